This design comes from an exercise in tuning for small area and a short achievable clock period on the open sky130 flow, not from production work.
RTL that was checked went through simulation tests only; none was proved equivalent to the original.
Order is by start time. A run may have started before the one above it ended, and the first run may already hold edits.
Some runs may be left out. An edit can pass the tests and still lose a function that they never use.
The RTL of runs 1 to 6, 11 to 17, 20, 21, 24 and 29 was laid out without a check of its function.
Power and IR drop assume default switching activity.

===== flow/design.v =====
module add1(
	input clk,
	input en,
	input [15:0] x,
	output [15:0] z
	);
wire       nz = |x;
wire [4:0] e1 = x[14:10] + 5'd1;
wire [14:0] d = {e1[4:1], e1[0] & nz, x[9:0]};
reg [14:0] q;
always @(posedge clk) begin
	if (en) q <= d;
end
assign z = {1'b0, q};
endmodule
module fp16(
	input clk_50,reset_50,
	input [15:0] x_50,y_50,
	output [15:0] m_50,a_50
	);
reg        s1_s;
reg  [4:0] s1_e;
reg  [9:0] s1_xm, s1_ym;
reg        s1_nz;
always @(posedge clk_50) begin
	s1_s  <= x_50[15] ^ y_50[15];
	s1_e  <= x_50[14:10] + y_50[14:10] + 5'd17;	 
	s1_xm <= x_50[9:0];
	s1_ym <= y_50[9:0];
end
always @(posedge clk_50 or posedge reset_50) begin
	if (reset_50) s1_nz <= 1'b0;
	else          s1_nz <= (x_50 != 16'h0000) && (y_50 != 16'h0000);
end
wire [9:0] xm = s1_xm, ym = s1_ym;
wire [9:0] nxm = ~xm, nym = ~ym;
wire [9:0] npp [0:9];
genvar gi, gj;
generate for (gi = 0; gi < 10; gi = gi + 1) begin : g_pp
	for (gj = 0; gj < 10; gj = gj + 1) begin : g_pp2
		assign npp[gi][gj] = ~(xm[gi] & ym[gj]);
	end
end endgenerate
  wire hs0, hc0;
  assign hs0 = ~(npp[0][9] ^ npp[1][8]);
  assign hc0 = npp[0][9] | npp[1][8];
  wire fs1, fc1;
  fp16_fa u_fa1 (.a(nxm[0]), .b(nym[0]), .c(npp[1][9]), .s(fs1), .co(fc1));
  wire hs2, hc2;
  assign hs2 = ~(npp[2][8] ^ npp[3][7]);
  assign hc2 = npp[2][8] | npp[3][7];
  wire fs3, fc3;
  fp16_fa u_fa3 (.a(nxm[1]), .b(nym[1]), .c(npp[2][9]), .s(fs3), .co(fc3));
  wire hs4, hc4;
  assign hs4 = ~(npp[3][8] ^ npp[4][7]);
  assign hc4 = npp[3][8] | npp[4][7];
  wire fs5, fc5;
  fp16_fa u_fa5 (.a(nxm[2]), .b(nym[2]), .c(npp[3][9]), .s(fs5), .co(fc5));
  wire hs6, hc6;
  assign hs6 = ~(npp[0][6] ^ npp[1][5]);
  assign hc6 = npp[0][6] | npp[1][5];
  wire fs7, fc7;
  fp16_fa u_fa7 (.a(npp[0][7]), .b(npp[1][6]), .c(npp[2][5]), .s(fs7), .co(fc7));
  wire hs8, hc8;
  assign hs8 = ~(npp[3][4] ^ npp[4][3]);
  assign hc8 = npp[3][4] | npp[4][3];
  wire fs9, fc9;
  fp16_fa u_fa9 (.a(npp[0][8]), .b(npp[1][7]), .c(npp[2][6]), .s(fs9), .co(fc9));
  wire fs10, fc10;
  fp16_fa u_fa10 (.a(npp[3][5]), .b(npp[4][4]), .c(npp[5][3]), .s(fs10), .co(fc10));
  wire hs11, hc11;
  assign hs11 = ~(npp[6][2] ^ npp[7][1]);
  assign hc11 = npp[6][2] | npp[7][1];
  wire fs12, fc12;
  fp16_fa u_fa12 (.a(npp[2][7]), .b(npp[3][6]), .c(npp[4][5]), .s(fs12), .co(fc12));
  wire fs13, fc13;
  fp16_fa u_fa13 (.a(npp[5][4]), .b(npp[6][3]), .c(npp[7][2]), .s(fs13), .co(fc13));
  wire fs14, fc14;
  fp16_fa u_fa14 (.a(npp[8][1]), .b(npp[9][0]), .c(hs0), .s(fs14), .co(fc14));
  wire fs15, fc15;
  fp16_fa u_fa15 (.a(npp[4][6]), .b(npp[5][5]), .c(npp[6][4]), .s(fs15), .co(fc15));
  wire fs16, fc16;
  fp16_fa u_fa16 (.a(npp[7][3]), .b(npp[8][2]), .c(npp[9][1]), .s(fs16), .co(fc16));
  wire fs17, fc17;
  fp16_fa u_fa17 (.a(hc0), .b(hs2), .c(fs1), .s(fs17), .co(fc17));
  wire fs18, fc18;
  fp16_fa u_fa18 (.a(npp[5][6]), .b(npp[6][5]), .c(npp[7][4]), .s(fs18), .co(fc18));
  wire fs19, fc19;
  fp16_fa u_fa19 (.a(npp[8][3]), .b(npp[9][2]), .c(hc2), .s(fs19), .co(fc19));
  wire fs20, fc20;
  fp16_fa u_fa20 (.a(hs4), .b(fc1), .c(fs3), .s(fs20), .co(fc20));
  wire fs21, fc21;
  fp16_fa u_fa21 (.a(npp[4][8]), .b(npp[5][7]), .c(npp[6][6]), .s(fs21), .co(fc21));
  wire fs22, fc22;
  fp16_fa u_fa22 (.a(npp[7][5]), .b(npp[8][4]), .c(npp[9][3]), .s(fs22), .co(fc22));
  wire fs23, fc23;
  fp16_fa u_fa23 (.a(hc4), .b(fc3), .c(fs5), .s(fs23), .co(fc23));
  wire fs24, fc24;
  fp16_fa u_fa24 (.a(nxm[3]), .b(nym[3]), .c(npp[4][9]), .s(fs24), .co(fc24));
  wire fs25, fc25;
  fp16_fa u_fa25 (.a(npp[5][8]), .b(npp[6][7]), .c(npp[7][6]), .s(fs25), .co(fc25));
  wire fs26, fc26;
  fp16_fa u_fa26 (.a(npp[8][5]), .b(npp[9][4]), .c(fc5), .s(fs26), .co(fc26));
  wire fs27, fc27;
  fp16_fa u_fa27 (.a(nxm[4]), .b(nym[4]), .c(npp[5][9]), .s(fs27), .co(fc27));
  wire fs28, fc28;
  fp16_fa u_fa28 (.a(npp[6][8]), .b(npp[7][7]), .c(npp[8][6]), .s(fs28), .co(fc28));
  wire fs29, fc29;
  fp16_fa u_fa29 (.a(nxm[5]), .b(nym[5]), .c(npp[6][9]), .s(fs29), .co(fc29));
  wire hs30, hc30;
  assign hs30 = ~(npp[0][4] ^ npp[1][3]);
  assign hc30 = npp[0][4] | npp[1][3];
  wire fs31, fc31;
  fp16_fa u_fa31 (.a(npp[0][5]), .b(npp[1][4]), .c(npp[2][3]), .s(fs31), .co(fc31));
  wire hs32, hc32;
  assign hs32 = ~(npp[3][2] ^ npp[4][1]);
  assign hc32 = npp[3][2] | npp[4][1];
  wire fs33, fc33;
  fp16_fa u_fa33 (.a(npp[2][4]), .b(npp[3][3]), .c(npp[4][2]), .s(fs33), .co(fc33));
  wire fs34, fc34;
  fp16_fa u_fa34 (.a(npp[5][1]), .b(npp[6][0]), .c(hs6), .s(fs34), .co(fc34));
  wire fs35, fc35;
  fp16_fa u_fa35 (.a(npp[5][2]), .b(npp[6][1]), .c(npp[7][0]), .s(fs35), .co(fc35));
  wire fs36, fc36;
  fp16_fa u_fa36 (.a(hc6), .b(hs8), .c(fs7), .s(fs36), .co(fc36));
  wire fs37, fc37;
  fp16_fa u_fa37 (.a(npp[8][0]), .b(hc8), .c(hs11), .s(fs37), .co(fc37));
  wire fs38, fc38;
  fp16_fa u_fa38 (.a(fc7), .b(fs9), .c(fs10), .s(fs38), .co(fc38));
  wire fs39, fc39;
  fp16_fa u_fa39 (.a(hc11), .b(fc9), .c(fc10), .s(fs39), .co(fc39));
  wire fs40, fc40;
  fp16_fa u_fa40 (.a(fs12), .b(fs13), .c(fs14), .s(fs40), .co(fc40));
  wire fs41, fc41;
  fp16_fa u_fa41 (.a(fc12), .b(fc13), .c(fs15), .s(fs41), .co(fc41));
  wire fs42, fc42;
  fp16_fa u_fa42 (.a(fs16), .b(fc14), .c(fs17), .s(fs42), .co(fc42));
  wire fs43, fc43;
  fp16_fa u_fa43 (.a(fc15), .b(fc16), .c(fs18), .s(fs43), .co(fc43));
  wire fs44, fc44;
  fp16_fa u_fa44 (.a(fs19), .b(fc17), .c(fs20), .s(fs44), .co(fc44));
  wire fs45, fc45;
  fp16_fa u_fa45 (.a(fc18), .b(fs21), .c(fs22), .s(fs45), .co(fc45));
  wire fs46, fc46;
  fp16_fa u_fa46 (.a(fc19), .b(fc20), .c(fs23), .s(fs46), .co(fc46));
  wire fs47, fc47;
  fp16_fa u_fa47 (.a(fc21), .b(fc22), .c(fs24), .s(fs47), .co(fc47));
  wire fs48, fc48;
  fp16_fa u_fa48 (.a(fs25), .b(fc23), .c(fs26), .s(fs48), .co(fc48));
  wire fs49, fc49;
  fp16_fa u_fa49 (.a(npp[9][5]), .b(fc24), .c(fc25), .s(fs49), .co(fc49));
  wire fs50, fc50;
  fp16_fa u_fa50 (.a(fs27), .b(fs28), .c(fc26), .s(fs50), .co(fc50));
  wire fs51, fc51;
  fp16_fa u_fa51 (.a(npp[7][8]), .b(npp[8][7]), .c(npp[9][6]), .s(fs51), .co(fc51));
  wire fs52, fc52;
  fp16_fa u_fa52 (.a(fc27), .b(fc28), .c(fs29), .s(fs52), .co(fc52));
  wire fs53, fc53;
  fp16_fa u_fa53 (.a(nxm[6]), .b(nym[6]), .c(npp[7][9]), .s(fs53), .co(fc53));
  wire fs54, fc54;
  fp16_fa u_fa54 (.a(npp[8][8]), .b(npp[9][7]), .c(fc29), .s(fs54), .co(fc54));
  wire fs55, fc55;
  fp16_fa u_fa55 (.a(nxm[7]), .b(nym[7]), .c(npp[8][9]), .s(fs55), .co(fc55));
  wire hs56, hc56;
  assign hs56 = ~(npp[0][3] ^ npp[1][2]);
  assign hc56 = npp[0][3] | npp[1][2];
  wire fs57, fc57;
  fp16_fa u_fa57 (.a(npp[2][2]), .b(npp[3][1]), .c(npp[4][0]), .s(fs57), .co(fc57));
  wire fs58, fc58;
  fp16_fa u_fa58 (.a(npp[5][0]), .b(hc30), .c(hs32), .s(fs58), .co(fc58));
  wire fs59, fc59;
  fp16_fa u_fa59 (.a(hc32), .b(fc31), .c(fs33), .s(fs59), .co(fc59));
  wire fs60, fc60;
  fp16_fa u_fa60 (.a(fc33), .b(fs35), .c(fc34), .s(fs60), .co(fc60));
  wire fs61, fc61;
  fp16_fa u_fa61 (.a(fc35), .b(fs37), .c(fc36), .s(fs61), .co(fc61));
  wire fs62, fc62;
  fp16_fa u_fa62 (.a(fc37), .b(fc38), .c(fs39), .s(fs62), .co(fc62));
  wire fs63, fc63;
  fp16_fa u_fa63 (.a(fc39), .b(fs41), .c(fc40), .s(fs63), .co(fc63));
  wire fs64, fc64;
  fp16_fa u_fa64 (.a(fc41), .b(fs43), .c(fc42), .s(fs64), .co(fc64));
  wire fs65, fc65;
  fp16_fa u_fa65 (.a(fc43), .b(fs45), .c(fc44), .s(fs65), .co(fc65));
  wire fs66, fc66;
  fp16_fa u_fa66 (.a(fc45), .b(fs47), .c(fc46), .s(fs66), .co(fc66));
  wire fs67, fc67;
  fp16_fa u_fa67 (.a(fc47), .b(fs49), .c(fc48), .s(fs67), .co(fc67));
  wire fs68, fc68;
  fp16_fa u_fa68 (.a(fs51), .b(fc49), .c(fs52), .s(fs68), .co(fc68));
  wire fs69, fc69;
  fp16_fa u_fa69 (.a(fc51), .b(fs53), .c(fc52), .s(fs69), .co(fc69));
  wire fs70, fc70;
  fp16_fa u_fa70 (.a(npp[9][8]), .b(fc53), .c(fs55), .s(fs70), .co(fc70));
  wire fs71, fc71;
  fp16_fa u_fa71 (.a(nxm[8]), .b(nym[8]), .c(npp[9][9]), .s(fs71), .co(fc71));
  wire hs72, hc72;
  assign hs72 = ~(npp[0][2] ^ npp[1][1]);
  assign hc72 = npp[0][2] | npp[1][1];
  wire fs73, fc73;
  fp16_fa u_fa73 (.a(npp[2][1]), .b(npp[3][0]), .c(hs56), .s(fs73), .co(fc73));
  wire fs74, fc74;
  fp16_fa u_fa74 (.a(hc56), .b(hs30), .c(fs57), .s(fs74), .co(fc74));
  wire fs75, fc75;
  fp16_fa u_fa75 (.a(fc57), .b(fs31), .c(fs58), .s(fs75), .co(fc75));
  wire fs76, fc76;
  fp16_fa u_fa76 (.a(fc58), .b(fs34), .c(fs59), .s(fs76), .co(fc76));
  wire fs77, fc77;
  fp16_fa u_fa77 (.a(fc59), .b(fs36), .c(fs60), .s(fs77), .co(fc77));
  wire fs78, fc78;
  fp16_fa u_fa78 (.a(fs38), .b(fc60), .c(fs61), .s(fs78), .co(fc78));
  wire fs79, fc79;
  fp16_fa u_fa79 (.a(fc61), .b(fs40), .c(fs62), .s(fs79), .co(fc79));
  wire fs80, fc80;
  fp16_fa u_fa80 (.a(fc62), .b(fs42), .c(fs63), .s(fs80), .co(fc80));
  wire fs81, fc81;
  fp16_fa u_fa81 (.a(fs44), .b(fc63), .c(fs64), .s(fs81), .co(fc81));
  wire fs82, fc82;
  fp16_fa u_fa82 (.a(fs46), .b(fc64), .c(fs65), .s(fs82), .co(fc82));
  wire fs83, fc83;
  fp16_fa u_fa83 (.a(fs48), .b(fc65), .c(fs66), .s(fs83), .co(fc83));
  wire fs84, fc84;
  fp16_fa u_fa84 (.a(fs50), .b(fc66), .c(fs67), .s(fs84), .co(fc84));
  wire fs85, fc85;
  fp16_fa u_fa85 (.a(fc50), .b(fs68), .c(fc67), .s(fs85), .co(fc85));
  wire fs86, fc86;
  fp16_fa u_fa86 (.a(fs54), .b(fc68), .c(fs69), .s(fs86), .co(fc86));
  wire fs87, fc87;
  fp16_fa u_fa87 (.a(fc54), .b(fs70), .c(fc69), .s(fs87), .co(fc87));
  wire fs88, fc88;
  fp16_fa u_fa88 (.a(fc55), .b(fs71), .c(fc70), .s(fs88), .co(fc88));
  wire fs89, fc89;
  fp16_fa u_fa89 (.a(nxm[9]), .b(nym[9]), .c(fc71), .s(fs89), .co(fc89));
wire [21:0] nra = {1'b1, fc89, fc88, fc87, fc86, fc85, fc84, fc83, fc82, fc81, fc80, fc79, fc78, fc77, fc76, fc75, fc74, fc73, hc72, hs72, npp[0][1], npp[0][0]};
wire [21:0] nrb = {1'b1, 1'b0, fs89, fs88, fs87, fs86, fs85, fs84, fs83, fs82, fs81, fs80, fs79, fs78, fs77, fs76, fs75, fs74, fs73, npp[2][0], npp[1][0], 1'b1};
wire [21:0] np  = nra + nrb + 22'd1;
wire [21:0] p   = ~np;
wire       hi  = p[21];
wire       sa  = s1_nz & hi;
wire       sb  = s1_nz & ~hi;
wire [4:0] e1  = s1_e + 5'd1;
wire [14:0] mag = ({15{sa}} & {e1, p[20:11]}) | ({15{sb}} & {s1_e, p[19:10]});
wire [15:0] m_d = {s1_nz & s1_s, mag};
reg [15:0] m_q;
always @(posedge clk_50 or posedge reset_50) begin
	if (reset_50) m_q <= 16'h0000;
	else          m_q <= m_d;
end
assign m_50 = m_q;
reg c0, c1;
wire ph0 = ~(c0 | c1);
always @(posedge clk_50 or posedge reset_50) begin
	if (reset_50) begin
		c0 <= 1'b0;
		c1 <= 1'b0;
	end else begin
		c0 <= ph0;
		c1 <= c0;
	end
end
add1 a1(.clk(clk_50), .en(ph0), .x(m_q), .z(a_50));
endmodule
module fp16_fa(input a, b, c, output s, co);
	assign s  = a ^ b ^ c;
	assign co = (a & b) | (a & c) | (b & c);
endmodule

===== flow/run.sh =====
#!/bin/bash
# synth_recipe.tcl (not shown) runs the flow's synth.tcl, then flattens the netlist and writes it again
# the make line also repeats each setting of config.mk as NAME=value (left out here)
make -C /OpenROAD-flow-scripts/flow DESIGN_CONFIG=/design/flow/config.mk WORK_HOME=/design/flow/orfs CLKGATE_MAP_FILE= SYNTH_SCRIPT=/design/flow/synth_recipe.tcl finish

===== flow/config.mk =====
export PLATFORM = sky130hd
export DESIGN_NAME = fp16
export DESIGN_NICKNAME = fp16
export VERILOG_FILES = /design/flow/design.v
export SDC_FILE = /design/flow/constraint.sdc
export NUM_CORES = 4
export LEC_CHECK = 0
export CAP_MARGIN = 20
export CORE_MARGIN = 2
export CORE_UTILIZATION = 40
export PLACE_DENSITY = 0.6
export SLEW_MARGIN = 20
export SYNTH_HIERARCHICAL = 1
export SYNTH_MINIMUM_KEEP_SIZE = 0

===== flow/constraint.sdc =====
create_clock -name core_clock -period 6.0 [get_ports {clk_50}]
set_input_delay 1.2000 -clock core_clock [delete_from_list [all_inputs] [get_ports {clk_50}]]
set_output_delay 1.2000 -clock core_clock [all_outputs]
set_load 0.01 [all_outputs]

==> flow_summary.json, run 1 <==
{
  "hold_ws_ns": 0.3918,
  "grt_antenna_before_repair": 0,
  "worst_slack_ns": 0.7988,
  "rr_worst_depth": 15,
  "crit_type": "register to register",
  "ios": 66,
  "postSynthCellCount": 563,
  "final_nets": 763,
  "clock_sink_count": 60,
  "status": "complete, no violations",
  "drtPass1Iterations": 4,
  "first_iter_violations": 230,
  "finalNonFillerCells": 791,
  "dominantRegCellSynth": "sky130_fd_sc_hd__dfxtp_1",
  "drv_cap": 0,
  "crit_path_frequent_cell": "sky130_fd_sc_hd__fa_1",
  "worst_r2r_endpoint": "m_q[4]$_DFF_PP0_",
  "route.detailed.wl_per_inst_um": 17.66,
  "tritoncts": "yes",
  "finalCritPeriodShare_pct": 86.69,
  "die_y_um": 121.7,
  "design_power_total_mw": 3.797,
  "globalplace.congestion": 0.9448,
  "critical_path_peak_fanout": 11,
  "worst_skew_pair.late_latency_ns": 0.34,
  "timing.critical_path.from": "s1_xm[1]$_DFF_P_",
  "ff2ff_setup_slack_ns": 0.80,
  "post_synth_instance_area_um2": 5539,
  "vias_per_cell": 5.381,
  "core-area_um2": 13400,
  "initial_core_utilization_pct": 41.34,
  "die_w_um": 121.7,
  "drcViolationCount": 0,
  "path_clk_slew_ns": 0.05,
  "grt_max_degree": 20,
  "critPathMaxStageDelay_ns": 0.53,
  "layout.filler_cells": 1245,
  "critPathRequiredTime_ns": 6.24,
  "synth_cell_type_count": 55,
  "timing.critical_path.cells": "inv_1 -> nor2_1 -> ha_1 -> inv_1 -> fa_1 -> fa_1 -> fa_1 -> fa_1 -> ha_1 -> nand2_1 -> o21ai_0 -> nor2_1 -> a21oi_2 -> o21ai_1 -> o22ai_1",
  "dieArea_um2": 14800,
  "timing.hold.worst.class": "register to register",
  "post_cts_setup_buffers": 0,
  "clock_tree.root_cell": "sky130_fd_sc_hd__clkbuf_16",
  "critPathSlowestCell": "sky130_fd_sc_hd__dfxtp_1",
  "crit_path_end_kind": "register",
  "ys_seq_area_share_pct": 26.11,
  "edff_count_synth": 15,
  "multi_input_area_um2": 3775,
  "total_cts_buffers": 9,
  "design_area_um2": 6556,
  "normalized_max_slew_margin_pct": 47.10,
  "placed_area_um2": 6267,
  "dr_total_vias": 4256,
  "max_freq_mhz": 192.3,
  "final_layout_size_suffix_gt1_share_pct": 3.577,
  "rsz0062_at_grt": "no",
  "overall_overflow_remaining_after_global_route": 0,
  "crit-reg2reg-launch": "s1_xm[1]$_DFF_P_",
  "area.growth.synth_to_final_pct": 18.36,
  "critical_path_at_ns": 5.44,
  "hpwlAfterDp_um": 11580,
  "leakagePower_nw": 2.580,
  "final_core_util_pct": 48.93,
  "detail_route.wirelength_um": 13970,
  "peakVddDrop_mv": 0.3048,
  "setup.worst_path.end": "m_q[4]$_DFF_PP0_",
  "clock-skew-final_ns": 0.006091,
  "final_hold_viol_count": 0,
  "rows": 42,
  "timing_worst_slew_pin_value_ns": 0.7862,
  "antenna_cells_inserted": 0,
  "setup-tns-final_ns": 0,
  "timing.final.max_slew_violations": 0,
  "numPortBuffers": 64,
  "synth_warnings": 8,
  "cts-hold-fix-buffers": 0,
  "cts_max_path_buffers": 2,
  "count_of_placed_standard_cells_including_taps": 775,
  "dpl_worst_slack_ns": 0.8567,
  "cts_resized": 0,
  "setup_viol": 0,
  "postSynthRegisterBits": 60,
  "ant_nets": 0,
  "syn_area_per_cell_um2": 9.838,
  "htreeDepth": 3,
  "pd_cells_nw_per_um2": 579.2,
  "register_area_um2": 1446,
  "critPathLaunchType": "register",
  "min_clock_period_post_route_ns": 5.201,
  "first_global_vias": 4415,
  "first_pass_grt_wire_length_um": 22880,
  "async_reset_ff_share_pct": 31.67,
  "groute.usage.overall_pct": 20.43
}
[synthesized netlist by cell type (all sizes together) (2+ instances only)]
| cell | number | area share (%) |
|---|---|---|
| nor2 | 32 | 2.2 |
| or4 | 3 | 0.41 |
| o21a | 4 | 0.54 |
| nand3 | 12 | 1.1 |
| o21ai | 17 | 1.7 |
| nor3b | 3 | 0.41 |
| nor4 | 13 | 1.5 |
| and4 | 3 | 0.52 |
| a211oi | 8 | 1.1 |
| or3 | 2 | 0.23 |
| o31ai | 3 | 0.41 |
| nand4 | 8 | 0.90 |
| fa | 81 | 29 |
| a21o | 8 | 1.1 |
| mux2i | 2 | 0.36 |
| and2 | 7 | 0.79 |
| dfxtp | 26 | 9.4 |
| buf | 6 | 0.90 |
| xnor2 | 9 | 1.4 |
| and3 | 5 | 0.56 |
| nor3 | 5 | 0.45 |
| a211o | 2 | 0.32 |
| a31oi | 4 | 0.45 |
| a2111oi | 2 | 0.32 |
| o22ai | 6 | 0.68 |
| xor2 | 5 | 0.79 |
| nand2 | 96 | 6.6 |
| a21boi | 2 | 0.27 |
| inv | 50 | 3.4 |
| nand2b | 3 | 0.34 |
| edfxtp | 15 | 8.1 |
| a21oi | 24 | 2.2 |
| clkbuf | 22 | 1.5 |
| o211ai | 7 | 1.0 |
| dfrtp | 19 | 8.6 |
| ha | 38 | 8.6 |
[kinds of logic after synthesis]
kind of cell | count (synthesis) | synth area share, %
DFF | 60 | 26.11
xor gates and xnor gates | 14 | 2.214
other | 1 | 0.06770
adders and majority gates | 119 | 37.86
muxes | 2 | 0.3614
AOI/OAI and AO/OA | 95 | 11.50
and+or+nand+nor | 194 | 16.11
buffers and inverters | 78 | 5.783
[cell usage in the layout (no fill, tap or decap), drive strengths merged, types with 4 or more instances in the layout]
| master | n |
|---|---|
| o21a | 4 |
| nand3 | 12 |
| a31oi | 4 |
| and2 | 7 |
| o21ai | 17 |
| clkdlybuf4s50 | 64 |
| nand4 | 8 |
| xor2 | 5 |
| a21o | 8 |
| a21oi | 24 |
| nor2 | 32 |
| inv | 50 |
| clkbuf | 11 |
| dfrtp | 19 |
| xnor2 | 9 |
| dfxtp | 26 |
| and3 | 5 |
| a211oi | 8 |
| o211ai | 7 |
| o22ai | 6 |
| ha | 38 |
| nor3 | 5 |
| edfxtp | 15 |
| nor4 | 13 |
| nand2 | 96 |
| fa | 81 |
[worst max-delay path, delay by kind of cell (launching register included)]
kind | cells | cell delay [ns]
fa+ha+maj | 6 | 2.40
compound gates | 4 | 1.40
flops | 1 | 0.53
simple gates | 3 | 0.47
buf+inv | 2 | 0.31
[Yosys stat by module (local to each module, per instance)]
module   cells  times used
fp16       452           1
fp16_fa      1          80
add1        31           1
[per-layer routing]
layer	vias to the layer above	wire [um]	track usage, %
met1	2081	6024	26.51
li1	1997	-	-
met4	0	301	7.256
met2	156	6785	34.09
met3	22	860	4.213
met5	-	0	0
[final cells by class]
cell class              count  area share [%]
clock inverters             5          0.8206
clock buffers              11           3.550
multi-input cells         425           57.58
repair buffers             64           9.771
inverters                  50           2.863
well taps                 176           3.359
flip-flops and latches     60           22.06
[how the worst min path moves through the flow]
| stage | startpoint | to | depth (start not counted) |
|---|---|---|---|
| 2_1_floorplan | c0$_DFF_PP0_ | c1$_DFF_PP0_ | 0 |
| 3_3_place_gp | c0$_DFF_PP0_ | c1$_DFF_PP0_ | 0 |
| 3_5_place_dp | c0$_DFF_PP0_ | c1$_DFF_PP0_ | 0 |
| 4_1_cts | c0$_DFF_PP0_ | c1$_DFF_PP0_ | 0 |
| 5_1_grt | c0$_DFF_PP0_ | c1$_DFF_PP0_ | 0 |
| 6_report | c0$_DFF_PP0_ | c1$_DFF_PP0_ | 0 |
[power by group]
group          switching (mW)  internal [mW]
Sequential             0.0877          0.571
Combinational            1.50           1.14
Clock                   0.181          0.319
Total                    1.77           2.03
[flip-flops by register name (all words and copies together), names as in the netlist]
name   cells
c1         1
a1.q      15
m_q       16
s1_e       5
s1_nz      1
s1_xm     10
s1_s       1
s1_ym     10
c0         1
==> run 2, diff against run 1 <==
--- a/flow/config.mk
+++ b/flow/config.mk
@@ -9,6 +9,7 @@
 export CORE_MARGIN = 2
 export CORE_UTILIZATION = 40
 export PLACE_DENSITY = 0.6
+export SETUP_SLACK_MARGIN = 2.5
 export SLEW_MARGIN = 20
 export SYNTH_HIERARCHICAL = 1
 export SYNTH_MINIMUM_KEEP_SIZE = 0
==> run 2 against run 1 <==
  * Clock-buffer cell count stayed put
  * Synthesized area stayed put
  * Total power is 40% higher
  * Die area stayed put
  * Clock skew hardly changed
==> flow_summary.json, run 2 <==
{
  "timing.critical_path.cells": "inv_6 -> fa_2 -> fa_1 -> fa_2 -> fa_2 -> fa_1 -> ha_4 -> a21o_4 -> and2_1 -> a2111oi_4 -> o211ai_1 -> o31ai_1 -> a21oi_1",
  "design_power_total_mw": 5.335,
  "hpwlAfterDp_um": 12010,
  "grt_antenna_before_repair": 0,
  "grt.busiest_layer": "met2",
  "final_layout_size_suffix_gt1_share_pct": 26.36,
  "drcViolationCount": 0,
  "max_freq_mhz": 222.8,
  "rsz0062_at_grt": "yes",
  "critPathSlowestCell": "sky130_fd_sc_hd__fa_2",
  "clock_tree.root_cell": "sky130_fd_sc_hd__clkbuf_16",
  "timing.hold.worst.class": "register to register",
  "design_area_um2": 7546,
  "overall_overflow_remaining_after_global_route": 0,
  "numPortBuffers": 64,
  "count_of_placed_standard_cells_including_taps": 775,
  "sw_frac_of_total_pct": 43.99,
  "leakagePower_nw": 2.925,
  "internal_power_mw": 2.988,
  "detail_route.wirelength_um": 15560,
  "die_w_um": 121.7,
  "first_global_vias": 4906,
  "register_containing_the_most_flip_flops_in_the_final_layout": "m_q",
  "post-synth-top-area-fraction_pct": 29.27,
  "syn_area_per_cell_um2": 9.838,
  "gr-usage-met3_pct": 4.213,
  "ys_seq_area_share_pct": 26.11,
  "setup_viol": 0,
  "crit_path_end_kind": "register",
  "critical_path_peak_fanout": 4,
  "dr_total_vias": 4601,
  "groute.usage.overall_pct": 22.08,
  "timing.final.max_slew_violations": 0,
  "finalNonFillerCells": 836,
  "die_y_um": 121.7,
  "clockPowerShare_pct": 11.0,
  "postSynthCellCount": 563,
  "setup-tns-final_ns": 0,
  "clock-skew-final_ns": 0.006058,
  "crit_type": "register to register",
  "grt_max_degree": 20,
  "synth_warnings": 8,
  "initial_core_utilization_pct": 41.34,
  "hold_ws_ns": 0.4114,
  "layout.cells.most_common_list": "sky130_fd_sc_hd__nand2_1, sky130_fd_sc_hd__fa_1, sky130_fd_sc_hd__clkdlybuf4s50_1, sky130_fd_sc_hd__inv_1, sky130_fd_sc_hd__buf_4",
  "synth.most_common_cell": "sky130_fd_sc_hd__nand2_1",
  "pd_cells_nw_per_um2": 706.9,
  "drv_cap": 0,
  "layout.filler_cells": 1125,
  "dpl_worst_slack_ns": 1.150,
  "layout_commonest_cell": "sky130_fd_sc_hd__nand2_1",
  "path_clk_slew_ns": 0.05,
  "antenna_cells_inserted": 0,
  "vias_per_cell": 5.504,
  "largest_register_ffs": 16,
  "postSynthRegisterBits": 60,
  "ant_nets": 0,
  "groute.layer.met2.usage_pct": 38.31,
  "edff_count_synth": 15,
  "path_buf_inv": 1,
  "crit-reg2reg-launch": "s1_xm[1]$_DFF_P_",
  "synth.area.top_cells": "sky130_fd_sc_hd__fa_1, sky130_fd_sc_hd__dfxtp_1, sky130_fd_sc_hd__dfrtp_1, sky130_fd_sc_hd__ha_1, sky130_fd_sc_hd__edfxtp_1",
  "p_switching_mw": 2.347,
  "async_reset_ff_share_pct": 31.67,
  "finalCritPeriodShare_pct": 74.81,
  "largestRegisters": "m_q: 16 flops, a1.q: 15 flops",
  "final_hold_viol_count": 0,
  "synth_cell_type_count": 55,
  "final_nets": 808,
  "first_iter_violations": 249,
  "critPathRequiredTime_ns": 6.21,
  "drtPass1Iterations": 5,
  "area.growth.synth_to_final_pct": 36.23,
  "netlist_top_cells_count": "sky130_fd_sc_hd__nand2_1, sky130_fd_sc_hd__fa_1, sky130_fd_sc_hd__inv_1, sky130_fd_sc_hd__ha_1, sky130_fd_sc_hd__nor2_1",
  "normalized_max_slew_margin_pct": 50.15,
  "route.detailed.wl_per_inst_um": 18.62,
  "tritoncts": "yes",
  "hold_path.startpoint": "c0$_DFF_PP0_",
  "critPathMaxStageDelay_ns": 0.56,
  "dieArea_um2": 14800,
  "critPathLaunchType": "register",
  "post_synth_instance_area_um2": 5539,
  "timing_worst_slew_pin_value_ns": 0.7409,
  "core-area_um2": 13400,
  "placed_area_um2": 6326,
  "min_clock_period_post_route_ns": 4.489,
  "total_cts_buffers": 9,
  "worst_skew_pair.late_latency_ns": 0.33,
  "clock_sink_count": 60,
  "rows": 42,
  "htreeDepth": 3,
  "status": "complete, no violations",
  "crit_path_frequent_cell": "sky130_fd_sc_hd__fa_2",
  "sequentialPowerShare_pct": 12.2,
  "peakVddDrop_mv": 0.3951,
  "timing.critical_path.from": "s1_xm[1]$_DFF_P_",
  "cts-hold-fix-buffers": 0,
  "gr-usage-met1_pct": 26.75,
  "critical_path_at_ns": 4.70,
  "ios": 66,
  "worst_path_dominant_cell_family": "adder cells",
  "synth_area_leader_cell": "sky130_fd_sc_hd__fa_1",
  "worst_slack_ns": 1.511,
  "cts_max_path_buffers": 2,
  "dominantRegCellSynth": "sky130_fd_sc_hd__dfxtp_1",
  "final_core_util_pct": 56.31,
  "first_pass_grt_wire_length_um": 24940,
  "globalplace.congestion": 0.9522,
  "combinationalPowerShare_pct": 76.7
}
run 2: cell types whose count changed in the layout (fill, tap and decap cells not counted), moves of 7 or more:
cell	before	now
sky130_fd_sc_hd__fa_1	81	66
sky130_fd_sc_hd__buf_6	0	9
sky130_fd_sc_hd__buf_4	0	34
sky130_fd_sc_hd__ha_1	38	28
sky130_fd_sc_hd__ha_4	0	7
sky130_fd_sc_hd__dfxtp_1	26	6
sky130_fd_sc_hd__dfxtp_4	0	17
sky130_fd_sc_hd__fa_2	0	15
sky130_fd_sc_hd__inv_1	50	40
run 2: worst register-to-register path: stages (launching register included):
cell                        delay [ns]
sky130_fd_sc_hd__dfxtp_4          0.40
sky130_fd_sc_hd__inv_6            0.06
sky130_fd_sc_hd__fa_2             0.56
sky130_fd_sc_hd__fa_1             0.42
sky130_fd_sc_hd__fa_2             0.35
sky130_fd_sc_hd__fa_2             0.53
sky130_fd_sc_hd__fa_1             0.45
sky130_fd_sc_hd__ha_4             0.26
sky130_fd_sc_hd__a21o_4           0.23
sky130_fd_sc_hd__and2_1           0.18
sky130_fd_sc_hd__a2111oi_4        0.33
sky130_fd_sc_hd__o211ai_1         0.23
sky130_fd_sc_hd__o31ai_1          0.28
sky130_fd_sc_hd__a21oi_1          0.07
run 2: final timing paths:
check	endpoint	slack, ns	cells after the start
worst min-delay path	c1$_DFF_PP0_	0.41	0
worst max-delay path	m_q[2]$_DFF_PP0_	1.51	13
max in group asynchronous	m_q[4]$_DFF_PP0_	4.29	2
worst max register to register	m_q[2]$_DFF_PP0_	1.51	13
min in group asynchronous	m_q[12]$_DFF_PP0_	1.27	2
worst min register to register	c1$_DFF_PP0_	0.41	0
run 2: final cells by class:
| class | instances | area [um2] | share of cell area (%) |
|---|---|---|---|
| timing repair buffer | 108 | 1017 | 13.48 |
| inverter | 50 | 200.2 | 2.653 |
| clock buffer | 11 | 242.7 | 3.217 |
| multi-input combinational | 426 | 4253 | 56.36 |
| clock inverter | 5 | 98.84 | 1.310 |
| tap | 176 | 220.2 | 2.918 |
| sequential | 60 | 1514 | 20.06 |
run 2: power by group through the flow:
| stage | combinational (mW) | clock, mW | sequential [mW] |
|---|---|---|---|
| floorplan | 2.02 | 0 | 0.690 |
| global placement | 2.71 | 0 | 0.664 |
| detailed placement | 2.74 | 0 | 0.667 |
| CTS | 3.62 | 0.597 | 0.655 |
| global route | 4.37 | 0.613 | 0.671 |
| finish | 4.09 | 0.589 | 0.653 |
run 2: Yosys stat by module, one instance, submodules excluded:
module	cell area, um2	cells inside	flip-flops and latches	times used
add1	565.5	31	15	1
fp16	3372	452	45	1
fp16_fa	20.02	1	0	80
run 2: kinds of logic after synthesis:
logic type	count (synthesis)	synth area share (%)
AO/OA/AOI/OAI	95	11.50
XOR/XNOR	14	2.214
adder cells (fa/ha/maj)	119	37.86
buffers and inverters	78	5.783
flip-flops	60	26.11
multiplexers	2	0.3614
other	1	0.06770
AND/OR/NAND/NOR	194	16.11
run 2: metal layers:
| metal | vias to the layer above | wire length (um) |
|---|---|---|
| met1 | 2283 | 6289 |
| li1 | 2091 | - |
| met5 | - | 0 |
| met4 | 0 | 571 |
| met2 | 185 | 7805 |
| met3 | 42 | 897 |
run 2: what timing repair did:
action | in CTS | in global routing
setup endpoints to repair | 15 | 15
buffers inserted | 40 | 4
gates resized for setup | 122 | 27
gates cloned | 1 | 0
pin swaps | 41 | 17
==> run 3, diff against run 2 <==
==> flow/flow/run.sh (new file) <==
#!/bin/bash
set -e
export BUFFER_PORTS_ARGS="-buffer_cell sky130_fd_sc_hd__buf_1"
bash standard.sh > standard.log 2>&1
==> flow/standard.sh (new file) <==
#!/bin/bash
# synth_recipe.tcl (not shown) runs the flow's synth.tcl, then flattens the netlist and writes it again
# the make line also repeats each setting of config.mk as NAME=value (left out here)
make -C /OpenROAD-flow-scripts/flow DESIGN_CONFIG=/design/flow/config.mk WORK_HOME=/design/flow/orfs CLKGATE_MAP_FILE= SYNTH_SCRIPT=/design/flow/synth_recipe.tcl "${@:-finish}"
--- a/flow/config.mk
+++ b/flow/config.mk
@@ -8,6 +8,7 @@
 export CAP_MARGIN = 20
 export CORE_MARGIN = 2
 export CORE_UTILIZATION = 40
+export CTS_BUF_LIST = sky130_fd_sc_hd__clkbuf_4 sky130_fd_sc_hd__clkbuf_8
 export PLACE_DENSITY = 0.6
 export SETUP_SLACK_MARGIN = 2.5
 export SLEW_MARGIN = 20
removed: flow/run.sh
==> run 3 against run 2 <==
  * Wire length shrank 5.0%
  * Synthesized cell count unchanged
  * Synthesized area stayed put
  * Clock power down 31%
  * Final area decreased by 11%
  * Cell count shrank 2.4%
  * Total power shrank 17%
  * Sequential power hardly changed
  * First-iteration DRC count shrank 10%
  * Global-route usage shrank 0.54 points
  * Register-to-register slack better by 0.06 ns
  * Combinational power is 18% lower
==> flow_summary.json, run 3 <==
{
  "die_w_um": 121.7,
  "ys_seq_area_share_pct": 26.11,
  "synth.most_common_cell": "sky130_fd_sc_hd__nand2_1",
  "timing_worst_slew_pin_value_ns": 0.9172,
  "synth_warnings": 8,
  "async_reset_ff_share_pct": 31.67,
  "synthAdderAreaFrac_pct": 37.86,
  "clock_tree.root_cell": "sky130_fd_sc_hd__clkbuf_8",
  "internal_power_mw": 2.361,
  "critical_path_peak_fanout": 6,
  "setup-tns-final_ns": 0,
  "critPathRequiredTime_ns": 6.24,
  "post-synth-top-area-fraction_pct": 29.27,
  "sw_frac_of_total_pct": 46.67,
  "pd_cells_nw_per_um2": 662.2,
  "synth-compound-area-share_pct": 11.50,
  "groute.usage.overall_pct": 21.54,
  "min_clock_period_post_route_ns": 4.427,
  "layout_commonest_cell": "sky130_fd_sc_hd__nand2_1",
  "cts_max_path_buffers": 2,
  "critPathLaunchType": "register",
  "combinationalPowerShare_pct": 76.1,
  "synth.area.top_cells": "sky130_fd_sc_hd__fa_1, sky130_fd_sc_hd__dfxtp_1, sky130_fd_sc_hd__dfrtp_1, sky130_fd_sc_hd__ha_1, sky130_fd_sc_hd__edfxtp_1",
  "total_cts_buffers": 9,
  "synth_area_leader_cell": "sky130_fd_sc_hd__fa_1",
  "sequentialPowerShare_pct": 14.8,
  "antenna_cells_inserted": 0,
  "initial_core_utilization_pct": 41.34,
  "postSynthCellCount": 563,
  "worst_skew_pair.late_latency_ns": 0.37,
  "drcViolationCount": 0,
  "tritoncts": "yes",
  "cts-hold-fix-buffers": 0,
  "first_pass_grt_wire_length_um": 24140,
  "overall_overflow_remaining_after_global_route": 0,
  "crit_path_end_kind": "register",
  "setup_viol": 0,
  "synth-xor-area-share_pct": 2.214,
  "drv_cap": 0,
  "first_global_vias": 4720,
  "clockPowerShare_pct": 9.1,
  "path_clk_slew_ns": 0.07,
  "final_layout_size_suffix_gt1_share_pct": 21.25,
  "globalplace.congestion": 0.9778,
  "status": "complete, no violations",
  "placed_area_um2": 5933,
  "hpwlAfterDp_um": 11670,
  "area.growth.synth_to_final_pct": 20.67,
  "die_y_um": 121.7,
  "dominantRegCellSynth": "sky130_fd_sc_hd__dfxtp_1",
  "first_iter_violations": 223,
  "netlist_top_cells_count": "sky130_fd_sc_hd__nand2_1, sky130_fd_sc_hd__fa_1, sky130_fd_sc_hd__inv_1, sky130_fd_sc_hd__ha_1, sky130_fd_sc_hd__nor2_1",
  "clock-skew-final_ns": 0.005895,
  "route.detailed.wl_per_inst_um": 18.11,
  "ios": 66,
  "layout.filler_cells": 1238,
  "htreeDepth": 3,
  "grt_max_degree": 20,
  "grt_antenna_before_repair": 0,
  "ant_nets": 0,
  "syn_area_per_cell_um2": 9.838,
  "rows": 42,
  "largest_register_ffs": 16,
  "p_switching_mw": 2.066,
  "synth-simple-area-share_pct": 16.11,
  "largestRegisters": "m_q: 16 flops, a1.q: 15 flops",
  "numPortBuffers": 64,
  "largest_family_of_logic_cells_by_synthesized_area": "adder cells",
  "drtPass1Iterations": 5,
  "layout.cells.most_common_list": "sky130_fd_sc_hd__nand2_1, sky130_fd_sc_hd__fa_1, sky130_fd_sc_hd__buf_1, sky130_fd_sc_hd__inv_1, sky130_fd_sc_hd__nor2_1",
  "dr_total_vias": 4420,
  "clock_sink_count": 60,
  "detail_route.wirelength_um": 14780,
  "normalized_max_slew_margin_pct": 38.29,
  "crit_type": "register to register",
  "post_synth_mux_area_share_pct": 0.3614,
  "design_area_um2": 6684,
  "rsz0062_at_grt": "yes",
  "postSynthRegisterBits": 60,
  "critical_path_at_ns": 4.67,
  "post_synth_instance_area_um2": 5539,
  "leakagePower_nw": 2.568,
  "register_containing_the_most_flip_flops_in_the_final_layout": "m_q",
  "timing.final.max_slew_violations": 0,
  "edff_count_synth": 15,
  "peakVddDrop_mv": 0.4105,
  "finalCritPeriodShare_pct": 73.79,
  "timing.hold.worst.class": "register to register",
  "vias_per_cell": 5.417,
  "final_hold_viol_count": 0,
  "synth_cell_type_count": 55,
  "dieArea_um2": 14800,
  "core-area_um2": 13400,
  "max_freq_mhz": 225.9,
  "final_nets": 788
}
## run 3: cell counts after synthesis
No cell type changed its count.
## run 3: worst paths after layout
path	startpoint	to	slack, ns	cells past startpoint
max in group asynchronous	reset_50	c1$_DFF_PP0_	4.67	2
hold / removal	c0$_DFF_PP0_	c1$_DFF_PP0_	0.40	0
setup reg to reg	s1_xm[1]$_DFF_P_	m_q[0]$_DFF_PP0_	1.57	13
setup / recovery	s1_xm[1]$_DFF_P_	m_q[0]$_DFF_PP0_	1.57	13
min in group asynchronous	reset_50	m_q[15]$_DFF_PP0_	0.89	2
hold reg to reg	c0$_DFF_PP0_	c1$_DFF_PP0_	0.40	0
## run 3: area by class of cell
class | count | area, um2 | share of cell area [%]
Multi-Input combinational cell | 425 | 4090 | 61.19
Sequential cell | 60 | 1503 | 22.48
Timing Repair Buffer | 89 | 459.2 | 6.870
Tap cell | 176 | 220.2 | 3.295
Inverter | 50 | 195.2 | 2.920
Clock buffer | 11 | 138.9 | 2.078
Clock inverter | 5 | 77.57 | 1.161
## run 3: through the flow
stage / std cells / utilization (%) / worst slack [ns] / power (mW) / hold WS, ns
floorplan: 563 / - / 1.656 / 2.705 / 0.3546
global placement: 776 / 44.28 / 1.125 / 3.222 / 0.3631
detailed placement: 776 / 44.28 / 1.115 / 3.247 / 0.3756
CTS: 814 / 49.32 / 1.603 / 4.247 / 0.3893
global route: 816 / 49.88 / 1.457 / 4.784 / 0.4264
finish: 816 / 49.88 / 1.573 / 4.426 / 0.4033
## run 3: power by group through the flow
stage / clock, mW / sequential (mW) / combinational, mW
3_5_place_dp: 0 / 0.665 / 2.58
6_report: 0.404 / 0.655 / 3.37
5_1_grt: 0.433 / 0.670 / 3.68
3_3_place_gp: 0 / 0.660 / 2.56
4_1_cts: 0.416 / 0.654 / 3.18
2_1_floorplan: 0 / 0.690 / 2.02
## run 3: timing repair
action,4_1_cts,5_1_grt
buffers inserted,22,2
resized for setup,95,15
pin swaps,28,10
endpoints found under the setup margin,15,15
## run 3: Yosys stat by module (local to each module, per instance)
| module | flip-flops and latches | area [um2] | cells |
|---|---|---|---|
| fp16_fa | 0 | 20.02 | 1 |
| add1 | 15 | 565.5 | 31 |
| fp16 | 45 | 3372 | 452 |
## run 3: per-layer routing
layer / vias to the layer above / global-route usage [%] / share of wire, %
met1: 2175 / 27.69 / 43
met3: 38 / 4.494 / 5.5
li1: 2046 / - / -
met5: - / 0 / 0
met2: 161 / 34.90 / 48
met4: 0 / 10.27 / 3.9
## run 3: worst max-delay path, stage by stage (launching register included)
cell                       delay [ns]
sky130_fd_sc_hd__dfxtp_4         0.40
sky130_fd_sc_hd__buf_4           0.14
sky130_fd_sc_hd__nand2_1         0.06
sky130_fd_sc_hd__fa_1            0.43
sky130_fd_sc_hd__fa_1            0.46
sky130_fd_sc_hd__fa_1            0.56
sky130_fd_sc_hd__fa_1            0.45
sky130_fd_sc_hd__ha_2            0.41
sky130_fd_sc_hd__nand2_1         0.11
sky130_fd_sc_hd__or3_1           0.45
sky130_fd_sc_hd__o21ai_2         0.26
sky130_fd_sc_hd__o21ai_0         0.15
sky130_fd_sc_hd__xnor2_1         0.31
sky130_fd_sc_hd__a211oi_2        0.12
## run 3: cells by family (layout without fill, tap and decap cells)
family,Yosys count,in the layout
simple gates,194,194
fa+ha+maj,119,119
compound gates,95,95
other cells,1,1
xor+xnor,14,14
buf+inv,78,155
mux,2,2
flops,60,60
==> run 4, diff against run 3 <==
--- a/flow/config.mk
+++ b/flow/config.mk
@@ -10,7 +10,7 @@
 export CORE_UTILIZATION = 40
 export CTS_BUF_LIST = sky130_fd_sc_hd__clkbuf_4 sky130_fd_sc_hd__clkbuf_8
 export PLACE_DENSITY = 0.6
-export SETUP_SLACK_MARGIN = 2.5
+export SETUP_SLACK_MARGIN = 1.5
 export SLEW_MARGIN = 20
 export SYNTH_HIERARCHICAL = 1
 export SYNTH_MINIMUM_KEEP_SIZE = 0
==> run 4 against run 3 <==
  * Clock-buffer cell count decreased by 1
  * Cell count shrank 0.98%
  * Wire length down 2.3%
  * Clock power fell by 9.4%
  * Combinational power fell by 7.7%
  * Synthesized cell count unchanged
  * Still clean on timing, DRC and antenna
  * Largest cell class unchanged
  * Critical endpoint unchanged
  * Synthesized area is the same
  * Final area decreased by 3.1%
  * Clock skew increased by 0.0013 ns
  * Total power decreased by 6.7%
  * Sequential cell count is the same
  * Maximum frequency decreased by 0.79%
==> flow_summary.json, run 4 <==
{
  "layout.cells.most_common_list": "sky130_fd_sc_hd__nand2_1, sky130_fd_sc_hd__fa_1, sky130_fd_sc_hd__buf_1, sky130_fd_sc_hd__inv_1",
  "timing_worst_slew_pin_value_ns": 0.8313,
  "rows": 42,
  "detail_route.wirelength_um": 14440,
  "netlist_top_cells_count": "sky130_fd_sc_hd__nand2_1, sky130_fd_sc_hd__fa_1, sky130_fd_sc_hd__inv_1, sky130_fd_sc_hd__ha_1, sky130_fd_sc_hd__nor2_1",
  "layout_commonest_cell": "sky130_fd_sc_hd__nand2_1",
  "setup_viol": 0,
  "design_power_total_mw": 4.131,
  "post_synth_instance_area_um2": 5539,
  "layout.filler_cells": 1290,
  "rr_worst_depth": 12,
  "crit_path_end_kind": "register",
  "path_buf_inv": 0,
  "largestRegisters": "m_q: 16 flops, a1.q: 15 flops",
  "final_core_util_pct": 48.31,
  "dr_total_vias": 4390,
  "dieArea_um2": 14800,
  "worst_slack_ns": 1.537,
  "path_clk_slew_ns": 0.07,
  "synth_warnings": 8,
  "die_y_um": 121.7,
  "final_nets": 780,
  "final_hold_viol_count": 0,
  "timing.critical_path.from": "s1_xm[5]$_DFF_P_",
  "vias_per_cell": 5.433,
  "async_reset_ff_share_pct": 31.67,
  "peakVddDrop_mv": 0.3591,
  "critical_path_peak_fanout": 11,
  "critPathMaxStageDelay_ns": 0.62,
  "final_layout_size_suffix_gt1_share_pct": 17.72,
  "hold_path.startpoint": "c0$_DFF_PP0_",
  "synth_area_leader_cell": "sky130_fd_sc_hd__fa_1",
  "worst_r2r_endpoint": "m_q[0]$_DFF_PP0_",
  "clock_sink_count": 60,
  "numPortBuffers": 64,
  "finalCritPeriodShare_pct": 74.38,
  "hpwlAfterDp_um": 11680,
  "min_clock_period_post_route_ns": 4.463,
  "ios": 66,
  "critPathLaunchType": "register",
  "drtPass1Iterations": 5,
  "pd_cells_nw_per_um2": 638.0,
  "edff_count_synth": 15,
  "area.growth.synth_to_final_pct": 16.87,
  "syn_area_per_cell_um2": 9.838,
  "clock-skew-final_ns": 0.007147,
  "timing.critical_path.cells": "nand2_1 -> fa_1 -> fa_1 -> fa_1 -> fa_1 -> ha_2 -> nand2_1 -> or3_1 -> o21ai_2 -> o21ai_0 -> xnor2_1 -> a211oi_1",
  "finalNonFillerCells": 808,
  "placed_area_um2": 5872,
  "htreeDepth": 3,
  "dpl_worst_slack_ns": 1.068,
  "crit-reg2reg-launch": "s1_xm[5]$_DFF_P_",
  "worst_skew_pair.late_latency_ns": 0.36,
  "groute.usage.overall_pct": 20.86,
  "timing.final.max_slew_violations": 0,
  "drv_cap": 0,
  "total_cts_buffers": 9,
  "design_area_um2": 6474,
  "overall_overflow_remaining_after_global_route": 0,
  "synth_cell_type_count": 55,
  "postSynthRegisterBits": 60,
  "tritoncts": "yes",
  "hold_ws_ns": 0.4001,
  "grt_antenna_before_repair": 0,
  "core-area_um2": 13400,
  "crit_path_frequent_cell": "sky130_fd_sc_hd__fa_1",
  "first_iter_violations": 223,
  "timing.hold.worst.class": "register to register",
  "setup-tns-final_ns": 0,
  "crit_type": "register to register",
  "register_containing_the_most_flip_flops_in_the_final_layout": "m_q",
  "normalized_max_slew_margin_pct": 44.07,
  "status": "complete, no violations",
  "multi_input_area_um2": 3990,
  "postSynthCellCount": 563,
  "critPathSlowestCell": "sky130_fd_sc_hd__fa_1",
  "post-synth-top-area-fraction_pct": 29.27,
  "first_global_vias": 4549,
  "drcViolationCount": 0,
  "max_freq_mhz": 224.1,
  "leakagePower_nw": 2.467,
  "setup.worst_path.end": "m_q[0]$_DFF_PP0_",
  "synth.area.top_cells": "sky130_fd_sc_hd__fa_1, sky130_fd_sc_hd__dfxtp_1, sky130_fd_sc_hd__dfrtp_1, sky130_fd_sc_hd__ha_1, sky130_fd_sc_hd__edfxtp_1",
  "ys_seq_area_share_pct": 26.11,
  "worst_path_dominant_cell_family": "adder cells",
  "route.detailed.wl_per_inst_um": 17.88,
  "ant_nets": 0,
  "cts_max_path_buffers": 2,
  "clock_tree.root_cell": "sky130_fd_sc_hd__clkbuf_8",
  "largest_register_ffs": 16,
  "critPathRequiredTime_ns": 6.26,
  "critical_path_at_ns": 4.72,
  "die_w_um": 121.7,
  "count_of_placed_standard_cells_including_taps": 775,
  "antenna_cells_inserted": 0,
  "grt_max_degree": 20,
  "ff2ff_setup_slack_ns": 1.54,
  "initial_core_utilization_pct": 41.34,
  "first_pass_grt_wire_length_um": 23450,
  "rsz0062_at_grt": "yes",
  "dominantRegCellSynth": "sky130_fd_sc_hd__dfxtp_1",
  "cp_num_cells": 12,
  "register_area_um2": 1506,
  "globalplace.congestion": 0.9140,
  "synth.most_common_cell": "sky130_fd_sc_hd__nand2_1"
}
==> run 4: cell counts after synthesis <==
No cell type changed its count.
==> run 4: power breakdown <==
group | total [mW] | internal, mW | switching, mW
logic | 3.11 | 1.38 | 1.73
registers | 0.653 | 0.568 | 0.0850
clock network | 0.366 | 0.196 | 0.170
total | 4.13 | 2.15 | 1.98
==> run 4: area by class of cell <==
| class | instances | share of cell area [%] |
|---|---|---|
| Multi-Input combinational cell | 426 | 61.64 |
| Sequential cell | 60 | 23.27 |
| Timing Repair Buffer | 80 | 5.721 |
| Tap cell | 176 | 3.402 |
| Inverter | 50 | 2.938 |
| Clock buffer | 10 | 2.029 |
| Clock inverter | 6 | 1.005 |
==> run 4: logic make-up (layout without fill, tap and decap cells) <==
| family | after synthesis | in the layout | share of synthesized area, % |
|---|---|---|---|
| buffers and inverters | 78 | 146 | 5.783 |
| other | 1 | 1 | 0.06770 |
| flip-flops | 60 | 60 | 26.11 |
| XOR/XNOR | 14 | 14 | 2.214 |
| AND/OR/NAND/NOR | 194 | 194 | 16.11 |
| AO/OA/AOI/OAI | 95 | 96 | 11.50 |
| adder cells (fa/ha/maj) | 119 | 119 | 37.86 |
| multiplexers | 2 | 2 | 0.3614 |
==> run 4: metal layers <==
| layer | up-vias | track usage, % | share of wire (%) |
|---|---|---|---|
| met5 | - | 0 | 0 |
| met1 | 2160 | 26.94 | 43 |
| met3 | 23 | 3.839 | 5.7 |
| met4 | 0 | 8.980 | 2.7 |
| li1 | 2034 | - | - |
| met2 | 173 | 34.48 | 48 |
==> run 4: repair_timing <==
item / CTS / global route
hold buffers: 0 / 0
setup buffers: 6 / 10
gates cloned: 0 / 1
resized for setup: 59 / 39
setup endpoints to repair: 15 / 15
pin swaps: 4 / 8
==> run 4: worst min-delay path by stage <==
stage	slack, ns	cells after the start	endpoint
after floorplan	0.35	0	c1$_DFF_PP0_
after global placement	0.36	0	c1$_DFF_PP0_
after detailed placement	0.37	0	c1$_DFF_PP0_
after CTS	0.38	0	c1$_DFF_PP0_
after global routing	0.41	0	c1$_DFF_PP0_
final	0.40	0	c1$_DFF_PP0_
==> run 4: modules after synthesis (local to each module, per instance) <==
module	flops+latches	copies in the design	cell area (um2)
fp16	45	1	3372
add1	15	1	565.5
fp16_fa	0	80	20.02
==> run 5, diff against run 4 <==
--- a/flow/config.mk
+++ b/flow/config.mk
@@ -10,7 +10,7 @@
 export CORE_UTILIZATION = 40
 export CTS_BUF_LIST = sky130_fd_sc_hd__clkbuf_4 sky130_fd_sc_hd__clkbuf_8
 export PLACE_DENSITY = 0.6
-export SETUP_SLACK_MARGIN = 1.5
+export SETUP_SLACK_MARGIN = 2.0
 export SLEW_MARGIN = 20
 export SYNTH_HIERARCHICAL = 1
 export SYNTH_MINIMUM_KEEP_SIZE = 0
==> run 5 against run 4 <==
  * Wire length up 2.3%
  * Global-route usage is 0.69 points higher
  * Utilization grew 1.6 points
  * Die area unchanged
  * Sequential power barely moved
  * Clock-buffer cell count rose by 1
  * Cell count rose by 0.99%
  * Clock power is about 10% higher
  * Final area is 3.2% higher
  * Clock skew down 0.0013 ns
  * Setup slack improved by 0.035 ns
  * Highest routed layer unchanged
==> flow_summary.json, run 5 <==
{
  "status": "complete, no violations",
  "total_cts_buffers": 9,
  "edff_count_synth": 15,
  "grt_antenna_before_repair": 0,
  "first_global_vias": 4720,
  "drtPass1Iterations": 5,
  "critical_path_at_ns": 4.67,
  "timing.final.max_slew_violations": 0,
  "numPortBuffers": 64,
  "internal_power_mw": 2.361,
  "critical_path_peak_fanout": 6,
  "cts_max_path_buffers": 2,
  "clockPowerShare_pct": 9.1,
  "critPathRequiredTime_ns": 6.24,
  "clock-skew-final_ns": 0.005895,
  "first_iter_violations": 223,
  "globalplace.congestion": 0.9778,
  "drcViolationCount": 0,
  "hpwlAfterDp_um": 11670,
  "area.growth.synth_to_final_pct": 20.67,
  "layout.filler_cells": 1238,
  "final_hold_viol_count": 0,
  "path_clk_slew_ns": 0.07,
  "cts-hold-fix-buffers": 0,
  "vias_per_cell": 5.417,
  "syn_area_per_cell_um2": 9.838,
  "overall_overflow_remaining_after_global_route": 0,
  "max_freq_mhz": 225.9,
  "setup-tns-final_ns": 0,
  "combinationalPowerShare_pct": 76.1,
  "hold_path.startpoint": "c0$_DFF_PP0_",
  "multi_input_area_um2": 4090,
  "dr_total_vias": 4420,
  "drv_cap": 0,
  "groute.usage.overall_pct": 21.54,
  "register_area_um2": 1503,
  "worst_slack_ns": 1.573,
  "sw_frac_of_total_pct": 46.67,
  "design_area_um2": 6684,
  "detail_route.wirelength_um": 14780,
  "critPathLaunchType": "register",
  "dominantRegCellSynth": "sky130_fd_sc_hd__dfxtp_1",
  "first_pass_grt_wire_length_um": 24140,
  "crit_path_end_kind": "register",
  "postSynthCellCount": 563,
  "leakagePower_nw": 2.568,
  "timing.critical_path.from": "s1_xm[1]$_DFF_P_",
  "die_y_um": 121.7,
  "initial_core_utilization_pct": 41.34,
  "htreeDepth": 3,
  "synth.most_common_cell": "sky130_fd_sc_hd__nand2_1",
  "layout.cells.most_common_list": "sky130_fd_sc_hd__nand2_1, sky130_fd_sc_hd__fa_1, sky130_fd_sc_hd__buf_1, sky130_fd_sc_hd__inv_1, sky130_fd_sc_hd__nor2_1",
  "peakVddDrop_mv": 0.4105,
  "grt_max_degree": 20,
  "tritoncts": "yes",
  "core-area_um2": 13400,
  "largestRegisters": "m_q: 16 flops, a1.q: 15 flops",
  "synth_area_leader_cell": "sky130_fd_sc_hd__fa_1",
  "route.detailed.wl_per_inst_um": 18.11,
  "post-synth-top-area-fraction_pct": 29.27,
  "postSynthRegisterBits": 60,
  "async_reset_ff_share_pct": 31.67,
  "dieArea_um2": 14800,
  "p_switching_mw": 2.066,
  "grt.busiest_layer": "met2",
  "gr-usage-met3_pct": 4.494,
  "final_core_util_pct": 49.88,
  "whs_path_depth": 0,
  "sequentialPowerShare_pct": 14.8,
  "ys_seq_area_share_pct": 26.11,
  "groute.layer.met2.usage_pct": 34.90,
  "die_w_um": 121.7,
  "synth_warnings": 8,
  "placed_area_um2": 5933,
  "ant_nets": 0,
  "pd_cells_nw_per_um2": 662.2,
  "synth_cell_type_count": 55,
  "rsz0062_at_grt": "yes",
  "clock_tree.root_cell": "sky130_fd_sc_hd__clkbuf_8",
  "rows": 42,
  "final_layout_size_suffix_gt1_share_pct": 21.25,
  "finalCritPeriodShare_pct": 73.79,
  "crit_type": "register to register",
  "gr-usage-met1_pct": 27.69,
  "worst_skew_pair.late_latency_ns": 0.37,
  "final_nets": 788,
  "timing.hold.worst.class": "register to register",
  "timing_worst_slew_pin_value_ns": 0.9172,
  "normalized_max_slew_margin_pct": 38.29,
  "rr_worst_depth": 13,
  "layout_commonest_cell": "sky130_fd_sc_hd__nand2_1",
  "crit-reg2reg-launch": "s1_xm[1]$_DFF_P_",
  "setup_viol": 0,
  "antenna_cells_inserted": 0,
  "dpl_worst_slack_ns": 1.115,
  "ios": 66,
  "synth.area.top_cells": "sky130_fd_sc_hd__fa_1, sky130_fd_sc_hd__dfxtp_1, sky130_fd_sc_hd__dfrtp_1, sky130_fd_sc_hd__ha_1, sky130_fd_sc_hd__edfxtp_1",
  "register_containing_the_most_flip_flops_in_the_final_layout": "m_q",
  "netlist_top_cells_count": "sky130_fd_sc_hd__nand2_1, sky130_fd_sc_hd__fa_1, sky130_fd_sc_hd__inv_1, sky130_fd_sc_hd__ha_1, sky130_fd_sc_hd__nor2_1",
  "post_synth_instance_area_um2": 5539,
  "clock_sink_count": 60,
  "largest_register_ffs": 16,
  "min_clock_period_post_route_ns": 4.427
}
[run 5: cell counts after synthesis]
Identical to the previous run, type by type.
[run 5: worst paths after layout]
path | endpoint | slack [ns]
setup / recovery | m_q[0]$_DFF_PP0_ | 1.57
hold / removal | c1$_DFF_PP0_ | 0.40
setup reg to reg | m_q[0]$_DFF_PP0_ | 1.57
hold reg to reg | c1$_DFF_PP0_ | 0.40
max in group asynchronous | c1$_DFF_PP0_ | 4.67
min in group asynchronous | m_q[15]$_DFF_PP0_ | 0.89
[run 5: repair_timing]
item / 4_1_cts / 5_1_grt
gates resized for setup: 95 / 15
buffers inserted: 22 / 2
setup endpoints to repair: 15 / 15
pin swaps: 28 / 10
[run 5: kinds of logic (layout without fill, tap and decap cells)]
group                      after synthesis  in the layout  synth area share (%)
AOI/OAI and AO/OA                       95             95                 11.50
buffers and inverters                   78            155                 5.783
other                                    1              1               0.06770
DFF                                     60             60                 26.11
adders and majority gates              119            119                 37.86
xor gates and xnor gates                14             14                 2.214
and+or+nand+nor                        194            194                 16.11
muxes                                    2              2                0.3614
[run 5: layout make-up]
class | instances | area share (%)
sequential | 60 | 22.48
timing repair buffer | 89 | 6.870
clock inverter | 5 | 1.161
inverter | 50 | 2.920
multi-input combinational | 425 | 61.19
tap | 176 | 3.295
clock buffer | 11 | 2.078
[run 5: per-layer routing]
metal / vias up / routed length [um]
met5: - / 0
met1: 2175 / 6362
li1: 2046 / -
met2: 161 / 7022
met3: 38 / 818
met4: 0 / 578
[run 5: modules after synthesis (local to each module, per instance)]
module	copies in the design	cells	flops+latches	cell area (um2)
add1	1	31	15	565.5
fp16	1	452	45	3372
fp16_fa	80	1	0	20.02
[run 5: per-stage QoR]
stage	std cells	total power [mW]	hold slack, ns
global route	816	4.784	0.4264
floorplan	563	2.705	0.3546
CTS	814	4.247	0.3893
finish	816	4.426	0.4033
detailed placement	776	3.247	0.3756
global placement	776	3.222	0.3631
[run 5: worst max-delay path: stages, from the launching register on]
cell and delay [ns]:
sky130_fd_sc_hd__dfxtp_4 0.40, sky130_fd_sc_hd__buf_4 0.14, sky130_fd_sc_hd__nand2_1 0.06, sky130_fd_sc_hd__fa_1 0.43, sky130_fd_sc_hd__fa_1 0.46, sky130_fd_sc_hd__fa_1 0.56, sky130_fd_sc_hd__fa_1 0.45, sky130_fd_sc_hd__ha_2 0.41
sky130_fd_sc_hd__nand2_1 0.11, sky130_fd_sc_hd__or3_1 0.45, sky130_fd_sc_hd__o21ai_2 0.26, sky130_fd_sc_hd__o21ai_0 0.15, sky130_fd_sc_hd__xnor2_1 0.31, sky130_fd_sc_hd__a211oi_2 0.12
[run 5: power by group through the flow]
stage | Combinational (mW) | Sequential, mW | Clock (mW)
3_3_place_gp | 2.56 | 0.660 | 0
3_5_place_dp | 2.58 | 0.665 | 0
6_report | 3.37 | 0.655 | 0.404
4_1_cts | 3.18 | 0.654 | 0.416
5_1_grt | 3.68 | 0.670 | 0.433
2_1_floorplan | 2.02 | 0.690 | 0
==> run 6, diff against run 5 <==
==> flow/design.v (replaced) <==
module add1(
	input clk,
	input en,
	input [15:0] x,
	output [15:0] z
	);
wire       nz = |x;
wire [4:0] e1 = x[14:10] + 5'd1;
wire [14:0] d = {e1[4:1], e1[0] & nz, x[9:0]};
reg [14:0] q;
always @(posedge clk) begin
	if (en) q <= d;
end
assign z = {1'b0, q};
endmodule
module fp16(
	input clk_50,reset_50,
	input [15:0] x_50,y_50,
	output [15:0] m_50,a_50
	);
reg        s1_s;
reg  [4:0] s1_e;
reg  [9:0] s1_xm, s1_ym;
reg        s1_nz;
always @(posedge clk_50) begin
	s1_s  <= x_50[15] ^ y_50[15];
	s1_e  <= x_50[14:10] + y_50[14:10] + 5'd17;	 
	s1_xm <= x_50[9:0];
	s1_ym <= y_50[9:0];
end
always @(posedge clk_50 or posedge reset_50) begin
	if (reset_50) s1_nz <= 1'b0;
	else          s1_nz <= (x_50 != 16'h0000) && (y_50 != 16'h0000);
end
wire [11:0] X  = {2'b01, s1_xm};
wire [12:0] Yx = {1'b1, s1_ym, 1'b0};	 
wire [4:0]  one, two, pneg, nneg;
wire [11:0] nb0, nb1, nb2, nb3, nb4, nb5;
wire [12:0] X2 = {X, 1'b0};
genvar gk;
generate for (gk = 0; gk < 5; gk = gk + 1) begin : g_enc
	wire ym1 = Yx[2*gk], y0 = Yx[2*gk+1], yp1 = Yx[2*gk+2];
	assign one[gk]  = y0 ^ ym1;
	assign two[gk]  = (yp1 & ~y0 & ~ym1) | (~yp1 & y0 & ym1);
	assign pneg[gk] = yp1;
	assign nneg[gk] = ~yp1;
end endgenerate
wire [11:0] nbr [0:4];
genvar gj;
generate for (gk = 0; gk < 5; gk = gk + 1) begin : g_row
	assign nbr[gk][0]  = ~((one[gk] & X[0]) ^ pneg[gk]);
	for (gj = 1; gj < 10; gj = gj + 1) begin : g_sel
		fp16_bsel u_sel (.one(one[gk]), .two(two[gk]), .neg(pneg[gk]), .a(X[gj]), .b(X[gj-1]), .nb(nbr[gk][gj]));
	end
	assign nbr[gk][10] = ~((one[gk] | two[gk] & X[9]) ^ pneg[gk]);
	assign nbr[gk][11] = ~(two[gk] ^ pneg[gk]);
end endgenerate
assign nb0 = nbr[0];
assign nb1 = nbr[1];
assign nb2 = nbr[2];
assign nb3 = nbr[3];
assign nb4 = nbr[4];
assign nb5 = ~(s1_ym[9] ? X2[11:0] : X);
wire ts0, tc0;
assign ts0 = ~(nneg[3] ^ nb0[6]);
assign tc0 = nneg[3] | nb0[6];
wire ts1, tc1;
assign ts1 = ~(nb0[7] ^ nb1[5]);
assign tc1 = nb0[7] | nb1[5];
wire ts2, tc2;
fp16_fa u_fa2 (.a(nneg[4]), .b(nb0[8]), .c(nb1[6]), .s(ts2), .co(tc2));
wire ts3, tc3;
assign ts3 = ~(nb2[4] ^ nb3[2]);
assign tc3 = nb2[4] | nb3[2];
wire ts4, tc4;
fp16_fa u_fa4 (.a(nb0[9]), .b(nb1[7]), .c(nb2[5]), .s(ts4), .co(tc4));
wire ts5, tc5;
assign ts5 = ~(nb3[3] ^ nb4[1]);
assign tc5 = nb3[3] | nb4[1];
wire ts6, tc6;
fp16_fa u_fa6 (.a(nb5[0]), .b(nb0[10]), .c(nb1[8]), .s(ts6), .co(tc6));
wire ts7, tc7;
fp16_fa u_fa7 (.a(nb2[6]), .b(nb3[4]), .c(nb4[2]), .s(ts7), .co(tc7));
wire ts8, tc8;
fp16_fa u_fa8 (.a(nb5[1]), .b(nb0[11]), .c(nb1[9]), .s(ts8), .co(tc8));
wire ts9, tc9;
fp16_fa u_fa9 (.a(nb2[7]), .b(nb3[5]), .c(nb4[3]), .s(ts9), .co(tc9));
wire ts10, tc10;
fp16_fa u_fa10 (.a(nneg[0]), .b(nb5[2]), .c(nb1[10]), .s(ts10), .co(tc10));
wire ts11, tc11;
fp16_fa u_fa11 (.a(nb2[8]), .b(nb3[6]), .c(nb4[4]), .s(ts11), .co(tc11));
wire ts12, tc12;
fp16_fa u_fa12 (.a(nneg[0]), .b(nb5[3]), .c(nb1[11]), .s(ts12), .co(tc12));
wire ts13, tc13;
fp16_fa u_fa13 (.a(nb2[9]), .b(nb3[7]), .c(nb4[5]), .s(ts13), .co(tc13));
wire ts14, tc14;
fp16_fa u_fa14 (.a(pneg[0]), .b(pneg[1]), .c(nb5[4]), .s(ts14), .co(tc14));
wire ts15, tc15;
fp16_fa u_fa15 (.a(nb2[10]), .b(nb3[8]), .c(nb4[6]), .s(ts15), .co(tc15));
wire ts16, tc16;
assign ts16 = nb5[5] ^ nb2[11];
assign tc16 = nb5[5] & nb2[11];
wire ts17, tc17;
assign ts17 = ~(nb3[9] ^ nb4[7]);
assign tc17 = nb3[9] | nb4[7];
wire ts18, tc18;
fp16_fa u_fa18 (.a(pneg[2]), .b(nb5[6]), .c(nb3[10]), .s(ts18), .co(tc18));
wire ts19, tc19;
assign ts19 = ~(1'b0 ^ nb5[7]);
assign tc19 = 1'b0 | nb5[7];
wire ts20, tc20;
assign ts20 = ~(nneg[2] ^ nb0[4]);
assign tc20 = nneg[2] | nb0[4];
wire ts21, tc21;
assign ts21 = ~(nb0[5] ^ nb1[3]);
assign tc21 = nb0[5] | nb1[3];
wire ts22, tc22;
fp16_fa u_fa22 (.a(nb1[4]), .b(nb2[2]), .c(nb3[0]), .s(ts22), .co(tc22));
wire ts23, tc23;
fp16_fa u_fa23 (.a(nb2[3]), .b(nb3[1]), .c(tc0), .s(ts23), .co(tc23));
wire ts24, tc24;
fp16_fa u_fa24 (.a(nb4[0]), .b(tc1), .c(ts3), .s(ts24), .co(tc24));
wire ts25, tc25;
fp16_fa u_fa25 (.a(tc3), .b(ts5), .c(tc2), .s(ts25), .co(tc25));
wire ts26, tc26;
fp16_fa u_fa26 (.a(tc5), .b(tc4), .c(ts6), .s(ts26), .co(tc26));
wire ts27, tc27;
fp16_fa u_fa27 (.a(tc6), .b(tc7), .c(ts8), .s(ts27), .co(tc27));
wire ts28, tc28;
fp16_fa u_fa28 (.a(tc8), .b(tc9), .c(ts10), .s(ts28), .co(tc28));
wire ts29, tc29;
fp16_fa u_fa29 (.a(tc10), .b(tc11), .c(ts12), .s(ts29), .co(tc29));
wire ts30, tc30;
fp16_fa u_fa30 (.a(ts14), .b(tc12), .c(tc13), .s(ts30), .co(tc30));
wire ts31, tc31;
fp16_fa u_fa31 (.a(tc14), .b(ts16), .c(ts17), .s(ts31), .co(tc31));
wire ts32, tc32;
fp16_fa u_fa32 (.a(nb4[8]), .b(tc16), .c(tc17), .s(ts32), .co(tc32));
wire ts33, tc33;
fp16_fa u_fa33 (.a(nb3[11]), .b(nb4[9]), .c(ts19), .s(ts33), .co(tc33));
wire ts34, tc34;
fp16_fa u_fa34 (.a(pneg[3]), .b(nb5[8]), .c(nb4[10]), .s(ts34), .co(tc34));
wire ts35, tc35;
assign ts35 = ~(1'b0 ^ nb5[9]);
assign tc35 = 1'b0 | nb5[9];
wire ts36, tc36;
assign ts36 = ~(nneg[1] ^ nb0[2]);
assign tc36 = nneg[1] | nb0[2];
wire ts37, tc37;
assign ts37 = ~(nb0[3] ^ nb1[1]);
assign tc37 = nb0[3] | nb1[1];
wire ts38, tc38;
fp16_fa u_fa38 (.a(nb1[2]), .b(nb2[0]), .c(ts20), .s(ts38), .co(tc38));
wire ts39, tc39;
fp16_fa u_fa39 (.a(nb2[1]), .b(tc20), .c(ts21), .s(ts39), .co(tc39));
wire ts40, tc40;
fp16_fa u_fa40 (.a(tc21), .b(ts0), .c(ts22), .s(ts40), .co(tc40));
wire ts41, tc41;
fp16_fa u_fa41 (.a(ts1), .b(tc22), .c(ts23), .s(ts41), .co(tc41));
wire ts42, tc42;
fp16_fa u_fa42 (.a(ts2), .b(tc23), .c(ts24), .s(ts42), .co(tc42));
wire ts43, tc43;
fp16_fa u_fa43 (.a(ts4), .b(tc24), .c(ts25), .s(ts43), .co(tc43));
wire ts44, tc44;
fp16_fa u_fa44 (.a(ts7), .b(tc25), .c(ts26), .s(ts44), .co(tc44));
wire ts45, tc45;
fp16_fa u_fa45 (.a(ts9), .b(tc26), .c(ts27), .s(ts45), .co(tc45));
wire ts46, tc46;
fp16_fa u_fa46 (.a(ts11), .b(tc27), .c(ts28), .s(ts46), .co(tc46));
wire ts47, tc47;
fp16_fa u_fa47 (.a(ts13), .b(tc28), .c(ts29), .s(ts47), .co(tc47));
wire ts48, tc48;
fp16_fa u_fa48 (.a(ts15), .b(tc29), .c(ts30), .s(ts48), .co(tc48));
wire ts49, tc49;
fp16_fa u_fa49 (.a(tc15), .b(ts31), .c(tc30), .s(ts49), .co(tc49));
wire ts50, tc50;
fp16_fa u_fa50 (.a(ts18), .b(ts32), .c(tc31), .s(ts50), .co(tc50));
wire ts51, tc51;
fp16_fa u_fa51 (.a(tc18), .b(tc32), .c(ts33), .s(ts51), .co(tc51));
wire ts52, tc52;
fp16_fa u_fa52 (.a(tc19), .b(ts34), .c(tc33), .s(ts52), .co(tc52));
wire ts53, tc53;
fp16_fa u_fa53 (.a(nb4[11]), .b(ts35), .c(tc34), .s(ts53), .co(tc53));
wire ts54, tc54;
fp16_fa u_fa54 (.a(pneg[4]), .b(nb5[10]), .c(tc35), .s(ts54), .co(tc54));
wire ts55, tc55;
assign ts55 = ~(1'b0 ^ nb5[11]);
assign tc55 = 1'b0 | nb5[11];
wire [21:0] nra = {tc54, tc53, tc52, tc51, tc50, tc49, tc48, tc47, tc46, tc45, tc44, tc43, tc42, tc41, tc40, tc39, tc38, tc37, tc36, ts36, nb0[1], nneg[0]};
wire [21:0] nrb = {ts55, ts54, ts53, ts52, ts51, ts50, ts49, ts48, ts47, ts46, ts45, ts44, ts43, ts42, ts41, ts40, ts39, ts38, ts37, nb1[0], 1'b1, nb0[0]};
wire [21:0] np  = nra + nrb + 22'd1;
wire [21:0] p   = ~np;
wire       hi  = p[21];
wire       sa  = s1_nz & hi;
wire       sb  = s1_nz & ~hi;
wire [4:0] e1  = s1_e + 5'd1;
wire [14:0] mag = ({15{sa}} & {e1, p[20:11]}) | ({15{sb}} & {s1_e, p[19:10]});
wire [15:0] m_d = {s1_nz & s1_s, mag};
reg [15:0] m_q;
always @(posedge clk_50 or posedge reset_50) begin
	if (reset_50) m_q <= 16'h0000;
	else          m_q <= m_d;
end
assign m_50 = m_q;
reg c0, c1;
wire ph0 = ~(c0 | c1);
always @(posedge clk_50 or posedge reset_50) begin
	if (reset_50) begin
		c0 <= 1'b0;
		c1 <= 1'b0;
	end else begin
		c0 <= ph0;
		c1 <= c0;
	end
end
add1 a1(.clk(clk_50), .en(ph0), .x(m_q), .z(a_50));
endmodule
module fp16_fa(input a, b, c, output s, co);
	assign s  = a ^ b ^ c;
	assign co = (a & b) | (a & c) | (b & c);
endmodule
module fp16_bsel(input one, two, neg, a, b, output nb);
	assign nb = ~(((one & a) | (two & b)) ^ neg);
endmodule
--- a/flow/config.mk
+++ b/flow/config.mk
@@ -10,7 +10,7 @@
 export CORE_UTILIZATION = 40
 export CTS_BUF_LIST = sky130_fd_sc_hd__clkbuf_4 sky130_fd_sc_hd__clkbuf_8
 export PLACE_DENSITY = 0.6
-export SETUP_SLACK_MARGIN = 2.0
+export SETUP_SLACK_MARGIN = 2.5
 export SLEW_MARGIN = 20
 export SYNTH_HIERARCHICAL = 1
 export SYNTH_MINIMUM_KEEP_SIZE = 0
==> run 6 against run 5 <==
  * Via count is 10% higher
  * Setup slack got worse by 0.22 ns
  * Critical endpoint is now m_q[14]$_DFF_PP0_
  * Hold slack better by 0.0071 ns
  * Final area is 15% higher
  * Largest cell class unchanged
  * Sequential cell count did not move
  * Clock skew rose by 0.0033 ns
  * Clock-buffer cell count decreased by 1
  * Non-clock buffer count increased by 45
  * Synthesized cell count is 0.71% higher
  * Sequential power increased by 2%
  * Largest power group unchanged
  * First-iteration DRC count rose by 11%
==> flow_summary.json, run 6 <==
{
  "status": "complete, no violations",
  "peakVddDrop_mv": 0.3865,
  "dominantRegCellSynth": "sky130_fd_sc_hd__dfxtp_1",
  "critPathSlowestCell": "sky130_fd_sc_hd__or4_4",
  "synth_cell_type_count": 68,
  "grt_max_degree": 23,
  "rows": 44,
  "final_nets": 815,
  "async_reset_ff_share_pct": 31.67,
  "timing.critical_path.cells": "or2_4 -> mux2i_4 -> buf_12 -> a22oi_2 -> xor2_1 -> fa_2 -> fa_1 -> fa_1 -> ha_4 -> a211o_1 -> a21oi_4 -> o21ai_4 -> a221oi_4 -> a21oi_4 -> or4_4 -> a21oi_2",
  "count_of_placed_standard_cells_including_taps": 802,
  "timing.hold.worst.class": "register to register",
  "setup_viol": 0,
  "clock_sink_count": 60,
  "die_y_um": 124.5,
  "postSynthCellCount": 567,
  "tritoncts": "yes",
  "post-synth-top-area-fraction_pct": 15.17,
  "initial_core_utilization_pct": 40.42,
  "first_global_vias": 4870,
  "clock-skew-final_ns": 0.009176,
  "pd_cells_nw_per_um2": 635.4,
  "groute.usage.overall_pct": 19.80,
  "crit_type": "register to register",
  "ys_seq_area_share_pct": 24.90,
  "synth_warnings": 8,
  "largest_register_ffs": 16,
  "globalplace.congestion": 0.8561,
  "synth.area.top_cells": "sky130_fd_sc_hd__fa_1, sky130_fd_sc_hd__a22oi_2, sky130_fd_sc_hd__dfxtp_1, sky130_fd_sc_hd__xor2_1, sky130_fd_sc_hd__ha_1",
  "finalNonFillerCells": 887,
  "max_freq_mhz": 215.0,
  "internal_power_mw": 2.522,
  "final_hold_viol_count": 0,
  "netlist_top_cells_count": "sky130_fd_sc_hd__xor2_1, sky130_fd_sc_hd__inv_1, sky130_fd_sc_hd__a22oi_2, sky130_fd_sc_hd__fa_1, sky130_fd_sc_hd__ha_1",
  "register_area_um2": 1471,
  "critPathMaxStageDelay_ns": 0.55,
  "critPathLaunchType": "register",
  "postSynthRegisterBits": 60,
  "dr_total_vias": 4877,
  "timing_worst_slew_pin_value_ns": 0.7673,
  "htreeDepth": 3,
  "register_containing_the_most_flip_flops_in_the_final_layout": "m_q",
  "edff_count_synth": 15,
  "route.detailed.wl_per_inst_um": 17.74,
  "ant_nets": 0,
  "layout.cells.most_common_list": "sky130_fd_sc_hd__buf_1, sky130_fd_sc_hd__buf_4, sky130_fd_sc_hd__xor2_1, sky130_fd_sc_hd__inv_1, sky130_fd_sc_hd__a22oi_2",
  "placed_area_um2": 6379,
  "core-area_um2": 14370,
  "leakagePower_nw": 2.974,
  "first_pass_grt_wire_length_um": 24630,
  "area.growth.synth_to_final_pct": 32.10,
  "worst_slack_ns": 1.349,
  "first_iter_violations": 248,
  "post_synth_instance_area_um2": 5808,
  "total_cts_buffers": 9,
  "setup-tns-final_ns": 0,
  "ios": 66,
  "drcViolationCount": 0,
  "finalCritPeriodShare_pct": 77.52,
  "rr_worst_depth": 16,
  "critical_path_at_ns": 4.94,
  "final_core_util_pct": 53.40,
  "critPathRequiredTime_ns": 6.29,
  "worst_skew_pair.late_latency_ns": 0.37,
  "dieArea_um2": 15500,
  "rsz0062_at_grt": "yes",
  "dpl_worst_slack_ns": 0.6901,
  "p_switching_mw": 2.353,
  "timing.final.max_slew_violations": 0,
  "antenna_cells_inserted": 0,
  "synth_area_leader_cell": "sky130_fd_sc_hd__fa_1",
  "combinationalPowerShare_pct": 78.8,
  "numPortBuffers": 64,
  "sw_frac_of_total_pct": 48.27,
  "whs_path_depth": 0,
  "final_layout_size_suffix_gt1_share_pct": 33.57,
  "overall_overflow_remaining_after_global_route": 0,
  "hold_ws_ns": 0.4104,
  "die_w_um": 124.5,
  "hpwlAfterDp_um": 11370,
  "largestRegisters": "m_q: 16 flops, a1.q: 15 flops",
  "syn_area_per_cell_um2": 10.24,
  "path_clk_slew_ns": 0.07,
  "synth.most_common_cell": "sky130_fd_sc_hd__xor2_1",
  "detail_route.wirelength_um": 15740,
  "grt_antenna_before_repair": 0,
  "critical_path_peak_fanout": 8,
  "crit_path_end_kind": "register",
  "cts_max_path_buffers": 2,
  "drv_cap": 0,
  "design_power_total_mw": 4.875,
  "layout_commonest_cell": "sky130_fd_sc_hd__buf_1",
  "layout.filler_cells": 1222,
  "sequentialPowerShare_pct": 13.6,
  "clock_tree.root_cell": "sky130_fd_sc_hd__clkbuf_8",
  "vias_per_cell": 5.498,
  "multi_input_area_um2": 4684,
  "drtPass1Iterations": 5,
  "normalized_max_slew_margin_pct": 48.68,
  "design_area_um2": 7672,
  "min_clock_period_post_route_ns": 4.651,
  "clockPowerShare_pct": 7.6
}
-- run 6: changes by cell type after synthesis, moves of 6 or more --
cell / delta
sky130_fd_sc_hd__nand2_1: -68
sky130_fd_sc_hd__clkbuf_1: -15
sky130_fd_sc_hd__xor2_1: +52
sky130_fd_sc_hd__a21oi_1: +8
sky130_fd_sc_hd__fa_1: -37
sky130_fd_sc_hd__a211oi_1: -6
sky130_fd_sc_hd__mux2i_1: +8
sky130_fd_sc_hd__nor2_1: -18
sky130_fd_sc_hd__a22oi_2: +45
sky130_fd_sc_hd__nand3_1: +8
-- run 6: worst max-delay path: cells and delay by family, from the launching register on --
| kind | cells | cell delay, ns |
|---|---|---|
| xor+xnor | 1 | 0.19 |
| compound gates | 7 | 1.24 |
| fa+ha+maj | 4 | 1.58 |
| buf+inv | 1 | 0.15 |
| flops | 1 | 0.40 |
| simple gates | 2 | 0.83 |
| mux | 1 | 0.17 |
-- run 6: cell families (layout without fill, tap and decap cells) --
logic type | Yosys count | after routing | share of synthesized area [%]
buffers and inverters | 66 | 201 | 4.696
AOI/OAI and AO/OA | 153 | 153 | 22.62
other | 1 | 1 | 0.06457
DFF | 60 | 60 | 24.90
muxes | 11 | 11 | 1.917
and+or+nand+nor | 124 | 125 | 11.83
xor gates and xnor gates | 69 | 69 | 10.41
adders and majority gates | 83 | 83 | 23.57
-- run 6: repair_timing --
action / in CTS / in global routing
setup buffers: 46 / 21
pin swaps: 20 / 38
hold buffers: 0 / 0
endpoints found under the setup margin: 15 / 15
gates cloned: 0 / 2
resized for setup: 41 / 49
-- run 6: worst paths after layout --
path	slack [ns]	end	startpoint
worst max-delay path	1.35	m_q[14]$_DFF_PP0_	s1_ym[7]$_DFF_P_
worst min-delay path	0.41	c1$_DFF_PP0_	c0$_DFF_PP0_
worst max register to register	1.35	m_q[14]$_DFF_PP0_	s1_ym[7]$_DFF_P_
worst min register to register	0.41	c1$_DFF_PP0_	c0$_DFF_PP0_
max in group asynchronous	4.68	m_q[7]$_DFF_PP0_	reset_50
min in group asynchronous	0.89	s1_nz$_DFF_PP0_	reset_50
-- run 6: area by class of cell --
cell class	count	area share, %
multi-input combinational	442	61.06
sequential	60	19.18
timing repair buffer	134	11.64
tap	184	3.001
inverter	51	2.560
clock buffer	10	1.712
clock inverter	6	0.8480
-- run 6: power by group through the flow --
| stage | Sequential [mW] | Clock (mW) | Combinational [mW] |
|---|---|---|---|
| final | 0.665 | 0.369 | 3.84 |
| after floorplan | 0.710 | 0 | 2.08 |
| after detailed placement | 0.682 | 0 | 2.68 |
| after global routing | 0.683 | 0.396 | 4.17 |
| after CTS | 0.665 | 0.375 | 3.04 |
| after global placement | 0.678 | 0 | 2.64 |
-- run 6: Yosys stat by module, one instance, submodules excluded --
module	cells	flops+latches	area [um2]	copies in the design
fp16_bsel	2	0	21.27	45
fp16_fa	1	0	20.02	43
add1	31	15	565.5	1
fp16	403	45	3425	1
-- run 6: routing by layer --
metal  vias to the layer above  global-route usage (%)  wire, um
met5                         -                       0         0
met4                         0                   7.006       398
met3                        27                   4.081       786
met2                       159                   33.17      7732
met1                      2374                   25.41      6820
li1                       2317                       -         -
==> run 7, diff against run 6 <==
--- a/flow/design.v
+++ b/flow/design.v
@@ -18,33 +18,38 @@
 	input [15:0] x_50,y_50,
 	output [15:0] m_50,a_50
 	);
+wire [12:0] Yx = {1'b1, y_50[9:0], 1'b0};	 
+wire [4:0]  one_d, two_d, neg_d;
+genvar gk;
+generate for (gk = 0; gk < 5; gk = gk + 1) begin : g_enc
+	wire ym1 = Yx[2*gk], y0 = Yx[2*gk+1], yp1 = Yx[2*gk+2];
+	assign one_d[gk] = y0 ^ ym1;
+	assign two_d[gk] = (yp1 & ~y0 & ~ym1) | (~yp1 & y0 & ym1);
+	assign neg_d[gk] = yp1;
+end endgenerate
 reg        s1_s;
 reg  [4:0] s1_e;
-reg  [9:0] s1_xm, s1_ym;
+reg  [9:0] s1_xm;
+reg  [4:0] s1_one, s1_two, s1_neg;
+reg        s1_y9;
 reg        s1_nz;
 always @(posedge clk_50) begin
-	s1_s  <= x_50[15] ^ y_50[15];
-	s1_e  <= x_50[14:10] + y_50[14:10] + 5'd17;	 
-	s1_xm <= x_50[9:0];
-	s1_ym <= y_50[9:0];
+	s1_s   <= x_50[15] ^ y_50[15];
+	s1_e   <= x_50[14:10] + y_50[14:10] + 5'd17;	 
+	s1_xm  <= x_50[9:0];
+	s1_one <= one_d;
+	s1_two <= two_d;
+	s1_neg <= neg_d;
+	s1_y9  <= y_50[9];
 end
 always @(posedge clk_50 or posedge reset_50) begin
 	if (reset_50) s1_nz <= 1'b0;
 	else          s1_nz <= (x_50 != 16'h0000) && (y_50 != 16'h0000);
 end
 wire [11:0] X  = {2'b01, s1_xm};
-wire [12:0] Yx = {1'b1, s1_ym, 1'b0};	 
-wire [4:0]  one, two, pneg, nneg;
+wire [4:0]  one = s1_one, two = s1_two, pneg = s1_neg, nneg = ~s1_neg;
 wire [11:0] nb0, nb1, nb2, nb3, nb4, nb5;
 wire [12:0] X2 = {X, 1'b0};
-genvar gk;
-generate for (gk = 0; gk < 5; gk = gk + 1) begin : g_enc
-	wire ym1 = Yx[2*gk], y0 = Yx[2*gk+1], yp1 = Yx[2*gk+2];
-	assign one[gk]  = y0 ^ ym1;
-	assign two[gk]  = (yp1 & ~y0 & ~ym1) | (~yp1 & y0 & ym1);
-	assign pneg[gk] = yp1;
-	assign nneg[gk] = ~yp1;
-end endgenerate
 wire [11:0] nbr [0:4];
 genvar gj;
 generate for (gk = 0; gk < 5; gk = gk + 1) begin : g_row
@@ -60,7 +65,7 @@
 assign nb2 = nbr[2];
 assign nb3 = nbr[3];
 assign nb4 = nbr[4];
-assign nb5 = ~(s1_ym[9] ? X2[11:0] : X);
+assign nb5 = ~(s1_y9 ? X2[11:0] : X);
 wire ts0, tc0;
 assign ts0 = ~(nneg[3] ^ nb0[6]);
 assign tc0 = nneg[3] | nb0[6];
@@ -186,21 +191,50 @@
 wire ts55, tc55;
 assign ts55 = ~(1'b0 ^ nb5[11]);
 assign tc55 = 1'b0 | nb5[11];
-wire [21:0] nra = {tc54, tc53, tc52, tc51, tc50, tc49, tc48, tc47, tc46, tc45, tc44, tc43, tc42, tc41, tc40, tc39, tc38, tc37, tc36, ts36, nb0[1], nneg[0]};
-wire [21:0] nrb = {ts55, ts54, ts53, ts52, ts51, ts50, ts49, ts48, ts47, ts46, ts45, ts44, ts43, ts42, ts41, ts40, ts39, ts38, ts37, nb1[0], 1'b1, nb0[0]};
-wire [21:0] np  = nra + nrb + 22'd1;
-wire [21:0] p   = ~np;
-wire       hi  = p[21];
-wire       sa  = s1_nz & hi;
-wire       sb  = s1_nz & ~hi;
-wire [4:0] e1  = s1_e + 5'd1;
-wire [14:0] mag = ({15{sa}} & {e1, p[20:11]}) | ({15{sb}} & {s1_e, p[19:10]});
-wire [15:0] m_d = {s1_nz & s1_s, mag};
-reg [15:0] m_q;
+wire [21:0] ra = ~{tc54, tc53, tc52, tc51, tc50, tc49, tc48, tc47, tc46, tc45, tc44, tc43, tc42, tc41, tc40, tc39, tc38, tc37, tc36, ts36, nb0[1], nneg[0]};
+wire [21:0] rb = ~{ts55, ts54, ts53, ts52, ts51, ts50, ts49, ts48, ts47, ts46, ts45, ts44, ts43, ts42, ts41, ts40, ts39, ts38, ts37, nb1[0], 1'b1, nb0[0]};
+wire [10:0] lo = {1'b0, ra[9:0]} + {1'b0, rb[9:0]};
+wire [11:0] pd = ra[21:10] ^ rb[21:10];
+wire [11:0] gd = ra[21:10] & rb[21:10];
+reg [11:0] s2_p, s2_g;
+reg        s2_c;
+reg        s2_s;
+reg  [4:0] s2_e;
+reg        s2_nz;
+always @(posedge clk_50) begin
+	s2_p <= pd;
+	s2_g <= gd;
+	s2_c <= lo[10];
+	s2_s <= s1_s;
+	s2_e <= s1_e;
+end
 always @(posedge clk_50 or posedge reset_50) begin
-	if (reset_50) m_q <= 16'h0000;
-	else          m_q <= m_d;
-end
+	if (reset_50) s2_nz <= 1'b0;
+	else          s2_nz <= s1_nz;
+end
+wire [12:0] kg [0:4];
+wire [12:0] kp [0:4];
+assign kg[0] = {s2_g, s2_c};
+assign kp[0] = {s2_p, 1'b0};
+genvar gl, gi;
+generate for (gl = 0; gl < 4; gl = gl + 1) begin : g_lvl
+	for (gi = 0; gi < 13; gi = gi + 1) begin : g_pos
+		if (gi >= (1 << gl)) begin : g_node
+			assign kg[gl+1][gi] = kg[gl][gi] | (kp[gl][gi] & kg[gl][gi-(1<<gl)]);
+			assign kp[gl+1][gi] = kp[gl][gi] & kp[gl][gi-(1<<gl)];
+		end else begin : g_pass
+			assign kg[gl+1][gi] = kg[gl][gi];
+			assign kp[gl+1][gi] = kp[gl][gi];
+		end
+	end
+end endgenerate
+wire [11:0] p = s2_p ^ kg[4][11:0];	 
+wire       hi  = p[11];
+wire       sa  = s2_nz & hi;
+wire       sb  = s2_nz & ~hi;
+wire [4:0] e1  = s2_e + 5'd1;
+wire [14:0] mag = ({15{sa}} & {e1, p[10:1]}) | ({15{sb}} & {s2_e, p[9:0]});
+wire [15:0] m_q = {s2_nz & s2_s, mag};
 assign m_50 = m_q;
 reg c0, c1;
 wire ph0 = ~(c0 | c1);
--- a/flow/config.mk
+++ b/flow/config.mk
@@ -10,7 +10,7 @@
 export CORE_UTILIZATION = 40
 export CTS_BUF_LIST = sky130_fd_sc_hd__clkbuf_4 sky130_fd_sc_hd__clkbuf_8
 export PLACE_DENSITY = 0.6
-export SETUP_SLACK_MARGIN = 2.5
+export SETUP_SLACK_MARGIN = 1.5
 export SLEW_MARGIN = 20
 export SYNTH_HIERARCHICAL = 1
 export SYNTH_MINIMUM_KEEP_SIZE = 0
==> run 7 against run 6 <==
  * Still clean
  * Hold slack worse by 0.081 ns
  * Wire length down 25%
  * Sequential power increased by 37%
  * Non-clock buffer count decreased by 69
  * Register-to-register slack better by 1.4 ns
  * First-iteration DRC count shrank 31%
  * Die area shrank 1.2%
  * Critical path depth shrank 8
  * Total power fell by 43%
  * Synthesized cell count shrank 7.6%
  * Synthesized area is 1.2% lower
  * Largest power group unchanged
  * Highest routed layer unchanged
==> flow_summary.json, run 7 <==
{
  "drcViolationCount": 0,
  "dieArea_um2": 15320,
  "async_reset_ff_share_pct": 5.000,
  "status": "complete, no violations",
  "finalNonFillerCells": 778,
  "htreeDepth": 3,
  "register_area_um2": 1772,
  "largestRegisters": "a1.q: 15 flops, s2_p: 12 flops, s2_g: 11 flops",
  "ant_nets": 0,
  "edff_count_synth": 15,
  "dr_total_vias": 3900,
  "core-area_um2": 13930,
  "first_pass_grt_wire_length_um": 19860,
  "route.detailed.wl_per_inst_um": 15.11,
  "critical_path_at_ns": 3.03,
  "die_w_um": 123.8,
  "synth_warnings": 8,
  "synth.most_common_cell": "sky130_fd_sc_hd__inv_1",
  "min_clock_period_post_route_ns": 4.227,
  "synth_area_leader_cell": "sky130_fd_sc_hd__dfxtp_1",
  "hpwlAfterDp_um": 9081,
  "critPathLaunchType": "register",
  "syn_area_per_cell_um2": 10.95,
  "timing_worst_slew_pin_value_ns": 0.8640,
  "leakagePower_nw": 2.656,
  "timing.final.max_slew_violations": 0,
  "final_layout_size_suffix_gt1_share_pct": 11.71,
  "critPathRequiredTime_ns": 4.80,
  "rr_worst_depth": 12,
  "cts_max_path_buffers": 2,
  "postSynthRegisterBits": 80,
  "clock_tree.root_cell": "sky130_fd_sc_hd__clkbuf_8",
  "setup-tns-final_ns": 0,
  "ys_seq_area_share_pct": 30.88,
  "clock-skew-final_ns": 0.01473,
  "antenna_cells_inserted": 0,
  "drtPass1Iterations": 4,
  "rows": 43,
  "ff2ff_setup_slack_ns": 2.70,
  "total_cts_buffers": 9,
  "groute.usage.overall_pct": 16.64,
  "die_y_um": 123.8,
  "finalCritPeriodShare_pct": 70.45,
  "globalplace.congestion": 0.8110,
  "synth_cell_type_count": 48,
  "setup_viol": 0,
  "dominantRegCellSynth": "sky130_fd_sc_hd__dfxtp_1",
  "whs_path_depth": 0,
  "ios": 66,
  "pd_cells_nw_per_um2": 437.3,
  "post-synth-top-area-fraction_pct": 21.28,
  "netlist_top_cells_count": "sky130_fd_sc_hd__inv_1, sky130_fd_sc_hd__xor2_1, sky130_fd_sc_hd__dfxtp_1, sky130_fd_sc_hd__a22oi_2, sky130_fd_sc_hd__fa_1",
  "layout_commonest_cell": "sky130_fd_sc_hd__inv_1",
  "max_freq_mhz": 236.6,
  "initial_core_utilization_pct": 41.18,
  "synth.area.top_cells": "sky130_fd_sc_hd__dfxtp_1, sky130_fd_sc_hd__fa_1, sky130_fd_sc_hd__a22oi_2, sky130_fd_sc_hd__xor2_1, sky130_fd_sc_hd__ha_1",
  "post_cts_setup_buffers": 0,
  "rsz0062_at_grt": "no",
  "layout.filler_cells": 1336,
  "design_area_um2": 6360,
  "clock_sink_count": 80,
  "layout.cells.most_common_list": "sky130_fd_sc_hd__inv_1, sky130_fd_sc_hd__xor2_1, sky130_fd_sc_hd__buf_1, sky130_fd_sc_hd__dfxtp_1, sky130_fd_sc_hd__a22oi_2",
  "crit_type": "register to primary output",
  "timing.hold.worst.class": "register to register",
  "numPortBuffers": 64,
  "count_of_placed_standard_cells_including_taps": 762,
  "design_power_total_mw": 2.781,
  "first_global_vias": 3925,
  "final_nets": 711,
  "overall_overflow_remaining_after_global_route": 0,
  "grt_max_degree": 23,
  "placed_area_um2": 6140,
  "register_containing_the_most_flip_flops_in_the_final_layout": "a1.q",
  "postSynthCellCount": 524,
  "tritoncts": "yes",
  "detail_route.wirelength_um": 11750,
  "path_clk_slew_ns": 0.08,
  "vias_per_cell": 5.013,
  "first_iter_violations": 171,
  "post_synth_instance_area_um2": 5738,
  "grt_antenna_before_repair": 0,
  "worst_skew_pair.late_latency_ns": 0.37,
  "crit_path_end_kind": "primary output",
  "drv_cap": 0,
  "area.growth.synth_to_final_pct": 10.84,
  "largest_register_ffs": 15,
  "peakVddDrop_mv": 0.1796,
  "critical_path_peak_fanout": 21,
  "final_hold_viol_count": 0,
  "multi_input_area_um2": 3625,
  "normalized_max_slew_margin_pct": 42.32
}
[run 7: changes by cell type in the layout (fill, tap and decap cells not counted), moves of 7 or more]
cell,previous run,this run
sky130_fd_sc_hd__nand2_1,25,17
sky130_fd_sc_hd__xor2_1,52,64
sky130_fd_sc_hd__dfrtp_1,19,4
sky130_fd_sc_hd__nand3_1,16,8
sky130_fd_sc_hd__buf_12,7,0
sky130_fd_sc_hd__xnor2_1,9,21
sky130_fd_sc_hd__nor3_2,9,0
sky130_fd_sc_hd__buf_4,56,1
sky130_fd_sc_hd__dfxtp_1,16,61
sky130_fd_sc_hd__ha_4,9,0
sky130_fd_sc_hd__ha_1,27,40
sky130_fd_sc_hd__a21oi_2,12,0
sky130_fd_sc_hd__inv_1,46,74
[run 7: per-module statistics from Yosys (local to each module, per instance)]
module | times used | cells inside | flops+latches
add1 | 1 | 31 | 15
fp16_bsel | 45 | 2 | 0
fp16 | 1 | 360 | 65
fp16_fa | 43 | 1 | 0
[run 7: worst max-delay path, cell delays in order, from the launching register on]
cell,delay [ns]
sky130_fd_sc_hd__dfxtp_1,0.33
sky130_fd_sc_hd__ha_1,0.21
sky130_fd_sc_hd__o211ai_1,0.31
sky130_fd_sc_hd__a2111oi_2,0.17
sky130_fd_sc_hd__o2111ai_1,0.38
sky130_fd_sc_hd__nand3_4,0.31
sky130_fd_sc_hd__or3_1,0.42
sky130_fd_sc_hd__a21oi_1,0.32
sky130_fd_sc_hd__buf_1,0.20
[run 7: logic make-up after synthesis]
group           synth area share (%)
simple gates                   7.305
xor+xnor                       12.97
other cells                  0.06535
fa+ha+maj                      24.07
compound gates                 15.94
flops                          30.88
mux                            2.638
buf+inv                        6.127
[run 7: cell type report]
| cell class | instances | share of cell area [%] |
|---|---|---|
| repair buffers | 65 | 3.895 |
| multi-input cells | 363 | 56.99 |
| clock buffers | 10 | 2.164 |
| inverters | 74 | 4.367 |
| clock inverters | 6 | 1.180 |
| well taps | 180 | 3.541 |
| flip-flops and latches | 80 | 27.86 |
[run 7: metrics by stage]
stage	setup WS [ns]	hold slack (ns)	utilization (%)
after CTS	1.600	0.3314	45.59
final	1.773	0.3298	45.64
after global routing	1.537	0.3384	45.64
after floorplan	2.698	0.3096	-
after detailed placement	2.020	0.3150	44.06
after global placement	2.112	0.3130	44.04
[run 7: report_power, final]
| group | leakage, nW | switching, mW | total, mW | internal [mW] |
|---|---|---|---|---|
| sequential | 0.691 | 0.156 | 0.912 | 0.756 |
| combinational | 1.86 | 0.835 | 1.45 | 0.614 |
| clock | 0.105 | 0.211 | 0.420 | 0.209 |
[run 7: worst paths after layout]
path                                       start               to
worst max-delay path                s2_c$_DFF_P_         m_50[13]
worst min-delay path             s1_e[1]$_DFF_P_  s2_e[1]$_DFF_P_
worst max register to register  s1_xm[6]$_DFF_P_     s2_c$_DFF_P_
worst min register to register   s1_e[1]$_DFF_P_  s2_e[1]$_DFF_P_
max in group asynchronous               reset_50  s2_nz$_DFF_PP0_
min in group asynchronous               reset_50     c0$_DFF_PP0_
[run 7: routing by layer]
metal	vias up	track usage [%]	routed length [um]	share of wire, %
met5	-	0	0	0
met4	0	4.688	133	1.1
met3	12	3.205	524	4.5
met2	83	27.58	5527	47
met1	1877	22.18	5566	47
li1	1928	-	-	-
[run 7: repair_timing]
action,4_1_cts,5_1_grt
resized for setup,0,1
setup endpoints to repair,0,2
hold buffers,0,0
==> run 8, diff against run 7 <==
--- a/flow/config.mk
+++ b/flow/config.mk
@@ -10,7 +10,7 @@
 export CORE_UTILIZATION = 40
 export CTS_BUF_LIST = sky130_fd_sc_hd__clkbuf_4 sky130_fd_sc_hd__clkbuf_8
 export PLACE_DENSITY = 0.6
-export SETUP_SLACK_MARGIN = 1.5
+export SETUP_SLACK_MARGIN = 2.5
 export SLEW_MARGIN = 20
 export SYNTH_HIERARCHICAL = 1
 export SYNTH_MINIMUM_KEEP_SIZE = 0
==> run 8 against run 7 <==
  * Largest power group unchanged
  * Critical path depth increased by 2
  * Critical endpoint unchanged
  * Largest cell class unchanged
  * Highest routed layer unchanged
  * Non-clock buffer count is 25 higher
  * Still clean
  * First-iteration DRC count up 4.1%
  * Total power rose by 14%
  * Synthesized cell count is the same
  * Wire length increased by 6.3%
  * Critical path type unchanged
  * Synthesized area did not move
  * Maximum frequency rose by 12%
  * Register-to-register slack about the same
  * Sequential cell count is the same
  * Cell count up 3.6%
  * Global-route usage grew 0.71 points
==> flow_summary.json, run 8 <==
{
  "post_synth_instance_area_um2": 5738,
  "clockPowerShare_pct": 13.4,
  "critical_path_peak_fanout": 6,
  "synth.most_common_cell": "sky130_fd_sc_hd__inv_1",
  "htreeDepth": 3,
  "largest_register_ffs": 15,
  "timing.final.max_slew_violations": 0,
  "clock-skew-final_ns": 0.01439,
  "critPathLaunchType": "register",
  "ff2ff_setup_slack_ns": 2.70,
  "ant_nets": 0,
  "route.detailed.wl_per_inst_um": 15.50,
  "layout.filler_cells": 1283,
  "netlist_top_cells_count": "sky130_fd_sc_hd__inv_1, sky130_fd_sc_hd__xor2_1, sky130_fd_sc_hd__dfxtp_1, sky130_fd_sc_hd__a22oi_2, sky130_fd_sc_hd__fa_1",
  "largest_family_of_logic_cells_by_synthesized_area": "adder cells",
  "finalCritPeriodShare_pct": 63.14,
  "final_layout_size_suffix_gt1_share_pct": 20.61,
  "worst_skew_pair.late_latency_ns": 0.37,
  "async_reset_ff_share_pct": 5.000,
  "overall_overflow_remaining_after_global_route": 0,
  "synth_area_leader_cell": "sky130_fd_sc_hd__dfxtp_1",
  "crit-reg2reg-launch": "s1_xm[6]$_DFF_P_",
  "critical_path_at_ns": 2.59,
  "core-area_um2": 13930,
  "initial_core_utilization_pct": 41.18,
  "die_w_um": 123.8,
  "syn_area_per_cell_um2": 10.95,
  "crit_type": "register to primary output",
  "edff_count_synth": 15,
  "globalplace.congestion": 0.8110,
  "drtPass1Iterations": 4,
  "detail_route.wirelength_um": 12490,
  "rsz0062_at_grt": "yes",
  "gr-usage-met3_pct": 3.205,
  "first_global_vias": 4128,
  "numPortBuffers": 64,
  "status": "complete, no violations",
  "normalized_max_slew_margin_pct": 41.40,
  "pd_cells_nw_per_um2": 467.6,
  "cts_max_path_buffers": 2,
  "final_core_util_pct": 48.65,
  "synth-simple-area-share_pct": 7.305,
  "dieArea_um2": 15320,
  "post-synth-top-area-fraction_pct": 21.28,
  "dominantRegCellSynth": "sky130_fd_sc_hd__dfxtp_1",
  "grt.busiest_layer": "met2",
  "hold_path.startpoint": "s1_e[1]$_DFF_P_",
  "sw_frac_of_total_pct": 42.58,
  "leakagePower_nw": 2.849,
  "worst_r2r_endpoint": "s2_c$_DFF_P_",
  "gr-usage-met1_pct": 22.80,
  "post_synth_mux_area_share_pct": 2.638,
  "internal_power_mw": 1.820,
  "grt_max_degree": 23,
  "ios": 66,
  "multi_input_area_um2": 3815,
  "p_switching_mw": 1.350,
  "worst_slack_ns": 2.211,
  "crit_path_end_kind": "primary output",
  "path_clk_slew_ns": 0.09,
  "synth_warnings": 8,
  "synth-compound-area-share_pct": 15.94,
  "synth_cell_type_count": 48,
  "first_pass_grt_wire_length_um": 20710,
  "die_y_um": 123.8,
  "vias_per_cell": 5.027,
  "synthAdderAreaFrac_pct": 24.07,
  "max_freq_mhz": 264.0,
  "register_containing_the_most_flip_flops_in_the_final_layout": "a1.q",
  "sequentialPowerShare_pct": 28.9,
  "groute.layer.met2.usage_pct": 29.36,
  "drv_cap": 0,
  "groute.usage.overall_pct": 17.35,
  "hpwlAfterDp_um": 9081,
  "final_hold_viol_count": 0,
  "largestRegisters": "a1.q: 15 flops, s2_p: 12 flops, s2_g: 11 flops",
  "dpl_worst_slack_ns": 2.020,
  "timing.hold.worst.class": "register to register",
  "synth-xor-area-share_pct": 12.97,
  "rows": 43,
  "antenna_cells_inserted": 0,
  "critPathRequiredTime_ns": 4.80,
  "dr_total_vias": 4052,
  "layout_commonest_cell": "sky130_fd_sc_hd__inv_1",
  "timing_worst_slew_pin_value_ns": 0.8778,
  "clock_sink_count": 80,
  "postSynthCellCount": 524,
  "synth.area.top_cells": "sky130_fd_sc_hd__dfxtp_1, sky130_fd_sc_hd__fa_1, sky130_fd_sc_hd__a22oi_2, sky130_fd_sc_hd__xor2_1, sky130_fd_sc_hd__ha_1",
  "whs_path_depth": 0,
  "first_iter_violations": 178,
  "area.growth.synth_to_final_pct": 18.14,
  "grt_antenna_before_repair": 0,
  "setup-tns-final_ns": 0,
  "postSynthRegisterBits": 80,
  "tritoncts": "yes",
  "holdPathEnd": "s2_e[1]$_DFF_P_",
  "ys_seq_area_share_pct": 30.88,
  "final_nets": 739,
  "min_clock_period_post_route_ns": 3.789,
  "total_cts_buffers": 9,
  "drcViolationCount": 0,
  "layout.cells.most_common_list": "sky130_fd_sc_hd__inv_1, sky130_fd_sc_hd__xor2_1, sky130_fd_sc_hd__dfxtp_1, sky130_fd_sc_hd__buf_1, sky130_fd_sc_hd__a22oi_2",
  "setup_viol": 0,
  "register_area_um2": 1778,
  "combinationalPowerShare_pct": 57.7,
  "timing.critical_path.from": "s2_c$_DFF_P_",
  "peakVddDrop_mv": 0.1926,
  "rr_worst_depth": 12,
  "clock_tree.root_cell": "sky130_fd_sc_hd__clkbuf_8"
}
run 8: cell counts after synthesis:
No cell type changed its count.
run 8: logic make-up (layout without fill, tap and decap cells):
family,Yosys count,after routing
xor+xnor,85,85
simple gates,78,81
flops,80,80
fa+ha+maj,84,84
buf+inv,81,180
mux,15,15
other cells,1,1
compound gates,100,100
run 8: timing repair:
item,CTS,global route
pin swaps,20,10
setup endpoints to repair,15,15
hold endpoints to repair,0,0
cloned,3,0
resized for setup,30,22
hold buffers,0,0
buffers inserted,17,8
run 8: worst max path at each step:
stage / cells after the start / end
global route: 11 / m_50[6]
floorplan: 8 / m_50[5]
detailed placement: 8 / m_50[13]
CTS: 10 / m_50[14]
finish: 10 / m_50[13]
global placement: 8 / m_50[13]
run 8: per-stage QoR:
step / instance area [um2] / instances / hold slack [ns] / total power, mW
finish: 6779 / 806 / 0.3296 / 3.170
global route: 6779 / 806 / 0.3384 / 3.463
CTS: 6628 / 798 / 0.3314 / 3.064
detailed placement: 6140 / 762 / 0.3150 / 2.389
global placement: 6137 / 762 / 0.3130 / 2.364
floorplan: 5738 / 524 / 0.3096 / 2.009
run 8: power groups by stage:
stage          registers (mW)  clock network [mW]  logic, mW
6_report                0.917               0.423       1.83
5_1_grt                 0.940               0.455       2.07
4_1_cts                 0.913               0.436       1.72
3_5_place_dp            0.923                   0       1.47
3_3_place_gp            0.915                   0       1.45
2_1_floorplan           0.912                   0       1.10
run 8: worst max-delay path: stages (launching register included):
cell and delay, ns:
sky130_fd_sc_hd__dfxtp_2 0.34, sky130_fd_sc_hd__ha_4 0.15, sky130_fd_sc_hd__o211ai_1 0.15, sky130_fd_sc_hd__buf_4 0.16
sky130_fd_sc_hd__a2111oi_4 0.07, sky130_fd_sc_hd__buf_4 0.18, sky130_fd_sc_hd__o2111ai_4 0.33, sky130_fd_sc_hd__nand3_4 0.17
sky130_fd_sc_hd__or3_4 0.37, sky130_fd_sc_hd__a21oi_4 0.17, sky130_fd_sc_hd__buf_6 0.12
run 8: modules after synthesis, one instance, submodules excluded:
| module | flip-flops and latches | area [um2] |
|---|---|---|
| fp16 | 65 | 3354 |
| add1 | 15 | 565.5 |
| fp16_bsel | 0 | 21.27 |
| fp16_fa | 0 | 20.02 |
run 8: per-layer routing:
metal	part of all wire (%)	wire length, um	up-vias
met5	0	0	-
li1	-	-	1990
met2	49	6092	86
met4	1.1	135	0
met1	46	5726	1964
met3	4.3	534	12
run 8: layout make-up:
cell class	instances	area share, %
Multi-Input combinational cell	366	56.28
Sequential cell	80	26.23
Timing Repair Buffer	90	6.940
Inverter	74	4.097
Tap cell	180	3.322
Clock buffer	10	2.030
Clock inverter	6	1.107
==> run 9, diff against run 8 <==
==> flow/design.v (replaced) <==
module add1(
	input clk,
	input en,
	input [15:0] x,
	output [15:0] z
	);
wire       nz = |x;
wire [4:0] e1 = x[14:10] + 5'd1;
wire [14:0] d = {e1[4:1], e1[0] & nz, x[9:0]};
reg [14:0] q;
always @(posedge clk) begin
	if (en) q <= d;
end
assign z = {1'b0, q};
endmodule
module fp16(
	input clk_50,reset_50,
	input [15:0] x_50,y_50,
	output [15:0] m_50,a_50
	);
reg        s1_s;
reg  [4:0] s1_e;
reg  [9:0] s1_xm, s1_ym;
reg        s1_nz;
always @(posedge clk_50) begin
	s1_s  <= x_50[15] ^ y_50[15];
	s1_e  <= x_50[14:10] + y_50[14:10] + 5'd17;	 
	s1_xm <= x_50[9:0];
	s1_ym <= y_50[9:0];
end
always @(posedge clk_50 or posedge reset_50) begin
	if (reset_50) s1_nz <= 1'b0;
	else          s1_nz <= (x_50 != 16'h0000) && (y_50 != 16'h0000);
end
wire [9:0] xm = s1_xm, ym = s1_ym;
wire [9:0] nxm = ~xm, nym = ~ym;
wire [9:0] npp [0:9];
genvar gi, gj;
generate for (gi = 0; gi < 10; gi = gi + 1) begin : g_pp
	for (gj = 0; gj < 10; gj = gj + 1) begin : g_pp2
		assign npp[gi][gj] = ~(xm[gi] & ym[gj]);
	end
end endgenerate
  wire hs0, hc0;
  assign hs0 = ~(npp[0][9] ^ npp[1][8]);
  assign hc0 = npp[0][9] | npp[1][8];
  wire fs1, fc1;
  fp16_fa u_fa1 (.a(nxm[0]), .b(nym[0]), .c(npp[1][9]), .s(fs1), .co(fc1));
  wire hs2, hc2;
  assign hs2 = ~(npp[2][8] ^ npp[3][7]);
  assign hc2 = npp[2][8] | npp[3][7];
  wire fs3, fc3;
  fp16_fa u_fa3 (.a(nxm[1]), .b(nym[1]), .c(npp[2][9]), .s(fs3), .co(fc3));
  wire hs4, hc4;
  assign hs4 = ~(npp[3][8] ^ npp[4][7]);
  assign hc4 = npp[3][8] | npp[4][7];
  wire fs5, fc5;
  fp16_fa u_fa5 (.a(nxm[2]), .b(nym[2]), .c(npp[3][9]), .s(fs5), .co(fc5));
  wire hs6, hc6;
  assign hs6 = ~(npp[0][6] ^ npp[1][5]);
  assign hc6 = npp[0][6] | npp[1][5];
  wire fs7, fc7;
  fp16_fa u_fa7 (.a(npp[0][7]), .b(npp[1][6]), .c(npp[2][5]), .s(fs7), .co(fc7));
  wire hs8, hc8;
  assign hs8 = ~(npp[3][4] ^ npp[4][3]);
  assign hc8 = npp[3][4] | npp[4][3];
  wire fs9, fc9;
  fp16_fa u_fa9 (.a(npp[0][8]), .b(npp[1][7]), .c(npp[2][6]), .s(fs9), .co(fc9));
  wire fs10, fc10;
  fp16_fa u_fa10 (.a(npp[3][5]), .b(npp[4][4]), .c(npp[5][3]), .s(fs10), .co(fc10));
  wire hs11, hc11;
  assign hs11 = ~(npp[6][2] ^ npp[7][1]);
  assign hc11 = npp[6][2] | npp[7][1];
  wire fs12, fc12;
  fp16_fa u_fa12 (.a(npp[2][7]), .b(npp[3][6]), .c(npp[4][5]), .s(fs12), .co(fc12));
  wire fs13, fc13;
  fp16_fa u_fa13 (.a(npp[5][4]), .b(npp[6][3]), .c(npp[7][2]), .s(fs13), .co(fc13));
  wire fs14, fc14;
  fp16_fa u_fa14 (.a(npp[8][1]), .b(npp[9][0]), .c(hs0), .s(fs14), .co(fc14));
  wire fs15, fc15;
  fp16_fa u_fa15 (.a(npp[4][6]), .b(npp[5][5]), .c(npp[6][4]), .s(fs15), .co(fc15));
  wire fs16, fc16;
  fp16_fa u_fa16 (.a(npp[7][3]), .b(npp[8][2]), .c(npp[9][1]), .s(fs16), .co(fc16));
  wire fs17, fc17;
  fp16_fa u_fa17 (.a(hc0), .b(hs2), .c(fs1), .s(fs17), .co(fc17));
  wire fs18, fc18;
  fp16_fa u_fa18 (.a(npp[5][6]), .b(npp[6][5]), .c(npp[7][4]), .s(fs18), .co(fc18));
  wire fs19, fc19;
  fp16_fa u_fa19 (.a(npp[8][3]), .b(npp[9][2]), .c(hc2), .s(fs19), .co(fc19));
  wire fs20, fc20;
  fp16_fa u_fa20 (.a(hs4), .b(fc1), .c(fs3), .s(fs20), .co(fc20));
  wire fs21, fc21;
  fp16_fa u_fa21 (.a(npp[4][8]), .b(npp[5][7]), .c(npp[6][6]), .s(fs21), .co(fc21));
  wire fs22, fc22;
  fp16_fa u_fa22 (.a(npp[7][5]), .b(npp[8][4]), .c(npp[9][3]), .s(fs22), .co(fc22));
  wire fs23, fc23;
  fp16_fa u_fa23 (.a(hc4), .b(fc3), .c(fs5), .s(fs23), .co(fc23));
  wire fs24, fc24;
  fp16_fa u_fa24 (.a(nxm[3]), .b(nym[3]), .c(npp[4][9]), .s(fs24), .co(fc24));
  wire fs25, fc25;
  fp16_fa u_fa25 (.a(npp[5][8]), .b(npp[6][7]), .c(npp[7][6]), .s(fs25), .co(fc25));
  wire fs26, fc26;
  fp16_fa u_fa26 (.a(npp[8][5]), .b(npp[9][4]), .c(fc5), .s(fs26), .co(fc26));
  wire fs27, fc27;
  fp16_fa u_fa27 (.a(nxm[4]), .b(nym[4]), .c(npp[5][9]), .s(fs27), .co(fc27));
  wire fs28, fc28;
  fp16_fa u_fa28 (.a(npp[6][8]), .b(npp[7][7]), .c(npp[8][6]), .s(fs28), .co(fc28));
  wire fs29, fc29;
  fp16_fa u_fa29 (.a(nxm[5]), .b(nym[5]), .c(npp[6][9]), .s(fs29), .co(fc29));
  wire hs30, hc30;
  assign hs30 = ~(npp[0][4] ^ npp[1][3]);
  assign hc30 = npp[0][4] | npp[1][3];
  wire fs31, fc31;
  fp16_fa u_fa31 (.a(npp[0][5]), .b(npp[1][4]), .c(npp[2][3]), .s(fs31), .co(fc31));
  wire hs32, hc32;
  assign hs32 = ~(npp[3][2] ^ npp[4][1]);
  assign hc32 = npp[3][2] | npp[4][1];
  wire fs33, fc33;
  fp16_fa u_fa33 (.a(npp[2][4]), .b(npp[3][3]), .c(npp[4][2]), .s(fs33), .co(fc33));
  wire fs34, fc34;
  fp16_fa u_fa34 (.a(npp[5][1]), .b(npp[6][0]), .c(hs6), .s(fs34), .co(fc34));
  wire fs35, fc35;
  fp16_fa u_fa35 (.a(npp[5][2]), .b(npp[6][1]), .c(npp[7][0]), .s(fs35), .co(fc35));
  wire fs36, fc36;
  fp16_fa u_fa36 (.a(hc6), .b(hs8), .c(fs7), .s(fs36), .co(fc36));
  wire fs37, fc37;
  fp16_fa u_fa37 (.a(npp[8][0]), .b(hc8), .c(hs11), .s(fs37), .co(fc37));
  wire fs38, fc38;
  fp16_fa u_fa38 (.a(fc7), .b(fs9), .c(fs10), .s(fs38), .co(fc38));
  wire fs39, fc39;
  fp16_fa u_fa39 (.a(hc11), .b(fc9), .c(fc10), .s(fs39), .co(fc39));
  wire fs40, fc40;
  fp16_fa u_fa40 (.a(fs12), .b(fs13), .c(fs14), .s(fs40), .co(fc40));
  wire fs41, fc41;
  fp16_fa u_fa41 (.a(fc12), .b(fc13), .c(fs15), .s(fs41), .co(fc41));
  wire fs42, fc42;
  fp16_fa u_fa42 (.a(fs16), .b(fc14), .c(fs17), .s(fs42), .co(fc42));
  wire fs43, fc43;
  fp16_fa u_fa43 (.a(fc15), .b(fc16), .c(fs18), .s(fs43), .co(fc43));
  wire fs44, fc44;
  fp16_fa u_fa44 (.a(fs19), .b(fc17), .c(fs20), .s(fs44), .co(fc44));
  wire fs45, fc45;
  fp16_fa u_fa45 (.a(fc18), .b(fs21), .c(fs22), .s(fs45), .co(fc45));
  wire fs46, fc46;
  fp16_fa u_fa46 (.a(fc19), .b(fc20), .c(fs23), .s(fs46), .co(fc46));
  wire fs47, fc47;
  fp16_fa u_fa47 (.a(fc21), .b(fc22), .c(fs24), .s(fs47), .co(fc47));
  wire fs48, fc48;
  fp16_fa u_fa48 (.a(fs25), .b(fc23), .c(fs26), .s(fs48), .co(fc48));
  wire fs49, fc49;
  fp16_fa u_fa49 (.a(npp[9][5]), .b(fc24), .c(fc25), .s(fs49), .co(fc49));
  wire fs50, fc50;
  fp16_fa u_fa50 (.a(fs27), .b(fs28), .c(fc26), .s(fs50), .co(fc50));
  wire fs51, fc51;
  fp16_fa u_fa51 (.a(npp[7][8]), .b(npp[8][7]), .c(npp[9][6]), .s(fs51), .co(fc51));
  wire fs52, fc52;
  fp16_fa u_fa52 (.a(fc27), .b(fc28), .c(fs29), .s(fs52), .co(fc52));
  wire fs53, fc53;
  fp16_fa u_fa53 (.a(nxm[6]), .b(nym[6]), .c(npp[7][9]), .s(fs53), .co(fc53));
  wire fs54, fc54;
  fp16_fa u_fa54 (.a(npp[8][8]), .b(npp[9][7]), .c(fc29), .s(fs54), .co(fc54));
  wire fs55, fc55;
  fp16_fa u_fa55 (.a(nxm[7]), .b(nym[7]), .c(npp[8][9]), .s(fs55), .co(fc55));
  wire hs56, hc56;
  assign hs56 = ~(npp[0][3] ^ npp[1][2]);
  assign hc56 = npp[0][3] | npp[1][2];
  wire fs57, fc57;
  fp16_fa u_fa57 (.a(npp[2][2]), .b(npp[3][1]), .c(npp[4][0]), .s(fs57), .co(fc57));
  wire fs58, fc58;
  fp16_fa u_fa58 (.a(npp[5][0]), .b(hc30), .c(hs32), .s(fs58), .co(fc58));
  wire fs59, fc59;
  fp16_fa u_fa59 (.a(hc32), .b(fc31), .c(fs33), .s(fs59), .co(fc59));
  wire fs60, fc60;
  fp16_fa u_fa60 (.a(fc33), .b(fs35), .c(fc34), .s(fs60), .co(fc60));
  wire fs61, fc61;
  fp16_fa u_fa61 (.a(fc35), .b(fs37), .c(fc36), .s(fs61), .co(fc61));
  wire fs62, fc62;
  fp16_fa u_fa62 (.a(fc37), .b(fc38), .c(fs39), .s(fs62), .co(fc62));
  wire fs63, fc63;
  fp16_fa u_fa63 (.a(fc39), .b(fs41), .c(fc40), .s(fs63), .co(fc63));
  wire fs64, fc64;
  fp16_fa u_fa64 (.a(fc41), .b(fs43), .c(fc42), .s(fs64), .co(fc64));
  wire fs65, fc65;
  fp16_fa u_fa65 (.a(fc43), .b(fs45), .c(fc44), .s(fs65), .co(fc65));
  wire fs66, fc66;
  fp16_fa u_fa66 (.a(fc45), .b(fs47), .c(fc46), .s(fs66), .co(fc66));
  wire fs67, fc67;
  fp16_fa u_fa67 (.a(fc47), .b(fs49), .c(fc48), .s(fs67), .co(fc67));
  wire fs68, fc68;
  fp16_fa u_fa68 (.a(fs51), .b(fc49), .c(fs52), .s(fs68), .co(fc68));
  wire fs69, fc69;
  fp16_fa u_fa69 (.a(fc51), .b(fs53), .c(fc52), .s(fs69), .co(fc69));
  wire fs70, fc70;
  fp16_fa u_fa70 (.a(npp[9][8]), .b(fc53), .c(fs55), .s(fs70), .co(fc70));
  wire fs71, fc71;
  fp16_fa u_fa71 (.a(nxm[8]), .b(nym[8]), .c(npp[9][9]), .s(fs71), .co(fc71));
  wire hs72, hc72;
  assign hs72 = ~(npp[0][2] ^ npp[1][1]);
  assign hc72 = npp[0][2] | npp[1][1];
  wire fs73, fc73;
  fp16_fa u_fa73 (.a(npp[2][1]), .b(npp[3][0]), .c(hs56), .s(fs73), .co(fc73));
  wire fs74, fc74;
  fp16_fa u_fa74 (.a(hc56), .b(hs30), .c(fs57), .s(fs74), .co(fc74));
  wire fs75, fc75;
  fp16_fa u_fa75 (.a(fc57), .b(fs31), .c(fs58), .s(fs75), .co(fc75));
  wire fs76, fc76;
  fp16_fa u_fa76 (.a(fc58), .b(fs34), .c(fs59), .s(fs76), .co(fc76));
  wire fs77, fc77;
  fp16_fa u_fa77 (.a(fc59), .b(fs36), .c(fs60), .s(fs77), .co(fc77));
  wire fs78, fc78;
  fp16_fa u_fa78 (.a(fs38), .b(fc60), .c(fs61), .s(fs78), .co(fc78));
  wire fs79, fc79;
  fp16_fa u_fa79 (.a(fc61), .b(fs40), .c(fs62), .s(fs79), .co(fc79));
  wire fs80, fc80;
  fp16_fa u_fa80 (.a(fc62), .b(fs42), .c(fs63), .s(fs80), .co(fc80));
  wire fs81, fc81;
  fp16_fa u_fa81 (.a(fs44), .b(fc63), .c(fs64), .s(fs81), .co(fc81));
  wire fs82, fc82;
  fp16_fa u_fa82 (.a(fs46), .b(fc64), .c(fs65), .s(fs82), .co(fc82));
  wire fs83, fc83;
  fp16_fa u_fa83 (.a(fs48), .b(fc65), .c(fs66), .s(fs83), .co(fc83));
  wire fs84, fc84;
  fp16_fa u_fa84 (.a(fs50), .b(fc66), .c(fs67), .s(fs84), .co(fc84));
  wire fs85, fc85;
  fp16_fa u_fa85 (.a(fc50), .b(fs68), .c(fc67), .s(fs85), .co(fc85));
  wire fs86, fc86;
  fp16_fa u_fa86 (.a(fs54), .b(fc68), .c(fs69), .s(fs86), .co(fc86));
  wire fs87, fc87;
  fp16_fa u_fa87 (.a(fc54), .b(fs70), .c(fc69), .s(fs87), .co(fc87));
  wire fs88, fc88;
  fp16_fa u_fa88 (.a(fc55), .b(fs71), .c(fc70), .s(fs88), .co(fc88));
  wire fs89, fc89;
  fp16_fa u_fa89 (.a(nxm[9]), .b(nym[9]), .c(fc71), .s(fs89), .co(fc89));
wire [21:0] nra = {1'b1, fc89, fc88, fc87, fc86, fc85, fc84, fc83, fc82, fc81, fc80, fc79, fc78, fc77, fc76, fc75, fc74, fc73, hc72, hs72, npp[0][1], npp[0][0]};
wire [21:0] nrb = {1'b1, 1'b0, fs89, fs88, fs87, fs86, fs85, fs84, fs83, fs82, fs81, fs80, fs79, fs78, fs77, fs76, fs75, fs74, fs73, npp[2][0], npp[1][0], 1'b1};
wire [21:0] kd  = nra & nrb;
wire [21:0] pd  = nra ^ nrb;
wire [9:0] lk [0:4];
wire [9:0] lp [0:4];
assign lk[0] = kd[9:0];
assign lp[0] = pd[9:0];
genvar gl;
generate for (gl = 0; gl < 4; gl = gl + 1) begin : g_lo
	for (gi = 0; gi < 10; gi = gi + 1) begin : g_pos
		if (gi >= (1 << gl)) begin : g_node
			assign lk[gl+1][gi] = lk[gl][gi] | (lp[gl][gi] & lk[gl][gi-(1<<gl)]);
			assign lp[gl+1][gi] = lp[gl][gi] & lp[gl][gi-(1<<gl)];
		end else begin : g_pass
			assign lk[gl+1][gi] = lk[gl][gi];
			assign lp[gl+1][gi] = lp[gl][gi];
		end
	end
end endgenerate
wire nc10 = lk[4][9] | lp[4][9];
reg [11:0] s2_p, s2_k;
reg        s2_nc;
reg        s2_s;
reg  [4:0] s2_e;
reg        s2_nz;
always @(posedge clk_50) begin
	s2_p  <= pd[21:10];
	s2_k  <= kd[21:10];
	s2_nc <= nc10;
	s2_s  <= s1_s;
	s2_e  <= s1_e;
end
always @(posedge clk_50 or posedge reset_50) begin
	if (reset_50) s2_nz <= 1'b0;
	else          s2_nz <= s1_nz;
end
wire [12:0] kk [0:4];
wire [12:0] kp [0:4];
assign kk[0] = {s2_k, s2_nc};
assign kp[0] = {s2_p, 1'b0};
generate for (gl = 0; gl < 4; gl = gl + 1) begin : g_lvl
	for (gi = 0; gi < 13; gi = gi + 1) begin : g_pos
		if (gi >= (1 << gl)) begin : g_node
			assign kk[gl+1][gi] = kk[gl][gi] | (kp[gl][gi] & kk[gl][gi-(1<<gl)]);
			assign kp[gl+1][gi] = kp[gl][gi] & kp[gl][gi-(1<<gl)];
		end else begin : g_pass
			assign kk[gl+1][gi] = kk[gl][gi];
			assign kp[gl+1][gi] = kp[gl][gi];
		end
	end
end endgenerate
wire [11:0] p = ~(s2_p ^ kk[4][11:0]);	 
wire       hi  = p[11];
wire       sa  = s2_nz & hi;
wire       sb  = s2_nz & ~hi;
wire [4:0] e1  = s2_e + 5'd1;
wire [14:0] mag = ({15{sa}} & {e1, p[10:1]}) | ({15{sb}} & {s2_e, p[9:0]});
wire [15:0] m_q = {s2_nz & s2_s, mag};
assign m_50 = m_q;
reg c0, c1;
wire ph0 = ~(c0 | c1);
always @(posedge clk_50 or posedge reset_50) begin
	if (reset_50) begin
		c0 <= 1'b0;
		c1 <= 1'b0;
	end else begin
		c0 <= ph0;
		c1 <= c0;
	end
end
add1 a1(.clk(clk_50), .en(ph0), .x(m_q), .z(a_50));
endmodule
module fp16_fa(input a, b, c, output s, co);
	assign s  = a ^ b ^ c;
	assign co = (a & b) | (a & c) | (b & c);
endmodule
==> run 9 against run 8 <==
  * Die area shrank 7.5%
  * Total power fell by 16%
  * Register-to-register slack hardly changed
  * Final area down 9.3%
  * Cell count fell by 7.8%
  * Sequential power down about 10%
  * First-iteration DRC count increased by 60%
  * Non-clock buffer count decreased by 16
  * Sequential cell count down 7
  * Via count decreased by 9.2%
  * Sequential share of layout area rose by 0.86 points
  * Utilization is 1.7 points lower
  * Highest routed layer unchanged
==> flow_summary.json, run 9 <==
{
  "clock_sink_count": 73,
  "overall_overflow_remaining_after_global_route": 0,
  "layout.cells.most_common_list": "sky130_fd_sc_hd__nand2_1, sky130_fd_sc_hd__fa_1, sky130_fd_sc_hd__buf_1, sky130_fd_sc_hd__inv_1, sky130_fd_sc_hd__ha_1",
  "largest_family_of_logic_cells_by_synthesized_area": "adder cells",
  "multi_input_area_um2": 3501,
  "dieArea_um2": 14170,
  "critical_path_at_ns": 2.23,
  "first_pass_grt_wire_length_um": 19400,
  "status": "complete, no violations",
  "ios": 66,
  "synth_area_leader_cell": "sky130_fd_sc_hd__fa_1",
  "setup-tns-final_ns": 0,
  "path_clk_slew_ns": 0.08,
  "min_clock_period_post_route_ns": 3.429,
  "layout_commonest_cell": "sky130_fd_sc_hd__nand2_1",
  "register_containing_the_most_flip_flops_in_the_final_layout": "a1.q",
  "post_synth_instance_area_um2": 5295,
  "die_w_um": 119.1,
  "drtPass1Iterations": 6,
  "core-area_um2": 13090,
  "critPathRequiredTime_ns": 4.80,
  "area.growth.synth_to_final_pct": 16.12,
  "critical_path_peak_fanout": 6,
  "hpwlAfterDp_um": 9674,
  "layout.filler_cells": 1222,
  "setup_viol": 0,
  "crit_type": "register to primary output",
  "final_layout_size_suffix_gt1_share_pct": 14.46,
  "grt_max_degree": 20,
  "peakVddDrop_mv": 0.1837,
  "ys_seq_area_share_pct": 30.81,
  "async_reset_ff_share_pct": 5.479,
  "clock-skew-final_ns": 0.01435,
  "path_buf_inv": 1,
  "synth_cell_type_count": 49,
  "ant_nets": 0,
  "design_area_um2": 6148,
  "crit_path_frequent_cell": "sky130_fd_sc_hd__a21oi_4",
  "netlist_top_cells_count": "sky130_fd_sc_hd__nand2_1, sky130_fd_sc_hd__fa_1, sky130_fd_sc_hd__dfxtp_1, sky130_fd_sc_hd__inv_1, sky130_fd_sc_hd__ha_1",
  "route.detailed.wl_per_inst_um": 16.01,
  "critPathLaunchType": "register",
  "timing.final.max_slew_violations": 0,
  "cts_max_path_buffers": 2,
  "worst_skew_pair.late_latency_ns": 0.36,
  "final_hold_viol_count": 0,
  "synth-xor-area-share_pct": 2.977,
  "largest_register_ffs": 15,
  "grt_antenna_before_repair": 0,
  "critPathSlowestCell": "sky130_fd_sc_hd__or3_4",
  "vias_per_cell": 4.953,
  "finalCritPeriodShare_pct": 57.15,
  "first_global_vias": 3830,
  "drv_cap": 0,
  "htreeDepth": 3,
  "normalized_max_slew_margin_pct": 47.76,
  "dominantRegCellSynth": "sky130_fd_sc_hd__dfxtp_1",
  "timing.critical_path.cells": "ha_4 -> nor2_4 -> o21ai_4 -> a21oi_4 -> a21oi_4 -> or3_4 -> a21boi_4 -> buf_6",
  "synth.area.top_cells": "sky130_fd_sc_hd__fa_1, sky130_fd_sc_hd__dfxtp_1, sky130_fd_sc_hd__ha_1, sky130_fd_sc_hd__edfxtp_1, sky130_fd_sc_hd__nand2_1",
  "pd_cells_nw_per_um2": 432.5,
  "synthAdderAreaFrac_pct": 40.08,
  "edff_count_synth": 15,
  "largestRegisters": "a1.q: 15 flops, s2_p: 11 flops",
  "globalplace.congestion": 0.9400,
  "numPortBuffers": 64,
  "total_cts_buffers": 9,
  "initial_core_utilization_pct": 40.47,
  "die_y_um": 119.1,
  "max_freq_mhz": 291.6,
  "leakagePower_nw": 2.424,
  "syn_area_per_cell_um2": 10.68,
  "tritoncts": "yes",
  "synth-compound-area-share_pct": 6.262,
  "timing_worst_slew_pin_value_ns": 0.7827,
  "post_synth_mux_area_share_pct": 1.701,
  "final_nets": 717,
  "synth.most_common_cell": "sky130_fd_sc_hd__nand2_1",
  "clock_tree.root_cell": "sky130_fd_sc_hd__clkbuf_8",
  "drcViolationCount": 0,
  "placed_area_um2": 5667,
  "first_iter_violations": 284,
  "worst_path_dominant_cell_family": "compound AO/OA/AOI/OAI gates",
  "post-synth-top-area-fraction_pct": 30.62,
  "rsz0062_at_grt": "yes",
  "crit_path_end_kind": "primary output",
  "postSynthCellCount": 496,
  "detail_route.wirelength_um": 11900,
  "rows": 42,
  "antenna_cells_inserted": 0,
  "design_power_total_mw": 2.659,
  "register_area_um2": 1665,
  "synth-simple-area-share_pct": 12.90,
  "postSynthRegisterBits": 73,
  "timing.hold.worst.class": "register to register",
  "dpl_worst_slack_ns": 2.488,
  "dr_total_vias": 3680,
  "cts-hold-fix-buffers": 0,
  "groute.usage.overall_pct": 17.99,
  "worst_slack_ns": 2.571,
  "final_core_util_pct": 46.99,
  "synth_warnings": 8,
  "critPathMaxStageDelay_ns": 0.42
}
-- run 9: cell count changes after synthesis, sizes merged, moves of 15 or more --
cell	before	now
a22oi	45	0
clkbuf	1	17
fa	44	81
inv	74	49
nand2	17	89
nor2	13	28
xor2	64	6
-- run 9: power by group --
| part | total, mW | switching, mW | leakage (nW) | internal (mW) |
|---|---|---|---|---|
| clock network | 0.429 | 0.179 | 0.113 | 0.249 |
| logic | 1.41 | 0.752 | 1.68 | 0.654 |
| registers | 0.825 | 0.123 | 0.633 | 0.702 |
-- run 9: per-stage QoR --
step | hold slack [ns] | cells
after floorplan | 0.3096 | 496
after global placement | 0.3132 | 716
after detailed placement | 0.3128 | 716
after CTS | 0.3183 | 739
after global routing | 0.3303 | 743
final | 0.3195 | 743
-- run 9: per-module statistics from Yosys, one instance, submodules excluded --
| module | cells | area, um2 | copies in the design |
|---|---|---|---|
| fp16 | 385 | 3128 | 1 |
| fp16_fa | 1 | 20.02 | 80 |
| add1 | 31 | 565.5 | 1 |
-- run 9: path summary, 6_finish.rpt --
check,slack [ns],cells past startpoint,startpoint,to
worst min-delay path,0.32,0,s1_e[0]$_DFF_P_,s2_e[0]$_DFF_P_
max in group asynchronous,5.18,2,reset_50,c0$_DFF_PP0_
worst min register to register,0.32,0,s1_e[0]$_DFF_P_,s2_e[0]$_DFF_P_
min in group asynchronous,0.67,2,reset_50,c1$_DFF_PP0_
worst max-delay path,2.57,8,s2_nc$_DFF_P_,m_50[14]
worst max register to register,2.69,11,s1_ym[6]$_DFF_P_,s2_nc$_DFF_P_
-- run 9: routing by layer --
layer | vias to the layer above | routed length, um | part of all wire, % | track usage [%]
met3 | 16 | 677 | 5.7 | 3.927
met2 | 121 | 5819 | 49 | 29.35
met5 | - | 0 | 0 | 0
met4 | 0 | 199 | 1.7 | 6.399
met1 | 1819 | 5203 | 44 | 23.65
li1 | 1724 | - | - | -
-- run 9: final cells by class --
type / instances / share of cell area [%]
Multi-Input combinational cell: 355 / 56.94
Sequential cell: 73 / 27.09
Timing Repair Buffer: 74 / 5.759
Tap cell: 176 / 3.582
Inverter: 49 / 2.991
Clock buffer: 11 / 2.361
Clock inverter: 5 / 1.282
-- run 9: cells by family (layout without fill, tap and decap cells) --
group / after synthesis / count (layout)
simple gates: 155 / 155
fa+ha+maj: 121 / 121
mux: 9 / 9
xor+xnor: 18 / 18
compound gates: 50 / 51
other cells: 1 / 1
flops: 73 / 73
buf+inv: 69 / 139
-- run 9: repair_timing --
action                                  in CTS  in global routing
gates cloned                                 1                  0
gates resized for setup                     15                 41
buffers inserted                             6                  4
endpoints found under the setup margin      16                 21
pin swaps                                    9                  8
==> run 10, diff against run 9 <==
==> flow/flow/run.sh (replaced) <==
#!/bin/bash
set -e
export BUFFER_PORTS_ARGS="-buffer_cell sky130_fd_sc_hd__buf_1"
export CTS_ARGS="-sink_clustering_enable -repair_clock_nets -dont_use_dummy_load -buf_list {sky130_fd_sc_hd__clkbuf_4 sky130_fd_sc_hd__clkbuf_8}"
bash standard.sh > standard.log 2>&1
==> run 10 against run 9 <==
  * Wire length hardly changed
  * Maximum frequency is 0.17% lower
  * Sequential cell count stayed put
  * Clock-buffer cell count is 2 lower
  * Highest routed layer unchanged
  * First-iteration DRC count stayed put
  * Hold slack worse by 0.014 ns
  * Largest power group unchanged
  * Clock skew is 0.0048 ns higher
  * Combinational power is 4% lower
  * Sequential power hardly changed
  * Still clean
  * Clock power is 32% lower
  * Global-route usage stayed put
==> flow_summary.json, run 10 <==
{
  "status": "complete, no violations",
  "setup-tns-final_ns": 0,
  "finalCritPeriodShare_pct": 57.24,
  "pd_cells_nw_per_um2": 411.6,
  "post_synth_instance_area_um2": 5295,
  "synth-xor-area-share_pct": 2.977,
  "htreeDepth": 3,
  "rsz0062_at_grt": "yes",
  "critical_path_peak_fanout": 3,
  "postSynthCellCount": 496,
  "setup_viol": 0,
  "largest_family_of_logic_cells_by_synthesized_area": "adder cells",
  "final_hold_viol_count": 0,
  "ant_nets": 0,
  "dr_total_vias": 3691,
  "timing.hold.worst.class": "register to register",
  "die_w_um": 119.1,
  "layout_commonest_cell": "sky130_fd_sc_hd__nand2_1",
  "initial_core_utilization_pct": 40.47,
  "largest_register_ffs": 15,
  "normalized_max_slew_margin_pct": 46.72,
  "critPathRequiredTime_ns": 4.80,
  "detail_route.wirelength_um": 11890,
  "hold_path.startpoint": "s1_e[0]$_DFF_P_",
  "worst_slack_ns": 2.565,
  "vias_per_cell": 5.022,
  "postSynthRegisterBits": 73,
  "edff_count_synth": 15,
  "critPathSlowestCell": "sky130_fd_sc_hd__dfxtp_4",
  "synthAdderAreaFrac_pct": 40.08,
  "route.detailed.wl_per_inst_um": 16.17,
  "overall_overflow_remaining_after_global_route": 0,
  "clock_sink_count": 73,
  "timing.final.max_slew_violations": 0,
  "synth_cell_type_count": 49,
  "area.growth.synth_to_final_pct": 13.19,
  "synth-compound-area-share_pct": 6.262,
  "async_reset_ff_share_pct": 5.479,
  "worst_skew_pair.late_latency_ns": 0.36,
  "synth.most_common_cell": "sky130_fd_sc_hd__nand2_1",
  "peakVddDrop_mv": 0.1849,
  "dieArea_um2": 14170,
  "placed_area_um2": 5667,
  "final_core_util_pct": 45.80,
  "grt_antenna_before_repair": 0,
  "timing_worst_slew_pin_value_ns": 0.7983,
  "hpwlAfterDp_um": 9674,
  "clock-skew-final_ns": 0.01915,
  "synth-simple-area-share_pct": 12.90,
  "critical_path_at_ns": 2.23,
  "path_clk_slew_ns": 0.07,
  "drv_cap": 0,
  "critPathLaunchType": "register",
  "die_y_um": 119.1,
  "post-synth-top-area-fraction_pct": 30.62,
  "worst_path_dominant_cell_family": "compound AO/OA/AOI/OAI gates",
  "max_freq_mhz": 291.2,
  "ff2ff_setup_slack_ns": 2.68,
  "crit_type": "register to primary output",
  "register_containing_the_most_flip_flops_in_the_final_layout": "a1.q",
  "first_iter_violations": 284,
  "final_layout_size_suffix_gt1_share_pct": 12.52,
  "final_nets": 716,
  "path_buf_inv": 2,
  "first_global_vias": 3838,
  "largestRegisters": "a1.q: 15 flops, s2_p: 11 flops",
  "clock_tree.root_cell": "sky130_fd_sc_hd__clkbuf_8",
  "globalplace.congestion": 0.9400,
  "timing.critical_path.from": "s2_nc$_DFF_P_",
  "dominantRegCellSynth": "sky130_fd_sc_hd__dfxtp_1",
  "antenna_cells_inserted": 0,
  "first_pass_grt_wire_length_um": 19460,
  "dpl_worst_slack_ns": 2.488,
  "layout.cells.most_common_list": "sky130_fd_sc_hd__nand2_1, sky130_fd_sc_hd__fa_1, sky130_fd_sc_hd__buf_1, sky130_fd_sc_hd__inv_1, sky130_fd_sc_hd__ha_1",
  "rows": 42,
  "core-area_um2": 13090,
  "cts_max_path_buffers": 2,
  "min_clock_period_post_route_ns": 3.435,
  "numPortBuffers": 64,
  "design_area_um2": 5993,
  "netlist_top_cells_count": "sky130_fd_sc_hd__nand2_1, sky130_fd_sc_hd__fa_1, sky130_fd_sc_hd__dfxtp_1, sky130_fd_sc_hd__inv_1, sky130_fd_sc_hd__ha_1",
  "grt_max_degree": 20,
  "leakagePower_nw": 2.345,
  "groute.usage.overall_pct": 17.99,
  "drtPass1Iterations": 4,
  "total_cts_buffers": 9,
  "syn_area_per_cell_um2": 10.68,
  "drcViolationCount": 0,
  "ios": 66,
  "ys_seq_area_share_pct": 30.81,
  "synth_warnings": 8,
  "layout.filler_cells": 1227,
  "crit-reg2reg-launch": "s1_ym[6]$_DFF_P_",
  "synth.area.top_cells": "sky130_fd_sc_hd__fa_1, sky130_fd_sc_hd__dfxtp_1, sky130_fd_sc_hd__ha_1, sky130_fd_sc_hd__edfxtp_1, sky130_fd_sc_hd__nand2_1",
  "critPathMaxStageDelay_ns": 0.36,
  "synth_area_leader_cell": "sky130_fd_sc_hd__fa_1",
  "timing.critical_path.cells": "ha_2 -> nor2_4 -> o21ai_4 -> a21oi_4 -> buf_4 -> and2b_2 -> mux2i_1 -> o221ai_1 -> buf_1",
  "crit_path_end_kind": "primary output",
  "hold_ws_ns": 0.3055,
  "tritoncts": "yes",
  "post_synth_mux_area_share_pct": 1.701,
  "cts-hold-fix-buffers": 0
}
==> run 10: cell counts after synthesis <==
Identical to the previous run, type by type.
==> run 10: Yosys stat by module (local to each module, per instance) <==
| module | flops+latches | cells inside |
|---|---|---|
| fp16 | 58 | 385 |
| add1 | 15 | 31 |
| fp16_fa | 0 | 1 |
==> run 10: cell families after synthesis <==
kind of cell / after synthesis
and+or+nand+nor: 155
adders and majority gates: 121
DFF: 73
buffers and inverters: 69
AOI/OAI and AO/OA: 50
xor gates and xnor gates: 18
muxes: 9
other: 1
==> run 10: layout make-up <==
class,count,area [um2],share of cell area [%]
multi-input cells,355,3475,57.97
inverters,49,183.9,3.069
repair buffers,73,325.3,5.428
flip-flops and latches,73,1665,27.79
well taps,176,220.2,3.674
clock buffers,9,123.9,2.067
==> run 10: final timing paths <==
path | to | cells past startpoint
setup reg to reg | s2_nc$_DFF_P_ | 11
setup / recovery | m_50[9] | 9
hold reg to reg | s2_e[0]$_DFF_P_ | 0
max in group asynchronous | c0$_DFF_PP0_ | 2
hold / removal | s2_e[0]$_DFF_P_ | 0
min in group asynchronous | c1$_DFF_PP0_ | 2
==> run 10: stage by stage <==
step / power (mW) / cells
finish: 2.467 / 735
CTS: 2.437 / 733
global route: 2.693 / 735
detailed placement: 2.063 / 716
floorplan: 1.692 / 496
global placement: 2.024 / 716
==> run 10: power breakdown <==
group / total, mW / switching, mW / internal, mW
Sequential: 0.822 / 0.120 / 0.703
Clock: 0.290 / 0.157 / 0.134
Combinational: 1.35 / 0.743 / 0.611
==> run 10: timing repair <==
action | in CTS | in global routing
setup buffers | 7 | 2
pin swaps | 9 | 2
setup endpoints to repair | 16 | 18
gates cloned | 1 | 0
gates resized for setup | 17 | 32
==> run 10: layer usage <==
metal	vias to the layer above	share of wire (%)	track usage, %	wire [um]
li1	1717	-	-	-
met1	1839	44	23.72	5234
met2	113	48	29.45	5740
met3	22	5.5	3.448	656
met4	0	2.2	6.771	257
met5	-	0	0	0
==> run 11, diff against run 10 <==
--- a/flow/design.v
+++ b/flow/design.v
@@ -42,35 +42,35 @@
 	end
 end endgenerate
   wire hs0, hc0;
-  assign hs0 = ~(npp[0][9] ^ npp[1][8]);
-  assign hc0 = npp[0][9] | npp[1][8];
+  fp16_xnor u_hx0 (.a(npp[0][9]), .b(npp[1][8]), .y(hs0));
+  fp16_or u_ho0 (.a(npp[0][9]), .b(npp[1][8]), .y(hc0));
   wire fs1, fc1;
   fp16_fa u_fa1 (.a(nxm[0]), .b(nym[0]), .c(npp[1][9]), .s(fs1), .co(fc1));
   wire hs2, hc2;
-  assign hs2 = ~(npp[2][8] ^ npp[3][7]);
-  assign hc2 = npp[2][8] | npp[3][7];
+  fp16_xnor u_hx2 (.a(npp[2][8]), .b(npp[3][7]), .y(hs2));
+  fp16_or u_ho2 (.a(npp[2][8]), .b(npp[3][7]), .y(hc2));
   wire fs3, fc3;
   fp16_fa u_fa3 (.a(nxm[1]), .b(nym[1]), .c(npp[2][9]), .s(fs3), .co(fc3));
   wire hs4, hc4;
-  assign hs4 = ~(npp[3][8] ^ npp[4][7]);
-  assign hc4 = npp[3][8] | npp[4][7];
+  fp16_xnor u_hx4 (.a(npp[3][8]), .b(npp[4][7]), .y(hs4));
+  fp16_or u_ho4 (.a(npp[3][8]), .b(npp[4][7]), .y(hc4));
   wire fs5, fc5;
   fp16_fa u_fa5 (.a(nxm[2]), .b(nym[2]), .c(npp[3][9]), .s(fs5), .co(fc5));
   wire hs6, hc6;
-  assign hs6 = ~(npp[0][6] ^ npp[1][5]);
-  assign hc6 = npp[0][6] | npp[1][5];
+  fp16_xnor u_hx6 (.a(npp[0][6]), .b(npp[1][5]), .y(hs6));
+  fp16_or u_ho6 (.a(npp[0][6]), .b(npp[1][5]), .y(hc6));
   wire fs7, fc7;
   fp16_fa u_fa7 (.a(npp[0][7]), .b(npp[1][6]), .c(npp[2][5]), .s(fs7), .co(fc7));
   wire hs8, hc8;
-  assign hs8 = ~(npp[3][4] ^ npp[4][3]);
-  assign hc8 = npp[3][4] | npp[4][3];
+  fp16_xnor u_hx8 (.a(npp[3][4]), .b(npp[4][3]), .y(hs8));
+  fp16_or u_ho8 (.a(npp[3][4]), .b(npp[4][3]), .y(hc8));
   wire fs9, fc9;
   fp16_fa u_fa9 (.a(npp[0][8]), .b(npp[1][7]), .c(npp[2][6]), .s(fs9), .co(fc9));
   wire fs10, fc10;
   fp16_fa u_fa10 (.a(npp[3][5]), .b(npp[4][4]), .c(npp[5][3]), .s(fs10), .co(fc10));
   wire hs11, hc11;
-  assign hs11 = ~(npp[6][2] ^ npp[7][1]);
-  assign hc11 = npp[6][2] | npp[7][1];
+  fp16_xnor u_hx11 (.a(npp[6][2]), .b(npp[7][1]), .y(hs11));
+  fp16_or u_ho11 (.a(npp[6][2]), .b(npp[7][1]), .y(hc11));
   wire fs12, fc12;
   fp16_fa u_fa12 (.a(npp[2][7]), .b(npp[3][6]), .c(npp[4][5]), .s(fs12), .co(fc12));
   wire fs13, fc13;
@@ -108,13 +108,13 @@
   wire fs29, fc29;
   fp16_fa u_fa29 (.a(nxm[5]), .b(nym[5]), .c(npp[6][9]), .s(fs29), .co(fc29));
   wire hs30, hc30;
-  assign hs30 = ~(npp[0][4] ^ npp[1][3]);
-  assign hc30 = npp[0][4] | npp[1][3];
+  fp16_xnor u_hx30 (.a(npp[0][4]), .b(npp[1][3]), .y(hs30));
+  fp16_or u_ho30 (.a(npp[0][4]), .b(npp[1][3]), .y(hc30));
   wire fs31, fc31;
   fp16_fa u_fa31 (.a(npp[0][5]), .b(npp[1][4]), .c(npp[2][3]), .s(fs31), .co(fc31));
   wire hs32, hc32;
-  assign hs32 = ~(npp[3][2] ^ npp[4][1]);
-  assign hc32 = npp[3][2] | npp[4][1];
+  fp16_xnor u_hx32 (.a(npp[3][2]), .b(npp[4][1]), .y(hs32));
+  fp16_or u_ho32 (.a(npp[3][2]), .b(npp[4][1]), .y(hc32));
   wire fs33, fc33;
   fp16_fa u_fa33 (.a(npp[2][4]), .b(npp[3][3]), .c(npp[4][2]), .s(fs33), .co(fc33));
   wire fs34, fc34;
@@ -162,8 +162,8 @@
   wire fs55, fc55;
   fp16_fa u_fa55 (.a(nxm[7]), .b(nym[7]), .c(npp[8][9]), .s(fs55), .co(fc55));
   wire hs56, hc56;
-  assign hs56 = ~(npp[0][3] ^ npp[1][2]);
-  assign hc56 = npp[0][3] | npp[1][2];
+  fp16_xnor u_hx56 (.a(npp[0][3]), .b(npp[1][2]), .y(hs56));
+  fp16_or u_ho56 (.a(npp[0][3]), .b(npp[1][2]), .y(hc56));
   wire fs57, fc57;
   fp16_fa u_fa57 (.a(npp[2][2]), .b(npp[3][1]), .c(npp[4][0]), .s(fs57), .co(fc57));
   wire fs58, fc58;
@@ -195,8 +195,8 @@
   wire fs71, fc71;
   fp16_fa u_fa71 (.a(nxm[8]), .b(nym[8]), .c(npp[9][9]), .s(fs71), .co(fc71));
   wire hs72, hc72;
-  assign hs72 = ~(npp[0][2] ^ npp[1][1]);
-  assign hc72 = npp[0][2] | npp[1][1];
+  fp16_xnor u_hx72 (.a(npp[0][2]), .b(npp[1][1]), .y(hs72));
+  fp16_or u_ho72 (.a(npp[0][2]), .b(npp[1][1]), .y(hc72));
   wire fs73, fc73;
   fp16_fa u_fa73 (.a(npp[2][1]), .b(npp[3][0]), .c(hs56), .s(fs73), .co(fc73));
   wire fs74, fc74;
@@ -308,3 +308,9 @@
 	assign s  = a ^ b ^ c;
 	assign co = (a & b) | (a & c) | (b & c);
 endmodule
+module fp16_xnor(input a, b, output y);
+	assign y = ~(a ^ b);
+endmodule
+module fp16_or(input a, b, output y);
+	assign y = a | b;
+endmodule
--- a/flow/config.mk
+++ b/flow/config.mk
@@ -10,7 +10,7 @@
 export CORE_UTILIZATION = 40
 export CTS_BUF_LIST = sky130_fd_sc_hd__clkbuf_4 sky130_fd_sc_hd__clkbuf_8
 export PLACE_DENSITY = 0.6
-export SETUP_SLACK_MARGIN = 2.5
+export SETUP_SLACK_MARGIN = 3.0
 export SLEW_MARGIN = 20
 export SYNTH_HIERARCHICAL = 1
 export SYNTH_MINIMUM_KEEP_SIZE = 0
==> run 11 against run 10 <==
  * Clock-buffer cell count did not move
  * Critical path depth is 1 lower
  * Combinational power rose by 25%
  * Sequential share of layout area down 1.2 points
  * Utilization increased by 5.1 points
  * Setup slack better by 0.11 ns
  * Maximum frequency increased by 3.3%
  * Final area is 8.1% higher
  * Clock power increased by 4%
  * Hold slack improved by 0.020 ns
  * Register-to-register slack gained 0.18 ns
  * Via count rose by 2.9%
  * Critical path type unchanged
==> flow_summary.json, run 11 <==
{
  "first_global_vias": 3858,
  "drtPass1Iterations": 4,
  "cts_max_path_buffers": 2,
  "first_iter_violations": 267,
  "final_hold_viol_count": 0,
  "synth_area_leader_cell": "sky130_fd_sc_hd__fa_1",
  "dominantRegCellSynth": "sky130_fd_sc_hd__dfxtp_1",
  "sequentialPowerShare_pct": 29.6,
  "timing.hold.worst.class": "register to register",
  "final_nets": 737,
  "htreeDepth": 3,
  "max_freq_mhz": 300.8,
  "synth_cell_type_count": 47,
  "drcViolationCount": 0,
  "register_containing_the_most_flip_flops_in_the_final_layout": "a1.q",
  "largest_register_ffs": 15,
  "initial_core_utilization_pct": 41.41,
  "vias_per_cell": 4.983,
  "finalCritPeriodShare_pct": 55.41,
  "detail_route.wirelength_um": 11880,
  "grt_max_degree": 20,
  "dr_total_vias": 3797,
  "clock-skew-final_ns": 0.01886,
  "combinationalPowerShare_pct": 59.7,
  "status": "complete, no violations",
  "layout_commonest_cell": "sky130_fd_sc_hd__nand2_1",
  "finalNonFillerCells": 762,
  "post_synth_instance_area_um2": 5269,
  "post-synth-top-area-fraction_pct": 30.78,
  "synth.most_common_cell": "sky130_fd_sc_hd__nand2_1",
  "hold_ws_ns": 0.3259,
  "leakagePower_nw": 2.517,
  "die_w_um": 118.8,
  "sw_frac_of_total_pct": 39.15,
  "dieArea_um2": 14110,
  "ys_seq_area_share_pct": 30.97,
  "async_reset_ff_share_pct": 5.479,
  "crit_path_end_kind": "primary output",
  "count_of_placed_standard_cells_including_taps": 706,
  "ant_nets": 0,
  "setup_viol": 0,
  "edff_count_synth": 15,
  "tritoncts": "yes",
  "largestRegisters": "a1.q: 15 flops, s2_p: 11 flops",
  "antenna_cells_inserted": 0,
  "crit_type": "register to primary output",
  "groute.usage.overall_pct": 17.18,
  "synth.area.top_cells": "sky130_fd_sc_hd__fa_1, sky130_fd_sc_hd__dfxtp_1, sky130_fd_sc_hd__edfxtp_1, sky130_fd_sc_hd__nand2_1, sky130_fd_sc_hd__ha_1",
  "clockPowerShare_pct": 10.7,
  "critPathLaunchType": "register",
  "area.growth.synth_to_final_pct": 22.94,
  "internal_power_mw": 1.718,
  "normalized_max_slew_margin_pct": 47.46,
  "postSynthCellCount": 494,
  "layout.cells.most_common_list": "sky130_fd_sc_hd__nand2_1, sky130_fd_sc_hd__fa_1, sky130_fd_sc_hd__buf_1, sky130_fd_sc_hd__buf_4, sky130_fd_sc_hd__inv_1",
  "grt_antenna_before_repair": 0,
  "postSynthRegisterBits": 73,
  "clock_sink_count": 73,
  "p_switching_mw": 1.106,
  "rsz0062_at_grt": "yes",
  "setup-tns-final_ns": 0,
  "hpwlAfterDp_um": 8668,
  "worst_slack_ns": 2.675,
  "core-area_um2": 12720,
  "drv_cap": 0,
  "syn_area_per_cell_um2": 10.67,
  "critical_path_peak_fanout": 8,
  "path_clk_slew_ns": 0.07,
  "total_cts_buffers": 9,
  "final_layout_size_suffix_gt1_share_pct": 27.46,
  "ios": 66,
  "worst_skew_pair.late_latency_ns": 0.37,
  "netlist_top_cells_count": "sky130_fd_sc_hd__nand2_1, sky130_fd_sc_hd__fa_1, sky130_fd_sc_hd__dfxtp_1, sky130_fd_sc_hd__inv_1, sky130_fd_sc_hd__ha_1",
  "numPortBuffers": 64,
  "synth_warnings": 8,
  "peakVddDrop_mv": 0.1609,
  "timing.final.max_slew_violations": 0,
  "critical_path_at_ns": 2.12,
  "route.detailed.wl_per_inst_um": 15.58,
  "clock_tree.root_cell": "sky130_fd_sc_hd__clkbuf_8",
  "pd_cells_nw_per_um2": 436.0,
  "min_clock_period_post_route_ns": 3.325,
  "first_pass_grt_wire_length_um": 18890,
  "die_y_um": 118.8,
  "rows": 41,
  "timing_worst_slew_pin_value_ns": 0.7873,
  "overall_overflow_remaining_after_global_route": 0,
  "critPathRequiredTime_ns": 4.80,
  "dpl_worst_slack_ns": 2.571,
  "globalplace.congestion": 0.8980
}
## run 11: final timing paths
kind / start / end / slack [ns] / cells past startpoint
setup / recovery: s2_nc$_DFF_P_ / m_50[14] / 2.68 / 8
hold / removal: s1_e[1]$_DFF_P_ / s2_e[1]$_DFF_P_ / 0.33 / 0
setup reg to reg: s1_xm[2]$_DFF_P_ / s2_p[3]$_DFF_P_ / 2.86 / 7
hold reg to reg: s1_e[1]$_DFF_P_ / s2_e[1]$_DFF_P_ / 0.33 / 0
max in group asynchronous: reset_50 / c1$_DFF_PP0_ / 5.17 / 2
min in group asynchronous: reset_50 / s1_nz$_DFF_PP0_ / 0.68 / 2
## run 11: stage by stage
| stage | utilization (%) | power, mW | instance area, um2 |
|---|---|---|---|
| 2_1_floorplan | - | 1.706 | 5384 |
| 3_3_place_gp | 44.34 | 2.028 | 5640 |
| 3_5_place_dp | 44.35 | 2.058 | 5643 |
| 4_1_cts | 49.20 | 2.650 | 6260 |
| 5_1_grt | 50.91 | 3.061 | 6477 |
| 6_report | 50.91 | 2.824 | 6477 |
## run 11: critical path, cell delays in order (launching register included)
cell and delay (ns):
sky130_fd_sc_hd__dfxtp_4 0.36, sky130_fd_sc_hd__ha_4 0.16, sky130_fd_sc_hd__nor2_4 0.11, sky130_fd_sc_hd__o21ai_4 0.08, sky130_fd_sc_hd__a21oi_4 0.23, sky130_fd_sc_hd__a21oi_4 0.13, sky130_fd_sc_hd__or3_4 0.35, sky130_fd_sc_hd__a21boi_2 0.19
sky130_fd_sc_hd__buf_2 0.16
## run 11: repair_timing
item,CTS,global route
setup buffers,31,15
setup endpoints to repair,30,26
cloned,1,0
gates resized for setup,99,33
hold buffers,0,0
pin swaps,16,10
## run 11: metal layers
layer | vias up | GRT usage [%] | share of wire [%]
li1 | 1783 | - | -
met3 | 23 | 4.826 | 6.4
met1 | 1870 | 23.01 | 43
met2 | 121 | 26.15 | 48
met5 | - | 0 | 0
met4 | 0 | 7.217 | 2.3
## run 11: cells by family after synthesis
group	count (synthesis)	synth area share (%)
flip-flops	73	30.97
AO/OA/AOI/OAI	50	6.246
other	1	0.07117
XOR/XNOR	28	4.654
buffers and inverters	57	4.346
AND/OR/NAND/NOR	165	14.11
adder cells (fa/ha/maj)	111	37.90
multiplexers	9	1.710
## run 11: layout make-up
cell class	instances	area, um2
clock buffer	9	123.9
fill	1173	6245
sequential	73	1723
multi-input combinational	365	3638
timing repair buffer	110	653.1
tap	172	215.2
inverter	33	123.9
## run 11: Yosys stat by module (local to each module, per instance)
module	times used	area [um2]	cells	flip-flops and latches
fp16_fa	80	20.02	1	0
fp16_or	10	6.256	1	0
add1	1	565.5	31	15
fp16	1	2952	363	58
fp16_xnor	10	8.758	1	0
## run 11: power groups by stage
| stage | Combinational (mW) | Sequential (mW) | Clock (mW) |
|---|---|---|---|
| detailed placement | 1.23 | 0.827 | 0 |
| global route | 1.87 | 0.855 | 0.336 |
| finish | 1.69 | 0.835 | 0.303 |
| CTS | 1.51 | 0.827 | 0.312 |
| global placement | 1.20 | 0.824 | 0 |
| floorplan | 0.896 | 0.811 | 0 |
==> run 12, diff against run 11 <==
--- a/flow/config.mk
+++ b/flow/config.mk
@@ -10,7 +10,7 @@
 export CORE_UTILIZATION = 40
 export CTS_BUF_LIST = sky130_fd_sc_hd__clkbuf_4 sky130_fd_sc_hd__clkbuf_8
 export PLACE_DENSITY = 0.6
-export SETUP_SLACK_MARGIN = 3.0
+export SETUP_SLACK_MARGIN = 3.5
 export SLEW_MARGIN = 20
 export SYNTH_HIERARCHICAL = 1
 export SYNTH_MINIMUM_KEEP_SIZE = 0
==> run 12 against run 11 <==
  * Register-to-register slack got worse by 0.02 ns
  * Critical path depth grew 1
  * Sequential cell count stayed put
  * Utilization up 3.3 points
  * Die area stayed put
  * First-iteration DRC count fell by 33%
  * Setup slack lost 0.0083 ns
  * Synthesized cell count unchanged
  * Maximum frequency fell by 0.25%
  * Clock-buffer cell count did not move
  * Hold slack is essentially flat
  * Sequential share of layout area is 1.7 points lower
  * Critical path type unchanged
  * Highest routed layer unchanged
==> flow_summary.json, run 12 <==
{
  "htreeDepth": 3,
  "edff_count_synth": 15,
  "tritoncts": "yes",
  "ys_seq_area_share_pct": 30.97,
  "die_y_um": 118.8,
  "synth.area.top_cells": "sky130_fd_sc_hd__fa_1, sky130_fd_sc_hd__dfxtp_1, sky130_fd_sc_hd__edfxtp_1, sky130_fd_sc_hd__nand2_1, sky130_fd_sc_hd__ha_1",
  "drcViolationCount": 0,
  "post-synth-top-area-fraction_pct": 30.78,
  "status": "complete, no violations",
  "ios": 66,
  "critical_path_at_ns": 2.13,
  "antenna_cells_inserted": 0,
  "register_containing_the_most_flip_flops_in_the_final_layout": "a1.q",
  "overall_overflow_remaining_after_global_route": 0,
  "setup_viol": 0,
  "vias_per_cell": 4.971,
  "critical_path_peak_fanout": 7,
  "groute.usage.overall_pct": 18.15,
  "grt_antenna_before_repair": 0,
  "dominantRegCellSynth": "sky130_fd_sc_hd__dfxtp_1",
  "die_w_um": 118.8,
  "min_clock_period_post_route_ns": 3.333,
  "layout_commonest_cell": "sky130_fd_sc_hd__nand2_1",
  "cts_max_path_buffers": 2,
  "post_synth_mux_area_share_pct": 1.710,
  "largest_register_ffs": 15,
  "leakagePower_nw": 2.682,
  "synth_area_leader_cell": "sky130_fd_sc_hd__fa_1",
  "synth_cell_type_count": 47,
  "initial_core_utilization_pct": 41.41,
  "total_cts_buffers": 9,
  "first_pass_grt_wire_length_um": 19970,
  "clockPowerShare_pct": 9.7,
  "postSynthRegisterBits": 73,
  "synthAdderAreaFrac_pct": 37.90,
  "grt_max_degree": 20,
  "synth-compound-area-share_pct": 6.246,
  "clock_sink_count": 73,
  "timing.hold.worst.class": "register to register",
  "normalized_max_slew_margin_pct": 53.40,
  "numPortBuffers": 64,
  "timing.final.max_slew_violations": 0,
  "post_synth_instance_area_um2": 5269,
  "ant_nets": 0,
  "crit_path_end_kind": "primary output",
  "setup-tns-final_ns": 0,
  "worst_skew_pair.late_latency_ns": 0.35,
  "p_switching_mw": 1.194,
  "synth-simple-area-share_pct": 14.11,
  "syn_area_per_cell_um2": 10.67,
  "first_global_vias": 4098,
  "rsz0062_at_grt": "yes",
  "detail_route.wirelength_um": 12740,
  "clock_tree.root_cell": "sky130_fd_sc_hd__clkbuf_8",
  "critPathRequiredTime_ns": 4.80,
  "finalCritPeriodShare_pct": 55.55,
  "dieArea_um2": 14110,
  "synth_warnings": 8,
  "clock-skew-final_ns": 0.02125,
  "async_reset_ff_share_pct": 5.479,
  "synth.most_common_cell": "sky130_fd_sc_hd__nand2_1",
  "rows": 41,
  "final_core_util_pct": 54.21,
  "crit_type": "register to primary output",
  "critPathLaunchType": "register",
  "whs_path_depth": 0,
  "largestRegisters": "a1.q: 15 flops, s2_p: 11 flops",
  "final_layout_size_suffix_gt1_share_pct": 36.56,
  "layout.cells.most_common_list": "sky130_fd_sc_hd__nand2_1, sky130_fd_sc_hd__buf_4, sky130_fd_sc_hd__fa_1, sky130_fd_sc_hd__buf_1",
  "timing_worst_slew_pin_value_ns": 0.6965,
  "first_iter_violations": 178,
  "route.detailed.wl_per_inst_um": 16.30,
  "postSynthCellCount": 494,
  "sequentialPowerShare_pct": 27.4,
  "internal_power_mw": 1.869,
  "cts-hold-fix-buffers": 0,
  "largest_family_of_logic_cells_by_synthesized_area": "adder cells",
  "pd_cells_nw_per_um2": 444.1,
  "path_clk_slew_ns": 0.07,
  "final_hold_viol_count": 0,
  "core-area_um2": 12720,
  "drv_cap": 0,
  "final_nets": 757,
  "combinationalPowerShare_pct": 62.9,
  "sw_frac_of_total_pct": 38.97,
  "dr_total_vias": 3887,
  "drtPass1Iterations": 4,
  "peakVddDrop_mv": 0.2279,
  "rr_worst_depth": 7,
  "synth-xor-area-share_pct": 4.654,
  "hpwlAfterDp_um": 9226,
  "netlist_top_cells_count": "sky130_fd_sc_hd__nand2_1, sky130_fd_sc_hd__fa_1, sky130_fd_sc_hd__dfxtp_1, sky130_fd_sc_hd__inv_1, sky130_fd_sc_hd__ha_1",
  "max_freq_mhz": 300.0,
  "area.growth.synth_to_final_pct": 30.90,
  "globalplace.congestion": 0.8712
}
## run 12: cell counts after synthesis
Identical to the previous run, type by type.
## run 12: area by class of cell
class	instances	area (um2)
timing repair buffer	131	860.8
tap	172	215.2
clock buffer	9	123.9
multi-input combinational	364	3852
sequential	73	1720
inverter	33	123.9
fill	1140	5826
## run 12: worst max-delay path: stages, from the launching register on
cell	delay [ns]
sky130_fd_sc_hd__dfxtp_4	0.37
sky130_fd_sc_hd__ha_4	0.16
sky130_fd_sc_hd__nor2_4	0.11
sky130_fd_sc_hd__o21ai_4	0.08
sky130_fd_sc_hd__a21oi_4	0.19
sky130_fd_sc_hd__a21oi_4	0.12
sky130_fd_sc_hd__buf_6	0.15
sky130_fd_sc_hd__or3_4	0.34
sky130_fd_sc_hd__a21boi_4	0.14
sky130_fd_sc_hd__buf_2	0.14
## run 12: path summary, 6_finish.rpt
| kind | startpoint | endpoint | slack, ns |
|---|---|---|---|
| worst max-delay path | s2_nc$_DFF_P_ | m_50[13] | 2.67 |
| max in group asynchronous | reset_50 | s2_nz$_DFF_PP0_ | 5.13 |
| min in group asynchronous | reset_50 | s1_nz$_DFF_PP0_ | 0.70 |
| worst max register to register | s1_xm[2]$_DFF_P_ | s2_p[3]$_DFF_P_ | 2.84 |
| worst min register to register | s1_e[3]$_DFF_P_ | s2_e[3]$_DFF_P_ | 0.33 |
| worst min-delay path | s1_e[3]$_DFF_P_ | s2_e[3]$_DFF_P_ | 0.33 |
## run 12: cell families (layout without fill, tap and decap cells)
family,Yosys count,in the layout
adders and majority gates,111,111
muxes,9,9
and+or+nand+nor,165,165
buffers and inverters,57,173
AOI/OAI and AO/OA,50,50
DFF,73,73
xor gates and xnor gates,28,28
other,1,1
## run 12: Yosys stat by module, one instance, submodules excluded
| module | copies in the design | cell area (um2) |
|---|---|---|
| add1 | 1 | 565.5 |
| fp16 | 1 | 2952 |
| fp16_fa | 80 | 20.02 |
| fp16_or | 10 | 6.256 |
| fp16_xnor | 10 | 8.758 |
## run 12: what timing repair did
item / in CTS / in global routing
pin swaps: 23 / 29
endpoints found under the setup margin: 36 / 35
gates resized for setup: 101 / 48
setup buffers: 46 / 20
## run 12: power by group through the flow
stage                     Sequential [mW]  Combinational [mW]  Clock (mW)
after floorplan                     0.818                1.03           0
after global placement              0.834                1.35           0
after detailed placement            0.837                1.37           0
after CTS                           0.824                1.74       0.304
after global routing                0.857                2.13       0.324
final                               0.840                1.93       0.296
## run 12: layer usage
metal  vias to the layer above  track usage, %  wire [um]
li1                       1817               -          -
met1                      1931           23.99       5390
met2                       125           29.17       6304
met3                        14           5.261        866
met4                         0           4.911        183
met5                         -               0          0
## run 12: stage by stage
step	setup WS, ns	instance area, um2	hold WS [ns]	power (mW)	instances
floorplan	2.898	5564	0.3096	1.847	494
global placement	2.569	5777	0.3137	2.180	706
detailed placement	2.530	5784	0.3172	2.206	707
CTS	2.614	6570	0.3301	2.872	762
global route	2.570	6897	0.3375	3.307	782
finish	2.667	6897	0.3254	3.063	782
==> run 13, diff against run 12 <==
--- a/flow/config.mk
+++ b/flow/config.mk
@@ -10,7 +10,7 @@
 export CORE_UTILIZATION = 40
 export CTS_BUF_LIST = sky130_fd_sc_hd__clkbuf_4 sky130_fd_sc_hd__clkbuf_8
 export PLACE_DENSITY = 0.6
-export SETUP_SLACK_MARGIN = 3.5
+export SETUP_SLACK_MARGIN = 2.5
 export SLEW_MARGIN = 20
 export SYNTH_HIERARCHICAL = 1
 export SYNTH_MINIMUM_KEEP_SIZE = 0
==> run 13 against run 12 <==
  * Still clean on timing, DRC and antenna
  * Sequential power shrank 2.9%
  * Clock power fell by 4%
  * Maximum frequency down 1.4%
  * Critical path depth fell by 2
  * Cell count down 7.5%
  * Synthesized cell count unchanged
  * Sequential share of layout area is 3.2 points higher
  * Die area stayed put
  * Clock skew down 0.0065 ns
  * Synthesized area stayed put
  * Utilization down 7.5 points
  * Register-to-register slack worse by 0.22 ns
==> flow_summary.json, run 13 <==
{
  "status": "complete, no violations",
  "layout_commonest_cell": "sky130_fd_sc_hd__nand2_1",
  "post_synth_mux_area_share_pct": 1.710,
  "timing.final.max_slew_violations": 0,
  "whs_path_depth": 0,
  "final_layout_size_suffix_gt1_share_pct": 11.07,
  "normalized_max_slew_margin_pct": 51.14,
  "path_clk_slew_ns": 0.07,
  "setup_viol": 0,
  "initial_core_utilization_pct": 41.41,
  "crit_path_end_kind": "register",
  "timing_worst_slew_pin_value_ns": 0.7252,
  "design_power_total_mw": 2.417,
  "critical_path_peak_fanout": 11,
  "largest_family_of_logic_cells_by_synthesized_area": "adder cells",
  "area.growth.synth_to_final_pct": 12.78,
  "dieArea_um2": 14110,
  "crit_type": "register to register",
  "post_synth_instance_area_um2": 5269,
  "synth.most_common_cell": "sky130_fd_sc_hd__nand2_1",
  "layout.cells.most_common_list": "sky130_fd_sc_hd__nand2_1, sky130_fd_sc_hd__fa_1, sky130_fd_sc_hd__buf_1, sky130_fd_sc_hd__dfxtp_1, sky130_fd_sc_hd__inv_1",
  "setup-tns-final_ns": 0,
  "htreeDepth": 3,
  "core-area_um2": 12720,
  "largest_register_ffs": 15,
  "synth_area_leader_cell": "sky130_fd_sc_hd__fa_1",
  "worst_skew_pair.late_latency_ns": 0.35,
  "min_clock_period_post_route_ns": 3.381,
  "hpwlAfterDp_um": 8530,
  "cts-hold-fix-buffers": 0,
  "synth-simple-area-share_pct": 14.11,
  "clock_sink_count": 73,
  "drtPass1Iterations": 5,
  "register_containing_the_most_flip_flops_in_the_final_layout": "a1.q",
  "route.detailed.wl_per_inst_um": 14.73,
  "clock_tree.root_cell": "sky130_fd_sc_hd__clkbuf_8",
  "postSynthRegisterBits": 73,
  "overall_overflow_remaining_after_global_route": 0,
  "syn_area_per_cell_um2": 10.67,
  "ios": 66,
  "grt_max_degree": 20,
  "peakVddDrop_mv": 0.1652,
  "die_w_um": 118.8,
  "async_reset_ff_share_pct": 5.479,
  "finalNonFillerCells": 723,
  "largestRegisters": "a1.q: 15 flops, s2_p: 11 flops",
  "dr_total_vias": 3574,
  "first_global_vias": 3739,
  "detail_route.wirelength_um": 10650,
  "ant_nets": 0,
  "final_nets": 698,
  "critical_path_at_ns": 3.61,
  "rows": 41,
  "numPortBuffers": 64,
  "synth-compound-area-share_pct": 6.246,
  "clock-skew-final_ns": 0.01472,
  "critPathLaunchType": "register",
  "cts_max_path_buffers": 2,
  "rsz0062_at_grt": "yes",
  "layout.filler_cells": 1233,
  "vias_per_cell": 4.943,
  "first_iter_violations": 162,
  "final_hold_viol_count": 0,
  "timing.hold.worst.class": "register to register",
  "synth.area.top_cells": "sky130_fd_sc_hd__fa_1, sky130_fd_sc_hd__dfxtp_1, sky130_fd_sc_hd__edfxtp_1, sky130_fd_sc_hd__nand2_1, sky130_fd_sc_hd__ha_1",
  "edff_count_synth": 15,
  "ys_seq_area_share_pct": 30.97,
  "synth_cell_type_count": 47,
  "hold_ws_ns": 0.3264,
  "synthAdderAreaFrac_pct": 37.90,
  "post-synth-top-area-fraction_pct": 30.78,
  "netlist_top_cells_count": "sky130_fd_sc_hd__nand2_1, sky130_fd_sc_hd__fa_1, sky130_fd_sc_hd__dfxtp_1, sky130_fd_sc_hd__inv_1, sky130_fd_sc_hd__ha_1",
  "drcViolationCount": 0,
  "critPathRequiredTime_ns": 6.23,
  "rr_worst_depth": 7,
  "groute.usage.overall_pct": 16.57,
  "total_cts_buffers": 9,
  "finalCritPeriodShare_pct": 56.34,
  "pd_cells_nw_per_um2": 406.8,
  "postSynthCellCount": 494,
  "dominantRegCellSynth": "sky130_fd_sc_hd__dfxtp_1",
  "antenna_cells_inserted": 0,
  "drv_cap": 0,
  "leakagePower_nw": 2.257,
  "count_of_placed_standard_cells_including_taps": 706,
  "synth_warnings": 8,
  "tritoncts": "yes",
  "synth-xor-area-share_pct": 4.654,
  "first_pass_grt_wire_length_um": 18350,
  "die_y_um": 118.8,
  "max_freq_mhz": 295.8,
  "grt_antenna_before_repair": 0,
  "globalplace.congestion": 0.8793
}
==> run 13: critical path, cell delays in order, from the launching register on <==
cell                      delay, ns
sky130_fd_sc_hd__dfxtp_1       0.59
sky130_fd_sc_hd__nand2_1       0.13
sky130_fd_sc_hd__fa_1          0.52
sky130_fd_sc_hd__fa_1          0.43
sky130_fd_sc_hd__fa_1          0.40
sky130_fd_sc_hd__fa_1          0.51
sky130_fd_sc_hd__fa_1          0.42
sky130_fd_sc_hd__ha_1          0.27
==> run 13: path summary, 6_finish.rpt <==
kind / slack [ns] / endpoint / startpoint
max: 2.62 / s2_p[3]$_DFF_P_ / s1_ym[9]$_DFF_P_
min: 0.33 / s2_e[2]$_DFF_P_ / s1_e[2]$_DFF_P_
max reg2reg: 2.62 / s2_p[3]$_DFF_P_ / s1_ym[9]$_DFF_P_
min reg2reg: 0.33 / s2_e[2]$_DFF_P_ / s1_e[2]$_DFF_P_
max in group asynchronous: 5.16 / s1_nz$_DFF_PP0_ / reset_50
min in group asynchronous: 0.70 / s2_nz$_DFF_PP0_ / reset_50
==> run 13: cell families (layout without fill, tap and decap cells) <==
family	count (synthesis)	after routing
buffers and inverters	57	113
DFF	73	73
adders and majority gates	111	111
xor gates and xnor gates	28	28
and+or+nand+nor	165	165
other	1	1
muxes	9	9
AOI/OAI and AO/OA	50	51
==> run 13: per-module statistics from Yosys (local to each module, per instance) <==
module / flops+latches / times used / area (um2) / cells inside
fp16_xnor: 0 / 10 / 8.758 / 1
fp16: 58 / 1 / 2952 / 363
fp16_fa: 0 / 80 / 20.02 / 1
fp16_or: 0 / 10 / 6.256 / 1
add1: 15 / 1 / 565.5 / 31
==> run 13: power breakdown <==
group | internal (mW) | switching [mW] | total (mW)
Clock | 0.134 | 0.152 | 0.285
Sequential | 0.700 | 0.116 | 0.816
Combinational | 0.599 | 0.717 | 1.32
==> run 13: area by class of cell <==
class	instances	area [um2]	share of cell area, %
sequential	73	1674	28.17
tap	172	215.2	3.622
inverter	33	123.9	2.085
multi-input combinational	365	3508	59.04
timing repair buffer	71	296.5	4.991
clock buffer	9	123.9	2.085
==> run 13: layer usage <==
layer	wire [um]	up-vias	track usage [%]
met5	0	-	0
met4	123	0	4.464
met3	629	10	3.620
met2	4904	123	26.04
met1	4992	1744	23.19
li1	-	1697	-
==> run 13: per-stage QoR <==
step	worst slack, ns	instance area [um2]	util [%]
floorplan	2.687	5269	-
global placement	2.571	5619	44.17
detailed placement	2.463	5622	44.19
CTS	2.507	5856	46.03
global route	2.474	5942	46.71
finish	2.619	5942	46.71
==> run 13: what timing repair did <==
item                                    CTS  global route
gates cloned                              1             0
endpoints found under the setup margin   15            18
setup buffers                             5             2
pin swaps                                 7             8
resized for setup                        14            38
==> run 14, diff against run 13 <==
--- a/flow/config.mk
+++ b/flow/config.mk
@@ -10,7 +10,7 @@
 export CORE_UTILIZATION = 40
 export CTS_BUF_LIST = sky130_fd_sc_hd__clkbuf_4 sky130_fd_sc_hd__clkbuf_8
 export PLACE_DENSITY = 0.6
-export SETUP_SLACK_MARGIN = 2.5
+export SETUP_SLACK_MARGIN = 2.2
 export SLEW_MARGIN = 20
 export SYNTH_HIERARCHICAL = 1
 export SYNTH_MINIMUM_KEEP_SIZE = 0
==> run 14 against run 13 <==
  * Wire length down 1.5%
  * Sequential cell count did not move
  * Clock skew barely moved
  * Synthesized area unchanged
  * Register-to-register slack lost 0.06 ns
  * Final area is 2.7% lower
  * Sequential share of layout area grew 0.17 points
  * Cell count down 0.97%
  * Largest cell class unchanged
==> flow_summary.json, run 14 <==
{
  "timing.hold.worst.class": "register to register",
  "cts_max_path_buffers": 2,
  "post-synth-top-area-fraction_pct": 30.78,
  "setup.worst_path.end": "m_50[14]",
  "finalNonFillerCells": 716,
  "path_clk_slew_ns": 0.07,
  "numPortBuffers": 64,
  "final_hold_viol_count": 0,
  "dr_total_vias": 3518,
  "max_freq_mhz": 277.0,
  "internal_power_mw": 1.364,
  "total_cts_buffers": 9,
  "largestRegisters": "a1.q: 15 flops, s2_p: 11 flops",
  "route.detailed.wl_per_inst_um": 14.65,
  "timing.final.max_slew_violations": 0,
  "status": "complete, no violations",
  "hold_path.startpoint": "s1_e[2]$_DFF_P_",
  "multi_input_area_um2": 3441,
  "normalized_max_slew_margin_pct": 51.24,
  "synth_warnings": 8,
  "postSynthCellCount": 494,
  "syn_area_per_cell_um2": 10.67,
  "critPathMaxStageDelay_ns": 0.42,
  "dieArea_um2": 14110,
  "combinationalPowerShare_pct": 52.6,
  "overall_overflow_remaining_after_global_route": 0,
  "count_of_placed_standard_cells_including_taps": 706,
  "worst_path_dominant_cell_family": "compound AO/OA/AOI/OAI gates",
  "final_core_util_pct": 45.46,
  "critPathRequiredTime_ns": 4.80,
  "post_synth_instance_area_um2": 5269,
  "rsz0062_at_grt": "no",
  "final_layout_size_suffix_gt1_share_pct": 4.963,
  "detail_route.wirelength_um": 10490,
  "grt_max_degree": 20,
  "antenna_cells_inserted": 0,
  "first_pass_grt_wire_length_um": 18170,
  "cp_num_cells": 8,
  "p_switching_uw": 947.6,
  "ys_seq_area_share_pct": 30.97,
  "final_nets": 691,
  "die_y_um": 118.8,
  "synth.most_common_cell": "sky130_fd_sc_hd__nand2_1",
  "core-area_um2": 12720,
  "min_clock_period_post_route_ns": 3.610,
  "finalCritPeriodShare_pct": 60.17,
  "layout.filler_cells": 1253,
  "design_area_um2": 5783,
  "setup-tns-final_ns": 0,
  "synth_area_leader_cell": "sky130_fd_sc_hd__fa_1",
  "critPathSlowestCell": "sky130_fd_sc_hd__or3_1",
  "tritoncts": "yes",
  "clock_tree.root_cell": "sky130_fd_sc_hd__clkbuf_8",
  "initial_core_utilization_pct": 41.41,
  "ant_nets": 0,
  "globalplace.congestion": 0.8793,
  "clock-skew-final_ns": 0.01458,
  "sw_frac_of_total_pct": 41.00,
  "sequentialPowerShare_pct": 35.1,
  "drv_cap": 0,
  "drtPass1Iterations": 7,
  "crit_path_end_kind": "primary output",
  "first_iter_violations": 152,
  "groute.usage.overall_pct": 16.40,
  "post_cts_setup_buffers": 0,
  "ff2ff_setup_slack_ns": 2.56,
  "hpwlAfterDp_um": 8530,
  "setup_viol": 0,
  "cts_resized": 0,
  "critical_path_at_ns": 2.41,
  "peakVddDrop_mv": 0.1652,
  "path_buf_inv": 1,
  "first_global_vias": 3718,
  "timing.critical_path.from": "s2_nc$_DFF_P_",
  "die_w_um": 118.8,
  "leakagePower_nw": 2.189,
  "rr_worst_depth": 7,
  "vias_per_cell": 4.913,
  "htreeDepth": 3,
  "placed_area_um2": 5622,
  "synth_cell_type_count": 47,
  "critPathLaunchType": "register",
  "async_reset_ff_share_pct": 5.479,
  "register_containing_the_most_flip_flops_in_the_final_layout": "a1.q",
  "grt_antenna_before_repair": 0,
  "pd_cells_nw_per_um2": 399.6,
  "timing.critical_path.cells": "ha_1 -> nor2_2 -> o21ai_2 -> a21oi_4 -> a21oi_2 -> or3_1 -> a21boi_2 -> buf_1",
  "layout_commonest_cell": "sky130_fd_sc_hd__nand2_1",
  "drcViolationCount": 0,
  "register_area_um2": 1639,
  "synth.area.top_cells": "sky130_fd_sc_hd__fa_1, sky130_fd_sc_hd__dfxtp_1, sky130_fd_sc_hd__edfxtp_1, sky130_fd_sc_hd__nand2_1, sky130_fd_sc_hd__ha_1",
  "cts-hold-fix-buffers": 0,
  "timing_worst_slew_pin_value_ns": 0.7306,
  "postSynthRegisterBits": 73,
  "crit_type": "register to primary output",
  "crit-reg2reg-launch": "s1_xm[2]$_DFF_P_",
  "dominantRegCellSynth": "sky130_fd_sc_hd__dfxtp_1",
  "clockPowerShare_pct": 12.3,
  "critical_path_peak_fanout": 8,
  "layout.cells.most_common_list": "sky130_fd_sc_hd__nand2_1, sky130_fd_sc_hd__fa_1, sky130_fd_sc_hd__buf_1, sky130_fd_sc_hd__dfxtp_1, sky130_fd_sc_hd__inv_1",
  "area.growth.synth_to_final_pct": 9.760,
  "clock_sink_count": 73,
  "worst_r2r_endpoint": "s2_p[3]$_DFF_P_",
  "rows": 41,
  "ios": 66,
  "worst_skew_pair.late_latency_ns": 0.34,
  "edff_count_synth": 15,
  "largest_register_ffs": 15,
  "netlist_top_cells_count": "sky130_fd_sc_hd__nand2_1, sky130_fd_sc_hd__fa_1, sky130_fd_sc_hd__dfxtp_1, sky130_fd_sc_hd__inv_1, sky130_fd_sc_hd__ha_1"
}
-- run 14: changes by cell type in the layout (fill, tap and decap cells not counted), moves of 3 or more --
cell | before | now
sky130_fd_sc_hd__dfxtp_4 | 7 | 0
sky130_fd_sc_hd__dfxtp_2 | 13 | 6
sky130_fd_sc_hd__dfxtp_1 | 34 | 48
sky130_fd_sc_hd__buf_1 | 61 | 64
sky130_fd_sc_hd__buf_4 | 7 | 0
sky130_fd_sc_hd__and2_1 | 8 | 11
-- run 14: cell type report --
cell class / count / share of cell area (%)
well taps: 172 / 3.721
inverters: 33 / 2.142
multi-input cells: 365 / 59.50
repair buffers: 64 / 4.154
flip-flops and latches: 73 / 28.34
clock buffers: 9 / 2.142
-- run 14: power by group through the flow --
stage	clock (mW)	combinational, mW	sequential [mW]
after floorplan	0	0.883	0.810
after global placement	0	1.19	0.818
after detailed placement	0	1.22	0.822
after CTS	0.300	1.23	0.811
after global routing	0.321	1.42	0.837
final	0.285	1.21	0.812
-- run 14: kinds of logic (layout without fill, tap and decap cells) --
kind of cell,count (synthesis),after routing,synth area share (%)
compound gates,50,51,6.246
xor+xnor,28,28,4.654
fa+ha+maj,111,111,37.90
buf+inv,57,106,4.346
flops,73,73,30.97
mux,9,9,1.710
other cells,1,1,0.07117
simple gates,165,165,14.11
-- run 14: modules after synthesis (local to each module, per instance) --
module | cells | copies in the design | flip-flops and latches
fp16 | 363 | 1 | 58
fp16_or | 1 | 10 | 0
add1 | 31 | 1 | 15
fp16_xnor | 1 | 10 | 0
fp16_fa | 1 | 80 | 0
-- run 14: worst register-to-register path, stage by stage, from the launching register on --
cell	delay [ns]
sky130_fd_sc_hd__dfxtp_1	0.59
sky130_fd_sc_hd__inv_1	0.14
sky130_fd_sc_hd__fa_1	0.58
sky130_fd_sc_hd__fa_1	0.43
sky130_fd_sc_hd__fa_1	0.39
sky130_fd_sc_hd__fa_1	0.51
sky130_fd_sc_hd__fa_1	0.42
sky130_fd_sc_hd__ha_1	0.27
-- run 14: how the worst min path moves through the flow --
stage	endpoint	cells after the start	slack (ns)
after floorplan	s2_e[0]$_DFF_P_	0	0.31
after global placement	s2_e[4]$_DFF_P_	0	0.31
after detailed placement	s2_e[0]$_DFF_P_	0	0.31
after CTS	s2_e[0]$_DFF_P_	0	0.33
after global routing	s2_e[0]$_DFF_P_	0	0.33
final	s2_e[2]$_DFF_P_	0	0.33
-- run 14: per-layer routing --
metal | global-route usage, % | part of all wire, % | up-vias
li1 | - | - | 1687
met1 | 22.97 | 48 | 1726
met2 | 25.72 | 46 | 96
met3 | 3.620 | 5.2 | 9
met4 | 4.464 | 0.95 | 0
met5 | 0 | 0 | -
-- run 14: metrics by stage --
step | total power, mW | hold WS, ns | worst slack (ns)
after floorplan | 1.693 | 0.3096 | 2.687
after global placement | 2.010 | 0.3144 | 2.571
after detailed placement | 2.042 | 0.3150 | 2.463
after CTS | 2.344 | 0.3275 | 2.207
after global routing | 2.579 | 0.3321 | 2.208
final | 2.311 | 0.3263 | 2.390
==> run 15, diff against run 14 <==
--- a/flow/design.v
+++ b/flow/design.v
@@ -268,27 +268,239 @@
 	if (reset_50) s2_nz <= 1'b0;
 	else          s2_nz <= s1_nz;
 end
-wire [12:0] kk [0:4];
-wire [12:0] kp [0:4];
-assign kk[0] = {s2_k, s2_nc};
-assign kp[0] = {s2_p, 1'b0};
-generate for (gl = 0; gl < 4; gl = gl + 1) begin : g_lvl
-	for (gi = 0; gi < 13; gi = gi + 1) begin : g_pos
-		if (gi >= (1 << gl)) begin : g_node
-			assign kk[gl+1][gi] = kk[gl][gi] | (kp[gl][gi] & kk[gl][gi-(1<<gl)]);
-			assign kp[gl+1][gi] = kp[gl][gi] & kp[gl][gi-(1<<gl)];
-		end else begin : g_pass
-			assign kk[gl+1][gi] = kk[gl][gi];
-			assign kp[gl+1][gi] = kp[gl][gi];
-		end
-	end
-end endgenerate
-wire [11:0] p = ~(s2_p ^ kk[4][11:0]);	 
-wire       hi  = p[11];
-wire       sa  = s2_nz & hi;
-wire       sb  = s2_nz & ~hi;
-wire [4:0] e1  = s2_e + 5'd1;
-wire [14:0] mag = ({15{sa}} & {e1, p[10:1]}) | ({15{sb}} & {s2_e, p[9:0]});
+wire [4:0]  e1 = s2_e + 5'd1;
+wire [14:0] mag;
+wire o0;
+fp16_aoi21 u_o0 (.a1(s2_p[0]), .a2(s2_nc), .b1(s2_k[0]), .y(o0));
+wire o1;
+fp16_aoi21 u_o1 (.a1(s2_p[1]), .a2(s2_k[0]), .b1(s2_k[1]), .y(o1));
+wire o2;
+fp16_nand2 u_o2 (.a(s2_p[1]), .b(s2_p[0]), .y(o2));
+wire o3;
+fp16_aoi21 u_o3 (.a1(s2_p[2]), .a2(s2_k[1]), .b1(s2_k[2]), .y(o3));
+wire o4;
+fp16_nand2 u_o4 (.a(s2_p[2]), .b(s2_p[1]), .y(o4));
+wire o5;
+fp16_aoi21 u_o5 (.a1(s2_p[3]), .a2(s2_k[2]), .b1(s2_k[3]), .y(o5));
+wire o6;
+fp16_nand2 u_o6 (.a(s2_p[3]), .b(s2_p[2]), .y(o6));
+wire o7;
+fp16_aoi21 u_o7 (.a1(s2_p[4]), .a2(s2_k[3]), .b1(s2_k[4]), .y(o7));
+wire o8;
+fp16_nand2 u_o8 (.a(s2_p[4]), .b(s2_p[3]), .y(o8));
+wire o9;
+fp16_aoi21 u_o9 (.a1(s2_p[5]), .a2(s2_k[4]), .b1(s2_k[5]), .y(o9));
+wire o10;
+fp16_nand2 u_o10 (.a(s2_p[5]), .b(s2_p[4]), .y(o10));
+wire o11;
+fp16_aoi21 u_o11 (.a1(s2_p[6]), .a2(s2_k[5]), .b1(s2_k[6]), .y(o11));
+wire o12;
+fp16_nand2 u_o12 (.a(s2_p[6]), .b(s2_p[5]), .y(o12));
+wire o13;
+fp16_aoi21 u_o13 (.a1(s2_p[7]), .a2(s2_k[6]), .b1(s2_k[7]), .y(o13));
+wire o14;
+fp16_nand2 u_o14 (.a(s2_p[7]), .b(s2_p[6]), .y(o14));
+wire o15;
+fp16_aoi21 u_o15 (.a1(s2_p[8]), .a2(s2_k[7]), .b1(s2_k[8]), .y(o15));
+wire o16;
+fp16_nand2 u_o16 (.a(s2_p[8]), .b(s2_p[7]), .y(o16));
+wire o17;
+fp16_aoi21 u_o17 (.a1(s2_p[9]), .a2(s2_k[8]), .b1(s2_k[9]), .y(o17));
+wire o18;
+fp16_nand2 u_o18 (.a(s2_p[9]), .b(s2_p[8]), .y(o18));
+wire o19;
+fp16_aoi21 u_o19 (.a1(s2_p[10]), .a2(s2_k[9]), .b1(s2_k[10]), .y(o19));
+wire o20;
+fp16_nand2 u_o20 (.a(s2_p[10]), .b(s2_p[9]), .y(o20));
+wire o21;
+fp16_aoi21 u_o21 (.a1(s2_p[11]), .a2(s2_k[10]), .b1(s2_k[11]), .y(o21));
+wire o22;
+fp16_nand2 u_o22 (.a(s2_p[11]), .b(s2_p[10]), .y(o22));
+wire o23;
+fp16_inv u_o23 (.a(s2_nc), .y(o23));
+wire o24;
+fp16_oai21 u_o24 (.a1(o2), .a2(o23), .b1(o1), .y(o24));
+wire o25;
+fp16_oai21 u_o25 (.a1(o4), .a2(o0), .b1(o3), .y(o25));
+wire o26;
+fp16_oai21 u_o26 (.a1(o6), .a2(o1), .b1(o5), .y(o26));
+wire o27;
+fp16_nor2 u_o27 (.a(o6), .b(o2), .y(o27));
+wire o28;
+fp16_oai21 u_o28 (.a1(o8), .a2(o3), .b1(o7), .y(o28));
+wire o29;
+fp16_nor2 u_o29 (.a(o8), .b(o4), .y(o29));
+wire o30;
+fp16_oai21 u_o30 (.a1(o10), .a2(o5), .b1(o9), .y(o30));
+wire o31;
+fp16_nor2 u_o31 (.a(o10), .b(o6), .y(o31));
+wire o32;
+fp16_oai21 u_o32 (.a1(o12), .a2(o7), .b1(o11), .y(o32));
+wire o33;
+fp16_nor2 u_o33 (.a(o12), .b(o8), .y(o33));
+wire o34;
+fp16_oai21 u_o34 (.a1(o14), .a2(o9), .b1(o13), .y(o34));
+wire o35;
+fp16_nor2 u_o35 (.a(o14), .b(o10), .y(o35));
+wire o36;
+fp16_oai21 u_o36 (.a1(o16), .a2(o11), .b1(o15), .y(o36));
+wire o37;
+fp16_nor2 u_o37 (.a(o16), .b(o12), .y(o37));
+wire o38;
+fp16_oai21 u_o38 (.a1(o18), .a2(o13), .b1(o17), .y(o38));
+wire o39;
+fp16_nor2 u_o39 (.a(o18), .b(o14), .y(o39));
+wire o40;
+fp16_oai21 u_o40 (.a1(o20), .a2(o15), .b1(o19), .y(o40));
+wire o41;
+fp16_nor2 u_o41 (.a(o20), .b(o16), .y(o41));
+wire o42;
+fp16_oai21 u_o42 (.a1(o22), .a2(o17), .b1(o21), .y(o42));
+wire o43;
+fp16_nor2 u_o43 (.a(o22), .b(o18), .y(o43));
+wire o44;
+fp16_aoi21 u_o44 (.a1(o27), .a2(s2_nc), .b1(o26), .y(o44));
+wire o45;
+fp16_inv u_o45 (.a(o0), .y(o45));
+wire o46;
+fp16_aoi21 u_o46 (.a1(o29), .a2(o45), .b1(o28), .y(o46));
+wire o47;
+fp16_aoi21 u_o47 (.a1(o31), .a2(o24), .b1(o30), .y(o47));
+wire o48;
+fp16_aoi21 u_o48 (.a1(o33), .a2(o25), .b1(o32), .y(o48));
+wire o49;
+fp16_aoi21 u_o49 (.a1(o35), .a2(o26), .b1(o34), .y(o49));
+wire o50;
+fp16_nand2 u_o50 (.a(o35), .b(o27), .y(o50));
+wire o51;
+fp16_aoi21 u_o51 (.a1(o37), .a2(o28), .b1(o36), .y(o51));
+wire o52;
+fp16_nand2 u_o52 (.a(o37), .b(o29), .y(o52));
+wire o53;
+fp16_aoi21 u_o53 (.a1(o39), .a2(o30), .b1(o38), .y(o53));
+wire o54;
+fp16_nand2 u_o54 (.a(o39), .b(o31), .y(o54));
+wire o55;
+fp16_aoi21 u_o55 (.a1(o41), .a2(o32), .b1(o40), .y(o55));
+wire o56;
+fp16_nand2 u_o56 (.a(o41), .b(o33), .y(o56));
+wire o57;
+fp16_aoi21 u_o57 (.a1(o43), .a2(o34), .b1(o42), .y(o57));
+wire o58;
+fp16_nand2 u_o58 (.a(o43), .b(o35), .y(o58));
+wire o59;
+fp16_oai21 u_o59 (.a1(o50), .a2(o23), .b1(o49), .y(o59));
+wire o60;
+fp16_oai21 u_o60 (.a1(o52), .a2(o0), .b1(o51), .y(o60));
+wire o61;
+fp16_inv u_o61 (.a(o24), .y(o61));
+wire o62;
+fp16_oai21 u_o62 (.a1(o54), .a2(o61), .b1(o53), .y(o62));
+wire o63;
+fp16_inv u_o63 (.a(o25), .y(o63));
+wire o64;
+fp16_oai21 u_o64 (.a1(o56), .a2(o63), .b1(o55), .y(o64));
+wire o65;
+fp16_oai21 u_o65 (.a1(o58), .a2(o44), .b1(o57), .y(o65));
+wire o66;
+fp16_xnor2 u_o66 (.a(s2_p[0]), .b(s2_nc), .y(o66));
+wire o67;
+fp16_xor2 u_o67 (.a(s2_p[1]), .b(o0), .y(o67));
+wire o68;
+fp16_xnor2 u_o68 (.a(s2_p[2]), .b(o24), .y(o68));
+wire o69;
+fp16_xnor2 u_o69 (.a(s2_p[3]), .b(o25), .y(o69));
+wire o70;
+fp16_xor2 u_o70 (.a(s2_p[4]), .b(o44), .y(o70));
+wire o71;
+fp16_xor2 u_o71 (.a(s2_p[5]), .b(o46), .y(o71));
+wire o72;
+fp16_xor2 u_o72 (.a(s2_p[6]), .b(o47), .y(o72));
+wire o73;
+fp16_xor2 u_o73 (.a(s2_p[7]), .b(o48), .y(o73));
+wire o74;
+fp16_xnor2 u_o74 (.a(s2_p[8]), .b(o59), .y(o74));
+wire o75;
+fp16_xnor2 u_o75 (.a(s2_p[9]), .b(o60), .y(o75));
+wire o76;
+fp16_xnor2 u_o76 (.a(s2_p[10]), .b(o62), .y(o76));
+wire o77;
+fp16_xnor2 u_o77 (.a(s2_p[11]), .b(o64), .y(o77));
+wire o78;
+fp16_xnor2 u_o78 (.a(s2_p[11]), .b(o64), .y(o78));
+wire o79;
+fp16_nand2 u_o79 (.a(s2_nz), .b(o66), .y(o79));
+wire o80;
+fp16_nand2 u_o80 (.a(s2_nz), .b(o67), .y(o80));
+wire o81;
+fp16_nand2 u_o81 (.a(s2_nz), .b(o68), .y(o81));
+wire o82;
+fp16_nand2 u_o82 (.a(s2_nz), .b(o69), .y(o82));
+wire o83;
+fp16_nand2 u_o83 (.a(s2_nz), .b(o70), .y(o83));
+wire o84;
+fp16_nand2 u_o84 (.a(s2_nz), .b(o71), .y(o84));
+wire o85;
+fp16_nand2 u_o85 (.a(s2_nz), .b(o72), .y(o85));
+wire o86;
+fp16_nand2 u_o86 (.a(s2_nz), .b(o73), .y(o86));
+wire o87;
+fp16_nand2 u_o87 (.a(s2_nz), .b(o74), .y(o87));
+wire o88;
+fp16_nand2 u_o88 (.a(s2_nz), .b(o75), .y(o88));
+wire o89;
+fp16_nand2 u_o89 (.a(s2_nz), .b(o76), .y(o89));
+wire o90;
+fp16_nand2 u_o90 (.a(s2_nz), .b(s2_e[0]), .y(o90));
+wire o91;
+fp16_nand2 u_o91 (.a(s2_nz), .b(s2_e[1]), .y(o91));
+wire o92;
+fp16_nand2 u_o92 (.a(s2_nz), .b(s2_e[2]), .y(o92));
+wire o93;
+fp16_nand2 u_o93 (.a(s2_nz), .b(s2_e[3]), .y(o93));
+wire o94;
+fp16_nand2 u_o94 (.a(s2_nz), .b(s2_e[4]), .y(o94));
+wire o95;
+fp16_nand2 u_o95 (.a(s2_nz), .b(e1[0]), .y(o95));
+wire o96;
+fp16_nand2 u_o96 (.a(s2_nz), .b(e1[1]), .y(o96));
+wire o97;
+fp16_nand2 u_o97 (.a(s2_nz), .b(e1[2]), .y(o97));
+wire o98;
+fp16_nand2 u_o98 (.a(s2_nz), .b(e1[3]), .y(o98));
+wire o99;
+fp16_nand2 u_o99 (.a(s2_nz), .b(e1[4]), .y(o99));
+wire o100;
+fp16_mux2i u_o100 (.s(o77), .a0(o79), .a1(o80), .y(o100));
+wire o101;
+fp16_mux2i u_o101 (.s(o77), .a0(o80), .a1(o81), .y(o101));
+wire o102;
+fp16_mux2i u_o102 (.s(o77), .a0(o81), .a1(o82), .y(o102));
+wire o103;
+fp16_mux2i u_o103 (.s(o77), .a0(o82), .a1(o83), .y(o103));
+wire o104;
+fp16_mux2i u_o104 (.s(o77), .a0(o83), .a1(o84), .y(o104));
+wire o105;
+fp16_mux2i u_o105 (.s(o77), .a0(o84), .a1(o85), .y(o105));
+wire o106;
+fp16_mux2i u_o106 (.s(o77), .a0(o85), .a1(o86), .y(o106));
+wire o107;
+fp16_mux2i u_o107 (.s(o77), .a0(o86), .a1(o87), .y(o107));
+wire o108;
+fp16_mux2i u_o108 (.s(o78), .a0(o87), .a1(o88), .y(o108));
+wire o109;
+fp16_mux2i u_o109 (.s(o78), .a0(o88), .a1(o89), .y(o109));
+wire o110;
+fp16_mux2i u_o110 (.s(o78), .a0(o90), .a1(o95), .y(o110));
+wire o111;
+fp16_mux2i u_o111 (.s(o78), .a0(o91), .a1(o96), .y(o111));
+wire o112;
+fp16_mux2i u_o112 (.s(o78), .a0(o92), .a1(o97), .y(o112));
+wire o113;
+fp16_mux2i u_o113 (.s(o78), .a0(o93), .a1(o98), .y(o113));
+wire o114;
+fp16_mux2i u_o114 (.s(o78), .a0(o94), .a1(o99), .y(o114));
+assign mag = {o114, o113, o112, o111, o110, o109, o108, o107, o106, o105, o104, o103, o102, o101, o100};
 wire [15:0] m_q = {s2_nz & s2_s, mag};
 assign m_50 = m_q;
 reg c0, c1;
@@ -314,3 +526,27 @@
 module fp16_or(input a, b, output y);
 	assign y = a | b;
 endmodule
+module fp16_inv(input a, output y);
+	assign y = ~a;
+endmodule
+module fp16_nand2(input a, b, output y);
+	assign y = ~(a & b);
+endmodule
+module fp16_nor2(input a, b, output y);
+	assign y = ~(a | b);
+endmodule
+module fp16_aoi21(input a1, a2, b1, output y);
+	assign y = ~((a1 & a2) | b1);
+endmodule
+module fp16_oai21(input a1, a2, b1, output y);
+	assign y = ~((a1 | a2) & b1);
+endmodule
+module fp16_xor2(input a, b, output y);
+	assign y = a ^ b;
+endmodule
+module fp16_xnor2(input a, b, output y);
+	assign y = ~(a ^ b);
+endmodule
+module fp16_mux2i(input s, a0, a1, output y);
+	assign y = ~(s ? a1 : a0);
+endmodule
--- a/flow/config.mk
+++ b/flow/config.mk
@@ -10,7 +10,7 @@
 export CORE_UTILIZATION = 40
 export CTS_BUF_LIST = sky130_fd_sc_hd__clkbuf_4 sky130_fd_sc_hd__clkbuf_8
 export PLACE_DENSITY = 0.6
-export SETUP_SLACK_MARGIN = 2.2
+export SETUP_SLACK_MARGIN = 2.5
 export SLEW_MARGIN = 20
 export SYNTH_HIERARCHICAL = 1
 export SYNTH_MINIMUM_KEEP_SIZE = 0
==> run 15 against run 14 <==
  * Clock power fell by 3%
  * Clock skew rose by 0.0069 ns
  * Final area rose by 3.6%
  * Total power rose by 5.6%
  * Clock-buffer cell count did not move
  * Global-route usage fell by 0.60 points
  * Die area rose by 3.3%
  * Synthesized area rose by 3.4%
  * Setup slack improved by 0.25 ns
  * Synthesized cell count rose by 6.3%
  * Utilization fell by 0.38 points
  * Critical path type is now register to register
  * Largest cell class unchanged
==> flow_summary.json, run 15 <==
{
  "status": "complete, no violations",
  "normalized_max_slew_margin_pct": 60.77,
  "clock_tree.root_cell": "sky130_fd_sc_hd__clkbuf_8",
  "crit_path_end_kind": "register",
  "met2_length_um": 5089,
  "cts_max_path_buffers": 2,
  "final_nets": 715,
  "ff2ff_setup_slack_ns": 2.64,
  "ios": 66,
  "cts-hold-fix-buffers": 0,
  "max_freq_mhz": 298.0,
  "synth.most_common_cell": "sky130_fd_sc_hd__nand2_1",
  "postSynthCellCount": 525,
  "vias_per_cell": 4.823,
  "synth_cell_type_count": 32,
  "leakagePower_nw": 2.326,
  "finalCritPeriodShare_pct": 55.93,
  "route.top_layer_used": "met4",
  "largestRegisters": "a1.q: 15 flops, s2_p: 11 flops",
  "detail_route.wirelength_um": 10830,
  "crit_path_frequent_cell": "sky130_fd_sc_hd__fa_1",
  "drtPass1Iterations": 5,
  "clock-skew-final_ns": 0.02151,
  "rsz0062_at_grt": "yes",
  "setup_viol": 0,
  "numPortBuffers": 64,
  "timing_worst_slew_pin_value_ns": 0.5885,
  "dieArea_um2": 14570,
  "synth_warnings": 8,
  "die_w_um": 120.7,
  "hpwlAfterDp_um": 8893,
  "syn_area_per_cell_um2": 10.38,
  "pd_cells_nw_per_um2": 407.3,
  "first_pass_grt_wire_length_um": 18040,
  "post-synth-top-area-fraction_pct": 29.77,
  "critPathLaunchType": "register",
  "total_cts_buffers": 9,
  "dominantRegCellSynth": "sky130_fd_sc_hd__dfxtp_1",
  "die_y_um": 120.7,
  "groute.usage.overall_pct": 15.80,
  "final_layout_size_suffix_gt1_share_pct": 11.95,
  "critPathSlowestCell": "sky130_fd_sc_hd__dfxtp_1",
  "overall_overflow_remaining_after_global_route": 0,
  "globalplace.congestion": 0.8546,
  "ant_nets": 0,
  "post_synth_instance_area_um2": 5448,
  "largest_register_ffs": 15,
  "ys_seq_area_share_pct": 29.95,
  "netlist_top_cells_count": "sky130_fd_sc_hd__nand2_1, sky130_fd_sc_hd__fa_1, sky130_fd_sc_hd__dfxtp_1, sky130_fd_sc_hd__inv_1, sky130_fd_sc_hd__ha_1",
  "crit_type": "register to register",
  "synth.area.top_cells": "sky130_fd_sc_hd__fa_1, sky130_fd_sc_hd__dfxtp_1, sky130_fd_sc_hd__nand2_1, sky130_fd_sc_hd__edfxtp_1, sky130_fd_sc_hd__ha_1",
  "path_clk_slew_ns": 0.06,
  "route.detailed.wl_per_inst_um": 14.53,
  "drv_cap": 0,
  "layout_commonest_cell": "sky130_fd_sc_hd__nand2_1",
  "edff_count_synth": 15,
  "wl_met1_um": 5151,
  "grt_max_degree": 23,
  "dr_total_vias": 3593,
  "clock_sink_count": 73,
  "dpl_worst_slack_ns": 2.399,
  "area.growth.synth_to_final_pct": 10.01,
  "critPathMaxStageDelay_ns": 0.60,
  "detailroute.wirelength.met3_um": 501,
  "layout.cells.most_common_list": "sky130_fd_sc_hd__nand2_1, sky130_fd_sc_hd__fa_1, sky130_fd_sc_hd__buf_1, sky130_fd_sc_hd__inv_1, sky130_fd_sc_hd__dfxtp_1",
  "register_containing_the_most_flip_flops_in_the_final_layout": "a1.q",
  "setup-tns-final_ns": 0,
  "core-area_um2": 13300,
  "min_clock_period_post_route_ns": 3.356,
  "drcViolationCount": 0,
  "timing.critical_path.cells": "nand2_1 -> or2_1 -> fa_1 -> fa_1 -> fa_1 -> ha_1 -> and4_1 -> a32oi_1 -> o211ai_1",
  "timing.final.max_slew_violations": 0,
  "postSynthRegisterBits": 73,
  "grt_antenna_before_repair": 0,
  "placed_area_um2": 5728,
  "worst_slack_ns": 2.644,
  "worst_skew_pair.late_latency_ns": 0.34,
  "critPathRequiredTime_ns": 6.20,
  "first_iter_violations": 168,
  "antenna_cells_inserted": 0,
  "initial_core_utilization_pct": 40.97,
  "htreeDepth": 3,
  "async_reset_ff_share_pct": 5.479,
  "tritoncts": "yes",
  "critical_path_at_ns": 3.56,
  "final_hold_viol_count": 0,
  "synth_area_leader_cell": "sky130_fd_sc_hd__fa_1",
  "design_area_um2": 5993,
  "first_global_vias": 3699,
  "timing.hold.worst.class": "register to register",
  "rows": 42,
  "peakVddDrop_mv": 0.1618,
  "critical_path_peak_fanout": 11
}
-- run 15: cell count changes after synthesis, sizes merged, moves of 4 or more --
cell / before / now
nand2: 109 / 135
buf: 2 / 16
and2: 11 / 2
mux2i: 9 / 15
a21oi: 17 / 21
xor2: 5 / 9
-- run 15: cell families (layout without fill, tap and decap cells) --
group           count (synthesis)  in the layout  synth area share [%]
simple gates                  176            176                 13.55
fa+ha+maj                     110            110                 36.43
flops                          73             73                 29.95
buf+inv                        72            114                 6.063
compound gates                 43             43                 5.650
xor+xnor                       34             34                 5.466
mux                            15             15                 2.756
other cells                     2              4                0.1379
-- run 15: path summary, 6_finish.rpt --
| kind | from | to | cells after the start |
|---|---|---|---|
| max reg2reg | s1_xm[7]$_DFF_P_ | s2_nc$_DFF_P_ | 9 |
| max | s1_xm[7]$_DFF_P_ | s2_nc$_DFF_P_ | 9 |
| min | s1_e[4]$_DFF_P_ | s2_e[4]$_DFF_P_ | 0 |
| min reg2reg | s1_e[4]$_DFF_P_ | s2_e[4]$_DFF_P_ | 0 |
| min in group asynchronous | reset_50 | c0$_DFF_PP0_ | 2 |
| max in group asynchronous | reset_50 | s1_nz$_DFF_PP0_ | 2 |
-- run 15: stage by stage --
step	utilization, %	std cells	hold WS, ns	power, mW
floorplan	-	527	0.3096	1.872
global placement	43.08	732	0.3120	2.089
detailed placement	43.08	732	0.3121	2.121
CTS	44.49	744	0.3261	2.435
global route	45.08	745	0.3311	2.687
finish	45.08	745	0.3254	2.441
-- run 15: layout make-up --
type	count	area, um2
inverters	36	135.1
well taps	176	220.2
multi-input cells	382	3547
repair buffers	69	292.8
flip-flops and latches	73	1674
fillers	1234	7302
clock buffers	9	123.9
-- run 15: power breakdown --
group	switching (mW)	leakage (nW)	total [mW]	internal [mW]
logic	0.775	1.63	1.34	0.560
registers	0.128	0.633	0.829	0.701
clock network	0.144	0.0647	0.277	0.133
total	1.05	2.33	2.44	1.39
-- run 15: critical path, delay by kind of cell, from the launching register on --
family | cells | cell delay [ns]
simple gates | 3 | 0.61
fa+ha+maj | 4 | 1.78
flops | 1 | 0.60
compound gates | 2 | 0.25
-- run 15: layer usage --
layer,global-route usage (%),up-vias
li1,-,1740
met1,22.06,1753
met2,24.65,94
met3,3.160,6
met4,5.305,0
met5,0,-
-- run 15: repair_timing --
action,CTS,global route
pin swaps,2,1
endpoints found under the setup margin,16,22
gates resized for setup,7,35
setup buffers,3,1
-- run 15: modules after synthesis, one instance, submodules excluded, excerpt --
module	cells inside	area [um2]	copies in the design
fp16_nor2	1	3.754	8
fp16_xor2	1	8.758	5
fp16_oai21	1	5.005	14
fp16_inv	1	3.754	4
fp16_mux2i	1	10.01	15
fp16_xnor2	1	8.758	8
fp16_nand2	1	3.754	35
fp16	286	2454	1
fp16_or	1	6.256	10
==> run 16, diff against run 15 <==
==> flow/flow/run.sh (replaced) <==
#!/bin/bash
set -e
export BUFFER_PORTS_ARGS="-buffer_cell sky130_fd_sc_hd__buf_1"
export CTS_ARGS="-repair_clock_nets -dont_use_dummy_load -buf_list {sky130_fd_sc_hd__clkbuf_8 sky130_fd_sc_hd__clkbuf_16}"
bash standard.sh > standard.log 2>&1
==> run 16 against run 15 <==
  * Clock power up 52%
  * Cell count decreased by 0.13%
  * Combinational power barely moved
  * Total power up 5.8%
  * Utilization rose by 0.72 points
  * Synthesized area unchanged
  * Hold slack worse by 0.0021 ns
  * Still clean on timing, DRC and antenna
  * Highest routed layer unchanged
  * Final area grew 1.6%
==> flow_summary.json, run 16 <==
{
  "final_core_util_pct": 45.79,
  "async_reset_ff_share_pct": 5.479,
  "dieArea_um2": 14570,
  "path_clk_slew_ns": 0.05,
  "die_w_um": 120.7,
  "setup-tns-final_ns": 0,
  "drtPass1Iterations": 5,
  "groute.usage.overall_pct": 15.73,
  "grt_antenna_before_repair": 0,
  "clock-skew-final_ns": 0.01586,
  "crit-reg2reg-launch": "s1_xm[1]$_DFF_P_",
  "largest_register_ffs": 15,
  "design_area_um2": 6088,
  "timing.hold.worst.class": "register to register",
  "first_global_vias": 3739,
  "clock_sink_count": 73,
  "first_pass_grt_wire_length_um": 18110,
  "detail_route.wirelength_um": 10880,
  "critPathSlowestCell": "sky130_fd_sc_hd__dfxtp_2",
  "post-synth-top-area-fraction_pct": 29.77,
  "max_freq_mhz": 298.3,
  "route.detailed.wl_per_inst_um": 14.62,
  "synth_cell_type_count": 32,
  "placed_area_um2": 5728,
  "netlist_top_cells_count": "sky130_fd_sc_hd__nand2_1, sky130_fd_sc_hd__fa_1, sky130_fd_sc_hd__dfxtp_1, sky130_fd_sc_hd__inv_1, sky130_fd_sc_hd__ha_1",
  "postSynthRegisterBits": 73,
  "syn_area_per_cell_um2": 10.38,
  "first_iter_violations": 187,
  "timing.critical_path.from": "s2_nc$_DFF_P_",
  "critical_path_at_ns": 2.15,
  "drv_cap": 0,
  "leakagePower_nw": 2.362,
  "area.growth.synth_to_final_pct": 11.76,
  "initial_core_utilization_pct": 40.97,
  "cts_max_path_buffers": 2,
  "synth.most_common_cell": "sky130_fd_sc_hd__nand2_1",
  "status": "complete, no violations",
  "grt.busiest_layer": "met2",
  "synth.area.top_cells": "sky130_fd_sc_hd__fa_1, sky130_fd_sc_hd__dfxtp_1, sky130_fd_sc_hd__nand2_1, sky130_fd_sc_hd__edfxtp_1, sky130_fd_sc_hd__ha_1",
  "dr_total_vias": 3622,
  "hpwlAfterDp_um": 8893,
  "final_nets": 714,
  "path_buf_inv": 4,
  "pd_cells_nw_per_um2": 424.3,
  "cts-hold-fix-buffers": 0,
  "timing.final.max_slew_violations": 0,
  "core-area_um2": 13300,
  "clock_tree.root_cell": "sky130_fd_sc_hd__clkbuf_16",
  "critPathRequiredTime_ns": 4.80,
  "grt_max_degree": 23,
  "critPathLaunchType": "register",
  "drcViolationCount": 0,
  "largestRegisters": "a1.q: 15 flops, s2_p: 11 flops",
  "antenna_cells_inserted": 0,
  "peakVddDrop_mv": 0.1567,
  "total_cts_buffers": 9,
  "gr-usage-met3_pct": 3.302,
  "edff_count_synth": 15,
  "final_layout_size_suffix_gt1_share_pct": 11.27,
  "rsz0062_at_grt": "yes",
  "final_hold_viol_count": 0,
  "min_clock_period_post_route_ns": 3.353,
  "setup_viol": 0,
  "crit_type": "register to primary output",
  "rows": 42,
  "design_power_total_mw": 2.584,
  "worst_skew_pair.late_latency_ns": 0.32,
  "groute.layer.met2.usage_pct": 25.00,
  "ff2ff_setup_slack_ns": 2.65,
  "vias_per_cell": 4.868,
  "timing_worst_slew_pin_value_ns": 0.5870,
  "critical_path_peak_fanout": 6,
  "tritoncts": "yes",
  "timing.critical_path.cells": "a21oi_2 -> o21ai_4 -> inv_1 -> o21ai_4 -> xnor2_2 -> buf_4 -> buf_4 -> mux2i_2 -> buf_1",
  "htreeDepth": 3,
  "finalCritPeriodShare_pct": 55.88,
  "gr-usage-met1_pct": 22.09,
  "postSynthCellCount": 525,
  "register_containing_the_most_flip_flops_in_the_final_layout": "a1.q",
  "synth_warnings": 8,
  "worst_path_dominant_cell_family": "buffers and inverters",
  "die_y_um": 120.7,
  "layout_commonest_cell": "sky130_fd_sc_hd__nand2_1",
  "synth_area_leader_cell": "sky130_fd_sc_hd__fa_1",
  "crit_path_end_kind": "primary output",
  "layout.cells.most_common_list": "sky130_fd_sc_hd__nand2_1, sky130_fd_sc_hd__fa_1, sky130_fd_sc_hd__buf_1, sky130_fd_sc_hd__inv_1, sky130_fd_sc_hd__dfxtp_1",
  "dominantRegCellSynth": "sky130_fd_sc_hd__dfxtp_1",
  "numPortBuffers": 64,
  "ant_nets": 0,
  "post_synth_instance_area_um2": 5448,
  "ys_seq_area_share_pct": 29.95,
  "normalized_max_slew_margin_pct": 60.87,
  "globalplace.congestion": 0.8546,
  "ios": 66,
  "hold_path.startpoint": "s1_s$_DFF_P_",
  "overall_overflow_remaining_after_global_route": 0,
  "critPathMaxStageDelay_ns": 0.35
}
[run 16: cell counts after synthesis]
Identical to the previous run, type by type.
[run 16: per-layer routing]
metal | vias to the layer above | share of wire (%)
met5 | - | 0
met1 | 1761 | 47
met3 | 9 | 5.4
met4 | 0 | 0.96
met2 | 111 | 47
li1 | 1741 | -
[run 16: report_power, final]
| part | switching (mW) | internal [mW] |
|---|---|---|
| combinational | 0.780 | 0.552 |
| clock | 0.159 | 0.261 |
| sequential | 0.129 | 0.702 |
[run 16: path summary, 6_finish.rpt]
path	end	depth (start not counted)
setup / recovery	m_50[9]	9
hold / removal	s2_s$_DFF_P_	0
setup reg to reg	s2_nc$_DFF_P_	9
hold reg to reg	s2_s$_DFF_P_	0
max in group asynchronous	c1$_DFF_PP0_	2
min in group asynchronous	c0$_DFF_PP0_	2
[run 16: per-module statistics from Yosys (local to each module, per instance), a selection]
module,flops+latches,cells,area (um2),times used
fp16,58,286,2454,1
add1,15,31,565.5,1
fp16_fa,0,1,20.02,80
fp16_mux2i,0,1,10.01,15
fp16_xnor,0,1,8.758,10
fp16_xnor2,0,1,8.758,8
fp16_xor2,0,1,8.758,5
fp16_oai21,0,1,5.005,14
fp16_nor2,0,1,3.754,8
[run 16: cell type report]
class	instances	area [um2]
clock buffer	9	225.2
fill	1227	7207
inverter	36	135.1
multi-input combinational	382	3555
sequential	73	1670
tap	176	220.2
timing repair buffer	68	282.8
[run 16: cells by family (layout without fill, tap and decap cells)]
group,count (synthesis),in the layout,synth area share [%]
flops,73,73,29.95
other cells,2,4,0.1379
mux,15,15,2.756
simple gates,176,176,13.55
fa+ha+maj,110,110,36.43
xor+xnor,34,34,5.466
compound gates,43,43,5.650
buf+inv,72,113,6.063
[run 16: per-stage QoR]
step | setup WS, ns | hold WS (ns) | cells
global route | 2.485 | 0.3343 | 744
CTS | 2.507 | 0.3238 | 744
global placement | 2.429 | 0.3120 | 732
floorplan | 2.656 | 0.3096 | 527
finish | 2.647 | 0.3233 | 744
detailed placement | 2.399 | 0.3121 | 732
[run 16: timing repair]
action | in CTS | in global routing
pin swaps | 2 | 0
resized for setup | 6 | 33
setup buffers | 3 | 0
setup endpoints to repair | 16 | 22
==> run 17, diff against run 16 <==
==> flow/flow/run.sh (replaced) <==
#!/bin/bash
set -e
export BUFFER_PORTS_ARGS="-buffer_cell sky130_fd_sc_hd__buf_1"
export CTS_ARGS="-sink_clustering_enable -repair_clock_nets -dont_use_dummy_load -sink_clustering_size 100 -sink_clustering_max_diameter 1000 -buf_list {sky130_fd_sc_hd__clkbuf_16}"
bash standard.sh > standard.log 2>&1
==> run 17 against run 16 <==
  * Highest routed layer unchanged
  * Wire length unchanged
  * Largest cell class unchanged
  * Clock-buffer cell count unchanged
  * Still clean
  * Utilization unchanged
  * Die area unchanged
  * Sequential share of layout area unchanged
  * Synthesized area unchanged
==> flow_summary.json, run 17 <==
{
  "worst_path_dominant_cell_family": "buffers and inverters",
  "dominantRegCellSynth": "sky130_fd_sc_hd__dfxtp_1",
  "finalCritPeriodShare_pct": 55.88,
  "syn_area_per_cell_um2": 10.38,
  "async_reset_ff_share_pct": 5.479,
  "first_pass_grt_wire_length_um": 18110,
  "rsz0062_at_grt": "yes",
  "final_hold_viol_count": 0,
  "crit_type": "register to primary output",
  "min_clock_period_post_route_ns": 3.353,
  "timing_worst_slew_pin_value_ns": 0.5870,
  "final_layout_size_suffix_gt1_share_pct": 11.27,
  "ant_nets": 0,
  "final_nets": 714,
  "worst_skew_pair.late_latency_ns": 0.32,
  "post_synth_instance_area_um2": 5448,
  "antenna_cells_inserted": 0,
  "synth.area.top_cells": "sky130_fd_sc_hd__fa_1, sky130_fd_sc_hd__dfxtp_1, sky130_fd_sc_hd__nand2_1, sky130_fd_sc_hd__edfxtp_1, sky130_fd_sc_hd__ha_1",
  "ios": 66,
  "clock-skew-final_ns": 0.01586,
  "globalplace.congestion": 0.8546,
  "core-area_um2": 13300,
  "cp_num_cells": 9,
  "detail_route.wirelength_um": 10880,
  "dieArea_um2": 14570,
  "area.growth.synth_to_final_pct": 11.76,
  "layout.cells.most_common_list": "sky130_fd_sc_hd__nand2_1, sky130_fd_sc_hd__fa_1, sky130_fd_sc_hd__buf_1, sky130_fd_sc_hd__inv_1, sky130_fd_sc_hd__dfxtp_1",
  "first_iter_violations": 187,
  "peakVddDrop_mv": 0.1567,
  "setup_viol": 0,
  "numPortBuffers": 64,
  "whs_path_depth": 0,
  "netlist_top_cells_count": "sky130_fd_sc_hd__nand2_1, sky130_fd_sc_hd__fa_1, sky130_fd_sc_hd__dfxtp_1, sky130_fd_sc_hd__inv_1, sky130_fd_sc_hd__ha_1",
  "path_clk_slew_ns": 0.05,
  "critical_path_at_ns": 2.15,
  "drtPass1Iterations": 5,
  "grt_max_degree": 23,
  "hpwlAfterDp_um": 8893,
  "path_buf_inv": 4,
  "dpl_worst_slack_ns": 2.399,
  "synth.most_common_cell": "sky130_fd_sc_hd__nand2_1",
  "timing.hold.worst.class": "register to register",
  "synth_cell_type_count": 32,
  "rows": 42,
  "vias_per_cell": 4.868,
  "critPathMaxStageDelay_ns": 0.35,
  "grt_antenna_before_repair": 0,
  "die_y_um": 120.7,
  "leakagePower_nw": 2.362,
  "die_w_um": 120.7,
  "cts-hold-fix-buffers": 0,
  "edff_count_synth": 15,
  "dr_total_vias": 3622,
  "ys_seq_area_share_pct": 29.95,
  "htreeDepth": 3,
  "clock_sink_count": 73,
  "layout.filler_cells": 1227,
  "overall_overflow_remaining_after_global_route": 0,
  "critPathLaunchType": "register",
  "first_global_vias": 3739,
  "critPathRequiredTime_ns": 4.80,
  "total_cts_buffers": 9,
  "synth_warnings": 8,
  "register_containing_the_most_flip_flops_in_the_final_layout": "a1.q",
  "postSynthRegisterBits": 73,
  "setup-tns-final_ns": 0,
  "tritoncts": "yes",
  "critPathSlowestCell": "sky130_fd_sc_hd__dfxtp_2",
  "cts_max_path_buffers": 2,
  "max_freq_mhz": 298.3,
  "worst_slack_ns": 2.647,
  "timing.critical_path.cells": "a21oi_2 -> o21ai_4 -> inv_1 -> o21ai_4 -> xnor2_2 -> buf_4 -> buf_4 -> mux2i_2 -> buf_1",
  "placed_area_um2": 5728,
  "layout_commonest_cell": "sky130_fd_sc_hd__nand2_1",
  "groute.usage.overall_pct": 15.73,
  "drcViolationCount": 0,
  "status": "complete, no violations",
  "postSynthCellCount": 525,
  "post-synth-top-area-fraction_pct": 29.77,
  "critical_path_peak_fanout": 6,
  "normalized_max_slew_margin_pct": 60.87,
  "crit_path_end_kind": "primary output",
  "largestRegisters": "a1.q: 15 flops, s2_p: 11 flops",
  "drv_cap": 0,
  "synth_area_leader_cell": "sky130_fd_sc_hd__fa_1",
  "largest_register_ffs": 15,
  "clock_tree.root_cell": "sky130_fd_sc_hd__clkbuf_16",
  "timing.final.max_slew_violations": 0,
  "pd_cells_nw_per_um2": 424.3,
  "design_area_um2": 6088,
  "final_core_util_pct": 45.79,
  "initial_core_utilization_pct": 40.97,
  "rr_worst_depth": 9,
  "route.detailed.wl_per_inst_um": 14.62
}
-- run 17: cell counts in the layout (fill, tap and decap cells not counted) --
No cell type changed its count.
-- run 17: report_power, final --
part	leakage, nW	switching [mW]	internal, mW
clock network	0.111	0.159	0.261
registers	0.633	0.129	0.702
logic	1.62	0.780	0.552
-- run 17: path summary, 6_finish.rpt --
check | startpoint | slack (ns) | to
setup / recovery | s2_nc$_DFF_P_ | 2.65 | m_50[9]
max in group asynchronous | reset_50 | 5.11 | c1$_DFF_PP0_
hold reg to reg | s1_s$_DFF_P_ | 0.32 | s2_s$_DFF_P_
min in group asynchronous | reset_50 | 0.73 | c0$_DFF_PP0_
setup reg to reg | s1_xm[1]$_DFF_P_ | 2.65 | s2_nc$_DFF_P_
hold / removal | s1_s$_DFF_P_ | 0.32 | s2_s$_DFF_P_
-- run 17: cells by family (layout without fill, tap and decap cells) --
logic type,Yosys count,after routing,synth area share [%]
simple gates,176,176,13.55
fa+ha+maj,110,110,36.43
flops,73,73,29.95
buf+inv,72,113,6.063
compound gates,43,43,5.650
xor+xnor,34,34,5.466
mux,15,15,2.756
other cells,2,4,0.1379
-- run 17: through the flow --
step	hold WS, ns	total power [mW]	std cells
floorplan	0.3096	1.872	527
global placement	0.3120	2.089	732
detailed placement	0.3121	2.121	732
CTS	0.3238	2.580	744
global route	0.3343	2.829	744
finish	0.3233	2.584	744
-- run 17: cell type report --
cell class | count | area (um2) | share of cell area, %
repair buffers | 68 | 282.8 | 4.644
flip-flops and latches | 73 | 1670 | 27.44
inverters | 36 | 135.1 | 2.219
multi-input cells | 382 | 3555 | 58.38
clock buffers | 9 | 225.2 | 3.699
well taps | 176 | 220.2 | 3.617
-- run 17: metal layers --
layer | part of all wire, % | GRT usage (%) | vias to the layer above
met5 | 0 | 0 | -
met4 | 0.96 | 3.779 | 0
met3 | 5.4 | 3.302 | 9
met2 | 47 | 25.00 | 111
met1 | 47 | 22.09 | 1761
li1 | - | - | 1741
-- run 17: timing repair --
action | 4_1_cts | 5_1_grt
pin swaps | 2 | 0
buffers inserted | 3 | 0
gates cloned | 0 | 0
endpoints found under the setup margin | 16 | 22
resized for setup | 6 | 33
-- run 17: Yosys stat by module (local to each module, per instance), excerpt --
module	flip-flops and latches	cell area, um2	cells	times used
fp16_nor2	0	3.754	1	8
fp16_fa	0	20.02	1	80
fp16_xnor	0	8.758	1	10
fp16_or	0	6.256	1	10
fp16_xor2	0	8.758	1	5
fp16_nand2	0	3.754	1	35
fp16	58	2454	286	1
fp16_inv	0	3.754	1	4
fp16_xnor2	0	8.758	1	8
fp16_aoi21	0	8.758	1	19
fp16_oai21	0	5.005	1	14
==> run 18, diff against run 17 <==
--- a/flow/design.v
+++ b/flow/design.v
@@ -309,198 +309,168 @@
 wire o18;
 fp16_nand2 u_o18 (.a(s2_p[9]), .b(s2_p[8]), .y(o18));
 wire o19;
-fp16_aoi21 u_o19 (.a1(s2_p[10]), .a2(s2_k[9]), .b1(s2_k[10]), .y(o19));
+fp16_inv u_o19 (.a(s2_nc), .y(o19));
 wire o20;
-fp16_nand2 u_o20 (.a(s2_p[10]), .b(s2_p[9]), .y(o20));
+fp16_oai21 u_o20 (.a1(o2), .a2(o19), .b1(o1), .y(o20));
 wire o21;
-fp16_aoi21 u_o21 (.a1(s2_p[11]), .a2(s2_k[10]), .b1(s2_k[11]), .y(o21));
+fp16_oai21 u_o21 (.a1(o4), .a2(o0), .b1(o3), .y(o21));
 wire o22;
-fp16_nand2 u_o22 (.a(s2_p[11]), .b(s2_p[10]), .y(o22));
+fp16_oai21 u_o22 (.a1(o6), .a2(o1), .b1(o5), .y(o22));
 wire o23;
-fp16_inv u_o23 (.a(s2_nc), .y(o23));
+fp16_nor2 u_o23 (.a(o6), .b(o2), .y(o23));
 wire o24;
-fp16_oai21 u_o24 (.a1(o2), .a2(o23), .b1(o1), .y(o24));
+fp16_oai21 u_o24 (.a1(o8), .a2(o3), .b1(o7), .y(o24));
 wire o25;
-fp16_oai21 u_o25 (.a1(o4), .a2(o0), .b1(o3), .y(o25));
+fp16_nor2 u_o25 (.a(o8), .b(o4), .y(o25));
 wire o26;
-fp16_oai21 u_o26 (.a1(o6), .a2(o1), .b1(o5), .y(o26));
+fp16_oai21 u_o26 (.a1(o10), .a2(o5), .b1(o9), .y(o26));
 wire o27;
-fp16_nor2 u_o27 (.a(o6), .b(o2), .y(o27));
+fp16_nor2 u_o27 (.a(o10), .b(o6), .y(o27));
 wire o28;
-fp16_oai21 u_o28 (.a1(o8), .a2(o3), .b1(o7), .y(o28));
+fp16_oai21 u_o28 (.a1(o12), .a2(o7), .b1(o11), .y(o28));
 wire o29;
-fp16_nor2 u_o29 (.a(o8), .b(o4), .y(o29));
+fp16_nor2 u_o29 (.a(o12), .b(o8), .y(o29));
 wire o30;
-fp16_oai21 u_o30 (.a1(o10), .a2(o5), .b1(o9), .y(o30));
+fp16_oai21 u_o30 (.a1(o14), .a2(o9), .b1(o13), .y(o30));
 wire o31;
-fp16_nor2 u_o31 (.a(o10), .b(o6), .y(o31));
+fp16_nor2 u_o31 (.a(o14), .b(o10), .y(o31));
 wire o32;
-fp16_oai21 u_o32 (.a1(o12), .a2(o7), .b1(o11), .y(o32));
+fp16_oai21 u_o32 (.a1(o16), .a2(o11), .b1(o15), .y(o32));
 wire o33;
-fp16_nor2 u_o33 (.a(o12), .b(o8), .y(o33));
+fp16_nor2 u_o33 (.a(o16), .b(o12), .y(o33));
 wire o34;
-fp16_oai21 u_o34 (.a1(o14), .a2(o9), .b1(o13), .y(o34));
+fp16_oai21 u_o34 (.a1(o18), .a2(o13), .b1(o17), .y(o34));
 wire o35;
-fp16_nor2 u_o35 (.a(o14), .b(o10), .y(o35));
+fp16_nor2 u_o35 (.a(o18), .b(o14), .y(o35));
 wire o36;
-fp16_oai21 u_o36 (.a1(o16), .a2(o11), .b1(o15), .y(o36));
+fp16_aoi21 u_o36 (.a1(o23), .a2(s2_nc), .b1(o22), .y(o36));
 wire o37;
-fp16_nor2 u_o37 (.a(o16), .b(o12), .y(o37));
+fp16_inv u_o37 (.a(o0), .y(o37));
 wire o38;
-fp16_oai21 u_o38 (.a1(o18), .a2(o13), .b1(o17), .y(o38));
+fp16_aoi21 u_o38 (.a1(o25), .a2(o37), .b1(o24), .y(o38));
 wire o39;
-fp16_nor2 u_o39 (.a(o18), .b(o14), .y(o39));
+fp16_aoi21 u_o39 (.a1(o27), .a2(o20), .b1(o26), .y(o39));
 wire o40;
-fp16_oai21 u_o40 (.a1(o20), .a2(o15), .b1(o19), .y(o40));
+fp16_aoi21 u_o40 (.a1(o29), .a2(o21), .b1(o28), .y(o40));
 wire o41;
-fp16_nor2 u_o41 (.a(o20), .b(o16), .y(o41));
+fp16_aoi21 u_o41 (.a1(o31), .a2(o22), .b1(o30), .y(o41));
 wire o42;
-fp16_oai21 u_o42 (.a1(o22), .a2(o17), .b1(o21), .y(o42));
+fp16_nand2 u_o42 (.a(o31), .b(o23), .y(o42));
 wire o43;
-fp16_nor2 u_o43 (.a(o22), .b(o18), .y(o43));
+fp16_aoi21 u_o43 (.a1(o33), .a2(o24), .b1(o32), .y(o43));
 wire o44;
-fp16_aoi21 u_o44 (.a1(o27), .a2(s2_nc), .b1(o26), .y(o44));
+fp16_nand2 u_o44 (.a(o33), .b(o25), .y(o44));
 wire o45;
-fp16_inv u_o45 (.a(o0), .y(o45));
+fp16_aoi21 u_o45 (.a1(o35), .a2(o26), .b1(o34), .y(o45));
 wire o46;
-fp16_aoi21 u_o46 (.a1(o29), .a2(o45), .b1(o28), .y(o46));
+fp16_nand2 u_o46 (.a(o35), .b(o27), .y(o46));
 wire o47;
-fp16_aoi21 u_o47 (.a1(o31), .a2(o24), .b1(o30), .y(o47));
+fp16_oai21 u_o47 (.a1(o42), .a2(o19), .b1(o41), .y(o47));
 wire o48;
-fp16_aoi21 u_o48 (.a1(o33), .a2(o25), .b1(o32), .y(o48));
+fp16_oai21 u_o48 (.a1(o44), .a2(o0), .b1(o43), .y(o48));
 wire o49;
-fp16_aoi21 u_o49 (.a1(o35), .a2(o26), .b1(o34), .y(o49));
+fp16_inv u_o49 (.a(o20), .y(o49));
 wire o50;
-fp16_nand2 u_o50 (.a(o35), .b(o27), .y(o50));
+fp16_oai21 u_o50 (.a1(o46), .a2(o49), .b1(o45), .y(o50));
 wire o51;
-fp16_aoi21 u_o51 (.a1(o37), .a2(o28), .b1(o36), .y(o51));
+fp16_xnor2 u_o51 (.a(s2_p[0]), .b(s2_nc), .y(o51));
 wire o52;
-fp16_nand2 u_o52 (.a(o37), .b(o29), .y(o52));
+fp16_xor2 u_o52 (.a(s2_p[1]), .b(o0), .y(o52));
 wire o53;
-fp16_aoi21 u_o53 (.a1(o39), .a2(o30), .b1(o38), .y(o53));
+fp16_xnor2 u_o53 (.a(s2_p[2]), .b(o20), .y(o53));
 wire o54;
-fp16_nand2 u_o54 (.a(o39), .b(o31), .y(o54));
+fp16_xnor2 u_o54 (.a(s2_p[3]), .b(o21), .y(o54));
 wire o55;
-fp16_aoi21 u_o55 (.a1(o41), .a2(o32), .b1(o40), .y(o55));
+fp16_xor2 u_o55 (.a(s2_p[4]), .b(o36), .y(o55));
 wire o56;
-fp16_nand2 u_o56 (.a(o41), .b(o33), .y(o56));
+fp16_xor2 u_o56 (.a(s2_p[5]), .b(o38), .y(o56));
 wire o57;
-fp16_aoi21 u_o57 (.a1(o43), .a2(o34), .b1(o42), .y(o57));
+fp16_xor2 u_o57 (.a(s2_p[6]), .b(o39), .y(o57));
 wire o58;
-fp16_nand2 u_o58 (.a(o43), .b(o35), .y(o58));
+fp16_xor2 u_o58 (.a(s2_p[7]), .b(o40), .y(o58));
 wire o59;
-fp16_oai21 u_o59 (.a1(o50), .a2(o23), .b1(o49), .y(o59));
+fp16_xnor2 u_o59 (.a(s2_p[8]), .b(o47), .y(o59));
 wire o60;
-fp16_oai21 u_o60 (.a1(o52), .a2(o0), .b1(o51), .y(o60));
+fp16_xnor2 u_o60 (.a(s2_p[9]), .b(o48), .y(o60));
 wire o61;
-fp16_inv u_o61 (.a(o24), .y(o61));
+fp16_xnor2 u_o61 (.a(s2_p[10]), .b(o50), .y(o61));
 wire o62;
-fp16_oai21 u_o62 (.a1(o54), .a2(o61), .b1(o53), .y(o62));
+fp16_nand2 u_o62 (.a(s2_p[10]), .b(o50), .y(o62));
 wire o63;
-fp16_inv u_o63 (.a(o25), .y(o63));
+fp16_nand2 u_o63 (.a(s2_p[10]), .b(o50), .y(o63));
 wire o64;
-fp16_oai21 u_o64 (.a1(o56), .a2(o63), .b1(o55), .y(o64));
+fp16_nand2 u_o64 (.a(s2_nz), .b(o51), .y(o64));
 wire o65;
-fp16_oai21 u_o65 (.a1(o58), .a2(o44), .b1(o57), .y(o65));
+fp16_nand2 u_o65 (.a(s2_nz), .b(o52), .y(o65));
 wire o66;
-fp16_xnor2 u_o66 (.a(s2_p[0]), .b(s2_nc), .y(o66));
+fp16_nand2 u_o66 (.a(s2_nz), .b(o53), .y(o66));
 wire o67;
-fp16_xor2 u_o67 (.a(s2_p[1]), .b(o0), .y(o67));
+fp16_nand2 u_o67 (.a(s2_nz), .b(o54), .y(o67));
 wire o68;
-fp16_xnor2 u_o68 (.a(s2_p[2]), .b(o24), .y(o68));
+fp16_nand2 u_o68 (.a(s2_nz), .b(o55), .y(o68));
 wire o69;
-fp16_xnor2 u_o69 (.a(s2_p[3]), .b(o25), .y(o69));
+fp16_nand2 u_o69 (.a(s2_nz), .b(o56), .y(o69));
 wire o70;
-fp16_xor2 u_o70 (.a(s2_p[4]), .b(o44), .y(o70));
+fp16_nand2 u_o70 (.a(s2_nz), .b(o57), .y(o70));
 wire o71;
-fp16_xor2 u_o71 (.a(s2_p[5]), .b(o46), .y(o71));
+fp16_nand2 u_o71 (.a(s2_nz), .b(o58), .y(o71));
 wire o72;
-fp16_xor2 u_o72 (.a(s2_p[6]), .b(o47), .y(o72));
+fp16_nand2 u_o72 (.a(s2_nz), .b(o59), .y(o72));
 wire o73;
-fp16_xor2 u_o73 (.a(s2_p[7]), .b(o48), .y(o73));
+fp16_nand2 u_o73 (.a(s2_nz), .b(o60), .y(o73));
 wire o74;
-fp16_xnor2 u_o74 (.a(s2_p[8]), .b(o59), .y(o74));
+fp16_nand2 u_o74 (.a(s2_nz), .b(o61), .y(o74));
 wire o75;
-fp16_xnor2 u_o75 (.a(s2_p[9]), .b(o60), .y(o75));
+fp16_nand2 u_o75 (.a(s2_nz), .b(s2_e[0]), .y(o75));
 wire o76;
-fp16_xnor2 u_o76 (.a(s2_p[10]), .b(o62), .y(o76));
+fp16_nand2 u_o76 (.a(s2_nz), .b(s2_e[1]), .y(o76));
 wire o77;
-fp16_xnor2 u_o77 (.a(s2_p[11]), .b(o64), .y(o77));
+fp16_nand2 u_o77 (.a(s2_nz), .b(s2_e[2]), .y(o77));
 wire o78;
-fp16_xnor2 u_o78 (.a(s2_p[11]), .b(o64), .y(o78));
+fp16_nand2 u_o78 (.a(s2_nz), .b(s2_e[3]), .y(o78));
 wire o79;
-fp16_nand2 u_o79 (.a(s2_nz), .b(o66), .y(o79));
+fp16_nand2 u_o79 (.a(s2_nz), .b(s2_e[4]), .y(o79));
 wire o80;
-fp16_nand2 u_o80 (.a(s2_nz), .b(o67), .y(o80));
+fp16_nand2 u_o80 (.a(s2_nz), .b(e1[0]), .y(o80));
 wire o81;
-fp16_nand2 u_o81 (.a(s2_nz), .b(o68), .y(o81));
+fp16_nand2 u_o81 (.a(s2_nz), .b(e1[1]), .y(o81));
 wire o82;
-fp16_nand2 u_o82 (.a(s2_nz), .b(o69), .y(o82));
+fp16_nand2 u_o82 (.a(s2_nz), .b(e1[2]), .y(o82));
 wire o83;
-fp16_nand2 u_o83 (.a(s2_nz), .b(o70), .y(o83));
+fp16_nand2 u_o83 (.a(s2_nz), .b(e1[3]), .y(o83));
 wire o84;
-fp16_nand2 u_o84 (.a(s2_nz), .b(o71), .y(o84));
+fp16_nand2 u_o84 (.a(s2_nz), .b(e1[4]), .y(o84));
 wire o85;
-fp16_nand2 u_o85 (.a(s2_nz), .b(o72), .y(o85));
+fp16_mux2i u_o85 (.s(o62), .a0(o64), .a1(o65), .y(o85));
 wire o86;
-fp16_nand2 u_o86 (.a(s2_nz), .b(o73), .y(o86));
+fp16_mux2i u_o86 (.s(o62), .a0(o65), .a1(o66), .y(o86));
 wire o87;
-fp16_nand2 u_o87 (.a(s2_nz), .b(o74), .y(o87));
+fp16_mux2i u_o87 (.s(o62), .a0(o66), .a1(o67), .y(o87));
 wire o88;
-fp16_nand2 u_o88 (.a(s2_nz), .b(o75), .y(o88));
+fp16_mux2i u_o88 (.s(o62), .a0(o67), .a1(o68), .y(o88));
 wire o89;
-fp16_nand2 u_o89 (.a(s2_nz), .b(o76), .y(o89));
+fp16_mux2i u_o89 (.s(o62), .a0(o68), .a1(o69), .y(o89));
 wire o90;
-fp16_nand2 u_o90 (.a(s2_nz), .b(s2_e[0]), .y(o90));
+fp16_mux2i u_o90 (.s(o62), .a0(o69), .a1(o70), .y(o90));
 wire o91;
-fp16_nand2 u_o91 (.a(s2_nz), .b(s2_e[1]), .y(o91));
+fp16_mux2i u_o91 (.s(o62), .a0(o70), .a1(o71), .y(o91));
 wire o92;
-fp16_nand2 u_o92 (.a(s2_nz), .b(s2_e[2]), .y(o92));
+fp16_mux2i u_o92 (.s(o62), .a0(o71), .a1(o72), .y(o92));
 wire o93;
-fp16_nand2 u_o93 (.a(s2_nz), .b(s2_e[3]), .y(o93));
+fp16_mux2i u_o93 (.s(o63), .a0(o72), .a1(o73), .y(o93));
 wire o94;
-fp16_nand2 u_o94 (.a(s2_nz), .b(s2_e[4]), .y(o94));
+fp16_mux2i u_o94 (.s(o63), .a0(o73), .a1(o74), .y(o94));
 wire o95;
-fp16_nand2 u_o95 (.a(s2_nz), .b(e1[0]), .y(o95));
+fp16_mux2i u_o95 (.s(o63), .a0(o75), .a1(o80), .y(o95));
 wire o96;
-fp16_nand2 u_o96 (.a(s2_nz), .b(e1[1]), .y(o96));
+fp16_mux2i u_o96 (.s(o63), .a0(o76), .a1(o81), .y(o96));
 wire o97;
-fp16_nand2 u_o97 (.a(s2_nz), .b(e1[2]), .y(o97));
+fp16_mux2i u_o97 (.s(o63), .a0(o77), .a1(o82), .y(o97));
 wire o98;
-fp16_nand2 u_o98 (.a(s2_nz), .b(e1[3]), .y(o98));
+fp16_mux2i u_o98 (.s(o63), .a0(o78), .a1(o83), .y(o98));
 wire o99;
-fp16_nand2 u_o99 (.a(s2_nz), .b(e1[4]), .y(o99));
-wire o100;
-fp16_mux2i u_o100 (.s(o77), .a0(o79), .a1(o80), .y(o100));
-wire o101;
-fp16_mux2i u_o101 (.s(o77), .a0(o80), .a1(o81), .y(o101));
-wire o102;
-fp16_mux2i u_o102 (.s(o77), .a0(o81), .a1(o82), .y(o102));
-wire o103;
-fp16_mux2i u_o103 (.s(o77), .a0(o82), .a1(o83), .y(o103));
-wire o104;
-fp16_mux2i u_o104 (.s(o77), .a0(o83), .a1(o84), .y(o104));
-wire o105;
-fp16_mux2i u_o105 (.s(o77), .a0(o84), .a1(o85), .y(o105));
-wire o106;
-fp16_mux2i u_o106 (.s(o77), .a0(o85), .a1(o86), .y(o106));
-wire o107;
-fp16_mux2i u_o107 (.s(o77), .a0(o86), .a1(o87), .y(o107));
-wire o108;
-fp16_mux2i u_o108 (.s(o78), .a0(o87), .a1(o88), .y(o108));
-wire o109;
-fp16_mux2i u_o109 (.s(o78), .a0(o88), .a1(o89), .y(o109));
-wire o110;
-fp16_mux2i u_o110 (.s(o78), .a0(o90), .a1(o95), .y(o110));
-wire o111;
-fp16_mux2i u_o111 (.s(o78), .a0(o91), .a1(o96), .y(o111));
-wire o112;
-fp16_mux2i u_o112 (.s(o78), .a0(o92), .a1(o97), .y(o112));
-wire o113;
-fp16_mux2i u_o113 (.s(o78), .a0(o93), .a1(o98), .y(o113));
-wire o114;
-fp16_mux2i u_o114 (.s(o78), .a0(o94), .a1(o99), .y(o114));
-assign mag = {o114, o113, o112, o111, o110, o109, o108, o107, o106, o105, o104, o103, o102, o101, o100};
+fp16_mux2i u_o99 (.s(o63), .a0(o79), .a1(o84), .y(o99));
+assign mag = {o99, o98, o97, o96, o95, o94, o93, o92, o91, o90, o89, o88, o87, o86, o85};
 wire [15:0] m_q = {s2_nz & s2_s, mag};
 assign m_50 = m_q;
 reg c0, c1;
==> flow/flow/run.sh (replaced) <==
#!/bin/bash
set -e
export BUFFER_PORTS_ARGS="-buffer_cell sky130_fd_sc_hd__buf_1"
export CTS_ARGS="-sink_clustering_enable -repair_clock_nets -dont_use_dummy_load -buf_list {sky130_fd_sc_hd__clkbuf_4 sky130_fd_sc_hd__clkbuf_8}"
bash standard.sh > standard.log 2>&1
==> run 18 against run 17 <==
  * Still clean on timing, DRC and antenna
  * Total power is 2.5% lower
  * Critical path depth stayed put
  * Synthesized cell count fell by 1.7%
  * Clock power decreased by 32%
  * Final area fell by 2.6%
  * Die area shrank 1.0%
  * Utilization decreased by 0.83 points
  * Global-route usage is 0.22 points higher
  * Register-to-register slack got worse by 0.02 ns
  * Hold slack gained 0.0070 ns
  * Critical endpoint is now s2_nc$_DFF_P_
  * Largest power group unchanged
==> flow_summary.json, run 18 <==
{
  "status": "complete, no violations",
  "edff_count_synth": 15,
  "dieArea_um2": 14420,
  "crit_path_end_kind": "register",
  "final_nets": 700,
  "final_core_util_pct": 44.96,
  "critPathRequiredTime_ns": 6.21,
  "syn_area_per_cell_um2": 10.45,
  "numPortBuffers": 64,
  "worst_skew_pair.late_latency_ns": 0.34,
  "total_cts_buffers": 9,
  "largestRegisters": "a1.q: 15 flops, s2_p: 11 flops",
  "async_reset_ff_share_pct": 5.479,
  "initial_core_utilization_pct": 40.87,
  "first_iter_violations": 111,
  "dominantRegCellSynth": "sky130_fd_sc_hd__dfxtp_1",
  "timing.final.max_slew_violations": 0,
  "netlist_top_cells_count": "sky130_fd_sc_hd__nand2_1, sky130_fd_sc_hd__fa_1, sky130_fd_sc_hd__dfxtp_1, sky130_fd_sc_hd__inv_1, sky130_fd_sc_hd__ha_1",
  "pd_cells_nw_per_um2": 424.7,
  "grt.busiest_layer": "met2",
  "grt_max_degree": 23,
  "ios": 66,
  "layout.cells.most_common_list": "sky130_fd_sc_hd__nand2_1, sky130_fd_sc_hd__fa_1, sky130_fd_sc_hd__buf_1, sky130_fd_sc_hd__dfxtp_1, sky130_fd_sc_hd__inv_1",
  "cts_max_path_buffers": 2,
  "layout.filler_cells": 1238,
  "clock-skew-final_ns": 0.02603,
  "post_synth_instance_area_um2": 5391,
  "design_power_total_mw": 2.518,
  "first_global_vias": 3657,
  "timing.hold.worst.class": "register to register",
  "cts-hold-fix-buffers": 0,
  "synth.area.top_cells": "sky130_fd_sc_hd__fa_1, sky130_fd_sc_hd__dfxtp_1, sky130_fd_sc_hd__nand2_1, sky130_fd_sc_hd__edfxtp_1, sky130_fd_sc_hd__ha_1",
  "drv_cap": 0,
  "overall_overflow_remaining_after_global_route": 0,
  "normalized_max_slew_margin_pct": 59.67,
  "hpwlAfterDp_um": 8814,
  "globalplace.congestion": 0.8567,
  "finalCritPeriodShare_pct": 56.17,
  "synth_area_leader_cell": "sky130_fd_sc_hd__fa_1",
  "largest_register_ffs": 15,
  "final_layout_size_suffix_gt1_share_pct": 11.37,
  "groute.usage.overall_pct": 15.94,
  "timing_worst_slew_pin_value_ns": 0.6050,
  "critical_path_peak_fanout": 10,
  "critical_path_at_ns": 3.58,
  "whs_path_depth": 0,
  "synth_cell_type_count": 32,
  "post-synth-top-area-fraction_pct": 30.08,
  "dr_total_vias": 3571,
  "min_clock_period_post_route_ns": 3.370,
  "tritoncts": "yes",
  "worst_slack_ns": 2.630,
  "synth.most_common_cell": "sky130_fd_sc_hd__nand2_1",
  "ys_seq_area_share_pct": 30.26,
  "register_containing_the_most_flip_flops_in_the_final_layout": "a1.q",
  "critPathLaunchType": "register",
  "rsz0062_at_grt": "yes",
  "register_area_um2": 1653,
  "antenna_cells_inserted": 0,
  "dpl_worst_slack_ns": 2.494,
  "clock_tree.root_cell": "sky130_fd_sc_hd__clkbuf_8",
  "detail_route.wirelength_um": 10860,
  "clock_sink_count": 73,
  "crit_type": "register to register",
  "htreeDepth": 3,
  "path_clk_slew_ns": 0.07,
  "ant_nets": 0,
  "peakVddDrop_mv": 0.2213,
  "leakagePower_nw": 2.257,
  "final_hold_viol_count": 0,
  "gr-usage-met3_pct": 3.137,
  "die_w_um": 120.1,
  "groute.layer.met2.usage_pct": 24.54,
  "drtPass1Iterations": 6,
  "gr-usage-met1_pct": 22.96,
  "area.growth.synth_to_final_pct": 10.00,
  "rows": 42,
  "postSynthRegisterBits": 73,
  "vias_per_cell": 4.892,
  "drcViolationCount": 0,
  "first_pass_grt_wire_length_um": 18170,
  "synth_warnings": 8,
  "setup_viol": 0,
  "layout_commonest_cell": "sky130_fd_sc_hd__nand2_1",
  "postSynthCellCount": 516,
  "rr_worst_depth": 9,
  "route.detailed.wl_per_inst_um": 14.88,
  "multi_input_area_um2": 3555,
  "setup-tns-final_ns": 0,
  "max_freq_mhz": 296.7,
  "die_y_um": 120.1,
  "grt_antenna_before_repair": 0,
  "core-area_um2": 13190
}
-- run 18: changes by cell type after synthesis --
cell / change
sky130_fd_sc_hd__a21oi_2: -2
sky130_fd_sc_hd__conb_1: -1
sky130_fd_sc_hd__inv_1: -1
sky130_fd_sc_hd__nor2_1: -1
sky130_fd_sc_hd__o21ai_1: -2
sky130_fd_sc_hd__xnor2_1: -2
-- run 18: cells by family after synthesis --
kind of cell	count (synthesis)	synth area share (%)
AND/OR/NAND/NOR	175	13.62
adder cells (fa/ha/maj)	110	36.81
flip-flops	73	30.26
buffers and inverters	71	6.057
AO/OA/AOI/OAI	39	5.198
XOR/XNOR	32	5.198
multiplexers	15	2.785
other	1	0.06955
-- run 18: area by class of cell --
type,count,area share [%]
multi-input cells,372,59.94
flip-flops and latches,73,27.87
repair buffers,65,4.177
well taps,176,3.713
inverters,35,2.215
clock buffers,9,2.089
-- run 18: modules after synthesis, one instance, submodules excluded, a selection --
module      times used  area (um2)
fp16                 1        2450
fp16_aoi21          17       8.758
fp16_fa             80       20.02
fp16_inv             3       3.754
fp16_mux2i          15       10.01
fp16_nor2            7       3.754
-- run 18: final timing paths --
check | start | to | slack, ns
setup / recovery | s1_xm[0]$_DFF_P_ | s2_nc$_DFF_P_ | 2.63
hold / removal | s1_e[2]$_DFF_P_ | s2_e[2]$_DFF_P_ | 0.33
setup reg to reg | s1_xm[0]$_DFF_P_ | s2_nc$_DFF_P_ | 2.63
hold reg to reg | s1_e[2]$_DFF_P_ | s2_e[2]$_DFF_P_ | 0.33
max in group asynchronous | reset_50 | s1_nz$_DFF_PP0_ | 5.14
min in group asynchronous | reset_50 | c0$_DFF_PP0_ | 0.70
-- run 18: per-stage QoR --
| step | instance area [um2] | cells | hold WS, ns |
|---|---|---|---|
| floorplan | 5391 | 516 | 0.3096 |
| finish | 5931 | 730 | 0.3304 |
| detailed placement | 5664 | 721 | 0.3172 |
| global placement | 5664 | 721 | 0.3123 |
| CTS | 5817 | 730 | 0.3349 |
| global route | 5931 | 730 | 0.3393 |
-- run 18: worst max-delay path, stage by stage (launching register included) --
cell and delay, ns:
sky130_fd_sc_hd__dfxtp_2 0.45, sky130_fd_sc_hd__nand2_1 0.12, sky130_fd_sc_hd__fa_1 0.45, sky130_fd_sc_hd__fa_1 0.51, sky130_fd_sc_hd__fa_1 0.55, sky130_fd_sc_hd__fa_1 0.42, sky130_fd_sc_hd__ha_1 0.32, sky130_fd_sc_hd__and4_1 0.17
sky130_fd_sc_hd__a32oi_1 0.15, sky130_fd_sc_hd__o211ai_1 0.11
-- run 18: timing repair --
| item | CTS | global route |
|---|---|---|
| cloned | 0 | 0 |
| buffers inserted | 0 | 0 |
| pin swaps | 1 | 0 |
| endpoints found under the setup margin | 16 | 20 |
| gates resized for setup | 9 | 34 |
-- run 18: metal layers --
metal | vias up | wire length, um
li1 | 1702 | -
met1 | 1765 | 5128
met2 | 92 | 5142
met3 | 12 | 459
met4 | 0 | 131
met5 | - | 0
-- run 18: power by group --
part	switching (mW)	internal [mW]
logic	0.818	0.586
registers	0.129	0.699
clock network	0.153	0.134
total	1.10	1.42
==> run 19, diff against run 18 <==
--- a/flow/config.mk
+++ b/flow/config.mk
@@ -7,9 +7,9 @@
 export LEC_CHECK = 0
 export CAP_MARGIN = 20
 export CORE_MARGIN = 2
-export CORE_UTILIZATION = 40
+export CORE_UTILIZATION = 60
 export CTS_BUF_LIST = sky130_fd_sc_hd__clkbuf_4 sky130_fd_sc_hd__clkbuf_8
-export PLACE_DENSITY = 0.6
+export PLACE_DENSITY = 0.7
 export SETUP_SLACK_MARGIN = 2.5
 export SLEW_MARGIN = 20
 export SYNTH_HIERARCHICAL = 1
==> run 19 against run 18 <==
  * Still clean on timing, DRC and antenna
  * Utilization increased by 22 points
  * Hold slack got worse by 0.015 ns
  * Synthesized cell count unchanged
  * Critical path depth did not move
  * Synthesized area is the same
  * Global-route usage up 8.1 points
  * Sequential share of layout area rose by 0.71 points
  * Non-clock buffer count grew 4
  * Clock power increased by 1%
  * Largest power group unchanged
==> flow_summary.json, run 19 <==
{
  "timing_worst_slew_pin_value_ns": 0.6276,
  "worst_skew_pair.late_latency_ns": 0.34,
  "min_clock_period_post_route_ns": 3.369,
  "route.detailed.wl_per_inst_um": 16.50,
  "critPathLaunchType": "register",
  "design_power_total_mw": 2.475,
  "globalplace.congestion": 0.9139,
  "synth_cell_type_count": 32,
  "first_global_vias": 3831,
  "final_nets": 704,
  "clock_tree.root_cell": "sky130_fd_sc_hd__clkbuf_8",
  "setup-tns-final_ns": 0,
  "groute.usage.overall_pct": 24.07,
  "total_cts_buffers": 9,
  "numPortBuffers": 64,
  "synth.area.top_cells": "sky130_fd_sc_hd__fa_1, sky130_fd_sc_hd__dfxtp_1, sky130_fd_sc_hd__nand2_1, sky130_fd_sc_hd__edfxtp_1, sky130_fd_sc_hd__ha_1",
  "synth.most_common_cell": "sky130_fd_sc_hd__nand2_1",
  "pd_cells_nw_per_um2": 421.8,
  "rr_worst_depth": 9,
  "edff_count_synth": 15,
  "crit_path_end_kind": "register",
  "post_synth_instance_area_um2": 5391,
  "first_pass_grt_wire_length_um": 18280,
  "critPathRequiredTime_ns": 6.19,
  "drv_cap": 0,
  "die_w_um": 98.79,
  "hold_ws_ns": 0.3152,
  "max_freq_mhz": 296.8,
  "clock-skew-final_ns": 0.03324,
  "timing.hold.worst.class": "register to register",
  "whs_path_depth": 0,
  "die_y_um": 98.79,
  "drtPass1Iterations": 5,
  "first_iter_violations": 254,
  "async_reset_ff_share_pct": 5.479,
  "timing.critical_path.from": "s1_xm[5]$_DFF_P_",
  "worst_slack_ns": 2.631,
  "final_hold_viol_count": 0,
  "detail_route.wirelength_um": 10990,
  "layout_commonest_cell": "sky130_fd_sc_hd__nand2_1",
  "largest_register_ffs": 15,
  "count_of_placed_standard_cells_including_taps": 653,
  "crit_type": "register to register",
  "post-synth-top-area-fraction_pct": 30.08,
  "syn_area_per_cell_um2": 10.45,
  "critical_path_at_ns": 3.56,
  "synth_warnings": 8,
  "timing.final.max_slew_violations": 0,
  "largestRegisters": "a1.q: 15 flops, s2_p: 11 flops",
  "path_clk_slew_ns": 0.08,
  "setup.worst_path.end": "s2_nc$_DFF_P_",
  "cts_max_path_buffers": 2,
  "postSynthCellCount": 516,
  "htreeDepth": 3,
  "ant_nets": 0,
  "synth_area_leader_cell": "sky130_fd_sc_hd__fa_1",
  "layout.cells.most_common_list": "sky130_fd_sc_hd__nand2_1, sky130_fd_sc_hd__fa_1, sky130_fd_sc_hd__buf_1, sky130_fd_sc_hd__dfxtp_1, sky130_fd_sc_hd__inv_1",
  "crit-reg2reg-launch": "s1_xm[5]$_DFF_P_",
  "area.growth.synth_to_final_pct": 8.819,
  "rows": 34,
  "drcViolationCount": 0,
  "antenna_cells_inserted": 0,
  "hpwlAfterDp_um": 8838,
  "dpl_worst_slack_ns": 2.473,
  "core-area_um2": 8721,
  "rsz0062_at_grt": "no",
  "initial_core_utilization_pct": 61.82,
  "dominantRegCellSynth": "sky130_fd_sc_hd__dfxtp_1",
  "status": "complete, no violations",
  "normalized_max_slew_margin_pct": 58.16,
  "critical_path_peak_fanout": 11,
  "overall_overflow_remaining_after_global_route": 0,
  "worst_r2r_endpoint": "s2_nc$_DFF_P_",
  "finalCritPeriodShare_pct": 56.15,
  "register_containing_the_most_flip_flops_in_the_final_layout": "a1.q",
  "ff2ff_setup_slack_ns": 2.63,
  "peakVddDrop_mv": 0.2006,
  "grt_max_degree": 23,
  "postSynthRegisterBits": 73,
  "netlist_top_cells_count": "sky130_fd_sc_hd__nand2_1, sky130_fd_sc_hd__fa_1, sky130_fd_sc_hd__dfxtp_1, sky130_fd_sc_hd__inv_1, sky130_fd_sc_hd__ha_1",
  "setup_viol": 0,
  "clock_sink_count": 73,
  "finalNonFillerCells": 666,
  "dieArea_um2": 9759,
  "tritoncts": "yes",
  "vias_per_cell": 5.527,
  "ys_seq_area_share_pct": 30.26,
  "dr_total_vias": 3681,
  "leakagePower_nw": 2.290,
  "final_layout_size_suffix_gt1_share_pct": 11.47,
  "cts-hold-fix-buffers": 0,
  "grt_antenna_before_repair": 0,
  "ios": 66
}
[run 19: cell counts after synthesis]
No cell type changed its count.
[run 19: repair_timing]
item                       CTS  global route
setup endpoints to repair   12            20
setup buffers                0             4
resized for setup           12            35
pin swaps                    0             0
[run 19: worst min path at each step]
stage | start | to | slack, ns
after global routing | s1_e[1]$_DFF_P_ | s2_e[1]$_DFF_P_ | 0.32
after detailed placement | s1_e[1]$_DFF_P_ | s2_e[1]$_DFF_P_ | 0.31
after CTS | s1_e[1]$_DFF_P_ | s2_e[1]$_DFF_P_ | 0.32
after global placement | s1_e[2]$_DFF_P_ | s2_e[2]$_DFF_P_ | 0.31
after floorplan | s1_e[0]$_DFF_P_ | s2_e[0]$_DFF_P_ | 0.31
final | s1_e[1]$_DFF_P_ | s2_e[1]$_DFF_P_ | 0.32
[run 19: cells by family after synthesis]
family	count (synthesis)	share of synthesized area, %
flops	73	30.26
other cells	1	0.06955
mux	15	2.785
simple gates	175	13.62
buf+inv	71	6.057
xor+xnor	32	5.198
fa+ha+maj	110	36.81
compound gates	39	5.198
[run 19: Yosys stat by module (local to each module, per instance), excerpt]
module / area, um2 / flops+latches / times used
fp16_xor2: 8.758 / 0 / 5
fp16_mux2i: 10.01 / 0 / 15
fp16_inv: 3.754 / 0 / 3
fp16_fa: 20.02 / 0 / 80
fp16_nand2: 3.754 / 0 / 35
fp16_xnor2: 8.758 / 0 / 6
fp16_oai21: 5.005 / 0 / 12
fp16: 2450 / 58 / 1
fp16_xnor: 8.758 / 0 / 10
fp16_nor2: 3.754 / 0 / 7
[run 19: cell type report]
| class | count | area, um2 |
|---|---|---|
| multi-input combinational | 372 | 3522 |
| fill | 681 | 2854 |
| sequential | 73 | 1677 |
| timing repair buffer | 69 | 277.8 |
| tap | 108 | 135.1 |
| inverter | 35 | 131.4 |
| clock buffer | 9 | 123.9 |
[run 19: routing by layer]
metal  global-route usage (%)  part of all wire [%]
met1                    33.84                    44
met2                    36.85                    46
met3                    7.376                   8.7
met4                    6.428                   1.3
met5                        0                     0
[run 19: power by group]
| part | internal [mW] | switching (mW) |
|---|---|---|
| sequential | 0.697 | 0.128 |
| combinational | 0.565 | 0.795 |
| clock | 0.134 | 0.156 |
[run 19: critical path, cell delays in order (launching register included)]
cell and delay [ns]:
sky130_fd_sc_hd__dfxtp_2 0.48, sky130_fd_sc_hd__nand2_1 0.11, sky130_fd_sc_hd__fa_1 0.46, sky130_fd_sc_hd__fa_1 0.40
sky130_fd_sc_hd__fa_1 0.57, sky130_fd_sc_hd__fa_1 0.44, sky130_fd_sc_hd__ha_1 0.32, sky130_fd_sc_hd__and4_1 0.17
sky130_fd_sc_hd__a32oi_1 0.16, sky130_fd_sc_hd__o211ai_1 0.11
[run 19: metrics by stage]
stage	cell area, um2	utilization (%)
2_1_floorplan	5391	-
3_3_place_gp	5579	63.97
3_5_place_dp	5579	63.97
4_1_cts	5725	65.65
5_1_grt	5867	67.27
6_report	5867	67.27
==> run 20, diff against run 19 <==
--- a/flow/design.v
+++ b/flow/design.v
@@ -235,13 +235,13 @@
 wire [21:0] nrb = {1'b1, 1'b0, fs89, fs88, fs87, fs86, fs85, fs84, fs83, fs82, fs81, fs80, fs79, fs78, fs77, fs76, fs75, fs74, fs73, npp[2][0], npp[1][0], 1'b1};
 wire [21:0] kd  = nra & nrb;
 wire [21:0] pd  = nra ^ nrb;
-wire [9:0] lk [0:4];
-wire [9:0] lp [0:4];
-assign lk[0] = kd[9:0];
-assign lp[0] = pd[9:0];
+wire [7:0] lk [0:3];
+wire [7:0] lp [0:3];
+assign lk[0] = kd[7:0];
+assign lp[0] = pd[7:0];
 genvar gl;
-generate for (gl = 0; gl < 4; gl = gl + 1) begin : g_lo
-	for (gi = 0; gi < 10; gi = gi + 1) begin : g_pos
+generate for (gl = 0; gl < 3; gl = gl + 1) begin : g_lo
+	for (gi = 0; gi < 8; gi = gi + 1) begin : g_pos
 		if (gi >= (1 << gl)) begin : g_node
 			assign lk[gl+1][gi] = lk[gl][gi] | (lp[gl][gi] & lk[gl][gi-(1<<gl)]);
 			assign lp[gl+1][gi] = lp[gl][gi] & lp[gl][gi-(1<<gl)];
@@ -251,16 +251,20 @@
 		end
 	end
 end endgenerate
-wire nc10 = lk[4][9] | lp[4][9];
+wire nc8  = lk[3][7] | lp[3][7];
+wire gk98 = kd[9] | (pd[9] & kd[8]);
+wire gp98 = pd[9] & pd[8];
 reg [11:0] s2_p, s2_k;
-reg        s2_nc;
+reg        s2_gk, s2_gp, s2_nc;
 reg        s2_s;
 reg  [4:0] s2_e;
 reg        s2_nz;
 always @(posedge clk_50) begin
 	s2_p  <= pd[21:10];
 	s2_k  <= kd[21:10];
-	s2_nc <= nc10;
+	s2_gk <= gk98;
+	s2_gp <= gp98;
+	s2_nc <= nc8;
 	s2_s  <= s1_s;
 	s2_e  <= s1_e;
 end
@@ -271,149 +275,149 @@
 wire [4:0]  e1 = s2_e + 5'd1;
 wire [14:0] mag;
 wire o0;
-fp16_aoi21 u_o0 (.a1(s2_p[0]), .a2(s2_nc), .b1(s2_k[0]), .y(o0));
+fp16_aoi21 u_o0 (.a1(s2_gp), .a2(s2_nc), .b1(s2_gk), .y(o0));
 wire o1;
-fp16_aoi21 u_o1 (.a1(s2_p[1]), .a2(s2_k[0]), .b1(s2_k[1]), .y(o1));
+fp16_aoi21 u_o1 (.a1(s2_p[0]), .a2(s2_gk), .b1(s2_k[0]), .y(o1));
 wire o2;
-fp16_nand2 u_o2 (.a(s2_p[1]), .b(s2_p[0]), .y(o2));
+fp16_nand2 u_o2 (.a(s2_p[0]), .b(s2_gp), .y(o2));
 wire o3;
-fp16_aoi21 u_o3 (.a1(s2_p[2]), .a2(s2_k[1]), .b1(s2_k[2]), .y(o3));
+fp16_aoi21 u_o3 (.a1(s2_p[1]), .a2(s2_k[0]), .b1(s2_k[1]), .y(o3));
 wire o4;
-fp16_nand2 u_o4 (.a(s2_p[2]), .b(s2_p[1]), .y(o4));
+fp16_nand2 u_o4 (.a(s2_p[1]), .b(s2_p[0]), .y(o4));
 wire o5;
-fp16_aoi21 u_o5 (.a1(s2_p[3]), .a2(s2_k[2]), .b1(s2_k[3]), .y(o5));
+fp16_aoi21 u_o5 (.a1(s2_p[2]), .a2(s2_k[1]), .b1(s2_k[2]), .y(o5));
 wire o6;
-fp16_nand2 u_o6 (.a(s2_p[3]), .b(s2_p[2]), .y(o6));
+fp16_nand2 u_o6 (.a(s2_p[2]), .b(s2_p[1]), .y(o6));
 wire o7;
-fp16_aoi21 u_o7 (.a1(s2_p[4]), .a2(s2_k[3]), .b1(s2_k[4]), .y(o7));
+fp16_aoi21 u_o7 (.a1(s2_p[3]), .a2(s2_k[2]), .b1(s2_k[3]), .y(o7));
 wire o8;
-fp16_nand2 u_o8 (.a(s2_p[4]), .b(s2_p[3]), .y(o8));
+fp16_nand2 u_o8 (.a(s2_p[3]), .b(s2_p[2]), .y(o8));
 wire o9;
-fp16_aoi21 u_o9 (.a1(s2_p[5]), .a2(s2_k[4]), .b1(s2_k[5]), .y(o9));
+fp16_aoi21 u_o9 (.a1(s2_p[4]), .a2(s2_k[3]), .b1(s2_k[4]), .y(o9));
 wire o10;
-fp16_nand2 u_o10 (.a(s2_p[5]), .b(s2_p[4]), .y(o10));
+fp16_nand2 u_o10 (.a(s2_p[4]), .b(s2_p[3]), .y(o10));
 wire o11;
-fp16_aoi21 u_o11 (.a1(s2_p[6]), .a2(s2_k[5]), .b1(s2_k[6]), .y(o11));
+fp16_aoi21 u_o11 (.a1(s2_p[5]), .a2(s2_k[4]), .b1(s2_k[5]), .y(o11));
 wire o12;
-fp16_nand2 u_o12 (.a(s2_p[6]), .b(s2_p[5]), .y(o12));
+fp16_nand2 u_o12 (.a(s2_p[5]), .b(s2_p[4]), .y(o12));
 wire o13;
-fp16_aoi21 u_o13 (.a1(s2_p[7]), .a2(s2_k[6]), .b1(s2_k[7]), .y(o13));
+fp16_aoi21 u_o13 (.a1(s2_p[6]), .a2(s2_k[5]), .b1(s2_k[6]), .y(o13));
 wire o14;
-fp16_nand2 u_o14 (.a(s2_p[7]), .b(s2_p[6]), .y(o14));
+fp16_nand2 u_o14 (.a(s2_p[6]), .b(s2_p[5]), .y(o14));
 wire o15;
-fp16_aoi21 u_o15 (.a1(s2_p[8]), .a2(s2_k[7]), .b1(s2_k[8]), .y(o15));
+fp16_aoi21 u_o15 (.a1(s2_p[7]), .a2(s2_k[6]), .b1(s2_k[7]), .y(o15));
 wire o16;
-fp16_nand2 u_o16 (.a(s2_p[8]), .b(s2_p[7]), .y(o16));
+fp16_nand2 u_o16 (.a(s2_p[7]), .b(s2_p[6]), .y(o16));
 wire o17;
-fp16_aoi21 u_o17 (.a1(s2_p[9]), .a2(s2_k[8]), .b1(s2_k[9]), .y(o17));
+fp16_aoi21 u_o17 (.a1(s2_p[8]), .a2(s2_k[7]), .b1(s2_k[8]), .y(o17));
 wire o18;
-fp16_nand2 u_o18 (.a(s2_p[9]), .b(s2_p[8]), .y(o18));
+fp16_nand2 u_o18 (.a(s2_p[8]), .b(s2_p[7]), .y(o18));
 wire o19;
-fp16_inv u_o19 (.a(s2_nc), .y(o19));
+fp16_aoi21 u_o19 (.a1(s2_p[9]), .a2(s2_k[8]), .b1(s2_k[9]), .y(o19));
 wire o20;
-fp16_oai21 u_o20 (.a1(o2), .a2(o19), .b1(o1), .y(o20));
+fp16_nand2 u_o20 (.a(s2_p[9]), .b(s2_p[8]), .y(o20));
 wire o21;
-fp16_oai21 u_o21 (.a1(o4), .a2(o0), .b1(o3), .y(o21));
+fp16_inv u_o21 (.a(s2_nc), .y(o21));
 wire o22;
-fp16_oai21 u_o22 (.a1(o6), .a2(o1), .b1(o5), .y(o22));
+fp16_oai21 u_o22 (.a1(o2), .a2(o21), .b1(o1), .y(o22));
 wire o23;
-fp16_nor2 u_o23 (.a(o6), .b(o2), .y(o23));
+fp16_oai21 u_o23 (.a1(o4), .a2(o0), .b1(o3), .y(o23));
 wire o24;
-fp16_oai21 u_o24 (.a1(o8), .a2(o3), .b1(o7), .y(o24));
+fp16_oai21 u_o24 (.a1(o6), .a2(o1), .b1(o5), .y(o24));
 wire o25;
-fp16_nor2 u_o25 (.a(o8), .b(o4), .y(o25));
+fp16_nor2 u_o25 (.a(o6), .b(o2), .y(o25));
 wire o26;
-fp16_oai21 u_o26 (.a1(o10), .a2(o5), .b1(o9), .y(o26));
+fp16_oai21 u_o26 (.a1(o8), .a2(o3), .b1(o7), .y(o26));
 wire o27;
-fp16_nor2 u_o27 (.a(o10), .b(o6), .y(o27));
+fp16_nor2 u_o27 (.a(o8), .b(o4), .y(o27));
 wire o28;
-fp16_oai21 u_o28 (.a1(o12), .a2(o7), .b1(o11), .y(o28));
+fp16_oai21 u_o28 (.a1(o10), .a2(o5), .b1(o9), .y(o28));
 wire o29;
-fp16_nor2 u_o29 (.a(o12), .b(o8), .y(o29));
+fp16_nor2 u_o29 (.a(o10), .b(o6), .y(o29));
 wire o30;
-fp16_oai21 u_o30 (.a1(o14), .a2(o9), .b1(o13), .y(o30));
+fp16_oai21 u_o30 (.a1(o12), .a2(o7), .b1(o11), .y(o30));
 wire o31;
-fp16_nor2 u_o31 (.a(o14), .b(o10), .y(o31));
+fp16_nor2 u_o31 (.a(o12), .b(o8), .y(o31));
 wire o32;
-fp16_oai21 u_o32 (.a1(o16), .a2(o11), .b1(o15), .y(o32));
+fp16_oai21 u_o32 (.a1(o14), .a2(o9), .b1(o13), .y(o32));
 wire o33;
-fp16_nor2 u_o33 (.a(o16), .b(o12), .y(o33));
+fp16_nor2 u_o33 (.a(o14), .b(o10), .y(o33));
 wire o34;
-fp16_oai21 u_o34 (.a1(o18), .a2(o13), .b1(o17), .y(o34));
+fp16_oai21 u_o34 (.a1(o16), .a2(o11), .b1(o15), .y(o34));
 wire o35;
-fp16_nor2 u_o35 (.a(o18), .b(o14), .y(o35));
+fp16_nor2 u_o35 (.a(o16), .b(o12), .y(o35));
 wire o36;
-fp16_aoi21 u_o36 (.a1(o23), .a2(s2_nc), .b1(o22), .y(o36));
+fp16_oai21 u_o36 (.a1(o18), .a2(o13), .b1(o17), .y(o36));
 wire o37;
-fp16_inv u_o37 (.a(o0), .y(o37));
+fp16_nor2 u_o37 (.a(o18), .b(o14), .y(o37));
 wire o38;
-fp16_aoi21 u_o38 (.a1(o25), .a2(o37), .b1(o24), .y(o38));
+fp16_oai21 u_o38 (.a1(o20), .a2(o15), .b1(o19), .y(o38));
 wire o39;
-fp16_aoi21 u_o39 (.a1(o27), .a2(o20), .b1(o26), .y(o39));
+fp16_nor2 u_o39 (.a(o20), .b(o16), .y(o39));
 wire o40;
-fp16_aoi21 u_o40 (.a1(o29), .a2(o21), .b1(o28), .y(o40));
+fp16_aoi21 u_o40 (.a1(o25), .a2(s2_nc), .b1(o24), .y(o40));
 wire o41;
-fp16_aoi21 u_o41 (.a1(o31), .a2(o22), .b1(o30), .y(o41));
+fp16_inv u_o41 (.a(o0), .y(o41));
 wire o42;
-fp16_nand2 u_o42 (.a(o31), .b(o23), .y(o42));
+fp16_aoi21 u_o42 (.a1(o27), .a2(o41), .b1(o26), .y(o42));
 wire o43;
-fp16_aoi21 u_o43 (.a1(o33), .a2(o24), .b1(o32), .y(o43));
+fp16_aoi21 u_o43 (.a1(o29), .a2(o22), .b1(o28), .y(o43));
 wire o44;
-fp16_nand2 u_o44 (.a(o33), .b(o25), .y(o44));
+fp16_aoi21 u_o44 (.a1(o31), .a2(o23), .b1(o30), .y(o44));
 wire o45;
-fp16_aoi21 u_o45 (.a1(o35), .a2(o26), .b1(o34), .y(o45));
+fp16_aoi21 u_o45 (.a1(o33), .a2(o24), .b1(o32), .y(o45));
 wire o46;
-fp16_nand2 u_o46 (.a(o35), .b(o27), .y(o46));
+fp16_nand2 u_o46 (.a(o33), .b(o25), .y(o46));
 wire o47;
-fp16_oai21 u_o47 (.a1(o42), .a2(o19), .b1(o41), .y(o47));
+fp16_aoi21 u_o47 (.a1(o35), .a2(o26), .b1(o34), .y(o47));
 wire o48;
-fp16_oai21 u_o48 (.a1(o44), .a2(o0), .b1(o43), .y(o48));
+fp16_nand2 u_o48 (.a(o35), .b(o27), .y(o48));
 wire o49;
-fp16_inv u_o49 (.a(o20), .y(o49));
+fp16_aoi21 u_o49 (.a1(o37), .a2(o28), .b1(o36), .y(o49));
 wire o50;
-fp16_oai21 u_o50 (.a1(o46), .a2(o49), .b1(o45), .y(o50));
+fp16_nand2 u_o50 (.a(o37), .b(o29), .y(o50));
 wire o51;
-fp16_xnor2 u_o51 (.a(s2_p[0]), .b(s2_nc), .y(o51));
+fp16_aoi21 u_o51 (.a1(o39), .a2(o30), .b1(o38), .y(o51));
 wire o52;
-fp16_xor2 u_o52 (.a(s2_p[1]), .b(o0), .y(o52));
+fp16_nand2 u_o52 (.a(o39), .b(o31), .y(o52));
 wire o53;
-fp16_xnor2 u_o53 (.a(s2_p[2]), .b(o20), .y(o53));
+fp16_oai21 u_o53 (.a1(o46), .a2(o21), .b1(o45), .y(o53));
 wire o54;
-fp16_xnor2 u_o54 (.a(s2_p[3]), .b(o21), .y(o54));
+fp16_oai21 u_o54 (.a1(o48), .a2(o0), .b1(o47), .y(o54));
 wire o55;
-fp16_xor2 u_o55 (.a(s2_p[4]), .b(o36), .y(o55));
+fp16_inv u_o55 (.a(o22), .y(o55));
 wire o56;
-fp16_xor2 u_o56 (.a(s2_p[5]), .b(o38), .y(o56));
+fp16_oai21 u_o56 (.a1(o50), .a2(o55), .b1(o49), .y(o56));
 wire o57;
-fp16_xor2 u_o57 (.a(s2_p[6]), .b(o39), .y(o57));
+fp16_inv u_o57 (.a(o23), .y(o57));
 wire o58;
-fp16_xor2 u_o58 (.a(s2_p[7]), .b(o40), .y(o58));
+fp16_oai21 u_o58 (.a1(o52), .a2(o57), .b1(o51), .y(o58));
 wire o59;
-fp16_xnor2 u_o59 (.a(s2_p[8]), .b(o47), .y(o59));
+fp16_xor2 u_o59 (.a(s2_p[0]), .b(o0), .y(o59));
 wire o60;
-fp16_xnor2 u_o60 (.a(s2_p[9]), .b(o48), .y(o60));
+fp16_xnor2 u_o60 (.a(s2_p[1]), .b(o22), .y(o60));
 wire o61;
-fp16_xnor2 u_o61 (.a(s2_p[10]), .b(o50), .y(o61));
+fp16_xnor2 u_o61 (.a(s2_p[2]), .b(o23), .y(o61));
 wire o62;
-fp16_nand2 u_o62 (.a(s2_p[10]), .b(o50), .y(o62));
+fp16_xor2 u_o62 (.a(s2_p[3]), .b(o40), .y(o62));
 wire o63;
-fp16_nand2 u_o63 (.a(s2_p[10]), .b(o50), .y(o63));
+fp16_xor2 u_o63 (.a(s2_p[4]), .b(o42), .y(o63));
 wire o64;
-fp16_nand2 u_o64 (.a(s2_nz), .b(o51), .y(o64));
+fp16_xor2 u_o64 (.a(s2_p[5]), .b(o43), .y(o64));
 wire o65;
-fp16_nand2 u_o65 (.a(s2_nz), .b(o52), .y(o65));
+fp16_xor2 u_o65 (.a(s2_p[6]), .b(o44), .y(o65));
 wire o66;
-fp16_nand2 u_o66 (.a(s2_nz), .b(o53), .y(o66));
+fp16_xnor2 u_o66 (.a(s2_p[7]), .b(o53), .y(o66));
 wire o67;
-fp16_nand2 u_o67 (.a(s2_nz), .b(o54), .y(o67));
+fp16_xnor2 u_o67 (.a(s2_p[8]), .b(o54), .y(o67));
 wire o68;
-fp16_nand2 u_o68 (.a(s2_nz), .b(o55), .y(o68));
+fp16_xnor2 u_o68 (.a(s2_p[9]), .b(o56), .y(o68));
 wire o69;
-fp16_nand2 u_o69 (.a(s2_nz), .b(o56), .y(o69));
+fp16_xnor2 u_o69 (.a(s2_p[10]), .b(o58), .y(o69));
 wire o70;
-fp16_nand2 u_o70 (.a(s2_nz), .b(o57), .y(o70));
+fp16_nand2 u_o70 (.a(s2_p[10]), .b(o58), .y(o70));
 wire o71;
-fp16_nand2 u_o71 (.a(s2_nz), .b(o58), .y(o71));
+fp16_nand2 u_o71 (.a(s2_p[10]), .b(o58), .y(o71));
 wire o72;
 fp16_nand2 u_o72 (.a(s2_nz), .b(o59), .y(o72));
 wire o73;
@@ -421,56 +425,72 @@
 wire o74;
 fp16_nand2 u_o74 (.a(s2_nz), .b(o61), .y(o74));
 wire o75;
-fp16_nand2 u_o75 (.a(s2_nz), .b(s2_e[0]), .y(o75));
+fp16_nand2 u_o75 (.a(s2_nz), .b(o62), .y(o75));
 wire o76;
-fp16_nand2 u_o76 (.a(s2_nz), .b(s2_e[1]), .y(o76));
+fp16_nand2 u_o76 (.a(s2_nz), .b(o63), .y(o76));
 wire o77;
-fp16_nand2 u_o77 (.a(s2_nz), .b(s2_e[2]), .y(o77));
+fp16_nand2 u_o77 (.a(s2_nz), .b(o64), .y(o77));
 wire o78;
-fp16_nand2 u_o78 (.a(s2_nz), .b(s2_e[3]), .y(o78));
+fp16_nand2 u_o78 (.a(s2_nz), .b(o65), .y(o78));
 wire o79;
-fp16_nand2 u_o79 (.a(s2_nz), .b(s2_e[4]), .y(o79));
+fp16_nand2 u_o79 (.a(s2_nz), .b(o66), .y(o79));
 wire o80;
-fp16_nand2 u_o80 (.a(s2_nz), .b(e1[0]), .y(o80));
+fp16_nand2 u_o80 (.a(s2_nz), .b(o67), .y(o80));
 wire o81;
-fp16_nand2 u_o81 (.a(s2_nz), .b(e1[1]), .y(o81));
+fp16_nand2 u_o81 (.a(s2_nz), .b(o68), .y(o81));
 wire o82;
-fp16_nand2 u_o82 (.a(s2_nz), .b(e1[2]), .y(o82));
+fp16_nand2 u_o82 (.a(s2_nz), .b(o69), .y(o82));
 wire o83;
-fp16_nand2 u_o83 (.a(s2_nz), .b(e1[3]), .y(o83));
+fp16_nand2 u_o83 (.a(s2_nz), .b(s2_e[0]), .y(o83));
 wire o84;
-fp16_nand2 u_o84 (.a(s2_nz), .b(e1[4]), .y(o84));
+fp16_nand2 u_o84 (.a(s2_nz), .b(s2_e[1]), .y(o84));
 wire o85;
-fp16_mux2i u_o85 (.s(o62), .a0(o64), .a1(o65), .y(o85));
+fp16_nand2 u_o85 (.a(s2_nz), .b(s2_e[2]), .y(o85));
 wire o86;
-fp16_mux2i u_o86 (.s(o62), .a0(o65), .a1(o66), .y(o86));
+fp16_nand2 u_o86 (.a(s2_nz), .b(s2_e[3]), .y(o86));
 wire o87;
-fp16_mux2i u_o87 (.s(o62), .a0(o66), .a1(o67), .y(o87));
+fp16_nand2 u_o87 (.a(s2_nz), .b(s2_e[4]), .y(o87));
 wire o88;
-fp16_mux2i u_o88 (.s(o62), .a0(o67), .a1(o68), .y(o88));
+fp16_nand2 u_o88 (.a(s2_nz), .b(e1[0]), .y(o88));
 wire o89;
-fp16_mux2i u_o89 (.s(o62), .a0(o68), .a1(o69), .y(o89));
+fp16_nand2 u_o89 (.a(s2_nz), .b(e1[1]), .y(o89));
 wire o90;
-fp16_mux2i u_o90 (.s(o62), .a0(o69), .a1(o70), .y(o90));
+fp16_nand2 u_o90 (.a(s2_nz), .b(e1[2]), .y(o90));
 wire o91;
-fp16_mux2i u_o91 (.s(o62), .a0(o70), .a1(o71), .y(o91));
+fp16_nand2 u_o91 (.a(s2_nz), .b(e1[3]), .y(o91));
 wire o92;
-fp16_mux2i u_o92 (.s(o62), .a0(o71), .a1(o72), .y(o92));
+fp16_nand2 u_o92 (.a(s2_nz), .b(e1[4]), .y(o92));
 wire o93;
-fp16_mux2i u_o93 (.s(o63), .a0(o72), .a1(o73), .y(o93));
+fp16_mux2i u_o93 (.s(o70), .a0(o72), .a1(o73), .y(o93));
 wire o94;
-fp16_mux2i u_o94 (.s(o63), .a0(o73), .a1(o74), .y(o94));
+fp16_mux2i u_o94 (.s(o70), .a0(o73), .a1(o74), .y(o94));
 wire o95;
-fp16_mux2i u_o95 (.s(o63), .a0(o75), .a1(o80), .y(o95));
+fp16_mux2i u_o95 (.s(o70), .a0(o74), .a1(o75), .y(o95));
 wire o96;
-fp16_mux2i u_o96 (.s(o63), .a0(o76), .a1(o81), .y(o96));
+fp16_mux2i u_o96 (.s(o70), .a0(o75), .a1(o76), .y(o96));
 wire o97;
-fp16_mux2i u_o97 (.s(o63), .a0(o77), .a1(o82), .y(o97));
+fp16_mux2i u_o97 (.s(o70), .a0(o76), .a1(o77), .y(o97));
 wire o98;
-fp16_mux2i u_o98 (.s(o63), .a0(o78), .a1(o83), .y(o98));
+fp16_mux2i u_o98 (.s(o70), .a0(o77), .a1(o78), .y(o98));
 wire o99;
-fp16_mux2i u_o99 (.s(o63), .a0(o79), .a1(o84), .y(o99));
-assign mag = {o99, o98, o97, o96, o95, o94, o93, o92, o91, o90, o89, o88, o87, o86, o85};
+fp16_mux2i u_o99 (.s(o70), .a0(o78), .a1(o79), .y(o99));
+wire o100;
+fp16_mux2i u_o100 (.s(o70), .a0(o79), .a1(o80), .y(o100));
+wire o101;
+fp16_mux2i u_o101 (.s(o71), .a0(o80), .a1(o81), .y(o101));
+wire o102;
+fp16_mux2i u_o102 (.s(o71), .a0(o81), .a1(o82), .y(o102));
+wire o103;
+fp16_mux2i u_o103 (.s(o71), .a0(o83), .a1(o88), .y(o103));
+wire o104;
+fp16_mux2i u_o104 (.s(o71), .a0(o84), .a1(o89), .y(o104));
+wire o105;
+fp16_mux2i u_o105 (.s(o71), .a0(o85), .a1(o90), .y(o105));
+wire o106;
+fp16_mux2i u_o106 (.s(o71), .a0(o86), .a1(o91), .y(o106));
+wire o107;
+fp16_mux2i u_o107 (.s(o71), .a0(o87), .a1(o92), .y(o107));
+assign mag = {o107, o106, o105, o104, o103, o102, o101, o100, o99, o98, o97, o96, o95, o94, o93};
 wire [15:0] m_q = {s2_nz & s2_s, mag};
 assign m_50 = m_q;
 reg c0, c1;
--- a/flow/config.mk
+++ b/flow/config.mk
@@ -7,10 +7,10 @@
 export LEC_CHECK = 0
 export CAP_MARGIN = 20
 export CORE_MARGIN = 2
-export CORE_UTILIZATION = 60
+export CORE_UTILIZATION = 40
 export CTS_BUF_LIST = sky130_fd_sc_hd__clkbuf_4 sky130_fd_sc_hd__clkbuf_8
-export PLACE_DENSITY = 0.7
-export SETUP_SLACK_MARGIN = 2.5
+export PLACE_DENSITY = 0.6
+export SETUP_SLACK_MARGIN = 2.7
 export SLEW_MARGIN = 20
 export SYNTH_HIERARCHICAL = 1
 export SYNTH_MINIMUM_KEEP_SIZE = 0
==> run 20 against run 19 <==
  * Still clean on timing, DRC and antenna
  * Synthesized cell count up 1.9%
  * Synthesized area up 1.5%
  * Cell count up 12%
  * Sequential power up 6.7%
  * Sequential share of layout area down 0.93 points
  * Critical path depth unchanged
  * Clock-buffer cell count unchanged
  * Combinational power up 19%
  * Wire length up 2.4%
  * Utilization down 20 points
  * Clock power down 2%
  * Hold slack better by 0.014 ns
  * Critical path type is now register to primary output
==> flow_summary.json, run 20 <==
{
  "timing.hold.worst.class": "register to register",
  "drv_cap": 0,
  "postSynthRegisterBits": 75,
  "first_pass_grt_wire_length_um": 18440,
  "tritoncts": "yes",
  "clock_sink_count": 75,
  "synth-compound-area-share_pct": 5.444,
  "die_y_um": 120.9,
  "worst_r2r_endpoint": "s2_p[2]$_DFF_P_",
  "synthAdderAreaFrac_pct": 36.28,
  "status": "complete, no violations",
  "syn_area_per_cell_um2": 10.40,
  "first_iter_violations": 179,
  "ff2ff_setup_slack_ns": 2.80,
  "critical_path_peak_fanout": 4,
  "ios": 66,
  "drcViolationCount": 0,
  "peakVddDrop_mv": 0.1858,
  "setup-tns-final_ns": 0,
  "antenna_cells_inserted": 0,
  "synth.area.top_cells": "sky130_fd_sc_hd__fa_1, sky130_fd_sc_hd__dfxtp_1, sky130_fd_sc_hd__nand2_1, sky130_fd_sc_hd__edfxtp_1, sky130_fd_sc_hd__ha_1",
  "grt_antenna_before_repair": 0,
  "area.growth.synth_to_final_pct": 13.93,
  "overall_overflow_remaining_after_global_route": 0,
  "detail_route.wirelength_um": 11260,
  "final_nets": 716,
  "synth.most_common_cell": "sky130_fd_sc_hd__nand2_1",
  "synth_warnings": 8,
  "crit_type": "register to primary output",
  "timing.critical_path.from": "s2_p[4]$_DFF_P_",
  "register_containing_the_most_flip_flops_in_the_final_layout": "a1.q",
  "final_hold_viol_count": 0,
  "synth-simple-area-share_pct": 13.75,
  "numPortBuffers": 64,
  "setup.worst_path.end": "m_50[9]",
  "dieArea_um2": 14630,
  "route.detailed.wl_per_inst_um": 15.09,
  "die_w_um": 120.9,
  "final_layout_size_suffix_gt1_share_pct": 16.84,
  "layout_commonest_cell": "sky130_fd_sc_hd__nand2_1",
  "critical_path_at_ns": 2.04,
  "finalNonFillerCells": 746,
  "synth-xor-area-share_pct": 5.124,
  "timing.final.max_slew_violations": 0,
  "largestRegisters": "a1.q: 15 flops, s2_p: 11 flops",
  "dr_total_vias": 3677,
  "edff_count_synth": 15,
  "grt_max_degree": 23,
  "postSynthCellCount": 526,
  "rr_worst_depth": 7,
  "layout.cells.most_common_list": "sky130_fd_sc_hd__nand2_1, sky130_fd_sc_hd__fa_1, sky130_fd_sc_hd__buf_1, sky130_fd_sc_hd__inv_1",
  "post-synth-top-area-fraction_pct": 29.64,
  "crit_path_end_kind": "primary output",
  "initial_core_utilization_pct": 41.14,
  "globalplace.congestion": 0.8850,
  "total_cts_buffers": 9,
  "vias_per_cell": 4.929,
  "worst_slack_ns": 2.759,
  "post_synth_mux_area_share_pct": 2.745,
  "rsz0062_at_grt": "yes",
  "dpl_worst_slack_ns": 2.618,
  "clock_tree.root_cell": "sky130_fd_sc_hd__clkbuf_8",
  "largest_register_ffs": 15,
  "async_reset_ff_share_pct": 5.333,
  "critPathRequiredTime_ns": 4.80,
  "cts-hold-fix-buffers": 0,
  "post_synth_instance_area_um2": 5470,
  "crit-reg2reg-launch": "s1_xm[1]$_DFF_P_",
  "synth_area_leader_cell": "sky130_fd_sc_hd__fa_1",
  "max_freq_mhz": 308.6,
  "largest_family_of_logic_cells_by_synthesized_area": "adder cells",
  "worst_skew_pair.late_latency_ns": 0.34,
  "hpwlAfterDp_um": 8899,
  "cts_max_path_buffers": 2,
  "clock-skew-final_ns": 0.01172,
  "drtPass1Iterations": 5,
  "leakagePower_nw": 2.358,
  "rows": 42,
  "setup_viol": 0,
  "dominantRegCellSynth": "sky130_fd_sc_hd__dfxtp_1",
  "finalCritPeriodShare_pct": 54.01,
  "normalized_max_slew_margin_pct": 60.08,
  "ant_nets": 0,
  "first_global_vias": 3800,
  "pd_cells_nw_per_um2": 446.2,
  "ys_seq_area_share_pct": 30.56,
  "groute.usage.overall_pct": 16.05,
  "min_clock_period_post_route_ns": 3.241,
  "count_of_placed_standard_cells_including_taps": 731,
  "synth_cell_type_count": 26,
  "hold_path.startpoint": "s1_e[1]$_DFF_P_",
  "netlist_top_cells_count": "sky130_fd_sc_hd__nand2_1, sky130_fd_sc_hd__fa_1, sky130_fd_sc_hd__dfxtp_1, sky130_fd_sc_hd__inv_1, sky130_fd_sc_hd__ha_1",
  "core-area_um2": 13300,
  "timing_worst_slew_pin_value_ns": 0.5988,
  "critPathLaunchType": "register",
  "htreeDepth": 3,
  "path_clk_slew_ns": 0.06
}
[run 20: cell count changes in the layout (fill, tap and decap cells not counted), sizes merged, moves of 2 or more]
cell,delta
a21oi,+3
a21o,+2
nand4,+2
dfxtp,+2
[run 20: per-module statistics from Yosys, one instance, submodules excluded]
| module | cells | cell area [um2] |
|---|---|---|
| fp16_nand2 | 1 | 3.754 |
| fp16_inv | 1 | 3.754 |
| fp16_or | 1 | 6.256 |
| fp16_xnor | 1 | 8.758 |
| fp16_fa | 1 | 20.02 |
| fp16_xnor2 | 1 | 8.758 |
| add1 | 31 | 565.5 |
| fp16_oai21 | 1 | 5.005 |
| fp16_mux2i | 1 | 10.01 |
| fp16 | 287 | 2486 |
| fp16_aoi21 | 1 | 8.758 |
| fp16_nor2 | 1 | 3.754 |
| fp16_xor2 | 1 | 8.758 |
[run 20: layout make-up]
class / count / area, um2
Tap cell: 176 / 220.2
Clock buffer: 9 / 123.9
Fill cell: 1251 / 7063
Inverter: 36 / 135.1
Timing Repair Buffer: 71 / 310.3
Sequential cell: 75 / 1723
Multi-Input combinational cell: 379 / 3720
[run 20: cell families after synthesis]
| group | Yosys count |
|---|---|
| XOR/XNOR | 32 |
| flip-flops | 75 |
| AND/OR/NAND/NOR | 179 |
| adder cells (fa/ha/maj) | 110 |
| buffers and inverters | 72 |
| AO/OA/AOI/OAI | 42 |
| other | 1 |
| multiplexers | 15 |
[run 20: metal layers]
layer	vias to the layer above	global-route usage (%)	share of wire (%)
li1	1741	-	-
met1	1815	22.47	46
met2	111	25.25	48
met3	10	3.618	5.0
met4	0	4.215	1.0
met5	-	0	0
[run 20: stage by stage]
stage	power (mW)	hold WS [ns]	util, %	cell area (um2)
CTS	2.616	0.3305	45.25	6016
global placement	2.138	0.3134	43.20	5743
finish	2.781	0.3288	46.88	6232
floorplan	1.928	0.3096	-	5473
detailed placement	2.174	0.3150	43.20	5743
global route	3.016	0.3376	46.88	6232
[run 20: worst min path at each step]
stage / end / slack, ns / cells past startpoint
5_1_grt: s2_e[3]$_DFF_P_ / 0.34 / 0
3_3_place_gp: s2_s$_DFF_P_ / 0.31 / 0
2_1_floorplan: s2_e[0]$_DFF_P_ / 0.31 / 0
6_report: s2_e[1]$_DFF_P_ / 0.33 / 0
3_5_place_dp: s2_e[3]$_DFF_P_ / 0.31 / 0
4_1_cts: s2_e[3]$_DFF_P_ / 0.33 / 0
[run 20: repair_timing]
| item | in CTS | in global routing |
|---|---|---|
| resized for setup | 36 | 54 |
| pin swaps | 0 | 5 |
| buffers inserted | 0 | 6 |
| endpoints found under the setup margin | 21 | 24 |
[run 20: critical path, cell delays in order (launching register included)]
cell,delay [ns]
sky130_fd_sc_hd__dfxtp_2,0.38
sky130_fd_sc_hd__nand2_1,0.15
sky130_fd_sc_hd__nor2_2,0.16
sky130_fd_sc_hd__nand2_1,0.10
sky130_fd_sc_hd__o21ai_4,0.17
sky130_fd_sc_hd__buf_12,0.14
sky130_fd_sc_hd__xnor2_1,0.11
sky130_fd_sc_hd__nand2_1,0.08
sky130_fd_sc_hd__mux2i_2,0.24
sky130_fd_sc_hd__clkbuf_2,0.18
[run 20: power breakdown]
group          leakage (nW)  total [mW]  internal, mW  switching, mW
registers             0.651       0.880         0.729          0.151
clock network        0.0647       0.284         0.134          0.150
logic                  1.64        1.62         0.696          0.920
total                  2.36        2.78          1.56           1.22
==> run 21, diff against run 20 <==
--- a/flow/config.mk
+++ b/flow/config.mk
@@ -10,7 +10,7 @@
 export CORE_UTILIZATION = 40
 export CTS_BUF_LIST = sky130_fd_sc_hd__clkbuf_4 sky130_fd_sc_hd__clkbuf_8
 export PLACE_DENSITY = 0.6
-export SETUP_SLACK_MARGIN = 2.7
+export SETUP_SLACK_MARGIN = 2.5
 export SLEW_MARGIN = 20
 export SYNTH_HIERARCHICAL = 1
 export SYNTH_MINIMUM_KEEP_SIZE = 0
==> run 21 against run 20 <==
  * Critical path type is now register to register
  * Hold slack worse by 0.0014 ns
  * Largest power group unchanged
  * Global-route usage shrank 0.16 points
  * Synthesized area did not move
  * Cell count fell by 0.80%
  * Critical path depth decreased by 2
  * Sequential share of layout area increased by 0.53 points
  * Via count shrank 0.95%
  * Still clean
  * Setup slack worse by 0.15 ns
  * Combinational power is 13% lower
  * Sequential power down 3.1%
  * Synthesized cell count unchanged
  * Highest routed layer unchanged
==> flow_summary.json, run 21 <==
{
  "initial_core_utilization_pct": 41.14,
  "post_cts_setup_buffers": 0,
  "die_w_um": 120.9,
  "critical_path_at_ns": 3.58,
  "min_clock_period_post_route_ns": 3.389,
  "path_buf_inv": 0,
  "worst_skew_pair.late_latency_ns": 0.34,
  "peakVddDrop_mv": 0.1728,
  "pd_cells_nw_per_um2": 428.4,
  "die_y_um": 120.9,
  "drtPass1Iterations": 4,
  "register_containing_the_most_flip_flops_in_the_final_layout": "a1.q",
  "timing.hold.worst.class": "register to register",
  "final_hold_viol_count": 0,
  "ys_seq_area_share_pct": 30.56,
  "layout.cells.most_common_list": "sky130_fd_sc_hd__nand2_1, sky130_fd_sc_hd__fa_1, sky130_fd_sc_hd__buf_1, sky130_fd_sc_hd__dfxtp_1, sky130_fd_sc_hd__inv_1",
  "timing_worst_slew_pin_value_ns": 0.6037,
  "clock_sink_count": 75,
  "cts_max_path_buffers": 2,
  "setup-tns-final_ns": 0,
  "drv_cap": 0,
  "status": "complete, no violations",
  "core-area_um2": 13300,
  "numPortBuffers": 64,
  "critPathMaxStageDelay_ns": 0.57,
  "largest_register_ffs": 15,
  "dr_total_vias": 3642,
  "overall_overflow_remaining_after_global_route": 0,
  "detail_route.wirelength_um": 11040,
  "critical_path_peak_fanout": 11,
  "edff_count_synth": 15,
  "htreeDepth": 3,
  "first_pass_grt_wire_length_um": 18170,
  "synth.area.top_cells": "sky130_fd_sc_hd__fa_1, sky130_fd_sc_hd__dfxtp_1, sky130_fd_sc_hd__nand2_1, sky130_fd_sc_hd__edfxtp_1, sky130_fd_sc_hd__ha_1",
  "ios": 66,
  "layout_commonest_cell": "sky130_fd_sc_hd__nand2_1",
  "globalplace.congestion": 0.8884,
  "largestRegisters": "a1.q: 15 flops, s2_p: 11 flops",
  "area.growth.synth_to_final_pct": 8.555,
  "dieArea_um2": 14630,
  "placed_area_um2": 5743,
  "vias_per_cell": 4.922,
  "groute.usage.overall_pct": 15.89,
  "layout.filler_cells": 1250,
  "design_area_um2": 5938,
  "hold_ws_ns": 0.3274,
  "syn_area_per_cell_um2": 10.40,
  "crit_path_frequent_cell": "sky130_fd_sc_hd__fa_1",
  "netlist_top_cells_count": "sky130_fd_sc_hd__nand2_1, sky130_fd_sc_hd__fa_1, sky130_fd_sc_hd__dfxtp_1, sky130_fd_sc_hd__inv_1, sky130_fd_sc_hd__ha_1",
  "synth_warnings": 8,
  "first_iter_violations": 178,
  "final_layout_size_suffix_gt1_share_pct": 8.333,
  "dominantRegCellSynth": "sky130_fd_sc_hd__dfxtp_1",
  "critPathSlowestCell": "sky130_fd_sc_hd__dfxtp_1",
  "max_freq_mhz": 295.1,
  "worst_path_dominant_cell_family": "adder cells",
  "async_reset_ff_share_pct": 5.333,
  "synth_area_leader_cell": "sky130_fd_sc_hd__fa_1",
  "ant_nets": 0,
  "drcViolationCount": 0,
  "path_clk_slew_ns": 0.07,
  "antenna_cells_inserted": 0,
  "setup_viol": 0,
  "crit_type": "register to register",
  "clock-skew-final_ns": 0.03045,
  "rsz0062_at_grt": "yes",
  "post-synth-top-area-fraction_pct": 29.64,
  "design_power_total_mw": 2.544,
  "final_core_util_pct": 44.66,
  "total_cts_buffers": 9,
  "critPathRequiredTime_ns": 6.19,
  "post_synth_instance_area_um2": 5470,
  "timing.final.max_slew_violations": 0,
  "postSynthCellCount": 526,
  "grt_antenna_before_repair": 1,
  "synth_cell_type_count": 26,
  "clock_tree.root_cell": "sky130_fd_sc_hd__clkbuf_8",
  "normalized_max_slew_margin_pct": 59.75,
  "hpwlAfterDp_um": 8962,
  "critPathLaunchType": "register",
  "route.detailed.wl_per_inst_um": 14.92,
  "postSynthRegisterBits": 75,
  "timing.critical_path.cells": "nand2_1 -> fa_1 -> fa_1 -> fa_1 -> fa_1 -> fa_1 -> ha_1",
  "final_nets": 710,
  "tritoncts": "yes",
  "ff2ff_setup_slack_ns": 2.61,
  "crit_path_end_kind": "register",
  "synth.most_common_cell": "sky130_fd_sc_hd__nand2_1",
  "rows": 42,
  "grt_max_degree": 23,
  "leakagePower_nw": 2.288,
  "first_global_vias": 3761,
  "finalCritPeriodShare_pct": 56.48
}
==> run 21: cell counts after synthesis <==
No cell type changed its count.
==> run 21: per-module statistics from Yosys (local to each module, per instance) <==
module	flip-flops and latches	cell area, um2	cells	times used
fp16_or	0	6.256	1	10
fp16_oai21	0	5.005	1	14
fp16_aoi21	0	8.758	1	19
fp16_nand2	0	3.754	1	37
fp16_xnor2	0	8.758	1	6
fp16_xor2	0	8.758	1	5
fp16_nor2	0	3.754	1	8
fp16_xnor	0	8.758	1	10
fp16_fa	0	20.02	1	80
add1	15	565.5	31	1
fp16_inv	0	3.754	1	4
fp16_mux2i	0	10.01	1	15
fp16	60	2486	287	1
==> run 21: path summary, 6_finish.rpt <==
check	startpoint	end	depth (start not counted)
min in group asynchronous	reset_50	s1_nz$_DFF_PP0_	2
hold / removal	s1_e[3]$_DFF_P_	s2_e[3]$_DFF_P_	0
setup reg to reg	s1_ym[9]$_DFF_P_	s2_p[3]$_DFF_P_	7
setup / recovery	s1_ym[9]$_DFF_P_	s2_p[3]$_DFF_P_	7
hold reg to reg	s1_e[3]$_DFF_P_	s2_e[3]$_DFF_P_	0
max in group asynchronous	reset_50	s2_nz$_DFF_PP0_	2
==> run 21: final cells by class <==
type	count	area [um2]	share of cell area, %
Clock buffer	9	123.9	2.086
Inverter	36	135.1	2.276
Multi-Input combinational cell	379	3538	59.59
Sequential cell	75	1673	28.17
Tap cell	176	220.2	3.708
Timing Repair Buffer	65	247.7	4.172
==> run 21: logic make-up (layout without fill, tap and decap cells) <==
| group | after synthesis | after routing | synth area share (%) |
|---|---|---|---|
| adder cells (fa/ha/maj) | 110 | 110 | 36.28 |
| other | 1 | 1 | 0.06855 |
| flip-flops | 75 | 75 | 30.56 |
| multiplexers | 15 | 15 | 2.745 |
| AO/OA/AOI/OAI | 42 | 42 | 5.444 |
| buffers and inverters | 72 | 110 | 6.038 |
| AND/OR/NAND/NOR | 179 | 179 | 13.75 |
| XOR/XNOR | 32 | 32 | 5.124 |
==> run 21: per-stage QoR <==
stage	worst slack, ns	std cells
finish	2.611	740
global route	2.450	740
CTS	2.405	740
detailed placement	2.620	731
global placement	2.701	731
floorplan	2.700	526
==> run 21: where the power goes <==
part	switching [mW]	total (mW)	leakage [nW]	internal (mW)
Sequential	0.134	0.853	0.648	0.719
Clock	0.148	0.281	0.0647	0.134
Combinational	0.825	1.41	1.58	0.585
==> run 21: per-layer routing <==
layer | share of wire [%] | global-route usage, % | vias up | wire length, um
li1 | - | - | 1727 | -
met1 | 47 | 22.46 | 1784 | 5133
met2 | 47 | 25.07 | 118 | 5220
met3 | 5.2 | 3.148 | 13 | 578
met4 | 0.95 | 4.142 | 0 | 105
met5 | 0 | 0 | - | 0
==> run 21: worst reg2reg max path: cells and delay by family (launching register included) <==
kind,cells,cell delay (ns)
adders and majority gates,6,2.56
DFF,1,0.57
and+or+nand+nor,1,0.13
==> run 21: repair_timing <==
action,4_1_cts,5_1_grt
resized for setup,5,14
endpoints found under the hold margin,0,0
setup endpoints to repair,13,17
hold buffers,0,0
==> run 22, diff against run 21 <==
==> flow/design.v: back to that of run 18 <==
==> flow/flow/run.sh (replaced) <==
#!/bin/bash
set -e
export BUFFER_PORTS_ARGS="-buffer_cell sky130_fd_sc_hd__buf_1"
export CTS_ARGS="-sink_clustering_enable -repair_clock_nets -dont_use_dummy_load -buf_list {sky130_fd_sc_hd__clkbuf_4 sky130_fd_sc_hd__clkbuf_8}"
export RECOVER_POWER=100
bash standard.sh > standard.log 2>&1
==> run 22 against run 21 <==
  * Still clean
  * Total power is 6.2% lower
  * Synthesized cell count is 1.9% lower
  * Cell count is 1.4% lower
  * Largest cell class unchanged
==> flow_summary.json, run 22 <==
{
  "htreeDepth": 3,
  "total_cts_buffers": 9,
  "post_synth_mux_area_share_pct": 2.785,
  "syn_area_per_cell_um2": 10.45,
  "critPathRequiredTime_ns": 4.80,
  "max_freq_mhz": 270.7,
  "synth_cell_type_count": 32,
  "final_core_util_pct": 44.02,
  "first_iter_violations": 125,
  "detail_route.wirelength_um": 10830,
  "crit-reg2reg-launch": "s1_xm[0]$_DFF_P_",
  "vias_per_cell": 4.897,
  "pd_cells_nw_per_um2": 411.1,
  "rows": 42,
  "whs_path_depth": 0,
  "die_y_um": 120.1,
  "postSynthRegisterBits": 73,
  "dieArea_um2": 14420,
  "worst_r2r_endpoint": "s2_nc$_DFF_P_",
  "ant_nets": 0,
  "rr_worst_depth": 9,
  "grt_max_degree": 23,
  "clock-skew-final_ns": 0.02544,
  "area.growth.synth_to_final_pct": 7.705,
  "register_area_um2": 1650,
  "dominantRegCellSynth": "sky130_fd_sc_hd__dfxtp_1",
  "layout.filler_cells": 1255,
  "synth_area_leader_cell": "sky130_fd_sc_hd__fa_1",
  "peakVddDrop_mv": 0.2212,
  "post_synth_instance_area_um2": 5391,
  "drv_cap": 0,
  "synth-xor-area-share_pct": 5.198,
  "setup-tns-final_ns": 0,
  "cts_max_path_buffers": 2,
  "holdPathEnd": "s2_e[2]$_DFF_P_",
  "initial_core_utilization_pct": 40.87,
  "async_reset_ff_share_pct": 5.479,
  "placed_area_um2": 5664,
  "hold_path.startpoint": "s1_e[2]$_DFF_P_",
  "synth-compound-area-share_pct": 5.198,
  "dpl_worst_slack_ns": 2.494,
  "tritoncts": "yes",
  "postSynthCellCount": 516,
  "layout.cells.most_common_list": "sky130_fd_sc_hd__nand2_1, sky130_fd_sc_hd__fa_1, sky130_fd_sc_hd__buf_1, sky130_fd_sc_hd__dfxtp_1, sky130_fd_sc_hd__inv_1",
  "timing_worst_slew_pin_value_ns": 0.8565,
  "ios": 66,
  "leakagePower_nw": 2.286,
  "ys_seq_area_share_pct": 30.26,
  "path_clk_slew_ns": 0.07,
  "die_w_um": 120.1,
  "dr_total_vias": 3575,
  "post_cts_setup_buffers": 0,
  "normalized_max_slew_margin_pct": 42.90,
  "final_layout_size_suffix_gt1_share_pct": 7.581,
  "hpwlAfterDp_um": 8814,
  "layout_commonest_cell": "sky130_fd_sc_hd__nand2_1",
  "overall_overflow_remaining_after_global_route": 0,
  "clock_tree.root_cell": "sky130_fd_sc_hd__clkbuf_8",
  "largest_family_of_logic_cells_by_synthesized_area": "adder cells",
  "worst_slack_ns": 2.305,
  "worst_skew_pair.late_latency_ns": 0.34,
  "numPortBuffers": 64,
  "first_pass_grt_wire_length_um": 18170,
  "timing.hold.worst.class": "register to register",
  "largestRegisters": "a1.q: 15 flops, s2_p: 11 flops",
  "synth.area.top_cells": "sky130_fd_sc_hd__fa_1, sky130_fd_sc_hd__dfxtp_1, sky130_fd_sc_hd__nand2_1, sky130_fd_sc_hd__edfxtp_1, sky130_fd_sc_hd__ha_1",
  "synth_warnings": 8,
  "timing.final.max_slew_violations": 0,
  "core-area_um2": 13190,
  "synthAdderAreaFrac_pct": 36.81,
  "cts-hold-fix-buffers": 0,
  "edff_count_synth": 15,
  "setup_viol": 0,
  "multi_input_area_um2": 3437,
  "critPathLaunchType": "register",
  "critical_path_peak_fanout": 7,
  "final_nets": 700,
  "finalCritPeriodShare_pct": 61.58,
  "rsz0062_at_grt": "yes",
  "post-synth-top-area-fraction_pct": 30.08,
  "clock_sink_count": 73,
  "design_area_um2": 5807,
  "synth.most_common_cell": "sky130_fd_sc_hd__nand2_1",
  "route.detailed.wl_per_inst_um": 14.83,
  "register_containing_the_most_flip_flops_in_the_final_layout": "a1.q",
  "first_global_vias": 3657,
  "synth-simple-area-share_pct": 13.62,
  "groute.usage.overall_pct": 15.94,
  "crit_type": "register to primary output",
  "globalplace.congestion": 0.8567,
  "drcViolationCount": 0,
  "min_clock_period_post_route_ns": 3.695,
  "drtPass1Iterations": 4,
  "critical_path_at_ns": 2.49,
  "status": "complete, no violations",
  "largest_register_ffs": 15,
  "crit_path_end_kind": "primary output",
  "ff2ff_setup_slack_ns": 2.49,
  "final_hold_viol_count": 0,
  "grt_antenna_before_repair": 0,
  "netlist_top_cells_count": "sky130_fd_sc_hd__nand2_1, sky130_fd_sc_hd__fa_1, sky130_fd_sc_hd__dfxtp_1, sky130_fd_sc_hd__inv_1, sky130_fd_sc_hd__ha_1",
  "antenna_cells_inserted": 0
}
==> run 22: worst max path at each step <==
stage | start | end | slack, ns | cells after the start
floorplan | s1_ym[8]$_DFF_P_ | s2_nc$_DFF_P_ | 2.66 | 10
global placement | s1_ym[6]$_DFF_P_ | s2_nc$_DFF_P_ | 2.55 | 9
detailed placement | s1_xm[3]$_DFF_P_ | s2_nc$_DFF_P_ | 2.49 | 9
CTS | s1_xm[0]$_DFF_P_ | s2_nc$_DFF_P_ | 2.50 | 9
global route | s2_p[6]$_DFF_P_ | m_50[13] | 2.05 | 7
finish | s2_nc$_DFF_P_ | m_50[12] | 2.31 | 7
==> run 22: power by group <==
part / internal [mW] / switching (mW)
sequential: 0.699 / 0.128
clock: 0.134 / 0.152
combinational: 0.517 / 0.757
==> run 22: per-layer routing <==
layer | GRT usage [%] | up-vias | routed length [um]
met5 | 0 | - | 0
met4 | 4.412 | 0 | 131
met3 | 3.137 | 12 | 437
met2 | 24.54 | 91 | 5145
met1 | 22.96 | 1770 | 5112
li1 | - | 1702 | -
==> run 22: cell families after synthesis <==
family          count (synthesis)
compound gates                 39
mux                            15
simple gates                  175
flops                          73
fa+ha+maj                     110
other cells                     1
buf+inv                        71
xor+xnor                       32
==> run 22: metrics by stage <==
step / cells / hold WS [ns] / power [mW]
global route: 730 / 0.3393 / 2.623
CTS: 730 / 0.3349 / 2.442
floorplan: 516 / 0.3096 / 1.880
global placement: 721 / 0.3123 / 2.087
finish: 730 / 0.3303 / 2.387
detailed placement: 721 / 0.3172 / 2.122
==> run 22: final cells by class <==
class | instances | area share (%)
Tap cell | 176 | 3.792
Multi-Input combinational cell | 372 | 59.19
Sequential cell | 73 | 28.42
Inverter | 35 | 2.262
Clock buffer | 9 | 2.133
Timing Repair Buffer | 65 | 4.202
==> run 22: critical path: stages (launching register included) <==
cell and delay (ns):
sky130_fd_sc_hd__dfxtp_1 0.44, sky130_fd_sc_hd__inv_1 0.11, sky130_fd_sc_hd__o21ai_2 0.22, sky130_fd_sc_hd__inv_1 0.05
sky130_fd_sc_hd__o21ai_0 0.32, sky130_fd_sc_hd__nand2_1 0.34, sky130_fd_sc_hd__mux2i_1 0.47, sky130_fd_sc_hd__buf_1 0.20
==> run 22: Yosys stat by module, one instance, submodules excluded, excerpt <==
module,flip-flops and latches,copies in the design
add1,15,1
fp16_aoi21,0,17
fp16_nand2,0,35
fp16_xor2,0,5
fp16_xnor2,0,6
fp16_inv,0,3
fp16_fa,0,80
==> run 22: timing repair <==
action,in CTS,in global routing
endpoints found under the setup margin,16,20
resized for setup,9,34
pin swaps,1,0
==> run 23, diff against run 22 <==
==> flow/flow/run.sh (replaced) <==
#!/bin/bash
set -e
export BUFFER_PORTS_ARGS="-buffer_cell sky130_fd_sc_hd__buf_1"
export CTS_ARGS="-sink_clustering_enable -repair_clock_nets -dont_use_dummy_load -buf_list {sky130_fd_sc_hd__clkbuf_4 sky130_fd_sc_hd__clkbuf_8}"
export RECOVER_POWER=50
bash standard.sh > standard.log 2>&1
==> run 23 against run 22 <==
  * Still clean on timing, DRC and antenna
  * Sequential share of layout area fell by 0.37 points
  * Clock-buffer cell count did not move
  * Combinational power rose by 6%
  * Die area is the same
  * Global-route usage is the same
  * Critical endpoint is now s2_nc$_DFF_P_
==> flow_summary.json, run 23 <==
{
  "critical_path_peak_fanout": 10,
  "rsz0062_at_grt": "yes",
  "timing_worst_slew_pin_value_ns": 0.8541,
  "layout.cells.most_common_list": "sky130_fd_sc_hd__nand2_1, sky130_fd_sc_hd__fa_1, sky130_fd_sc_hd__buf_1, sky130_fd_sc_hd__dfxtp_1, sky130_fd_sc_hd__inv_1",
  "layout.filler_cells": 1246,
  "drcViolationCount": 0,
  "finalNonFillerCells": 730,
  "worst_slack_ns": 2.629,
  "path_buf_inv": 0,
  "tritoncts": "yes",
  "cts-hold-fix-buffers": 0,
  "rows": 42,
  "synth_area_leader_cell": "sky130_fd_sc_hd__fa_1",
  "dominantRegCellSynth": "sky130_fd_sc_hd__dfxtp_1",
  "max_freq_mhz": 296.6,
  "status": "complete, no violations",
  "first_global_vias": 3657,
  "grt_antenna_before_repair": 0,
  "syn_area_per_cell_um2": 10.45,
  "area.growth.synth_to_final_pct": 9.306,
  "dr_total_vias": 3569,
  "globalplace.congestion": 0.8567,
  "overall_overflow_remaining_after_global_route": 0,
  "final_layout_size_suffix_gt1_share_pct": 9.567,
  "met2_length_um": 5127,
  "timing.final.max_slew_violations": 0,
  "worst_path_dominant_cell_family": "adder cells",
  "detailroute.wirelength.met3_um": 411,
  "synth_warnings": 8,
  "htreeDepth": 3,
  "ios": 66,
  "synth.most_common_cell": "sky130_fd_sc_hd__nand2_1",
  "worst_skew_pair.late_latency_ns": 0.34,
  "dieArea_um2": 14420,
  "async_reset_ff_share_pct": 5.479,
  "critPathMaxStageDelay_ns": 0.55,
  "groute.usage.overall_pct": 15.94,
  "clock-skew-final_ns": 0.02721,
  "finalCritPeriodShare_pct": 56.19,
  "vias_per_cell": 4.889,
  "synthAdderAreaFrac_pct": 36.81,
  "netlist_top_cells_count": "sky130_fd_sc_hd__nand2_1, sky130_fd_sc_hd__fa_1, sky130_fd_sc_hd__dfxtp_1, sky130_fd_sc_hd__inv_1, sky130_fd_sc_hd__ha_1",
  "synth-compound-area-share_pct": 5.198,
  "grt_max_degree": 23,
  "leakagePower_nw": 2.283,
  "wl_met1_um": 5200,
  "setup-tns-final_ns": 0,
  "critPathSlowestCell": "sky130_fd_sc_hd__fa_1",
  "largestRegisters": "a1.q: 15 flops, s2_p: 11 flops",
  "first_pass_grt_wire_length_um": 18170,
  "setup_viol": 0,
  "critPathRequiredTime_ns": 6.21,
  "post_synth_instance_area_um2": 5391,
  "clock_tree.root_cell": "sky130_fd_sc_hd__clkbuf_8",
  "first_iter_violations": 113,
  "synth-xor-area-share_pct": 5.198,
  "ant_nets": 0,
  "initial_core_utilization_pct": 40.87,
  "multi_input_area_um2": 3521,
  "synth-simple-area-share_pct": 13.62,
  "cts_max_path_buffers": 2,
  "crit_path_frequent_cell": "sky130_fd_sc_hd__fa_1",
  "final_hold_viol_count": 0,
  "route.top_layer_used": "met4",
  "die_w_um": 120.1,
  "edff_count_synth": 15,
  "post-synth-top-area-fraction_pct": 30.08,
  "dpl_worst_slack_ns": 2.494,
  "core-area_um2": 13190,
  "largest_register_ffs": 15,
  "postSynthRegisterBits": 73,
  "layout_commonest_cell": "sky130_fd_sc_hd__nand2_1",
  "antenna_cells_inserted": 0,
  "count_of_placed_standard_cells_including_taps": 721,
  "postSynthCellCount": 516,
  "final_nets": 700,
  "register_area_um2": 1653,
  "ys_seq_area_share_pct": 30.26,
  "die_y_um": 120.1,
  "total_cts_buffers": 9,
  "pd_cells_nw_per_um2": 415.8,
  "crit_type": "register to register",
  "synth_cell_type_count": 32,
  "synth.area.top_cells": "sky130_fd_sc_hd__fa_1, sky130_fd_sc_hd__dfxtp_1, sky130_fd_sc_hd__nand2_1, sky130_fd_sc_hd__edfxtp_1, sky130_fd_sc_hd__ha_1",
  "critical_path_at_ns": 3.58,
  "detail_route.wirelength_um": 10870,
  "path_clk_slew_ns": 0.07,
  "drv_cap": 0,
  "timing.critical_path.cells": "nand2_1 -> fa_1 -> fa_1 -> fa_1 -> fa_1 -> ha_1 -> and4_1 -> a32oi_1 -> o211ai_1",
  "min_clock_period_post_route_ns": 3.371,
  "timing.hold.worst.class": "register to register",
  "register_containing_the_most_flip_flops_in_the_final_layout": "a1.q",
  "post_synth_mux_area_share_pct": 2.785,
  "normalized_max_slew_margin_pct": 43.06,
  "peakVddDrop_mv": 0.2213,
  "critPathLaunchType": "register",
  "numPortBuffers": 64,
  "route.detailed.wl_per_inst_um": 14.89,
  "largest_family_of_logic_cells_by_synthesized_area": "adder cells",
  "hpwlAfterDp_um": 8814,
  "clock_sink_count": 73,
  "drtPass1Iterations": 4,
  "crit_path_end_kind": "register"
}
==> run 23: through the flow <==
step           instance area (um2)  hold WS, ns  power [mW]  util (%)
3_3_place_gp                  5664       0.3123       2.087     42.94
2_1_floorplan                 5391       0.3096       1.880         -
3_5_place_dp                  5664       0.3172       2.122     42.94
4_1_cts                       5817       0.3349       2.442     44.10
6_report                      5893       0.3304       2.451     44.68
5_1_grt                       5893       0.3393       2.681     44.68
==> run 23: cells by family (layout without fill, tap and decap cells) <==
logic type / Yosys count / in the layout
simple gates: 175 / 175
fa+ha+maj: 110 / 110
flops: 73 / 73
buf+inv: 71 / 109
compound gates: 39 / 39
xor+xnor: 32 / 32
mux: 15 / 15
other cells: 1 / 1
==> run 23: area by class of cell <==
type                    instances  area share, %
clock buffers                   9          2.102
inverters                      35          2.229
multi-input cells             372          59.75
flip-flops and latches         73          28.05
well taps                     176          3.737
repair buffers                 65          4.140
==> run 23: final timing paths <==
kind | startpoint | to | slack [ns] | cells past startpoint
max reg2reg | s1_xm[0]$_DFF_P_ | s2_nc$_DFF_P_ | 2.63 | 9
min reg2reg | s1_e[2]$_DFF_P_ | s2_e[2]$_DFF_P_ | 0.33 | 0
max in group asynchronous | reset_50 | s1_nz$_DFF_PP0_ | 5.14 | 2
max | s1_xm[0]$_DFF_P_ | s2_nc$_DFF_P_ | 2.63 | 9
min in group asynchronous | reset_50 | c0$_DFF_PP0_ | 0.70 | 2
min | s1_e[2]$_DFF_P_ | s2_e[2]$_DFF_P_ | 0.33 | 0
==> run 23: worst register-to-register path, delay by kind of cell (launching register included) <==
| family | cells | cell delay [ns] |
|---|---|---|
| AO/OA/AOI/OAI | 2 | 0.26 |
| adder cells (fa/ha/maj) | 5 | 2.25 |
| flip-flops | 1 | 0.45 |
| AND/OR/NAND/NOR | 2 | 0.29 |
==> run 23: timing repair <==
item	CTS	global route
gates cloned	0	0
pin swaps	1	0
resized for setup	9	34
endpoints found under the setup margin	16	20
buffers inserted	0	0
==> run 23: Yosys stat by module, one instance, submodules excluded, a selection <==
module	flip-flops and latches	copies in the design
fp16_xor2	0	5
fp16_mux2i	0	15
fp16_aoi21	0	17
fp16_or	0	10
fp16_oai21	0	12
fp16_xnor2	0	6
==> run 23: where the power goes <==
part           internal, mW  switching [mW]  leakage (nW)
sequential            0.699           0.129         0.631
combinational         0.548           0.788          1.59
clock                 0.134           0.153        0.0647
==> run 23: layer usage <==
layer	track usage (%)	vias up
li1	-	1701
met1	22.96	1768
met2	24.54	88
met3	3.137	12
met4	4.412	0
met5	0	-
==> run 24, diff against run 23 <==
--- a/flow/design.v
+++ b/flow/design.v
@@ -235,13 +235,13 @@
 wire [21:0] nrb = {1'b1, 1'b0, fs89, fs88, fs87, fs86, fs85, fs84, fs83, fs82, fs81, fs80, fs79, fs78, fs77, fs76, fs75, fs74, fs73, npp[2][0], npp[1][0], 1'b1};
 wire [21:0] kd  = nra & nrb;
 wire [21:0] pd  = nra ^ nrb;
-wire [9:0] lk [0:4];
-wire [9:0] lp [0:4];
-assign lk[0] = kd[9:0];
-assign lp[0] = pd[9:0];
+wire [7:0] lk [0:3];
+wire [7:0] lp [0:3];
+assign lk[0] = kd[7:0];
+assign lp[0] = pd[7:0];
 genvar gl;
-generate for (gl = 0; gl < 4; gl = gl + 1) begin : g_lo
-	for (gi = 0; gi < 10; gi = gi + 1) begin : g_pos
+generate for (gl = 0; gl < 3; gl = gl + 1) begin : g_lo
+	for (gi = 0; gi < 8; gi = gi + 1) begin : g_pos
 		if (gi >= (1 << gl)) begin : g_node
 			assign lk[gl+1][gi] = lk[gl][gi] | (lp[gl][gi] & lk[gl][gi-(1<<gl)]);
 			assign lp[gl+1][gi] = lp[gl][gi] & lp[gl][gi-(1<<gl)];
@@ -251,16 +251,20 @@
 		end
 	end
 end endgenerate
-wire nc10 = lk[4][9] | lp[4][9];
+wire nc8  = lk[3][7] | lp[3][7];
+wire gk98 = kd[9] | (pd[9] & kd[8]);
+wire gp98 = pd[9] & pd[8];
 reg [11:0] s2_p, s2_k;
-reg        s2_nc;
+reg        s2_gk, s2_gp, s2_nc;
 reg        s2_s;
 reg  [4:0] s2_e;
 reg        s2_nz;
 always @(posedge clk_50) begin
 	s2_p  <= pd[21:10];
 	s2_k  <= kd[21:10];
-	s2_nc <= nc10;
+	s2_gk <= gk98;
+	s2_gp <= gp98;
+	s2_nc <= nc8;
 	s2_s  <= s1_s;
 	s2_e  <= s1_e;
 end
@@ -271,206 +275,246 @@
 wire [4:0]  e1 = s2_e + 5'd1;
 wire [14:0] mag;
 wire o0;
-fp16_aoi21 u_o0 (.a1(s2_p[0]), .a2(s2_nc), .b1(s2_k[0]), .y(o0));
+fp16_aoi21 u_o0 (.a1(s2_gp), .a2(s2_nc), .b1(s2_gk), .y(o0));
 wire o1;
-fp16_aoi21 u_o1 (.a1(s2_p[1]), .a2(s2_k[0]), .b1(s2_k[1]), .y(o1));
+fp16_aoi21 u_o1 (.a1(s2_p[0]), .a2(s2_gk), .b1(s2_k[0]), .y(o1));
 wire o2;
-fp16_nand2 u_o2 (.a(s2_p[1]), .b(s2_p[0]), .y(o2));
+fp16_nand2 u_o2 (.a(s2_p[0]), .b(s2_gp), .y(o2));
 wire o3;
-fp16_aoi21 u_o3 (.a1(s2_p[2]), .a2(s2_k[1]), .b1(s2_k[2]), .y(o3));
+fp16_aoi21 u_o3 (.a1(s2_p[1]), .a2(s2_k[0]), .b1(s2_k[1]), .y(o3));
 wire o4;
-fp16_nand2 u_o4 (.a(s2_p[2]), .b(s2_p[1]), .y(o4));
+fp16_nand2 u_o4 (.a(s2_p[1]), .b(s2_p[0]), .y(o4));
 wire o5;
-fp16_aoi21 u_o5 (.a1(s2_p[3]), .a2(s2_k[2]), .b1(s2_k[3]), .y(o5));
+fp16_aoi21 u_o5 (.a1(s2_p[2]), .a2(s2_k[1]), .b1(s2_k[2]), .y(o5));
 wire o6;
-fp16_nand2 u_o6 (.a(s2_p[3]), .b(s2_p[2]), .y(o6));
+fp16_nand2 u_o6 (.a(s2_p[2]), .b(s2_p[1]), .y(o6));
 wire o7;
-fp16_aoi21 u_o7 (.a1(s2_p[4]), .a2(s2_k[3]), .b1(s2_k[4]), .y(o7));
+fp16_aoi21 u_o7 (.a1(s2_p[3]), .a2(s2_k[2]), .b1(s2_k[3]), .y(o7));
 wire o8;
-fp16_nand2 u_o8 (.a(s2_p[4]), .b(s2_p[3]), .y(o8));
+fp16_nand2 u_o8 (.a(s2_p[3]), .b(s2_p[2]), .y(o8));
 wire o9;
-fp16_aoi21 u_o9 (.a1(s2_p[5]), .a2(s2_k[4]), .b1(s2_k[5]), .y(o9));
+fp16_aoi21 u_o9 (.a1(s2_p[4]), .a2(s2_k[3]), .b1(s2_k[4]), .y(o9));
 wire o10;
-fp16_nand2 u_o10 (.a(s2_p[5]), .b(s2_p[4]), .y(o10));
+fp16_nand2 u_o10 (.a(s2_p[4]), .b(s2_p[3]), .y(o10));
 wire o11;
-fp16_aoi21 u_o11 (.a1(s2_p[6]), .a2(s2_k[5]), .b1(s2_k[6]), .y(o11));
+fp16_aoi21 u_o11 (.a1(s2_p[5]), .a2(s2_k[4]), .b1(s2_k[5]), .y(o11));
 wire o12;
-fp16_nand2 u_o12 (.a(s2_p[6]), .b(s2_p[5]), .y(o12));
+fp16_nand2 u_o12 (.a(s2_p[5]), .b(s2_p[4]), .y(o12));
 wire o13;
-fp16_aoi21 u_o13 (.a1(s2_p[7]), .a2(s2_k[6]), .b1(s2_k[7]), .y(o13));
+fp16_aoi21 u_o13 (.a1(s2_p[6]), .a2(s2_k[5]), .b1(s2_k[6]), .y(o13));
 wire o14;
-fp16_nand2 u_o14 (.a(s2_p[7]), .b(s2_p[6]), .y(o14));
+fp16_nand2 u_o14 (.a(s2_p[6]), .b(s2_p[5]), .y(o14));
 wire o15;
-fp16_aoi21 u_o15 (.a1(s2_p[8]), .a2(s2_k[7]), .b1(s2_k[8]), .y(o15));
+fp16_aoi21 u_o15 (.a1(s2_p[7]), .a2(s2_k[6]), .b1(s2_k[7]), .y(o15));
 wire o16;
-fp16_nand2 u_o16 (.a(s2_p[8]), .b(s2_p[7]), .y(o16));
+fp16_nand2 u_o16 (.a(s2_p[7]), .b(s2_p[6]), .y(o16));
 wire o17;
-fp16_aoi21 u_o17 (.a1(s2_p[9]), .a2(s2_k[8]), .b1(s2_k[9]), .y(o17));
+fp16_aoi21 u_o17 (.a1(s2_p[8]), .a2(s2_k[7]), .b1(s2_k[8]), .y(o17));
 wire o18;
-fp16_nand2 u_o18 (.a(s2_p[9]), .b(s2_p[8]), .y(o18));
+fp16_nand2 u_o18 (.a(s2_p[8]), .b(s2_p[7]), .y(o18));
 wire o19;
-fp16_inv u_o19 (.a(s2_nc), .y(o19));
+fp16_aoi21 u_o19 (.a1(s2_p[9]), .a2(s2_k[8]), .b1(s2_k[9]), .y(o19));
 wire o20;
-fp16_oai21 u_o20 (.a1(o2), .a2(o19), .b1(o1), .y(o20));
+fp16_nand2 u_o20 (.a(s2_p[9]), .b(s2_p[8]), .y(o20));
 wire o21;
-fp16_oai21 u_o21 (.a1(o4), .a2(o0), .b1(o3), .y(o21));
+fp16_inv u_o21 (.a(s2_nc), .y(o21));
 wire o22;
-fp16_oai21 u_o22 (.a1(o6), .a2(o1), .b1(o5), .y(o22));
+fp16_oai21 u_o22 (.a1(o2), .a2(o21), .b1(o1), .y(o22));
 wire o23;
-fp16_nor2 u_o23 (.a(o6), .b(o2), .y(o23));
+fp16_oai21 u_o23 (.a1(o4), .a2(o0), .b1(o3), .y(o23));
 wire o24;
-fp16_oai21 u_o24 (.a1(o8), .a2(o3), .b1(o7), .y(o24));
+fp16_oai21 u_o24 (.a1(o6), .a2(o1), .b1(o5), .y(o24));
 wire o25;
-fp16_nor2 u_o25 (.a(o8), .b(o4), .y(o25));
+fp16_nor2 u_o25 (.a(o6), .b(o2), .y(o25));
 wire o26;
-fp16_oai21 u_o26 (.a1(o10), .a2(o5), .b1(o9), .y(o26));
+fp16_oai21 u_o26 (.a1(o8), .a2(o3), .b1(o7), .y(o26));
 wire o27;
-fp16_nor2 u_o27 (.a(o10), .b(o6), .y(o27));
+fp16_nor2 u_o27 (.a(o8), .b(o4), .y(o27));
 wire o28;
-fp16_oai21 u_o28 (.a1(o12), .a2(o7), .b1(o11), .y(o28));
+fp16_oai21 u_o28 (.a1(o10), .a2(o5), .b1(o9), .y(o28));
 wire o29;
-fp16_nor2 u_o29 (.a(o12), .b(o8), .y(o29));
+fp16_nor2 u_o29 (.a(o10), .b(o6), .y(o29));
 wire o30;
-fp16_oai21 u_o30 (.a1(o14), .a2(o9), .b1(o13), .y(o30));
+fp16_oai21 u_o30 (.a1(o12), .a2(o7), .b1(o11), .y(o30));
 wire o31;
-fp16_nor2 u_o31 (.a(o14), .b(o10), .y(o31));
+fp16_nor2 u_o31 (.a(o12), .b(o8), .y(o31));
 wire o32;
-fp16_oai21 u_o32 (.a1(o16), .a2(o11), .b1(o15), .y(o32));
+fp16_oai21 u_o32 (.a1(o14), .a2(o9), .b1(o13), .y(o32));
 wire o33;
-fp16_nor2 u_o33 (.a(o16), .b(o12), .y(o33));
+fp16_nor2 u_o33 (.a(o14), .b(o10), .y(o33));
 wire o34;
-fp16_oai21 u_o34 (.a1(o18), .a2(o13), .b1(o17), .y(o34));
+fp16_oai21 u_o34 (.a1(o16), .a2(o11), .b1(o15), .y(o34));
 wire o35;
-fp16_nor2 u_o35 (.a(o18), .b(o14), .y(o35));
+fp16_nor2 u_o35 (.a(o16), .b(o12), .y(o35));
 wire o36;
-fp16_aoi21 u_o36 (.a1(o23), .a2(s2_nc), .b1(o22), .y(o36));
+fp16_oai21 u_o36 (.a1(o18), .a2(o13), .b1(o17), .y(o36));
 wire o37;
-fp16_inv u_o37 (.a(o0), .y(o37));
+fp16_nor2 u_o37 (.a(o18), .b(o14), .y(o37));
 wire o38;
-fp16_aoi21 u_o38 (.a1(o25), .a2(o37), .b1(o24), .y(o38));
+fp16_oai21 u_o38 (.a1(o20), .a2(o15), .b1(o19), .y(o38));
 wire o39;
-fp16_aoi21 u_o39 (.a1(o27), .a2(o20), .b1(o26), .y(o39));
+fp16_nor2 u_o39 (.a(o20), .b(o16), .y(o39));
 wire o40;
-fp16_aoi21 u_o40 (.a1(o29), .a2(o21), .b1(o28), .y(o40));
+fp16_aoi21 u_o40 (.a1(o25), .a2(s2_nc), .b1(o24), .y(o40));
 wire o41;
-fp16_aoi21 u_o41 (.a1(o31), .a2(o22), .b1(o30), .y(o41));
+fp16_inv u_o41 (.a(o0), .y(o41));
 wire o42;
-fp16_nand2 u_o42 (.a(o31), .b(o23), .y(o42));
+fp16_aoi21 u_o42 (.a1(o27), .a2(o41), .b1(o26), .y(o42));
 wire o43;
-fp16_aoi21 u_o43 (.a1(o33), .a2(o24), .b1(o32), .y(o43));
+fp16_aoi21 u_o43 (.a1(o29), .a2(o22), .b1(o28), .y(o43));
 wire o44;
-fp16_nand2 u_o44 (.a(o33), .b(o25), .y(o44));
+fp16_aoi21 u_o44 (.a1(o31), .a2(o23), .b1(o30), .y(o44));
 wire o45;
-fp16_aoi21 u_o45 (.a1(o35), .a2(o26), .b1(o34), .y(o45));
+fp16_aoi21 u_o45 (.a1(o33), .a2(o24), .b1(o32), .y(o45));
 wire o46;
-fp16_nand2 u_o46 (.a(o35), .b(o27), .y(o46));
+fp16_nand2 u_o46 (.a(o33), .b(o25), .y(o46));
 wire o47;
-fp16_oai21 u_o47 (.a1(o42), .a2(o19), .b1(o41), .y(o47));
+fp16_aoi21 u_o47 (.a1(o35), .a2(o26), .b1(o34), .y(o47));
 wire o48;
-fp16_oai21 u_o48 (.a1(o44), .a2(o0), .b1(o43), .y(o48));
+fp16_nand2 u_o48 (.a(o35), .b(o27), .y(o48));
 wire o49;
-fp16_inv u_o49 (.a(o20), .y(o49));
+fp16_aoi21 u_o49 (.a1(o37), .a2(o28), .b1(o36), .y(o49));
 wire o50;
-fp16_oai21 u_o50 (.a1(o46), .a2(o49), .b1(o45), .y(o50));
+fp16_nand2 u_o50 (.a(o37), .b(o29), .y(o50));
 wire o51;
-fp16_xnor2 u_o51 (.a(s2_p[0]), .b(s2_nc), .y(o51));
+fp16_aoi21 u_o51 (.a1(o39), .a2(o30), .b1(o38), .y(o51));
 wire o52;
-fp16_xor2 u_o52 (.a(s2_p[1]), .b(o0), .y(o52));
+fp16_nand2 u_o52 (.a(o39), .b(o31), .y(o52));
 wire o53;
-fp16_xnor2 u_o53 (.a(s2_p[2]), .b(o20), .y(o53));
+fp16_oai21 u_o53 (.a1(o46), .a2(o21), .b1(o45), .y(o53));
 wire o54;
-fp16_xnor2 u_o54 (.a(s2_p[3]), .b(o21), .y(o54));
+fp16_oai21 u_o54 (.a1(o48), .a2(o0), .b1(o47), .y(o54));
 wire o55;
-fp16_xor2 u_o55 (.a(s2_p[4]), .b(o36), .y(o55));
+fp16_inv u_o55 (.a(o22), .y(o55));
 wire o56;
-fp16_xor2 u_o56 (.a(s2_p[5]), .b(o38), .y(o56));
+fp16_oai21 u_o56 (.a1(o50), .a2(o55), .b1(o49), .y(o56));
 wire o57;
-fp16_xor2 u_o57 (.a(s2_p[6]), .b(o39), .y(o57));
+fp16_inv u_o57 (.a(o23), .y(o57));
 wire o58;
-fp16_xor2 u_o58 (.a(s2_p[7]), .b(o40), .y(o58));
+fp16_oai21 u_o58 (.a1(o52), .a2(o57), .b1(o51), .y(o58));
 wire o59;
-fp16_xnor2 u_o59 (.a(s2_p[8]), .b(o47), .y(o59));
+fp16_inv u_o59 (.a(s2_nz), .y(o59));
 wire o60;
-fp16_xnor2 u_o60 (.a(s2_p[9]), .b(o48), .y(o60));
+fp16_and2 u_o60 (.a(s2_nz), .b(s2_p[0]), .y(o60));
 wire o61;
-fp16_xnor2 u_o61 (.a(s2_p[10]), .b(o50), .y(o61));
+fp16_nor2 u_o61 (.a(o59), .b(s2_p[0]), .y(o61));
 wire o62;
-fp16_nand2 u_o62 (.a(s2_p[10]), .b(o50), .y(o62));
+fp16_mux2i u_o62 (.s(o0), .a0(o60), .a1(o61), .y(o62));
 wire o63;
-fp16_nand2 u_o63 (.a(s2_p[10]), .b(o50), .y(o63));
+fp16_and2 u_o63 (.a(s2_nz), .b(s2_p[1]), .y(o63));
 wire o64;
-fp16_nand2 u_o64 (.a(s2_nz), .b(o51), .y(o64));
+fp16_nor2 u_o64 (.a(o59), .b(s2_p[1]), .y(o64));
 wire o65;
-fp16_nand2 u_o65 (.a(s2_nz), .b(o52), .y(o65));
+fp16_mux2i u_o65 (.s(o22), .a0(o64), .a1(o63), .y(o65));
 wire o66;
-fp16_nand2 u_o66 (.a(s2_nz), .b(o53), .y(o66));
+fp16_and2 u_o66 (.a(s2_nz), .b(s2_p[2]), .y(o66));
 wire o67;
-fp16_nand2 u_o67 (.a(s2_nz), .b(o54), .y(o67));
+fp16_nor2 u_o67 (.a(o59), .b(s2_p[2]), .y(o67));
 wire o68;
-fp16_nand2 u_o68 (.a(s2_nz), .b(o55), .y(o68));
+fp16_mux2i u_o68 (.s(o23), .a0(o67), .a1(o66), .y(o68));
 wire o69;
-fp16_nand2 u_o69 (.a(s2_nz), .b(o56), .y(o69));
+fp16_and2 u_o69 (.a(s2_nz), .b(s2_p[3]), .y(o69));
 wire o70;
-fp16_nand2 u_o70 (.a(s2_nz), .b(o57), .y(o70));
+fp16_nor2 u_o70 (.a(o59), .b(s2_p[3]), .y(o70));
 wire o71;
-fp16_nand2 u_o71 (.a(s2_nz), .b(o58), .y(o71));
+fp16_mux2i u_o71 (.s(o40), .a0(o69), .a1(o70), .y(o71));
 wire o72;
-fp16_nand2 u_o72 (.a(s2_nz), .b(o59), .y(o72));
+fp16_and2 u_o72 (.a(s2_nz), .b(s2_p[4]), .y(o72));
 wire o73;
-fp16_nand2 u_o73 (.a(s2_nz), .b(o60), .y(o73));
+fp16_nor2 u_o73 (.a(o59), .b(s2_p[4]), .y(o73));
 wire o74;
-fp16_nand2 u_o74 (.a(s2_nz), .b(o61), .y(o74));
+fp16_mux2i u_o74 (.s(o42), .a0(o72), .a1(o73), .y(o74));
 wire o75;
-fp16_nand2 u_o75 (.a(s2_nz), .b(s2_e[0]), .y(o75));
+fp16_and2 u_o75 (.a(s2_nz), .b(s2_p[5]), .y(o75));
 wire o76;
-fp16_nand2 u_o76 (.a(s2_nz), .b(s2_e[1]), .y(o76));
+fp16_nor2 u_o76 (.a(o59), .b(s2_p[5]), .y(o76));
 wire o77;
-fp16_nand2 u_o77 (.a(s2_nz), .b(s2_e[2]), .y(o77));
+fp16_mux2i u_o77 (.s(o43), .a0(o75), .a1(o76), .y(o77));
 wire o78;
-fp16_nand2 u_o78 (.a(s2_nz), .b(s2_e[3]), .y(o78));
+fp16_and2 u_o78 (.a(s2_nz), .b(s2_p[6]), .y(o78));
 wire o79;
-fp16_nand2 u_o79 (.a(s2_nz), .b(s2_e[4]), .y(o79));
+fp16_nor2 u_o79 (.a(o59), .b(s2_p[6]), .y(o79));
 wire o80;
-fp16_nand2 u_o80 (.a(s2_nz), .b(e1[0]), .y(o80));
+fp16_mux2i u_o80 (.s(o44), .a0(o78), .a1(o79), .y(o80));
 wire o81;
-fp16_nand2 u_o81 (.a(s2_nz), .b(e1[1]), .y(o81));
+fp16_and2 u_o81 (.a(s2_nz), .b(s2_p[7]), .y(o81));
 wire o82;
-fp16_nand2 u_o82 (.a(s2_nz), .b(e1[2]), .y(o82));
+fp16_nor2 u_o82 (.a(o59), .b(s2_p[7]), .y(o82));
 wire o83;
-fp16_nand2 u_o83 (.a(s2_nz), .b(e1[3]), .y(o83));
+fp16_mux2i u_o83 (.s(o53), .a0(o82), .a1(o81), .y(o83));
 wire o84;
-fp16_nand2 u_o84 (.a(s2_nz), .b(e1[4]), .y(o84));
+fp16_and2 u_o84 (.a(s2_nz), .b(s2_p[8]), .y(o84));
 wire o85;
-fp16_mux2i u_o85 (.s(o62), .a0(o64), .a1(o65), .y(o85));
+fp16_nor2 u_o85 (.a(o59), .b(s2_p[8]), .y(o85));
 wire o86;
-fp16_mux2i u_o86 (.s(o62), .a0(o65), .a1(o66), .y(o86));
+fp16_mux2i u_o86 (.s(o54), .a0(o85), .a1(o84), .y(o86));
 wire o87;
-fp16_mux2i u_o87 (.s(o62), .a0(o66), .a1(o67), .y(o87));
+fp16_and2 u_o87 (.a(s2_nz), .b(s2_p[9]), .y(o87));
 wire o88;
-fp16_mux2i u_o88 (.s(o62), .a0(o67), .a1(o68), .y(o88));
+fp16_nor2 u_o88 (.a(o59), .b(s2_p[9]), .y(o88));
 wire o89;
-fp16_mux2i u_o89 (.s(o62), .a0(o68), .a1(o69), .y(o89));
+fp16_mux2i u_o89 (.s(o56), .a0(o88), .a1(o87), .y(o89));
 wire o90;
-fp16_mux2i u_o90 (.s(o62), .a0(o69), .a1(o70), .y(o90));
+fp16_and2 u_o90 (.a(s2_nz), .b(s2_p[10]), .y(o90));
 wire o91;
-fp16_mux2i u_o91 (.s(o62), .a0(o70), .a1(o71), .y(o91));
+fp16_nor2 u_o91 (.a(o59), .b(s2_p[10]), .y(o91));
 wire o92;
-fp16_mux2i u_o92 (.s(o62), .a0(o71), .a1(o72), .y(o92));
+fp16_mux2i u_o92 (.s(o58), .a0(o91), .a1(o90), .y(o92));
 wire o93;
-fp16_mux2i u_o93 (.s(o63), .a0(o72), .a1(o73), .y(o93));
+fp16_nand2 u_o93 (.a(s2_p[10]), .b(o58), .y(o93));
 wire o94;
-fp16_mux2i u_o94 (.s(o63), .a0(o73), .a1(o74), .y(o94));
+fp16_nand2 u_o94 (.a(s2_p[10]), .b(o58), .y(o94));
 wire o95;
-fp16_mux2i u_o95 (.s(o63), .a0(o75), .a1(o80), .y(o95));
+fp16_nand2 u_o95 (.a(s2_nz), .b(s2_e[0]), .y(o95));
 wire o96;
-fp16_mux2i u_o96 (.s(o63), .a0(o76), .a1(o81), .y(o96));
+fp16_nand2 u_o96 (.a(s2_nz), .b(s2_e[1]), .y(o96));
 wire o97;
-fp16_mux2i u_o97 (.s(o63), .a0(o77), .a1(o82), .y(o97));
+fp16_nand2 u_o97 (.a(s2_nz), .b(s2_e[2]), .y(o97));
 wire o98;
-fp16_mux2i u_o98 (.s(o63), .a0(o78), .a1(o83), .y(o98));
+fp16_nand2 u_o98 (.a(s2_nz), .b(s2_e[3]), .y(o98));
 wire o99;
-fp16_mux2i u_o99 (.s(o63), .a0(o79), .a1(o84), .y(o99));
-assign mag = {o99, o98, o97, o96, o95, o94, o93, o92, o91, o90, o89, o88, o87, o86, o85};
+fp16_nand2 u_o99 (.a(s2_nz), .b(s2_e[4]), .y(o99));
+wire o100;
+fp16_nand2 u_o100 (.a(s2_nz), .b(e1[0]), .y(o100));
+wire o101;
+fp16_nand2 u_o101 (.a(s2_nz), .b(e1[1]), .y(o101));
+wire o102;
+fp16_nand2 u_o102 (.a(s2_nz), .b(e1[2]), .y(o102));
+wire o103;
+fp16_nand2 u_o103 (.a(s2_nz), .b(e1[3]), .y(o103));
+wire o104;
+fp16_nand2 u_o104 (.a(s2_nz), .b(e1[4]), .y(o104));
+wire o105;
+fp16_mux2i u_o105 (.s(o93), .a0(o62), .a1(o65), .y(o105));
+wire o106;
+fp16_mux2i u_o106 (.s(o93), .a0(o65), .a1(o68), .y(o106));
+wire o107;
+fp16_mux2i u_o107 (.s(o93), .a0(o68), .a1(o71), .y(o107));
+wire o108;
+fp16_mux2i u_o108 (.s(o93), .a0(o71), .a1(o74), .y(o108));
+wire o109;
+fp16_mux2i u_o109 (.s(o93), .a0(o74), .a1(o77), .y(o109));
+wire o110;
+fp16_mux2i u_o110 (.s(o93), .a0(o77), .a1(o80), .y(o110));
+wire o111;
+fp16_mux2i u_o111 (.s(o93), .a0(o80), .a1(o83), .y(o111));
+wire o112;
+fp16_mux2i u_o112 (.s(o93), .a0(o83), .a1(o86), .y(o112));
+wire o113;
+fp16_mux2i u_o113 (.s(o94), .a0(o86), .a1(o89), .y(o113));
+wire o114;
+fp16_mux2i u_o114 (.s(o94), .a0(o89), .a1(o92), .y(o114));
+wire o115;
+fp16_mux2i u_o115 (.s(o94), .a0(o95), .a1(o100), .y(o115));
+wire o116;
+fp16_mux2i u_o116 (.s(o94), .a0(o96), .a1(o101), .y(o116));
+wire o117;
+fp16_mux2i u_o117 (.s(o94), .a0(o97), .a1(o102), .y(o117));
+wire o118;
+fp16_mux2i u_o118 (.s(o94), .a0(o98), .a1(o103), .y(o118));
+wire o119;
+fp16_mux2i u_o119 (.s(o94), .a0(o99), .a1(o104), .y(o119));
+assign mag = {o119, o118, o117, o116, o115, o114, o113, o112, o111, o110, o109, o108, o107, o106, o105};
 wire [15:0] m_q = {s2_nz & s2_s, mag};
 assign m_50 = m_q;
 reg c0, c1;
@@ -520,3 +564,6 @@
 module fp16_mux2i(input s, a0, a1, output y);
 	assign y = ~(s ? a1 : a0);
 endmodule
+module fp16_and2(input a, b, output y);
+	assign y = a & b;
+endmodule
--- a/flow/config.mk
+++ b/flow/config.mk
@@ -10,7 +10,7 @@
 export CORE_UTILIZATION = 40
 export CTS_BUF_LIST = sky130_fd_sc_hd__clkbuf_4 sky130_fd_sc_hd__clkbuf_8
 export PLACE_DENSITY = 0.6
-export SETUP_SLACK_MARGIN = 2.5
+export SETUP_SLACK_MARGIN = 2.6
 export SLEW_MARGIN = 20
 export SYNTH_HIERARCHICAL = 1
 export SYNTH_MINIMUM_KEEP_SIZE = 0
==> run 24 against run 23 <==
  * Still clean on timing, DRC and antenna
  * Wire length is 7.8% higher
  * Die area rose by 3.0%
  * Critical path depth fell by 2
  * Critical path type is now register to primary output
  * Largest power group unchanged
==> flow_summary.json, run 24 <==
{
  "status": "complete, no violations",
  "rr_worst_depth": 7,
  "rows": 43,
  "setup-tns-final_ns": 0,
  "final_nets": 725,
  "overall_overflow_remaining_after_global_route": 0,
  "postSynthCellCount": 538,
  "area.growth.synth_to_final_pct": 10.47,
  "clock-skew-final_ns": 0.03460,
  "critical_path_peak_fanout": 8,
  "ant_nets": 0,
  "ios": 66,
  "post-synth-top-area-fraction_pct": 29.18,
  "timing.critical_path.from": "s2_p[3]$_DFF_P_",
  "synthAdderAreaFrac_pct": 35.71,
  "crit-reg2reg-launch": "s1_xm[1]$_DFF_P_",
  "syn_area_per_cell_um2": 10.33,
  "critical_path_at_ns": 2.28,
  "first_pass_grt_wire_length_um": 18830,
  "final_layout_size_suffix_gt1_share_pct": 10.71,
  "total_cts_buffers": 9,
  "timing.hold.worst.class": "register to register",
  "design_area_um2": 6138,
  "globalplace.congestion": 0.8394,
  "min_clock_period_post_route_ns": 3.478,
  "drtPass1Iterations": 5,
  "timing_worst_slew_pin_value_ns": 0.5723,
  "dominantRegCellSynth": "sky130_fd_sc_hd__dfxtp_1",
  "peakVddDrop_mv": 0.1378,
  "holdPathEnd": "s2_e[1]$_DFF_P_",
  "leakagePower_nw": 2.372,
  "die_y_um": 121.9,
  "path_clk_slew_ns": 0.07,
  "ys_seq_area_share_pct": 30.08,
  "crit_path_end_kind": "primary output",
  "whs_path_depth": 0,
  "pd_cells_nw_per_um2": 403.6,
  "initial_core_utilization_pct": 40.50,
  "clock_sink_count": 75,
  "worst_skew_pair.late_latency_ns": 0.35,
  "edff_count_synth": 15,
  "largest_family_of_logic_cells_by_synthesized_area": "adder cells",
  "largest_register_ffs": 15,
  "finalNonFillerCells": 759,
  "layout.cells.most_common_list": "sky130_fd_sc_hd__nand2_1, sky130_fd_sc_hd__fa_1, sky130_fd_sc_hd__buf_1, sky130_fd_sc_hd__dfxtp_1, sky130_fd_sc_hd__inv_1",
  "drcViolationCount": 0,
  "critPathRequiredTime_ns": 4.80,
  "groute.usage.overall_pct": 16.41,
  "worst_r2r_endpoint": "s2_p[2]$_DFF_P_",
  "antenna_cells_inserted": 0,
  "detail_route.wirelength_um": 11720,
  "htreeDepth": 3,
  "synth.area.top_cells": "sky130_fd_sc_hd__fa_1, sky130_fd_sc_hd__dfxtp_1, sky130_fd_sc_hd__nand2_1, sky130_fd_sc_hd__edfxtp_1, sky130_fd_sc_hd__ha_1",
  "worst_slack_ns": 2.522,
  "synth-xor-area-share_pct": 3.310,
  "max_freq_mhz": 287.5,
  "dr_total_vias": 3787,
  "synth-compound-area-share_pct": 5.359,
  "layout_commonest_cell": "sky130_fd_sc_hd__nand2_1",
  "dieArea_um2": 14850,
  "count_of_placed_standard_cells_including_taps": 747,
  "normalized_max_slew_margin_pct": 61.70,
  "drv_cap": 0,
  "route.detailed.wl_per_inst_um": 15.44,
  "clock_tree.root_cell": "sky130_fd_sc_hd__clkbuf_8",
  "netlist_top_cells_count": "sky130_fd_sc_hd__nand2_1, sky130_fd_sc_hd__fa_1, sky130_fd_sc_hd__dfxtp_1, sky130_fd_sc_hd__inv_1, sky130_fd_sc_hd__ha_1",
  "synth_cell_type_count": 26,
  "crit_type": "register to primary output",
  "tritoncts": "yes",
  "post_synth_instance_area_um2": 5557,
  "placed_area_um2": 5834,
  "finalCritPeriodShare_pct": 57.97,
  "numPortBuffers": 64,
  "first_iter_violations": 148,
  "timing.final.max_slew_violations": 0,
  "post_synth_mux_area_share_pct": 4.684,
  "register_containing_the_most_flip_flops_in_the_final_layout": "a1.q",
  "hpwlAfterDp_um": 9224,
  "synth.most_common_cell": "sky130_fd_sc_hd__nand2_1",
  "synth_warnings": 8,
  "setup_viol": 0,
  "core-area_um2": 13720,
  "cts_max_path_buffers": 2,
  "first_global_vias": 3860,
  "grt_max_degree": 24,
  "largestRegisters": "a1.q: 15 flops, s2_p: 11 flops",
  "cts-hold-fix-buffers": 0,
  "grt_antenna_before_repair": 0,
  "dpl_worst_slack_ns": 2.614,
  "critPathLaunchType": "register",
  "final_hold_viol_count": 0,
  "vias_per_cell": 4.989,
  "hold_path.startpoint": "s1_e[1]$_DFF_P_",
  "rsz0062_at_grt": "yes",
  "die_w_um": 121.9,
  "synth-simple-area-share_pct": 14.77,
  "final_core_util_pct": 44.74,
  "ff2ff_setup_slack_ns": 2.73,
  "async_reset_ff_share_pct": 5.333,
  "synth_area_leader_cell": "sky130_fd_sc_hd__fa_1",
  "postSynthRegisterBits": 75
}
==> run 24: cell types whose count changed after synthesis, sizes merged, moves of 5 or more <==
| cell | before | now |
|---|---|---|
| and2 | 2 | 14 |
| mux2i | 15 | 26 |
| nand2 | 135 | 125 |
| nor2 | 8 | 20 |
| xnor2 | 23 | 17 |
| xor2 | 9 | 4 |
==> run 24: worst max path at each step <==
| stage | end | slack [ns] | cells after the start |
|---|---|---|---|
| floorplan | s2_p[2]$_DFF_P_ | 2.70 | 8 |
| global placement | m_50[10] | 2.66 | 7 |
| detailed placement | s2_p[2]$_DFF_P_ | 2.61 | 7 |
| CTS | s2_p[2]$_DFF_P_ | 2.60 | 7 |
| global route | m_50[3] | 2.35 | 7 |
| finish | m_50[3] | 2.52 | 7 |
==> run 24: what timing repair did <==
| action | 4_1_cts | 5_1_grt |
|---|---|---|
| endpoints found under the setup margin | 16 | 26 |
| buffers inserted | 0 | 3 |
| endpoints found under the hold margin | 0 | 0 |
| pin swaps | 0 | 1 |
| gates resized for setup | 24 | 28 |
==> run 24: per-module statistics from Yosys (local to each module, per instance) <==
| module | cells inside | flops+latches |
|---|---|---|
| fp16_inv | 1 | 0 |
| fp16_or | 1 | 0 |
| fp16_aoi21 | 1 | 0 |
| fp16_mux2i | 1 | 0 |
| fp16_nor2 | 1 | 0 |
| add1 | 31 | 15 |
| fp16_fa | 1 | 0 |
| fp16 | 287 | 60 |
| fp16_nand2 | 1 | 0 |
| fp16_and2 | 1 | 0 |
| fp16_xnor | 1 | 0 |
| fp16_oai21 | 1 | 0 |
==> run 24: worst max-delay path, cell delays in order (launching register included) <==
cell and delay (ns):
sky130_fd_sc_hd__dfxtp_1 0.43, sky130_fd_sc_hd__nand2_1 0.13, sky130_fd_sc_hd__nor2_1 0.18, sky130_fd_sc_hd__nand2_1 0.11
sky130_fd_sc_hd__o21ai_4 0.18, sky130_fd_sc_hd__nand2_1 0.32, sky130_fd_sc_hd__mux2i_1 0.40, sky130_fd_sc_hd__buf_1 0.19
==> run 24: cells by family (layout without fill, tap and decap cells) <==
family / after synthesis / in the layout
xor+xnor: 21 / 21
buf+inv: 73 / 114
flops: 75 / 75
other cells: 1 / 1
fa+ha+maj: 110 / 110
compound gates: 42 / 42
simple gates: 190 / 190
mux: 26 / 26
==> run 24: routing by layer <==
layer / global-route usage (%) / part of all wire, % / vias up
li1: - / - / 1793
met1: 22.65 / 46 / 1890
met2: 27.03 / 50 / 95
met3: 2.762 / 3.6 / 9
met4: 4.167 / 0.85 / 0
met5: 0 / 0 / -
==> run 24: area by class of cell <==
| cell class | instances | area [um2] |
|---|---|---|
| Fill cell | 1312 | 7581 |
| Multi-Input combinational cell | 390 | 3676 |
| Sequential cell | 75 | 1695 |
| Timing Repair Buffer | 68 | 279.0 |
| Tap cell | 180 | 225.2 |
| Inverter | 37 | 138.9 |
| Clock buffer | 9 | 123.9 |
==> run 24: report_power, final <==
| group | switching, mW | total, mW | internal [mW] |
|---|---|---|---|
| registers | 0.136 | 0.850 | 0.715 |
| logic | 0.754 | 1.34 | 0.587 |
| clock network | 0.153 | 0.287 | 0.134 |
==> run 24: through the flow <==
step | power, mW | hold WS [ns]
after global routing | 2.700 | 0.3318
after floorplan | 1.830 | 0.3096
after detailed placement | 2.078 | 0.3147
after CTS | 2.470 | 0.3212
final | 2.478 | 0.3178
after global placement | 2.039 | 0.3126
==> run 25, diff against run 24 <==
==> flow/design.v: back to that of run 18 <==
==> flow/flow/run.sh (replaced) <==
#!/bin/bash
set -e
export BUFFER_PORTS_ARGS="-buffer_cell sky130_fd_sc_hd__buf_1"
export CTS_ARGS="-sink_clustering_enable -repair_clock_nets -dont_use_dummy_load -buf_list {sky130_fd_sc_hd__clkbuf_2 sky130_fd_sc_hd__clkbuf_4}"
export RECOVER_POWER=50
bash standard.sh > standard.log 2>&1
--- a/flow/config.mk
+++ b/flow/config.mk
@@ -10,7 +10,7 @@
 export CORE_UTILIZATION = 40
 export CTS_BUF_LIST = sky130_fd_sc_hd__clkbuf_4 sky130_fd_sc_hd__clkbuf_8
 export PLACE_DENSITY = 0.6
-export SETUP_SLACK_MARGIN = 2.6
+export SETUP_SLACK_MARGIN = 2.5
 export SLEW_MARGIN = 20
 export SYNTH_HIERARCHICAL = 1
 export SYNTH_MINIMUM_KEEP_SIZE = 0
==> run 25 against run 24 <==
  * Synthesized cell count shrank 4.1%
  * First-iteration DRC count grew 0.68%
  * Still clean on timing, DRC and antenna
  * Clock-buffer cell count is the same
  * Wire length shrank 7.4%
==> flow_summary.json, run 25 <==
{
  "clock_tree.root_cell": "sky130_fd_sc_hd__clkbuf_4",
  "antenna_cells_inserted": 0,
  "max_freq_mhz": 292.9,
  "synth_warnings": 8,
  "leakagePower_nw": 2.256,
  "area.growth.synth_to_final_pct": 8.355,
  "largestRegisters": "a1.q: 15 flops, s2_p: 11 flops",
  "overall_overflow_remaining_after_global_route": 0,
  "setup.worst_path.end": "m_50[8]",
  "timing.critical_path.from": "s2_nc$_DFF_P_",
  "syn_area_per_cell_um2": 10.45,
  "largest_register_ffs": 15,
  "gr-usage-met3_pct": 3.184,
  "critPathSlowestCell": "sky130_fd_sc_hd__dfxtp_1",
  "htreeDepth": 3,
  "drcViolationCount": 0,
  "async_reset_ff_share_pct": 5.479,
  "die_y_um": 120.1,
  "final_hold_viol_count": 0,
  "edff_count_synth": 15,
  "cts_resized": 26,
  "first_pass_grt_wire_length_um": 18330,
  "register_area_um2": 1654,
  "ff2ff_setup_slack_ns": 2.61,
  "ys_seq_area_share_pct": 30.26,
  "synth.area.top_cells": "sky130_fd_sc_hd__fa_1, sky130_fd_sc_hd__dfxtp_1, sky130_fd_sc_hd__nand2_1, sky130_fd_sc_hd__edfxtp_1, sky130_fd_sc_hd__ha_1",
  "rsz0062_at_grt": "yes",
  "rows": 42,
  "total_cts_buffers": 9,
  "critical_path_at_ns": 2.21,
  "initial_core_utilization_pct": 40.87,
  "dominantRegCellSynth": "sky130_fd_sc_hd__dfxtp_1",
  "setup-tns-final_ns": 0,
  "synth.most_common_cell": "sky130_fd_sc_hd__nand2_1",
  "critPathMaxStageDelay_ns": 0.45,
  "crit_path_end_kind": "primary output",
  "peakVddDrop_mv": 0.1949,
  "drtPass1Iterations": 4,
  "netlist_top_cells_count": "sky130_fd_sc_hd__nand2_1, sky130_fd_sc_hd__fa_1, sky130_fd_sc_hd__dfxtp_1, sky130_fd_sc_hd__inv_1, sky130_fd_sc_hd__ha_1",
  "timing.hold.worst.class": "register to register",
  "grt_antenna_before_repair": 0,
  "hpwlAfterDp_um": 8814,
  "placed_area_um2": 5664,
  "multi_input_area_um2": 3525,
  "final_layout_size_suffix_gt1_share_pct": 9.928,
  "timing.critical_path.cells": "inv_1 -> o21ai_2 -> inv_1 -> o21ai_4 -> nand2_4 -> mux2i_1 -> buf_1",
  "ant_nets": 0,
  "worst_skew_pair.late_latency_ns": 0.41,
  "timing.final.max_slew_violations": 0,
  "first_iter_violations": 149,
  "postSynthRegisterBits": 73,
  "layout.filler_cells": 1252,
  "min_clock_period_post_route_ns": 3.414,
  "globalplace.congestion": 0.8567,
  "die_w_um": 120.1,
  "design_area_um2": 5842,
  "critPathLaunchType": "register",
  "crit_type": "register to primary output",
  "layout.cells.most_common_list": "sky130_fd_sc_hd__nand2_1, sky130_fd_sc_hd__fa_1, sky130_fd_sc_hd__buf_1, sky130_fd_sc_hd__dfxtp_1, sky130_fd_sc_hd__inv_1",
  "clock-skew-final_ns": 0.04070,
  "hold_path.startpoint": "s1_nz$_DFF_PP0_",
  "route.detailed.wl_per_inst_um": 14.87,
  "clock_sink_count": 73,
  "dr_total_vias": 3545,
  "numPortBuffers": 64,
  "timing_worst_slew_pin_value_ns": 0.8407,
  "setup_viol": 0,
  "path_buf_inv": 3,
  "gr-usage-met1_pct": 23.49,
  "crit_path_frequent_cell": "sky130_fd_sc_hd__inv_1",
  "layout_commonest_cell": "sky130_fd_sc_hd__nand2_1",
  "path_clk_slew_ns": 0.11,
  "post_synth_instance_area_um2": 5391,
  "worst_r2r_endpoint": "s2_nc$_DFF_P_",
  "synth_cell_type_count": 32,
  "cp_num_cells": 7,
  "groute.usage.overall_pct": 16.15,
  "vias_per_cell": 4.856,
  "final_nets": 700,
  "cts_max_path_buffers": 2,
  "drv_cap": 0,
  "first_global_vias": 3648,
  "cts-hold-fix-buffers": 0,
  "register_containing_the_most_flip_flops_in_the_final_layout": "a1.q",
  "dieArea_um2": 14420,
  "synth_area_leader_cell": "sky130_fd_sc_hd__fa_1",
  "groute.layer.met2.usage_pct": 24.43,
  "normalized_max_slew_margin_pct": 43.95,
  "tritoncts": "yes",
  "rr_worst_depth": 9,
  "finalCritPeriodShare_pct": 56.90,
  "core-area_um2": 13190,
  "post-synth-top-area-fraction_pct": 30.08,
  "finalNonFillerCells": 730,
  "worst_path_dominant_cell_family": "flip-flops",
  "pd_cells_nw_per_um2": 408.5,
  "detail_route.wirelength_um": 10860,
  "status": "complete, no violations",
  "grt_max_degree": 23,
  "crit-reg2reg-launch": "s1_xm[0]$_DFF_P_",
  "ios": 66,
  "count_of_placed_standard_cells_including_taps": 721,
  "critPathRequiredTime_ns": 4.80,
  "postSynthCellCount": 516,
  "post_cts_setup_buffers": 0,
  "critical_path_peak_fanout": 7,
  "grt.busiest_layer": "met2"
}
[run 25: changes by cell type in the layout (fill, tap and decap cells not counted), sizes merged, moves of 5 or more]
cell | before | now
and2 | 14 | 2
mux2i | 26 | 15
nand2 | 125 | 135
nor2 | 20 | 8
xnor2 | 17 | 23
xor2 | 4 | 9
[run 25: area by class of cell]
cell class | count | area share (%)
sequential | 73 | 28.31
timing repair buffer | 65 | 4.176
tap | 176 | 3.770
multi-input combinational | 372 | 60.33
clock buffer | 9 | 1.157
inverter | 35 | 2.249
[run 25: stage by stage]
stage	worst slack (ns)	util [%]	total power, mW	hold WS, ns
floorplan	2.656	-	1.880	0.3096
global placement	2.550	42.94	2.087	0.3123
detailed placement	2.494	42.94	2.122	0.3172
CTS	2.501	44.15	2.446	0.3427
global route	2.439	44.29	2.615	0.3424
finish	2.586	44.29	2.387	0.3387
[run 25: cell families (layout without fill, tap and decap cells)]
group | count (synthesis) | after routing | share of synthesized area (%)
multiplexers | 15 | 15 | 2.785
flip-flops | 73 | 73 | 30.26
AO/OA/AOI/OAI | 39 | 39 | 5.198
XOR/XNOR | 32 | 32 | 5.198
buffers and inverters | 71 | 109 | 6.057
adder cells (fa/ha/maj) | 110 | 110 | 36.81
AND/OR/NAND/NOR | 175 | 175 | 13.62
other | 1 | 1 | 0.06955
[run 25: layer usage]
metal / vias to the layer above / wire [um]
li1: 1703 / -
met1: 1744 / 5100
met2: 85 / 5133
met3: 13 / 453
met4: 0 / 171
met5: - / 0
[run 25: Yosys stat by module, one instance, submodules excluded, a selection]
| module | flops+latches | cells |
|---|---|---|
| add1 | 15 | 31 |
| fp16_inv | 0 | 1 |
| fp16_mux2i | 0 | 1 |
| fp16_nand2 | 0 | 1 |
| fp16_oai21 | 0 | 1 |
| fp16_or | 0 | 1 |
| fp16_xor2 | 0 | 1 |
[run 25: how the worst min path moves through the flow]
stage,end,slack (ns),depth (start not counted)
floorplan,s2_e[0]$_DFF_P_,0.31,0
global placement,s2_e[4]$_DFF_P_,0.31,0
detailed placement,s2_e[2]$_DFF_P_,0.32,0
CTS,s2_nz$_DFF_PP0_,0.34,0
global route,s2_nz$_DFF_PP0_,0.34,0
finish,s2_nz$_DFF_PP0_,0.34,0
[run 25: where the power goes]
part	internal [mW]	switching, mW	total, mW
logic	0.552	0.794	1.35
registers	0.699	0.128	0.827
clock network	0.0697	0.144	0.214
==> run 26, diff against run 25 <==
==> flow/flow/run.sh (replaced) <==
#!/bin/bash
set -e
export BUFFER_PORTS_ARGS="-buffer_cell sky130_fd_sc_hd__buf_1"
export CTS_ARGS="-sink_clustering_enable -repair_clock_nets -dont_use_dummy_load -sink_clustering_size 30 -sink_clustering_max_diameter 80 -buf_list {sky130_fd_sc_hd__clkbuf_4 sky130_fd_sc_hd__clkbuf_8}"
export RECOVER_POWER=50
bash standard.sh > standard.log 2>&1
==> run 26 against run 25 <==
  * Sequential power barely moved
  * Clock-buffer cell count did not move
  * Critical endpoint is now s2_nc$_DFF_P_
  * Die area did not move
  * Synthesized cell count did not move
  * Wire length rose by 0.12%
  * Final area rose by 0.88%
  * Clock skew fell by 0.013 ns
  * Maximum frequency rose by 1.3%
  * Sequential cell count did not move
  * Via count rose by 0.68%
  * Still clean on timing, DRC and antenna
==> flow_summary.json, run 26 <==
{
  "status": "complete, no violations",
  "leakagePower_nw": 2.283,
  "setup_viol": 0,
  "antenna_cells_inserted": 0,
  "largestRegisters": "a1.q: 15 flops, s2_p: 11 flops",
  "normalized_max_slew_margin_pct": 43.06,
  "tritoncts": "yes",
  "clock_sink_count": 73,
  "dieArea_um2": 14420,
  "detail_route.wirelength_um": 10870,
  "finalCritPeriodShare_pct": 56.19,
  "numPortBuffers": 64,
  "postSynthRegisterBits": 73,
  "htreeDepth": 3,
  "layout.filler_cells": 1246,
  "post-synth-top-area-fraction_pct": 30.08,
  "total_cts_buffers": 9,
  "clock_tree.root_cell": "sky130_fd_sc_hd__clkbuf_8",
  "netlist_top_cells_count": "sky130_fd_sc_hd__nand2_1, sky130_fd_sc_hd__fa_1, sky130_fd_sc_hd__dfxtp_1, sky130_fd_sc_hd__inv_1, sky130_fd_sc_hd__ha_1",
  "ant_nets": 0,
  "grt_antenna_before_repair": 0,
  "layout_commonest_cell": "sky130_fd_sc_hd__nand2_1",
  "critPathRequiredTime_ns": 6.21,
  "first_pass_grt_wire_length_um": 18170,
  "final_nets": 700,
  "groute.usage.overall_pct": 15.94,
  "vias_per_cell": 4.889,
  "path_clk_slew_ns": 0.07,
  "syn_area_per_cell_um2": 10.45,
  "register_containing_the_most_flip_flops_in_the_final_layout": "a1.q",
  "critical_path_at_ns": 3.58,
  "area.growth.synth_to_final_pct": 9.306,
  "die_y_um": 120.1,
  "register_area_um2": 1653,
  "rsz0062_at_grt": "yes",
  "drtPass1Iterations": 4,
  "post_cts_setup_buffers": 0,
  "max_freq_mhz": 296.6,
  "critPathLaunchType": "register",
  "initial_core_utilization_pct": 40.87,
  "async_reset_ff_share_pct": 5.479,
  "ys_seq_area_share_pct": 30.26,
  "timing_worst_slew_pin_value_ns": 0.8541,
  "crit_type": "register to register",
  "clock-skew-final_ns": 0.02721,
  "first_global_vias": 3657,
  "synth_area_leader_cell": "sky130_fd_sc_hd__fa_1",
  "synth.area.top_cells": "sky130_fd_sc_hd__fa_1, sky130_fd_sc_hd__dfxtp_1, sky130_fd_sc_hd__nand2_1, sky130_fd_sc_hd__edfxtp_1, sky130_fd_sc_hd__ha_1",
  "postSynthCellCount": 516,
  "layout.cells.most_common_list": "sky130_fd_sc_hd__nand2_1, sky130_fd_sc_hd__fa_1, sky130_fd_sc_hd__buf_1, sky130_fd_sc_hd__dfxtp_1, sky130_fd_sc_hd__inv_1",
  "min_clock_period_post_route_ns": 3.371,
  "largest_register_ffs": 15,
  "route.detailed.wl_per_inst_um": 14.89,
  "multi_input_area_um2": 3521,
  "edff_count_synth": 15,
  "ios": 66,
  "cts_max_path_buffers": 2,
  "drcViolationCount": 0,
  "hold_ws_ns": 0.3304,
  "rows": 42,
  "dominantRegCellSynth": "sky130_fd_sc_hd__dfxtp_1",
  "final_hold_viol_count": 0,
  "timing.hold.worst.class": "register to register",
  "synth.most_common_cell": "sky130_fd_sc_hd__nand2_1",
  "crit_path_end_kind": "register",
  "synth_warnings": 8,
  "critical_path_peak_fanout": 10,
  "dr_total_vias": 3569,
  "timing.final.max_slew_violations": 0,
  "globalplace.congestion": 0.8567,
  "die_w_um": 120.1,
  "worst_skew_pair.late_latency_ns": 0.34,
  "grt_max_degree": 23,
  "synth_cell_type_count": 32,
  "overall_overflow_remaining_after_global_route": 0,
  "core-area_um2": 13190,
  "first_iter_violations": 113,
  "final_layout_size_suffix_gt1_share_pct": 9.567,
  "hpwlAfterDp_um": 8814,
  "drv_cap": 0,
  "pd_cells_nw_per_um2": 415.8,
  "setup-tns-final_ns": 0,
  "peakVddDrop_mv": 0.2213,
  "post_synth_instance_area_um2": 5391,
  "cts-hold-fix-buffers": 0
}
==> run 26: critical path, cell delays in order (launching register included) <==
cell	delay [ns]
sky130_fd_sc_hd__dfxtp_2	0.45
sky130_fd_sc_hd__nand2_1	0.12
sky130_fd_sc_hd__fa_1	0.45
sky130_fd_sc_hd__fa_1	0.51
sky130_fd_sc_hd__fa_1	0.55
sky130_fd_sc_hd__fa_1	0.42
sky130_fd_sc_hd__ha_1	0.32
sky130_fd_sc_hd__and4_1	0.17
sky130_fd_sc_hd__a32oi_1	0.15
sky130_fd_sc_hd__o211ai_1	0.11
==> run 26: path summary, 6_finish.rpt <==
check / from / cells after the start / slack, ns / endpoint
setup / recovery: s1_xm[0]$_DFF_P_ / 9 / 2.63 / s2_nc$_DFF_P_
hold / removal: s1_e[2]$_DFF_P_ / 0 / 0.33 / s2_e[2]$_DFF_P_
setup reg to reg: s1_xm[0]$_DFF_P_ / 9 / 2.63 / s2_nc$_DFF_P_
hold reg to reg: s1_e[2]$_DFF_P_ / 0 / 0.33 / s2_e[2]$_DFF_P_
max in group asynchronous: reset_50 / 2 / 5.14 / s1_nz$_DFF_PP0_
min in group asynchronous: reset_50 / 2 / 0.70 / c0$_DFF_PP0_
==> run 26: area by class of cell <==
class / instances / area share (%)
multi-input combinational: 372 / 59.75
tap: 176 / 3.737
sequential: 73 / 28.05
clock buffer: 9 / 2.102
inverter: 35 / 2.229
timing repair buffer: 65 / 4.140
==> run 26: through the flow <==
step	instances	util [%]	setup slack [ns]	area [um2]	power, mW
floorplan	516	-	2.656	5391	1.880
CTS	730	44.10	2.501	5817	2.442
detailed placement	721	42.94	2.494	5664	2.122
global route	730	44.68	2.488	5893	2.681
finish	730	44.68	2.629	5893	2.451
global placement	721	42.94	2.550	5664	2.087
==> run 26: what timing repair did <==
item	in CTS	in global routing
gates resized for setup	9	34
pin swaps	1	0
endpoints found under the setup margin	16	20
==> run 26: per-layer routing <==
metal	vias to the layer above	track usage (%)	routed length [um]
met5	-	0	0
met1	1768	22.96	5200
met4	0	4.412	131
met2	88	24.54	5127
met3	12	3.137	411
li1	1701	-	-
==> run 26: cell families (layout without fill, tap and decap cells) <==
group,Yosys count,after routing,synth area share [%]
AO/OA/AOI/OAI,39,39,5.198
XOR/XNOR,32,32,5.198
adder cells (fa/ha/maj),110,110,36.81
buffers and inverters,71,109,6.057
flip-flops,73,73,30.26
multiplexers,15,15,2.785
other,1,1,0.06955
AND/OR/NAND/NOR,175,175,13.62
==> run 26: report_power, final <==
group	total (mW)	leakage (nW)	internal, mW	switching [mW]
clock	0.287	0.0647	0.134	0.153
combinational	1.34	1.59	0.548	0.788
sequential	0.828	0.631	0.699	0.129
total	2.45	2.28	1.38	1.07
==> run 26: per-module statistics from Yosys, one instance, submodules excluded, excerpt <==
module      area, um2  cells
fp16_oai21      5.005      1
fp16             2450    285
fp16_mux2i      10.01      1
add1            565.5     31
fp16_xnor2      8.758      1
fp16_aoi21      8.758      1
==> run 27, diff against run 26 <==
==> flow/flow/run.sh (replaced) <==
#!/bin/bash
set -e
export BUFFER_PORTS_ARGS="-buffer_cell sky130_fd_sc_hd__buf_1"
export CTS_ARGS="-sink_clustering_enable -repair_clock_nets -dont_use_dummy_load -buf_list {sky130_fd_sc_hd__clkbuf_4 sky130_fd_sc_hd__clkbuf_8}"
export RECOVER_POWER=50
bash standard.sh synth > synth.log 2>&1
openroad -no_init -exit flow/downsize.tcl > downsize.log 2>&1
bash standard.sh > standard.log 2>&1
==> flow/flow/downsize.tcl (new file) <==
# Swap a21oi_2 instances of the synthesized netlist for a21oi_1.
set f orfs/results/sky130hd/fp16/base/1_synth.odb
read_db $f
set db [ord::get_db]
set small [$db findMaster sky130_fd_sc_hd__a21oi_1]
set n 0
foreach inst [[ord::get_db_block] getInsts] {
  if {[[$inst getMaster] getName] eq "sky130_fd_sc_hd__a21oi_2"} {
    $inst swapMaster $small
    incr n
  }
}
puts "swapped $n a21oi_2 to a21oi_1"
write_db $f
==> run 27 against run 26 <==
  * Synthesized cell count is the same
  * Register-to-register slack lost 0.02 ns
  * Cell count shrank 0.14%
  * Die area shrank 1.1%
  * Sequential power shrank 2%
  * Largest power group unchanged
  * Critical path depth shrank 2
  * First-iteration DRC count grew 120%
  * Still clean
  * Hold slack is essentially flat
  * Largest cell class unchanged
  * Critical path type is now register to primary output
  * Non-clock buffer count shrank 1
  * Wire length grew 0.48%
  * Sequential cell count is the same
==> flow_summary.json, run 27 <==
{
  "crit_path_frequent_cell": "sky130_fd_sc_hd__inv_1",
  "dieArea_um2": 14260,
  "vias_per_cell": 4.892,
  "postSynthCellCount": 516,
  "cts_max_path_buffers": 2,
  "setup_viol": 0,
  "tritoncts": "yes",
  "final_hold_viol_count": 0,
  "clock-skew-final_ns": 0.03554,
  "dr_total_vias": 3566,
  "dpl_worst_slack_ns": 2.470,
  "layout.cells.most_common_list": "sky130_fd_sc_hd__nand2_1, sky130_fd_sc_hd__fa_1, sky130_fd_sc_hd__buf_1, sky130_fd_sc_hd__dfxtp_1, sky130_fd_sc_hd__inv_1",
  "area.growth.synth_to_final_pct": 8.643,
  "first_global_vias": 3695,
  "largestRegisters": "a1.q: 15 flops, s2_p: 11 flops",
  "internal_power_mw": 1.357,
  "rsz0062_at_grt": "yes",
  "largest_register_ffs": 15,
  "total_cts_buffers": 9,
  "normalized_max_slew_margin_pct": 16.64,
  "clock_tree.root_cell": "sky130_fd_sc_hd__clkbuf_8",
  "ios": 66,
  "sw_frac_of_total_pct": 42.44,
  "setup-tns-final_ns": 0,
  "timing.final.max_slew_violations": 0,
  "path_buf_inv": 3,
  "grt_max_degree": 23,
  "timing_worst_slew_pin_value_ns": 1.246,
  "rows": 42,
  "final_layout_size_suffix_gt1_share_pct": 5.606,
  "die_y_um": 119.4,
  "crit_type": "register to primary output",
  "route.detailed.wl_per_inst_um": 14.98,
  "sequentialPowerShare_pct": 34.3,
  "core-area_um2": 13140,
  "die_w_um": 119.4,
  "hpwlAfterDp_um": 8987,
  "hold_path.startpoint": "s1_e[3]$_DFF_P_",
  "first_pass_grt_wire_length_um": 17730,
  "drcViolationCount": 0,
  "detail_route.wirelength_um": 10920,
  "path_clk_slew_ns": 0.06,
  "numPortBuffers": 64,
  "antenna_cells_inserted": 0,
  "worst_skew_pair.late_latency_ns": 0.36,
  "cts-hold-fix-buffers": 0,
  "drtPass1Iterations": 5,
  "leakagePower_nw": 2.265,
  "status": "complete, no violations",
  "worst_slack_ns": 2.247,
  "p_switching_mw": 1.000,
  "groute.usage.overall_pct": 16.11,
  "first_iter_violations": 245,
  "ant_nets": 0,
  "final_nets": 699,
  "crit-reg2reg-launch": "s1_ym[0]$_DFF_P_",
  "drv_cap": 0,
  "timing.critical_path.cells": "inv_1 -> o21ai_0 -> inv_1 -> o21ai_2 -> nand2_1 -> mux2i_2 -> buf_1",
  "critPathMaxStageDelay_ns": 0.43,
  "critical_path_peak_fanout": 7,
  "critical_path_at_ns": 2.55,
  "peakVddDrop_mv": 0.1613,
  "post_synth_instance_area_um2": 5328,
  "overall_overflow_remaining_after_global_route": 0,
  "critPathSlowestCell": "sky130_fd_sc_hd__o21ai_0",
  "layout_commonest_cell": "sky130_fd_sc_hd__nand2_1",
  "crit_path_end_kind": "primary output",
  "final_core_util_pct": 44.06,
  "grt_antenna_before_repair": 0,
  "ff2ff_setup_slack_ns": 2.61,
  "clockPowerShare_pct": 12.4,
  "initial_core_utilization_pct": 40.55,
  "critPathRequiredTime_ns": 4.80,
  "finalCritPeriodShare_pct": 62.54,
  "syn_area_per_cell_um2": 10.32,
  "pd_cells_nw_per_um2": 407.2,
  "register_containing_the_most_flip_flops_in_the_final_layout": "a1.q",
  "htreeDepth": 3,
  "layout.filler_cells": 1304,
  "globalplace.congestion": 0.8848,
  "worst_path_dominant_cell_family": "compound AO/OA/AOI/OAI gates",
  "post_cts_setup_buffers": 0,
  "min_clock_period_post_route_ns": 3.753,
  "clock_sink_count": 73,
  "combinationalPowerShare_pct": 53.3,
  "synth_warnings": 8,
  "max_freq_mhz": 266.5,
  "timing.hold.worst.class": "register to register",
  "critPathLaunchType": "register",
  "timing.critical_path.from": "s2_nc$_DFF_P_"
}
-- run 27: layout make-up --
| cell class | instances | area [um2] | share of cell area [%] |
|---|---|---|---|
| multi-input combinational | 372 | 3422 | 59.12 |
| sequential | 73 | 1650 | 28.51 |
| timing repair buffer | 64 | 240.2 | 4.150 |
| tap | 176 | 220.2 | 3.805 |
| inverter | 35 | 131.4 | 2.270 |
| clock buffer | 9 | 123.9 | 2.140 |
-- run 27: metrics by stage --
step	std cells	total power, mW	instance area (um2)	hold slack (ns)
final	729	2.357	5788	0.3304
after global routing	729	2.581	5788	0.3382
after CTS	729	2.388	5761	0.3291
after detailed placement	720	2.054	5595	0.3150
after global placement	720	2.016	5593	0.3131
after floorplan	516	1.830	5328	0.3096
-- run 27: routing by layer --
metal  GRT usage, %  part of all wire, %  up-vias
li1               -                    -     1698
met1          22.49                   46     1726
met2          25.43                   47      128
met3          3.017                  5.6       14
met4          5.294                  1.3        0
met5              0                    0        -
-- run 27: timing repair --
action,in CTS,in global routing
setup endpoints to repair,15,18
resized for setup,13,21
gates cloned,0,0
-- run 27: power groups by stage --
stage	registers [mW]	clock network (mW)	logic [mW]
global placement	0.817	0	1.20
CTS	0.809	0.301	1.28
finish	0.808	0.293	1.26
global route	0.827	0.321	1.43
detailed placement	0.820	0	1.23
floorplan	0.805	0	1.03
-- run 27: worst register-to-register path, stage by stage (launching register included) --
cell                      delay, ns
sky130_fd_sc_hd__dfxtp_1       0.59
sky130_fd_sc_hd__inv_1         0.12
sky130_fd_sc_hd__fa_1          0.54
sky130_fd_sc_hd__fa_1          0.43
sky130_fd_sc_hd__fa_1          0.40
sky130_fd_sc_hd__fa_1          0.51
sky130_fd_sc_hd__fa_1          0.42
sky130_fd_sc_hd__ha_1          0.28
-- run 27: worst paths after layout --
kind	to	cells past startpoint
worst max-delay path	m_50[13]	7
max in group asynchronous	s1_nz$_DFF_PP0_	2
min in group asynchronous	s2_nz$_DFF_PP0_	2
worst min register to register	s2_e[3]$_DFF_P_	0
worst max register to register	s2_p[1]$_DFF_P_	7
worst min-delay path	s2_e[3]$_DFF_P_	0
==> run 28, diff against run 27 <==
==> flow/flow/run.sh (replaced) <==
#!/bin/bash
set -e
export BUFFER_PORTS_ARGS="-buffer_cell sky130_fd_sc_hd__buf_1"
export CTS_ARGS="-sink_clustering_enable -repair_clock_nets -dont_use_dummy_load -buf_list {sky130_fd_sc_hd__clkbuf_4}"
export RECOVER_POWER=50
bash standard.sh > standard.log 2>&1
removed: flow/flow/downsize.tcl
==> run 28 against run 27 <==
  * Maximum frequency rose by 9.9%
  * Hold slack better by 0.0083 ns
  * Critical path depth is the same
  * Still clean on timing, DRC and antenna
  * Largest power group unchanged
  * Critical path type unchanged
  * Synthesized cell count is the same
==> flow_summary.json, run 28 <==
{
  "rows": 42,
  "layout.cells.most_common_list": "sky130_fd_sc_hd__nand2_1, sky130_fd_sc_hd__fa_1, sky130_fd_sc_hd__buf_1, sky130_fd_sc_hd__dfxtp_1, sky130_fd_sc_hd__inv_1",
  "layout_commonest_cell": "sky130_fd_sc_hd__nand2_1",
  "critical_path_peak_fanout": 7,
  "final_hold_viol_count": 0,
  "hpwlAfterDp_um": 8814,
  "first_pass_grt_wire_length_um": 18330,
  "critPathLaunchType": "register",
  "antenna_cells_inserted": 0,
  "finalNonFillerCells": 730,
  "die_w_um": 120.1,
  "post-synth-top-area-fraction_pct": 30.08,
  "setup_viol": 0,
  "largest_register_ffs": 15,
  "htreeDepth": 3,
  "clock_tree.root_cell": "sky130_fd_sc_hd__clkbuf_4",
  "area.growth.synth_to_final_pct": 8.355,
  "first_iter_violations": 149,
  "synth.area.top_cells": "sky130_fd_sc_hd__fa_1, sky130_fd_sc_hd__dfxtp_1, sky130_fd_sc_hd__nand2_1, sky130_fd_sc_hd__edfxtp_1, sky130_fd_sc_hd__ha_1",
  "first_global_vias": 3648,
  "worst_skew_pair.late_latency_ns": 0.41,
  "largestRegisters": "a1.q: 15 flops, s2_p: 11 flops",
  "dieArea_um2": 14420,
  "peakVddDrop_mv": 0.1949,
  "crit_path_end_kind": "primary output",
  "multi_input_area_um2": 3525,
  "detail_route.wirelength_um": 10860,
  "finalCritPeriodShare_pct": 56.90,
  "ios": 66,
  "synth.most_common_cell": "sky130_fd_sc_hd__nand2_1",
  "count_of_placed_standard_cells_including_taps": 721,
  "ys_seq_area_share_pct": 30.26,
  "postSynthCellCount": 516,
  "drv_cap": 0,
  "critical_path_at_ns": 2.21,
  "status": "complete, no violations",
  "die_y_um": 120.1,
  "edff_count_synth": 15,
  "register_area_um2": 1654,
  "design_area_um2": 5842,
  "timing_worst_slew_pin_value_ns": 0.8407,
  "core-area_um2": 13190,
  "final_layout_size_suffix_gt1_share_pct": 9.928,
  "netlist_top_cells_count": "sky130_fd_sc_hd__nand2_1, sky130_fd_sc_hd__fa_1, sky130_fd_sc_hd__dfxtp_1, sky130_fd_sc_hd__inv_1, sky130_fd_sc_hd__ha_1",
  "pd_cells_nw_per_um2": 408.5,
  "max_freq_mhz": 292.9,
  "syn_area_per_cell_um2": 10.45,
  "post_synth_instance_area_um2": 5391,
  "synth_cell_type_count": 32,
  "dr_total_vias": 3545,
  "synth_area_leader_cell": "sky130_fd_sc_hd__fa_1",
  "numPortBuffers": 64,
  "dominantRegCellSynth": "sky130_fd_sc_hd__dfxtp_1",
  "post_cts_setup_buffers": 0,
  "min_clock_period_post_route_ns": 3.414,
  "normalized_max_slew_margin_pct": 43.95,
  "route.detailed.wl_per_inst_um": 14.87,
  "setup-tns-final_ns": 0,
  "leakagePower_nw": 2.256,
  "clock_sink_count": 73,
  "layout.filler_cells": 1252,
  "total_cts_buffers": 9,
  "drtPass1Iterations": 4,
  "rsz0062_at_grt": "yes",
  "grt_antenna_before_repair": 0,
  "crit_type": "register to primary output",
  "overall_overflow_remaining_after_global_route": 0,
  "async_reset_ff_share_pct": 5.479,
  "cts-hold-fix-buffers": 0,
  "initial_core_utilization_pct": 40.87,
  "globalplace.congestion": 0.8567,
  "drcViolationCount": 0,
  "final_nets": 700,
  "vias_per_cell": 4.856,
  "register_containing_the_most_flip_flops_in_the_final_layout": "a1.q",
  "timing.final.max_slew_violations": 0,
  "hold_ws_ns": 0.3387,
  "placed_area_um2": 5664,
  "tritoncts": "yes",
  "groute.usage.overall_pct": 16.15,
  "cts_max_path_buffers": 2,
  "synth_warnings": 8,
  "grt_max_degree": 23,
  "ant_nets": 0,
  "postSynthRegisterBits": 73,
  "clock-skew-final_ns": 0.04070,
  "path_clk_slew_ns": 0.11,
  "timing.hold.worst.class": "register to register",
  "critPathRequiredTime_ns": 4.80
}
[run 28: logic make-up (layout without fill, tap and decap cells)]
family	count (synthesis)	count (layout)	synth area share [%]
muxes	15	15	2.785
AOI/OAI and AO/OA	39	39	5.198
adders and majority gates	110	110	36.81
xor gates and xnor gates	32	32	5.198
and+or+nand+nor	175	175	13.62
DFF	73	73	30.26
buffers and inverters	71	109	6.057
other	1	1	0.06955
[run 28: what timing repair did]
action,4_1_cts,5_1_grt
cloned,0,0
endpoints found under the setup margin,16,20
gates resized for setup,26,18
[run 28: per-module statistics from Yosys, one instance, submodules excluded, excerpt]
| module | cell area [um2] | times used |
|---|---|---|
| fp16_xor2 | 8.758 | 5 |
| fp16_xnor | 8.758 | 10 |
| fp16_nor2 | 3.754 | 7 |
| fp16_mux2i | 10.01 | 15 |
| fp16 | 2450 | 1 |
| fp16_nand2 | 3.754 | 35 |
| fp16_aoi21 | 8.758 | 17 |
| fp16_or | 6.256 | 10 |
| fp16_fa | 20.02 | 80 |
| fp16_xnor2 | 8.758 | 6 |
[run 28: final cells by class]
type | instances | share of cell area (%)
Tap cell | 176 | 3.770
Sequential cell | 73 | 28.31
Multi-Input combinational cell | 372 | 60.33
Inverter | 35 | 2.249
Clock buffer | 9 | 1.157
Timing Repair Buffer | 65 | 4.176
[run 28: worst max-delay path, stage by stage (launching register included)]
cell,delay [ns]
sky130_fd_sc_hd__dfxtp_1,0.45
sky130_fd_sc_hd__inv_1,0.11
sky130_fd_sc_hd__o21ai_2,0.21
sky130_fd_sc_hd__inv_1,0.11
sky130_fd_sc_hd__o21ai_4,0.24
sky130_fd_sc_hd__nand2_4,0.18
sky130_fd_sc_hd__mux2i_1,0.33
sky130_fd_sc_hd__buf_1,0.19
[run 28: per-layer routing]
layer,vias up,part of all wire [%],GRT usage (%)
li1,1703,-,-
met3,13,4.2,3.184
met1,1744,47,23.49
met5,-,0,0
met2,85,47,24.43
met4,0,1.6,4.853
[run 28: metrics by stage]
stage | utilization, % | total power, mW | setup WS, ns
2_1_floorplan | - | 1.880 | 2.656
4_1_cts | 44.15 | 2.446 | 2.501
5_1_grt | 44.29 | 2.615 | 2.439
3_3_place_gp | 42.94 | 2.087 | 2.550
3_5_place_dp | 42.94 | 2.122 | 2.494
6_report | 44.29 | 2.387 | 2.586
[run 28: worst paths after layout]
check,start,endpoint,slack [ns],depth (start not counted)
worst min register to register,s1_nz$_DFF_PP0_,s2_nz$_DFF_PP0_,0.34,0
max in group asynchronous,reset_50,s1_nz$_DFF_PP0_,5.21,2
worst min-delay path,s1_nz$_DFF_PP0_,s2_nz$_DFF_PP0_,0.34,0
worst max-delay path,s2_nc$_DFF_P_,m_50[8],2.59,7
worst max register to register,s1_xm[0]$_DFF_P_,s2_nc$_DFF_P_,2.61,9
min in group asynchronous,reset_50,c0$_DFF_PP0_,0.62,2
[run 28: where the power goes]
group	total [mW]	internal, mW	switching (mW)
logic	1.35	0.552	0.794
registers	0.827	0.699	0.128
clock network	0.214	0.0697	0.144
==> run 29, diff against run 28 <==
==> flow/design.v: back to that of run 20 <==
==> flow/flow/run.sh (replaced) <==
#!/bin/bash
set -e
export BUFFER_PORTS_ARGS="-buffer_cell sky130_fd_sc_hd__buf_1"
export CTS_ARGS="-sink_clustering_enable -repair_clock_nets -dont_use_dummy_load -buf_list {sky130_fd_sc_hd__clkbuf_4 sky130_fd_sc_hd__clkbuf_8}"
export RECOVER_POWER=50
bash standard.sh > standard.log 2>&1
==> run 29 against run 28 <==
  * Via count increased by 2.0%
  * Final area is 1.0% higher
  * Largest cell class unchanged
  * Wire length grew 1.4%
  * Sequential power up 3.0%
  * Clock power up 32%
  * Hold slack got worse by 0.011 ns
  * Highest routed layer unchanged
  * Largest power group unchanged
==> flow_summary.json, run 29 <==
{
  "status": "complete, no violations",
  "synth_warnings": 8,
  "detail_route.wirelength_um": 11020,
  "min_clock_period_post_route_ns": 3.723,
  "critical_path_peak_fanout": 8,
  "final_layout_size_suffix_gt1_share_pct": 6.560,
  "dpl_worst_slack_ns": 2.620,
  "ios": 66,
  "crit_type": "register to primary output",
  "tritoncts": "yes",
  "ys_seq_area_share_pct": 30.56,
  "synth.most_common_cell": "sky130_fd_sc_hd__nand2_1",
  "cts_max_path_buffers": 2,
  "clockPowerShare_pct": 11.3,
  "timing.hold.worst.class": "register to register",
  "hpwlAfterDp_um": 8962,
  "layout.cells.most_common_list": "sky130_fd_sc_hd__nand2_1, sky130_fd_sc_hd__fa_1, sky130_fd_sc_hd__buf_1, sky130_fd_sc_hd__dfxtp_1, sky130_fd_sc_hd__inv_1",
  "initial_core_utilization_pct": 41.14,
  "sequentialPowerShare_pct": 34.3,
  "postSynthCellCount": 526,
  "peakVddDrop_mv": 0.1447,
  "clock_tree.root_cell": "sky130_fd_sc_hd__clkbuf_8",
  "critPathLaunchType": "register",
  "post_synth_instance_area_um2": 5470,
  "worst_slack_ns": 2.277,
  "synth_cell_type_count": 26,
  "placed_area_um2": 5743,
  "grt_antenna_before_repair": 1,
  "edff_count_synth": 15,
  "finalNonFillerCells": 740,
  "hold_ws_ns": 0.3273,
  "count_of_placed_standard_cells_including_taps": 731,
  "critPathRequiredTime_ns": 4.80,
  "core-area_um2": 13300,
  "syn_area_per_cell_um2": 10.40,
  "async_reset_ff_share_pct": 5.333,
  "design_area_um2": 5903,
  "area.growth.synth_to_final_pct": 7.914,
  "timing_worst_slew_pin_value_ns": 0.8075,
  "final_hold_viol_count": 0,
  "max_freq_mhz": 268.6,
  "register_containing_the_most_flip_flops_in_the_final_layout": "a1.q",
  "combinationalPowerShare_pct": 54.4,
  "internal_power_mw": 1.408,
  "antenna_cells_inserted": 0,
  "design_power_total_mw": 2.487,
  "normalized_max_slew_margin_pct": 46.17,
  "dieArea_um2": 14630,
  "die_y_um": 120.9,
  "leakagePower_nw": 2.302,
  "sw_frac_of_total_pct": 43.38,
  "setup_viol": 0,
  "die_w_um": 120.9,
  "layout_commonest_cell": "sky130_fd_sc_hd__nand2_1",
  "first_global_vias": 3761,
  "vias_per_cell": 4.885,
  "finalCritPeriodShare_pct": 62.05,
  "globalplace.congestion": 0.8884,
  "largestRegisters": "a1.q: 15 flops, s2_p: 11 flops",
  "p_switching_mw": 1.079,
  "netlist_top_cells_count": "sky130_fd_sc_hd__nand2_1, sky130_fd_sc_hd__fa_1, sky130_fd_sc_hd__dfxtp_1, sky130_fd_sc_hd__inv_1, sky130_fd_sc_hd__ha_1",
  "final_nets": 710,
  "overall_overflow_remaining_after_global_route": 0,
  "drcViolationCount": 0,
  "drtPass1Iterations": 5,
  "dr_total_vias": 3615,
  "synth_area_leader_cell": "sky130_fd_sc_hd__fa_1",
  "ant_nets": 0,
  "route.detailed.wl_per_inst_um": 14.89,
  "critical_path_at_ns": 2.52,
  "crit_path_end_kind": "primary output",
  "rsz0062_at_grt": "yes",
  "total_cts_buffers": 9,
  "post_cts_setup_buffers": 0,
  "first_iter_violations": 155,
  "grt_max_degree": 23,
  "timing.final.max_slew_violations": 0,
  "worst_skew_pair.late_latency_ns": 0.34,
  "layout.filler_cells": 1261,
  "setup-tns-final_ns": 0,
  "htreeDepth": 3,
  "pd_cells_nw_per_um2": 421.3,
  "clock_sink_count": 75,
  "first_pass_grt_wire_length_um": 18170,
  "groute.usage.overall_pct": 15.89,
  "post-synth-top-area-fraction_pct": 29.64,
  "clock-skew-final_ns": 0.03081,
  "numPortBuffers": 64,
  "rows": 42,
  "largest_register_ffs": 15,
  "dominantRegCellSynth": "sky130_fd_sc_hd__dfxtp_1",
  "final_core_util_pct": 44.40,
  "synth.area.top_cells": "sky130_fd_sc_hd__fa_1, sky130_fd_sc_hd__dfxtp_1, sky130_fd_sc_hd__nand2_1, sky130_fd_sc_hd__edfxtp_1, sky130_fd_sc_hd__ha_1",
  "postSynthRegisterBits": 75,
  "drv_cap": 0,
  "path_clk_slew_ns": 0.06
}
[run 29: final timing paths]
path	start	endpoint	slack, ns	cells past startpoint
worst max-delay path	s2_p[2]$_DFF_P_	m_50[0]	2.28	7
worst min-delay path	s1_e[3]$_DFF_P_	s2_e[3]$_DFF_P_	0.33	0
worst max register to register	s1_xm[1]$_DFF_P_	s2_p[2]$_DFF_P_	2.62	7
worst min register to register	s1_e[3]$_DFF_P_	s2_e[3]$_DFF_P_	0.33	0
min in group asynchronous	reset_50	s1_nz$_DFF_PP0_	0.72	2
max in group asynchronous	reset_50	s2_nz$_DFF_PP0_	5.13	2
[run 29: final cells by class]
class	instances	area (um2)	area share, %
inverters	36	135.1	2.289
well taps	176	220.2	3.730
clock buffers	9	123.9	2.098
multi-input cells	379	3507	59.41
flip-flops and latches	75	1673	28.34
repair buffers	65	244.0	4.133
[run 29: worst max-delay path: stages (launching register included)]
cell and delay [ns]:
sky130_fd_sc_hd__dfxtp_1 0.43, sky130_fd_sc_hd__nand2_1 0.13, sky130_fd_sc_hd__nor2_1 0.21, sky130_fd_sc_hd__nand2_1 0.08, sky130_fd_sc_hd__o21ai_0 0.34, sky130_fd_sc_hd__nand2_1 0.41
sky130_fd_sc_hd__mux2i_1 0.39, sky130_fd_sc_hd__buf_1 0.20
[run 29: logic make-up (layout without fill, tap and decap cells)]
kind of cell | after synthesis | in the layout | synth area share, %
flip-flops | 75 | 75 | 30.56
AND/OR/NAND/NOR | 179 | 179 | 13.75
adder cells (fa/ha/maj) | 110 | 110 | 36.28
multiplexers | 15 | 15 | 2.745
other | 1 | 1 | 0.06855
AO/OA/AOI/OAI | 42 | 42 | 5.444
XOR/XNOR | 32 | 32 | 5.124
buffers and inverters | 72 | 110 | 6.038
[run 29: power by group through the flow]
stage          clock (mW)  combinational, mW  sequential [mW]
2_1_floorplan           0               1.08            0.847
3_5_place_dp            0               1.31            0.864
6_report            0.282               1.35            0.852
3_3_place_gp            0               1.28            0.858
5_1_grt             0.314               1.54            0.869
4_1_cts             0.293               1.34            0.854
[run 29: metal layers]
metal  wire, um  GRT usage, %
met1       5115         22.46
met2       5297         25.07
met3        515         3.148
met5          0             0
met4         87         4.142
[run 29: timing repair]
action | 4_1_cts | 5_1_grt
hold endpoints to repair | 0 | 0
endpoints found under the setup margin | 13 | 17
gates resized for setup | 5 | 14
hold buffers | 0 | 0
[run 29: Yosys stat by module (local to each module, per instance), a selection]
module | cells | flops+latches | times used | cell area, um2
fp16_mux2i | 1 | 0 | 15 | 10.01
fp16_nand2 | 1 | 0 | 37 | 3.754
fp16_fa | 1 | 0 | 80 | 20.02
fp16_xnor2 | 1 | 0 | 6 | 8.758
fp16_inv | 1 | 0 | 4 | 3.754
fp16_oai21 | 1 | 0 | 14 | 5.005
fp16 | 287 | 60 | 1 | 2486
fp16_xor2 | 1 | 0 | 5 | 8.758
fp16_aoi21 | 1 | 0 | 19 | 8.758
fp16_xnor | 1 | 0 | 10 | 8.758
add1 | 31 | 15 | 1 | 565.5
fp16_or | 1 | 0 | 10 | 6.256
==> run 30, diff against run 29 <==
==> flow/design.v: back to that of run 18 <==
--- a/flow/config.mk
+++ b/flow/config.mk
@@ -10,7 +10,7 @@
 export CORE_UTILIZATION = 40
 export CTS_BUF_LIST = sky130_fd_sc_hd__clkbuf_4 sky130_fd_sc_hd__clkbuf_8
 export PLACE_DENSITY = 0.6
-export SETUP_SLACK_MARGIN = 2.5
+export SETUP_SLACK_MARGIN = 2.6
 export SLEW_MARGIN = 20
 export SYNTH_HIERARCHICAL = 1
 export SYNTH_MINIMUM_KEEP_SIZE = 0
==> run 30 against run 29 <==
  * Still clean on timing, DRC and antenna
  * Clock-buffer cell count did not move
  * Clock power barely moved
  * Sequential share of layout area fell by 0.44 points
  * Utilization rose by 1.4 points
  * Total power fell by 0.49%
  * Die area fell by 1.4%
  * Non-clock buffer count rose by 15
  * Largest power group unchanged
  * Highest routed layer unchanged
==> flow_summary.json, run 30 <==
{
  "dominantRegCellSynth": "sky130_fd_sc_hd__dfxtp_1",
  "overall_overflow_remaining_after_global_route": 0,
  "tritoncts": "yes",
  "drtPass1Iterations": 4,
  "postSynthRegisterBits": 73,
  "syn_area_per_cell_um2": 10.45,
  "clock_sink_count": 73,
  "detail_route.wirelength_um": 11120,
  "final_hold_viol_count": 0,
  "drcViolationCount": 0,
  "first_global_vias": 3665,
  "peakVddDrop_mv": 0.2038,
  "layout.filler_cells": 1229,
  "largestRegisters": "a1.q: 15 flops, s2_p: 11 flops",
  "crit_type": "register to primary output",
  "clock_tree.root_cell": "sky130_fd_sc_hd__clkbuf_8",
  "grt_antenna_before_repair": 0,
  "postSynthCellCount": 516,
  "normalized_max_slew_margin_pct": 42.88,
  "first_pass_grt_wire_length_um": 18350,
  "dieArea_um2": 14420,
  "dr_total_vias": 3633,
  "pd_cells_nw_per_um2": 409.4,
  "design_power_total_mw": 2.475,
  "edff_count_synth": 15,
  "die_y_um": 120.1,
  "min_clock_period_post_route_ns": 3.502,
  "htreeDepth": 3,
  "timing_worst_slew_pin_value_ns": 0.8569,
  "timing.hold.worst.class": "register to register",
  "critPathRequiredTime_ns": 4.80,
  "critical_path_peak_fanout": 8,
  "globalplace.congestion": 0.8567,
  "ys_seq_area_share_pct": 30.26,
  "synth.area.top_cells": "sky130_fd_sc_hd__fa_1, sky130_fd_sc_hd__dfxtp_1, sky130_fd_sc_hd__nand2_1, sky130_fd_sc_hd__edfxtp_1, sky130_fd_sc_hd__ha_1",
  "layout.cells.most_common_list": "sky130_fd_sc_hd__nand2_1, sky130_fd_sc_hd__fa_1, sky130_fd_sc_hd__buf_1, sky130_fd_sc_hd__inv_1, sky130_fd_sc_hd__dfxtp_1",
  "final_core_util_pct": 45.83,
  "setup_viol": 0,
  "final_nets": 715,
  "clock-skew-final_ns": 0.02486,
  "ios": 66,
  "rsz0062_at_grt": "no",
  "cts_max_path_buffers": 2,
  "post_synth_instance_area_um2": 5391,
  "die_w_um": 120.1,
  "synth_warnings": 8,
  "critPathLaunchType": "register",
  "worst_skew_pair.late_latency_ns": 0.34,
  "register_area_um2": 1687,
  "setup-tns-final_ns": 0,
  "multi_input_area_um2": 3526,
  "post-synth-top-area-fraction_pct": 30.08,
  "hpwlAfterDp_um": 8814,
  "layout_commonest_cell": "sky130_fd_sc_hd__nand2_1",
  "ant_nets": 0,
  "path_clk_slew_ns": 0.07,
  "max_freq_mhz": 285.5,
  "timing.final.max_slew_violations": 0,
  "netlist_top_cells_count": "sky130_fd_sc_hd__nand2_1, sky130_fd_sc_hd__fa_1, sky130_fd_sc_hd__dfxtp_1, sky130_fd_sc_hd__inv_1, sky130_fd_sc_hd__ha_1",
  "critical_path_at_ns": 2.30,
  "status": "complete, no violations",
  "rows": 42,
  "grt_max_degree": 23,
  "first_iter_violations": 184,
  "async_reset_ff_share_pct": 5.479,
  "crit_path_end_kind": "primary output",
  "cts-hold-fix-buffers": 0,
  "drv_cap": 0,
  "numPortBuffers": 64,
  "area.growth.synth_to_final_pct": 12.11,
  "synth.most_common_cell": "sky130_fd_sc_hd__nand2_1",
  "core-area_um2": 13190,
  "antenna_cells_inserted": 0,
  "synth_cell_type_count": 32,
  "route.detailed.wl_per_inst_um": 14.93,
  "design_area_um2": 6045,
  "hold_ws_ns": 0.3304,
  "vias_per_cell": 4.877,
  "register_containing_the_most_flip_flops_in_the_final_layout": "a1.q",
  "finalCritPeriodShare_pct": 58.37,
  "synth_area_leader_cell": "sky130_fd_sc_hd__fa_1",
  "final_layout_size_suffix_gt1_share_pct": 12.48,
  "initial_core_utilization_pct": 40.87,
  "placed_area_um2": 5664,
  "largest_register_ffs": 15,
  "total_cts_buffers": 9,
  "leakagePower_nw": 2.353,
  "groute.usage.overall_pct": 16.10
}
-- run 30: cell types whose count changed after synthesis, sizes merged, moves of 2 or more --
cell / change
dfxtp: -2
a21o: -2
a21oi: -3
nand4: -2
-- run 30: critical path, cell delays in order (launching register included) --
cell	delay, ns
sky130_fd_sc_hd__dfxtp_1	0.41
sky130_fd_sc_hd__nand2_1	0.12
sky130_fd_sc_hd__nor2_1	0.19
sky130_fd_sc_hd__nand2_1	0.13
sky130_fd_sc_hd__o21ai_4	0.19
sky130_fd_sc_hd__nand2_1	0.34
sky130_fd_sc_hd__mux2i_1	0.41
sky130_fd_sc_hd__buf_1	0.19
-- run 30: cell families (layout without fill, tap and decap cells) --
| group | after synthesis | after routing | synth area share (%) |
|---|---|---|---|
| adder cells (fa/ha/maj) | 110 | 110 | 36.81 |
| multiplexers | 15 | 15 | 2.785 |
| AO/OA/AOI/OAI | 39 | 39 | 5.198 |
| buffers and inverters | 71 | 124 | 6.057 |
| flip-flops | 73 | 73 | 30.26 |
| AND/OR/NAND/NOR | 175 | 175 | 13.62 |
| other | 1 | 1 | 0.06955 |
| XOR/XNOR | 32 | 32 | 5.198 |
-- run 30: layout make-up --
type                    instances  area share, %
multi-input cells             372          58.33
clock buffers                   9          2.049
inverters                      35          2.173
well taps                     176          3.643
flip-flops and latches         73          27.90
repair buffers                 80          5.899
-- run 30: repair_timing --
action / CTS / global route
pin swaps: 0 / 1
gates resized for setup: 35 / 24
endpoints found under the setup margin: 17 / 24
setup buffers: 0 / 15
-- run 30: worst paths after layout --
| path | slack [ns] | to | start | cells past startpoint |
|---|---|---|---|---|
| max in group asynchronous | 5.14 | s1_nz$_DFF_PP0_ | reset_50 | 2 |
| setup / recovery | 2.50 | m_50[3] | s2_p[7]$_DFF_P_ | 7 |
| setup reg to reg | 2.70 | s2_nc$_DFF_P_ | s1_ym[5]$_DFF_P_ | 9 |
| hold reg to reg | 0.33 | s2_e[2]$_DFF_P_ | s1_e[2]$_DFF_P_ | 0 |
| min in group asynchronous | 0.70 | c0$_DFF_PP0_ | reset_50 | 2 |
| hold / removal | 0.33 | s2_e[2]$_DFF_P_ | s1_e[2]$_DFF_P_ | 0 |
-- run 30: routing by layer --
| layer | track usage (%) | share of wire [%] |
|---|---|---|
| met5 | 0 | 0 |
| met4 | 4.412 | 1.2 |
| met3 | 3.089 | 4.4 |
| met2 | 24.57 | 48 |
| met1 | 23.45 | 47 |
-- run 30: report_power, final --
part	leakage [nW]	internal, mW	switching (mW)
registers	0.635	0.698	0.125
logic	1.65	0.565	0.802
clock network	0.0647	0.134	0.151
total	2.35	1.40	1.08
-- run 30: modules after synthesis, one instance, submodules excluded --
module	flops+latches	cell area, um2	copies in the design
fp16	58	2450	1
add1	15	565.5	1
fp16_fa	0	20.02	80
fp16_mux2i	0	10.01	15
fp16_aoi21	0	8.758	17
fp16_xnor	0	8.758	10
fp16_xnor2	0	8.758	6
fp16_xor2	0	8.758	5
fp16_or	0	6.256	10
fp16_oai21	0	5.005	12
fp16_inv	0	3.754	3
fp16_nand2	0	3.754	35
fp16_nor2	0	3.754	7
-- run 30: per-stage QoR --
| stage | setup slack [ns] | instances |
|---|---|---|
| 3_5_place_dp | 2.494 | 721 |
| 5_1_grt | 2.325 | 745 |
| 6_report | 2.498 | 745 |
| 3_3_place_gp | 2.550 | 721 |
| 2_1_floorplan | 2.656 | 516 |
| 4_1_cts | 2.610 | 730 |
==> run 31, diff against run 30 <==
--- a/flow/config.mk
+++ b/flow/config.mk
@@ -9,8 +9,9 @@
 export CORE_MARGIN = 2
 export CORE_UTILIZATION = 40
 export CTS_BUF_LIST = sky130_fd_sc_hd__clkbuf_4 sky130_fd_sc_hd__clkbuf_8
+export GPL_ROUTABILITY_DRIVEN = 0
 export PLACE_DENSITY = 0.6
-export SETUP_SLACK_MARGIN = 2.6
+export SETUP_SLACK_MARGIN = 2.5
 export SLEW_MARGIN = 20
 export SYNTH_HIERARCHICAL = 1
 export SYNTH_MINIMUM_KEEP_SIZE = 0
==> run 31 against run 30 <==
  * Clock-buffer cell count did not move
  * Clock skew fell by 0.011 ns
  * Final area fell by 2.9%
  * Global-route usage rose by 0.15 points
  * Cell count fell by 2.0%
  * Sequential share of layout area rose by 0.21 points
  * Via count fell by 2.0%
  * Total power fell by 2.6%
  * Sequential power rose by 0.9%
  * Utilization fell by 1.3 points
  * Non-clock buffer count fell by 15
==> flow_summary.json, run 31 <==
{
  "synth_warnings": 8,
  "synth_cell_type_count": 32,
  "timing_worst_slew_pin_value_ns": 0.7976,
  "layout.cells.most_common_list": "sky130_fd_sc_hd__nand2_1, sky130_fd_sc_hd__fa_1, sky130_fd_sc_hd__buf_1, sky130_fd_sc_hd__dfxtp_1, sky130_fd_sc_hd__inv_1",
  "final_core_util_pct": 44.48,
  "netlist_top_cells_count": "sky130_fd_sc_hd__nand2_1, sky130_fd_sc_hd__fa_1, sky130_fd_sc_hd__dfxtp_1, sky130_fd_sc_hd__inv_1, sky130_fd_sc_hd__ha_1",
  "critical_path_at_ns": 3.00,
  "rows": 42,
  "hold_ws_ns": 0.3171,
  "cts_max_path_buffers": 2,
  "postSynthRegisterBits": 73,
  "syn_area_per_cell_um2": 10.45,
  "leakagePower_nw": 2.275,
  "timing.hold.worst.class": "register to register",
  "detail_route.wirelength_um": 10740,
  "grt_max_degree": 23,
  "largest_register_ffs": 15,
  "multi_input_area_um2": 3498,
  "finalCritPeriodShare_pct": 69.96,
  "post-synth-top-area-fraction_pct": 30.08,
  "clock_sink_count": 73,
  "crit_path_end_kind": "primary output",
  "cts-hold-fix-buffers": 0,
  "max_freq_mhz": 238.2,
  "rsz0062_at_grt": "yes",
  "core-area_um2": 13190,
  "synth.most_common_cell": "sky130_fd_sc_hd__nand2_1",
  "worst_r2r_endpoint": "s2_nc$_DFF_P_",
  "synth.area.top_cells": "sky130_fd_sc_hd__fa_1, sky130_fd_sc_hd__dfxtp_1, sky130_fd_sc_hd__nand2_1, sky130_fd_sc_hd__edfxtp_1, sky130_fd_sc_hd__ha_1",
  "worst_skew_pair.late_latency_ns": 0.34,
  "path_clk_slew_ns": 0.07,
  "hold_path.startpoint": "s1_s$_DFF_P_",
  "dpl_worst_slack_ns": 2.481,
  "die_y_um": 120.1,
  "status": "complete, no violations",
  "first_iter_violations": 164,
  "final_hold_viol_count": 0,
  "setup_viol": 0,
  "initial_core_utilization_pct": 40.87,
  "worst_slack_ns": 1.803,
  "placed_area_um2": 5664,
  "final_layout_size_suffix_gt1_share_pct": 8.484,
  "edff_count_synth": 15,
  "htreeDepth": 3,
  "design_power_total_mw": 2.411,
  "numPortBuffers": 64,
  "total_cts_buffers": 9,
  "critical_path_peak_fanout": 8,
  "dieArea_um2": 14420,
  "whs_path_depth": 0,
  "ff2ff_setup_slack_ns": 2.63,
  "layout.filler_cells": 1264,
  "tritoncts": "yes",
  "drtPass1Iterations": 4,
  "holdPathEnd": "s2_s$_DFF_P_",
  "dr_total_vias": 3559,
  "setup-tns-final_ns": 0,
  "async_reset_ff_share_pct": 5.479,
  "clock-skew-final_ns": 0.01432,
  "count_of_placed_standard_cells_including_taps": 721,
  "crit_type": "register to primary output",
  "antenna_cells_inserted": 0,
  "synth_area_leader_cell": "sky130_fd_sc_hd__fa_1",
  "largestRegisters": "a1.q: 15 flops, s2_p: 11 flops",
  "register_containing_the_most_flip_flops_in_the_final_layout": "a1.q",
  "post_synth_instance_area_um2": 5391,
  "critPathRequiredTime_ns": 4.80,
  "drv_cap": 0,
  "peakVddDrop_mv": 0.1765,
  "drcViolationCount": 0,
  "first_global_vias": 3735,
  "vias_per_cell": 4.875,
  "crit-reg2reg-launch": "s1_xm[7]$_DFF_P_",
  "die_w_um": 120.1,
  "ios": 66,
  "area.growth.synth_to_final_pct": 8.819,
  "pd_cells_nw_per_um2": 411.0,
  "hpwlAfterDp_um": 8830,
  "grt_antenna_before_repair": 0,
  "route.detailed.wl_per_inst_um": 14.72,
  "timing.final.max_slew_violations": 0,
  "critPathSlowestCell": "sky130_fd_sc_hd__mux2i_1",
  "final_nets": 700,
  "min_clock_period_post_route_ns": 4.197,
  "rr_worst_depth": 9,
  "dominantRegCellSynth": "sky130_fd_sc_hd__dfxtp_1",
  "normalized_max_slew_margin_pct": 46.83,
  "ys_seq_area_share_pct": 30.26,
  "first_pass_grt_wire_length_um": 18300,
  "overall_overflow_remaining_after_global_route": 0,
  "finalNonFillerCells": 730,
  "register_area_um2": 1649,
  "critPathMaxStageDelay_ns": 0.50,
  "layout_commonest_cell": "sky130_fd_sc_hd__nand2_1",
  "clock_tree.root_cell": "sky130_fd_sc_hd__clkbuf_8",
  "groute.usage.overall_pct": 16.26,
  "postSynthCellCount": 516,
  "design_area_um2": 5867,
  "ant_nets": 0,
  "critPathLaunchType": "register",
  "timing.critical_path.cells": "inv_1 -> o21ai_0 -> inv_1 -> o21ai_0 -> nand2_1 -> mux2i_1 -> buf_1"
}
run 31: cell counts after synthesis:
No cell type changed its count.
run 31: where the power goes:
group | switching (mW) | internal [mW]
Clock | 0.147 | 0.133
Combinational | 0.757 | 0.544
Sequential | 0.130 | 0.699
run 31: what timing repair did:
item	4_1_cts	5_1_grt
buffers inserted	0	0
gates resized for setup	21	16
setup endpoints to repair	16	19
gates cloned	0	0
run 31: metal layers:
| layer | wire length, um | GRT usage [%] | vias up |
|---|---|---|---|
| met3 | 566 | 3.375 | 9 |
| met5 | 0 | 0 | - |
| met2 | 5126 | 25.71 | 96 |
| li1 | - | - | 1703 |
| met1 | 4919 | 22.72 | 1751 |
| met4 | 131 | 4.485 | 0 |
run 31: worst max path at each step:
stage,startpoint,endpoint,depth (start not counted)
2_1_floorplan,s1_ym[8]$_DFF_P_,s2_nc$_DFF_P_,10
3_3_place_gp,s1_ym[6]$_DFF_P_,s2_nc$_DFF_P_,9
3_5_place_dp,s1_ym[5]$_DFF_P_,s2_nc$_DFF_P_,9
4_1_cts,s2_nc$_DFF_P_,m_50[13],7
5_1_grt,s2_nc$_DFF_P_,m_50[2],7
6_report,s2_nc$_DFF_P_,m_50[2],7
run 31: final cells by class:
| type | instances | share of cell area (%) |
|---|---|---|
| Inverter | 35 | 2.239 |
| Multi-Input combinational cell | 372 | 59.63 |
| Timing Repair Buffer | 65 | 4.159 |
| Sequential cell | 73 | 28.11 |
| Clock buffer | 9 | 2.111 |
| Tap cell | 176 | 3.753 |
run 31: kinds of logic (layout without fill, tap and decap cells):
group / count (synthesis) / after routing / share of synthesized area (%)
simple gates: 175 / 175 / 13.62
fa+ha+maj: 110 / 110 / 36.81
flops: 73 / 73 / 30.26
buf+inv: 71 / 109 / 6.057
compound gates: 39 / 39 / 5.198
xor+xnor: 32 / 32 / 5.198
mux: 15 / 15 / 2.785
other cells: 1 / 1 / 0.06955
run 31: worst max-delay path: cells and delay by family (launching register included):
kind                   cells  cell delay (ns)
muxes                      1             0.50
DFF                        1             0.45
AOI/OAI and AO/OA          2             0.90
buffers and inverters      3             0.40
and+or+nand+nor            1             0.41
run 31: modules after synthesis, one instance, submodules excluded:
module      times used  flip-flops and latches  area (um2)  cells inside
fp16_xnor           10                       0       8.758             1
fp16_or             10                       0       6.256             1
fp16_xor2            5                       0       8.758             1
add1                 1                      15       565.5            31
fp16                 1                      58        2450           285
fp16_xnor2           6                       0       8.758             1
fp16_oai21          12                       0       5.005             1
fp16_nand2          35                       0       3.754             1
fp16_mux2i          15                       0       10.01             1
fp16_fa             80                       0       20.02             1
fp16_inv             3                       0       3.754             1
fp16_aoi21          17                       0       8.758             1
fp16_nor2            7                       0       3.754             1
==> run 32, diff against run 31 <==
--- a/flow/config.mk
+++ b/flow/config.mk
@@ -7,9 +7,8 @@
 export LEC_CHECK = 0
 export CAP_MARGIN = 20
 export CORE_MARGIN = 2
-export CORE_UTILIZATION = 40
+export CORE_UTILIZATION = 50
 export CTS_BUF_LIST = sky130_fd_sc_hd__clkbuf_4 sky130_fd_sc_hd__clkbuf_8
-export GPL_ROUTABILITY_DRIVEN = 0
 export PLACE_DENSITY = 0.6
 export SETUP_SLACK_MARGIN = 2.5
 export SLEW_MARGIN = 20
==> run 32 against run 31 <==
  * Still clean
  * Synthesized cell count is the same
  * Sequential power grew 0.6%
  * Via count grew 0.17%
  * Global-route usage grew 4.4 points
  * Hold slack lost 0.0082 ns
  * Register-to-register slack lost 0.02 ns
  * Largest power group unchanged
==> flow_summary.json, run 32 <==
{
  "antenna_cells_inserted": 0,
  "grt_antenna_before_repair": 0,
  "crit_type": "register to primary output",
  "design_area_um2": 5838,
  "die_w_um": 107.8,
  "drtPass1Iterations": 5,
  "postSynthRegisterBits": 73,
  "layout.cells.most_common_list": "sky130_fd_sc_hd__nand2_1, sky130_fd_sc_hd__fa_1, sky130_fd_sc_hd__buf_1, sky130_fd_sc_hd__dfxtp_1, sky130_fd_sc_hd__inv_1",
  "worst_slack_ns": 2.254,
  "combinationalPowerShare_pct": 54.2,
  "edff_count_synth": 15,
  "ios": 66,
  "dominantRegCellSynth": "sky130_fd_sc_hd__dfxtp_1",
  "first_pass_grt_wire_length_um": 18480,
  "hpwlAfterDp_um": 8849,
  "path_clk_slew_ns": 0.08,
  "overall_overflow_remaining_after_global_route": 0,
  "clock_tree.root_cell": "sky130_fd_sc_hd__clkbuf_8",
  "layout_commonest_cell": "sky130_fd_sc_hd__nand2_1",
  "first_global_vias": 3749,
  "ys_seq_area_share_pct": 30.26,
  "normalized_max_slew_margin_pct": 42.69,
  "die_y_um": 107.8,
  "synth.area.top_cells": "sky130_fd_sc_hd__fa_1, sky130_fd_sc_hd__dfxtp_1, sky130_fd_sc_hd__nand2_1, sky130_fd_sc_hd__edfxtp_1, sky130_fd_sc_hd__ha_1",
  "first_iter_violations": 181,
  "status": "complete, no violations",
  "final_layout_size_suffix_gt1_share_pct": 9.747,
  "numPortBuffers": 64,
  "max_freq_mhz": 266.9,
  "placed_area_um2": 5614,
  "synth.most_common_cell": "sky130_fd_sc_hd__nand2_1",
  "timing.hold.worst.class": "register to register",
  "clock-skew-final_ns": 0.02599,
  "largestRegisters": "a1.q: 15 flops, s2_p: 11 flops",
  "critical_path_at_ns": 2.55,
  "globalplace.congestion": 0.8955,
  "register_containing_the_most_flip_flops_in_the_final_layout": "a1.q",
  "final_core_util_pct": 56.05,
  "drv_cap": 0,
  "grt_max_degree": 23,
  "dieArea_um2": 11630,
  "internal_power_mw": 1.379,
  "critPathRequiredTime_ns": 4.80,
  "vias_per_cell": 5.167,
  "largest_register_ffs": 15,
  "netlist_top_cells_count": "sky130_fd_sc_hd__nand2_1, sky130_fd_sc_hd__fa_1, sky130_fd_sc_hd__dfxtp_1, sky130_fd_sc_hd__inv_1, sky130_fd_sc_hd__ha_1",
  "critPathLaunchType": "register",
  "core-area_um2": 10420,
  "setup-tns-final_ns": 0,
  "sw_frac_of_total_pct": 43.32,
  "min_clock_period_post_route_ns": 3.746,
  "route.detailed.wl_per_inst_um": 15.73,
  "synth_warnings": 8,
  "crit_path_end_kind": "primary output",
  "rsz0062_at_grt": "yes",
  "sequentialPowerShare_pct": 34.3,
  "post_synth_instance_area_um2": 5391,
  "design_power_total_mw": 2.433,
  "leakagePower_nw": 2.263,
  "rows": 37,
  "post-synth-top-area-fraction_pct": 30.08,
  "synth_area_leader_cell": "sky130_fd_sc_hd__fa_1",
  "clockPowerShare_pct": 11.5,
  "final_nets": 700,
  "p_switching_mw": 1.054,
  "detail_route.wirelength_um": 10850,
  "dpl_worst_slack_ns": 2.443,
  "syn_area_per_cell_um2": 10.45,
  "pd_cells_nw_per_um2": 416.8,
  "synth_cell_type_count": 32,
  "tritoncts": "yes",
  "async_reset_ff_share_pct": 5.479,
  "postSynthCellCount": 516,
  "area.growth.synth_to_final_pct": 8.285,
  "timing_worst_slew_pin_value_ns": 0.8597,
  "initial_core_utilization_pct": 51.76,
  "critical_path_peak_fanout": 7,
  "dr_total_vias": 3565,
  "ant_nets": 0,
  "groute.usage.overall_pct": 20.67,
  "timing.final.max_slew_violations": 0,
  "final_hold_viol_count": 0,
  "cts_max_path_buffers": 2,
  "worst_skew_pair.late_latency_ns": 0.33,
  "clock_sink_count": 73,
  "drcViolationCount": 0,
  "setup_viol": 0,
  "peakVddDrop_mv": 0.3012,
  "finalCritPeriodShare_pct": 62.44,
  "total_cts_buffers": 9,
  "htreeDepth": 3
}
[run 32: cell type report]
class / instances / area, um2
clock buffers: 9 / 123.9
well taps: 136 / 170.2
flip-flops and latches: 73 / 1672
multi-input cells: 372 / 3497
repair buffers: 65 / 244.0
fillers: 946 / 4578
inverters: 35 / 131.4
[run 32: timing repair]
action	4_1_cts	5_1_grt
hold buffers	0	0
setup buffers	0	0
setup endpoints to repair	16	22
pin swaps	1	0
gates resized for setup	17	30
[run 32: metrics by stage]
stage,hold WS [ns],std cells
after detailed placement,0.3121,681
after global placement,0.3139,681
final,0.3089,690
after CTS,0.3121,690
after floorplan,0.3096,516
after global routing,0.3159,690
[run 32: Yosys stat by module (local to each module, per instance)]
module      flip-flops and latches  cell area, um2  times used  cells
add1                            15           565.5           1     31
fp16_inv                         0           3.754           3      1
fp16_nand2                       0           3.754          35      1
fp16_aoi21                       0           8.758          17      1
fp16_or                          0           6.256          10      1
fp16_nor2                        0           3.754           7      1
fp16_xnor2                       0           8.758           6      1
fp16_oai21                       0           5.005          12      1
fp16_fa                          0           20.02          80      1
fp16_mux2i                       0           10.01          15      1
fp16_xor2                        0           8.758           5      1
fp16_xnor                        0           8.758          10      1
fp16                            58            2450           1    285
[run 32: logic make-up (layout without fill, tap and decap cells)]
kind of cell | after synthesis | count (layout) | synth area share [%]
and+or+nand+nor | 175 | 175 | 13.62
adders and majority gates | 110 | 110 | 36.81
DFF | 73 | 73 | 30.26
buffers and inverters | 71 | 109 | 6.057
AOI/OAI and AO/OA | 39 | 39 | 5.198
xor gates and xnor gates | 32 | 32 | 5.198
muxes | 15 | 15 | 2.785
other | 1 | 1 | 0.06955
[run 32: worst paths after layout]
check,slack (ns),cells after the start,from,endpoint
hold reg to reg,0.31,0,s1_s$_DFF_P_,s2_s$_DFF_P_
max in group asynchronous,5.13,2,reset_50,c0$_DFF_PP0_
setup / recovery,2.25,7,s2_nc$_DFF_P_,m_50[11]
min in group asynchronous,0.71,2,reset_50,s1_nz$_DFF_PP0_
hold / removal,0.31,0,s1_s$_DFF_P_,s2_s$_DFF_P_
setup reg to reg,2.61,9,s1_ym[6]$_DFF_P_,s2_nc$_DFF_P_
[run 32: worst max-delay path, stage by stage (launching register included)]
cell	delay, ns
sky130_fd_sc_hd__dfxtp_1	0.45
sky130_fd_sc_hd__inv_1	0.10
sky130_fd_sc_hd__o21ai_2	0.23
sky130_fd_sc_hd__inv_1	0.06
sky130_fd_sc_hd__o21ai_0	0.33
sky130_fd_sc_hd__nand2_1	0.47
sky130_fd_sc_hd__mux2i_2	0.40
sky130_fd_sc_hd__buf_1	0.18
[run 32: per-layer routing]
metal / global-route usage, % / wire length [um] / part of all wire [%]
met4: 3.938 / 55 / 0.51
met5: 0 / 0 / 0
met2: 31.27 / 4939 / 46
met3: 4.661 / 711 / 6.6
met1: 30.81 / 5147 / 47
[run 32: power groups by stage]
| stage | Combinational (mW) | Sequential (mW) | Clock, mW |
|---|---|---|---|
| 2_1_floorplan | 1.06 | 0.823 | 0 |
| 3_3_place_gp | 1.24 | 0.843 | 0 |
| 3_5_place_dp | 1.27 | 0.846 | 0 |
| 4_1_cts | 1.30 | 0.837 | 0.296 |
| 5_1_grt | 1.52 | 0.855 | 0.315 |
| 6_report | 1.32 | 0.835 | 0.281 |
==> run 33, diff against run 32 <==
==> flow/flow/run.sh (replaced) <==
#!/bin/bash
set -e
export BUFFER_PORTS_ARGS="-buffer_cell sky130_fd_sc_hd__buf_1"
export CTS_ARGS="-sink_clustering_enable -repair_clock_nets -dont_use_dummy_load -buf_list {sky130_fd_sc_hd__clkbuf_4 sky130_fd_sc_hd__clkbuf_8}"
export RECOVER_POWER=70
bash standard.sh > standard.log 2>&1
--- a/flow/config.mk
+++ b/flow/config.mk
@@ -7,7 +7,7 @@
 export LEC_CHECK = 0
 export CAP_MARGIN = 20
 export CORE_MARGIN = 2
-export CORE_UTILIZATION = 50
+export CORE_UTILIZATION = 40
 export CTS_BUF_LIST = sky130_fd_sc_hd__clkbuf_4 sky130_fd_sc_hd__clkbuf_8
 export PLACE_DENSITY = 0.6
 export SETUP_SLACK_MARGIN = 2.5
==> run 33 against run 32 <==
  * Sequential cell count is the same
  * Total power shrank 0.82%
  * Non-clock buffer count is the same
  * Synthesized cell count is the same
  * Critical path depth is the same
  * Critical endpoint is now m_50[12]
  * Utilization shrank 12 points
  * Critical path type unchanged
  * Final area grew 0.13%
  * Wire length is essentially flat
  * Largest cell class unchanged
  * First-iteration DRC count shrank 34%
  * Cell count grew 5.8%
==> flow_summary.json, run 33 <==
{
  "hpwlAfterDp_um": 8814,
  "multi_input_area_um2": 3473,
  "initial_core_utilization_pct": 40.87,
  "status": "complete, no violations",
  "synth.area.top_cells": "sky130_fd_sc_hd__fa_1, sky130_fd_sc_hd__dfxtp_1, sky130_fd_sc_hd__nand2_1, sky130_fd_sc_hd__edfxtp_1, sky130_fd_sc_hd__ha_1",
  "pd_cells_nw_per_um2": 412.8,
  "final_core_util_pct": 44.32,
  "min_clock_period_post_route_ns": 4.011,
  "core-area_um2": 13190,
  "crit_type": "register to primary output",
  "post_synth_instance_area_um2": 5391,
  "vias_per_cell": 4.866,
  "die_w_um": 120.1,
  "clock_tree.root_cell": "sky130_fd_sc_hd__clkbuf_8",
  "finalCritPeriodShare_pct": 66.85,
  "clockPowerShare_pct": 11.9,
  "worst_skew_pair.late_latency_ns": 0.34,
  "largest_register_ffs": 15,
  "overall_overflow_remaining_after_global_route": 0,
  "sequentialPowerShare_pct": 34.3,
  "path_clk_slew_ns": 0.07,
  "postSynthCellCount": 516,
  "area.growth.synth_to_final_pct": 8.424,
  "route.detailed.wl_per_inst_um": 14.88,
  "drtPass1Iterations": 4,
  "critical_path_peak_fanout": 7,
  "timing_worst_slew_pin_value_ns": 0.8486,
  "ios": 66,
  "edff_count_synth": 15,
  "leakagePower_nw": 2.283,
  "largestRegisters": "a1.q: 15 flops, s2_p: 11 flops",
  "async_reset_ff_share_pct": 5.479,
  "synth_area_leader_cell": "sky130_fd_sc_hd__fa_1",
  "combinationalPowerShare_pct": 53.8,
  "htreeDepth": 3,
  "dominantRegCellSynth": "sky130_fd_sc_hd__dfxtp_1",
  "groute.usage.overall_pct": 15.94,
  "first_iter_violations": 120,
  "sw_frac_of_total_pct": 43.53,
  "layout.cells.most_common_list": "sky130_fd_sc_hd__nand2_1, sky130_fd_sc_hd__fa_1, sky130_fd_sc_hd__buf_1, sky130_fd_sc_hd__dfxtp_1, sky130_fd_sc_hd__inv_1",
  "drv_cap": 0,
  "clock_sink_count": 73,
  "max_freq_mhz": 249.3,
  "critPathLaunchType": "register",
  "normalized_max_slew_margin_pct": 43.43,
  "register_area_um2": 1653,
  "timing.final.max_slew_violations": 0,
  "syn_area_per_cell_um2": 10.45,
  "total_cts_buffers": 9,
  "synth_warnings": 8,
  "ant_nets": 0,
  "cts-hold-fix-buffers": 0,
  "dieArea_um2": 14420,
  "rsz0062_at_grt": "yes",
  "clock-skew-final_ns": 0.02697,
  "timing.hold.worst.class": "register to register",
  "detail_route.wirelength_um": 10860,
  "post-synth-top-area-fraction_pct": 30.08,
  "numPortBuffers": 64,
  "synth.most_common_cell": "sky130_fd_sc_hd__nand2_1",
  "layout_commonest_cell": "sky130_fd_sc_hd__nand2_1",
  "ys_seq_area_share_pct": 30.26,
  "grt_max_degree": 23,
  "setup-tns-final_ns": 0,
  "synth_cell_type_count": 32,
  "netlist_top_cells_count": "sky130_fd_sc_hd__nand2_1, sky130_fd_sc_hd__fa_1, sky130_fd_sc_hd__dfxtp_1, sky130_fd_sc_hd__inv_1, sky130_fd_sc_hd__ha_1",
  "count_of_placed_standard_cells_including_taps": 721,
  "final_hold_viol_count": 0,
  "p_switching_mw": 1.050,
  "grt_antenna_before_repair": 0,
  "design_power_total_mw": 2.413,
  "post_cts_setup_buffers": 0,
  "register_containing_the_most_flip_flops_in_the_final_layout": "a1.q",
  "final_layout_size_suffix_gt1_share_pct": 8.664,
  "hold_ws_ns": 0.3304,
  "critPathRequiredTime_ns": 4.80,
  "globalplace.congestion": 0.8567,
  "finalNonFillerCells": 730,
  "final_nets": 700,
  "antenna_cells_inserted": 0,
  "die_y_um": 120.1,
  "postSynthRegisterBits": 73,
  "first_pass_grt_wire_length_um": 18170,
  "peakVddDrop_mv": 0.2210,
  "dr_total_vias": 3552,
  "critical_path_at_ns": 2.81,
  "cts_max_path_buffers": 2,
  "layout.filler_cells": 1250,
  "first_global_vias": 3657,
  "drcViolationCount": 0,
  "crit_path_end_kind": "primary output",
  "setup_viol": 0,
  "rows": 42,
  "tritoncts": "yes",
  "internal_power_mw": 1.363
}
==> run 33: cell families (layout without fill, tap and decap cells) <==
family                     after synthesis  in the layout  share of synthesized area (%)
adders and majority gates              110            110                          36.81
muxes                                   15             15                          2.785
xor gates and xnor gates                32             32                          5.198
DFF                                     73             73                          30.26
and+or+nand+nor                        175            175                          13.62
AOI/OAI and AO/OA                       39             39                          5.198
other                                    1              1                        0.06955
buffers and inverters                   71            109                          6.057
==> run 33: layout make-up <==
| type | instances | area share (%) |
|---|---|---|
| inverter | 35 | 2.247 |
| tap | 176 | 3.767 |
| multi-input combinational | 372 | 59.42 |
| timing repair buffer | 65 | 4.174 |
| clock buffer | 9 | 2.119 |
| sequential | 73 | 28.27 |
==> run 33: per-layer routing <==
| metal | track usage, % | part of all wire [%] | vias up |
|---|---|---|---|
| met5 | 0 | 0 | - |
| met4 | 4.412 | 1.2 | 0 |
| met3 | 3.137 | 3.6 | 12 |
| met2 | 24.54 | 47 | 76 |
| met1 | 22.96 | 48 | 1764 |
| li1 | - | - | 1700 |
==> run 33: worst max-delay path, stage by stage, from the launching register on <==
cell                      delay [ns]
sky130_fd_sc_hd__dfxtp_1        0.44
sky130_fd_sc_hd__inv_1          0.11
sky130_fd_sc_hd__o21ai_2        0.22
sky130_fd_sc_hd__inv_1          0.05
sky130_fd_sc_hd__o21ai_0        0.46
sky130_fd_sc_hd__nand2_1        0.47
sky130_fd_sc_hd__mux2i_1        0.52
sky130_fd_sc_hd__buf_1          0.20
==> run 33: power by group through the flow <==
stage,clock network [mW],logic [mW],registers (mW)
after floorplan,0,1.06,0.823
after global placement,0,1.25,0.836
after detailed placement,0,1.28,0.838
after CTS,0.299,1.32,0.828
after global routing,0.319,1.48,0.848
final,0.287,1.30,0.828
==> run 33: worst paths after layout <==
| check | startpoint | endpoint | slack (ns) | cells past startpoint |
|---|---|---|---|---|
| min reg2reg | s1_e[2]$_DFF_P_ | s2_e[2]$_DFF_P_ | 0.33 | 0 |
| min | s1_e[2]$_DFF_P_ | s2_e[2]$_DFF_P_ | 0.33 | 0 |
| max | s2_nc$_DFF_P_ | m_50[12] | 1.99 | 7 |
| min in group asynchronous | reset_50 | c0$_DFF_PP0_ | 0.70 | 2 |
| max in group asynchronous | reset_50 | s1_nz$_DFF_PP0_ | 5.14 | 2 |
| max reg2reg | s1_xm[0]$_DFF_P_ | s2_nc$_DFF_P_ | 2.63 | 9 |
==> run 33: what timing repair did <==
action | in CTS | in global routing
gates resized for setup | 9 | 34
gates cloned | 0 | 0
endpoints found under the setup margin | 16 | 20
pin swaps | 1 | 0
==> run 33: per-module statistics from Yosys (local to each module, per instance), a selection <==
| module | cell area, um2 | times used |
|---|---|---|
| fp16 | 2450 | 1 |
| fp16_aoi21 | 8.758 | 17 |
| fp16_inv | 3.754 | 3 |
| fp16_mux2i | 10.01 | 15 |
| fp16_nor2 | 3.754 | 7 |
| fp16_oai21 | 5.005 | 12 |
| fp16_xnor | 8.758 | 10 |
| fp16_xor2 | 8.758 | 5 |
==> run 33: through the flow <==
| step | cell area [um2] | worst slack [ns] |
|---|---|---|
| 2_1_floorplan | 5391 | 2.656 |
| 3_5_place_dp | 5664 | 2.494 |
| 4_1_cts | 5817 | 2.501 |
| 5_1_grt | 5846 | 1.753 |
| 6_report | 5846 | 1.989 |
| 3_3_place_gp | 5664 | 2.550 |
==> run 34, diff against run 33 <==
==> flow/flow/run.sh (replaced) <==
#!/bin/bash
set -e
export BUFFER_PORTS_ARGS="-buffer_cell sky130_fd_sc_hd__buf_1"
export CTS_ARGS="-sink_clustering_enable -repair_clock_nets -dont_use_dummy_load -buf_list {sky130_fd_sc_hd__clkbuf_4 sky130_fd_sc_hd__clkbuf_8}"
export RECOVER_POWER=30
bash standard.sh > standard.log 2>&1
==> run 34 against run 33 <==
  * Sequential cell count unchanged
  * Utilization up 0.62 points
  * Maximum frequency up 19%
  * Sequential power about the same
  * Synthesized cell count unchanged
  * Wire length down 0.11%
  * Register-to-register slack about the same
  * Global-route usage unchanged
  * Still clean on timing, DRC and antenna
  * Critical path depth up 2
==> flow_summary.json, run 34 <==
{
  "synth_cell_type_count": 32,
  "leakagePower_nw": 2.253,
  "timing.critical_path.cells": "nand2_1 -> or2_1 -> fa_1 -> fa_1 -> fa_1 -> ha_1 -> and4_1 -> a32oi_1 -> o211ai_1",
  "die_y_um": 120.1,
  "worst_skew_pair.late_latency_ns": 0.34,
  "post_synth_instance_area_um2": 5391,
  "edff_count_synth": 15,
  "drcViolationCount": 0,
  "timing.final.max_slew_violations": 0,
  "critical_path_at_ns": 3.58,
  "vias_per_cell": 4.881,
  "synth_area_leader_cell": "sky130_fd_sc_hd__fa_1",
  "path_clk_slew_ns": 0.07,
  "final_hold_viol_count": 0,
  "setup-tns-final_ns": 0,
  "critPathMaxStageDelay_ns": 0.61,
  "overall_overflow_remaining_after_global_route": 0,
  "hold_ws_ns": 0.3304,
  "netlist_top_cells_count": "sky130_fd_sc_hd__nand2_1, sky130_fd_sc_hd__fa_1, sky130_fd_sc_hd__dfxtp_1, sky130_fd_sc_hd__inv_1, sky130_fd_sc_hd__ha_1",
  "path_buf_inv": 0,
  "synth-simple-area-share_pct": 13.62,
  "largest_family_of_logic_cells_by_synthesized_area": "adder cells",
  "critPathSlowestCell": "sky130_fd_sc_hd__dfxtp_1",
  "synthAdderAreaFrac_pct": 36.81,
  "layout_commonest_cell": "sky130_fd_sc_hd__nand2_1",
  "finalCritPeriodShare_pct": 56.12,
  "dieArea_um2": 14420,
  "ant_nets": 0,
  "detail_route.wirelength_um": 10850,
  "crit_path_end_kind": "register",
  "status": "complete, no violations",
  "rsz0062_at_grt": "yes",
  "layout.filler_cells": 1237,
  "max_freq_mhz": 297.0,
  "globalplace.congestion": 0.8567,
  "setup_viol": 0,
  "post-synth-top-area-fraction_pct": 30.08,
  "register_containing_the_most_flip_flops_in_the_final_layout": "a1.q",
  "grt_max_degree": 23,
  "async_reset_ff_share_pct": 5.479,
  "peakVddDrop_mv": 0.2213,
  "drv_cap": 0,
  "htreeDepth": 3,
  "antenna_cells_inserted": 0,
  "clock_tree.root_cell": "sky130_fd_sc_hd__clkbuf_8",
  "first_pass_grt_wire_length_um": 18170,
  "numPortBuffers": 64,
  "tritoncts": "yes",
  "ios": 66,
  "core-area_um2": 13190,
  "die_w_um": 120.1,
  "worst_path_dominant_cell_family": "adder cells",
  "crit_path_frequent_cell": "sky130_fd_sc_hd__fa_1",
  "cts-hold-fix-buffers": 0,
  "largest_register_ffs": 15,
  "synth-compound-area-share_pct": 5.198,
  "synth.area.top_cells": "sky130_fd_sc_hd__fa_1, sky130_fd_sc_hd__dfxtp_1, sky130_fd_sc_hd__nand2_1, sky130_fd_sc_hd__edfxtp_1, sky130_fd_sc_hd__ha_1",
  "initial_core_utilization_pct": 40.87,
  "ys_seq_area_share_pct": 30.26,
  "total_cts_buffers": 9,
  "timing_worst_slew_pin_value_ns": 0.8425,
  "first_global_vias": 3657,
  "clock_sink_count": 73,
  "area.growth.synth_to_final_pct": 9.933,
  "min_clock_period_post_route_ns": 3.367,
  "critPathLaunchType": "register",
  "dominantRegCellSynth": "sky130_fd_sc_hd__dfxtp_1",
  "normalized_max_slew_margin_pct": 43.84,
  "clock-skew-final_ns": 0.02603,
  "layout.cells.most_common_list": "sky130_fd_sc_hd__nand2_1, sky130_fd_sc_hd__fa_1, sky130_fd_sc_hd__buf_1, sky130_fd_sc_hd__dfxtp_1, sky130_fd_sc_hd__inv_1",
  "synth_warnings": 8,
  "route.detailed.wl_per_inst_um": 14.86,
  "postSynthRegisterBits": 73,
  "rows": 42,
  "critPathRequiredTime_ns": 6.21,
  "pd_cells_nw_per_um2": 424.9,
  "post_synth_mux_area_share_pct": 2.785,
  "final_nets": 700,
  "critical_path_peak_fanout": 11,
  "first_iter_violations": 111,
  "timing.hold.worst.class": "register to register",
  "cts_max_path_buffers": 2,
  "synth-xor-area-share_pct": 5.198,
  "groute.usage.overall_pct": 15.94,
  "dr_total_vias": 3563,
  "largestRegisters": "a1.q: 15 flops, s2_p: 11 flops",
  "drtPass1Iterations": 6,
  "syn_area_per_cell_um2": 10.45,
  "grt_antenna_before_repair": 0,
  "synth.most_common_cell": "sky130_fd_sc_hd__nand2_1",
  "hpwlAfterDp_um": 8814,
  "final_layout_size_suffix_gt1_share_pct": 11.19,
  "crit_type": "register to register",
  "postSynthCellCount": 516
}
## run 34: final cells by class
type	instances	area, um2	share of cell area, %
repair buffers	65	244.0	4.117
clock buffers	9	123.9	2.090
inverters	35	131.4	2.217
flip-flops and latches	73	1653	27.89
multi-input cells	372	3555	59.97
well taps	176	220.2	3.715
## run 34: routing by layer
metal | global-route usage [%] | vias up | wire length (um)
li1 | - | 1701 | -
met1 | 22.96 | 1755 | 5143
met2 | 24.54 | 93 | 5135
met3 | 3.137 | 14 | 421
met4 | 4.412 | 0 | 150
met5 | 0 | - | 0
## run 34: what timing repair did
item                                    CTS  global route
setup buffers                             0             0
endpoints found under the setup margin   16            20
resized for setup                         9            34
pin swaps                                 1             0
cloned                                    0             0
endpoints found under the hold margin     0             0
## run 34: worst register-to-register path, stage by stage, from the launching register on
cell and delay [ns]:
sky130_fd_sc_hd__dfxtp_1 0.61, sky130_fd_sc_hd__nand2_1 0.15, sky130_fd_sc_hd__or2_1 0.25, sky130_fd_sc_hd__fa_1 0.58, sky130_fd_sc_hd__fa_1 0.46, sky130_fd_sc_hd__fa_1 0.44, sky130_fd_sc_hd__ha_1 0.32, sky130_fd_sc_hd__and4_1 0.17
sky130_fd_sc_hd__a32oi_1 0.15, sky130_fd_sc_hd__o211ai_1 0.11
## run 34: through the flow
stage | area (um2) | power (mW) | cells | utilization, % | setup WS [ns]
6_report | 5927 | 2.518 | 730 | 44.93 | 2.633
5_1_grt | 5927 | 2.750 | 730 | 44.93 | 2.496
4_1_cts | 5817 | 2.442 | 730 | 44.10 | 2.501
3_5_place_dp | 5664 | 2.122 | 721 | 42.94 | 2.494
3_3_place_gp | 5664 | 2.087 | 721 | 42.94 | 2.550
2_1_floorplan | 5391 | 1.880 | 516 | - | 2.656
## run 34: worst paths after layout
kind,end,from,slack [ns],cells past startpoint
min in group asynchronous,c0$_DFF_PP0_,reset_50,0.70,2
setup reg to reg,s2_nc$_DFF_P_,s1_xm[6]$_DFF_P_,2.63,9
hold / removal,s2_e[2]$_DFF_P_,s1_e[2]$_DFF_P_,0.33,0
max in group asynchronous,s1_nz$_DFF_PP0_,reset_50,5.14,2
setup / recovery,s2_nc$_DFF_P_,s1_xm[6]$_DFF_P_,2.63,9
hold reg to reg,s2_e[2]$_DFF_P_,s1_e[2]$_DFF_P_,0.33,0
## run 34: cells by family (layout without fill, tap and decap cells)
logic type	count (synthesis)	after routing
XOR/XNOR	32	32
multiplexers	15	15
AND/OR/NAND/NOR	175	175
other	1	1
buffers and inverters	71	109
adder cells (fa/ha/maj)	110	110
flip-flops	73	73
AO/OA/AOI/OAI	39	39
## run 34: power by group
part           switching (mW)  internal, mW  total, mW
Combinational           0.818         0.586       1.40
Sequential              0.128         0.699      0.828
Clock                   0.153         0.134      0.286
Total                    1.10          1.42       2.52
## run 34: per-module statistics from Yosys, one instance, submodules excluded, excerpt
module / cells inside / area (um2) / copies in the design / flops+latches
fp16_inv: 1 / 3.754 / 3 / 0
fp16_oai21: 1 / 5.005 / 12 / 0
fp16_or: 1 / 6.256 / 10 / 0
fp16_xor2: 1 / 8.758 / 5 / 0
fp16_xnor: 1 / 8.758 / 10 / 0
fp16_nand2: 1 / 3.754 / 35 / 0
fp16: 285 / 2450 / 1 / 58
fp16_xnor2: 1 / 8.758 / 6 / 0
==> run 35, diff against run 34 <==
==> flow/flow/run.sh (replaced) <==
#!/bin/bash
set -e
export BUFFER_PORTS_ARGS="-buffer_cell sky130_fd_sc_hd__buf_1"
export CTS_ARGS="-sink_clustering_enable -repair_clock_nets -dont_use_dummy_load -buf_list {sky130_fd_sc_hd__clkbuf_4 sky130_fd_sc_hd__clkbuf_8}"
bash standard.sh > standard.log 2>&1
--- a/flow/config.mk
+++ b/flow/config.mk
@@ -5,6 +5,7 @@
 export SDC_FILE = /design/flow/constraint.sdc
 export NUM_CORES = 4
 export LEC_CHECK = 0
+export ABC_AREA = 1
 export CAP_MARGIN = 20
 export CORE_MARGIN = 2
 export CORE_UTILIZATION = 40
==> run 35 against run 34 <==
  * Still clean
  * Hold slack got worse by 0.0028 ns
  * Setup slack got worse by 0.013 ns
  * Synthesized area grew 12%
  * Non-clock buffer count stayed put
  * Clock skew is 0.010 ns lower
  * Via count increased by 23%
  * Utilization decreased by 0.77 points
  * Sequential share of layout area decreased by 2.3 points
==> flow_summary.json, run 35 <==
{
  "final_nets": 938,
  "register_area_um2": 1648,
  "setup_viol": 0,
  "critical_path_peak_fanout": 11,
  "first_global_vias": 4200,
  "area.growth.synth_to_final_pct": 7.159,
  "min_clock_period_post_route_ns": 3.380,
  "postSynthCellCount": 754,
  "timing.hold.worst.class": "register to register",
  "core-area_um2": 14590,
  "ys_seq_area_share_pct": 27.14,
  "synth_area_leader_cell": "sky130_fd_sc_hd__fa_1",
  "dominantRegCellSynth": "sky130_fd_sc_hd__dfxtp_1",
  "drv_cap": 0,
  "status": "complete, no violations",
  "detail_route.wirelength_um": 11650,
  "drtPass1Iterations": 4,
  "largestRegisters": "a1.q: 15 flops, s2_p: 11 flops",
  "initial_core_utilization_pct": 41.21,
  "synth.area.top_cells": "sky130_fd_sc_hd__fa_1, sky130_fd_sc_hd__dfxtp_1, sky130_fd_sc_hd__nand2_1, sky130_fd_sc_hd__inv_1, sky130_fd_sc_hd__edfxtp_1",
  "groute.usage.overall_pct": 15.94,
  "max_freq_mhz": 295.9,
  "hpwlAfterDp_um": 9510,
  "synth_cell_type_count": 20,
  "register_containing_the_most_flip_flops_in_the_final_layout": "a1.q",
  "vias_per_cell": 4.474,
  "ios": 66,
  "peakVddDrop_mv": 0.1434,
  "ant_nets": 0,
  "final_hold_viol_count": 0,
  "dr_total_vias": 4367,
  "layout_commonest_cell": "sky130_fd_sc_hd__nand2_1",
  "clock_tree.root_cell": "sky130_fd_sc_hd__clkbuf_8",
  "dieArea_um2": 16030,
  "critPathRequiredTime_ns": 6.25,
  "final_core_util_pct": 44.16,
  "first_iter_violations": 237,
  "drcViolationCount": 0,
  "die_y_um": 126.6,
  "crit_type": "register to register",
  "layout.cells.most_common_list": "sky130_fd_sc_hd__nand2_1, sky130_fd_sc_hd__inv_1, sky130_fd_sc_hd__fa_1, sky130_fd_sc_hd__buf_1, sky130_fd_sc_hd__dfxtp_1",
  "finalCritPeriodShare_pct": 56.33,
  "die_w_um": 126.6,
  "netlist_top_cells_count": "sky130_fd_sc_hd__nand2_1, sky130_fd_sc_hd__inv_1, sky130_fd_sc_hd__fa_1, sky130_fd_sc_hd__dfxtp_1, sky130_fd_sc_hd__nor2_1",
  "first_pass_grt_wire_length_um": 20130,
  "layout.filler_cells": 1460,
  "postSynthRegisterBits": 73,
  "multi_input_area_um2": 3615,
  "crit_path_end_kind": "register",
  "overall_overflow_remaining_after_global_route": 0,
  "path_clk_slew_ns": 0.07,
  "post-synth-top-area-fraction_pct": 26.97,
  "final_layout_size_suffix_gt1_share_pct": 6.187,
  "edff_count_synth": 15,
  "largest_register_ffs": 15,
  "worst_skew_pair.late_latency_ns": 0.36,
  "grt_max_degree": 23,
  "synth_warnings": 8,
  "globalplace.congestion": 0.8193,
  "antenna_cells_inserted": 0,
  "timing_worst_slew_pin_value_ns": 0.6540,
  "cts_max_path_buffers": 2,
  "leakagePower_nw": 3.311,
  "setup-tns-final_ns": 0,
  "syn_area_per_cell_um2": 7.973,
  "async_reset_ff_share_pct": 5.479,
  "dpl_worst_slack_ns": 2.572,
  "post_cts_setup_buffers": 0,
  "normalized_max_slew_margin_pct": 56.40,
  "total_cts_buffers": 9,
  "route.detailed.wl_per_inst_um": 11.94,
  "worst_slack_ns": 2.620,
  "pd_cells_nw_per_um2": 380.7,
  "tritoncts": "yes",
  "post_synth_instance_area_um2": 6012,
  "critPathLaunchType": "register",
  "htreeDepth": 3,
  "grt_antenna_before_repair": 0,
  "critical_path_at_ns": 3.63,
  "synth.most_common_cell": "sky130_fd_sc_hd__nand2_1",
  "clock-skew-final_ns": 0.01594,
  "rsz0062_at_grt": "yes",
  "timing.final.max_slew_violations": 0,
  "numPortBuffers": 64,
  "rows": 44,
  "clock_sink_count": 73
}
[run 35: cells by family (layout without fill, tap and decap cells)]
logic type / after synthesis / count (layout) / share of synthesized area, %
xor+xnor: 8 / 8 / 1.165
buf+inv: 190 / 228 / 13.28
compound gates: 33 / 33 / 3.850
other cells: 1 / 1 / 0.06238
fa+ha+maj: 110 / 110 / 33.01
simple gates: 339 / 339 / 21.50
flops: 73 / 73 / 27.14
[run 35: layer usage]
| metal | share of wire, % | track usage, % | vias to the layer above |
|---|---|---|---|
| li1 | - | - | 2237 |
| met1 | 48 | 23.16 | 1990 |
| met2 | 44 | 24.25 | 127 |
| met3 | 6.1 | 2.320 | 13 |
| met4 | 1.6 | 5.947 | 0 |
| met5 | 0 | 0 | - |
[run 35: where the power goes]
| part | internal [mW] | switching, mW | leakage (nW) |
|---|---|---|---|
| registers | 0.688 | 0.135 | 0.638 |
| logic | 0.514 | 0.815 | 2.61 |
| clock network | 0.134 | 0.167 | 0.0647 |
| total | 1.34 | 1.12 | 3.31 |
[run 35: cell type report]
type,count,area share (%)
tap,184,3.574
clock buffer,9,1.923
inverter,154,8.973
multi-input combinational,491,56.11
timing repair buffer,65,3.845
sequential,73,25.58
[run 35: worst max-delay path: stages (launching register included)]
cell and delay [ns]:
sky130_fd_sc_hd__dfxtp_1 0.61, sky130_fd_sc_hd__inv_1 0.12, sky130_fd_sc_hd__fa_1 0.53, sky130_fd_sc_hd__fa_1 0.43, sky130_fd_sc_hd__fa_1 0.39, sky130_fd_sc_hd__fa_1 0.51, sky130_fd_sc_hd__fa_1 0.42, sky130_fd_sc_hd__ha_1 0.28
[run 35: worst paths after layout]
path | startpoint | to | slack, ns | depth (start not counted)
worst min register to register | s1_e[2]$_DFF_P_ | s2_e[2]$_DFF_P_ | 0.33 | 0
worst max-delay path | s1_ym[2]$_DFF_P_ | s2_p[3]$_DFF_P_ | 2.62 | 7
min in group asynchronous | reset_50 | s1_nz$_DFF_PP0_ | 0.69 | 2
worst min-delay path | s1_e[2]$_DFF_P_ | s2_e[2]$_DFF_P_ | 0.33 | 0
max in group asynchronous | reset_50 | c1$_DFF_PP0_ | 5.16 | 2
worst max register to register | s1_ym[2]$_DFF_P_ | s2_p[3]$_DFF_P_ | 2.62 | 7
[run 35: modules after synthesis (local to each module, per instance)]
module	flops+latches	cell area (um2)	cells	times used
fp16_xnor	0	18.77	5	10
fp16_nand2	0	3.754	1	35
fp16_oai21	0	5.005	1	12
fp16_or	0	11.26	3	10
add1	15	594.3	42	1
fp16_xor2	0	18.77	5	5
fp16_fa	0	20.02	1	80
fp16	58	2594	333	1
fp16_inv	0	3.754	1	3
fp16_aoi21	0	8.758	1	17
fp16_xnor2	0	18.77	5	6
fp16_mux2i	0	22.52	6	15
fp16_nor2	0	3.754	1	7
[run 35: per-stage QoR]
stage	hold WS, ns	power, mW	cells	cell area (um2)
floorplan	0.3096	1.917	754	6012
detailed placement	0.3121	2.165	967	6270
finish	0.3276	2.453	976	6442
CTS	0.3285	2.483	976	6404
global placement	0.3126	2.146	967	6270
global route	0.3328	2.753	976	6442
[run 35: timing repair]
action,CTS,global route
setup endpoints to repair,15,17
resized for setup,4,17
hold buffers,0,0
pin swaps,0,0
==> run 36, diff against run 35 <==
==> flow/flow/run.sh (replaced) <==
#!/bin/bash
set -e
export BUFFER_PORTS_ARGS="-buffer_cell sky130_fd_sc_hd__buf_1"
export CTS_ARGS="-sink_clustering_enable -repair_clock_nets -dont_use_dummy_load -buf_list {sky130_fd_sc_hd__clkbuf_4 sky130_fd_sc_hd__clkbuf_8}"
export RECOVER_POWER=50
bash standard.sh > standard.log 2>&1
==> run 36 against run 35 <==
  * Setup slack got worse by 0.67 ns
  * Synthesized cell count stayed put
  * Critical path type is now register to primary output
  * Via count is 0.18% lower
  * Cell count stayed put
  * Register-to-register slack worse by 0.02 ns
  * Non-clock buffer count is the same
  * Wire length grew 0.16%
  * Clock-buffer cell count unchanged
  * Combinational power barely moved
  * Hold slack is essentially flat
==> flow_summary.json, run 36 <==
{
  "crit_path_end_kind": "primary output",
  "grt_max_degree": 23,
  "gr-usage-met1_pct": 23.16,
  "final_layout_size_suffix_gt1_share_pct": 5.682,
  "tritoncts": "yes",
  "status": "complete, no violations",
  "crit-reg2reg-launch": "s1_ym[2]$_DFF_P_",
  "rows": 44,
  "critPathLaunchType": "register",
  "cts-hold-fix-buffers": 0,
  "synth.area.top_cells": "sky130_fd_sc_hd__fa_1, sky130_fd_sc_hd__dfxtp_1, sky130_fd_sc_hd__nand2_1, sky130_fd_sc_hd__inv_1, sky130_fd_sc_hd__edfxtp_1",
  "total_cts_buffers": 9,
  "whs_path_depth": 0,
  "worst_skew_pair.late_latency_ns": 0.36,
  "htreeDepth": 3,
  "design_area_um2": 6416,
  "holdPathEnd": "s2_e[2]$_DFF_P_",
  "cts_resized": 4,
  "async_reset_ff_share_pct": 5.479,
  "critPathRequiredTime_ns": 4.80,
  "max_freq_mhz": 247.1,
  "dominantRegCellSynth": "sky130_fd_sc_hd__dfxtp_1",
  "area.growth.synth_to_final_pct": 6.722,
  "drv_cap": 0,
  "first_pass_grt_wire_length_um": 20130,
  "gr-usage-met3_pct": 2.320,
  "final_hold_viol_count": 0,
  "dieArea_um2": 16030,
  "hpwlAfterDp_um": 9510,
  "numPortBuffers": 64,
  "crit_path_frequent_cell": "sky130_fd_sc_hd__nand2_1",
  "groute.usage.overall_pct": 15.94,
  "critPathMaxStageDelay_ns": 0.49,
  "grt_antenna_before_repair": 0,
  "ff2ff_setup_slack_ns": 2.60,
  "peakVddDrop_mv": 0.1435,
  "syn_area_per_cell_um2": 7.973,
  "drcViolationCount": 0,
  "clock_tree.root_cell": "sky130_fd_sc_hd__clkbuf_8",
  "layout.filler_cells": 1463,
  "groute.layer.met2.usage_pct": 24.25,
  "initial_core_utilization_pct": 41.21,
  "timing.critical_path.from": "s2_p[1]$_DFF_P_",
  "edff_count_synth": 15,
  "rsz0062_at_grt": "yes",
  "synth_warnings": 8,
  "timing.final.max_slew_violations": 0,
  "netlist_top_cells_count": "sky130_fd_sc_hd__nand2_1, sky130_fd_sc_hd__inv_1, sky130_fd_sc_hd__fa_1, sky130_fd_sc_hd__dfxtp_1, sky130_fd_sc_hd__nor2_1",
  "min_clock_period_post_route_ns": 4.047,
  "timing.hold.worst.class": "register to register",
  "grt.busiest_layer": "met2",
  "critPathSlowestCell": "sky130_fd_sc_hd__o21ai_0",
  "ios": 66,
  "dr_total_vias": 4359,
  "worst_path_dominant_cell_family": "compound AO/OA/AOI/OAI gates",
  "die_y_um": 126.6,
  "globalplace.congestion": 0.8193,
  "path_buf_inv": 3,
  "postSynthCellCount": 754,
  "detail_route.wirelength_um": 11670,
  "first_global_vias": 4200,
  "post-synth-top-area-fraction_pct": 26.97,
  "design_power_total_mw": 2.435,
  "cp_num_cells": 9,
  "finalNonFillerCells": 976,
  "critical_path_peak_fanout": 16,
  "setup_viol": 0,
  "crit_type": "register to primary output",
  "route.detailed.wl_per_inst_um": 11.96,
  "post_cts_setup_buffers": 0,
  "postSynthRegisterBits": 73,
  "register_containing_the_most_flip_flops_in_the_final_layout": "a1.q",
  "first_iter_violations": 255,
  "pd_cells_nw_per_um2": 379.5,
  "leakagePower_nw": 3.299,
  "die_w_um": 126.6,
  "register_area_um2": 1648,
  "synth.most_common_cell": "sky130_fd_sc_hd__nand2_1",
  "path_clk_slew_ns": 0.07,
  "drtPass1Iterations": 5,
  "timing.critical_path.cells": "nand2_1 -> o21ai_0 -> inv_1 -> o21ai_0 -> nand2_1 -> inv_1 -> nand2_1 -> nand2_1 -> buf_1",
  "multi_input_area_um2": 3592,
  "worst_r2r_endpoint": "s2_p[3]$_DFF_P_",
  "post_synth_instance_area_um2": 6012,
  "clock_sink_count": 73,
  "ys_seq_area_share_pct": 27.14,
  "setup-tns-final_ns": 0,
  "antenna_cells_inserted": 0,
  "synth_cell_type_count": 20,
  "cts_max_path_buffers": 2,
  "largestRegisters": "a1.q: 15 flops, s2_p: 11 flops",
  "core-area_um2": 14590,
  "rr_worst_depth": 7,
  "largest_register_ffs": 15,
  "critical_path_at_ns": 2.85,
  "ant_nets": 0,
  "overall_overflow_remaining_after_global_route": 0,
  "clock-skew-final_ns": 0.01482,
  "layout_commonest_cell": "sky130_fd_sc_hd__nand2_1",
  "normalized_max_slew_margin_pct": 38.15,
  "synth_area_leader_cell": "sky130_fd_sc_hd__fa_1",
  "vias_per_cell": 4.466,
  "hold_path.startpoint": "s1_e[2]$_DFF_P_",
  "final_nets": 938,
  "timing_worst_slew_pin_value_ns": 0.9278,
  "finalCritPeriodShare_pct": 67.45,
  "placed_area_um2": 6270,
  "layout.cells.most_common_list": "sky130_fd_sc_hd__nand2_1, sky130_fd_sc_hd__inv_1, sky130_fd_sc_hd__fa_1, sky130_fd_sc_hd__buf_1, sky130_fd_sc_hd__dfxtp_1",
  "count_of_placed_standard_cells_including_taps": 967,
  "hold_ws_ns": 0.3276
}
-- run 36: cell type report --
type                    count  area share [%]
inverters                 154           9.009
clock buffers               9           1.931
repair buffers             65           3.803
flip-flops and latches     73           25.68
well taps                 184           3.588
multi-input cells         491           55.99
-- run 36: power breakdown --
| group | switching (mW) | internal, mW | leakage [nW] | total (mW) |
|---|---|---|---|---|
| Combinational | 0.803 | 0.508 | 2.60 | 1.31 |
| Sequential | 0.135 | 0.688 | 0.638 | 0.823 |
| Clock | 0.168 | 0.134 | 0.0647 | 0.301 |
| Total | 1.11 | 1.33 | 3.30 | 2.44 |
-- run 36: stage by stage --
| stage | setup WS, ns | util (%) |
|---|---|---|
| floorplan | 2.828 | - |
| global placement | 2.674 | 42.98 |
| detailed placement | 2.572 | 42.98 |
| CTS | 2.544 | 43.89 |
| global route | 1.533 | 43.98 |
| finish | 1.953 | 43.98 |
-- run 36: kinds of logic after synthesis --
logic type	Yosys count	share of synthesized area (%)
buffers and inverters	190	13.28
and+or+nand+nor	339	21.50
DFF	73	27.14
AOI/OAI and AO/OA	33	3.850
other	1	0.06238
adders and majority gates	110	33.01
xor gates and xnor gates	8	1.165
-- run 36: worst max-delay path by stage --
stage / end / slack, ns
after global routing: m_50[2] / 1.53
after global placement: s2_p[3]$_DFF_P_ / 2.67
after CTS: m_50[10] / 2.54
after floorplan: s2_p[2]$_DFF_P_ / 2.83
after detailed placement: s2_p[3]$_DFF_P_ / 2.57
final: m_50[1] / 1.95
-- run 36: modules after synthesis, one instance, submodules excluded, excerpt --
module	cell area [um2]	cells	flops+latches	times used
fp16_nand2	3.754	1	0	35
fp16_aoi21	8.758	1	0	17
fp16_or	11.26	3	0	10
add1	594.3	42	15	1
fp16_inv	3.754	1	0	3
fp16_xnor	18.77	5	0	10
fp16_oai21	5.005	1	0	12
-- run 36: metal layers --
layer  wire length, um  vias up
li1                  -     2236
met1              5667     1990
met2              5177      120
met3               634       13
met4               191        0
met5                 0        -

==> port drivers added, routing unchanged <==
No port has a modelled driver above. Below, the same layouts with a new extraction and two added sets of constraints. Step 1 sets driving cells, clkbuf_16 on the clock port and buf_2 on the other inputs (assumed; they add their load-dependent delay and slew). Step 2, shift: input delay + t, output delay - t, t = (earliest + latest rising clock arrival at the registers) / 2. This alone moves slack from input paths to output paths. Three values: no drivers, after step 1, after step 2; two values: the first two.
run	shift t [ns]	slack for setup (ns)	worst slew at a driven data input, ns
run 1	0.379	0.799 / 0.799 / 0.799	0.04
run 2	0.374	1.511 / 1.511 / 1.511	0.04
run 3	0.399	1.573 / 1.573 / 1.573	0.04
run 4	0.396	1.537 / 1.537 / 1.537	0.04
run 5	0.399	1.573 / 1.573 / 1.573	0.04
run 6	0.397	1.349 / 1.349 / 1.349	0.03
run 7	0.394	1.773 / 1.741 / 2.135	0.04
run 8	0.393	2.211 / 2.180 / 2.573	0.04
run 9	0.391	2.571 / 2.537 / 2.688	0.03
run 10	0.386	2.565 / 2.531 / 2.683	0.03
run 11	0.385	2.675 / 2.646 / 2.864	0.03
run 12	0.368	2.667 / 2.636 / 2.836	0.04
run 13	0.366	2.619 / 2.595 / 2.619	0.04
run 14	0.364	2.390 / 2.360 / 2.555	0.04
run 15	0.357	2.644 / 2.619 / 2.644	0.04
run 16	0.345	2.647 / 2.616 / 2.649	0.04
run 17	0.345	2.647 / 2.616 / 2.649	0.04
run 18	0.357	2.630 / 2.630 / 2.630	0.05
run 19	0.360	2.631 / 2.631 / 2.631	0.04
run 20	0.362	2.759 / 2.729 / 2.801	0.04
run 21	0.351	2.611 / 2.596 / 2.611	0.04
run 22	0.357	2.305 / 2.277 / 2.490	0.05
run 23	0.358	2.629 / 2.629 / 2.629	0.05
run 24	0.369	2.522 / 2.488 / 2.733	0.03
run 25	0.419	2.586 / 2.559 / 2.611	0.04
run 26	0.358	2.629 / 2.629 / 2.629	0.05
run 27	0.370	2.247 / 2.218 / 2.588	0.03
run 28	0.419	2.586 / 2.559 / 2.611	0.04
run 29	0.351	2.277 / 2.248 / 2.599	0.04
run 30	0.356	2.498 / 2.470 / 2.699	0.05
run 31	0.367	1.803 / 1.770 / 2.137	0.04
run 32	0.350	2.254 / 2.220 / 2.570	0.03
run 33	0.358	1.989 / 1.962 / 2.320	0.05
run 34	0.357	2.633 / 2.633 / 2.633	0.05
run 35	0.389	2.620 / 2.620 / 2.620	0.03
run 36	0.390	1.953 / 1.919 / 2.308	0.03
After both steps every run listed still meets setup and hold.
